Context: an optimization exercise on an open-source flow, tuned for small area. The choices shown serve that exercise and are no tape-out recipe. RTL that was checked went through simulation tests only; none was proved equivalent to the original. The runs stand in the order in which they began. Some may have run side by side, so a run need not build on the results above it, and the first need not be the original design. Not every run is shown, and edits may drop behaviour that the tests do not exercise. The RTL of run 19 was laid out without a check of its function. No activity file was given, so power comes from the tool's default toggle rates. The clock port is modelled as an ideal driver; clocking choices that lean on that would not hold on a real chip.

## flow/run.sh

```bash
#!/bin/bash
# synth_recipe.tcl (not shown) runs the flow's synth.tcl, then flattens the netlist and writes it again
# the make line also repeats each setting of config.mk as NAME=value (left out here)
make -C /OpenROAD-flow-scripts/flow DESIGN_CONFIG=/design/flow/config.mk WORK_HOME=/design/flow/orfs CLKGATE_MAP_FILE= SYNTH_SCRIPT=/design/flow/synth_recipe.tcl finish
```

## flow/config.mk

```make
export PLATFORM = sky130hd
export DESIGN_NAME = ddr_memory_rtl
export DESIGN_NICKNAME = ddr_memory_rtl
export VERILOG_FILES = /design/flow/design.v
export SDC_FILE = /design/flow/constraint.sdc
export NUM_CORES = 4
export LEC_CHECK = 0
export CAP_MARGIN = 20
export CORE_MARGIN = 2
export CORE_UTILIZATION = 40
export SLEW_MARGIN = 20
```

## flow/constraint.sdc

```tcl
create_clock -name core_clock -period 4.0 [get_ports {clk}]
set_input_delay 0.8000 -clock core_clock [delete_from_list [all_inputs] [get_ports {clk}]]
set_output_delay 0.8000 -clock core_clock [all_outputs]
set_load 0.01 [all_outputs]
```

## flow/design.v

```verilog
module ddr_memory_rtl #(
    parameter ADDR_WIDTH = 4,
    parameter DATA_WIDTH = 32,
    parameter MEM_SIZE   = 16
) (
    input  logic                  clk,
    input  logic                  reset,
    input  logic                  wr,        
    input  logic                  rd,        
    input  logic [ADDR_WIDTH-1:0] addr,      
    input  logic [DATA_WIDTH-1:0] wdata,     
    output logic [DATA_WIDTH-1:0] rdata,     
    output logic                  response
);
  logic [DATA_WIDTH-1:0] mem[0:MEM_SIZE-1];
  logic [DATA_WIDTH-1:0] data_out;
  logic out_enable;
  assign rdata = out_enable ? data_out : '0;
  always_ff @(posedge clk or posedge reset) begin
    if (reset) begin
      for (int i = 0; i < MEM_SIZE; i++) mem[i] <= '0;
      response <= 0;
    end else if (wr) begin
      mem[addr] <= wdata;
      response  <= 1;
    end else begin
      response <= 0;
    end
  end
  always_ff @(posedge clk) begin
    if (rd) begin
      data_out   <= mem[addr];
      out_enable <= 1;
    end else begin
      out_enable <= 0;
    end
  end
endmodule
```

==> insert_results.sql, run 1 <==
INSERT INTO impl_metrics (metric_group, metric, value, unit) VALUES
('outcome', 'run_status', 'timing/DRC/antenna clean', ''),
('synthesis', 'post_synth_num_cell_types', '43', ''),
('synthesis', 'synth_ff_type', 'dfrtp_1', ''),
('layout', 'final_common_cell', 'dfrtp_1', ''),
('detailed_routing', 'maxUsedRoutingLayer', 'met5', ''),
('place', 'place.gp.congestion', '0.804', ''),
('cts', 'numClockSinks', '546', ''),
('synthesis', 'synthesized_area_fraction_occupied_by_ao_oa_aoi_and_oai_cells', '9.88', '%'),
('global_routing', 'grt_pass1_wl', '105000', 'um'),
('sta', 'max_clock_freq', '0.298', 'GHz'),
('power', 'internal_power', '11.3', 'mW'),
('min_path', 'hold_path.class', 'reg -> reg', ''),
('layout', 'final_design_instance_area_without_fill', '28000', 'um^2'),
('synthesis', 'post_synthesis_cell_area', '24300', 'um^2'),
('cts', 'tritoncts', 'done', ''),
('worst_setup_path', 'cp_slowest_stage_delay', '0.96', 'ns'),
('cts', 'clock_tree_root_buffer_cell', 'clkbuf_16', ''),
('global_routing', 'grt_antenna_before_repair', '4', ''),
('detailed_routing', 'routed-wl-met3', '4170', 'um'),
('global_routing', 'grtUsageTotal', '22.1', '%'),
('die', 'die_area', '62700', 'um^2'),
('synthesis', 'yosysSeqAreaShare', '56.9', '%'),
('power', 'power.net_switching', '3.82', 'mW'),
('synthesis', 'async_flop_share', '94.0', '%'),
('layout', 'filler_cell_count', '5295', ''),
('sta', 'final.setup_skew', '0.0127', 'ns'),
('worst_setup_path', 'critPathSlowestCell', 'dfxtp_2', ''),
('layout', 'final_cell_count_without_fillers', '2716', ''),
('worst_setup_path', 'crit_path_dat', '2.56', 'ns'),
('cts', 'hold_bufs_at_cts', '0', ''),
('worst_setup_path', 'critical_path_class', 'reg -> out', ''),
('detailed_routing', 'antenna_violating_nets_post_route', '0', ''),
('synthesis', 'ys_warn_count', '2', ''),
('synthesis', 'count_of_flip_flops_with_a_built_in_enable_after_synthesis', '32', ''),
('power', 'p_sw_share', '25.2', '%'),
('job', 'max_cap_viols', '0', ''),
('die', 'die_w', '250', 'um'),
('sta', 'grt_setup_unrepaired', 'no', ''),
('cts', 'postCtsResizedCells', '0', ''),
('synthesis', 'synth.avg_cell_area', '13.3', 'um^2'),
('synthesis', 'synth-xor-area-share', '0', '%'),
('worst_setup_path', 'worstPathCellList', 'and2_1, clkdlybuf4s50_1', ''),
('place', 'dpl.hpwl', '42100', 'um'),
('detailed_routing', 'drt_first_pass_iters', '5', ''),
('detailed_routing', 'detail_route.iter0.violations', '1078', ''),
('die', 'placementRows', '90', ''),
('cts', 'cts_made_buffers', '57', ''),
('layout', 'layout.cells.most_common_list', 'dfrtp_1 (513), mux2_2 (487), a21oi_1 (115)', ''),
('synthesis', 'yosys.area_share.adder', '0', '%'),
('cts', 'cts_buffer_depth', '3', ''),
('synthesis', 'synth_top_family_by_area', 'multiplexers', ''),
('sta', 'layout_worst_path_cycle_share', '84.0', '%'),
('layout', 'post_route_cells_drive_above_1_share', '36.0', '%'),
('detailed_routing', 'route.detailed.vias_per_inst', '5.80', ''),
('cts', 'htree_levels', '2', ''),
('sta', 'timing.setup.tns', '0', 'ns'),
('die', 'start_util', '40.3', '%'),
('synthesis', 'synth-seq-cells', '546', ''),
('power', 'p_comb_share', '15.3', '%'),
('detailed_routing', 'routed-wl-met2', '31700', 'um'),
('power', 'power_frac_clock', '35.4', '%'),
('power', 'pwr_density_cell', '541', 'nW/um^2'),
('power', 'p_leak', '11.8', 'nW'),
('worst_setup_path', 'timing.critical_path.required', '3.20', 'ns'),
('place', 'place.detailed.instances', '2606', ''),
('power', 'p_seq_share', '49.3', '%'),
('layout', 'num-nets-final', '1923', ''),
('global_routing', 'via_count_of_the_first_global_routing_pass', '16500', ''),
('global_routing', 'overflow', '0', ''),
('sta', 'timing.final.hold_violations', '0', ''),
('die', 'design.core.area', '60200', 'um^2');
worst max-delay path, delay by kind of cell (launching register included):
family	cells	cell delay (ns)
flops	1	0.96
buf+inv	1	0.60
simple gates	1	0.38
cell usage after synthesis (all sizes together) (32+ instances only):
| master | instances | area, um^2 |
|---|---|---|
| a21oi | 115 | 576 |
| a22oi | 98 | 736 |
| and2 | 39 | 244 |
| buf | 106 | 586 |
| clkbuf | 52 | 195 |
| dfrtp | 513 | 12800 |
| edfxtp | 32 | 961 |
| mux2 | 514 | 5790 |
| mux2i | 57 | 571 |
| nand2 | 43 | 166 |
| nor2 | 49 | 206 |
| o22ai | 57 | 357 |
routing by layer:
layer | GRT usage [%] | vias up
li1 | - | 6816
met1 | 30.5 | 8333
met2 | 35.0 | 485
met3 | 3.96 | 112
met4 | 8.09 | 2
met5 | 0 | -
through the flow:
stage	hold WS [ns]	setup slack, ns
after floorplan	0.450	-3.77
after global placement	0.461	0.292
after detailed placement	0.469	0.302
after CTS	0.483	0.601
after global routing	0.504	0.537
final	0.480	0.641
cell families (layout without fill, tap and decap cells):
| kind of cell | Yosys count | in the layout |
|---|---|---|
| buf+inv | 186 | 291 |
| mux | 571 | 571 |
| simple gates | 165 | 165 |
| flops | 546 | 546 |
| other cells | 0 | 4 |
| compound gates | 357 | 357 |
cell type report:
type | count | area, um^2 | area share, %
Tap cell | 782 | 978 | 3.49
Clock inverter | 14 | 156 | 0.558
Inverter | 28 | 109 | 0.388
Clock buffer | 92 | 1760 | 6.28
Multi-Input combinational cell | 1093 | 9710 | 34.6
Sequential cell | 546 | 13800 | 49.3
Antenna cell | 4 | 10.0 | 0.0357
Timing Repair Buffer | 157 | 1490 | 5.31
worst paths after layout:
path | startpoint | end | slack [ns] | depth (start not counted)
setup / recovery | out_enable | rdata[4] | 0.64 | 2
hold / removal | mem[2][31] | mem[2][31] | 0.48 | 1
setup reg to reg | mem[10][10] | data_out[10] | 2.15 | 5
hold reg to reg | mem[2][31] | mem[2][31] | 0.48 | 1
max in group asynchronous | reset | mem[7][25] | 2.36 | 3
min in group asynchronous | reset | mem[9][9] | 0.66 | 2
sequential cells by signal, indices dropped and copies added (netlist names):
register / count
mem: 512
data_out: 32
out_enable: 1
response: 1
power groups by stage:
stage / sequential, mW / clock, mW / combinational [mW]
6_report: 7.48 / 5.37 / 2.31
3_3_place_gp: 7.50 / 0 / 2.24
5_1_grt: 7.63 / 5.73 / 2.53
4_1_cts: 7.48 / 5.49 / 2.34
2_1_floorplan: 7.38 / 0 / 1.75
3_5_place_dp: 7.57 / 0 / 2.33
==> run 2: changes to the inputs <==
==> flow/design.v (replaced) <==
module ddr_memory_rtl #(
    parameter ADDR_WIDTH = 4,
    parameter DATA_WIDTH = 32,
    parameter MEM_SIZE   = 16
) (
    input  logic                  clk,
    input  logic                  reset,
    input  logic                  wr,        
    input  logic                  rd,        
    input  logic [ADDR_WIDTH-1:0] addr,      
    input  logic [DATA_WIDTH-1:0] wdata,     
    output logic [DATA_WIDTH-1:0] rdata,     
    output logic                  response
);
  logic [DATA_WIDTH-1:0] mem[0:MEM_SIZE-1];
  logic [MEM_SIZE-1:0]   valid;
  logic [DATA_WIDTH-1:0] rd_next;
  always_ff @(posedge clk or posedge reset) begin
    if (reset) begin
      valid    <= '0;
      response <= 1'b0;
    end else begin
      if (wr) valid[addr] <= 1'b1;
      response <= wr;
    end
  end
  always_ff @(posedge clk) begin
    if (wr) mem[addr] <= wdata;
  end
  always_comb begin
    rd_next = '0;
    for (int i = 0; i < MEM_SIZE; i++)
      if (rd && valid[i] && addr == i) rd_next = rd_next | mem[i];
  end
  always_ff @(posedge clk) begin
    rdata <= rd_next;
  end
endmodule
==> run 2 against run 1 <==
Still clean on timing, DRC and antenna. Design area down 15%. Maximum frequency rose by 20%. Register-to-register slack got worse by 0.03 ns. Sequential share of layout area rose by 19 points. Final cell count decreased by 32%. Worst setup slack better by 0.57 ns. Combinational power is 78% lower. Critical path depth increased by 5. Global-route usage fell by 3.2 points.
==> insert_results.sql, run 2 <==
INSERT INTO impl_metrics (metric_group, metric, value, unit) VALUES
('cts', 'clock_tree_root_buffer_cell', 'clkbuf_16', ''),
('worst_setup_path', 'reg2reg_to', 'rdata[29]', ''),
('die', 'die_area', '52700', 'um^2'),
('die', 'placementRows', '82', ''),
('power', 'p_sw_share', '20.7', '%'),
('worst_setup_path', 'timing.critical_path.required', '4.53', 'ns'),
('sta', 'max_clock_freq', '0.358', 'GHz'),
('worst_setup_path', 'origin_of_the_critical_flop_to_flop_path', 'valid[13]', ''),
('sta', 'setup_viol_count_final', '0', ''),
('synthesis', 'synthesized_area_fraction_occupied_by_and_or_nand_nor_cells', '3.15', '%'),
('worst_setup_path', 'crit_path_max_fanout', '20', ''),
('outcome', 'run_status', 'timing/DRC/antenna clean', ''),
('place', 'dpl.hpwl', '25800', 'um'),
('synthesis', 'post_synthesis_cell_area', '20300', 'um^2'),
('synthesis', 'synth_commonest_cells', 'edfxtp_1 (512), a22o_1 (121), a221oi_1 (66), a221oi_2 (56), nand4_1 (33)', ''),
('layout', 'final_cell_count_without_fillers', '1851', ''),
('min_path', 'endpoint_with_the_worst_hold_slack', 'rdata[0]', ''),
('detailed_routing', 'antenna_violating_nets_post_route', '0', ''),
('power', 'power_frac_clock', '41.5', '%'),
('sta', 'final_period_minus_worst_setup_slack', '2.79', 'ns'),
('synthesis', 'post-synth-top-count-cell', 'edfxtp_1', ''),
('sta', 'timing.final.hold_violations', '0', ''),
('worst_setup_path', 'worst_setup_path_end_kind', 'flop', ''),
('synthesis', 'post_synth_num_cell_types', '46', ''),
('synthesis', 'synth_ff_type', 'edfxtp_1', ''),
('layout', 'final_design_instance_area_without_fill', '23900', 'um^2'),
('sta', 'grt_setup_unrepaired', 'no', ''),
('global_routing', 'via_count_of_the_first_global_routing_pass', '10800', ''),
('synthesis', 'synth.largest_area_cell', 'edfxtp_1', ''),
('cts', 'cts_made_buffers', '56', ''),
('global_routing', 'overflow', '0', ''),
('synthesis', 'synthesis.instances', '1024', ''),
('place', 'place.detailed.instances', '1746', ''),
('power', 'ir_drop', '0.343', 'mV'),
('die', 'die_w', '230', 'um'),
('synthesis', 'synth-xor-area-share', '0', '%'),
('cts', 'hold_bufs_at_cts', '0', ''),
('min_path', 'hold_path.class', 'reg -> reg', ''),
('detailed_routing', 'post-route-drc-count', '0', ''),
('worst_setup_path', 'worstSetupStartpoint', 'addr[1]', ''),
('layout', 'filler_cell_count', '4087', ''),
('power', 'power.net_switching', '2.54', 'mW'),
('cts', 'htree_levels', '2', ''),
('synthesis', 'muxShareOfSynthArea', '0', '%'),
('power', 'p_seq_share', '54.3', '%'),
('layout', 'registers.top_by_ff_count', 'mem', ''),
('die', 'die_h', '230', 'um'),
('power', 'p_comb_share', '4.2', '%'),
('sta', 'timing.setup.tns', '0', 'ns'),
('synthesis', 'ys_top_cells_by_area', 'edfxtp_1 (76%), a22o_1 (5.2%), a221oi_2 (4.1%), dfxtp_1 (3.1%), a221oi_1 (2.8%)', ''),
('detailed_routing', 'route.detailed.vias_per_inst', '5.68', ''),
('worst_setup_path', 'critical_path_class', 'in -> reg', ''),
('cts', 'numClockSinks', '561', ''),
('cts', 'postCtsResizedCells', '0', ''),
('die', 'start_util', '40.6', '%'),
('sta', 'report.final.slew_viol_count', '0', ''),
('power', 'internal_power', '9.73', 'mW'),
('cts', 'tritoncts', 'done', ''),
('detailed_routing', 'wl_per_cell', '26.4', 'um'),
('min_path', 'hold_path_depth', '2', ''),
('detailed_routing', 'drt_first_pass_iters', '5', ''),
('layout', 'post_route_cells_drive_above_1_share', '18.4', '%'),
('synthesis', 'synthesized_area_fraction_occupied_by_ao_oa_aoi_and_oai_cells', '13.4', '%'),
('power', 'total_power', '12.3', 'mW'),
('die', 'io_pins', '73', ''),
('synthesis', 'mappedNetlistNets', '1069', ''),
('global_routing', 'grt_max_degree', '33', ''),
('die', 'design.core.area', '50200', 'um^2'),
('synthesis', 'synth.avg_cell_area', '19.9', 'um^2'),
('layout', 'num-nets-final', '1177', ''),
('sta', 'layout_worst_path_cycle_share', '69.7', '%'),
('cts', 'cts_buffer_depth', '3', ''),
('worst_setup_path', 'r2r_setup_slack', '2.12', 'ns'),
('detailed_routing', 'detail_route.iter0.violations', '1027', ''),
('global_routing', 'grt_antenna_before_repair', '1', ''),
('layout', 'largest_register_ffs', '512', ''),
('synthesis', 'synth-seq-cells', '561', ''),
('power', 'p_leak', '7.56', 'nW'),
('layout', 'layout_top_registers', 'mem (512), rdata (32), valid (16)', ''),
('synthesis', 'yosysSeqAreaShare', '80.8', '%'),
('power', 'pwr_density_cell', '513', 'nW/um^2'),
('synthesis', 'synth_top_family_by_area', 'compound AO/OA/AOI/OAI gates', ''),
('worst_setup_path', 'worst_r2r_path_depth', '6', ''),
('place', 'port-buffer-count', '72', ''),
('synthesis', 'yosys.area_share.adder', '0.308', '%'),
('place', 'place.gp.congestion', '0.823', ''),
('worst_setup_path', 'startpoint_type', 'input port', ''),
('layout', 'synthesis_to_finish_area_growth', '17.6', '%'),
('layout', 'layout.cells.most_common_list', 'edfxtp_1 (512), a22o_1 (121), clkdlybuf4s50_1 (72)', ''),
('job', 'max_cap_viols', '0', ''),
('global_routing', 'grt_pass1_wl', '72900', 'um'),
('cts', 'clk-insertion-delay-late', '0.60', 'ns'),
('sta', 'maxSlewHeadroom', '42.0', '%'),
('place', 'post_dp_cell_area', '22100', 'um^2'),
('synthesis', 'ys_warn_count', '1', ''),
('global_routing', 'grtUsageTotal', '18.9', '%'),
('detailed_routing', 'postRouteWirelength', '49000', 'um'),
('cts', 'post_cts_buffers', '0', ''),
('min_path', 'timing.hold.worst.start', 'mem[15][0]', ''),
('sta', 'final.setup_skew', '0.0224', 'ns'),
('detailed_routing', 'via_total_after_detailed_routing', '10500', ''),
('layout', 'final_common_cell', 'edfxtp_1', ''),
('cts', 'clkTransAtPathRegs', '0.06', 'ns'),
('synthesis', 'count_of_flip_flops_with_a_built_in_enable_after_synthesis', '512', ''),
('synthesis', 'async_flop_share', '3.03', '%'),
('worst_setup_path', 'crit_path_dat', '3.32', 'ns'),
('synthesis', 'yosysTopAreaCellShare', '75.6', '%'),
('sta', 'worstMarginPinSlew', '0.868', 'ns');
==> run 2: cell types whose count changed after synthesis, sizes merged, moves of 90 or more <==
cell,previous run,this run
a21oi,115,3
a221oi,6,122
a22o,31,121
dfrtp,513,17
edfxtp,32,512
mux2,514,0
==> run 2: logic make-up after synthesis <==
logic type                 Yosys count
AOI/OAI and AO/OA                  278
buffers and inverters               68
DFF                                561
adders and majority gates            5
and+or+nand+nor                    112
==> run 2: final cells by class <==
cell class                 count  area, um^2  area share, %
sequential                   561       16400           68.7
multi-input combinational    395        3610           15.1
clock buffer                  77        1560           6.53
timing repair buffer         113        1200           5.03
tap                          672         841           3.51
clock inverter                27         238          0.994
inverter                       5        18.8         0.0785
antenna                        1        2.50         0.0105
==> run 2: layer usage <==
metal / GRT usage (%) / part of all wire (%) / routed length, um
met2: 29.9 / 47 / 23200
met4: 6.41 / 2.6 / 1290
met5: 0 / 0 / 0
met3: 2.93 / 5.6 / 2760
met1: 26.6 / 44 / 21700
==> run 2: critical path, cell delays in order <==
cell	delay [ns]
clkdlybuf4s50_1	0.64
ha_1	0.33
and2_1	0.17
and4_2	0.71
buf_4	0.38
a221oi_1	0.14
nand4_1	0.12
==> run 2: power groups by stage <==
stage          Sequential (mW)  Combinational, mW  Clock, mW
4_1_cts                   6.67              0.516       5.19
5_1_grt                   6.68              0.555       5.41
3_5_place_dp              6.79              0.514          0
2_1_floorplan             6.77              0.204          0
3_3_place_gp              6.79              0.502          0
6_report                  6.66              0.511       5.09
==> run 2: per-stage QoR <==
| stage | setup slack (ns) | util [%] | hold WS [ns] |
|---|---|---|---|
| after CTS | 1.26 | 47.7 | 0.471 |
| after global placement | 0.501 | 44.1 | 0.452 |
| after global routing | 1.08 | 47.7 | 0.484 |
| after detailed placement | 0.627 | 44.1 | 0.458 |
| final | 1.21 | 47.7 | 0.466 |
| after floorplan | 0.687 | - | 0.432 |
==> run 2: worst max path at each step <==
stage	endpoint	slack, ns
3_5_place_dp	rdata[2]	0.63
4_1_cts	rdata[2]	1.26
3_3_place_gp	rdata[1]	0.50
2_1_floorplan	mem[12][0]	0.69
5_1_grt	rdata[2]	1.08
6_report	rdata[9]	1.21
==> run 3: changes to the inputs <==
--- a/flow/config.mk
+++ b/flow/config.mk
@@ -6,6 +6,8 @@
 export NUM_CORES = 4
 export LEC_CHECK = 0
+export ABC_AREA = 1
 export CAP_MARGIN = 20
 export CORE_MARGIN = 2
 export CORE_UTILIZATION = 40
+export CTS_BUF_LIST = sky130_fd_sc_hd__clkbuf_4
 export SLEW_MARGIN = 20
==> run 3 against run 2 <==
Still clean. Non-clock buffer count is 28 higher. Worst hold slack worse by 0.21 ns. Final cell count is 66% higher. Via count is 53% higher. Design area is 13% higher. Power is 6.8% higher. Sequential power hardly changed. Critical path depth is 6 lower. Sequential cell count stayed put. Largest power group unchanged. Highest routed layer unchanged.
==> insert_results.sql, run 3 <==
INSERT INTO impl_metrics (metric_group, metric, value, unit) VALUES
('detailed_routing', 'route.detailed.vias_per_inst', '5.24', ''),
('sta', 'maxSlewHeadroom', '34.6', '%'),
('worst_setup_path', 'worstPathCellList', 'clkdlybuf4s50_1', ''),
('die', 'die_h', '245', 'um'),
('sta', 'final_period_minus_worst_setup_slack', '2.74', 'ns'),
('cts', 'postCtsResizedCells', '0', ''),
('synthesis', 'post_synth_num_cell_types', '24', ''),
('layout', 'registers.top_by_ff_count', 'mem', ''),
('die', 'placementRows', '88', ''),
('place', 'dpl.hpwl', '37500', 'um'),
('job', 'max_cap_viols', '0', ''),
('synthesis', 'async_flop_share', '3.03', '%'),
('global_routing', 'via_count_of_the_first_global_routing_pass', '16200', ''),
('outcome', 'run_status', 'timing/DRC/antenna clean', ''),
('worst_setup_path', 'worst_setup_path_end_kind', 'output port', ''),
('min_path', 'hold_path.class', 'in -> async', ''),
('layout', 'filler_cell_count', '5256', ''),
('synthesis', 'count_of_flip_flops_with_a_built_in_enable_after_synthesis', '512', ''),
('cts', 'clk-insertion-delay-late', '0.97', 'ns'),
('place', 'port-buffer-count', '72', ''),
('cts', 'cts_made_buffers', '149', ''),
('worst_setup_path', 'worstSetupStartpoint', 'rdata[12]', ''),
('sta', 'report.final.slew_viol_count', '0', ''),
('sta', 'grt_setup_unrepaired', 'no', ''),
('power', 'p_leak', '10.6', 'nW'),
('power', 'internal_power', '9.94', 'mW'),
('sta', 'final.setup_skew', '0.0601', 'ns'),
('sta', 'layout_worst_path_cycle_share', '68.6', '%'),
('power', 'p_comb_share', '7.5', '%'),
('layout', 'post_route_cells_drive_above_1_share', '16.1', '%'),
('synthesis', 'mappedNetlistNets', '2051', ''),
('die', 'io_pins', '73', ''),
('cts', 'tritoncts', 'done', ''),
('die', 'die_w', '245', 'um'),
('detailed_routing', 'drt_first_pass_iters', '7', ''),
('worst_setup_path', 'timing.critical_path.required', '3.20', 'ns'),
('layout', 'final_core_utilization', '47.2', '%'),
('sta', 'timing.final.hold_violations', '0', ''),
('synthesis', 'yosysTopAreaCellShare', '66.4', '%'),
('sta', 'max_clock_freq', '0.365', 'GHz'),
('cts', 'post_cts_buffers', '0', ''),
('die', 'start_util', '40.3', '%'),
('synthesis', 'yosysSeqAreaShare', '71.0', '%'),
('power', 'p_seq_share', '50.9', '%'),
('synthesis', 'synth.largest_area_cell', 'edfxtp_1', ''),
('detailed_routing', 'antenna_violating_nets_post_route', '0', ''),
('worst_setup_path', 'critPathSlowestCell', 'clkdlybuf4s50_1', ''),
('worst_setup_path', 'crit_path_max_fanout', '1', ''),
('layout', 'layout_top_registers', 'mem (512), rdata (32), valid (16)', ''),
('worst_setup_path', 'origin_of_the_critical_flop_to_flop_path', 'valid[9]', ''),
('power', 'power_frac_clock', '41.6', '%'),
('cts', 'htree_levels', '4', ''),
('place', 'place.gp.congestion', '0.805', ''),
('worst_setup_path', 'cp_slowest_stage_delay', '0.57', 'ns'),
('power', 'ir_drop', '0.269', 'mV'),
('synthesis', 'synth.avg_cell_area', '11.5', 'um^2'),
('detailed_routing', 'via_total_after_detailed_routing', '16000', ''),
('synthesis', 'post-synth-top-count-cell', 'edfxtp_1', ''),
('sta', 'setup_viol_count_final', '0', ''),
('global_routing', 'grt_pass1_wl', '97300', 'um'),
('cts', 'clkTransAtPathRegs', '0.07', 'ns'),
('synthesis', 'synth-seq-cells', '561', ''),
('power', 'p_sw_share', '24.1', '%'),
('power', 'power.net_switching', '3.15', 'mW'),
('synthesis', 'synth_commonest_cells', 'edfxtp_1 (512), inv_1 (298), nand2_1 (243), nor2_1 (203), nand4_1 (192)', ''),
('worst_setup_path', 'crit_path_dat', '1.94', 'ns'),
('worst_setup_path', 'worst-path-buf-inv', '1', ''),
('global_routing', 'grt_antenna_before_repair', '1', ''),
('layout', 'largest_register_ffs', '512', ''),
('cts', 'numClockSinks', '561', ''),
('global_routing', 'overflow', '0', ''),
('worst_setup_path', 'cp_top_family', 'buffers and inverters', ''),
('synthesis', 'post_synthesis_cell_area', '23200', 'um^2'),
('layout', 'layout.cells.most_common_list', 'edfxtp_1 (512), inv_1 (298), nand2_1 (243)', ''),
('cts', 'cts_buffer_depth', '3', ''),
('sta', 'timing.setup.tns', '0', 'ns'),
('power', 'pwr_density_cell', '483', 'nW/um^2'),
('detailed_routing', 'detail_route.iter0.violations', '1346', ''),
('layout', 'synthesis_to_finish_area_growth', '17.0', '%'),
('cts', 'hold_bufs_at_cts', '0', ''),
('worst_setup_path', 'startpoint_type', 'flop', ''),
('synthesis', 'synthesis.instances', '2006', ''),
('worst_setup_path', 'critical_path_class', 'reg -> out', ''),
('cts', 'clock_tree_root_buffer_cell', 'clkbuf_4', ''),
('detailed_routing', 'post-route-drc-count', '0', ''),
('die', 'die_area', '59900', 'um^2'),
('global_routing', 'grt_max_degree', '67', ''),
('detailed_routing', 'wl_per_cell', '21.2', 'um'),
('power', 'total_power', '13.1', 'mW'),
('synthesis', 'ys_top_cells_by_area', 'edfxtp_1 (66%), nand4_1 (5.2%), inv_1 (4.8%), nand2_1 (3.9%), nand3_1 (3.6%)', ''),
('global_routing', 'grtUsageTotal', '22.0', '%'),
('sta', 'worstMarginPinSlew', '0.982', 'ns'),
('layout', 'final_common_cell', 'edfxtp_1', ''),
('synthesis', 'synth_ff_type', 'edfxtp_1', ''),
('detailed_routing', 'postRouteWirelength', '64900', 'um'),
('synthesis', 'ys_warn_count', '1', ''),
('layout', 'num-nets-final', '2224', ''),
('die', 'design.core.area', '57500', 'um^2');
==> run 3: per-stage QoR <==
| stage | worst slack (ns) | instances | hold slack, ns | instance area, um^2 |
|---|---|---|---|---|
| after floorplan | -0.0911 | 2006 | 0.443 | 23200 |
| after global placement | 0.711 | 2793 | 0.458 | 25000 |
| after detailed placement | 0.685 | 2793 | 0.462 | 25000 |
| after CTS | 1.11 | 3063 | 0.176 | 27100 |
| after global routing | 1.17 | 3064 | 0.255 | 27100 |
| final | 1.26 | 3064 | 0.252 | 27100 |
==> run 3: power groups by stage <==
stage                     logic [mW]  registers [mW]  clock network (mW)
after floorplan                0.458            6.77                   0
after global routing            1.05            6.67                5.91
after global placement         0.974            6.79                   0
after CTS                      0.987            6.67                5.57
after detailed placement       0.985            6.79                   0
final                          0.987            6.66                5.44
==> run 3: worst paths after layout <==
path | endpoint | slack [ns] | cells after the start
max in group asynchronous | valid[15] | 3.29 | 2
worst min-delay path | response | 0.25 | 2
worst max-delay path | rdata[12] | 1.26 | 1
worst max register to register | rdata[31] | 2.15 | 9
min in group core_clock | valid[5] | 0.48 | 1
worst min register to register | valid[5] | 0.48 | 1
==> run 3: per-layer routing <==
metal	wire length (um)	vias to the layer above	share of wire, %	global-route usage [%]
met1	26000	7905	40	27.0
met2	32000	616	49	36.9
met3	4640	126	7.1	5.17
li1	-	7394	-	-
met5	0	-	0	0
met4	2200	0	3.4	10.2
==> run 3: final cells by class <==
cell class                 instances  area [um^2]  area share, %
antenna                            1         2.50        0.00923
sequential                       561        16400           60.7
clock inverter                    37          338           1.25
tap                              765          957           3.53
clock buffer                     233         1750           6.45
inverter                         313         1170           4.34
timing repair buffer             141         1430           5.26
multi-input combinational       1013         5010           18.5
==> run 3: kinds of logic after synthesis <==
group / count (synthesis) / share of synthesized area (%)
adder cells (fa/ha/maj): 5 / 0.270
AO/OA/AOI/OAI: 16 / 0.508
flip-flops: 561 / 71.0
XOR/XNOR: 1 / 0.0702
AND/OR/NAND/NOR: 991 / 20.3
buffers and inverters: 432 / 7.86
==> run 4: changes to the inputs <==
--- a/flow/config.mk
+++ b/flow/config.mk
@@ -6,8 +6,6 @@
 export NUM_CORES = 4
 export LEC_CHECK = 0
-export ABC_AREA = 1
 export CAP_MARGIN = 20
 export CORE_MARGIN = 2
-export CORE_UTILIZATION = 40
-export CTS_BUF_LIST = sky130_fd_sc_hd__clkbuf_4
+export CORE_UTILIZATION = 60
 export SLEW_MARGIN = 20
==> run 4 against run 3 <==
Synthesized cell count down 49%. Worst hold slack better by 0.22 ns. Count of clock-buffer cells in the layout down 153. Utilization up 23 points. Still clean. Non-clock buffer count down 29. Register-to-register slack better by 0.02 ns. Highest routed layer is now met5. Critical path type is now in -> reg. Sequential cell count unchanged.
==> insert_results.sql, run 4 <==
INSERT INTO impl_metrics (metric_group, metric, value, unit) VALUES
('synthesis', 'synth.avg_cell_area', '19.9', 'um^2'),
('die', 'placementRows', '67', ''),
('worst_setup_path', 'startpoint_type', 'input port', ''),
('synthesis', 'async_flop_share', '3.03', '%'),
('power', 'pwr_density_cell', '516', 'nW/um^2'),
('die', 'design.core.area', '33400', 'um^2'),
('die', 'io_pins', '73', ''),
('sta', 'worstMarginPinSlew', '1.11', 'ns'),
('outcome', 'run_status', 'timing/DRC/antenna clean', ''),
('layout', 'synthesis_to_finish_area_growth', '15.8', '%'),
('sta', 'max_clock_freq', '0.354', 'GHz'),
('synthesis', 'synth_commonest_cells', 'edfxtp_1 (512), a22o_1 (121), a221oi_1 (66), a221oi_2 (56), nand4_1 (33)', ''),
('power', 'power.net_switching', '2.45', 'mW'),
('detailed_routing', 'postRouteWirelength', '47900', 'um'),
('sta', 'grt_setup_unrepaired', 'no', ''),
('detailed_routing', 'route.detailed.vias_per_inst', '6.49', ''),
('worst_setup_path', 'r2r_setup_slack', '2.17', 'ns'),
('die', 'start_util', '60.8', '%'),
('synthesis', 'synthesis.instances', '1024', ''),
('synthesis', 'synth-seq-cells', '561', ''),
('detailed_routing', 'wl_per_cell', '29.5', 'um'),
('worst_setup_path', 'worstPathCellList', 'clkdlybuf4s50_1, ha_1, and2_1, and3_2, a22o_1, a221oi_1, nand4_1', ''),
('synthesis', 'synth.largest_area_cell', 'edfxtp_1', ''),
('sta', 'report.final.slew_viol_count', '0', ''),
('worst_setup_path', 'origin_of_the_critical_flop_to_flop_path', 'valid[3]', ''),
('min_path', 'hold_path_depth', '1', ''),
('layout', 'layout_top_registers', 'mem (512), rdata (32), valid (16)', ''),
('job', 'max_cap_viols', '0', ''),
('power', 'p_seq_share', '54.7', '%'),
('cts', 'post_cts_buffers', '0', ''),
('sta', 'timing.setup.tns', '0', 'ns'),
('worst_setup_path', 'critical_path_class', 'in -> reg', ''),
('detailed_routing', 'via_total_after_detailed_routing', '10500', ''),
('sta', 'final_period_minus_worst_setup_slack', '2.82', 'ns'),
('place', 'place.gp.congestion', '0.829', ''),
('layout', 'layout.cells.most_common_list', 'edfxtp_1 (512), a22o_1 (121), clkdlybuf4s50_1 (72)', ''),
('synthesis', 'count_of_flip_flops_with_a_built_in_enable_after_synthesis', '512', ''),
('sta', 'layout_worst_path_cycle_share', '70.5', '%'),
('power', 'p_comb_share', '4.2', '%'),
('layout', 'largest_register_ffs', '512', ''),
('die', 'die_w', '188', 'um'),
('die', 'die_h', '188', 'um'),
('layout', 'post_route_cells_drive_above_1_share', '17.2', '%'),
('detailed_routing', 'drt_first_pass_iters', '5', ''),
('layout', 'registers.top_by_ff_count', 'mem', ''),
('worst_setup_path', 'crit_path_max_fanout', '32', ''),
('synthesis', 'mappedNetlistNets', '1069', ''),
('synthesis', 'ys_warn_count', '1', ''),
('place', 'dpl.hpwl', '24000', 'um'),
('cts', 'cts_made_buffers', '54', ''),
('global_routing', 'grt_pass1_wl', '69900', 'um'),
('worst_setup_path', 'worst_r2r_path_depth', '4', ''),
('sta', 'maxSlewHeadroom', '26.2', '%'),
('sta', 'timing.final.hold_violations', '0', ''),
('global_routing', 'grt_max_degree', '33', ''),
('sta', 'worst_hold_slack_after_final_layout', '0.475', 'ns'),
('synthesis', 'synth_ff_type', 'edfxtp_1', ''),
('layout', 'final_design_instance_area_without_fill', '23600', 'um^2'),
('cts', 'tritoncts', 'done', ''),
('layout', 'final-seq-area', '16400', 'um^2'),
('global_routing', 'overflow', '0', ''),
('sta', 'final.setup_skew', '0.0188', 'ns'),
('cts', 'numClockSinks', '561', ''),
('layout', 'multiInputGateArea', '3610', 'um^2'),
('place', 'port-buffer-count', '72', ''),
('sta', 'setup_viol_count_final', '0', ''),
('layout', 'num-nets-final', '1174', ''),
('synthesis', 'ys_top_cells_by_area', 'edfxtp_1 (76%), a22o_1 (5.2%), a221oi_2 (4.1%), dfxtp_1 (3.1%), a221oi_1 (2.8%)', ''),
('worst_setup_path', 'worst-path-buf-inv', '1', ''),
('power', 'internal_power', '9.71', 'mW'),
('place', 'place.detailed.instances', '1521', ''),
('power', 'ir_drop', '0.378', 'mV'),
('worst_setup_path', 'reg2reg_to', 'rdata[2]', ''),
('cts', 'clk-insertion-delay-late', '0.58', 'ns'),
('cts', 'cts_buffer_depth', '3', ''),
('layout', 'diodes', '0', ''),
('power', 'total_power', '12.2', 'mW'),
('cts', 'clock_tree_root_buffer_cell', 'clkbuf_16', ''),
('worst_setup_path', 'worst_setup_path_end_kind', 'flop', ''),
('synthesis', 'yosysSeqAreaShare', '80.8', '%'),
('synthesis', 'yosysTopAreaCellShare', '75.6', '%'),
('worst_setup_path', 'crit_path_dat', '3.32', 'ns'),
('min_path', 'timing.hold.worst.start', 'valid[3]', ''),
('layout', 'filler_cell_count', '2117', ''),
('worst_setup_path', 'cp_slowest_stage_delay', '0.93', 'ns'),
('cts', 'postCtsResizedCells', '0', ''),
('synthesis', 'post_synth_num_cell_types', '46', ''),
('layout', 'final_common_cell', 'edfxtp_1', ''),
('worst_setup_path', 'timing.critical_path.required', '4.50', 'ns'),
('power', 'p_sw_share', '20.1', '%'),
('layout', 'final_cell_count_without_fillers', '1623', ''),
('die', 'die_area', '35400', 'um^2'),
('place', 'post_dp_cell_area', '21800', 'um^2'),
('detailed_routing', 'post-route-drc-count', '0', ''),
('power', 'power_frac_clock', '41.1', '%'),
('synthesis', 'post_synthesis_cell_area', '20300', 'um^2'),
('cts', 'htree_levels', '2', ''),
('cts', 'hold_bufs_at_cts', '0', ''),
('min_path', 'endpoint_with_the_worst_hold_slack', 'valid[3]', ''),
('synthesis', 'post-synth-top-count-cell', 'edfxtp_1', ''),
('detailed_routing', 'antenna_violating_nets_post_route', '0', ''),
('global_routing', 'grt_antenna_before_repair', '1', ''),
('detailed_routing', 'detail_route.iter0.violations', '891', ''),
('worst_setup_path', 'critPathSlowestCell', 'and3_2', ''),
('worst_setup_path', 'cp_top_family', 'simple AND/OR/NAND/NOR gates', ''),
('global_routing', 'via_count_of_the_first_global_routing_pass', '10600', ''),
('min_path', 'hold_path.class', 'reg -> reg', ''),
('global_routing', 'grtUsageTotal', '27.6', '%'),
('power', 'p_leak', '7.51', 'nW'),
('cts', 'clkTransAtPathRegs', '0.06', 'ns');
==> run 4: cell types whose count changed after synthesis, moves of 56 or more <==
cell,previous run,this run
a221oi_1,0,66
a221oi_2,0,56
a22o_1,0,121
inv_1,298,5
nand2_1,243,16
nand3_1,168,7
nand4_1,192,33
nor2_1,203,25
nor3_1,168,0
==> run 4: cell type report <==
| cell class | instances | share of cell area [%] |
|---|---|---|
| sequential | 561 | 69.8 |
| inverter | 5 | 0.0797 |
| clock buffer | 80 | 6.55 |
| clock inverter | 22 | 0.871 |
| timing repair buffer | 112 | 5.02 |
| tap | 448 | 2.38 |
| multi-input combinational | 395 | 15.3 |
==> run 4: logic make-up (layout without fill, tap and decap cells) <==
family	after synthesis	after routing	synth area share [%]
compound gates	278	278	13.4
fa+ha+maj	5	5	0.308
buf+inv	68	219	2.29
flops	561	561	80.8
simple gates	112	112	3.15
==> run 4: metal layers <==
layer	vias up	GRT usage (%)	share of wire, %
li1	4575	-	-
met1	5459	39.8	42
met2	426	44.9	49
met3	71	4.77	7.2
met4	2	6.48	1.8
met5	-	0	0.027
==> run 4: power groups by stage <==
stage,Sequential (mW),Combinational (mW),Clock [mW]
after floorplan,6.77,0.204,0
final,6.65,0.510,4.99
after detailed placement,6.77,0.512,0
after global placement,6.77,0.502,0
after CTS,6.65,0.513,5.04
after global routing,6.67,0.548,5.26
==> run 4: how the worst max path moves through the flow <==
stage               startpoint         end  slack, ns  depth (start not counted)
global route           addr[0]   rdata[18]       0.97                          8
floorplan              addr[0]  mem[12][0]       0.69                          5
CTS                    addr[3]   rdata[25]       1.19                          6
finish                 addr[1]   rdata[25]       1.18                          7
detailed placement     addr[3]   rdata[22]       0.60                          6
global placement       addr[3]  mem[6][26]       0.61                          5
==> run 4: per-stage QoR <==
stage	worst slack, ns	utilization, %
after floorplan	0.687	-
after global placement	0.612	65.2
after detailed placement	0.600	65.2
after CTS	1.19	70.4
after global routing	0.967	70.4
final	1.18	70.4
==> run 5: changes to the inputs <==
--- a/flow/config.mk
+++ b/flow/config.mk
@@ -8,4 +8,6 @@
 export CAP_MARGIN = 20
 export CORE_MARGIN = 2
-export CORE_UTILIZATION = 60
+export CORE_UTILIZATION = 40
+export CTS_BUF_LIST = sky130_fd_sc_hd__clkbuf_8
+export CTS_CLUSTER_SIZE = 20
 export SLEW_MARGIN = 20
==> run 5 against run 4 <==
Worst setup slack better by 0.096 ns. Clock skew grew 0.013 ns. Non-clock buffer count grew 1. Sequential power is essentially flat. Clock power fell by 11%. Final cell count increased by 18%. Synthesized area stayed put. Register-to-register slack lost 0.07 ns. Count of clock-buffer cells in the layout up 14. Die area up 49%. Utilization down 23 points. Maximum frequency increased by 3.5%.
==> insert_results.sql, run 5 <==
INSERT INTO impl_metrics (metric_group, metric, value, unit) VALUES
('power', 'total_power', '11.6', 'mW'),
('job', 'max_cap_viols', '0', ''),
('detailed_routing', 'drt_first_pass_iters', '5', ''),
('layout', 'layout_top_registers', 'mem (512), rdata (32), valid (16)', ''),
('layout', 'final_common_cell', 'edfxtp_1', ''),
('synthesis', 'ys_warn_count', '1', ''),
('detailed_routing', 'route.detailed.vias_per_inst', '5.60', ''),
('die', 'start_util', '40.6', '%'),
('layout', 'final_design_instance_area_without_fill', '23800', 'um^2'),
('cts', 'tritoncts', 'done', ''),
('sta', 'setup_viol_count_final', '0', ''),
('worst_setup_path', 'cp_slowest_stage_delay', '0.70', 'ns'),
('cts', 'numClockSinks', '561', ''),
('sta', 'maxSlewHeadroom', '42.1', '%'),
('sta', 'max_clock_freq', '0.367', 'GHz'),
('synthesis', 'synthesis.instances', '1024', ''),
('cts', 'postCtsResizedCells', '0', ''),
('sta', 'timing.final.hold_violations', '0', ''),
('sta', 'layout_worst_path_cycle_share', '68.1', '%'),
('worst_setup_path', 'crit_path_dat', '3.31', 'ns'),
('power', 'ir_drop', '0.294', 'mV'),
('global_routing', 'grt_max_degree', '33', ''),
('detailed_routing', 'antenna_violating_nets_post_route', '0', ''),
('cts', 'clkTransAtPathRegs', '0.06', 'ns'),
('die', 'die_area', '52700', 'um^2'),
('synthesis', 'synth_ff_type', 'edfxtp_1', ''),
('die', 'placementRows', '82', ''),
('layout', 'num-nets-final', '1211', ''),
('cts', 'cts_buffer_depth', '3', ''),
('synthesis', 'mappedNetlistNets', '1069', ''),
('min_path', 'hold_path.class', 'reg -> reg', ''),
('synthesis', 'synth.largest_area_cell', 'edfxtp_1', ''),
('worst_setup_path', 'startpoint_type', 'input port', ''),
('power', 'pwr_density_cell', '489', 'nW/um^2'),
('cts', 'hold_bufs_at_cts', '0', ''),
('global_routing', 'via_count_of_the_first_global_routing_pass', '11000', ''),
('synthesis', 'ys_top_cells_by_area', 'edfxtp_1 (76%), a22o_1 (5.2%), a221oi_2 (4.1%), dfxtp_1 (3.1%), a221oi_1 (2.8%)', ''),
('synthesis', 'yosysTopAreaCellShare', '75.6', '%'),
('cts', 'clk-insertion-delay-late', '0.66', 'ns'),
('synthesis', 'post_synthesis_cell_area', '20300', 'um^2'),
('global_routing', 'grt_antenna_before_repair', '1', ''),
('global_routing', 'grt_pass1_wl', '73200', 'um'),
('synthesis', 'synth-seq-cells', '561', ''),
('place', 'dpl.hpwl', '25800', 'um'),
('cts', 'post_cts_buffers', '0', ''),
('layout', 'synthesis_to_finish_area_growth', '16.8', '%'),
('die', 'die_h', '230', 'um'),
('place', 'place.gp.congestion', '0.823', ''),
('sta', 'final.setup_skew', '0.0321', 'ns'),
('place', 'port-buffer-count', '72', ''),
('sta', 'worst_hold_slack_after_final_layout', '0.468', 'ns'),
('place', 'post-place-ws', '0.627', 'ns'),
('place', 'post_dp_cell_area', '22100', 'um^2'),
('layout', 'multiInputGateArea', '3610', 'um^2'),
('synthesis', 'synth.avg_cell_area', '19.9', 'um^2'),
('sta', 'final_period_minus_worst_setup_slack', '2.72', 'ns'),
('sta', 'report.final.slew_viol_count', '0', ''),
('worst_setup_path', 'worstPathCellList', 'clkdlybuf4s50_1, ha_1, and2_1, and4_2, buf_4, a221oi_1, nand4_1', ''),
('layout', 'final-seq-area', '16400', 'um^2'),
('power', 'p_leak', '7.64', 'nW'),
('worst_setup_path', 'crit_path_max_fanout', '20', ''),
('synthesis', 'async_flop_share', '3.03', '%'),
('cts', 'cts_made_buffers', '90', ''),
('cts', 'clock_tree_root_buffer_cell', 'clkbuf_8', ''),
('die', 'io_pins', '73', ''),
('detailed_routing', 'post-route-drc-count', '0', ''),
('layout', 'registers.top_by_ff_count', 'mem', ''),
('layout', 'post_route_cells_drive_above_1_share', '20.1', '%'),
('die', 'die_w', '230', 'um'),
('worst_setup_path', 'critPathSlowestCell', 'and4_2', ''),
('global_routing', 'grtUsageTotal', '19.1', '%'),
('detailed_routing', 'postRouteWirelength', '49400', 'um'),
('synthesis', 'post-synth-top-count-cell', 'edfxtp_1', ''),
('detailed_routing', 'detail_route.iter0.violations', '972', ''),
('cts', 'htree_levels', '3', ''),
('outcome', 'run_status', 'timing/DRC/antenna clean', ''),
('layout', 'layout.cells.most_common_list', 'edfxtp_1 (512), a22o_1 (121), clkbuf_8 (94)', ''),
('synthesis', 'synth_commonest_cells', 'edfxtp_1 (512), a22o_1 (121), a221oi_1 (66), a221oi_2 (56), nand4_1 (33)', ''),
('detailed_routing', 'via_total_after_detailed_routing', '10700', ''),
('detailed_routing', 'wl_per_cell', '25.9', 'um'),
('sta', 'grt_setup_unrepaired', 'no', ''),
('layout', 'filler_cell_count', '4150', ''),
('sta', 'worst_slack', '1.28', 'ns'),
('worst_setup_path', 'worst_setup_path_end_kind', 'flop', ''),
('die', 'design.core.area', '50200', 'um^2'),
('layout', 'largest_register_ffs', '512', ''),
('synthesis', 'post_synth_num_cell_types', '46', ''),
('sta', 'timing.setup.tns', '0', 'ns'),
('global_routing', 'overflow', '0', ''),
('worst_setup_path', 'timing.critical_path.required', '4.59', 'ns'),
('sta', 'worstMarginPinSlew', '0.867', 'ns'),
('synthesis', 'yosysSeqAreaShare', '80.8', '%'),
('synthesis', 'count_of_flip_flops_with_a_built_in_enable_after_synthesis', '512', ''),
('worst_setup_path', 'critical_path_class', 'in -> reg', '');
[run 5: area by class of cell]
cell class | instances | share of cell area (%)
flip-flops and latches | 561 | 69.2
multi-input cells | 395 | 15.2
clock buffers | 94 | 5.45
repair buffers | 113 | 5.07
well taps | 672 | 3.54
clock inverters | 69 | 1.42
inverters | 5 | 0.0790
diodes | 1 | 0.0105
[run 5: power by group]
group	total, mW	leakage [nW]	switching [mW]	internal [mW]
registers	6.67	5.07	0.0808	6.59
clock network	4.44	0.956	2.18	2.25
logic	0.511	1.62	0.301	0.211
total	11.6	7.64	2.56	9.05
[run 5: final timing paths]
kind                             endpoint        from  slack [ns]  cells past startpoint
worst max-delay path             rdata[9]     addr[1]        1.28                      7
worst min-delay path             rdata[5]  mem[15][5]        0.47                      2
worst max register to register  rdata[29]   valid[13]        2.10                      6
worst min register to register   rdata[5]  mem[15][5]        0.47                      2
max in group asynchronous       valid[15]       reset        3.04                      2
min in group asynchronous        valid[4]       reset        0.53                      2
[run 5: kinds of logic after synthesis]
logic type	synth area share [%]
fa+ha+maj	0.308
compound gates	13.4
buf+inv	2.29
simple gates	3.15
flops	80.8
[run 5: critical path, delay by kind of cell]
family / cells / cell delay (ns)
buffers and inverters: 2 / 1.02
AND/OR/NAND/NOR: 3 / 0.99
adder cells (fa/ha/maj): 1 / 0.33
AO/OA/AOI/OAI: 1 / 0.14
[run 5: routing by layer]
layer / GRT usage, % / vias up / wire length, um
li1: - / 4665 / -
met1: 26.3 / 5599 / 21900
met2: 30.1 / 351 / 23500
met3: 4.05 / 88 / 2840
met4: 6.35 / 0 / 1190
met5: 0 / - / 0
[run 5: stage by stage]
step                util (%)  std cells
finish                  47.3       1910
global route            47.3       1910
CTS                     47.3       1909
detailed placement      44.1       1746
global placement        44.1       1746
floorplan                  -       1024
==> run 6: changes to the inputs <==
--- a/flow/config.mk
+++ b/flow/config.mk
@@ -8,6 +8,7 @@
 export CAP_MARGIN = 20
 export CORE_MARGIN = 2
-export CORE_UTILIZATION = 40
-export CTS_BUF_LIST = sky130_fd_sc_hd__clkbuf_8
-export CTS_CLUSTER_SIZE = 20
+export CORE_UTILIZATION = 60
+export CTS_BUF_LIST = sky130_fd_sc_hd__clkbuf_16
+export CTS_CLUSTER_DIAMETER = 60
+export CTS_CLUSTER_SIZE = 34
 export SLEW_MARGIN = 20
==> run 6 against run 5 <==
First-iteration DRC count increased by 12%. Design area fell by 2.7%. Via count decreased by 2.2%. Routed wire length fell by 3.7%. Synthesized area stayed put. Die area down 33%. Sequential cell count did not move. Synthesized cell count did not move. Clock power shrank 7.4%. Utilization is 22 points higher. Non-clock buffer count down 1. Critical path type unchanged. Highest routed layer is now met5.
==> insert_results.sql, run 6 <==
INSERT INTO impl_metrics (metric_group, metric, value, unit) VALUES
('global_routing', 'global_route.usage.met3', '3.35', '%'),
('global_routing', 'grt_pass1_wl', '69400', 'um'),
('global_routing', 'grt_max_degree', '33', ''),
('detailed_routing', 'postRouteWirelength', '47600', 'um'),
('power', 'p_seq_share', '59.0', '%'),
('sta', 'worst_hold_slack_after_final_layout', '0.478', 'ns'),
('layout', 'final_cell_count_without_fillers', '1586', ''),
('worst_setup_path', 'critical_path_class', 'in -> reg', ''),
('min_path', 'hold_path.class', 'reg -> reg', ''),
('place', 'port-buffer-count', '72', ''),
('synthesis', 'synth-xor-area-share', '0', '%'),
('worst_setup_path', 'worst_setup_path_end_kind', 'flop', ''),
('cts', 'clock_tree_root_buffer_cell', 'clkbuf_16', ''),
('synthesis', 'ys_warn_count', '1', ''),
('global_routing', 'grtUsageTotal', '27.4', '%'),
('die', 'io_pins', '73', ''),
('place', 'dpl.hpwl', '24000', 'um'),
('cts', 'clk-insertion-delay-late', '0.55', 'ns'),
('synthesis', 'synth.largest_area_cell', 'edfxtp_1', ''),
('detailed_routing', 'detail_route.iter0.violations', '1084', ''),
('global_routing', 'globalRouteMet1Util', '40.4', '%'),
('sta', 'max_clock_freq', '0.350', 'GHz'),
('synthesis', 'synth_ff_type', 'edfxtp_1', ''),
('global_routing', 'use_met2', '44.9', '%'),
('synthesis', 'yosys.area_share.adder', '0.308', '%'),
('synthesis', 'synthesis.instances', '1024', ''),
('power', 'p_leak', '7.31', 'nW'),
('sta', 'maxSlewHeadroom', '25.1', '%'),
('worst_setup_path', 'startpoint_type', 'input port', ''),
('worst_setup_path', 'crit_path_dat', '3.33', 'ns'),
('cts', 'htree_levels', '2', ''),
('detailed_routing', 'wl_per_cell', '30.0', 'um'),
('layout', 'post_route_cells_drive_above_1_share', '16.9', '%'),
('die', 'design.core.area', '33400', 'um^2'),
('power', 'power.net_switching', '2.43', 'mW'),
('sta', 'worstMarginPinSlew', '1.12', 'ns'),
('power', 'p_sw_share', '21.5', '%'),
('global_routing', 'gr-max-usage-layer', 'met2', ''),
('worst_setup_path', 'crit_path_max_fanout', '32', ''),
('place', 'place.detailed.instances', '1521', ''),
('place', 'place.gp.congestion', '0.829', ''),
('layout', 'final_design_instance_area_without_fill', '23100', 'um^2'),
('synthesis', 'synth_commonest_cells', 'edfxtp_1 (512), a22o_1 (121), a221oi_1 (66), a221oi_2 (56), nand4_1 (33)', ''),
('cts', 'numClockSinks', '561', ''),
('synthesis', 'async_flop_share', '3.03', '%'),
('detailed_routing', 'drt_first_pass_iters', '5', ''),
('outcome', 'run_status', 'timing/DRC/antenna clean', ''),
('detailed_routing', 'via_total_after_detailed_routing', '10500', ''),
('synthesis', 'ys_top_cells_by_area', 'edfxtp_1 (76%), a22o_1 (5.2%), a221oi_2 (4.1%), dfxtp_1 (3.1%), a221oi_1 (2.8%)', ''),
('global_routing', 'grt_antenna_before_repair', '1', ''),
('detailed_routing', 'route.detailed.vias_per_inst', '6.60', ''),
('die', 'placementRows', '67', ''),
('global_routing', 'overflow', '0', ''),
('detailed_routing', 'antenna_violating_nets_post_route', '0', ''),
('job', 'max_cap_viols', '0', ''),
('die', 'die_h', '188', 'um'),
('synthesis', 'synth_top_family_by_area', 'compound AO/OA/AOI/OAI gates', ''),
('synthesis', 'yosysTopAreaCellShare', '75.6', '%'),
('cts', 'hold_bufs_at_cts', '0', ''),
('synthesis', 'post-synth-top-count-cell', 'edfxtp_1', ''),
('synthesis', 'synthesized_area_fraction_occupied_by_ao_oa_aoi_and_oai_cells', '13.4', '%'),
('die', 'die_w', '188', 'um'),
('synthesis', 'synthesized_area_fraction_occupied_by_and_or_nand_nor_cells', '3.15', '%'),
('synthesis', 'count_of_flip_flops_with_a_built_in_enable_after_synthesis', '512', ''),
('sta', 'timing.final.hold_violations', '0', ''),
('layout', 'diodes', '0', ''),
('place', 'post_dp_cell_area', '21800', 'um^2'),
('cts', 'clkTransAtPathRegs', '0.08', 'ns'),
('layout', 'synthesis_to_finish_area_growth', '13.6', '%'),
('sta', 'final_period_minus_worst_setup_slack', '2.86', 'ns'),
('layout', 'largest_register_ffs', '512', ''),
('sta', 'report.final.slew_viol_count', '0', ''),
('die', 'start_util', '60.8', '%'),
('layout', 'layout_top_registers', 'mem (512), rdata (32), valid (16)', ''),
('global_routing', 'via_count_of_the_first_global_routing_pass', '10400', ''),
('synthesis', 'synth.avg_cell_area', '19.9', 'um^2'),
('sta', 'layout_worst_path_cycle_share', '71.5', '%'),
('detailed_routing', 'post-route-drc-count', '0', ''),
('power', 'p_comb_share', '4.5', '%'),
('power', 'power_frac_clock', '36.5', '%'),
('sta', 'grt_setup_unrepaired', 'no', ''),
('cts', 'post_cts_buffers', '0', ''),
('cts', 'tritoncts', 'done', ''),
('cts', 'postCtsResizedCells', '0', ''),
('synthesis', 'mappedNetlistNets', '1069', ''),
('layout', 'final_common_cell', 'edfxtp_1', ''),
('cts', 'cts_made_buffers', '37', ''),
('power', 'ir_drop', '0.501', 'mV'),
('layout', 'layout.cells.most_common_list', 'edfxtp_1 (512), a22o_1 (121), clkdlybuf4s50_1 (72)', ''),
('cts', 'cts_buffer_depth', '3', ''),
('sta', 'timing.setup.tns', '0', 'ns'),
('layout', 'registers.top_by_ff_count', 'mem', ''),
('sta', 'setup_viol_count_final', '0', ''),
('layout', 'num-nets-final', '1157', ''),
('synthesis', 'yosysSeqAreaShare', '80.8', '%'),
('synthesis', 'post_synthesis_cell_area', '20300', 'um^2'),
('worst_setup_path', 'timing.critical_path.required', '4.47', 'ns'),
('power', 'internal_power', '8.84', 'mW'),
('synthesis', 'muxShareOfSynthArea', '0', '%'),
('die', 'die_area', '35400', 'um^2'),
('synthesis', 'synth-seq-cells', '561', ''),
('power', 'pwr_density_cell', '487', 'nW/um^2'),
('sta', 'final.setup_skew', '0.0237', 'ns'),
('synthesis', 'post_synth_num_cell_types', '46', '');
-- run 6: changes by cell type in the layout (fill, tap and decap cells not counted), moves of 3 or more --
| cell | delta |
|---|---|
| clkbuf_8 | -94 |
| clkbuf_16 | +37 |
| inv_1 | -27 |
| clkinv_1 | -15 |
| clkinv_2 | -14 |
| inv_6 | +4 |
| bufinv_16 | +3 |
| inv_8 | +3 |
-- run 6: worst paths after layout --
check | slack [ns] | endpoint | from | cells after the start
max in group asynchronous | 2.90 | valid[0] | reset | 2
min in group asynchronous | 0.65 | valid[15] | reset | 2
hold / removal | 0.48 | valid[3] | valid[3] | 1
setup reg to reg | 2.16 | rdata[10] | valid[2] | 4
setup / recovery | 1.14 | rdata[26] | addr[1] | 7
hold reg to reg | 0.48 | valid[3] | valid[3] | 1
-- run 6: power by group through the flow --
stage	Combinational, mW	Clock, mW	Sequential (mW)
finish	0.510	4.11	6.64
global route	0.548	4.36	6.66
CTS	0.513	4.16	6.64
detailed placement	0.512	0	6.77
global placement	0.502	0	6.77
floorplan	0.204	0	6.77
-- run 6: cell type report --
cell class	instances	area, um^2
Fill cell	2162	10300
Multi-Input combinational cell	395	3610
Tap cell	448	561
Timing Repair Buffer	112	1180
Clock buffer	37	926
Sequential cell	561	16400
Clock inverter	28	373
Inverter	5	18.8
-- run 6: metrics by stage --
stage          util [%]  setup slack (ns)  total power, mW
2_1_floorplan         -             0.687             6.98
3_3_place_gp       65.2             0.612             7.27
3_5_place_dp       65.2             0.600             7.29
4_1_cts            69.1              1.15             11.3
5_1_grt            69.1             0.985             11.6
6_report           69.1              1.14             11.3
-- run 6: cells by family (layout without fill, tap and decap cells) --
kind of cell	after synthesis	after routing
adder cells (fa/ha/maj)	5	5
AND/OR/NAND/NOR	112	112
AO/OA/AOI/OAI	278	278
buffers and inverters	68	182
flip-flops	561	561
-- run 6: critical path, stage by stage --
cell	delay, ns
clkdlybuf4s50_1	0.64
ha_1	0.32
and2_1	0.17
and3_2	0.95
a22o_1	0.24
a221oi_1	0.06
nand4_1	0.12
-- run 6: per-layer routing --
layer  up-vias  wire [um]
met1      5471      20300
met4         2        908
met5         -         13
met2       404      23300
met3        70       3000
li1       4519          -
==> run 7: changes to the inputs <==
--- a/flow/config.mk
+++ b/flow/config.mk
@@ -10,5 +10,4 @@
 export CORE_UTILIZATION = 60
 export CTS_BUF_LIST = sky130_fd_sc_hd__clkbuf_16
-export CTS_CLUSTER_DIAMETER = 60
-export CTS_CLUSTER_SIZE = 34
+export CTS_CLUSTER_SIZE = 25
 export SLEW_MARGIN = 20
==> run 7 against run 6 <==
Sequential share of layout area fell by 1.3 points. Highest routed layer unchanged. Power rose by 6.9%. Critical endpoint is now rdata[2]. Via count barely moved. Still clean on timing, DRC and antenna. Utilization rose by 1.3 points. Count of clock-buffer cells in the layout rose by 20. Largest power group unchanged. Synthesized cell count did not move.
==> insert_results.sql, run 7 <==
INSERT INTO impl_metrics (metric_group, metric, value, unit) VALUES
('layout', 'final_design_instance_area_without_fill', '23500', 'um^2'),
('layout', 'layout.cells.most_common_list', 'edfxtp_1 (512), a22o_1 (121), clkdlybuf4s50_1 (72)', ''),
('sta', 'layout_worst_path_cycle_share', '70.7', '%'),
('detailed_routing', 'wl_per_cell', '29.4', 'um'),
('sta', 'maxSlewHeadroom', '25.9', '%'),
('sta', 'worstMarginPinSlew', '1.11', 'ns'),
('synthesis', 'yosysTopAreaCellShare', '75.6', '%'),
('die', 'die_w', '188', 'um'),
('die', 'die_area', '35400', 'um^2'),
('cts', 'hold_bufs_at_cts', '0', ''),
('sta', 'setup_viol_count_final', '0', ''),
('worst_setup_path', 'startpoint_type', 'input port', ''),
('layout', 'layout_top_registers', 'mem (512), rdata (32), valid (16)', ''),
('detailed_routing', 'antenna_violating_nets_post_route', '0', ''),
('power', 'p_sw_share', '20.3', '%'),
('layout', 'filler_cell_count', '2126', ''),
('synthesis', 'synthesis.instances', '1024', ''),
('synthesis', 'count_of_flip_flops_with_a_built_in_enable_after_synthesis', '512', ''),
('detailed_routing', 'via_total_after_detailed_routing', '10500', ''),
('place', 'dpl.hpwl', '24000', 'um'),
('sta', 'grt_setup_unrepaired', 'no', ''),
('synthesis', 'ys_warn_count', '1', ''),
('place', 'post-place-ws', '0.600', 'ns'),
('layout', 'registers.top_by_ff_count', 'mem', ''),
('cts', 'numClockSinks', '561', ''),
('layout', 'largest_register_ffs', '512', ''),
('synthesis', 'post_synth_num_cell_types', '46', ''),
('power', 'p_seq_share', '55.2', '%'),
('detailed_routing', 'drt_first_pass_iters', '5', ''),
('sta', 'final.setup_skew', '0.0194', 'ns'),
('global_routing', 'grt_max_degree', '33', ''),
('synthesis', 'async_flop_share', '3.03', '%'),
('cts', 'cts_made_buffers', '54', ''),
('cts', 'clock_tree_root_buffer_cell', 'clkbuf_16', ''),
('cts', 'postCtsResizedCells', '0', ''),
('detailed_routing', 'post-route-drc-count', '0', ''),
('synthesis', 'synth_ff_type', 'edfxtp_1', ''),
('synthesis', 'post-synth-top-count-cell', 'edfxtp_1', ''),
('synthesis', 'mappedNetlistNets', '1069', ''),
('cts', 'clkTransAtPathRegs', '0.06', 'ns'),
('die', 'start_util', '60.8', '%'),
('die', 'io_pins', '73', ''),
('cts', 'clk-insertion-delay-late', '0.58', 'ns'),
('synthesis', 'synth.avg_cell_area', '19.9', 'um^2'),
('layout', 'synthesis_to_finish_area_growth', '15.7', '%'),
('global_routing', 'grtUsageTotal', '27.6', '%'),
('power', 'pwr_density_cell', '512', 'nW/um^2'),
('sta', 'final_period_minus_worst_setup_slack', '2.83', 'ns'),
('place', 'port-buffer-count', '72', ''),
('layout', 'post_route_cells_drive_above_1_share', '16.9', '%'),
('die', 'placementRows', '67', ''),
('global_routing', 'grt_pass1_wl', '69900', 'um'),
('synthesis', 'ys_top_cells_by_area', 'edfxtp_1 (76%), a22o_1 (5.2%), a221oi_2 (4.1%), dfxtp_1 (3.1%), a221oi_1 (2.8%)', ''),
('global_routing', 'grt_antenna_before_repair', '1', ''),
('layout', 'final_core_utilization', '70.4', '%'),
('power', 'internal_power', '9.60', 'mW'),
('layout', 'diodes', '0', ''),
('cts', 'htree_levels', '2', ''),
('synthesis', 'yosysSeqAreaShare', '80.8', '%'),
('detailed_routing', 'route.detailed.vias_per_inst', '6.45', ''),
('cts', 'cts_buffer_depth', '3', ''),
('synthesis', 'synth-seq-cells', '561', ''),
('job', 'max_cap_viols', '0', ''),
('sta', 'timing.setup.tns', '0', 'ns'),
('place', 'place.gp.congestion', '0.829', ''),
('global_routing', 'overflow', '0', ''),
('power', 'power_frac_clock', '40.5', '%'),
('cts', 'tritoncts', 'done', ''),
('layout', 'num-nets-final', '1174', ''),
('global_routing', 'via_count_of_the_first_global_routing_pass', '10600', ''),
('sta', 'max_clock_freq', '0.354', 'GHz'),
('sta', 'worst_slack', '1.17', 'ns'),
('power', 'power.net_switching', '2.44', 'mW'),
('min_path', 'hold_path.class', 'reg -> reg', ''),
('power', 'ir_drop', '0.379', 'mV'),
('sta', 'report.final.slew_viol_count', '0', ''),
('detailed_routing', 'detail_route.iter0.violations', '974', ''),
('cts', 'post_cts_buffers', '0', ''),
('synthesis', 'synth.largest_area_cell', 'edfxtp_1', ''),
('place', 'post_dp_cell_area', '21800', 'um^2'),
('layout', 'final_common_cell', 'edfxtp_1', ''),
('synthesis', 'post_synthesis_cell_area', '20300', 'um^2'),
('power', 'p_leak', '7.58', 'nW'),
('worst_setup_path', 'crit_path_dat', '3.26', 'ns'),
('sta', 'timing.final.hold_violations', '0', ''),
('die', 'die_h', '188', 'um'),
('worst_setup_path', 'timing.critical_path.required', '4.43', 'ns'),
('detailed_routing', 'postRouteWirelength', '47800', 'um'),
('outcome', 'run_status', 'timing/DRC/antenna clean', ''),
('worst_setup_path', 'crit_path_max_fanout', '32', ''),
('synthesis', 'synth_commonest_cells', 'edfxtp_1 (512), a22o_1 (121), a221oi_1 (66), a221oi_2 (56), nand4_1 (33)', ''),
('worst_setup_path', 'worst_setup_path_end_kind', 'flop', ''),
('die', 'design.core.area', '33400', 'um^2'),
('worst_setup_path', 'critical_path_class', 'in -> reg', ''),
('sta', 'worst_hold_slack_after_final_layout', '0.475', 'ns'),
('power', 'p_comb_share', '4.2', '%');
-- run 7: cell counts after synthesis --
No cell type changed its count.
-- run 7: final timing paths --
kind	endpoint	slack, ns	depth (start not counted)	from
setup / recovery	rdata[2]	1.17	6	addr[3]
hold / removal	valid[3]	0.47	1	valid[3]
setup reg to reg	rdata[2]	2.16	4	valid[3]
hold reg to reg	valid[3]	0.47	1	valid[3]
max in group asynchronous	valid[9]	2.97	2	reset
min in group asynchronous	valid[11]	0.61	2	reset
-- run 7: layer usage --
layer	up-vias	routed length, um	GRT usage (%)
met4	2	927	6.48
met3	75	3320	4.77
li1	4575	-	-
met2	385	23400	44.9
met1	5424	20100	39.7
met5	-	13	0
-- run 7: cell families after synthesis --
group,after synthesis,synth area share [%]
buffers and inverters,68,2.29
adders and majority gates,5,0.308
DFF,561,80.8
and+or+nand+nor,112,3.15
AOI/OAI and AO/OA,278,13.4
-- run 7: area by class of cell --
cell class                 instances  area (um^2)  area share [%]
inverter                           5         18.8          0.0798
multi-input combinational        395         3610            15.3
clock buffer                      57         1430            6.06
timing repair buffer             112         1180            5.03
sequential                       561        16400            69.9
clock inverter                    45          292            1.24
tap                              448          561            2.38
-- run 7: critical path, cell delays in order --
cell and delay [ns]:
clkdlybuf4s50_1 0.95, nor2_1 0.12, and3_2 0.61, a22o_1 0.39, a221oi_1 0.23, nand4_1 0.14
-- run 7: per-stage QoR --
stage / instances / total power [mW]
2_1_floorplan: 1024 / 6.98
3_3_place_gp: 1521 / 7.27
3_5_place_dp: 1521 / 7.29
4_1_cts: 1623 / 12.1
5_1_grt: 1623 / 12.4
6_report: 1623 / 12.0
-- run 7: power by group through the flow --
stage / logic (mW) / registers, mW / clock network (mW)
2_1_floorplan: 0.204 / 6.77 / 0
3_3_place_gp: 0.502 / 6.77 / 0
3_5_place_dp: 0.512 / 6.77 / 0
4_1_cts: 0.513 / 6.65 / 4.94
5_1_grt: 0.548 / 6.67 / 5.15
6_report: 0.510 / 6.65 / 4.88
==> run 8: changes to the inputs <==
--- a/flow/config.mk
+++ b/flow/config.mk
@@ -10,4 +10,5 @@
 export CORE_UTILIZATION = 60
 export CTS_BUF_LIST = sky130_fd_sc_hd__clkbuf_16
-export CTS_CLUSTER_SIZE = 25
+export CTS_CLUSTER_DIAMETER = 100
+export CTS_CLUSTER_SIZE = 30
 export SLEW_MARGIN = 20
==> run 8 against run 7 <==
Still clean on timing, DRC and antenna. Synthesized area unchanged. Die area unchanged. Maximum frequency decreased by 0.61%. Sequential power hardly changed. Clock power shrank 44%. Global-route usage decreased by 0.69 points. Design area is 4.6% lower. Sequential cell count is the same. Register-to-register slack barely moved. Critical path type unchanged. Largest cell class unchanged.
==> insert_results.sql, run 8 <==
INSERT INTO impl_metrics (metric_group, metric, value, unit) VALUES
('detailed_routing', 'detail_route.iter0.violations', '974', ''),
('worst_setup_path', 'cp_slowest_stage_delay', '0.81', 'ns'),
('power', 'p_leak', '7.05', 'nW'),
('detailed_routing', 'post-route-drc-count', '0', ''),
('layout', 'post_route_cells_drive_above_1_share', '14.0', '%'),
('die', 'die_w', '188', 'um'),
('synthesis', 'async_flop_share', '3.03', '%'),
('cts', 'clkTransAtPathRegs', '0.11', 'ns'),
('synthesis', 'post_synthesis_cell_area', '20300', 'um^2'),
('layout', 'layout.cells.most_common_list', 'edfxtp_1 (512), a22o_1 (121), clkdlybuf4s50_1 (72)', ''),
('worst_setup_path', 'critPathSlowestCell', 'clkdlybuf4s50_1', ''),
('cts', 'htree_levels', '1', ''),
('synthesis', 'ys_top_cells_by_area', 'edfxtp_1 (76%), a22o_1 (5.2%), a221oi_2 (4.1%), dfxtp_1 (3.1%), a221oi_1 (2.8%)', ''),
('cts', 'numClockSinks', '561', ''),
('synthesis', 'synth.largest_area_cell', 'edfxtp_1', ''),
('global_routing', 'grt_max_degree', '33', ''),
('sta', 'timing.setup.tns', '0', 'ns'),
('worst_setup_path', 'crit_path_dat', '3.04', 'ns'),
('sta', 'maxSlewHeadroom', '24.8', '%'),
('power', 'ir_drop', '0.400', 'mV'),
('worst_setup_path', 'critical_path_class', 'in -> reg', ''),
('sta', 'final.setup_skew', '0.0293', 'ns'),
('layout', 'final_cell_count_without_fillers', '1561', ''),
('place', 'dpl.hpwl', '24000', 'um'),
('sta', 'worstMarginPinSlew', '1.13', 'ns'),
('worst_setup_path', 'timing.critical_path.required', '4.20', 'ns'),
('detailed_routing', 'antenna_violating_nets_post_route', '0', ''),
('die', 'start_util', '60.8', '%'),
('sta', 'grt_setup_unrepaired', 'no', ''),
('sta', 'max_clock_freq', '0.351', 'GHz'),
('global_routing', 'grt_antenna_before_repair', '1', ''),
('worst_setup_path', 'crit_path_max_fanout', '24', ''),
('die', 'io_pins', '73', ''),
('cts', 'tritoncts', 'done', ''),
('worst_setup_path', 'cp_top_family', 'buffers and inverters', ''),
('min_path', 'hold_path.class', 'reg -> reg', ''),
('detailed_routing', 'postRouteWirelength', '46900', 'um'),
('layout', 'registers.top_by_ff_count', 'mem', ''),
('layout', 'final_core_utilization', '67.1', '%'),
('layout', 'num-nets-final', '1142', ''),
('worst_setup_path', 'worstPathCellList', 'clkdlybuf4s50_1, inv_1, nand2_1, nor2_4, buf_4', ''),
('synthesis', 'post-synth-top-count-cell', 'edfxtp_1', ''),
('cts', 'post_cts_buffers', '0', ''),
('synthesis', 'count_of_flip_flops_with_a_built_in_enable_after_synthesis', '512', ''),
('worst_setup_path', 'startpoint_type', 'input port', ''),
('sta', 'layout_worst_path_cycle_share', '71.1', '%'),
('layout', 'final_design_instance_area_without_fill', '22500', 'um^2'),
('synthesis', 'synth_commonest_cells', 'edfxtp_1 (512), a22o_1 (121), a221oi_1 (66), a221oi_2 (56), nand4_1 (33)', ''),
('place', 'post_dp_cell_area', '21800', 'um^2'),
('layout', 'diodes', '0', ''),
('cts', 'postCtsResizedCells', '0', ''),
('cts', 'hold_bufs_at_cts', '0', ''),
('global_routing', 'overflow', '0', ''),
('detailed_routing', 'wl_per_cell', '30.1', 'um'),
('detailed_routing', 'via_total_after_detailed_routing', '10300', ''),
('place', 'place.detailed.instances', '1521', ''),
('global_routing', 'grtUsageTotal', '26.9', '%'),
('cts', 'cts_buffer_depth', '3', ''),
('global_routing', 'via_count_of_the_first_global_routing_pass', '10200', ''),
('synthesis', 'yosysSeqAreaShare', '80.8', '%'),
('synthesis', 'synth_ff_type', 'edfxtp_1', ''),
('synthesis', 'synth.avg_cell_area', '19.9', 'um^2'),
('layout', 'filler_cell_count', '2230', ''),
('synthesis', 'yosysTopAreaCellShare', '75.6', '%'),
('synthesis', 'post_synth_num_cell_types', '46', ''),
('die', 'die_h', '188', 'um'),
('die', 'die_area', '35400', 'um^2'),
('worst_setup_path', 'worst-path-buf-inv', '3', ''),
('cts', 'clock_tree_root_buffer_cell', 'clkbuf_16', ''),
('power', 'total_power', '9.87', 'mW'),
('detailed_routing', 'drt_first_pass_iters', '5', ''),
('layout', 'final_common_cell', 'edfxtp_1', ''),
('layout', 'layout_top_registers', 'mem (512), rdata (32), valid (16)', ''),
('cts', 'cts_made_buffers', '22', ''),
('detailed_routing', 'route.detailed.vias_per_inst', '6.58', ''),
('place', 'place.gp.congestion', '0.829', ''),
('worst_setup_path', 'worst_setup_path_end_kind', 'flop', ''),
('sta', 'report.final.slew_viol_count', '0', ''),
('place', 'port-buffer-count', '72', ''),
('layout', 'largest_register_ffs', '512', ''),
('synthesis', 'mappedNetlistNets', '1069', ''),
('job', 'max_cap_viols', '0', ''),
('global_routing', 'grt_pass1_wl', '68400', 'um'),
('sta', 'final_period_minus_worst_setup_slack', '2.85', 'ns'),
('cts', 'clk-insertion-delay-late', '0.57', 'ns'),
('die', 'design.core.area', '33400', 'um^2'),
('synthesis', 'synthesis.instances', '1024', ''),
('synthesis', 'synth-seq-cells', '561', ''),
('power', 'pwr_density_cell', '440', 'nW/um^2'),
('synthesis', 'ys_warn_count', '1', ''),
('layout', 'synthesis_to_finish_area_growth', '10.4', '%'),
('outcome', 'run_status', 'timing/DRC/antenna clean', ''),
('sta', 'setup_viol_count_final', '0', ''),
('die', 'placementRows', '67', ''),
('sta', 'timing.final.hold_violations', '0', '');
run 8: cell counts after synthesis:
No cell type changed its count.
run 8: power breakdown:
part	switching (mW)	internal [mW]	leakage, nW
Combinational	0.301	0.209	1.61
Sequential	0.0682	6.57	5.07
Clock	1.66	1.06	0.369
run 8: cells by family (layout without fill, tap and decap cells):
family / after synthesis / count (layout) / synth area share, %
AOI/OAI and AO/OA: 278 / 278 / 13.4
and+or+nand+nor: 112 / 112 / 3.15
adders and majority gates: 5 / 5 / 0.308
buffers and inverters: 68 / 157 / 2.29
DFF: 561 / 561 / 80.8
run 8: path summary, 6_finish.rpt:
check | start | endpoint | slack (ns) | cells after the start
max in group asynchronous | reset | valid[4] | 2.95 | 2
setup / recovery | addr[3] | mem[4][29] | 1.15 | 5
hold reg to reg | mem[15][4] | rdata[4] | 0.49 | 2
min in group asynchronous | reset | valid[15] | 0.61 | 2
hold / removal | mem[15][4] | rdata[4] | 0.49 | 2
setup reg to reg | valid[2] | rdata[10] | 2.16 | 4
run 8: layout make-up:
type	instances	area [um^2]	area share, %
Multi-Input combinational cell	395	3610	16.1
Sequential cell	561	16400	73.2
Clock buffer	23	576	2.56
Inverter	5	18.8	0.0836
Clock inverter	17	68.8	0.306
Tap cell	448	561	2.50
Timing Repair Buffer	112	1180	5.27
run 8: metal layers:
layer	part of all wire, %	wire length [um]	global-route usage, %	up-vias
met5	0.023	11	0	-
met1	43	20200	39.9	5389
met4	1.8	837	4.88	2
met2	49	23200	44.6	356
met3	5.9	2790	2.83	53
li1	-	-	-	4469
run 8: worst min-delay path: stages, from the launching register on:
cell      delay [ns]
edfxtp_1        0.33
a221oi_1        0.07
nand4_1         0.06
run 8: per-stage QoR:
stage | hold WS, ns | setup WS [ns]
2_1_floorplan | 0.432 | 0.687
3_3_place_gp | 0.452 | 0.612
3_5_place_dp | 0.458 | 0.600
4_1_cts | 0.487 | 1.18
5_1_grt | 0.503 | 0.998
6_report | 0.488 | 1.15
==> run 9: changes to the inputs <==
--- a/flow/design.v
+++ b/flow/design.v
@@ -15,5 +15,13 @@
   logic [DATA_WIDTH-1:0] mem[0:MEM_SIZE-1];
   logic [MEM_SIZE-1:0]   valid;
+  logic [MEM_SIZE-1:0]   we;
+  logic [MEM_SIZE-1:0]   sel;
   logic [DATA_WIDTH-1:0] rd_next;
+  always_comb begin
+    for (int i = 0; i < MEM_SIZE; i++) begin
+      we[i]  = wr && addr == ADDR_WIDTH'(i);
+      sel[i] = rd && valid[i] && addr == ADDR_WIDTH'(i);
+    end
+  end
   always_ff @(posedge clk or posedge reset) begin
     if (reset) begin
@@ -21,15 +29,16 @@
       response <= 1'b0;
     end else begin
-      if (wr) valid[addr] <= 1'b1;
+      valid    <= valid | we;
       response <= wr;
     end
   end
   always_ff @(posedge clk) begin
-    if (wr) mem[addr] <= wdata;
+    for (int i = 0; i < MEM_SIZE; i++)
+      if (we[i]) mem[i] <= wdata;
   end
   always_comb begin
     rd_next = '0;
     for (int i = 0; i < MEM_SIZE; i++)
-      if (rd && valid[i] && addr == i) rd_next = rd_next | mem[i];
+      rd_next = rd_next | (mem[i] & {DATA_WIDTH{sel[i]}});
   end
   always_ff @(posedge clk) begin
==> run 9 against run 8 <==
Non-clock buffer count is 1 higher. Final cell count is 1.3% lower. First-iteration DRC count is 26% higher. Global-route usage is 0.55 points higher. Critical path depth is 2 higher. Via count hardly changed. Register-to-register slack worse by 0.17 ns. Routed wire length is 2.2% lower. Die area is 3.0% lower. Synthesized cell count is 1.4% lower. Clock skew is 0.015 ns lower. Critical path type unchanged.
==> insert_results.sql, run 9 <==
INSERT INTO impl_metrics (metric_group, metric, value, unit) VALUES
('outcome', 'run_status', 'timing/DRC/antenna clean', ''),
('place', 'place.gp.congestion', '0.818', ''),
('cts', 'clock_tree_root_buffer_cell', 'clkbuf_16', ''),
('die', 'die_h', '185', 'um'),
('layout', 'post_route_cells_drive_above_1_share', '10.5', '%'),
('detailed_routing', 'post-route-drc-count', '0', ''),
('worst_setup_path', 'timing.critical_path.required', '4.50', 'ns'),
('synthesis', 'synth_ff_type', 'edfxtp_1', ''),
('layout', 'diodes', '0', ''),
('detailed_routing', 'route.detailed.vias_per_inst', '6.67', ''),
('worst_setup_path', 'crit_path_max_fanout', '30', ''),
('layout', 'final_common_cell', 'edfxtp_1', ''),
('worst_setup_path', 'worst_setup_path_end_kind', 'flop', ''),
('synthesis', 'yosysSeqAreaShare', '83.3', '%'),
('die', 'die_area', '34300', 'um^2'),
('cts', 'tritoncts', 'done', ''),
('place', 'dpl.hpwl', '24400', 'um'),
('power', 'ir_drop', '0.395', 'mV'),
('sta', 'final_period_minus_worst_setup_slack', '2.84', 'ns'),
('cts', 'clkTransAtPathRegs', '0.11', 'ns'),
('power', 'pwr_density_cell', '449', 'nW/um^2'),
('sta', 'final.setup_skew', '0.0140', 'ns'),
('layout', 'layout_top_registers', 'mem (512), rdata (32), valid (16)', ''),
('global_routing', 'grt_antenna_before_repair', '1', ''),
('synthesis', 'synth.largest_area_cell', 'edfxtp_1', ''),
('worst_setup_path', 'startpoint_type', 'input port', ''),
('sta', 'report.final.slew_viol_count', '0', ''),
('layout', 'num-nets-final', '1123', ''),
('cts', 'numClockSinks', '561', ''),
('cts', 'clk-insertion-delay-late', '0.56', 'ns'),
('worst_setup_path', 'critPathSlowestCell', 'and3_2', ''),
('synthesis', 'ys_top_cells_by_area', 'edfxtp_1 (78%), a22o_1 (5.0%), a221oi_1 (4.8%), dfxtp_1 (3.2%), dfrtp_1 (2.2%)', ''),
('worst_setup_path', 'critical_path_class', 'in -> reg', ''),
('cts', 'htree_levels', '1', ''),
('place', 'place.detailed.instances', '1501', ''),
('power', 'p_leak', '6.88', 'nW'),
('layout', 'final_cell_count_without_fillers', '1541', ''),
('cts', 'hold_bufs_at_cts', '0', ''),
('global_routing', 'grt_max_degree', '34', ''),
('sta', 'setup_viol_count_final', '0', ''),
('job', 'max_cap_viols', '0', ''),
('detailed_routing', 'via_total_after_detailed_routing', '10300', ''),
('place', 'post-place-ws', '0.626', 'ns'),
('cts', 'cts_buffer_depth', '3', ''),
('synthesis', 'async_flop_share', '3.03', '%'),
('global_routing', 'overflow', '0', ''),
('sta', 'maxSlewHeadroom', '36.4', '%'),
('die', 'placementRows', '66', ''),
('synthesis', 'post-synth-top-count-cell', 'edfxtp_1', ''),
('cts', 'postCtsResizedCells', '0', ''),
('sta', 'max_clock_freq', '0.353', 'GHz'),
('detailed_routing', 'detail_route.iter0.violations', '1228', ''),
('worst_setup_path', 'crit_path_dat', '3.33', 'ns'),
('worst_setup_path', 'worst-path-buf-inv', '2', ''),
('sta', 'worst_slack', '1.16', 'ns'),
('global_routing', 'via_count_of_the_first_global_routing_pass', '10200', ''),
('layout', 'layout.cells.most_common_list', 'edfxtp_1 (512), a22o_1 (113), a221oi_1 (107)', ''),
('global_routing', 'grtUsageTotal', '27.5', '%'),
('layout', 'final_design_instance_area_without_fill', '21800', 'um^2'),
('cts', 'post_cts_buffers', '0', ''),
('sta', 'timing.final.hold_violations', '0', ''),
('synthesis', 'yosysTopAreaCellShare', '77.9', '%'),
('detailed_routing', 'drt_first_pass_iters', '5', ''),
('synthesis', 'synthesis.instances', '1010', ''),
('die', 'start_util', '60.8', '%'),
('layout', 'final_core_utilization', '67.3', '%'),
('synthesis', 'post_synthesis_cell_area', '19700', 'um^2'),
('synthesis', 'synth.avg_cell_area', '19.5', 'um^2'),
('synthesis', 'count_of_flip_flops_with_a_built_in_enable_after_synthesis', '512', ''),
('layout', 'largest_register_ffs', '512', ''),
('layout', 'registers.top_by_ff_count', 'mem', ''),
('min_path', 'hold_path.class', 'reg -> reg', ''),
('worst_setup_path', 'worstPathCellList', 'clkdlybuf4s50_1, nor2_1, and3_2, buf_4, a22o_1, a221oi_1, nand4_1', ''),
('die', 'io_pins', '73', ''),
('place', 'post_dp_cell_area', '21200', 'um^2'),
('detailed_routing', 'wl_per_cell', '29.8', 'um'),
('detailed_routing', 'antenna_violating_nets_post_route', '0', ''),
('sta', 'layout_worst_path_cycle_share', '70.9', '%'),
('global_routing', 'grt_pass1_wl', '67200', 'um'),
('detailed_routing', 'postRouteWirelength', '45900', 'um'),
('layout', 'synthesis_to_finish_area_growth', '10.7', '%'),
('die', 'design.core.area', '32500', 'um^2'),
('synthesis', 'ys_warn_count', '2', ''),
('die', 'die_w', '185', 'um'),
('place', 'port-buffer-count', '72', ''),
('cts', 'cts_made_buffers', '22', ''),
('synthesis', 'synth-seq-cells', '561', ''),
('sta', 'worstMarginPinSlew', '0.953', 'ns'),
('synthesis', 'synth_commonest_cells', 'edfxtp_1 (512), a22o_1 (113), a221oi_1 (107), nand4_1 (41), buf_2 (34)', ''),
('synthesis', 'mappedNetlistNets', '1050', ''),
('worst_setup_path', 'cp_slowest_stage_delay', '0.89', 'ns'),
('synthesis', 'post_synth_num_cell_types', '34', ''),
('sta', 'grt_setup_unrepaired', 'no', ''),
('worst_setup_path', 'cp_top_family', 'simple AND/OR/NAND/NOR gates', '');
==> run 9: cell families (layout without fill, tap and decap cells) <==
family	Yosys count	in the layout	synth area share, %
AO/OA/AOI/OAI	251	251	11.0
buffers and inverters	65	154	1.70
flip-flops	561	561	83.3
AND/OR/NAND/NOR	133	133	3.98
==> run 9: final timing paths <==
check                          from         to  slack (ns)  depth (start not counted)
setup reg to reg           valid[3]   rdata[5]        1.99                          4
min in group asynchronous     reset   response        0.63                          2
hold reg to reg            valid[1]   valid[1]        0.47                          1
hold / removal             valid[1]   valid[1]        0.47                          1
max in group asynchronous     reset  valid[14]        2.92                          2
setup / recovery            addr[1]   rdata[3]        1.16                          7
==> run 9: stage by stage <==
stage	hold slack (ns)	total power [mW]	TNS, ns
global placement	0.444	7.21	0
finish	0.469	9.81	0
global route	0.483	10.1	0
CTS	0.471	9.84	0
detailed placement	0.443	7.22	0
floorplan	0.430	6.93	-51.84
==> run 9: power by group <==
group	internal (mW)	switching [mW]
clock network	1.07	1.66
registers	6.57	0.0609
logic	0.189	0.272
==> run 9: final cells by class <==
class	count	area (um^2)
Tap cell	442	553
Clock buffer	23	576
Fill cell	2194	10600
Clock inverter	17	71.3
Multi-Input combinational cell	384	3080
Inverter	1	3.75
Sequential cell	561	16400
Timing Repair Buffer	113	1120
==> run 9: routing by layer <==
metal / vias to the layer above / track usage, % / routed length (um)
li1: 4404 / - / -
met1: 5339 / 40.7 / 19600
met2: 461 / 44.4 / 22000
met3: 70 / 3.48 / 3270
met4: 0 / 6.44 / 1050
met5: - / 0 / 0
==> run 10: changes to the inputs <==
==> flow/flow/run.sh (new file) <==
#!/bin/bash
# Standard layout, with the port buffers built from the smallest buffer cell and
# the clock tree built without dummy balancing loads.
set -euo pipefail
export BUFFER_PORTS_ARGS="-buffer_cell sky130_fd_sc_hd__buf_1"
export CTS_ARGS="-sink_clustering_enable -repair_clock_nets -buf_list sky130_fd_sc_hd__clkbuf_16 -sink_clustering_size 30 -sink_clustering_max_diameter 100 -dont_use_dummy_load"
bash standard.sh > standard_flow.log 2>&1
==> flow/standard.sh (new file) <==
#!/bin/bash
# synth_recipe.tcl (not shown) runs the flow's synth.tcl, then flattens the netlist and writes it again
# the make line also repeats each setting of config.mk as NAME=value (left out here)
make -C /OpenROAD-flow-scripts/flow DESIGN_CONFIG=/design/flow/config.mk WORK_HOME=/design/flow/orfs CLKGATE_MAP_FILE= SYNTH_SCRIPT=/design/flow/synth_recipe.tcl "${@:-finish}"
removed: flow/run.sh
==> run 10 against run 9 <==
Maximum frequency up 8.8%. Design area down 2.9%. Synthesized area unchanged. Worst setup slack better by 0.23 ns. Count of clock-buffer cells in the layout down 1. Clock power down 4%. Largest cell class unchanged.
==> insert_results.sql, run 10 <==
INSERT INTO impl_metrics (metric_group, metric, value, unit) VALUES
('cts', 'clk-insertion-delay-late', '0.56', 'ns'),
('layout', 'layout.cells.most_common_list', 'edfxtp_1 (512), a22o_1 (113), a221oi_1 (107)', ''),
('layout', 'synthesis_to_finish_area_growth', '7.52', '%'),
('sta', 'maxSlewHeadroom', '26.8', '%'),
('global_routing', 'via_count_of_the_first_global_routing_pass', '9912', ''),
('power', 'power_frac_clock', '27.1', '%'),
('min_path', 'hold_path.class', 'in -> async', ''),
('cts', 'hold_bufs_at_cts', '0', ''),
('layout', 'num-nets-final', '1119', ''),
('synthesis', 'synth_ff_type', 'edfxtp_1', ''),
('detailed_routing', 'antenna_violating_nets_post_route', '0', ''),
('synthesis', 'post_synthesis_cell_area', '19700', 'um^2'),
('synthesis', 'ys_top_cells_by_area', 'edfxtp_1 (78%), a22o_1 (5.0%), a221oi_1 (4.8%), dfxtp_1 (3.2%), dfrtp_1 (2.2%)', ''),
('cts', 'cts_buffer_depth', '3', ''),
('die', 'design.core.area', '32500', 'um^2'),
('power', 'internal_power', '7.67', 'mW'),
('synthesis', 'synth.largest_area_cell', 'edfxtp_1', ''),
('sta', 'final_period_minus_worst_setup_slack', '2.61', 'ns'),
('synthesis', 'async_flop_share', '3.03', '%'),
('layout', 'registers.top_by_ff_count', 'mem', ''),
('sta', 'timing.final.hold_violations', '0', ''),
('place', 'post-place-ws', '0.879', 'ns'),
('die', 'die_area', '34300', 'um^2'),
('cts', 'numClockSinks', '561', ''),
('worst_setup_path', 'crit_path_max_fanout', '18', ''),
('sta', 'final.setup_skew', '0.0229', 'ns'),
('detailed_routing', 'postRouteWirelength', '46900', 'um'),
('die', 'die_h', '185', 'um'),
('power', 'pwr_density_cell', '454', 'nW/um^2'),
('detailed_routing', 'post-route-drc-count', '0', ''),
('place', 'dpl.hpwl', '24400', 'um'),
('worst_setup_path', 'worst_path_most_repeated_cell', 'buf_4', ''),
('worst_setup_path', 'cp_slowest_stage_delay', '0.42', 'ns'),
('power', 'p_seq_share', '68.8', '%'),
('sta', 'max_clock_freq', '0.384', 'GHz'),
('power', 'p_leak', '6.56', 'nW'),
('sta', 'setup_viol_count_final', '0', ''),
('power', 'p_sw_share', '20.3', '%'),
('global_routing', 'grt_antenna_before_repair', '1', ''),
('worst_setup_path', 'critical_path_class', 'in -> reg', ''),
('layout', 'layout_top_registers', 'mem (512), rdata (32), valid (16)', ''),
('worst_setup_path', 'worstPathCellList', 'buf_1, nand2b_1, nor3_2, buf_4, buf_4, a22oi_1, and4_1, nand4_1', ''),
('cts', 'post_cts_buffers', '0', ''),
('die', 'placementRows', '66', ''),
('die', 'io_pins', '73', ''),
('global_routing', 'grtUsageTotal', '27.8', '%'),
('die', 'die_w', '185', 'um'),
('sta', 'worstMarginPinSlew', '1.10', 'ns'),
('worst_setup_path', 'worstSetupStartpoint', 'addr[2]', ''),
('layout', 'final_common_cell', 'edfxtp_1', ''),
('outcome', 'run_status', 'timing/DRC/antenna clean', ''),
('global_routing', 'overflow', '0', ''),
('synthesis', 'synthesis.instances', '1010', ''),
('synthesis', 'count_of_flip_flops_with_a_built_in_enable_after_synthesis', '512', ''),
('synthesis', 'post-synth-top-count-cell', 'edfxtp_1', ''),
('synthesis', 'yosysTopAreaCellShare', '77.9', '%'),
('detailed_routing', 'via_total_after_detailed_routing', '10300', ''),
('power', 'ir_drop', '0.359', 'mV'),
('die', 'start_util', '60.8', '%'),
('synthesis', 'synth_commonest_cells', 'edfxtp_1 (512), a22o_1 (113), a221oi_1 (107), nand4_1 (41), buf_2 (34)', ''),
('synthesis', 'synth-seq-cells', '561', ''),
('detailed_routing', 'route.detailed.vias_per_inst', '6.77', ''),
('cts', 'clock_tree_root_buffer_cell', 'clkbuf_16', ''),
('global_routing', 'grt_pass1_wl', '67500', 'um'),
('synthesis', 'ys_warn_count', '2', ''),
('layout', 'largest_register_ffs', '512', ''),
('worst_setup_path', 'origin_of_the_critical_flop_to_flop_path', 'valid[2]', ''),
('global_routing', 'grt_max_degree', '34', ''),
('synthesis', 'post_synth_num_cell_types', '34', ''),
('place', 'place.gp.congestion', '0.776', ''),
('sta', 'grt_setup_unrepaired', 'no', ''),
('sta', 'worst_slack', '1.39', 'ns'),
('sta', 'report.final.slew_viol_count', '0', ''),
('worst_setup_path', 'critPathSlowestCell', 'buf_1', ''),
('cts', 'htree_levels', '1', ''),
('synthesis', 'yosysSeqAreaShare', '83.3', '%'),
('worst_setup_path', 'timing.critical_path.required', '4.49', 'ns'),
('worst_setup_path', 'startpoint_type', 'input port', ''),
('cts', 'clkTransAtPathRegs', '0.11', 'ns'),
('sta', 'layout_worst_path_cycle_share', '65.2', '%'),
('place', 'place.detailed.instances', '1497', ''),
('sta', 'worst_hold_slack_after_final_layout', '0.317', 'ns'),
('synthesis', 'synth.avg_cell_area', '19.5', 'um^2'),
('cts', 'postCtsResizedCells', '0', ''),
('power', 'total_power', '9.62', 'mW'),
('worst_setup_path', 'crit_path_dat', '3.10', 'ns'),
('detailed_routing', 'detail_route.iter0.violations', '1356', ''),
('synthesis', 'mappedNetlistNets', '1050', ''),
('layout', 'final_cell_count_without_fillers', '1520', ''),
('power', 'p_comb_share', '4.0', '%'),
('cts', 'tritoncts', 'done', ''),
('layout', 'post_route_cells_drive_above_1_share', '10.1', '%'),
('place', 'port-buffer-count', '72', ''),
('cts', 'cts_made_buffers', '22', ''),
('power', 'power.net_switching', '1.95', 'mW'),
('detailed_routing', 'wl_per_cell', '30.8', 'um'),
('worst_setup_path', 'worst_setup_path_end_kind', 'flop', ''),
('detailed_routing', 'drt_first_pass_iters', '5', ''),
('job', 'max_cap_viols', '0', '');
## run 10: cell counts after synthesis
Identical to the previous run, type by type.
## run 10: final timing paths
| kind | cells after the start | end | slack (ns) |
|---|---|---|---|
| worst max-delay path | 8 | rdata[22] | 1.39 |
| worst min-delay path | 2 | valid[2] | 0.32 |
| worst max register to register | 5 | rdata[0] | 2.03 |
| worst min register to register | 1 | valid[13] | 0.47 |
| max in group asynchronous | 2 | valid[13] | 3.20 |
| min in group core_clock | 1 | response | 0.44 |
## run 10: final cells by class
type	instances	area (um^2)
antenna	1	2.50
clock buffer	22	551
fill	2221	11200
inverter	1	3.75
multi-input combinational	384	3080
sequential	561	16400
tap	442	553
timing repair buffer	109	586
## run 10: power groups by stage
stage / clock, mW / combinational [mW] / sequential (mW)
final: 2.61 / 0.388 / 6.63
after global routing: 2.82 / 0.422 / 6.64
after CTS: 2.63 / 0.389 / 6.63
after detailed placement: 0 / 0.389 / 6.76
after global placement: 0 / 0.381 / 6.75
after floorplan: 0 / 0.168 / 6.76
## run 10: worst max-delay path, delay by kind of cell
kind                   cells  cell delay (ns)
AND/OR/NAND/NOR            4             1.02
buffers and inverters      3             1.11
AO/OA/AOI/OAI              1             0.15
## run 10: cells by family after synthesis
| family | Yosys count | share of synthesized area, % |
|---|---|---|
| flip-flops | 561 | 83.3 |
| buffers and inverters | 65 | 1.70 |
| AO/OA/AOI/OAI | 251 | 11.0 |
| AND/OR/NAND/NOR | 133 | 3.98 |
## run 10: metrics by stage
stage | instance area (um^2) | util (%) | TNS [ns]
after global placement | 20700 | 63.7 | 0
after floorplan | 19700 | - | -51.84
after CTS | 21200 | 65.4 | 0
final | 21200 | 65.4 | 0
after detailed placement | 20700 | 63.7 | 0
after global routing | 21200 | 65.4 | 0
## run 10: layer usage
metal | vias to the layer above | share of wire [%] | track usage [%]
met4 | 0 | 2.1 | 5.68
li1 | 4373 | - | -
met1 | 5391 | 43 | 43.2
met2 | 473 | 47 | 43.1
met3 | 56 | 8.1 | 3.40
met5 | - | 0 | 0
==> run 11: changes to the inputs <==
--- a/flow/design.v
+++ b/flow/design.v
@@ -39,6 +39,7 @@
   always_comb begin
     rd_next = '0;
-    for (int i = 0; i < MEM_SIZE; i++)
-      rd_next = rd_next | (mem[i] & {DATA_WIDTH{sel[i]}});
+    for (int k = 0; k < 5; k++)
+      rd_next = rd_next | ((mem[3*k] & {DATA_WIDTH{sel[3*k]}}) | (mem[3*k+1] & {DATA_WIDTH{sel[3*k+1]}}) | (mem[3*k+2] & {DATA_WIDTH{sel[3*k+2]}}));
+    rd_next = rd_next | (mem[15] & {DATA_WIDTH{sel[15]}});
   end
   always_ff @(posedge clk) begin
--- a/flow/config.mk
+++ b/flow/config.mk
@@ -6,5 +6,5 @@
 export NUM_CORES = 4
 export LEC_CHECK = 0
-export CAP_MARGIN = 20
+export CAP_MARGIN = 0
 export CORE_MARGIN = 2
 export CORE_UTILIZATION = 60
@@ -12,3 +12,3 @@
 export CTS_CLUSTER_DIAMETER = 100
 export CTS_CLUSTER_SIZE = 30
-export SLEW_MARGIN = 20
+export SLEW_MARGIN = 0
==> run 11 against run 10 <==
Count of clock-buffer cells in the layout unchanged. Register-to-register slack got worse by 0.02 ns. Die area fell by 0.43%. Still clean. Power down 0.20%.
==> insert_results.sql, run 11 <==
INSERT INTO impl_metrics (metric_group, metric, value, unit) VALUES
('outcome', 'run_status', 'timing/DRC/antenna clean', ''),
('synthesis', 'synthesis.instances', '994', ''),
('worst_setup_path', 'crit_path_max_fanout', '32', ''),
('global_routing', 'via_count_of_the_first_global_routing_pass', '9828', ''),
('sta', 'max_clock_freq', '0.423', 'GHz'),
('worst_setup_path', 'r2r_setup_slack', '2.01', 'ns'),
('cts', 'clk-insertion-delay-late', '0.56', 'ns'),
('sta', 'final.setup_skew', '0.0187', 'ns'),
('sta', 'layout_worst_path_cycle_share', '59.1', '%'),
('die', 'die_area', '34200', 'um^2'),
('place', 'dpl.hpwl', '23600', 'um'),
('worst_setup_path', 'critPathCapture', 'rdata[18]', ''),
('die', 'die_w', '185', 'um'),
('die', 'design.core.area', '32400', 'um^2'),
('detailed_routing', 'post-route-drc-count', '0', ''),
('worst_setup_path', 'reg2reg_to', 'rdata[16]', ''),
('worst_setup_path', 'critical_path_class', 'in -> reg', ''),
('synthesis', 'yosysSeqAreaShare', '83.7', '%'),
('synthesis', 'async_flop_share', '3.03', '%'),
('layout', 'final_common_cell', 'edfxtp_1', ''),
('die', 'placementRows', '66', ''),
('power', 'ir_drop', '0.390', 'mV'),
('cts', 'hold_bufs_at_cts', '0', ''),
('sta', 'worstMarginPinSlew', '1.04', 'ns'),
('layout', 'layout_top_registers', 'mem (512), rdata (32), valid (16)', ''),
('synthesis', 'count_of_flip_flops_with_a_built_in_enable_after_synthesis', '512', ''),
('global_routing', 'overflow', '0', ''),
('worst_setup_path', 'worst_r2r_path_depth', '4', ''),
('power', 'total_power', '9.60', 'mW'),
('synthesis', 'post_synth_num_cell_types', '29', ''),
('synthesis', 'synth_ff_type', 'edfxtp_1', ''),
('synthesis', 'mappedNetlistNets', '1034', ''),
('synthesis', 'post_synthesis_cell_area', '19600', 'um^2'),
('cts', 'clock_tree_root_buffer_cell', 'clkbuf_16', ''),
('synthesis', 'yosysTopAreaCellShare', '78.3', '%'),
('synthesis', 'synth_commonest_cells', 'edfxtp_1 (512), a22o_1 (130), a221oi_1 (113), nand4_1 (36)', ''),
('layout', 'largest_register_ffs', '512', ''),
('worst_setup_path', 'origin_of_the_critical_flop_to_flop_path', 'valid[13]', ''),
('global_routing', 'grt_max_degree', '34', ''),
('global_routing', 'grtUsageTotal', '26.6', '%'),
('die', 'io_pins', '73', ''),
('sta', 'timing.final.hold_violations', '0', ''),
('job', 'max_cap_viols', '0', ''),
('detailed_routing', 'wl_per_cell', '30.2', 'um'),
('cts', 'clkTransAtPathRegs', '0.11', 'ns'),
('global_routing', 'use_met2', '44.7', '%'),
('synthesis', 'synth.largest_area_cell', 'edfxtp_1', ''),
('global_routing', 'globalRouteMet1Util', '37.0', '%'),
('sta', 'report.final.slew_viol_count', '0', ''),
('worst_setup_path', 'worstSetupStartpoint', 'addr[1]', ''),
('layout', 'filler_cell_count', '2249', ''),
('worst_setup_path', 'worst_setup_path_end_kind', 'flop', ''),
('min_path', 'hold_path.class', 'in -> async', ''),
('cts', 'htree_levels', '1', ''),
('cts', 'postCtsResizedCells', '0', ''),
('power', 'pwr_density_cell', '454', 'nW/um^2'),
('detailed_routing', 'postRouteWirelength', '45100', 'um'),
('sta', 'worst_hold_slack_after_final_layout', '0.306', 'ns'),
('cts', 'tritoncts', 'done', ''),
('sta', 'setup_viol_count_final', '0', ''),
('detailed_routing', 'drt_first_pass_iters', '5', ''),
('global_routing', 'gr-max-usage-layer', 'met2', ''),
('place', 'place.gp.congestion', '0.790', ''),
('layout', 'registers.top_by_ff_count', 'mem', ''),
('power', 'p_leak', '6.54', 'nW'),
('synthesis', 'synth-seq-cells', '561', ''),
('global_routing', 'grt_pass1_wl', '64900', 'um'),
('synthesis', 'ys_warn_count', '2', ''),
('synthesis', 'ys_top_cells_by_area', 'edfxtp_1 (78%), a22o_1 (5.8%), a221oi_1 (5.0%), dfxtp_1 (3.3%), dfrtp_1 (2.2%)', ''),
('layout', 'post_route_cells_drive_above_1_share', '9.60', '%'),
('synthesis', 'synth.avg_cell_area', '19.8', 'um^2'),
('layout', 'layout.cells.most_common_list', 'edfxtp_1 (512), a22o_1 (130), a221oi_1 (113)', ''),
('global_routing', 'global_route.usage.met3', '2.95', '%'),
('detailed_routing', 'route.detailed.vias_per_inst', '6.69', ''),
('layout', 'num-nets-final', '1094', ''),
('detailed_routing', 'detail_route.iter0.violations', '871', ''),
('worst_setup_path', 'timing.critical_path.required', '4.49', 'ns'),
('detailed_routing', 'via_total_after_detailed_routing', '10000', ''),
('global_routing', 'grt_antenna_before_repair', '3', ''),
('detailed_routing', 'antenna_violating_nets_post_route', '0', ''),
('sta', 'grt_setup_unrepaired', 'no', ''),
('die', 'die_h', '185', 'um'),
('sta', 'final_period_minus_worst_setup_slack', '2.36', 'ns'),
('worst_setup_path', 'crit_path_dat', '2.86', 'ns'),
('die', 'start_util', '60.7', '%'),
('cts', 'cts_buffer_depth', '3', ''),
('synthesis', 'post-synth-top-count-cell', 'edfxtp_1', ''),
('sta', 'timing.setup.tns', '0', 'ns'),
('layout', 'synthesis_to_finish_area_growth', '7.74', '%'),
('sta', 'maxSlewHeadroom', '30.5', '%'),
('place', 'port-buffer-count', '72', ''),
('cts', 'cts_made_buffers', '22', ''),
('cts', 'post_cts_buffers', '0', ''),
('worst_setup_path', 'startpoint_type', 'input port', ''),
('cts', 'numClockSinks', '561', '');
run 11: worst min-delay path by stage:
| stage | cells after the start | start | to |
|---|---|---|---|
| 2_1_floorplan | 1 | valid[0] | valid[0] |
| 3_3_place_gp | 1 | valid[3] | valid[3] |
| 3_5_place_dp | 1 | valid[3] | valid[3] |
| 4_1_cts | 2 | reset | valid[10] |
| 5_1_grt | 2 | reset | valid[10] |
| 6_report | 2 | reset | valid[10] |
run 11: per-layer routing:
layer	part of all wire [%]	vias up
li1	-	4292
met1	42	5264
met2	50	364
met3	5.0	80
met4	2.9	2
met5	0.029	-
run 11: power by group:
group | switching, mW | internal [mW]
clock | 1.60 | 0.997
sequential | 0.0584 | 6.57
combinational | 0.267 | 0.114
run 11: kinds of logic after synthesis:
family / share of synthesized area, %
compound gates: 11.3
flops: 83.7
simple gates: 3.34
buf+inv: 1.63
run 11: layout make-up:
type	instances	area (um^2)	share of cell area, %
Antenna cell	1	2.50	0.0118
Clock buffer	22	551	2.60
Inverter	1	3.75	0.0177
Multi-Input combinational cell	369	3020	14.3
Sequential cell	561	16400	77.7
Tap cell	442	553	2.61
Timing Repair Buffer	99	586	2.77
run 11: critical path, cell delays in order:
cell and delay [ns]:
buf_1 0.23, nor2b_1 0.40, and3_2 0.93, a22o_1 0.24, a221oi_1 0.06, nand4_1 0.18
run 11: per-stage QoR:
stage	utilization, %	area (um^2)	worst slack (ns)	cells
global route	65.4	21200	1.54	1495
CTS	65.4	21200	1.69	1494
detailed placement	63.7	20600	1.12	1472
global placement	63.7	20600	1.14	1472
floorplan	-	19600	0.886	994
finish	65.4	21200	1.64	1495
==> run 12: changes to the inputs <==
--- a/flow/config.mk
+++ b/flow/config.mk
@@ -8,5 +8,5 @@
 export CAP_MARGIN = 0
 export CORE_MARGIN = 2
-export CORE_UTILIZATION = 60
+export CORE_UTILIZATION = 75
 export CTS_BUF_LIST = sky130_fd_sc_hd__clkbuf_16
 export CTS_CLUSTER_DIAMETER = 100
==> run 12 against run 11 <==
Sequential share of layout area up 0.84 points. Maximum frequency down 4.4%. Worst hold slack worse by 0.0040 ns. Register-to-register slack worse by 0.11 ns. Synthesized area unchanged. Critical path type unchanged. Sequential power about the same.
==> insert_results.sql, run 12 <==
INSERT INTO impl_metrics (metric_group, metric, value, unit) VALUES
('outcome', 'run_status', 'timing/DRC/antenna clean', ''),
('global_routing', 'grt_antenna_before_repair', '1', ''),
('synthesis', 'count_of_flip_flops_with_a_built_in_enable_after_synthesis', '512', ''),
('die', 'placementRows', '59', ''),
('sta', 'final_period_minus_worst_setup_slack', '2.47', 'ns'),
('layout', 'multiInputGateArea', '3020', 'um^2'),
('detailed_routing', 'via_total_after_detailed_routing', '10300', ''),
('synthesis', 'synth_commonest_cells', 'edfxtp_1 (512), a22o_1 (130), a221oi_1 (113), nand4_1 (36)', ''),
('place', 'port-buffer-count', '72', ''),
('worst_setup_path', 'critical_path_class', 'in -> reg', ''),
('global_routing', 'overflow', '0', ''),
('layout', 'post_route_cells_drive_above_1_share', '9.43', '%'),
('cts', 'cts_buffer_depth', '3', ''),
('sta', 'final.setup_skew', '0.0325', 'ns'),
('layout', 'largest_register_ffs', '512', ''),
('detailed_routing', 'drt_first_pass_iters', '6', ''),
('worst_setup_path', 'critPathSlowestCell', 'and3_2', ''),
('synthesis', 'synth_ff_type', 'edfxtp_1', ''),
('synthesis', 'yosysTopAreaCellShare', '78.3', '%'),
('worst_setup_path', 'worstPathCellList', 'buf_1, nor2b_1, and3_2, a221oi_1, nand4_1', ''),
('power', 'pwr_density_cell', '457', 'nW/um^2'),
('sta', 'timing.final.hold_violations', '0', ''),
('place', 'place.gp.congestion', '0.801', ''),
('cts', 'numClockSinks', '561', ''),
('worst_setup_path', 'crit_path_max_fanout', '31', ''),
('power', 'p_sw_share', '19.8', '%'),
('layout', 'synthesis_to_finish_area_growth', '6.59', '%'),
('die', 'die_w', '166', 'um'),
('detailed_routing', 'routed-wl-met3', '4610', 'um'),
('layout', 'diodes', '0', ''),
('die', 'design.core.area', '25900', 'um^2'),
('sta', 'worst_slack', '1.53', 'ns'),
('place', 'dpl.hpwl', '23000', 'um'),
('synthesis', 'synth.largest_area_cell', 'edfxtp_1', ''),
('worst_setup_path', 'worst_setup_path_end_kind', 'flop', ''),
('cts', 'hold_bufs_at_cts', '0', ''),
('synthesis', 'yosysSeqAreaShare', '83.7', '%'),
('layout', 'registers.top_by_ff_count', 'mem', ''),
('detailed_routing', 'maxUsedRoutingLayer', 'met5', ''),
('sta', 'grt_setup_unrepaired', 'no', ''),
('global_routing', 'grt_pass1_wl', '64400', 'um'),
('worst_setup_path', 'cp_slowest_stage_delay', '1.00', 'ns'),
('die', 'start_util', '75.8', '%'),
('sta', 'worst_hold_slack_after_final_layout', '0.302', 'ns'),
('global_routing', 'grtUsageTotal', '32.2', '%'),
('sta', 'worstMarginPinSlew', '1.07', 'ns'),
('min_path', 'hold_path.class', 'in -> async', ''),
('synthesis', 'ys_top_cells_by_area', 'edfxtp_1 (78%), a22o_1 (5.8%), a221oi_1 (5.0%), dfxtp_1 (3.3%), dfrtp_1 (2.2%)', ''),
('synthesis', 'synthesis.instances', '994', ''),
('power', 'ir_drop', '0.550', 'mV'),
('detailed_routing', 'wl_per_cell', '31.6', 'um'),
('layout', 'final-seq-area', '16400', 'um^2'),
('worst_setup_path', 'crit_path_dat', '2.95', 'ns'),
('cts', 'clkTransAtPathRegs', '0.11', 'ns'),
('detailed_routing', 'route.layer.met1.wl', '16000', 'um'),
('cts', 'clk-insertion-delay-late', '0.56', 'ns'),
('synthesis', 'post_synth_num_cell_types', '29', ''),
('power', 'power_frac_clock', '26.8', '%'),
('cts', 'cts_made_buffers', '22', ''),
('synthesis', 'synth-seq-cells', '561', ''),
('sta', 'timing.setup.tns', '0', 'ns'),
('power', 'internal_power', '7.67', 'mW'),
('die', 'die_area', '27500', 'um^2'),
('global_routing', 'grt_max_degree', '34', ''),
('cts', 'post_cts_buffers', '0', ''),
('sta', 'layout_worst_path_cycle_share', '61.8', '%'),
('detailed_routing', 'routed-wl-met2', '21800', 'um'),
('synthesis', 'post_synthesis_cell_area', '19600', 'um^2'),
('cts', 'clock_tree_root_buffer_cell', 'clkbuf_16', ''),
('layout', 'layout.cells.most_common_list', 'edfxtp_1 (512), a22o_1 (130), a221oi_1 (113)', ''),
('die', 'io_pins', '73', ''),
('place', 'post-place-ws', '1.01', 'ns'),
('worst_setup_path', 'worst-path-buf-inv', '1', ''),
('die', 'die_h', '166', 'um'),
('cts', 'htree_levels', '1', ''),
('worst_setup_path', 'startpoint_type', 'input port', ''),
('layout', 'filler_cell_count', '1263', ''),
('worst_setup_path', 'timing.critical_path.required', '4.47', 'ns'),
('sta', 'setup_viol_count_final', '0', ''),
('layout', 'num-nets-final', '1092', ''),
('detailed_routing', 'post-route-drc-count', '0', ''),
('detailed_routing', 'route.detailed.vias_per_inst', '7.42', ''),
('synthesis', 'post-synth-top-count-cell', 'edfxtp_1', ''),
('detailed_routing', 'postRouteWirelength', '43800', 'um'),
('synthesis', 'synth.avg_cell_area', '19.8', 'um^2'),
('sta', 'report.final.slew_viol_count', '0', ''),
('sta', 'max_clock_freq', '0.405', 'GHz'),
('detailed_routing', 'detail_route.iter0.violations', '1515', ''),
('worst_setup_path', 'cp_top_family', 'simple AND/OR/NAND/NOR gates', ''),
('cts', 'tritoncts', 'done', ''),
('job', 'max_cap_viols', '0', ''),
('power', 'p_seq_share', '69.3', '%'),
('layout', 'final_common_cell', 'edfxtp_1', ''),
('synthesis', 'mappedNetlistNets', '1034', ''),
('synthesis', 'async_flop_share', '3.03', '%'),
('power', 'p_comb_share', '4.0', '%'),
('sta', 'maxSlewHeadroom', '28.4', '%'),
('power', 'power.net_switching', '1.89', 'mW'),
('synthesis', 'ys_warn_count', '2', ''),
('detailed_routing', 'antenna_violating_nets_post_route', '0', ''),
('cts', 'postCtsResizedCells', '0', ''),
('power', 'p_leak', '6.51', 'nW'),
('layout', 'layout_top_registers', 'mem (512), rdata (32), valid (16)', ''),
('global_routing', 'via_count_of_the_first_global_routing_pass', '10100', '');
-- run 12: cell types whose count changed in the layout (fill, tap and decap cells not counted), sizes merged --
cell   previous run  this run
buf              99        97
diode             1         0
-- run 12: power groups by stage --
stage                     logic [mW]  registers (mW)  clock network, mW
after floorplan                0.159            6.76                  0
after global placement         0.361            6.75                  0
after detailed placement       0.375            6.76                  0
after CTS                      0.375            6.62               2.55
after global routing           0.406            6.64               2.74
final                          0.378            6.63               2.56
-- run 12: final timing paths --
check / start / to / slack (ns) / depth (start not counted)
max: addr[1] / rdata[0] / 1.53 / 5
min: reset / response / 0.30 / 2
max reg2reg: valid[15] / rdata[13] / 1.90 / 6
min reg2reg: mem[15][16] / rdata[16] / 0.46 / 2
max in group asynchronous: reset / valid[4] / 3.25 / 2
min in group core_clock: wr / response / 0.42 / 1
-- run 12: cell families (layout without fill, tap and decap cells) --
family / count (synthesis) / count (layout) / share of synthesized area, %
compound gates: 254 / 254 / 11.3
buf+inv: 64 / 120 / 1.63
flops: 561 / 561 / 83.7
simple gates: 115 / 115 / 3.34
-- run 12: final cells by class --
type | count | share of cell area, %
clock buffers | 22 | 2.63
inverters | 1 | 0.0179
multi-input cells | 369 | 14.4
flip-flops and latches | 561 | 78.5
well taps | 335 | 2.00
repair buffers | 97 | 2.37
-- run 12: through the flow --
step | total power [mW] | std cells | utilization (%) | area, um^2
4_1_cts | 9.55 | 1385 | 80.8 | 20900
2_1_floorplan | 6.92 | 994 | - | 19600
6_report | 9.57 | 1385 | 80.8 | 20900
5_1_grt | 9.79 | 1385 | 80.8 | 20900
3_5_place_dp | 7.13 | 1363 | 78.7 | 20400
3_3_place_gp | 7.11 | 1363 | 78.7 | 20400
-- run 12: routing by layer --
layer	track usage [%]	vias to the layer above
li1	-	4290
met1	44.7	5190
met2	53.5	697
met3	5.39	104
met4	11.0	2
met5	0	-
==> run 13: changes to the inputs <==
==> flow/flow/run.sh (replaced) <==
#!/bin/bash
# Standard layout, with the port buffers built from the smallest buffer cell and
# the clock tree built without dummy balancing loads.
set -euo pipefail
export BUFFER_PORTS_ARGS="-buffer_cell sky130_fd_sc_hd__buf_1"
export CTS_ARGS="-sink_clustering_enable -repair_clock_nets -buf_list sky130_fd_sc_hd__clkbuf_8 -sink_clustering_size 16 -sink_clustering_max_diameter 100 -dont_use_dummy_load"
bash standard.sh > standard_flow.log 2>&1
--- a/flow/config.mk
+++ b/flow/config.mk
@@ -8,5 +8,5 @@
 export CAP_MARGIN = 0
 export CORE_MARGIN = 2
-export CORE_UTILIZATION = 75
+export CORE_UTILIZATION = 60
 export CTS_BUF_LIST = sky130_fd_sc_hd__clkbuf_16
 export CTS_CLUSTER_DIAMETER = 100
==> run 13 against run 12 <==
Still clean. Utilization down 15 points. Clock skew rose by 0.014 ns. Routed wire length is 2.8% higher. Combinational power is essentially flat. Via count down 3.0%. First-iteration DRC count fell by 39%. Final cell count increased by 9.3%. Sequential cell count is the same. Synthesized cell count is the same. Worst setup slack better by 0.11 ns. Critical path type unchanged.
==> insert_results.sql, run 13 <==
INSERT INTO impl_metrics (metric_group, metric, value, unit) VALUES
('outcome', 'run_status', 'timing/DRC/antenna clean', ''),
('sta', 'final.setup_skew', '0.0461', 'ns'),
('layout', 'final_core_utilization', '65.4', '%'),
('min_path', 'hold_path.class', 'in -> async', ''),
('synthesis', 'synth.avg_cell_area', '19.8', 'um^2'),
('global_routing', 'grt_max_degree', '34', ''),
('layout', 'filler_cell_count', '2264', ''),
('worst_setup_path', 'timing.critical_path.required', '4.50', 'ns'),
('cts', 'tritoncts', 'done', ''),
('synthesis', 'synth-xor-area-share', '0', '%'),
('worst_setup_path', 'crit_path_max_fanout', '32', ''),
('synthesis', 'yosysSeqAreaShare', '83.7', '%'),
('synthesis', 'async_flop_share', '3.03', '%'),
('cts', 'clk-insertion-delay-late', '0.54', 'ns'),
('worst_setup_path', 'startpoint_type', 'input port', ''),
('die', 'design.core.area', '32400', 'um^2'),
('cts', 'post_cts_buffers', '0', ''),
('die', 'die_h', '185', 'um'),
('layout', 'post_route_cells_drive_above_1_share', '11.2', '%'),
('die', 'io_pins', '73', ''),
('worst_setup_path', 'crit_path_dat', '2.87', 'ns'),
('worst_setup_path', 'critical_path_class', 'in -> reg', ''),
('synthesis', 'post_synthesis_cell_area', '19600', 'um^2'),
('detailed_routing', 'antenna_violating_nets_post_route', '0', ''),
('worst_setup_path', 'worst_setup_path_end_kind', 'flop', ''),
('job', 'max_cap_viols', '0', ''),
('synthesis', 'synth_commonest_cells', 'edfxtp_1 (512), a22o_1 (130), a221oi_1 (113), nand4_1 (36)', ''),
('die', 'die_area', '34200', 'um^2'),
('sta', 'report.final.slew_viol_count', '0', ''),
('global_routing', 'grt_antenna_before_repair', '2', ''),
('sta', 'grt_setup_unrepaired', 'no', ''),
('sta', 'layout_worst_path_cycle_share', '59.1', '%'),
('place', 'port-buffer-count', '72', ''),
('global_routing', 'grt_pass1_wl', '65200', 'um'),
('die', 'die_w', '185', 'um'),
('synthesis', 'muxShareOfSynthArea', '0', '%'),
('sta', 'worst_slack', '1.63', 'ns'),
('cts', 'cts_made_buffers', '41', ''),
('cts', 'htree_levels', '2', ''),
('synthesis', 'synthesized_area_fraction_occupied_by_ao_oa_aoi_and_oai_cells', '11.3', '%'),
('synthesis', 'synth_top_family_by_area', 'compound AO/OA/AOI/OAI gates', ''),
('sta', 'setup_viol_count_final', '0', ''),
('cts', 'clock_tree_root_buffer_cell', 'clkbuf_8', ''),
('layout', 'num-nets-final', '1113', ''),
('sta', 'final_period_minus_worst_setup_slack', '2.37', 'ns'),
('detailed_routing', 'drt_first_pass_iters', '5', ''),
('detailed_routing', 'wl_per_cell', '29.8', 'um'),
('synthesis', 'synth-seq-cells', '561', ''),
('detailed_routing', 'route.detailed.vias_per_inst', '6.59', ''),
('worst_setup_path', 'reg2reg_to', 'rdata[16]', ''),
('cts', 'clkTransAtPathRegs', '0.10', 'ns'),
('die', 'placementRows', '66', ''),
('place', 'post-place-ws', '1.12', 'ns'),
('worst_setup_path', 'worst_r2r_path_depth', '4', ''),
('synthesis', 'synth.largest_area_cell', 'edfxtp_1', ''),
('layout', 'synthesis_to_finish_area_growth', '7.81', '%'),
('place', 'place.gp.congestion', '0.790', ''),
('synthesis', 'synthesized_area_fraction_occupied_by_and_or_nand_nor_cells', '3.34', '%'),
('die', 'start_util', '60.7', '%'),
('power', 'pwr_density_cell', '452', 'nW/um^2'),
('layout', 'layout.cells.most_common_list', 'edfxtp_1 (512), a22o_1 (130), a221oi_1 (113)', ''),
('detailed_routing', 'post-route-drc-count', '0', ''),
('synthesis', 'yosysTopAreaCellShare', '78.3', '%'),
('synthesis', 'synthesis.instances', '994', ''),
('synthesis', 'post_synth_num_cell_types', '29', ''),
('cts', 'numClockSinks', '561', ''),
('sta', 'maxSlewHeadroom', '31.6', '%'),
('synthesis', 'synth_ff_type', 'edfxtp_1', ''),
('sta', 'timing.setup.tns', '0', 'ns'),
('detailed_routing', 'detail_route.iter0.violations', '917', ''),
('synthesis', 'post-synth-top-count-cell', 'edfxtp_1', ''),
('synthesis', 'yosys.area_share.adder', '0', '%'),
('cts', 'postCtsResizedCells', '0', ''),
('worst_setup_path', 'origin_of_the_critical_flop_to_flop_path', 'valid[13]', ''),
('layout', 'largest_register_ffs', '512', ''),
('layout', 'registers.top_by_ff_count', 'mem', ''),
('global_routing', 'overflow', '0', ''),
('synthesis', 'ys_warn_count', '2', ''),
('sta', 'max_clock_freq', '0.423', 'GHz'),
('layout', 'final_common_cell', 'edfxtp_1', ''),
('global_routing', 'grtUsageTotal', '26.8', '%'),
('place', 'dpl.hpwl', '23600', 'um'),
('worst_setup_path', 'r2r_setup_slack', '2.00', 'ns'),
('cts', 'cts_buffer_depth', '3', ''),
('power', 'p_leak', '6.56', 'nW'),
('sta', 'timing.final.hold_violations', '0', ''),
('power', 'ir_drop', '0.348', 'mV'),
('cts', 'hold_bufs_at_cts', '0', ''),
('global_routing', 'via_count_of_the_first_global_routing_pass', '9944', ''),
('detailed_routing', 'via_total_after_detailed_routing', '9976', ''),
('sta', 'worstMarginPinSlew', '1.03', 'ns'),
('synthesis', 'mappedNetlistNets', '1034', ''),
('synthesis', 'count_of_flip_flops_with_a_built_in_enable_after_synthesis', '512', ''),
('layout', 'layout_top_registers', 'mem (512), rdata (32), valid (16)', ''),
('detailed_routing', 'postRouteWirelength', '45100', 'um'),
('synthesis', 'ys_top_cells_by_area', 'edfxtp_1 (78%), a22o_1 (5.8%), a221oi_1 (5.0%), dfxtp_1 (3.3%), dfrtp_1 (2.2%)', '');
## run 13: per-layer routing
| metal | global-route usage (%) | vias to the layer above | wire length (um) |
|---|---|---|---|
| met2 | 44.3 | 368 | 22200 |
| met1 | 37.1 | 5177 | 18900 |
| met4 | 9.87 | 2 | 1540 |
| met5 | 0 | - | 12 |
| met3 | 3.68 | 105 | 2360 |
| li1 | - | 4324 | - |
## run 13: worst max path at each step
| stage | from | end | slack [ns] | cells after the start |
|---|---|---|---|---|
| after floorplan | addr[2] | mem[0][0] | 0.89 | 2 |
| after global placement | addr[3] | rdata[5] | 1.14 | 6 |
| after detailed placement | addr[1] | rdata[10] | 1.12 | 6 |
| after CTS | addr[3] | mem[11][15] | 1.70 | 4 |
| after global routing | addr[3] | mem[11][15] | 1.54 | 4 |
| final | addr[1] | rdata[6] | 1.63 | 6 |
## run 13: area by class of cell
class	count	area, um^2	share of cell area, %
Timing Repair Buffer	99	586	2.77
Tap cell	442	553	2.61
Sequential cell	561	16400	77.6
Inverter	1	3.75	0.0177
Clock buffer	41	564	2.67
Antenna cell	1	2.50	0.0118
Multi-Input combinational cell	369	3020	14.3
## run 13: power by group
group | switching [mW] | internal, mW | total [mW]
combinational | 0.264 | 0.114 | 0.378
sequential | 0.0586 | 6.57 | 6.62
clock | 1.64 | 0.924 | 2.57
total | 1.97 | 7.60 | 9.57
## run 13: critical path: stages
cell and delay [ns]:
buf_1 0.22, nor2b_1 0.41, and3_2 0.94, a22o_1 0.24, a221oi_1 0.06, nand4_1 0.17
## run 13: logic make-up (layout without fill, tap and decap cells)
| kind of cell | count (synthesis) | in the layout |
|---|---|---|
| flops | 561 | 561 |
| other cells | 0 | 1 |
| simple gates | 115 | 115 |
| buf+inv | 64 | 141 |
| compound gates | 254 | 254 |
## run 13: through the flow
step	area [um^2]	hold slack, ns	total power [mW]	instances
6_report	21200	0.282	9.57	1514
5_1_grt	21200	0.323	9.84	1514
4_1_cts	21200	0.277	9.62	1513
3_5_place_dp	20600	0.442	7.14	1472
3_3_place_gp	20600	0.449	7.13	1472
2_1_floorplan	19600	0.430	6.92	994
==> run 14: changes to the inputs <==
==> flow/flow/run.sh (replaced) <==
#!/bin/bash
# Standard layout, with the port buffers built from the smallest buffer cell and
# the clock tree built without dummy balancing loads.
set -euo pipefail
export BUFFER_PORTS_ARGS="-buffer_cell sky130_fd_sc_hd__buf_1"
export CTS_ARGS="-sink_clustering_enable -repair_clock_nets -buf_list sky130_fd_sc_hd__clkbuf_16 -sink_clustering_size 30 -sink_clustering_max_diameter 100 -dont_use_dummy_load"
bash standard.sh > standard_flow.log 2>&1
--- a/flow/config.mk
+++ b/flow/config.mk
@@ -8,7 +8,8 @@
 export CAP_MARGIN = 0
 export CORE_MARGIN = 2
-export CORE_UTILIZATION = 60
+export CORE_UTILIZATION = 75
 export CTS_BUF_LIST = sky130_fd_sc_hd__clkbuf_16
 export CTS_CLUSTER_DIAMETER = 100
 export CTS_CLUSTER_SIZE = 30
+export GPL_TIMING_DRIVEN = 0
 export SLEW_MARGIN = 0
==> run 14 against run 13 <==
Largest power group unchanged. Synthesized cell count unchanged. Non-clock buffer count grew 52. Via count rose by 7.5%.
==> insert_results.sql, run 14 <==
INSERT INTO impl_metrics (metric_group, metric, value, unit) VALUES
('sta', 'worst_hold_slack_after_final_layout', '0.310', 'ns'),
('layout', 'filler_cell_count', '1255', ''),
('synthesis', 'yosysSeqAreaShare', '83.7', '%'),
('worst_setup_path', 'critical_path_class', 'in -> reg', ''),
('layout', 'largest_register_ffs', '512', ''),
('synthesis', 'yosysTopAreaCellShare', '78.3', '%'),
('sta', 'setup_viol_count_final', '0', ''),
('synthesis', 'ys_top_cells_by_area', 'edfxtp_1 (78%), a22o_1 (5.8%), a221oi_1 (5.0%), dfxtp_1 (3.3%), dfrtp_1 (2.2%)', ''),
('power', 'p_leak', '6.72', 'nW'),
('detailed_routing', 'antenna_violating_nets_post_route', '0', ''),
('detailed_routing', 'via_total_after_detailed_routing', '10700', ''),
('worst_setup_path', 'crit_path_max_fanout', '10', ''),
('cts', 'postCtsResizedCells', '0', ''),
('worst_setup_path', 'cp_slowest_stage_delay', '0.81', 'ns'),
('sta', 'timing.setup.tns', '0', 'ns'),
('global_routing', 'grt_antenna_before_repair', '0', ''),
('job', 'max_cap_viols', '0', ''),
('sta', 'report.final.slew_viol_count', '0', ''),
('synthesis', 'mappedNetlistNets', '1034', ''),
('layout', 'post_route_cells_drive_above_1_share', '9.42', '%'),
('cts', 'clock_tree_root_buffer_cell', 'clkbuf_16', ''),
('detailed_routing', 'detail_route.iter0.violations', '1407', ''),
('power', 'ir_drop', '0.412', 'mV'),
('synthesis', 'synth.avg_cell_area', '19.8', 'um^2'),
('worst_setup_path', 'worstPathCellList', 'buf_1, nor3b_1, and3_1, clkbuf_1, clkbuf_1, a221oi_1, nand4_1', ''),
('detailed_routing', 'post-route-drc-count', '0', ''),
('worst_setup_path', 'worst-path-buf-inv', '3', ''),
('cts', 'clkTransAtPathRegs', '0.12', 'ns'),
('sta', 'grt_setup_unrepaired', 'no', ''),
('cts', 'numClockSinks', '561', ''),
('detailed_routing', 'wl_per_cell', '33.1', 'um'),
('power', 'pwr_density_cell', '449', 'nW/um^2'),
('global_routing', 'grt_pass1_wl', '68400', 'um'),
('worst_setup_path', 'origin_of_the_critical_flop_to_flop_path', 'valid[15]', ''),
('layout', 'multiInputGateArea', '3000', 'um^2'),
('sta', 'layout_worst_path_cycle_share', '71.0', '%'),
('layout', 'layout_top_registers', 'mem (512), rdata (32), valid (16)', ''),
('worst_setup_path', 'cp_top_family', 'buffers and inverters', ''),
('synthesis', 'count_of_flip_flops_with_a_built_in_enable_after_synthesis', '512', ''),
('synthesis', 'ys_warn_count', '2', ''),
('layout', 'layout.cells.most_common_list', 'edfxtp_1 (512), a22o_1 (130), a221oi_1 (113)', ''),
('die', 'die_h', '166', 'um'),
('sta', 'final.setup_skew', '0.0353', 'ns'),
('cts', 'hold_bufs_at_cts', '0', ''),
('synthesis', 'synth_ff_type', 'edfxtp_1', ''),
('layout', 'final_cell_count_without_fillers', '1439', ''),
('detailed_routing', 'route.detailed.vias_per_inst', '7.45', ''),
('die', 'placementRows', '59', ''),
('cts', 'tritoncts', 'done', ''),
('synthesis', 'synth-seq-cells', '561', ''),
('global_routing', 'via_count_of_the_first_global_routing_pass', '10700', ''),
('layout', 'final_core_utilization', '82.4', '%'),
('sta', 'final_period_minus_worst_setup_slack', '2.84', 'ns'),
('detailed_routing', 'postRouteWirelength', '47600', 'um'),
('synthesis', 'post-synth-top-count-cell', 'edfxtp_1', ''),
('die', 'die_w', '166', 'um'),
('cts', 'clk-insertion-delay-late', '0.55', 'ns'),
('global_routing', 'grt_max_degree', '31', ''),
('cts', 'htree_levels', '1', ''),
('layout', 'diodes', '0', ''),
('worst_setup_path', 'worst_setup_path_end_kind', 'flop', ''),
('worst_setup_path', 'critPathSlowestCell', 'clkbuf_1', ''),
('worst_setup_path', 'startpoint_type', 'input port', ''),
('detailed_routing', 'drt_first_pass_iters', '5', ''),
('synthesis', 'synth_commonest_cells', 'edfxtp_1 (512), a22o_1 (130), a221oi_1 (113), nand4_1 (36)', ''),
('sta', 'max_clock_freq', '0.352', 'GHz'),
('die', 'io_pins', '73', ''),
('sta', 'worstMarginPinSlew', '1.05', 'ns'),
('die', 'start_util', '75.8', '%'),
('layout', 'synthesis_to_finish_area_growth', '8.67', '%'),
('min_path', 'hold_path.class', 'in -> async', ''),
('synthesis', 'synth.largest_area_cell', 'edfxtp_1', ''),
('cts', 'cts_made_buffers', '22', ''),
('global_routing', 'overflow', '0', ''),
('cts', 'cts_buffer_depth', '3', ''),
('global_routing', 'grtUsageTotal', '34.9', '%'),
('worst_setup_path', 'worst_path_most_repeated_cell', 'clkbuf_1', ''),
('synthesis', 'synthesis.instances', '994', ''),
('synthesis', 'async_flop_share', '3.03', '%'),
('worst_setup_path', 'crit_path_dat', '3.34', 'ns'),
('place', 'dpl.hpwl', '28600', 'um'),
('layout', 'final-seq-area', '16400', 'um^2'),
('synthesis', 'post_synthesis_cell_area', '19600', 'um^2'),
('place', 'port-buffer-count', '72', ''),
('die', 'die_area', '27500', 'um^2'),
('synthesis', 'post_synth_num_cell_types', '29', ''),
('worst_setup_path', 'timing.critical_path.required', '4.50', 'ns'),
('layout', 'final_common_cell', 'edfxtp_1', ''),
('outcome', 'run_status', 'timing/DRC/antenna clean', ''),
('layout', 'num-nets-final', '1146', ''),
('place', 'place.gp.congestion', '0.882', ''),
('worst_setup_path', 'worstSetupStartpoint', 'addr[2]', ''),
('sta', 'timing.final.hold_violations', '0', ''),
('place', 'place.detailed.instances', '1417', ''),
('layout', 'registers.top_by_ff_count', 'mem', ''),
('sta', 'maxSlewHeadroom', '30.1', '%'),
('die', 'design.core.area', '25900', 'um^2'),
('cts', 'post_cts_buffers', '0', '');
==> run 14: layer usage <==
layer	vias to the layer above	part of all wire [%]	routed length (um)	GRT usage [%]
met5	-	0	0	0
met4	0	4.9	2320	15.2
met3	173	11	5250	6.27
met2	793	49	23500	58.1
met1	5362	35	16500	46.3
li1	4398	-	-	-
==> run 14: path summary, 6_finish.rpt <==
check	to	slack [ns]	cells after the start
worst max register to register	rdata[2]	1.70	6
max in group asynchronous	valid[4]	3.22	2
min in group core_clock	response	0.46	1
worst max-delay path	rdata[7]	1.16	7
worst min register to register	valid[4]	0.47	1
worst min-delay path	valid[9]	0.31	2
==> run 14: area by class of cell <==
class / count / area share, %
clock buffer: 22 / 2.58
buffer: 63 / 1.48
multi-input combinational: 369 / 14.1
tap: 335 / 1.96
sequential: 561 / 77.0
inverter: 1 / 0.0176
timing repair buffer: 88 / 2.87
==> run 14: cells by family after synthesis <==
family                 synth area share, %
DFF                                   83.7
AOI/OAI and AO/OA                     11.3
buffers and inverters                 1.63
and+or+nand+nor                       3.34
==> run 14: power by group <==
group / switching, mW / internal [mW]
clock: 1.57 / 0.994
combinational: 0.282 / 0.122
sequential: 0.0565 / 6.57
==> run 14: per-stage QoR <==
step | setup WS (ns) | instance area, um^2 | total power, mW
after CTS | 1.25 | 21300 | 9.56
after detailed placement | 0.687 | 20800 | 7.15
after global routing | 1.11 | 21300 | 9.78
after global placement | -0.975 | 20300 | 7.10
after floorplan | 0.886 | 19600 | 6.92
final | 1.16 | 21300 | 9.59
==> run 15: changes to the inputs <==
--- a/flow/config.mk
+++ b/flow/config.mk
@@ -8,8 +8,7 @@
 export CAP_MARGIN = 0
 export CORE_MARGIN = 2
-export CORE_UTILIZATION = 75
+export CORE_UTILIZATION = 85
 export CTS_BUF_LIST = sky130_fd_sc_hd__clkbuf_16
 export CTS_CLUSTER_DIAMETER = 100
 export CTS_CLUSTER_SIZE = 30
-export GPL_TIMING_DRIVEN = 0
 export SLEW_MARGIN = 0
==> run 15 against run 14 <==
Critical path type unchanged. Worst setup slack worse by 0.031 ns. Sequential share of layout area rose by 1.7 points. Synthesized cell count is the same. Largest cell class unchanged. Non-clock buffer count down 55. Global-route usage increased by 9.2 points. Design area fell by 2.1%. Routed wire length grew 10%.
==> insert_results.sql, run 15 <==
INSERT INTO impl_metrics (metric_group, metric, value, unit) VALUES
('layout', 'final_common_cell', 'edfxtp_1', ''),
('synthesis', 'muxShareOfSynthArea', '0', '%'),
('worst_setup_path', 'worst_setup_path_end_kind', 'flop', ''),
('synthesis', 'synth_ff_type', 'edfxtp_1', ''),
('cts', 'clk-insertion-delay-late', '0.58', 'ns'),
('detailed_routing', 'antenna_violating_nets_post_route', '0', ''),
('die', 'design.core.area', '22600', 'um^2'),
('cts', 'htree_levels', '1', ''),
('global_routing', 'use_met2', '71.7', '%'),
('synthesis', 'synth-seq-cells', '561', ''),
('cts', 'numClockSinks', '561', ''),
('global_routing', 'gr-max-usage-layer', 'met2', ''),
('die', 'io_pins', '73', ''),
('die', 'die_w', '156', 'um'),
('sta', 'grt_setup_unrepaired', 'no', ''),
('power', 'p_leak', '6.51', 'nW'),
('cts', 'postCtsResizedCells', '0', ''),
('worst_setup_path', 'critical_path_class', 'in -> reg', ''),
('cts', 'cts_buffer_depth', '3', ''),
('global_routing', 'overflow', '0', ''),
('layout', 'final_core_utilization', '92.3', '%'),
('synthesis', 'mappedNetlistNets', '1034', ''),
('global_routing', 'grt_max_degree', '34', ''),
('synthesis', 'synth.largest_area_cell', 'edfxtp_1', ''),
('cts', 'tritoncts', 'done', ''),
('layout', 'multiInputGateArea', '3020', 'um^2'),
('layout', 'layout_top_registers', 'mem (512), rdata (32), valid (16)', ''),
('synthesis', 'synthesized_area_fraction_occupied_by_and_or_nand_nor_cells', '3.34', '%'),
('worst_setup_path', 'r2r_setup_slack', '1.66', 'ns'),
('synthesis', 'post-synth-top-count-cell', 'edfxtp_1', ''),
('worst_setup_path', 'reg2reg_to', 'rdata[31]', ''),
('place', 'port-buffer-count', '72', ''),
('layout', 'layout.cells.most_common_list', 'edfxtp_1 (512), a22o_1 (130), a221oi_1 (113)', ''),
('detailed_routing', 'postRouteWirelength', '52400', 'um'),
('sta', 'final.setup_skew', '0.0419', 'ns'),
('synthesis', 'post_synthesis_cell_area', '19600', 'um^2'),
('synthesis', 'synth.avg_cell_area', '19.8', 'um^2'),
('worst_setup_path', 'crit_path_max_fanout', '31', ''),
('place', 'dpl.hpwl', '25800', 'um'),
('die', 'die_h', '156', 'um'),
('worst_setup_path', 'worst_r2r_path_depth', '4', ''),
('global_routing', 'globalRouteMet1Util', '57.4', '%'),
('detailed_routing', 'route.detailed.vias_per_inst', '8.53', ''),
('power', 'pwr_density_cell', '462', 'nW/um^2'),
('sta', 'worstMarginPinSlew', '1.24', 'ns'),
('detailed_routing', 'wl_per_cell', '39.2', 'um'),
('cts', 'clock_tree_root_buffer_cell', 'clkbuf_16', ''),
('power', 'total_power', '9.66', 'mW'),
('global_routing', 'global_route.usage.met3', '8.53', '%'),
('cts', 'hold_bufs_at_cts', '0', ''),
('sta', 'setup_viol_count_final', '0', ''),
('job', 'max_cap_viols', '0', ''),
('outcome', 'run_status', 'timing/DRC/antenna clean', ''),
('cts', 'clkTransAtPathRegs', '0.11', 'ns'),
('sta', 'maxSlewHeadroom', '17.4', '%'),
('cts', 'post_cts_buffers', '0', ''),
('layout', 'post_route_cells_drive_above_1_share', '9.34', '%'),
('die', 'placementRows', '55', ''),
('die', 'start_util', '86.7', '%'),
('synthesis', 'async_flop_share', '3.03', '%'),
('synthesis', 'synth-xor-area-share', '0', '%'),
('global_routing', 'grtUsageTotal', '44.1', '%'),
('place', 'place.gp.congestion', '0.829', ''),
('sta', 'report.final.slew_viol_count', '0', ''),
('sta', 'timing.final.hold_violations', '0', ''),
('layout', 'largest_register_ffs', '512', ''),
('synthesis', 'ys_top_cells_by_area', 'edfxtp_1 (78%), a22o_1 (5.8%), a221oi_1 (5.0%), dfxtp_1 (3.3%), dfrtp_1 (2.2%)', ''),
('layout', 'num-nets-final', '1091', ''),
('sta', 'timing.setup.tns', '0', 'ns'),
('detailed_routing', 'via_total_after_detailed_routing', '11400', ''),
('detailed_routing', 'drt_first_pass_iters', '5', ''),
('cts', 'cts_made_buffers', '22', ''),
('detailed_routing', 'detail_route.iter0.violations', '2244', ''),
('global_routing', 'grt_antenna_before_repair', '1', ''),
('layout', 'registers.top_by_ff_count', 'mem', ''),
('layout', 'final-seq-area', '16400', 'um^2'),
('worst_setup_path', 'origin_of_the_critical_flop_to_flop_path', 'valid[12]', ''),
('worst_setup_path', 'startpoint_type', 'input port', ''),
('sta', 'max_clock_freq', '0.348', 'GHz'),
('die', 'die_area', '24300', 'um^2'),
('worst_setup_path', 'crit_path_dat', '3.37', 'ns'),
('sta', 'final_period_minus_worst_setup_slack', '2.87', 'ns'),
('min_path', 'hold_path.class', 'in -> async', ''),
('detailed_routing', 'post-route-drc-count', '0', ''),
('layout', 'filler_cell_count', '594', ''),
('sta', 'layout_worst_path_cycle_share', '71.8', '%'),
('synthesis', 'synthesized_area_fraction_occupied_by_ao_oa_aoi_and_oai_cells', '11.3', '%'),
('worst_setup_path', 'timing.critical_path.required', '4.50', 'ns'),
('synthesis', 'post_synth_num_cell_types', '29', ''),
('synthesis', 'synth_commonest_cells', 'edfxtp_1 (512), a22o_1 (130), a221oi_1 (113), nand4_1 (36)', ''),
('global_routing', 'grt_pass1_wl', '74700', 'um'),
('synthesis', 'synthesis.instances', '994', ''),
('power', 'ir_drop', '0.480', 'mV'),
('synthesis', 'yosysSeqAreaShare', '83.7', '%'),
('synthesis', 'count_of_flip_flops_with_a_built_in_enable_after_synthesis', '512', ''),
('synthesis', 'synth_top_family_by_area', 'compound AO/OA/AOI/OAI gates', ''),
('layout', 'synthesis_to_finish_area_growth', '6.38', '%'),
('synthesis', 'yosysTopAreaCellShare', '78.3', '%'),
('synthesis', 'ys_warn_count', '2', ''),
('synthesis', 'yosys.area_share.adder', '0', '%'),
('global_routing', 'via_count_of_the_first_global_routing_pass', '11400', '');
run 15: cell counts after synthesis:
Identical to the previous run, type by type.
run 15: worst max-delay path by stage:
stage,start,to,slack (ns),depth (start not counted)
final,addr[3],rdata[19],1.13,6
after global routing,addr[2],rdata[19],1.18,6
after CTS,addr[2],rdata[19],1.39,6
after detailed placement,addr[2],rdata[24],0.96,6
after global placement,addr[2],mem[0][27],1.15,3
after floorplan,addr[2],mem[0][0],0.89,2
run 15: per-layer routing:
| layer | vias to the layer above | share of wire [%] |
|---|---|---|
| met2 | 1364 | 50 |
| met3 | 252 | 14 |
| met5 | - | 0 |
| li1 | 4289 | - |
| met1 | 5490 | 30 |
| met4 | 0 | 5.9 |
run 15: through the flow:
stage	cells	setup slack [ns]	cell area, um^2	hold WS, ns
2_1_floorplan	994	0.886	19600	0.430
3_3_place_gp	1312	1.15	20300	0.449
3_5_place_dp	1312	0.959	20300	0.454
4_1_cts	1334	1.39	20900	0.317
5_1_grt	1335	1.18	20900	0.382
6_report	1336	1.13	20900	0.308
run 15: power by group:
group          internal (mW)  total [mW]  switching, mW
registers               6.57        6.65         0.0806
logic                  0.112       0.410          0.299
clock network          0.996        2.60           1.60
run 15: layout make-up:
| class | count | share of cell area [%] |
|---|---|---|
| diodes | 2 | 0.0240 |
| multi-input cells | 369 | 14.5 |
| clock buffers | 22 | 2.63 |
| inverters | 1 | 0.0180 |
| repair buffers | 96 | 2.46 |
| well taps | 285 | 1.71 |
| flip-flops and latches | 561 | 78.7 |
run 15: cell families (layout without fill, tap and decap cells):
| family | count (synthesis) | after routing |
|---|---|---|
| buf+inv | 64 | 119 |
| other cells | 0 | 2 |
| compound gates | 254 | 254 |
| flops | 561 | 561 |
| simple gates | 115 | 115 |
run 15: critical path: stages:
cell and delay [ns]:
buf_1 0.23, nor3b_1 0.73, and3_2 0.90, a22o_1 0.34, a221oi_1 0.12, nand4_1 0.23
==> run 16: changes to the inputs <==
==> flow/flow/run.sh (replaced) <==
#!/bin/bash
# The standard layout (standard.sh), with three changes to how it is built:
#  - synthesis is synth_recipe.tcl unchanged, except that its technology mapping
#    call (abc) runs flow/abc_area.script, an area-oriented mapping, in place of
#    ORFS's speed script;
#  - the port buffers use the smallest buffer cell;
#  - the clock tree is built from large clusters of clkbuf_16, without dummy loads.
# Each tool's output goes to the logs under orfs/logs and to flow_standard.log.
set -euo pipefail
W=$PWD
cat > "$W/flow_synth.tcl" <<EOF
proc abc {args} {
  set i [lsearch -exact \$args -script]
  if {\$i >= 0} { lset args [expr {\$i + 1}] {$W/flow/abc_area.script} }
  yosys abc {*}\$args
}
source {$W/synth_recipe.tcl}
EOF
sed "s#SYNTH_SCRIPT=[^ ]*#SYNTH_SCRIPT=$W/flow_synth.tcl#" standard.sh > flow_standard.sh
grep -q "SYNTH_SCRIPT=$W/flow_synth.tcl" flow_standard.sh
export BUFFER_PORTS_ARGS="-buffer_cell sky130_fd_sc_hd__buf_1"
export CTS_ARGS="-sink_clustering_enable -repair_clock_nets -buf_list sky130_fd_sc_hd__clkbuf_16 -sink_clustering_size 30 -sink_clustering_max_diameter 100 -dont_use_dummy_load"
bash flow_standard.sh > flow_standard.log 2>&1
==> flow/flow/abc_area.script (new file) <==
strash
&get -n
&st
&dch
&nf -R 1000 -C 32
&put
--- a/flow/config.mk
+++ b/flow/config.mk
@@ -8,5 +8,5 @@
 export CAP_MARGIN = 0
 export CORE_MARGIN = 2
-export CORE_UTILIZATION = 85
+export CORE_UTILIZATION = 75
 export CTS_BUF_LIST = sky130_fd_sc_hd__clkbuf_16
 export CTS_CLUSTER_DIAMETER = 100
==> run 16 against run 15 <==
Power fell by 1.6%. Worst setup slack improved by 0.27 ns. Sequential cell count did not move. Via count fell by 10%. Sequential power barely moved. Worst hold slack got worse by 0.10 ns. Critical endpoint is now rdata[9]. Largest cell class unchanged. Largest power group unchanged. Highest routed layer unchanged.
==> insert_results.sql, run 16 <==
INSERT INTO impl_metrics (metric_group, metric, value, unit) VALUES
('place', 'place.detailed.instances', '1293', ''),
('power', 'pwr_density_cell', '466', 'nW/um^2'),
('synthesis', 'synth_top_family_by_area', 'compound AO/OA/AOI/OAI gates', ''),
('sta', 'final_period_minus_worst_setup_slack', '2.60', 'ns'),
('global_routing', 'overflow', '0', ''),
('synthesis', 'yosysSeqAreaShare', '86.7', '%'),
('worst_setup_path', 'origin_of_the_critical_flop_to_flop_path', 'valid[14]', ''),
('synthesis', 'synth-xor-area-share', '0', '%'),
('die', 'start_util', '75.9', '%'),
('power', 'p_seq_share', '69.7', '%'),
('synthesis', 'synth.avg_cell_area', '21.7', 'um^2'),
('synthesis', 'synth_commonest_cells', 'edfxtp_1 (512), a222oi_1 (160), and3_1 (48)', ''),
('synthesis', 'synthesized_area_fraction_occupied_by_ao_oa_aoi_and_oai_cells', '8.45', '%'),
('cts', 'numClockSinks', '561', ''),
('layout', 'num-nets-final', '1027', ''),
('cts', 'hold_bufs_at_cts', '0', ''),
('sta', 'grt_setup_unrepaired', 'no', ''),
('detailed_routing', 'route.detailed.vias_per_inst', '7.79', ''),
('die', 'die_w', '163', 'um'),
('die', 'io_pins', '73', ''),
('global_routing', 'grt_antenna_before_repair', '0', ''),
('synthesis', 'ys_warn_count', '2', ''),
('layout', 'diodes', '0', ''),
('layout', 'final_core_utilization', '81.7', '%'),
('sta', 'final.setup_skew', '0.0234', 'ns'),
('die', 'die_area', '26600', 'um^2'),
('synthesis', 'synth-seq-cells', '561', ''),
('worst_setup_path', 'crit_path_dat', '3.08', 'ns'),
('layout', 'final_cell_count_without_fillers', '1315', ''),
('global_routing', 'via_count_of_the_first_global_routing_pass', '10300', ''),
('cts', 'tritoncts', 'done', ''),
('layout', 'final_common_cell', 'edfxtp_1', ''),
('global_routing', 'grt_pass1_wl', '63000', 'um'),
('layout', 'layout_top_registers', 'mem (512), rdata (32), valid (16)', ''),
('layout', 'registers.top_by_ff_count', 'mem', ''),
('worst_setup_path', 'startpoint_type', 'input port', ''),
('cts', 'cts_buffer_depth', '3', ''),
('synthesis', 'mappedNetlistNets', '914', ''),
('detailed_routing', 'drt_first_pass_iters', '9', ''),
('sta', 'worst_slack', '1.40', 'ns'),
('cts', 'clkTransAtPathRegs', '0.11', 'ns'),
('synthesis', 'synthesized_area_fraction_occupied_by_and_or_nand_nor_cells', '4.78', '%'),
('cts', 'clk-insertion-delay-late', '0.55', 'ns'),
('layout', 'post_route_cells_drive_above_1_share', '5.58', '%'),
('place', 'place.gp.congestion', '0.799', ''),
('synthesis', 'async_flop_share', '3.03', '%'),
('place', 'port-buffer-count', '72', ''),
('sta', 'timing.setup.tns', '0', 'ns'),
('sta', 'max_clock_freq', '0.384', 'GHz'),
('synthesis', 'synth_ff_type', 'edfxtp_1', ''),
('layout', 'largest_register_ffs', '512', ''),
('synthesis', 'yosysTopAreaCellShare', '81.1', '%'),
('sta', 'maxSlewHeadroom', '13.8', '%'),
('worst_setup_path', 'critical_path_class', 'in -> reg', ''),
('global_routing', 'grtUsageTotal', '33.1', '%'),
('min_path', 'hold_path.class', 'in -> async', ''),
('sta', 'report.final.slew_viol_count', '0', ''),
('synthesis', 'post_synth_num_cell_types', '13', ''),
('detailed_routing', 'via_total_after_detailed_routing', '10200', ''),
('sta', 'timing.final.hold_violations', '0', ''),
('worst_setup_path', 'worst_setup_path_end_kind', 'flop', ''),
('detailed_routing', 'postRouteWirelength', '43000', 'um'),
('synthesis', 'muxShareOfSynthArea', '0', '%'),
('cts', 'postCtsResizedCells', '0', ''),
('power', 'power.net_switching', '1.84', 'mW'),
('worst_setup_path', 'timing.critical_path.required', '4.48', 'ns'),
('synthesis', 'count_of_flip_flops_with_a_built_in_enable_after_synthesis', '512', ''),
('cts', 'clock_tree_root_buffer_cell', 'clkbuf_16', ''),
('power', 'power_frac_clock', '26.5', '%'),
('layout', 'synthesis_to_finish_area_growth', '7.55', '%'),
('power', 'p_comb_share', '3.7', '%'),
('outcome', 'run_status', 'timing/DRC/antenna clean', ''),
('die', 'design.core.area', '25000', 'um^2'),
('worst_setup_path', 'worstSetupStartpoint', 'addr[1]', ''),
('detailed_routing', 'post-route-drc-count', '0', ''),
('power', 'total_power', '9.50', 'mW'),
('detailed_routing', 'antenna_violating_nets_post_route', '0', ''),
('sta', 'setup_viol_count_final', '0', ''),
('detailed_routing', 'detail_route.iter0.violations', '2090', ''),
('cts', 'htree_levels', '1', ''),
('synthesis', 'post_synthesis_cell_area', '19000', 'um^2'),
('synthesis', 'post-synth-top-count-cell', 'edfxtp_1', ''),
('cts', 'post_cts_buffers', '0', ''),
('power', 'p_leak', '6.16', 'nW'),
('detailed_routing', 'wl_per_cell', '32.7', 'um'),
('layout', 'layout.cells.most_common_list', 'edfxtp_1 (512), a222oi_1 (160), buf_1 (72)', ''),
('job', 'max_cap_viols', '0', ''),
('power', 'ir_drop', '0.461', 'mV'),
('die', 'placementRows', '58', ''),
('layout', 'filler_cell_count', '1231', ''),
('power', 'p_sw_share', '19.4', '%'),
('synthesis', 'synth.largest_area_cell', 'edfxtp_1', ''),
('synthesis', 'synthesis.instances', '874', ''),
('sta', 'worstMarginPinSlew', '1.29', 'ns'),
('place', 'dpl.hpwl', '22100', 'um'),
('synthesis', 'yosys.area_share.adder', '0', '%'),
('power', 'internal_power', '7.66', 'mW'),
('synthesis', 'ys_top_cells_by_area', 'edfxtp_1 (81%), a222oi_1 (8.5%), dfxtp_1 (3.4%), dfrtp_1 (2.2%), and3_1 (1.6%)', ''),
('worst_setup_path', 'crit_path_max_fanout', '17', ''),
('global_routing', 'grt_max_degree', '34', ''),
('cts', 'cts_made_buffers', '22', ''),
('place', 'post-place-ws', '0.957', 'ns'),
('sta', 'layout_worst_path_cycle_share', '65.1', '%'),
('die', 'die_h', '163', 'um');
run 16: changes by cell type after synthesis, sizes merged, moves of 4 or more:
| cell | delta |
|---|---|
| nor2 | -23 |
| and3 | +32 |
| a222oi | +160 |
| nand4 | -4 |
| a22oi | -10 |
| buf | -31 |
| nand2 | +25 |
| clkbuf | -32 |
| a221oi | -114 |
| and4 | +16 |
| a22o | -130 |
run 16: power groups by stage:
stage	sequential (mW)	clock [mW]	combinational [mW]
after floorplan	6.76	0	0.137
after global placement	6.74	0	0.332
after detailed placement	6.75	0	0.351
after CTS	6.62	2.52	0.352
after global routing	6.64	2.69	0.384
final	6.63	2.52	0.356
run 16: critical path, stage by stage:
cell,delay [ns]
buf_1,0.16
nor2b_1,0.39
and4_1,0.95
buf_4,0.45
a222oi_1,0.17
nand4_1,0.15
run 16: kinds of logic (layout without fill, tap and decap cells):
group | Yosys count | after routing
AOI/OAI and AO/OA | 160 | 160
buffers and inverters | 1 | 112
DFF | 561 | 561
and+or+nand+nor | 152 | 152
run 16: layer usage:
layer  share of wire (%)  vias to the layer above  track usage, %
met5                   0                        -               0
met1                  35                     5122            49.1
li1                    -                     4156               -
met2                  48                      858            51.7
met3                  13                      113            5.17
met4                 3.4                        0            12.5
run 16: worst paths after layout:
check / to / depth (start not counted) / slack [ns]
worst min register to register: rdata[10] / 2 / 0.44
worst min-delay path: valid[15] / 2 / 0.20
max in group asynchronous: valid[7] / 2 / 3.49
worst max-delay path: rdata[9] / 6 / 1.40
min in group core_clock: rdata[10] / 2 / 0.44
worst max register to register: rdata[9] / 4 / 1.93
run 16: metrics by stage:
stage / instance area, um^2 / hold WS [ns]
after detailed placement: 19800 / 0.439
after floorplan: 19000 / 0.421
after CTS: 20400 / 0.206
after global routing: 20400 / 0.231
after global placement: 19800 / 0.430
final: 20400 / 0.204
run 16: layout make-up:
| cell class | count | area [um^2] | area share [%] |
|---|---|---|---|
| clock buffer | 22 | 551 | 2.70 |
| inverter | 1 | 3.75 | 0.0184 |
| multi-input combinational | 312 | 2530 | 12.4 |
| sequential | 561 | 16400 | 80.7 |
| tap | 330 | 413 | 2.03 |
| timing repair buffer | 89 | 448 | 2.20 |
==> run 17: changes to the inputs <==
--- a/flow/flow/run.sh
+++ b/flow/flow/run.sh
@@ -20,4 +20,4 @@
 grep -q "SYNTH_SCRIPT=$W/flow_synth.tcl" flow_standard.sh
 export BUFFER_PORTS_ARGS="-buffer_cell sky130_fd_sc_hd__buf_1"
-export CTS_ARGS="-sink_clustering_enable -repair_clock_nets -buf_list sky130_fd_sc_hd__clkbuf_16 -sink_clustering_size 30 -sink_clustering_max_diameter 100 -dont_use_dummy_load"
+export CTS_ARGS="-sink_clustering_enable -repair_clock_nets -buf_list sky130_fd_sc_hd__clkbuf_16 -sink_clustering_size 40 -sink_clustering_max_diameter 60 -dont_use_dummy_load"
 bash flow_standard.sh > flow_standard.log 2>&1
==> run 17 against run 16 <==
Still clean on timing, DRC and antenna. Critical path depth is the same. Global-route usage grew 0.85 points. Power grew 4.7%. Count of clock-buffer cells in the layout grew 9. Register-to-register slack lost 0.05 ns. Sequential power is essentially flat. Final cell count grew 0.68%. Die area is the same. Synthesized area is the same. Highest routed layer unchanged.
==> insert_results.sql, run 17 <==
INSERT INTO impl_metrics (metric_group, metric, value, unit) VALUES
('outcome', 'run_status', 'timing/DRC/antenna clean', ''),
('job', 'max_cap_viols', '0', ''),
('place', 'post_dp_cell_area', '19800', 'um^2'),
('power', 'ir_drop', '0.441', 'mV'),
('layout', 'post_route_cells_drive_above_1_share', '6.44', '%'),
('detailed_routing', 'post-route-drc-count', '0', ''),
('cts', 'htree_levels', '1', ''),
('synthesis', 'synth.avg_cell_area', '21.7', 'um^2'),
('synthesis', 'synth-seq-cells', '561', ''),
('power', 'pwr_density_cell', '483', 'nW/um^2'),
('detailed_routing', 'wl_per_cell', '33.0', 'um'),
('worst_setup_path', 'crit_path_dat', '3.04', 'ns'),
('die', 'placementRows', '58', ''),
('sta', 'timing.setup.tns', '0', 'ns'),
('cts', 'tritoncts', 'done', ''),
('sta', 'final.setup_skew', '0.0437', 'ns'),
('global_routing', 'grt_pass1_wl', '64800', 'um'),
('cts', 'postCtsResizedCells', '0', ''),
('synthesis', 'post_synthesis_cell_area', '19000', 'um^2'),
('layout', 'synthesis_to_finish_area_growth', '8.74', '%'),
('detailed_routing', 'routed-wl-met2', '21700', 'um'),
('cts', 'numClockSinks', '561', ''),
('place', 'dpl.hpwl', '22100', 'um'),
('synthesis', 'synth.largest_area_cell', 'edfxtp_1', ''),
('layout', 'final-seq-area', '16400', 'um^2'),
('synthesis', 'ys_top_cells_by_area', 'edfxtp_1 (81%), a222oi_1 (8.5%), dfxtp_1 (3.4%), dfrtp_1 (2.2%), and3_1 (1.6%)', ''),
('synthesis', 'yosysSeqAreaShare', '86.7', '%'),
('worst_setup_path', 'critical_path_class', 'in -> reg', ''),
('global_routing', 'overflow', '0', ''),
('layout', 'num-nets-final', '1036', ''),
('detailed_routing', 'drt_first_pass_iters', '10', ''),
('synthesis', 'synthesis.instances', '874', ''),
('die', 'io_pins', '73', ''),
('die', 'start_util', '75.9', '%'),
('layout', 'final_design_instance_area_without_fill', '20600', 'um^2'),
('sta', 'grt_setup_unrepaired', 'no', ''),
('global_routing', 'grtUsageTotal', '34.0', '%'),
('detailed_routing', 'routed-wl-met3', '6180', 'um'),
('detailed_routing', 'via_total_after_detailed_routing', '10300', ''),
('cts', 'cts_made_buffers', '31', ''),
('cts', 'clock_tree_root_buffer_cell', 'clkbuf_16', ''),
('synthesis', 'mappedNetlistNets', '914', ''),
('sta', 'final_period_minus_worst_setup_slack', '2.56', 'ns'),
('die', 'die_area', '26600', 'um^2'),
('place', 'place.gp.congestion', '0.799', ''),
('cts', 'cts_buffer_depth', '3', ''),
('min_path', 'hold_path.class', 'in -> async', ''),
('sta', 'setup_viol_count_final', '0', ''),
('synthesis', 'synth_ff_type', 'edfxtp_1', ''),
('layout', 'largest_register_ffs', '512', ''),
('sta', 'maxSlewHeadroom', '18.1', '%'),
('layout', 'layout_top_registers', 'mem (512), rdata (32), valid (16)', ''),
('die', 'die_h', '163', 'um'),
('synthesis', 'yosysTopAreaCellShare', '81.1', '%'),
('detailed_routing', 'detail_route.iter0.violations', '2075', ''),
('place', 'port-buffer-count', '72', ''),
('layout', 'filler_cell_count', '1193', ''),
('synthesis', 'post_synth_num_cell_types', '13', ''),
('layout', 'registers.top_by_ff_count', 'mem', ''),
('cts', 'hold_bufs_at_cts', '0', ''),
('worst_setup_path', 'timing.critical_path.required', '4.48', 'ns'),
('layout', 'layout.cells.most_common_list', 'edfxtp_1 (512), a222oi_1 (160), buf_1 (72)', ''),
('detailed_routing', 'route.layer.met1.wl', '14600', 'um'),
('worst_setup_path', 'worst_setup_path_end_kind', 'flop', ''),
('worst_setup_path', 'crit_path_max_fanout', '17', ''),
('global_routing', 'grt_max_degree', '37', ''),
('die', 'die_w', '163', 'um'),
('power', 'p_leak', '6.28', 'nW'),
('detailed_routing', 'antenna_violating_nets_post_route', '0', ''),
('synthesis', 'async_flop_share', '3.03', '%'),
('sta', 'layout_worst_path_cycle_share', '64.0', '%'),
('detailed_routing', 'route.detailed.vias_per_inst', '7.79', ''),
('synthesis', 'count_of_flip_flops_with_a_built_in_enable_after_synthesis', '512', ''),
('detailed_routing', 'maxUsedRoutingLayer', 'met4', ''),
('synthesis', 'post-synth-top-count-cell', 'edfxtp_1', ''),
('cts', 'post_cts_buffers', '0', ''),
('sta', 'report.final.slew_viol_count', '0', ''),
('cts', 'clk-insertion-delay-late', '0.59', 'ns'),
('sta', 'max_clock_freq', '0.391', 'GHz'),
('synthesis', 'ys_warn_count', '2', ''),
('layout', 'final_core_utilization', '82.6', '%'),
('cts', 'clkTransAtPathRegs', '0.09', 'ns'),
('layout', 'multiInputGateArea', '2530', 'um^2'),
('global_routing', 'via_count_of_the_first_global_routing_pass', '10600', ''),
('die', 'design.core.area', '25000', 'um^2'),
('sta', 'worstMarginPinSlew', '1.23', 'ns'),
('detailed_routing', 'postRouteWirelength', '43700', 'um'),
('layout', 'final_common_cell', 'edfxtp_1', ''),
('global_routing', 'grt_antenna_before_repair', '0', ''),
('worst_setup_path', 'startpoint_type', 'input port', ''),
('layout', 'diodes', '0', ''),
('synthesis', 'synth_commonest_cells', 'edfxtp_1 (512), a222oi_1 (160), and3_1 (48)', ''),
('sta', 'timing.final.hold_violations', '0', '');
-- run 17: cell count changes in the layout (fill, tap and decap cells not counted) --
cell       change
clkbuf_16      +9
-- run 17: cell families after synthesis --
group                  share of synthesized area [%]
flip-flops                                      86.7
AO/OA/AOI/OAI                                   8.45
AND/OR/NAND/NOR                                 4.78
buffers and inverters                         0.0198
-- run 17: stage by stage --
stage	setup slack [ns]	cells	power [mW]	hold slack, ns
5_1_grt	1.31	1324	10.2	0.182
2_1_floorplan	1.65	874	6.89	0.421
4_1_cts	1.50	1324	9.95	0.171
3_5_place_dp	0.957	1293	7.11	0.439
3_3_place_gp	1.04	1293	7.08	0.430
6_report	1.44	1324	9.95	0.176
-- run 17: power by group --
part	total (mW)	internal, mW	switching, mW
Sequential	6.63	6.57	0.0590
Clock	2.96	1.37	1.59
Combinational	0.357	0.0993	0.258
-- run 17: layer usage --
| layer | vias to the layer above | track usage, % |
|---|---|---|
| li1 | 4181 | - |
| met1 | 5140 | 48.7 |
| met2 | 892 | 54.2 |
| met3 | 98 | 6.65 |
| met4 | 0 | 11.5 |
| met5 | - | 0 |
-- run 17: final cells by class --
class	count	area share, %
multi-input cells	312	12.3
flip-flops and latches	561	79.8
clock buffers	31	3.76
inverters	1	0.0182
repair buffers	89	2.17
well taps	330	2.00
-- run 17: worst paths after layout --
kind,startpoint,to,slack (ns),cells past startpoint
worst max-delay path,addr[1],rdata[9],1.44,6
worst min-delay path,reset,valid[11],0.18,2
worst max register to register,valid[2],rdata[9],1.88,5
worst min register to register,mem[15][7],rdata[7],0.43,2
max in group asynchronous,reset,valid[0],3.47,2
min in group core_clock,mem[15][7],rdata[7],0.43,2
-- run 17: critical path: stages --
cell	delay, ns
buf_1	0.15
nor2b_1	0.38
and4_1	0.92
buf_4	0.45
a222oi_1	0.17
nand4_1	0.16
==> run 18: changes to the inputs <==
--- a/flow/flow/run.sh
+++ b/flow/flow/run.sh
@@ -20,4 +20,4 @@
 grep -q "SYNTH_SCRIPT=$W/flow_synth.tcl" flow_standard.sh
 export BUFFER_PORTS_ARGS="-buffer_cell sky130_fd_sc_hd__buf_1"
-export CTS_ARGS="-sink_clustering_enable -repair_clock_nets -buf_list sky130_fd_sc_hd__clkbuf_16 -sink_clustering_size 40 -sink_clustering_max_diameter 60 -dont_use_dummy_load"
+export CTS_ARGS="-sink_clustering_enable -repair_clock_nets -buf_list sky130_fd_sc_hd__clkbuf_16 -sink_clustering_size 34 -sink_clustering_max_diameter 150 -dont_use_dummy_load"
 bash flow_standard.sh > flow_standard.log 2>&1
==> run 18 against run 17 <==
Global-route usage down 0.96 points. Synthesized area unchanged. Power down 5.4%. Worst hold slack better by 0.020 ns. First-iteration DRC count down 8.9%. Sequential power about the same. Critical path depth unchanged. Clock power down 18%. Utilization down 1.1 points. Sequential cell count unchanged. Critical path type unchanged. Largest cell class unchanged.
==> insert_results.sql, run 18 <==
INSERT INTO impl_metrics (metric_group, metric, value, unit) VALUES
('synthesis', 'ys_top_cells_by_area', 'edfxtp_1 (81%), a222oi_1 (8.5%), dfxtp_1 (3.4%), dfrtp_1 (2.2%), and3_1 (1.6%)', ''),
('power', 'total_power', '9.41', 'mW'),
('synthesis', 'synth-seq-cells', '561', ''),
('layout', 'largest_register_ffs', '512', ''),
('synthesis', 'mappedNetlistNets', '914', ''),
('sta', 'final_period_minus_worst_setup_slack', '2.58', 'ns'),
('detailed_routing', 'detail_route.iter0.violations', '1891', ''),
('sta', 'final.setup_skew', '0.0564', 'ns'),
('global_routing', 'grtUsageTotal', '33.0', '%'),
('global_routing', 'via_count_of_the_first_global_routing_pass', '10300', ''),
('synthesis', 'synth-xor-area-share', '0', '%'),
('synthesis', 'synthesis.instances', '874', ''),
('cts', 'cts_made_buffers', '20', ''),
('detailed_routing', 'route.detailed.vias_per_inst', '7.78', ''),
('layout', 'diodes', '0', ''),
('synthesis', 'post-synth-top-count-cell', 'edfxtp_1', ''),
('detailed_routing', 'post-route-drc-count', '0', ''),
('sta', 'timing.final.hold_violations', '0', ''),
('sta', 'worst_slack', '1.42', 'ns'),
('synthesis', 'yosysSeqAreaShare', '86.7', '%'),
('sta', 'setup_viol_count_final', '0', ''),
('synthesis', 'ys_warn_count', '2', ''),
('detailed_routing', 'antenna_violating_nets_post_route', '0', ''),
('layout', 'layout_top_registers', 'mem (512), rdata (32), valid (16)', ''),
('sta', 'maxSlewHeadroom', '14.2', '%'),
('place', 'post-place-ws', '0.957', 'ns'),
('cts', 'hold_bufs_at_cts', '0', ''),
('worst_setup_path', 'cp_top_family', 'simple AND/OR/NAND/NOR gates', ''),
('sta', 'layout_worst_path_cycle_share', '64.5', '%'),
('synthesis', 'synth.largest_area_cell', 'edfxtp_1', ''),
('global_routing', 'grt_pass1_wl', '62800', 'um'),
('place', 'dpl.hpwl', '22100', 'um'),
('synthesis', 'yosysTopAreaCellShare', '81.1', '%'),
('worst_setup_path', 'critPathSlowestCell', 'and4_1', ''),
('global_routing', 'grt_antenna_before_repair', '0', ''),
('worst_setup_path', 'worst_setup_path_end_kind', 'flop', ''),
('worst_setup_path', 'critical_path_class', 'in -> reg', ''),
('sta', 'max_clock_freq', '0.388', 'GHz'),
('synthesis', 'synthesized_area_fraction_occupied_by_and_or_nand_nor_cells', '4.78', '%'),
('die', 'io_pins', '73', ''),
('synthesis', 'synth.avg_cell_area', '21.7', 'um^2'),
('power', 'p_leak', '6.14', 'nW'),
('cts', 'numClockSinks', '561', ''),
('die', 'die_w', '163', 'um'),
('layout', 'num-nets-final', '1025', ''),
('cts', 'postCtsResizedCells', '0', ''),
('power', 'pwr_density_cell', '463', 'nW/um^2'),
('worst_setup_path', 'crit_path_dat', '3.02', 'ns'),
('cts', 'htree_levels', '1', ''),
('worst_setup_path', 'worstPathCellList', 'buf_1, nor2b_1, and4_1, buf_4, a222oi_1, nand4_1', ''),
('worst_setup_path', 'crit_path_max_fanout', '17', ''),
('job', 'max_cap_viols', '0', ''),
('cts', 'clkTransAtPathRegs', '0.11', 'ns'),
('cts', 'clock_tree_root_buffer_cell', 'clkbuf_16', ''),
('sta', 'worstMarginPinSlew', '1.29', 'ns'),
('sta', 'report.final.slew_viol_count', '0', ''),
('layout', 'post_route_cells_drive_above_1_share', '5.39', '%'),
('detailed_routing', 'drt_first_pass_iters', '12', ''),
('detailed_routing', 'via_total_after_detailed_routing', '10200', ''),
('place', 'place.detailed.instances', '1293', ''),
('worst_setup_path', 'cp_slowest_stage_delay', '0.92', 'ns'),
('die', 'die_h', '163', 'um'),
('cts', 'cts_buffer_depth', '3', ''),
('synthesis', 'synthesized_area_fraction_occupied_by_ao_oa_aoi_and_oai_cells', '8.45', '%'),
('die', 'die_area', '26600', 'um^2'),
('synthesis', 'synth_top_family_by_area', 'compound AO/OA/AOI/OAI gates', ''),
('global_routing', 'grt_max_degree', '35', ''),
('detailed_routing', 'wl_per_cell', '32.7', 'um'),
('die', 'placementRows', '58', ''),
('place', 'place.gp.congestion', '0.799', ''),
('synthesis', 'async_flop_share', '3.03', '%'),
('worst_setup_path', 'timing.critical_path.required', '4.44', 'ns'),
('synthesis', 'count_of_flip_flops_with_a_built_in_enable_after_synthesis', '512', ''),
('die', 'design.core.area', '25000', 'um^2'),
('sta', 'grt_setup_unrepaired', 'no', ''),
('worst_setup_path', 'worst-path-buf-inv', '2', ''),
('global_routing', 'overflow', '0', ''),
('layout', 'synthesis_to_finish_area_growth', '7.29', '%'),
('synthesis', 'synth_ff_type', 'edfxtp_1', ''),
('layout', 'final_cell_count_without_fillers', '1313', ''),
('outcome', 'run_status', 'timing/DRC/antenna clean', ''),
('synthesis', 'yosys.area_share.adder', '0', '%'),
('cts', 'tritoncts', 'done', ''),
('worst_setup_path', 'r2r_setup_slack', '1.94', 'ns'),
('layout', 'final_common_cell', 'edfxtp_1', ''),
('place', 'port-buffer-count', '72', ''),
('min_path', 'hold_path.class', 'in -> async', ''),
('die', 'start_util', '75.9', '%'),
('power', 'ir_drop', '0.522', 'mV'),
('cts', 'clk-insertion-delay-late', '0.55', 'ns'),
('synthesis', 'muxShareOfSynthArea', '0', '%'),
('synthesis', 'synth_commonest_cells', 'edfxtp_1 (512), a222oi_1 (160), and3_1 (48)', ''),
('layout', 'layout.cells.most_common_list', 'edfxtp_1 (512), a222oi_1 (160), buf_1 (72)', ''),
('sta', 'timing.setup.tns', '0', 'ns'),
('cts', 'post_cts_buffers', '0', ''),
('detailed_routing', 'postRouteWirelength', '42900', 'um'),
('synthesis', 'post_synth_num_cell_types', '13', ''),
('worst_setup_path', 'startpoint_type', 'input port', ''),
('synthesis', 'post_synthesis_cell_area', '19000', 'um^2'),
('layout', 'registers.top_by_ff_count', 'mem', '');
[run 18: kinds of logic (layout without fill, tap and decap cells)]
group,after synthesis,after routing
flip-flops,561,561
AO/OA/AOI/OAI,160,160
AND/OR/NAND/NOR,152,152
buffers and inverters,1,110
[run 18: through the flow]
| step | utilization [%] | hold WS (ns) | cell area [um^2] |
|---|---|---|---|
| after floorplan | - | 0.421 | 19000 |
| after global placement | 79.4 | 0.430 | 19800 |
| after detailed placement | 79.4 | 0.439 | 19800 |
| after CTS | 81.5 | 0.199 | 20300 |
| after global routing | 81.5 | 0.229 | 20300 |
| final | 81.5 | 0.195 | 20300 |
[run 18: power breakdown]
group          switching [mW]  total [mW]  internal (mW)  leakage, nW
combinational           0.256       0.356         0.0993        0.829
clock                    1.52        2.43          0.911        0.246
sequential             0.0577        6.63           6.57         5.06
total                    1.83        9.41           7.58         6.14
[run 18: cell type report]
cell class,instances,area (um^2)
inverters,1,3.75
clock buffers,20,500
fillers,1257,4630
well taps,330,413
multi-input cells,312,2530
repair buffers,89,448
flip-flops and latches,561,16400
[run 18: worst paths after layout]
| check | start | to | cells after the start |
|---|---|---|---|
| max in group asynchronous | reset | valid[1] | 2 |
| min reg2reg | mem[15][5] | rdata[5] | 2 |
| max | addr[1] | rdata[10] | 6 |
| max reg2reg | valid[2] | rdata[10] | 5 |
| min in group core_clock | mem[15][5] | rdata[5] | 2 |
| min | reset | valid[13] | 2 |
[run 18: layer usage]
| layer | GRT usage [%] | part of all wire [%] | vias to the layer above | routed length [um] |
|---|---|---|---|---|
| met4 | 11.4 | 2.7 | 0 | 1140 |
| met1 | 47.7 | 34 | 5082 | 14600 |
| met5 | 0 | 0 | - | 0 |
| met2 | 52.4 | 49 | 880 | 21000 |
| li1 | - | - | 4152 | - |
| met3 | 6.19 | 14 | 99 | 6130 |
[run 18: worst reg2reg max path: cells and delay by family (launching register included)]
family | cells | cell delay (ns)
AND/OR/NAND/NOR | 3 | 1.07
AO/OA/AOI/OAI | 1 | 0.14
buffers and inverters | 1 | 0.37
flip-flops | 1 | 0.38
==> run 19: changes to the inputs <==
--- a/flow/design.v
+++ b/flow/design.v
@@ -18,8 +18,14 @@
   logic [MEM_SIZE-1:0]   sel;
   logic [DATA_WIDTH-1:0] rd_next;
+  logic [3:0] lo, whi, rhi;
   always_comb begin
+    for (int j = 0; j < 4; j++) begin
+      lo[j]  = addr[1:0] == 2'(j);
+      whi[j] = wr && addr[3:2] == 2'(j);
+      rhi[j] = rd && addr[3:2] == 2'(j);
+    end
     for (int i = 0; i < MEM_SIZE; i++) begin
-      we[i]  = wr && addr == ADDR_WIDTH'(i);
-      sel[i] = rd && valid[i] && addr == ADDR_WIDTH'(i);
+      we[i]  = whi[i/4] && lo[i%4];
+      sel[i] = rhi[i/4] && lo[i%4] && valid[i];
     end
   end
--- a/flow/flow/run.sh
+++ b/flow/flow/run.sh
@@ -20,4 +20,4 @@
 grep -q "SYNTH_SCRIPT=$W/flow_synth.tcl" flow_standard.sh
 export BUFFER_PORTS_ARGS="-buffer_cell sky130_fd_sc_hd__buf_1"
-export CTS_ARGS="-sink_clustering_enable -repair_clock_nets -buf_list sky130_fd_sc_hd__clkbuf_16 -sink_clustering_size 34 -sink_clustering_max_diameter 150 -dont_use_dummy_load"
+export CTS_ARGS="-sink_clustering_enable -repair_clock_nets -buf_list sky130_fd_sc_hd__clkbuf_16 -sink_clustering_size 33 -sink_clustering_max_diameter 100 -dont_use_dummy_load"
 bash flow_standard.sh > flow_standard.log 2>&1
==> run 19 against run 18 <==
Largest cell class unchanged. Sequential cell count stayed put. Clock power about the same. Sequential share of layout area down 1.0 points. Count of clock-buffer cells in the layout is the same. Design area up 1.3%. Sequential power hardly changed. Global-route usage up 0.69 points. Maximum frequency down 9.4%. Routed wire length up 2.1%. Non-clock buffer count up 22.
==> insert_results.sql, run 19 <==
INSERT INTO impl_metrics (metric_group, metric, value, unit) VALUES
('outcome', 'run_status', 'timing/DRC/antenna clean', ''),
('global_routing', 'grt_max_degree', '34', ''),
('sta', 'timing.final.hold_violations', '0', ''),
('synthesis', 'synth.avg_cell_area', '21.5', 'um^2'),
('layout', 'layout_top_registers', 'mem (512), rdata (32), valid (16)', ''),
('global_routing', 'overflow', '0', ''),
('layout', 'largest_register_ffs', '512', ''),
('sta', 'worst_slack', '1.15', 'ns'),
('sta', 'final.setup_skew', '0.0209', 'ns'),
('die', 'design.core.area', '25000', 'um^2'),
('global_routing', 'grtUsageTotal', '33.7', '%'),
('die', 'placementRows', '58', ''),
('cts', 'clock_tree_root_buffer_cell', 'clkbuf_16', ''),
('place', 'post-place-ws', '0.684', 'ns'),
('layout', 'final_cell_count_without_fillers', '1343', ''),
('synthesis', 'yosysTopAreaCellShare', '81.2', '%'),
('global_routing', 'grt_antenna_before_repair', '0', ''),
('worst_setup_path', 'timing.critical_path.required', '4.48', 'ns'),
('layout', 'layout.cells.most_common_list', 'edfxtp_1 (512), a222oi_1 (160), buf_1 (72)', ''),
('synthesis', 'synthesis.instances', '882', ''),
('min_path', 'hold_path.class', 'in -> async', ''),
('worst_setup_path', 'crit_path_max_fanout', '18', ''),
('cts', 'tritoncts', 'done', ''),
('sta', 'grt_setup_unrepaired', 'no', ''),
('sta', 'maxSlewHeadroom', '12.3', '%'),
('layout', 'post_route_cells_drive_above_1_share', '7.40', '%'),
('die', 'die_w', '163', 'um'),
('synthesis', 'synth.largest_area_cell', 'edfxtp_1', ''),
('layout', 'diodes', '0', ''),
('sta', 'layout_worst_path_cycle_share', '71.2', '%'),
('die', 'die_area', '26500', 'um^2'),
('synthesis', 'synth_commonest_cells', 'edfxtp_1 (512), a222oi_1 (160), and3_1 (49), nand2_1 (34)', ''),
('power', 'ir_drop', '0.473', 'mV'),
('place', 'dpl.hpwl', '24400', 'um'),
('synthesis', 'synth_ff_type', 'edfxtp_1', ''),
('job', 'max_cap_viols', '0', ''),
('place', 'place.gp.congestion', '0.838', ''),
('detailed_routing', 'postRouteWirelength', '43800', 'um'),
('worst_setup_path', 'critical_path_class', 'in -> reg', ''),
('sta', 'worstMarginPinSlew', '1.31', 'ns'),
('layout', 'num-nets-final', '1055', ''),
('die', 'start_util', '75.8', '%'),
('sta', 'max_clock_freq', '0.351', 'GHz'),
('cts', 'cts_made_buffers', '20', ''),
('global_routing', 'globalRouteMet1Util', '47.9', '%'),
('synthesis', 'yosysSeqAreaShare', '86.9', '%'),
('worst_setup_path', 'crit_path_dat', '3.33', 'ns'),
('cts', 'htree_levels', '1', ''),
('cts', 'numClockSinks', '561', ''),
('detailed_routing', 'drt_first_pass_iters', '9', ''),
('detailed_routing', 'wl_per_cell', '32.6', 'um'),
('synthesis', 'count_of_flip_flops_with_a_built_in_enable_after_synthesis', '512', ''),
('global_routing', 'grt_pass1_wl', '63700', 'um'),
('synthesis', 'post-synth-top-count-cell', 'edfxtp_1', ''),
('detailed_routing', 'antenna_violating_nets_post_route', '0', ''),
('power', 'total_power', '9.42', 'mW'),
('layout', 'final_core_utilization', '82.5', '%'),
('place', 'port-buffer-count', '72', ''),
('detailed_routing', 'via_total_after_detailed_routing', '10400', ''),
('power', 'pwr_density_cell', '457', 'nW/um^2'),
('power', 'p_leak', '6.27', 'nW'),
('synthesis', 'ys_warn_count', '2', ''),
('global_routing', 'gr-max-usage-layer', 'met2', ''),
('detailed_routing', 'post-route-drc-count', '0', ''),
('die', 'io_pins', '73', ''),
('sta', 'final_period_minus_worst_setup_slack', '2.85', 'ns'),
('die', 'die_h', '163', 'um'),
('global_routing', 'global_route.usage.met3', '5.88', '%'),
('synthesis', 'ys_top_cells_by_area', 'edfxtp_1 (81%), a222oi_1 (8.5%), dfxtp_1 (3.4%), dfrtp_1 (2.2%), and3_1 (1.6%)', ''),
('detailed_routing', 'route.detailed.vias_per_inst', '7.72', ''),
('cts', 'clk-insertion-delay-late', '0.55', 'ns'),
('worst_setup_path', 'worst_setup_path_end_kind', 'flop', ''),
('detailed_routing', 'detail_route.iter0.violations', '2240', ''),
('global_routing', 'use_met2', '55.2', '%'),
('worst_setup_path', 'startpoint_type', 'input port', ''),
('place', 'place.detailed.instances', '1323', ''),
('synthesis', 'mappedNetlistNets', '922', ''),
('synthesis', 'post_synth_num_cell_types', '17', ''),
('layout', 'synthesis_to_finish_area_growth', '8.78', '%'),
('synthesis', 'async_flop_share', '3.03', '%'),
('synthesis', 'post_synthesis_cell_area', '18900', 'um^2'),
('sta', 'setup_viol_count_final', '0', ''),
('global_routing', 'via_count_of_the_first_global_routing_pass', '10400', ''),
('cts', 'cts_buffer_depth', '3', ''),
('cts', 'hold_bufs_at_cts', '0', ''),
('sta', 'timing.setup.tns', '0', 'ns'),
('cts', 'post_cts_buffers', '0', ''),
('sta', 'report.final.slew_viol_count', '0', ''),
('layout', 'registers.top_by_ff_count', 'mem', ''),
('cts', 'postCtsResizedCells', '0', ''),
('cts', 'clkTransAtPathRegs', '0.12', 'ns'),
('synthesis', 'synth-seq-cells', '561', ''),
('layout', 'final_common_cell', 'edfxtp_1', '');
## run 19: cell types whose count changed after synthesis
cell and delta:
and3_1 +1, nand2b_1 +2, nand3_1 +1, nor2b_1 -2, nand2_1 +2, nor2_1 +12
nand3b_1 +2, and3b_1 +2, and4_1 -16, nor3_1 +4
## run 19: report_power, final
group          total [mW]  switching (mW)  leakage, nW  internal, mW
logic               0.375           0.269        0.961         0.106
clock network        2.42            1.51        0.246         0.910
registers            6.63          0.0602         5.06          6.57
total                9.42            1.83         6.27          7.58
## run 19: worst paths after layout
check	end	startpoint	slack, ns	cells past startpoint
min in group core_clock	rdata[21]	mem[15][21]	0.44	2
max in group asynchronous	valid[13]	reset	3.46	2
min reg2reg	rdata[21]	mem[15][21]	0.44	2
min	valid[12]	reset	0.22	2
max	rdata[25]	addr[1]	1.15	7
max reg2reg	rdata[25]	valid[2]	1.84	5
## run 19: cell type report
cell class / instances / area, um^2
sequential: 561 / 16400
fill: 1213 / 4370
multi-input combinational: 320 / 2590
timing repair buffer: 111 / 638
clock buffer: 20 / 500
tap: 330 / 413
inverter: 1 / 3.75
## run 19: cells by family (layout without fill, tap and decap cells)
kind of cell / after synthesis / after routing / share of synthesized area [%]
simple gates: 160 / 160 / 4.66
compound gates: 160 / 160 / 8.46
flops: 561 / 561 / 86.9
buf+inv: 1 / 132 / 0.0198
## run 19: critical path, stage by stage
cell	delay (ns)
buf_1	0.41
nor2b_1	0.35
and3_1	0.80
buf_4	0.45
a222oi_1	0.16
and3_1	0.23
nand4_1	0.11
## run 19: stage by stage
step / instance area (um^2) / hold slack, ns
3_5_place_dp: 20100 / 0.433
3_3_place_gp: 20100 / 0.428
5_1_grt: 20600 / 0.243
2_1_floorplan: 18900 / 0.421
6_report: 20600 / 0.218
4_1_cts: 20600 / 0.218
## run 19: per-layer routing
| metal | up-vias | wire (um) |
|---|---|---|
| met4 | 0 | 1310 |
| met3 | 87 | 6130 |
| met1 | 5194 | 14600 |
| met2 | 882 | 21700 |
| met5 | - | 0 |
| li1 | 4203 | - |
==> run 20: changes to the inputs <==
--- a/flow/design.v
+++ b/flow/design.v
@@ -18,14 +18,8 @@
   logic [MEM_SIZE-1:0]   sel;
   logic [DATA_WIDTH-1:0] rd_next;
-  logic [3:0] lo, whi, rhi;
   always_comb begin
-    for (int j = 0; j < 4; j++) begin
-      lo[j]  = addr[1:0] == 2'(j);
-      whi[j] = wr && addr[3:2] == 2'(j);
-      rhi[j] = rd && addr[3:2] == 2'(j);
-    end
     for (int i = 0; i < MEM_SIZE; i++) begin
-      we[i]  = whi[i/4] && lo[i%4];
-      sel[i] = rhi[i/4] && lo[i%4] && valid[i];
+      we[i]  = wr && addr == ADDR_WIDTH'(i);
+      sel[i] = rd && valid[i] && addr == ADDR_WIDTH'(i);
     end
   end
--- a/flow/config.mk
+++ b/flow/config.mk
@@ -12,3 +12,4 @@
 export CTS_CLUSTER_DIAMETER = 100
 export CTS_CLUSTER_SIZE = 30
+export PLACE_DENSITY = 0.85
 export SLEW_MARGIN = 0
==> run 20 against run 19 <==
The layout now fails its checks (max-capacitance violations, max-slew violations). Non-clock buffer count down 7. Synthesized cell count is 0.91% lower. Synthesized area is 0.13% higher. Critical path depth shrank 1. Critical endpoint is now rdata[30]. Largest cell class unchanged. Largest power group unchanged.
==> insert_results.sql, run 20 <==
INSERT INTO impl_metrics (metric_group, metric, value, unit) VALUES
('outcome', 'run_status', 'complete, but fails checks', ''),
('outcome', 'checkFailReasons', 'max-capacitance violations, max-slew violations', ''),
('place', 'place.gp.congestion', '0.780', ''),
('layout', 'final_common_cell', 'edfxtp_1', ''),
('die', 'io_pins', '73', ''),
('cts', 'clkTransAtPathRegs', '0.11', 'ns'),
('synthesis', 'synth_top_family_by_area', 'compound AO/OA/AOI/OAI gates', ''),
('worst_setup_path', 'cp_top_family', 'simple AND/OR/NAND/NOR gates', ''),
('global_routing', 'grt_antenna_before_repair', '0', ''),
('detailed_routing', 'antenna_violating_nets_post_route', '0', ''),
('synthesis', 'synthesis.instances', '874', ''),
('sta', 'setup_viol_count_final', '0', ''),
('layout', 'registers.top_by_ff_count', 'mem', ''),
('cts', 'numClockSinks', '561', ''),
('worst_setup_path', 'crit_path_max_fanout', '23', ''),
('synthesis', 'synthesized_area_fraction_occupied_by_and_or_nand_nor_cells', '4.78', '%'),
('sta', 'timing.setup.tns', '0', 'ns'),
('sta', 'maxSlewHeadroom', '-0.427', '%'),
('sta', 'worst_hold_slack_after_final_layout', '0.202', 'ns'),
('die', 'placementRows', '58', ''),
('detailed_routing', 'drt_first_pass_iters', '12', ''),
('detailed_routing', 'postRouteWirelength', '45800', 'um'),
('detailed_routing', 'via_total_after_detailed_routing', '10600', ''),
('synthesis', 'synth-xor-area-share', '0', '%'),
('detailed_routing', 'wl_per_cell', '34.5', 'um'),
('die', 'start_util', '75.9', '%'),
('sta', 'worstMarginPinSlew', '1.51', 'ns'),
('power', 'total_power', '9.41', 'mW'),
('cts', 'htree_levels', '1', ''),
('sta', 'layout_worst_path_cycle_share', '70.9', '%'),
('worst_setup_path', 'reg2reg_to', 'rdata[30]', ''),
('synthesis', 'yosysTopAreaCellShare', '81.1', '%'),
('worst_setup_path', 'critical_path_class', 'in -> reg', ''),
('layout', 'layout.cells.most_common_list', 'edfxtp_1 (512), a222oi_1 (160), buf_1 (72)', ''),
('die', 'design.core.area', '25000', 'um^2'),
('worst_setup_path', 'worst_setup_path_end_kind', 'flop', ''),
('synthesis', 'synth.avg_cell_area', '21.7', 'um^2'),
('layout', 'filler_cell_count', '1160', ''),
('cts', 'tritoncts', 'done', ''),
('synthesis', 'synthesized_area_fraction_occupied_by_ao_oa_aoi_and_oai_cells', '8.45', '%'),
('layout', 'synthesis_to_finish_area_growth', '7.62', '%'),
('detailed_routing', 'route.detailed.vias_per_inst', '7.97', ''),
('layout', 'num-nets-final', '1040', ''),
('global_routing', 'global_route.usage.met3', '6.57', '%'),
('sta', 'grt_setup_unrepaired', 'no', ''),
('global_routing', 'grt_pass1_wl', '66000', 'um'),
('die', 'die_h', '163', 'um'),
('synthesis', 'post-synth-top-count-cell', 'edfxtp_1', ''),
('synthesis', 'count_of_flip_flops_with_a_built_in_enable_after_synthesis', '512', ''),
('worst_setup_path', 'worst_r2r_path_depth', '4', ''),
('layout', 'final_core_utilization', '81.7', '%'),
('synthesis', 'muxShareOfSynthArea', '0', '%'),
('global_routing', 'gr-max-usage-layer', 'met2', ''),
('sta', 'max_clock_freq', '0.352', 'GHz'),
('global_routing', 'grtUsageTotal', '35.3', '%'),
('worst_setup_path', 'worstPathCellList', 'buf_1, nor2b_1, and4_1, buf_4, a222oi_1, nand4_1', ''),
('worst_setup_path', 'critPathSlowestCell', 'and4_1', ''),
('min_path', 'hold_path.class', 'in -> async', ''),
('synthesis', 'ys_warn_count', '2', ''),
('worst_setup_path', 'crit_path_dat', '3.31', 'ns'),
('global_routing', 'use_met2', '55.3', '%'),
('synthesis', 'synth-seq-cells', '561', ''),
('synthesis', 'synth_commonest_cells', 'edfxtp_1 (512), a222oi_1 (160), and3_1 (48)', ''),
('cts', 'clk-insertion-delay-late', '0.56', 'ns'),
('global_routing', 'via_count_of_the_first_global_routing_pass', '10600', ''),
('sta', 'report.final.slew_viol_count', '24', ''),
('cts', 'post_cts_buffers', '0', ''),
('cts', 'cts_made_buffers', '20', ''),
('synthesis', 'async_flop_share', '3.03', '%'),
('layout', 'post_route_cells_drive_above_1_share', '6.81', '%'),
('worst_setup_path', 'worst-path-buf-inv', '2', ''),
('worst_setup_path', 'cp_slowest_stage_delay', '1.29', 'ns'),
('cts', 'hold_bufs_at_cts', '0', ''),
('power', 'p_leak', '6.21', 'nW'),
('synthesis', 'mappedNetlistNets', '914', ''),
('die', 'die_w', '163', 'um'),
('synthesis', 'synth_ff_type', 'edfxtp_1', ''),
('worst_setup_path', 'timing.critical_path.required', '4.47', 'ns'),
('global_routing', 'globalRouteMet1Util', '50.4', '%'),
('layout', 'layout_top_registers', 'mem (512), rdata (32), valid (16)', ''),
('sta', 'final.setup_skew', '0.0385', 'ns'),
('power', 'ir_drop', '0.590', 'mV'),
('job', 'max_cap_viols', '1', ''),
('worst_setup_path', 'r2r_setup_slack', '1.66', 'ns'),
('cts', 'postCtsResizedCells', '0', ''),
('die', 'die_area', '26600', 'um^2'),
('worst_setup_path', 'startpoint_type', 'input port', ''),
('detailed_routing', 'post-route-drc-count', '0', ''),
('worst_setup_path', 'origin_of_the_critical_flop_to_flop_path', 'valid[14]', ''),
('sta', 'final_period_minus_worst_setup_slack', '2.84', 'ns'),
('layout', 'largest_register_ffs', '512', ''),
('synthesis', 'post_synthesis_cell_area', '19000', 'um^2'),
('place', 'port-buffer-count', '72', ''),
('layout', 'diodes', '0', ''),
('global_routing', 'overflow', '0', ''),
('synthesis', 'post_synth_num_cell_types', '13', ''),
('synthesis', 'yosys.area_share.adder', '0', '%'),
('place', 'dpl.hpwl', '23700', 'um'),
('cts', 'clock_tree_root_buffer_cell', 'clkbuf_16', ''),
('synthesis', 'ys_top_cells_by_area', 'edfxtp_1 (81%), a222oi_1 (8.5%), dfxtp_1 (3.4%), dfrtp_1 (2.2%), and3_1 (1.6%)', ''),
('layout', 'final_cell_count_without_fillers', '1328', ''),
('synthesis', 'yosysSeqAreaShare', '86.7', '%'),
('sta', 'timing.final.hold_violations', '0', ''),
('synthesis', 'synth.largest_area_cell', 'edfxtp_1', ''),
('detailed_routing', 'detail_route.iter0.violations', '2616', ''),
('place', 'place.detailed.instances', '1308', ''),
('global_routing', 'grt_max_degree', '34', ''),
('power', 'pwr_density_cell', '462', 'nW/um^2'),
('cts', 'cts_buffer_depth', '3', '');
## run 20: power by group
part	switching, mW	leakage [nW]	internal (mW)	total, mW
Sequential	0.0651	5.06	6.57	6.63
Combinational	0.262	0.899	0.100	0.363
Clock	1.51	0.246	0.911	2.42
## run 20: kinds of logic after synthesis
group	count (synthesis)
simple gates	152
compound gates	160
flops	561
buf+inv	1
## run 20: worst max path at each step
| stage | to | cells past startpoint | startpoint | slack, ns |
|---|---|---|---|---|
| final | rdata[30] | 6 | addr[1] | 1.16 |
| after global routing | rdata[30] | 6 | addr[1] | 1.16 |
| after CTS | rdata[30] | 6 | addr[1] | 1.31 |
| after detailed placement | rdata[30] | 6 | addr[1] | 0.73 |
| after global placement | rdata[30] | 6 | addr[1] | 0.95 |
| after floorplan | mem[11][0] | 2 | addr[3] | 1.65 |
## run 20: layer usage
layer / routed length [um] / up-vias
met5: 0 / -
met4: 1980 / 0
met3: 7540 / 165
met2: 21900 / 1126
met1: 14400 / 5103
li1: - / 4186
## run 20: final cells by class
class	count	area, um^2	share of cell area [%]
multi-input cells	312	2530	12.4
inverters	1	3.75	0.0184
clock buffers	20	500	2.45
flip-flops and latches	561	16400	80.6
repair buffers	104	510	2.50
well taps	330	413	2.02
## run 20: worst register-to-register path: stages (launching register included)
cell and delay (ns):
dfrtp_1 0.37, and4_1 1.20, buf_4 0.42, a222oi_1 0.16, nand4_1 0.12
## run 20: metrics by stage
step | cell area, um^2 | setup slack [ns]
4_1_cts | 20400 | 1.31
3_5_place_dp | 19900 | 0.729
3_3_place_gp | 19900 | 0.950
5_1_grt | 20400 | 1.16
6_report | 20400 | 1.16
2_1_floorplan | 19000 | 1.65
==> run 21: changes to the inputs <==
--- a/flow/config.mk
+++ b/flow/config.mk
@@ -12,4 +12,3 @@
 export CTS_CLUSTER_DIAMETER = 100
 export CTS_CLUSTER_SIZE = 30
-export PLACE_DENSITY = 0.85
 export SLEW_MARGIN = 0
==> run 21 against run 20 <==
The run now finishes clean. Die area stayed put. Synthesized area stayed put. Design area is 0.31% lower. Critical path type unchanged. Sequential share of layout area is 0.25 points higher. First-iteration DRC count is 28% lower.
==> insert_results.sql, run 21 <==
INSERT INTO impl_metrics (metric_group, metric, value, unit) VALUES
('cts', 'clk-insertion-delay-late', '0.55', 'ns'),
('worst_setup_path', 'r2r_setup_slack', '1.91', 'ns'),
('worst_setup_path', 'origin_of_the_critical_flop_to_flop_path', 'valid[2]', ''),
('global_routing', 'grt_pass1_wl', '63100', 'um'),
('synthesis', 'synth.avg_cell_area', '21.7', 'um^2'),
('cts', 'postCtsResizedCells', '0', ''),
('cts', 'clock_tree_root_buffer_cell', 'clkbuf_16', ''),
('layout', 'final_common_cell', 'edfxtp_1', ''),
('synthesis', 'post_synth_num_cell_types', '13', ''),
('cts', 'tritoncts', 'done', ''),
('die', 'die_area', '26600', 'um^2'),
('synthesis', 'post_synthesis_cell_area', '19000', 'um^2'),
('cts', 'htree_levels', '1', ''),
('synthesis', 'yosysTopAreaCellShare', '81.1', '%'),
('layout', 'final_design_instance_area_without_fill', '20300', 'um^2'),
('global_routing', 'globalRouteMet1Util', '47.9', '%'),
('synthesis', 'muxShareOfSynthArea', '0', '%'),
('outcome', 'run_status', 'timing/DRC/antenna clean', ''),
('place', 'place.gp.congestion', '0.799', ''),
('sta', 'maxSlewHeadroom', '14.1', '%'),
('global_routing', 'use_met2', '52.0', '%'),
('power', 'ir_drop', '0.394', 'mV'),
('detailed_routing', 'detail_route.iter0.violations', '1871', ''),
('global_routing', 'grt_antenna_before_repair', '0', ''),
('synthesis', 'synth_top_family_by_area', 'compound AO/OA/AOI/OAI gates', ''),
('layout', 'synthesis_to_finish_area_growth', '7.29', '%'),
('place', 'post_dp_cell_area', '19800', 'um^2'),
('layout', 'registers.top_by_ff_count', 'mem', ''),
('power', 'power.net_switching', '1.82', 'mW'),
('layout', 'filler_cell_count', '1250', ''),
('global_routing', 'global_route.usage.met3', '6.34', '%'),
('synthesis', 'synth-seq-cells', '561', ''),
('job', 'max_cap_viols', '0', ''),
('power', 'p_comb_share', '3.8', '%'),
('global_routing', 'via_count_of_the_first_global_routing_pass', '10400', ''),
('die', 'die_h', '163', 'um'),
('detailed_routing', 'via_total_after_detailed_routing', '10200', ''),
('cts', 'cts_buffer_depth', '3', ''),
('sta', 'worst_hold_slack_after_final_layout', '0.207', 'ns'),
('worst_setup_path', 'worst_r2r_path_depth', '5', ''),
('synthesis', 'ys_warn_count', '2', ''),
('worst_setup_path', 'worst_setup_path_end_kind', 'flop', ''),
('layout', 'num-nets-final', '1025', ''),
('sta', 'timing.setup.tns', '0', 'ns'),
('synthesis', 'async_flop_share', '3.03', '%'),
('die', 'die_w', '163', 'um'),
('layout', 'largest_register_ffs', '512', ''),
('detailed_routing', 'antenna_violating_nets_post_route', '0', ''),
('power', 'p_seq_share', '70.5', '%'),
('synthesis', 'count_of_flip_flops_with_a_built_in_enable_after_synthesis', '512', ''),
('sta', 'report.final.slew_viol_count', '0', ''),
('detailed_routing', 'drt_first_pass_iters', '9', ''),
('cts', 'clkTransAtPathRegs', '0.11', 'ns'),
('layout', 'diodes', '0', ''),
('sta', 'layout_worst_path_cycle_share', '64.8', '%'),
('power', 'power_frac_clock', '25.7', '%'),
('cts', 'numClockSinks', '561', ''),
('sta', 'final.setup_skew', '0.0271', 'ns'),
('global_routing', 'grt_max_degree', '34', ''),
('die', 'io_pins', '73', ''),
('worst_setup_path', 'timing.critical_path.required', '4.48', 'ns'),
('min_path', 'hold_path.class', 'in -> async', ''),
('worst_setup_path', 'crit_path_dat', '3.08', 'ns'),
('power', 'internal_power', '7.58', 'mW'),
('sta', 'timing.final.hold_violations', '0', ''),
('die', 'start_util', '75.9', '%'),
('synthesis', 'synthesized_area_fraction_occupied_by_ao_oa_aoi_and_oai_cells', '8.45', '%'),
('cts', 'post_cts_buffers', '0', ''),
('sta', 'max_clock_freq', '0.386', 'GHz'),
('power', 'p_sw_share', '19.4', '%'),
('die', 'placementRows', '58', ''),
('place', 'dpl.hpwl', '22100', 'um'),
('synthesis', 'synthesized_area_fraction_occupied_by_and_or_nand_nor_cells', '4.78', '%'),
('layout', 'post_route_cells_drive_above_1_share', '5.39', '%'),
('detailed_routing', 'postRouteWirelength', '42700', 'um'),
('synthesis', 'post-synth-top-count-cell', 'edfxtp_1', ''),
('worst_setup_path', 'crit_path_max_fanout', '17', ''),
('layout', 'layout_top_registers', 'mem (512), rdata (32), valid (16)', ''),
('global_routing', 'grtUsageTotal', '33.2', '%'),
('synthesis', 'synth-xor-area-share', '0', '%'),
('sta', 'grt_setup_unrepaired', 'no', ''),
('detailed_routing', 'route.detailed.vias_per_inst', '7.78', ''),
('layout', 'final_cell_count_without_fillers', '1313', ''),
('global_routing', 'gr-max-usage-layer', 'met2', ''),
('layout', 'multiInputGateArea', '2530', 'um^2'),
('detailed_routing', 'post-route-drc-count', '0', ''),
('synthesis', 'synth.largest_area_cell', 'edfxtp_1', ''),
('synthesis', 'synth_ff_type', 'edfxtp_1', ''),
('synthesis', 'synth_commonest_cells', 'edfxtp_1 (512), a222oi_1 (160), and3_1 (48)', ''),
('power', 'p_leak', '6.14', 'nW'),
('synthesis', 'ys_top_cells_by_area', 'edfxtp_1 (81%), a222oi_1 (8.5%), dfxtp_1 (3.4%), dfrtp_1 (2.2%), and3_1 (1.6%)', ''),
('layout', 'layout.cells.most_common_list', 'edfxtp_1 (512), a222oi_1 (160), buf_1 (72)', ''),
('power', 'pwr_density_cell', '462', 'nW/um^2'),
('synthesis', 'synthesis.instances', '874', ''),
('detailed_routing', 'wl_per_cell', '32.6', 'um'),
('layout', 'final-seq-area', '16400', 'um^2'),
('worst_setup_path', 'startpoint_type', 'input port', ''),
('synthesis', 'yosysSeqAreaShare', '86.7', '%'),
('die', 'design.core.area', '25000', 'um^2'),
('worst_setup_path', 'reg2reg_to', 'rdata[9]', ''),
('sta', 'final_period_minus_worst_setup_slack', '2.59', 'ns'),
('sta', 'setup_viol_count_final', '0', ''),
('layout', 'final_core_utilization', '81.5', '%'),
('global_routing', 'overflow', '0', ''),
('worst_setup_path', 'critical_path_class', 'in -> reg', ''),
('place', 'port-buffer-count', '72', ''),
('synthesis', 'yosys.area_share.adder', '0', '%'),
('synthesis', 'mappedNetlistNets', '914', ''),
('cts', 'cts_made_buffers', '20', ''),
('sta', 'worstMarginPinSlew', '1.29', 'ns'),
('cts', 'hold_bufs_at_cts', '0', ''),
('place', 'place.detailed.instances', '1293', '');
[run 21: cell counts after synthesis]
No cell type changed its count.
[run 21: critical path, stage by stage]
cell,delay [ns]
buf_1,0.15
nor2b_1,0.38
and4_1,0.95
buf_4,0.45
a222oi_1,0.17
nand4_1,0.17
[run 21: cell families (layout without fill, tap and decap cells)]
| family | after synthesis | after routing |
|---|---|---|
| simple gates | 152 | 152 |
| buf+inv | 1 | 110 |
| compound gates | 160 | 160 |
| flops | 561 | 561 |
[run 21: worst max path at each step]
stage	from	end	cells past startpoint
floorplan	addr[3]	mem[11][0]	2
detailed placement	addr[1]	rdata[9]	6
CTS	addr[1]	rdata[9]	6
global placement	addr[1]	rdata[12]	7
finish	addr[1]	rdata[9]	6
global route	addr[1]	rdata[1]	7
[run 21: cell type report]
| class | instances | share of cell area, % |
|---|---|---|
| flip-flops and latches | 561 | 80.9 |
| multi-input cells | 312 | 12.4 |
| clock buffers | 20 | 2.46 |
| repair buffers | 89 | 2.20 |
| well taps | 330 | 2.03 |
| inverters | 1 | 0.0185 |
[run 21: stage by stage]
stage | power, mW | setup slack (ns)
CTS | 9.40 | 1.53
floorplan | 6.89 | 1.65
global placement | 7.08 | 1.04
detailed placement | 7.11 | 0.957
finish | 9.40 | 1.41
global route | 9.63 | 1.34
[run 21: metal layers]
layer	vias up	share of wire [%]
met1	5063	35
met2	885	48
met5	-	0
met4	0	3.3
met3	113	14
li1	4153	-
[run 21: power groups by stage]
stage / Clock, mW / Combinational [mW] / Sequential [mW]
final: 2.42 / 0.355 / 6.63
after global routing: 2.61 / 0.384 / 6.64
after CTS: 2.42 / 0.353 / 6.62
after detailed placement: 0 / 0.351 / 6.75
after global placement: 0 / 0.332 / 6.74
after floorplan: 0 / 0.137 / 6.76
==> run 22: changes to the inputs <==
--- a/flow/flow/run.sh
+++ b/flow/flow/run.sh
@@ -17,5 +17,5 @@
 source {$W/synth_recipe.tcl}
 EOF
-sed "s#SYNTH_SCRIPT=[^ ]*#SYNTH_SCRIPT=$W/flow_synth.tcl#" standard.sh > flow_standard.sh
+sed -e "s#SYNTH_SCRIPT=[^ ]*#SYNTH_SCRIPT=$W/flow_synth.tcl MATCH_CELL_FOOTPRINT=0#" standard.sh > flow_standard.sh
 grep -q "SYNTH_SCRIPT=$W/flow_synth.tcl" flow_standard.sh
 export BUFFER_PORTS_ARGS="-buffer_cell sky130_fd_sc_hd__buf_1"
==> run 22 against run 21 <==
Count of clock-buffer cells in the layout unchanged. Via count did not move. Sequential power barely moved. Combinational power about the same. Clock skew did not move. Final cell count is the same. Worst setup slack did not move. Clock power hardly changed. Global-route usage stayed put. Utilization is the same.
==> insert_results.sql, run 22 <==
INSERT INTO impl_metrics (metric_group, metric, value, unit) VALUES
('global_routing', 'overflow', '0', ''),
('worst_setup_path', 'worst_r2r_path_depth', '5', ''),
('global_routing', 'via_count_of_the_first_global_routing_pass', '10400', ''),
('die', 'die_area', '26600', 'um^2'),
('worst_setup_path', 'startpoint_type', 'input port', ''),
('synthesis', 'synth_commonest_cells', 'edfxtp_1 (512), a222oi_1 (160), and3_1 (48)', ''),
('cts', 'postCtsResizedCells', '0', ''),
('synthesis', 'post-synth-top-count-cell', 'edfxtp_1', ''),
('sta', 'timing.final.hold_violations', '0', ''),
('power', 'internal_power', '7.58', 'mW'),
('synthesis', 'synth_ff_type', 'edfxtp_1', ''),
('synthesis', 'post_synth_num_cell_types', '13', ''),
('die', 'io_pins', '73', ''),
('synthesis', 'synthesized_area_fraction_occupied_by_and_or_nand_nor_cells', '4.78', '%'),
('sta', 'report.final.slew_viol_count', '0', ''),
('place', 'place.gp.congestion', '0.799', ''),
('place', 'dpl.hpwl', '22100', 'um'),
('power', 'power.net_switching', '1.82', 'mW'),
('cts', 'cts_buffer_depth', '3', ''),
('detailed_routing', 'route.detailed.vias_per_inst', '7.78', ''),
('power', 'p_sw_share', '19.4', '%'),
('synthesis', 'async_flop_share', '3.03', '%'),
('power', 'power_frac_clock', '25.7', '%'),
('sta', 'max_clock_freq', '0.386', 'GHz'),
('synthesis', 'count_of_flip_flops_with_a_built_in_enable_after_synthesis', '512', ''),
('cts', 'clk-insertion-delay-late', '0.55', 'ns'),
('global_routing', 'grt_max_degree', '34', ''),
('cts', 'numClockSinks', '561', ''),
('power', 'ir_drop', '0.394', 'mV'),
('synthesis', 'post_synthesis_cell_area', '19000', 'um^2'),
('sta', 'timing.setup.tns', '0', 'ns'),
('cts', 'clock_tree_root_buffer_cell', 'clkbuf_16', ''),
('sta', 'grt_setup_unrepaired', 'no', ''),
('min_path', 'hold_path.class', 'in -> async', ''),
('worst_setup_path', 'crit_path_max_fanout', '17', ''),
('power', 'p_comb_share', '3.8', '%'),
('power', 'p_leak', '6.14', 'nW'),
('die', 'start_util', '75.9', '%'),
('synthesis', 'muxShareOfSynthArea', '0', '%'),
('layout', 'post_route_cells_drive_above_1_share', '5.39', '%'),
('global_routing', 'grt_antenna_before_repair', '0', ''),
('cts', 'tritoncts', 'done', ''),
('sta', 'maxSlewHeadroom', '14.1', '%'),
('synthesis', 'synth.avg_cell_area', '21.7', 'um^2'),
('die', 'die_w', '163', 'um'),
('layout', 'layout_top_registers', 'mem (512), rdata (32), valid (16)', ''),
('sta', 'final_period_minus_worst_setup_slack', '2.59', 'ns'),
('detailed_routing', 'detail_route.iter0.violations', '1871', ''),
('place', 'post-place-ws', '0.957', 'ns'),
('cts', 'cts_made_buffers', '20', ''),
('worst_setup_path', 'critical_path_class', 'in -> reg', ''),
('synthesis', 'synthesis.instances', '874', ''),
('detailed_routing', 'wl_per_cell', '32.6', 'um'),
('synthesis', 'synth-seq-cells', '561', ''),
('synthesis', 'ys_warn_count', '2', ''),
('detailed_routing', 'post-route-drc-count', '0', ''),
('sta', 'final.setup_skew', '0.0271', 'ns'),
('layout', 'synthesis_to_finish_area_growth', '7.29', '%'),
('cts', 'clkTransAtPathRegs', '0.11', 'ns'),
('synthesis', 'mappedNetlistNets', '914', ''),
('worst_setup_path', 'r2r_setup_slack', '1.91', 'ns'),
('sta', 'worst_slack', '1.41', 'ns'),
('synthesis', 'synthesized_area_fraction_occupied_by_ao_oa_aoi_and_oai_cells', '8.45', '%'),
('layout', 'diodes', '0', ''),
('worst_setup_path', 'crit_path_dat', '3.08', 'ns'),
('worst_setup_path', 'worst_setup_path_end_kind', 'flop', ''),
('layout', 'registers.top_by_ff_count', 'mem', ''),
('die', 'placementRows', '58', ''),
('synthesis', 'ys_top_cells_by_area', 'edfxtp_1 (81%), a222oi_1 (8.5%), dfxtp_1 (3.4%), dfrtp_1 (2.2%), and3_1 (1.6%)', ''),
('synthesis', 'synth.largest_area_cell', 'edfxtp_1', ''),
('detailed_routing', 'drt_first_pass_iters', '9', ''),
('layout', 'largest_register_ffs', '512', ''),
('place', 'port-buffer-count', '72', ''),
('synthesis', 'synth_top_family_by_area', 'compound AO/OA/AOI/OAI gates', ''),
('cts', 'post_cts_buffers', '0', ''),
('layout', 'layout.cells.most_common_list', 'edfxtp_1 (512), a222oi_1 (160), buf_1 (72)', ''),
('worst_setup_path', 'timing.critical_path.required', '4.48', 'ns'),
('cts', 'hold_bufs_at_cts', '0', ''),
('detailed_routing', 'antenna_violating_nets_post_route', '0', ''),
('layout', 'num-nets-final', '1025', ''),
('power', 'pwr_density_cell', '462', 'nW/um^2'),
('synthesis', 'yosysTopAreaCellShare', '81.1', '%'),
('job', 'max_cap_viols', '0', ''),
('layout', 'final_common_cell', 'edfxtp_1', ''),
('synthesis', 'yosys.area_share.adder', '0', '%'),
('outcome', 'run_status', 'timing/DRC/antenna clean', ''),
('global_routing', 'grtUsageTotal', '33.2', '%'),
('sta', 'worstMarginPinSlew', '1.29', 'ns'),
('sta', 'layout_worst_path_cycle_share', '64.8', '%'),
('detailed_routing', 'postRouteWirelength', '42700', 'um'),
('global_routing', 'grt_pass1_wl', '63100', 'um'),
('cts', 'htree_levels', '1', ''),
('sta', 'setup_viol_count_final', '0', ''),
('detailed_routing', 'via_total_after_detailed_routing', '10200', ''),
('die', 'die_h', '163', 'um'),
('layout', 'filler_cell_count', '1250', ''),
('power', 'p_seq_share', '70.5', '%'),
('synthesis', 'synth-xor-area-share', '0', '%'),
('synthesis', 'yosysSeqAreaShare', '86.7', '%'),
('die', 'design.core.area', '25000', 'um^2');
-- run 22: routing by layer --
layer  GRT usage, %  routed length, um
met1           47.9              14800
met2           52.0              20600
met3           6.34               5890
met4           12.8               1410
met5              0                  0
-- run 22: cells by family after synthesis --
family | count (synthesis)
DFF | 561
AOI/OAI and AO/OA | 160
and+or+nand+nor | 152
buffers and inverters | 1
-- run 22: per-stage QoR --
step	instances	util, %	hold WS, ns	cell area (um^2)	power (mW)
after detailed placement	1293	79.4	0.439	19800	7.11
after global placement	1293	79.4	0.430	19800	7.08
after CTS	1313	81.5	0.208	20300	9.40
after global routing	1313	81.5	0.231	20300	9.63
final	1313	81.5	0.207	20300	9.40
after floorplan	874	-	0.421	19000	6.89
-- run 22: worst paths after layout --
kind / startpoint / end
hold reg to reg: mem[15][23] / rdata[23]
setup / recovery: addr[1] / rdata[9]
hold / removal: reset / valid[13]
setup reg to reg: valid[2] / rdata[9]
min in group core_clock: mem[15][23] / rdata[23]
max in group asynchronous: reset / valid[1]
-- run 22: cell type report --
type                    count  area [um^2]  area share [%]
clock buffers              20          500            2.46
multi-input cells         312         2530            12.4
well taps                 330          413            2.03
repair buffers             89          448            2.20
flip-flops and latches    561        16400            80.9
inverters                   1         3.75          0.0185
-- run 22: critical path, cell delays in order --
cell and delay (ns):
buf_1 0.15, nor2b_1 0.38, and4_1 0.95, buf_4 0.45, a222oi_1 0.17, nand4_1 0.17
-- run 22: power by group through the flow --
stage	Sequential, mW	Combinational, mW	Clock (mW)
finish	6.63	0.355	2.42
global route	6.64	0.384	2.61
detailed placement	6.75	0.351	0
floorplan	6.76	0.137	0
CTS	6.62	0.353	2.42
global placement	6.74	0.332	0
==> run 23: changes to the inputs <==
--- a/flow/flow/run.sh
+++ b/flow/flow/run.sh
@@ -17,5 +17,5 @@
 source {$W/synth_recipe.tcl}
 EOF
-sed -e "s#SYNTH_SCRIPT=[^ ]*#SYNTH_SCRIPT=$W/flow_synth.tcl MATCH_CELL_FOOTPRINT=0#" standard.sh > flow_standard.sh
+sed "s#SYNTH_SCRIPT=[^ ]*#SYNTH_SCRIPT=$W/flow_synth.tcl#" standard.sh > flow_standard.sh
 grep -q "SYNTH_SCRIPT=$W/flow_synth.tcl" flow_standard.sh
 export BUFFER_PORTS_ARGS="-buffer_cell sky130_fd_sc_hd__buf_1"
--- a/flow/config.mk
+++ b/flow/config.mk
@@ -8,5 +8,5 @@
 export CAP_MARGIN = 0
 export CORE_MARGIN = 2
-export CORE_UTILIZATION = 75
+export CORE_UTILIZATION = 70
 export CTS_BUF_LIST = sky130_fd_sc_hd__clkbuf_16
 export CTS_CLUSTER_DIAMETER = 100
==> run 23 against run 22 <==
Register-to-register slack better by 0.13 ns. Worst setup slack better by 0.11 ns. Sequential power is essentially flat. Utilization shrank 5.7 points. Count of clock-buffer cells in the layout is the same. Critical path type unchanged. Die area up 7.0%. Global-route usage fell by 4.3 points. Final cell count up 0.99%. Non-clock buffer count rose by 2. Sequential share of layout area rose by 0.085 points. First-iteration DRC count fell by 3.1%. Sequential cell count did not move.
==> insert_results.sql, run 23 <==
INSERT INTO impl_metrics (metric_group, metric, value, unit) VALUES
('sta', 'worstMarginPinSlew', '1.13', 'ns'),
('place', 'dpl.hpwl', '21500', 'um'),
('worst_setup_path', 'worst_r2r_path_depth', '5', ''),
('synthesis', 'synth_commonest_cells', 'edfxtp_1 (512), a222oi_1 (160), and3_1 (48)', ''),
('job', 'max_cap_viols', '0', ''),
('sta', 'report.final.slew_viol_count', '0', ''),
('cts', 'htree_levels', '1', ''),
('cts', 'clock_tree_root_buffer_cell', 'clkbuf_16', ''),
('detailed_routing', 'postRouteWirelength', '40800', 'um'),
('layout', 'registers.top_by_ff_count', 'mem', ''),
('cts', 'cts_buffer_depth', '3', ''),
('synthesis', 'synth.largest_area_cell', 'edfxtp_1', ''),
('synthesis', 'synth_top_family_by_area', 'compound AO/OA/AOI/OAI gates', ''),
('place', 'place.gp.congestion', '0.801', ''),
('cts', 'tritoncts', 'done', ''),
('cts', 'cts_made_buffers', '20', ''),
('cts', 'clkTransAtPathRegs', '0.12', 'ns'),
('die', 'design.core.area', '26800', 'um^2'),
('sta', 'worst_hold_slack_after_final_layout', '0.181', 'ns'),
('worst_setup_path', 'timing.critical_path.required', '4.49', 'ns'),
('synthesis', 'yosys.area_share.adder', '0', '%'),
('min_path', 'hold_path.class', 'in -> async', ''),
('synthesis', 'post_synthesis_cell_area', '19000', 'um^2'),
('layout', 'post_route_cells_drive_above_1_share', '5.58', '%'),
('global_routing', 'grt_antenna_before_repair', '0', ''),
('worst_setup_path', 'cp_slowest_stage_delay', '0.89', 'ns'),
('detailed_routing', 'drt_first_pass_iters', '7', ''),
('worst_setup_path', 'worst_setup_path_end_kind', 'flop', ''),
('global_routing', 'global_route.usage.met3', '4.33', '%'),
('power', 'pwr_density_cell', '462', 'nW/um^2'),
('synthesis', 'count_of_flip_flops_with_a_built_in_enable_after_synthesis', '512', ''),
('global_routing', 'grt_max_degree', '34', ''),
('detailed_routing', 'route.detailed.vias_per_inst', '7.42', ''),
('outcome', 'run_status', 'timing/DRC/antenna clean', ''),
('sta', 'final_period_minus_worst_setup_slack', '2.48', 'ns'),
('die', 'die_w', '169', 'um'),
('layout', 'diodes', '0', ''),
('synthesis', 'synth-xor-area-share', '0', '%'),
('sta', 'timing.setup.tns', '0', 'ns'),
('synthesis', 'synthesis.instances', '874', ''),
('layout', 'layout.cells.most_common_list', 'edfxtp_1 (512), a222oi_1 (160), buf_1 (72)', ''),
('layout', 'final_common_cell', 'edfxtp_1', ''),
('synthesis', 'ys_top_cells_by_area', 'edfxtp_1 (81%), a222oi_1 (8.5%), dfxtp_1 (3.4%), dfrtp_1 (2.2%), and3_1 (1.6%)', ''),
('die', 'start_util', '70.7', '%'),
('die', 'die_area', '28400', 'um^2'),
('detailed_routing', 'antenna_violating_nets_post_route', '0', ''),
('sta', 'setup_viol_count_final', '0', ''),
('detailed_routing', 'post-route-drc-count', '0', ''),
('global_routing', 'overflow', '0', ''),
('place', 'post_dp_cell_area', '19800', 'um^2'),
('worst_setup_path', 'reg2reg_to', 'rdata[23]', ''),
('global_routing', 'gr-max-usage-layer', 'met2', ''),
('worst_setup_path', 'origin_of_the_critical_flop_to_flop_path', 'valid[6]', ''),
('layout', 'final_design_instance_area_without_fill', '20300', 'um^2'),
('layout', 'final_cell_count_without_fillers', '1326', ''),
('synthesis', 'post_synth_num_cell_types', '13', ''),
('synthesis', 'synthesized_area_fraction_occupied_by_and_or_nand_nor_cells', '4.78', '%'),
('die', 'die_h', '169', 'um'),
('detailed_routing', 'wl_per_cell', '30.7', 'um'),
('global_routing', 'globalRouteMet1Util', '40.9', '%'),
('worst_setup_path', 'r2r_setup_slack', '2.04', 'ns'),
('cts', 'postCtsResizedCells', '0', ''),
('cts', 'numClockSinks', '561', ''),
('layout', 'final_core_utilization', '75.8', '%'),
('sta', 'grt_setup_unrepaired', 'no', ''),
('place', 'place.detailed.instances', '1306', ''),
('worst_setup_path', 'startpoint_type', 'input port', ''),
('sta', 'final.setup_skew', '0.0347', 'ns'),
('worst_setup_path', 'crit_path_max_fanout', '14', ''),
('synthesis', 'yosysTopAreaCellShare', '81.1', '%'),
('power', 'ir_drop', '0.396', 'mV'),
('layout', 'synthesis_to_finish_area_growth', '7.18', '%'),
('sta', 'maxSlewHeadroom', '24.3', '%'),
('layout', 'layout_top_registers', 'mem (512), rdata (32), valid (16)', ''),
('synthesis', 'async_flop_share', '3.03', '%'),
('global_routing', 'via_count_of_the_first_global_routing_pass', '9819', ''),
('sta', 'timing.final.hold_violations', '0', ''),
('sta', 'max_clock_freq', '0.403', 'GHz'),
('die', 'io_pins', '73', ''),
('synthesis', 'synth-seq-cells', '561', ''),
('synthesis', 'ys_warn_count', '2', ''),
('place', 'port-buffer-count', '72', ''),
('synthesis', 'post-synth-top-count-cell', 'edfxtp_1', ''),
('synthesis', 'synthesized_area_fraction_occupied_by_ao_oa_aoi_and_oai_cells', '8.45', '%'),
('die', 'placementRows', '60', ''),
('layout', 'num-nets-final', '1027', ''),
('worst_setup_path', 'crit_path_dat', '2.97', 'ns'),
('worst_setup_path', 'critPathSlowestCell', 'and4_1', ''),
('detailed_routing', 'via_total_after_detailed_routing', '9842', ''),
('global_routing', 'grtUsageTotal', '28.9', '%'),
('synthesis', 'mappedNetlistNets', '914', ''),
('detailed_routing', 'detail_route.iter0.violations', '1813', ''),
('global_routing', 'use_met2', '48.4', '%'),
('power', 'total_power', '9.39', 'mW'),
('cts', 'hold_bufs_at_cts', '0', ''),
('layout', 'filler_cell_count', '1477', ''),
('sta', 'layout_worst_path_cycle_share', '62.0', '%'),
('cts', 'post_cts_buffers', '0', ''),
('worst_setup_path', 'critical_path_class', 'in -> reg', ''),
('synthesis', 'synth_ff_type', 'edfxtp_1', ''),
('cts', 'clk-insertion-delay-late', '0.56', 'ns'),
('layout', 'largest_register_ffs', '512', ''),
('worst_setup_path', 'worstPathCellList', 'buf_1, nor2b_1, and4_1, buf_4, a222oi_1, and3_1, nand4_1', ''),
('synthesis', 'yosysSeqAreaShare', '86.7', '%'),
('sta', 'worst_slack', '1.52', 'ns'),
('synthesis', 'synth.avg_cell_area', '21.7', 'um^2'),
('power', 'p_leak', '6.14', 'nW'),
('synthesis', 'muxShareOfSynthArea', '0', '%'),
('global_routing', 'grt_pass1_wl', '60100', 'um'),
('place', 'post-place-ws', '1.04', 'ns');
==> run 23: cell counts after synthesis <==
No cell type changed its count.
==> run 23: logic make-up after synthesis <==
kind of cell    after synthesis
compound gates              160
buf+inv                       1
flops                       561
simple gates                152
==> run 23: worst max path at each step <==
stage	from	end	slack (ns)	depth (start not counted)
final	addr[2]	rdata[23]	1.52	7
after global routing	addr[2]	rdata[18]	1.45	7
after CTS	addr[2]	rdata[18]	1.60	7
after detailed placement	addr[2]	rdata[18]	1.04	7
after global placement	addr[1]	rdata[19]	1.14	7
after floorplan	addr[3]	mem[11][0]	1.65	2
==> run 23: area by class of cell <==
class | instances | area [um^2] | share of cell area (%)
timing repair buffer | 91 | 413 | 2.03
tap | 341 | 427 | 2.10
multi-input combinational | 312 | 2530 | 12.4
sequential | 561 | 16400 | 80.9
inverter | 1 | 3.75 | 0.0185
clock buffer | 20 | 500 | 2.46
==> run 23: where the power goes <==
group | switching, mW | internal [mW] | total [mW]
Sequential | 0.0565 | 6.57 | 6.62
Clock | 1.50 | 0.911 | 2.42
Combinational | 0.252 | 0.0978 | 0.350
==> run 23: critical path: cells and delay by family <==
kind / cells / cell delay [ns]
AOI/OAI and AO/OA: 1 / 0.11
buffers and inverters: 2 / 0.49
and+or+nand+nor: 4 / 1.57
==> run 23: metal layers <==
metal  vias up  part of all wire, %
li1       4155                    -
met1      5033                   38
met2       594                   50
met3        60                  9.5
met4         0                  2.1
met5         -                    0
==> run 24: changes to the inputs <==
--- a/flow/config.mk
+++ b/flow/config.mk
@@ -8,5 +8,5 @@
 export CAP_MARGIN = 0
 export CORE_MARGIN = 2
-export CORE_UTILIZATION = 70
+export CORE_UTILIZATION = 80
 export CTS_BUF_LIST = sky130_fd_sc_hd__clkbuf_16
 export CTS_CLUSTER_DIAMETER = 100
==> run 24 against run 23 <==
Via count rose by 5.4%. Largest power group unchanged. Sequential power barely moved. Utilization rose by 11 points. Still clean. Clock power barely moved. Critical endpoint is now rdata[18]. Combinational power rose by 3%. Synthesized area did not move. Count of clock-buffer cells in the layout did not move. Routed wire length rose by 7.2%. Highest routed layer unchanged. Non-clock buffer count fell by 3. Clock skew fell by 0.0032 ns.
==> insert_results.sql, run 24 <==
INSERT INTO impl_metrics (metric_group, metric, value, unit) VALUES
('outcome', 'run_status', 'timing/DRC/antenna clean', ''),
('worst_setup_path', 'critical_path_class', 'in -> reg', ''),
('worst_setup_path', 'crit_path_max_fanout', '19', ''),
('synthesis', 'synth.largest_area_cell', 'edfxtp_1', ''),
('power', 'p_comb_share', '3.8', '%'),
('place', 'dpl.hpwl', '22200', 'um'),
('power', 'power.net_switching', '1.84', 'mW'),
('cts', 'postCtsResizedCells', '0', ''),
('global_routing', 'grtUsageTotal', '35.8', '%'),
('layout', 'registers.top_by_ff_count', 'mem', ''),
('place', 'post-place-ws', '0.959', 'ns'),
('worst_setup_path', 'crit_path_dat', '3.13', 'ns'),
('detailed_routing', 'antenna_violating_nets_post_route', '0', ''),
('synthesis', 'synth-xor-area-share', '0', '%'),
('synthesis', 'synth.avg_cell_area', '21.7', 'um^2'),
('synthesis', 'synth_top_family_by_area', 'compound AO/OA/AOI/OAI gates', ''),
('power', 'power_frac_clock', '25.7', '%'),
('synthesis', 'ys_warn_count', '2', ''),
('power', 'pwr_density_cell', '463', 'nW/um^2'),
('synthesis', 'synthesized_area_fraction_occupied_by_and_or_nand_nor_cells', '4.78', '%'),
('power', 'p_leak', '6.13', 'nW'),
('detailed_routing', 'route.detailed.vias_per_inst', '7.97', ''),
('sta', 'maxSlewHeadroom', '20.2', '%'),
('detailed_routing', 'drt_first_pass_iters', '10', ''),
('global_routing', 'via_count_of_the_first_global_routing_pass', '10700', ''),
('worst_setup_path', 'startpoint_type', 'input port', ''),
('min_path', 'hold_path.class', 'in -> async', ''),
('synthesis', 'yosysTopAreaCellShare', '81.1', '%'),
('worst_setup_path', 'critPathSlowestCell', 'and4_1', ''),
('synthesis', 'count_of_flip_flops_with_a_built_in_enable_after_synthesis', '512', ''),
('global_routing', 'overflow', '0', ''),
('sta', 'worstMarginPinSlew', '1.20', 'ns'),
('layout', 'diodes', '0', ''),
('power', 'ir_drop', '0.440', 'mV'),
('detailed_routing', 'post-route-drc-count', '0', ''),
('sta', 'final_period_minus_worst_setup_slack', '2.65', 'ns'),
('synthesis', 'synthesized_area_fraction_occupied_by_ao_oa_aoi_and_oai_cells', '8.45', '%'),
('cts', 'htree_levels', '1', ''),
('synthesis', 'ys_top_cells_by_area', 'edfxtp_1 (81%), a222oi_1 (8.5%), dfxtp_1 (3.4%), dfrtp_1 (2.2%), and3_1 (1.6%)', ''),
('worst_setup_path', 'r2r_setup_slack', '1.81', 'ns'),
('synthesis', 'yosysSeqAreaShare', '86.7', '%'),
('sta', 'max_clock_freq', '0.377', 'GHz'),
('synthesis', 'mappedNetlistNets', '914', ''),
('synthesis', 'post-synth-top-count-cell', 'edfxtp_1', ''),
('cts', 'numClockSinks', '561', ''),
('sta', 'setup_viol_count_final', '0', ''),
('power', 'total_power', '9.41', 'mW'),
('layout', 'num-nets-final', '1024', ''),
('cts', 'cts_buffer_depth', '3', ''),
('cts', 'hold_bufs_at_cts', '0', ''),
('detailed_routing', 'postRouteWirelength', '43700', 'um'),
('cts', 'clkTransAtPathRegs', '0.11', 'ns'),
('global_routing', 'grt_antenna_before_repair', '0', ''),
('power', 'internal_power', '7.58', 'mW'),
('layout', 'post_route_cells_drive_above_1_share', '5.30', '%'),
('layout', 'layout.cells.most_common_list', 'edfxtp_1 (512), a222oi_1 (160), buf_1 (72)', ''),
('die', 'io_pins', '73', ''),
('cts', 'cts_made_buffers', '20', ''),
('cts', 'tritoncts', 'done', ''),
('synthesis', 'synth_commonest_cells', 'edfxtp_1 (512), a222oi_1 (160), and3_1 (48)', ''),
('die', 'die_w', '158', 'um'),
('sta', 'grt_setup_unrepaired', 'no', ''),
('layout', 'largest_register_ffs', '512', ''),
('power', 'p_seq_share', '70.5', '%'),
('sta', 'report.final.slew_viol_count', '0', ''),
('sta', 'final.setup_skew', '0.0315', 'ns'),
('worst_setup_path', 'cp_slowest_stage_delay', '0.94', 'ns'),
('die', 'design.core.area', '23300', 'um^2'),
('die', 'die_h', '158', 'um'),
('detailed_routing', 'detail_route.iter0.violations', '2416', ''),
('synthesis', 'post_synthesis_cell_area', '19000', 'um^2'),
('power', 'p_sw_share', '19.5', '%'),
('synthesis', 'synth_ff_type', 'edfxtp_1', ''),
('place', 'post_dp_cell_area', '19800', 'um^2'),
('synthesis', 'synthesis.instances', '874', ''),
('detailed_routing', 'via_total_after_detailed_routing', '10400', ''),
('job', 'max_cap_viols', '0', ''),
('die', 'start_util', '81.2', '%'),
('worst_setup_path', 'worst_setup_path_end_kind', 'flop', ''),
('synthesis', 'muxShareOfSynthArea', '0', '%'),
('worst_setup_path', 'worstPathCellList', 'buf_1, nor2b_1, and4_1, buf_12, a222oi_1, and3_1, nand4_1', ''),
('layout', 'layout_top_registers', 'mem (512), rdata (32), valid (16)', ''),
('place', 'port-buffer-count', '72', ''),
('detailed_routing', 'wl_per_cell', '33.6', 'um'),
('global_routing', 'grt_pass1_wl', '63400', 'um'),
('layout', 'final_design_instance_area_without_fill', '20300', 'um^2'),
('global_routing', 'grt_max_degree', '34', ''),
('sta', 'worst_slack', '1.35', 'ns'),
('cts', 'clk-insertion-delay-late', '0.56', 'ns'),
('cts', 'clock_tree_root_buffer_cell', 'clkbuf_16', ''),
('cts', 'post_cts_buffers', '0', ''),
('synthesis', 'async_flop_share', '3.03', '%'),
('synthesis', 'yosys.area_share.adder', '0', '%'),
('worst_setup_path', 'timing.critical_path.required', '4.48', 'ns'),
('die', 'placementRows', '56', ''),
('layout', 'synthesis_to_finish_area_growth', '7.18', '%'),
('synthesis', 'synth-seq-cells', '561', ''),
('sta', 'timing.setup.tns', '0', 'ns'),
('layout', 'final_common_cell', 'edfxtp_1', ''),
('synthesis', 'post_synth_num_cell_types', '13', ''),
('die', 'die_area', '24900', 'um^2'),
('sta', 'layout_worst_path_cycle_share', '66.3', '%'),
('sta', 'timing.final.hold_violations', '0', ''),
('place', 'place.gp.congestion', '0.793', '');
==> run 24: cell types whose count changed in the layout (fill, tap and decap cells not counted), sizes merged <==
| cell | change |
|---|---|
| buf | -3 |
==> run 24: worst paths after layout <==
path                                   from        end  cells past startpoint
worst max-delay path                addr[2]  rdata[18]                      7
worst min-delay path                  reset   response                      2
worst max register to register     valid[5]  rdata[18]                      5
worst min register to register  mem[15][13]  rdata[13]                      2
max in group asynchronous             reset   valid[8]                      2
min in group core_clock         mem[15][13]  rdata[13]                      2
==> run 24: critical path, delay by kind of cell <==
| family | cells | cell delay, ns |
|---|---|---|
| buffers and inverters | 2 | 0.43 |
| AO/OA/AOI/OAI | 1 | 0.13 |
| AND/OR/NAND/NOR | 4 | 1.74 |
==> run 24: logic make-up (layout without fill, tap and decap cells) <==
kind of cell,count (synthesis),after routing
flip-flops,561,561
buffers and inverters,1,109
AND/OR/NAND/NOR,152,152
AO/OA/AOI/OAI,160,160
==> run 24: routing by layer <==
| metal | part of all wire, % | track usage (%) | up-vias |
|---|---|---|---|
| li1 | - | - | 4153 |
| met1 | 32 | 50.4 | 5029 |
| met2 | 48 | 56.5 | 1039 |
| met3 | 15 | 6.43 | 152 |
| met4 | 4.3 | 16.9 | 0 |
| met5 | 0 | 0 | - |
==> run 24: per-stage QoR <==
step                std cells  util (%)  hold slack [ns]
detailed placement       1281      84.9            0.439
floorplan                 874         -            0.421
finish                   1301      87.1            0.210
global route             1301      87.1            0.228
CTS                      1301      87.1            0.214
global placement         1281      84.9            0.429
==> run 24: area by class of cell <==
type / instances / area, um^2
fillers: 933 / 3020
well taps: 319 / 399
multi-input cells: 312 / 2530
inverters: 1 / 3.75
repair buffers: 88 / 440
flip-flops and latches: 561 / 16400
clock buffers: 20 / 500
==> run 24: power groups by stage <==
stage / sequential [mW] / combinational, mW / clock (mW)
after global routing: 6.65 / 0.386 / 2.57
after global placement: 6.75 / 0.326 / 0
final: 6.63 / 0.360 / 2.42
after floorplan: 6.76 / 0.137 / 0
after CTS: 6.63 / 0.355 / 2.40
after detailed placement: 6.76 / 0.352 / 0
==> run 25: changes to the inputs <==
--- a/flow/config.mk
+++ b/flow/config.mk
@@ -8,7 +8,8 @@
 export CAP_MARGIN = 0
 export CORE_MARGIN = 2
-export CORE_UTILIZATION = 80
+export CORE_UTILIZATION = 75
 export CTS_BUF_LIST = sky130_fd_sc_hd__clkbuf_16
 export CTS_CLUSTER_DIAMETER = 100
 export CTS_CLUSTER_SIZE = 30
+export GPL_TIMING_DRIVEN = 0
 export SLEW_MARGIN = 0
==> run 25 against run 24 <==
Still clean on timing, DRC and antenna. Clock skew down 0.0086 ns. Sequential share of layout area down 1.5 points. Design area up 1.9%. Routed wire length up 2.0%. Via count down 0.25%.
==> insert_results.sql, run 25 <==
INSERT INTO impl_metrics (metric_group, metric, value, unit) VALUES
('outcome', 'run_status', 'timing/DRC/antenna clean', ''),
('worst_setup_path', 'cp_top_family', 'simple AND/OR/NAND/NOR gates', ''),
('cts', 'clk-insertion-delay-late', '0.55', 'ns'),
('sta', 'final_period_minus_worst_setup_slack', '2.65', 'ns'),
('worst_setup_path', 'critPathSlowestCell', 'and4_2', ''),
('layout', 'final_common_cell', 'edfxtp_1', ''),
('worst_setup_path', 'cp_slowest_stage_delay', '1.00', 'ns'),
('layout', 'post_route_cells_drive_above_1_share', '7.68', '%'),
('synthesis', 'post_synth_num_cell_types', '13', ''),
('worst_setup_path', 'r2r_setup_slack', '1.95', 'ns'),
('detailed_routing', 'postRouteWirelength', '44500', 'um'),
('cts', 'clock_tree_root_buffer_cell', 'clkbuf_16', ''),
('synthesis', 'post-synth-top-count-cell', 'edfxtp_1', ''),
('detailed_routing', 'via_total_after_detailed_routing', '10300', ''),
('die', 'start_util', '75.9', '%'),
('power', 'ir_drop', '0.463', 'mV'),
('worst_setup_path', 'origin_of_the_critical_flop_to_flop_path', 'valid[2]', ''),
('detailed_routing', 'drt_first_pass_iters', '9', ''),
('worst_setup_path', 'worst_r2r_path_depth', '4', ''),
('detailed_routing', 'wl_per_cell', '33.7', 'um'),
('sta', 'worstMarginPinSlew', '1.01', 'ns'),
('place', 'post_dp_cell_area', '20200', 'um^2'),
('sta', 'timing.setup.tns', '0', 'ns'),
('synthesis', 'synth_ff_type', 'edfxtp_1', ''),
('synthesis', 'synth.avg_cell_area', '21.7', 'um^2'),
('synthesis', 'ys_warn_count', '2', ''),
('synthesis', 'ys_top_cells_by_area', 'edfxtp_1 (81%), a222oi_1 (8.5%), dfxtp_1 (3.4%), dfrtp_1 (2.2%), and3_1 (1.6%)', ''),
('sta', 'worst_hold_slack_after_final_layout', '0.200', 'ns'),
('synthesis', 'yosysTopAreaCellShare', '81.1', '%'),
('die', 'die_h', '163', 'um'),
('cts', 'postCtsResizedCells', '0', ''),
('min_path', 'hold_path.class', 'in -> async', ''),
('place', 'port-buffer-count', '72', ''),
('worst_setup_path', 'worst_setup_path_end_kind', 'flop', ''),
('synthesis', 'count_of_flip_flops_with_a_built_in_enable_after_synthesis', '512', ''),
('cts', 'tritoncts', 'done', ''),
('synthesis', 'synthesis.instances', '874', ''),
('layout', 'layout.cells.most_common_list', 'edfxtp_1 (512), a222oi_1 (160), buf_1 (72)', ''),
('synthesis', 'synth-seq-cells', '561', ''),
('die', 'die_w', '163', 'um'),
('die', 'placementRows', '58', ''),
('synthesis', 'synth_commonest_cells', 'edfxtp_1 (512), a222oi_1 (160), and3_1 (48)', ''),
('worst_setup_path', 'startpoint_type', 'input port', ''),
('worst_setup_path', 'crit_path_max_fanout', '32', ''),
('layout', 'num-nets-final', '1032', ''),
('place', 'post-place-ws', '0.979', 'ns'),
('global_routing', 'grt_max_degree', '34', ''),
('worst_setup_path', 'worst-path-buf-inv', '1', ''),
('sta', 'setup_viol_count_final', '0', ''),
('die', 'die_area', '26600', 'um^2'),
('cts', 'cts_buffer_depth', '3', ''),
('detailed_routing', 'route.detailed.vias_per_inst', '7.84', ''),
('die', 'design.core.area', '25000', 'um^2'),
('layout', 'registers.top_by_ff_count', 'mem', ''),
('detailed_routing', 'antenna_violating_nets_post_route', '0', ''),
('global_routing', 'overflow', '0', ''),
('detailed_routing', 'post-route-drc-count', '0', ''),
('synthesis', 'mappedNetlistNets', '914', ''),
('sta', 'grt_setup_unrepaired', 'no', ''),
('synthesis', 'synth.largest_area_cell', 'edfxtp_1', ''),
('worst_setup_path', 'path_depth', '6', ''),
('global_routing', 'grt_pass1_wl', '64400', 'um'),
('synthesis', 'async_flop_share', '3.03', '%'),
('synthesis', 'post_synthesis_cell_area', '19000', 'um^2'),
('cts', 'clkTransAtPathRegs', '0.12', 'ns'),
('global_routing', 'grtUsageTotal', '34.3', '%'),
('sta', 'maxSlewHeadroom', '32.7', '%'),
('layout', 'synthesis_to_finish_area_growth', '9.23', '%'),
('power', 'p_leak', '6.25', 'nW'),
('sta', 'report.final.slew_viol_count', '0', ''),
('place', 'place.gp.congestion', '0.746', ''),
('cts', 'hold_bufs_at_cts', '0', ''),
('detailed_routing', 'detail_route.iter0.violations', '2420', ''),
('worst_setup_path', 'worstSetupStartpoint', 'addr[1]', ''),
('worst_setup_path', 'critical_path_class', 'in -> reg', ''),
('worst_setup_path', 'crit_path_dat', '3.12', 'ns'),
('cts', 'post_cts_buffers', '0', ''),
('sta', 'timing.final.hold_violations', '0', ''),
('worst_setup_path', 'reg2reg_to', 'rdata[24]', ''),
('sta', 'final.setup_skew', '0.0229', 'ns'),
('power', 'pwr_density_cell', '456', 'nW/um^2'),
('layout', 'final_core_utilization', '82.9', '%'),
('layout', 'largest_register_ffs', '512', ''),
('layout', 'final-seq-area', '16400', 'um^2'),
('cts', 'numClockSinks', '561', ''),
('sta', 'max_clock_freq', '0.378', 'GHz'),
('layout', 'diodes', '0', ''),
('layout', 'multiInputGateArea', '2550', 'um^2'),
('layout', 'filler_cell_count', '1107', ''),
('job', 'max_cap_viols', '0', ''),
('die', 'io_pins', '73', ''),
('cts', 'cts_made_buffers', '20', ''),
('sta', 'worst_slack', '1.35', 'ns'),
('cts', 'htree_levels', '1', ''),
('layout', 'final_design_instance_area_without_fill', '20700', 'um^2'),
('layout', 'layout_top_registers', 'mem (512), rdata (32), valid (16)', ''),
('global_routing', 'grt_antenna_before_repair', '0', ''),
('worst_setup_path', 'worstPathCellList', 'buf_1, nor2b_1, and4_2, a222oi_1, and3_1, nand4_1', ''),
('synthesis', 'yosysSeqAreaShare', '86.7', '%'),
('worst_setup_path', 'critPathCapture', 'rdata[24]', ''),
('global_routing', 'via_count_of_the_first_global_routing_pass', '10400', ''),
('sta', 'layout_worst_path_cycle_share', '66.2', '%'),
('worst_setup_path', 'timing.critical_path.required', '4.47', 'ns'),
('place', 'dpl.hpwl', '24100', 'um');
==> run 25: worst register-to-register path, cell delays in order (launching register included) <==
cell and delay [ns]:
dfrtp_1 0.38, and4_2 0.90, a222oi_1 0.28, and3_1 0.29, nand4_1 0.13
==> run 25: logic make-up (layout without fill, tap and decap cells) <==
| group | count (synthesis) | in the layout | share of synthesized area, % |
|---|---|---|---|
| AOI/OAI and AO/OA | 160 | 160 | 8.45 |
| buffers and inverters | 1 | 117 | 0.0198 |
| DFF | 561 | 561 | 86.7 |
| and+or+nand+nor | 152 | 152 | 4.78 |
==> run 25: layout make-up <==
class | count | area share (%)
timing repair buffer | 96 | 3.84
tap | 330 | 1.99
inverter | 1 | 0.0181
multi-input combinational | 312 | 12.3
clock buffer | 20 | 2.42
sequential | 561 | 79.4
==> run 25: where the power goes <==
part           switching, mW  internal [mW]  leakage (nW)  total [mW]
clock network           1.53          0.910         0.246        2.44
registers             0.0586           6.57          5.06        6.62
logic                  0.258          0.112         0.943       0.370
total                   1.85           7.59          6.25        9.43
==> run 25: how the worst min path moves through the flow <==
stage                 from         to  slack [ns]
2_1_floorplan   mem[15][0]   rdata[0]        0.42
3_3_place_gp   mem[15][27]  rdata[27]        0.43
3_5_place_dp   mem[15][31]  rdata[31]        0.43
4_1_cts              reset  valid[14]        0.21
5_1_grt              reset  valid[14]        0.23
6_report             reset  valid[14]        0.20
==> run 25: metrics by stage <==
step	power, mW	cells
4_1_cts	9.42	1320
3_3_place_gp	7.06	1276
5_1_grt	9.65	1320
3_5_place_dp	7.12	1300
2_1_floorplan	6.89	874
6_report	9.43	1320
==> run 25: metal layers <==
layer | part of all wire, % | up-vias | wire [um] | track usage, %
met5 | 0 | - | 0 | 0
met4 | 3.3 | 0 | 1460 | 12.1
met3 | 15 | 126 | 6670 | 6.85
met2 | 47 | 925 | 20900 | 52.4
met1 | 35 | 5118 | 15500 | 51.1
li1 | - | 4178 | - | -
==> run 26: changes to the inputs <==
--- a/flow/config.mk
+++ b/flow/config.mk
@@ -12,4 +12,4 @@
 export CTS_CLUSTER_DIAMETER = 100
 export CTS_CLUSTER_SIZE = 30
-export GPL_TIMING_DRIVEN = 0
+export GPL_ROUTABILITY_DRIVEN = 0
 export SLEW_MARGIN = 0
==> run 26 against run 25 <==
Still clean on timing, DRC and antenna. Via count down 1.3%. Routed wire length fell by 4.0%. Register-to-register slack got worse by 0.04 ns. Sequential share of layout area up 1.4 points. Die area unchanged. Design area down 1.8%. Power shrank 0.33%. Count of clock-buffer cells in the layout stayed put. Final cell count fell by 0.53%. Non-clock buffer count decreased by 7. Sequential cell count stayed put. Largest cell class unchanged. Highest routed layer unchanged.
==> insert_results.sql, run 26 <==
INSERT INTO impl_metrics (metric_group, metric, value, unit) VALUES
('outcome', 'run_status', 'timing/DRC/antenna clean', ''),
('global_routing', 'grt_pass1_wl', '63100', 'um'),
('detailed_routing', 'detail_route.iter0.violations', '1871', ''),
('synthesis', 'async_flop_share', '3.03', '%'),
('die', 'die_w', '163', 'um'),
('sta', 'report.final.slew_viol_count', '0', ''),
('synthesis', 'count_of_flip_flops_with_a_built_in_enable_after_synthesis', '512', ''),
('worst_setup_path', 'startpoint_type', 'input port', ''),
('worst_setup_path', 'worst-path-buf-inv', '2', ''),
('worst_setup_path', 'timing.critical_path.required', '4.48', 'ns'),
('layout', 'final_common_cell', 'edfxtp_1', ''),
('sta', 'timing.final.hold_violations', '0', ''),
('power', 'pwr_density_cell', '462', 'nW/um^2'),
('synthesis', 'synthesis.instances', '874', ''),
('global_routing', 'overflow', '0', ''),
('detailed_routing', 'drt_first_pass_iters', '9', ''),
('die', 'die_area', '26600', 'um^2'),
('detailed_routing', 'via_total_after_detailed_routing', '10200', ''),
('detailed_routing', 'route.detailed.vias_per_inst', '7.78', ''),
('synthesis', 'mappedNetlistNets', '914', ''),
('worst_setup_path', 'crit_path_dat', '3.08', 'ns'),
('power', 'p_leak', '6.14', 'nW'),
('synthesis', 'yosysSeqAreaShare', '86.7', '%'),
('sta', 'worstMarginPinSlew', '1.29', 'ns'),
('sta', 'final.setup_skew', '0.0271', 'ns'),
('layout', 'synthesis_to_finish_area_growth', '7.29', '%'),
('cts', 'hold_bufs_at_cts', '0', ''),
('synthesis', 'ys_warn_count', '2', ''),
('synthesis', 'synth_commonest_cells', 'edfxtp_1 (512), a222oi_1 (160), and3_1 (48)', ''),
('sta', 'worst_slack', '1.41', 'ns'),
('layout', 'post_route_cells_drive_above_1_share', '5.39', '%'),
('layout', 'layout_top_registers', 'mem (512), rdata (32), valid (16)', ''),
('worst_setup_path', 'critical_path_class', 'in -> reg', ''),
('cts', 'htree_levels', '1', ''),
('global_routing', 'via_count_of_the_first_global_routing_pass', '10400', ''),
('synthesis', 'synth.largest_area_cell', 'edfxtp_1', ''),
('sta', 'setup_viol_count_final', '0', ''),
('global_routing', 'grt_antenna_before_repair', '0', ''),
('power', 'ir_drop', '0.394', 'mV'),
('synthesis', 'post_synth_num_cell_types', '13', ''),
('layout', 'registers.top_by_ff_count', 'mem', ''),
('synthesis', 'synth_ff_type', 'edfxtp_1', ''),
('layout', 'diodes', '0', ''),
('synthesis', 'ys_top_cells_by_area', 'edfxtp_1 (81%), a222oi_1 (8.5%), dfxtp_1 (3.4%), dfrtp_1 (2.2%), and3_1 (1.6%)', ''),
('layout', 'layout.cells.most_common_list', 'edfxtp_1 (512), a222oi_1 (160), buf_1 (72)', ''),
('worst_setup_path', 'crit_path_max_fanout', '17', ''),
('synthesis', 'post-synth-top-count-cell', 'edfxtp_1', ''),
('place', 'port-buffer-count', '72', ''),
('cts', 'cts_buffer_depth', '3', ''),
('sta', 'grt_setup_unrepaired', 'no', ''),
('sta', 'worst_hold_slack_after_final_layout', '0.207', 'ns'),
('synthesis', 'post_synthesis_cell_area', '19000', 'um^2'),
('layout', 'num-nets-final', '1025', ''),
('detailed_routing', 'antenna_violating_nets_post_route', '0', ''),
('sta', 'final_period_minus_worst_setup_slack', '2.59', 'ns'),
('worst_setup_path', 'worstPathCellList', 'buf_1, nor2b_1, and4_1, buf_4, a222oi_1, nand4_1', ''),
('die', 'io_pins', '73', ''),
('place', 'post-place-ws', '0.957', 'ns'),
('global_routing', 'grtUsageTotal', '33.2', '%'),
('detailed_routing', 'postRouteWirelength', '42700', 'um'),
('cts', 'tritoncts', 'done', ''),
('job', 'max_cap_viols', '0', ''),
('layout', 'largest_register_ffs', '512', ''),
('cts', 'numClockSinks', '561', ''),
('power', 'total_power', '9.40', 'mW'),
('worst_setup_path', 'cp_slowest_stage_delay', '0.95', 'ns'),
('cts', 'clkTransAtPathRegs', '0.11', 'ns'),
('die', 'placementRows', '58', ''),
('die', 'design.core.area', '25000', 'um^2'),
('worst_setup_path', 'cp_top_family', 'simple AND/OR/NAND/NOR gates', ''),
('sta', 'maxSlewHeadroom', '14.1', '%'),
('layout', 'filler_cell_count', '1250', ''),
('cts', 'cts_made_buffers', '20', ''),
('place', 'dpl.hpwl', '22100', 'um'),
('detailed_routing', 'post-route-drc-count', '0', ''),
('global_routing', 'grt_max_degree', '34', ''),
('cts', 'post_cts_buffers', '0', ''),
('synthesis', 'synth.avg_cell_area', '21.7', 'um^2'),
('sta', 'timing.setup.tns', '0', 'ns'),
('die', 'die_h', '163', 'um'),
('cts', 'postCtsResizedCells', '0', ''),
('cts', 'clock_tree_root_buffer_cell', 'clkbuf_16', ''),
('sta', 'layout_worst_path_cycle_share', '64.8', '%'),
('die', 'start_util', '75.9', '%'),
('cts', 'clk-insertion-delay-late', '0.55', 'ns'),
('worst_setup_path', 'worst_setup_path_end_kind', 'flop', ''),
('min_path', 'hold_path.class', 'in -> async', ''),
('synthesis', 'synth-seq-cells', '561', ''),
('synthesis', 'yosysTopAreaCellShare', '81.1', '%'),
('sta', 'max_clock_freq', '0.386', 'GHz'),
('detailed_routing', 'wl_per_cell', '32.6', 'um'),
('worst_setup_path', 'critPathSlowestCell', 'and4_1', '');
## run 26: changes by cell type in the layout (fill, tap and decap cells not counted)
cell    change
buf_12     -14
and4_1     +16
buf_16      -6
buf_4      +13
and4_2     -16
## run 26: routing by layer
metal	part of all wire (%)	global-route usage, %	vias up
met4	3.3	12.8	0
met2	48	52.0	885
li1	-	-	4153
met1	35	47.9	5063
met5	0	0	-
met3	14	6.34	113
## run 26: cells by family after synthesis
family	share of synthesized area (%)
AO/OA/AOI/OAI	8.45
flip-flops	86.7
buffers and inverters	0.0198
AND/OR/NAND/NOR	4.78
## run 26: per-stage QoR
step                      cell area [um^2]  cells  util, %
final                                20300   1313     81.5
after global routing                 20300   1313     81.5
after CTS                            20300   1313     81.5
after detailed placement             19800   1293     79.4
after global placement               19800   1293     79.4
after floorplan                      19000    874        -
## run 26: worst paths after layout
| kind | slack, ns | from | end | cells past startpoint |
|---|---|---|---|---|
| max | 1.41 | addr[1] | rdata[9] | 6 |
| min | 0.21 | reset | valid[13] | 2 |
| max reg2reg | 1.91 | valid[2] | rdata[9] | 5 |
| min reg2reg | 0.46 | mem[15][23] | rdata[23] | 2 |
| max in group asynchronous | 3.47 | reset | valid[1] | 2 |
| min in group core_clock | 0.46 | mem[15][23] | rdata[23] | 2 |
## run 26: layout make-up
type	count	area, um^2	area share [%]
Timing Repair Buffer	89	448	2.20
Clock buffer	20	500	2.46
Multi-Input combinational cell	312	2530	12.4
Inverter	1	3.75	0.0185
Sequential cell	561	16400	80.9
Tap cell	330	413	2.03
## run 26: report_power, final
part | internal, mW | leakage [nW] | switching [mW]
Sequential | 6.57 | 5.06 | 0.0574
Combinational | 0.0993 | 0.829 | 0.256
Clock | 0.911 | 0.246 | 1.51
Total | 7.58 | 6.14 | 1.82
==> run 27: changes to the inputs <==
--- a/flow/flow/run.sh
+++ b/flow/flow/run.sh
@@ -5,5 +5,8 @@
 #    ORFS's speed script;
 #  - the port buffers use the smallest buffer cell;
-#  - the clock tree is built from large clusters of clkbuf_16, without dummy loads.
+#  - the clock tree is built from large clusters of clkbuf_16, without dummy loads;
+#  - before the resizer's repair after global placement, flow/upsize.tcl swaps the
+#    buffers timing-driven placement put on internal high-fanout nets for
+#    stronger drivers of those nets.
 # Each tool's output goes to the logs under orfs/logs and to flow_standard.log.
 set -euo pipefail
@@ -20,4 +23,5 @@
 grep -q "SYNTH_SCRIPT=$W/flow_synth.tcl" flow_standard.sh
 export BUFFER_PORTS_ARGS="-buffer_cell sky130_fd_sc_hd__buf_1"
+export PRE_RESIZE_TCL="$W/flow/upsize.tcl"
 export CTS_ARGS="-sink_clustering_enable -repair_clock_nets -buf_list sky130_fd_sc_hd__clkbuf_16 -sink_clustering_size 33 -sink_clustering_max_diameter 100 -dont_use_dummy_load"
 bash flow_standard.sh > flow_standard.log 2>&1
==> flow/flow/upsize.tcl (new file) <==
# Before the resizer's repair: take out the buffers that timing-driven global
# placement put on internal nets (never a port's buffer), and give the drivers
# of the high-fanout nets left the strongest drive of their own cell family.
set bufs {}
foreach cell [get_cells *] {
  set ref [get_property $cell ref_name]
  if {![regexp {^sky130_fd_sc_hd__buf_[0-9]+$} $ref]} { continue }
  set port 0
  foreach pin [get_pins -of_objects $cell] {
    set net [get_nets -quiet -of_objects $pin]
    if {$net ne "" && [llength [get_ports -quiet -of_objects $net]] > 0} { set port 1 }
  }
  if {!$port} { lappend bufs [get_full_name $cell] }
}
puts "upsize.tcl: removing [llength $bufs] internal buffers"
if {[llength $bufs] > 0} { remove_buffers {*}$bufs }
set n_up 0
foreach cell [get_cells *] {
  set ref [get_property $cell ref_name]
  if {![regexp {^(sky130_fd_sc_hd__(and|nand|nor|or)[0-9][a-z]*)_([12])$} $ref -> fam]} { continue }
  foreach pin [get_pins -of_objects $cell -filter "direction == output"] {
    set net [get_nets -quiet -of_objects $pin]
    if {$net eq ""} { continue }
    set nload [llength [get_pins -quiet -of_objects $net -filter "direction == input"]]
    if {$nload > 12 && [llength [get_ports -quiet -of_objects $net]] == 0 &&
        [llength [get_lib_cells -quiet */${fam}_4]] > 0} {
      replace_cell $cell ${fam}_4
      incr n_up
    }
  }
}
puts "upsize.tcl: upsized $n_up drivers"
--- a/flow/config.mk
+++ b/flow/config.mk
@@ -8,8 +8,7 @@
 export CAP_MARGIN = 0
 export CORE_MARGIN = 2
-export CORE_UTILIZATION = 75
+export CORE_UTILIZATION = 70
 export CTS_BUF_LIST = sky130_fd_sc_hd__clkbuf_16
 export CTS_CLUSTER_DIAMETER = 100
 export CTS_CLUSTER_SIZE = 30
-export GPL_ROUTABILITY_DRIVEN = 0
 export SLEW_MARGIN = 0
==> run 27 against run 26 <==
Clock power barely moved. Combinational power fell by 1%. Via count fell by 4.5%. Final cell count fell by 0.46%. Die area rose by 7.0%. Critical endpoint is now rdata[20]. Largest power group unchanged.
==> insert_results.sql, run 27 <==
INSERT INTO impl_metrics (metric_group, metric, value, unit) VALUES
('die', 'design.core.area', '26800', 'um^2'),
('worst_setup_path', 'worstSetupStartpoint', 'addr[0]', ''),
('detailed_routing', 'post-route-drc-count', '0', ''),
('power', 'p_seq_share', '70.5', '%'),
('synthesis', 'mappedNetlistNets', '914', ''),
('die', 'die_area', '28400', 'um^2'),
('layout', 'registers.top_by_ff_count', 'mem', ''),
('worst_setup_path', 'timing.critical_path.required', '4.47', 'ns'),
('worst_setup_path', 'worstPathCellList', 'buf_1, nor2b_1, and4_4, a222oi_1, and3_1, nand4_1', ''),
('die', 'die_w', '169', 'um'),
('synthesis', 'yosysTopAreaCellShare', '81.1', '%'),
('sta', 'timing.setup.tns', '0', 'ns'),
('global_routing', 'grtUsageTotal', '28.8', '%'),
('layout', 'num-nets-final', '1008', ''),
('cts', 'hold_bufs_at_cts', '0', ''),
('synthesis', 'synth.largest_area_cell', 'edfxtp_1', ''),
('cts', 'cts_made_buffers', '20', ''),
('synthesis', 'synth.avg_cell_area', '21.7', 'um^2'),
('layout', 'final_common_cell', 'edfxtp_1', ''),
('job', 'max_cap_viols', '0', ''),
('power', 'p_comb_share', '3.7', '%'),
('place', 'place.detailed.instances', '1287', ''),
('detailed_routing', 'postRouteWirelength', '40700', 'um'),
('sta', 'worstMarginPinSlew', '0.721', 'ns'),
('detailed_routing', 'wl_per_cell', '31.1', 'um'),
('detailed_routing', 'route.detailed.vias_per_inst', '7.46', ''),
('detailed_routing', 'detail_route.iter0.violations', '1871', ''),
('sta', 'timing.final.hold_violations', '0', ''),
('place', 'dpl.hpwl', '20800', 'um'),
('power', 'p_leak', '6.03', 'nW'),
('layout', 'final_cell_count_without_fillers', '1307', ''),
('worst_setup_path', 'worst_r2r_path_depth', '4', ''),
('global_routing', 'grt_pass1_wl', '60200', 'um'),
('global_routing', 'grt_antenna_before_repair', '0', ''),
('layout', 'layout.cells.most_common_list', 'edfxtp_1 (512), a222oi_1 (160), buf_1 (72)', ''),
('detailed_routing', 'drt_first_pass_iters', '10', ''),
('layout', 'layout_top_registers', 'mem (512), rdata (32), valid (16)', ''),
('global_routing', 'grt_max_degree', '34', ''),
('cts', 'tritoncts', 'done', ''),
('worst_setup_path', 'origin_of_the_critical_flop_to_flop_path', 'valid[2]', ''),
('sta', 'worst_slack', '1.65', 'ns'),
('synthesis', 'yosysSeqAreaShare', '86.7', '%'),
('power', 'ir_drop', '0.394', 'mV'),
('die', 'placementRows', '60', ''),
('worst_setup_path', 'r2r_setup_slack', '2.23', 'ns'),
('place', 'place.gp.congestion', '0.801', ''),
('synthesis', 'count_of_flip_flops_with_a_built_in_enable_after_synthesis', '512', ''),
('global_routing', 'overflow', '0', ''),
('synthesis', 'ys_warn_count', '2', ''),
('synthesis', 'post_synth_num_cell_types', '13', ''),
('power', 'power.net_switching', '1.83', 'mW'),
('sta', 'maxSlewHeadroom', '51.9', '%'),
('cts', 'clk-insertion-delay-late', '0.55', 'ns'),
('worst_setup_path', 'critPathCapture', 'rdata[20]', ''),
('sta', 'final_period_minus_worst_setup_slack', '2.35', 'ns'),
('min_path', 'hold_path.class', 'in -> async', ''),
('power', 'power_frac_clock', '25.8', '%'),
('worst_setup_path', 'critical_path_class', 'in -> reg', ''),
('sta', 'report.final.slew_viol_count', '0', ''),
('cts', 'clock_tree_root_buffer_cell', 'clkbuf_16', ''),
('detailed_routing', 'antenna_violating_nets_post_route', '0', ''),
('sta', 'final.setup_skew', '0.0319', 'ns'),
('layout', 'final-seq-area', '16400', 'um^2'),
('power', 'p_sw_share', '19.4', '%'),
('die', 'io_pins', '73', ''),
('worst_setup_path', 'critPathSlowestCell', 'and4_4', ''),
('cts', 'htree_levels', '1', ''),
('cts', 'cts_buffer_depth', '3', ''),
('layout', 'multiInputGateArea', '2630', 'um^2'),
('worst_setup_path', 'startpoint_type', 'input port', ''),
('die', 'die_h', '169', 'um'),
('sta', 'layout_worst_path_cycle_share', '58.7', '%'),
('worst_setup_path', 'crit_path_max_fanout', '32', ''),
('synthesis', 'synth_commonest_cells', 'edfxtp_1 (512), a222oi_1 (160), and3_1 (48)', ''),
('layout', 'synthesis_to_finish_area_growth', '6.95', '%'),
('outcome', 'run_status', 'timing/DRC/antenna clean', ''),
('layout', 'diodes', '0', ''),
('cts', 'clkTransAtPathRegs', '0.12', 'ns'),
('synthesis', 'async_flop_share', '3.03', '%'),
('sta', 'max_clock_freq', '0.426', 'GHz'),
('layout', 'filler_cell_count', '1473', ''),
('global_routing', 'via_count_of_the_first_global_routing_pass', '9991', ''),
('detailed_routing', 'via_total_after_detailed_routing', '9751', ''),
('layout', 'largest_register_ffs', '512', ''),
('synthesis', 'synth-seq-cells', '561', ''),
('cts', 'numClockSinks', '561', ''),
('worst_setup_path', 'cp_slowest_stage_delay', '0.73', 'ns'),
('sta', 'grt_setup_unrepaired', 'no', ''),
('cts', 'post_cts_buffers', '0', ''),
('synthesis', 'synth_ff_type', 'edfxtp_1', ''),
('synthesis', 'ys_top_cells_by_area', 'edfxtp_1 (81%), a222oi_1 (8.5%), dfxtp_1 (3.4%), dfrtp_1 (2.2%), and3_1 (1.6%)', ''),
('synthesis', 'synthesis.instances', '874', ''),
('place', 'port-buffer-count', '72', ''),
('synthesis', 'post-synth-top-count-cell', 'edfxtp_1', ''),
('worst_setup_path', 'reg2reg_to', 'rdata[20]', ''),
('power', 'internal_power', '7.58', 'mW'),
('layout', 'post_route_cells_drive_above_1_share', '5.38', '%'),
('sta', 'setup_viol_count_final', '0', ''),
('synthesis', 'post_synthesis_cell_area', '19000', 'um^2'),
('worst_setup_path', 'crit_path_dat', '2.82', 'ns'),
('power', 'pwr_density_cell', '464', 'nW/um^2'),
('die', 'start_util', '70.7', '%'),
('worst_setup_path', 'worst_setup_path_end_kind', 'flop', ''),
('cts', 'postCtsResizedCells', '0', ''),
('place', 'post-place-ws', '1.18', 'ns');
## run 27: cell count changes in the layout (fill, tap and decap cells not counted), sizes merged
cell | previous run | this run
buf | 89 | 72
## run 27: worst max-delay path, delay by kind of cell
| family | cells | cell delay (ns) |
|---|---|---|
| AOI/OAI and AO/OA | 1 | 0.25 |
| and+or+nand+nor | 4 | 1.63 |
| buffers and inverters | 1 | 0.13 |
## run 27: logic make-up after synthesis
group	after synthesis	share of synthesized area, %
buffers and inverters	1	0.0198
AND/OR/NAND/NOR	152	4.78
AO/OA/AOI/OAI	160	8.45
flip-flops	561	86.7
## run 27: final cells by class
type,instances,area share (%)
well taps,341,2.10
inverters,1,0.0185
repair buffers,72,1.33
flip-flops and latches,561,81.1
multi-input cells,312,13.0
clock buffers,20,2.47
## run 27: stage by stage
stage          utilization, %  hold slack, ns  total power, mW  cell area (um^2)
6_report                 75.6           0.191             9.40             20300
5_1_grt                  75.6           0.237             9.61             20300
4_1_cts                  75.6           0.212             9.41             20300
3_5_place_dp             73.8           0.433             7.11             19800
3_3_place_gp             73.9           0.426             7.08             19800
2_1_floorplan               -           0.421             6.89             19000
## run 27: per-layer routing
layer	global-route usage [%]	wire length (um)
met1	40.8	15600
met2	48.6	20700
met3	4.21	3630
met4	7.72	745
met5	0	0
## run 27: worst min-delay path by stage
stage	startpoint	end	slack (ns)	cells after the start
floorplan	mem[15][0]	rdata[0]	0.42	2
global placement	mem[15][17]	rdata[17]	0.43	2
detailed placement	mem[15][26]	rdata[26]	0.43	2
CTS	reset	valid[1]	0.21	2
global route	reset	valid[2]	0.24	2
finish	reset	response	0.19	2
## run 27: power by group through the flow
stage	logic, mW	clock network, mW	registers [mW]
after floorplan	0.137	0	6.76
after global placement	0.331	0	6.75
after detailed placement	0.351	0	6.76
after CTS	0.353	2.43	6.62
after global routing	0.383	2.59	6.64
final	0.351	2.42	6.63
==> run 28: changes to the inputs <==
--- a/flow/flow/upsize.tcl
+++ b/flow/flow/upsize.tcl
@@ -1,5 +1,5 @@
 # Before the resizer's repair: take out the buffers that timing-driven global
 # placement put on internal nets (never a port's buffer), and give the drivers
-# of the high-fanout nets left the strongest drive of their own cell family.
+# of the high-fanout nets left the next drive strength of their own cell family.
 set bufs {}
 foreach cell [get_cells *] {
@@ -18,5 +18,5 @@
 foreach cell [get_cells *] {
   set ref [get_property $cell ref_name]
-  if {![regexp {^(sky130_fd_sc_hd__(and|nand|nor|or)[0-9][a-z]*)_([12])$} $ref -> fam]} { continue }
+  if {![regexp {^(sky130_fd_sc_hd__(and|nand|nor|or)[0-9][a-z]*)_1$} $ref -> fam]} { continue }
   foreach pin [get_pins -of_objects $cell -filter "direction == output"] {
     set net [get_nets -quiet -of_objects $pin]
@@ -24,6 +24,6 @@
     set nload [llength [get_pins -quiet -of_objects $net -filter "direction == input"]]
     if {$nload > 12 && [llength [get_ports -quiet -of_objects $net]] == 0 &&
-        [llength [get_lib_cells -quiet */${fam}_4]] > 0} {
-      replace_cell $cell ${fam}_4
+        [llength [get_lib_cells -quiet */${fam}_2]] > 0} {
+      replace_cell $cell ${fam}_2
       incr n_up
     }
==> run 28 against run 27 <==
Still clean. Critical path type unchanged. Maximum frequency shrank 9.5%. Register-to-register slack worse by 0.23 ns. Critical endpoint is now rdata[16]. Sequential power about the same.
==> insert_results.sql, run 28 <==
INSERT INTO impl_metrics (metric_group, metric, value, unit) VALUES
('die', 'die_h', '169', 'um'),
('synthesis', 'count_of_flip_flops_with_a_built_in_enable_after_synthesis', '512', ''),
('place', 'place.detailed.instances', '1287', ''),
('synthesis', 'yosysSeqAreaShare', '86.7', '%'),
('worst_setup_path', 'critical_path_class', 'in -> reg', ''),
('die', 'die_w', '169', 'um'),
('sta', 'timing.final.hold_violations', '0', ''),
('outcome', 'run_status', 'timing/DRC/antenna clean', ''),
('layout', 'final_common_cell', 'edfxtp_1', ''),
('cts', 'hold_bufs_at_cts', '0', ''),
('synthesis', 'synth.largest_area_cell', 'edfxtp_1', ''),
('worst_setup_path', 'cp_top_family', 'simple AND/OR/NAND/NOR gates', ''),
('job', 'max_cap_viols', '0', ''),
('die', 'placementRows', '60', ''),
('sta', 'layout_worst_path_cycle_share', '64.9', '%'),
('die', 'die_area', '28400', 'um^2'),
('synthesis', 'ys_top_cells_by_area', 'edfxtp_1 (81%), a222oi_1 (8.5%), dfxtp_1 (3.4%), dfrtp_1 (2.2%), and3_1 (1.6%)', ''),
('synthesis', 'async_flop_share', '3.03', '%'),
('detailed_routing', 'detail_route.iter0.violations', '1775', ''),
('global_routing', 'grt_antenna_before_repair', '0', ''),
('layout', 'post_route_cells_drive_above_1_share', '5.38', '%'),
('sta', 'worstMarginPinSlew', '1.14', 'ns'),
('sta', 'setup_viol_count_final', '0', ''),
('cts', 'htree_levels', '1', ''),
('sta', 'final.setup_skew', '0.0308', 'ns'),
('detailed_routing', 'drt_first_pass_iters', '10', ''),
('worst_setup_path', 'cp_slowest_stage_delay', '1.01', 'ns'),
('detailed_routing', 'post-route-drc-count', '0', ''),
('layout', 'layout_top_registers', 'mem (512), rdata (32), valid (16)', ''),
('synthesis', 'mappedNetlistNets', '914', ''),
('detailed_routing', 'postRouteWirelength', '40700', 'um'),
('place', 'dpl.hpwl', '20700', 'um'),
('synthesis', 'ys_warn_count', '2', ''),
('detailed_routing', 'via_total_after_detailed_routing', '9872', ''),
('detailed_routing', 'antenna_violating_nets_post_route', '0', ''),
('synthesis', 'synth_commonest_cells', 'edfxtp_1 (512), a222oi_1 (160), and3_1 (48)', ''),
('global_routing', 'grt_pass1_wl', '59900', 'um'),
('power', 'ir_drop', '0.402', 'mV'),
('die', 'design.core.area', '26800', 'um^2'),
('layout', 'num-nets-final', '1008', ''),
('worst_setup_path', 'timing.critical_path.required', '4.47', 'ns'),
('sta', 'final_period_minus_worst_setup_slack', '2.60', 'ns'),
('worst_setup_path', 'startpoint_type', 'input port', ''),
('layout', 'registers.top_by_ff_count', 'mem', ''),
('sta', 'max_clock_freq', '0.385', 'GHz'),
('worst_setup_path', 'worstPathCellList', 'buf_1, nor2b_1, and4_2, a222oi_1, and3_1, nand4_1', ''),
('cts', 'tritoncts', 'done', ''),
('cts', 'cts_buffer_depth', '3', ''),
('layout', 'synthesis_to_finish_area_growth', '6.53', '%'),
('global_routing', 'overflow', '0', ''),
('layout', 'final_core_utilization', '75.3', '%'),
('cts', 'clk-insertion-delay-late', '0.55', 'ns'),
('synthesis', 'yosysTopAreaCellShare', '81.1', '%'),
('synthesis', 'post_synth_num_cell_types', '13', ''),
('worst_setup_path', 'crit_path_max_fanout', '32', ''),
('synthesis', 'synthesis.instances', '874', ''),
('sta', 'report.final.slew_viol_count', '0', ''),
('detailed_routing', 'route.detailed.vias_per_inst', '7.55', ''),
('power', 'total_power', '9.39', 'mW'),
('cts', 'cts_made_buffers', '20', ''),
('synthesis', 'post-synth-top-count-cell', 'edfxtp_1', ''),
('global_routing', 'via_count_of_the_first_global_routing_pass', '9974', ''),
('cts', 'post_cts_buffers', '0', ''),
('layout', 'largest_register_ffs', '512', ''),
('die', 'io_pins', '73', ''),
('worst_setup_path', 'worst-path-buf-inv', '1', ''),
('global_routing', 'grtUsageTotal', '28.7', '%'),
('detailed_routing', 'wl_per_cell', '31.1', 'um'),
('sta', 'worst_slack', '1.40', 'ns'),
('worst_setup_path', 'critPathSlowestCell', 'and4_2', ''),
('synthesis', 'post_synthesis_cell_area', '19000', 'um^2'),
('sta', 'timing.setup.tns', '0', 'ns'),
('cts', 'numClockSinks', '561', ''),
('synthesis', 'synth.avg_cell_area', '21.7', 'um^2'),
('sta', 'grt_setup_unrepaired', 'no', ''),
('cts', 'clkTransAtPathRegs', '0.12', 'ns'),
('sta', 'maxSlewHeadroom', '24.3', '%'),
('layout', 'diodes', '0', ''),
('worst_setup_path', 'crit_path_dat', '3.06', 'ns'),
('place', 'post-place-ws', '0.969', 'ns'),
('layout', 'layout.cells.most_common_list', 'edfxtp_1 (512), a222oi_1 (160), buf_1 (72)', ''),
('cts', 'clock_tree_root_buffer_cell', 'clkbuf_16', ''),
('layout', 'final_cell_count_without_fillers', '1307', ''),
('power', 'p_leak', '6.04', 'nW'),
('power', 'pwr_density_cell', '465', 'nW/um^2'),
('cts', 'postCtsResizedCells', '0', ''),
('worst_setup_path', 'worst_setup_path_end_kind', 'flop', ''),
('place', 'place.gp.congestion', '0.801', ''),
('synthesis', 'synth-seq-cells', '561', ''),
('die', 'start_util', '70.7', '%'),
('place', 'port-buffer-count', '72', ''),
('synthesis', 'synth_ff_type', 'edfxtp_1', ''),
('global_routing', 'grt_max_degree', '34', ''),
('min_path', 'hold_path.class', 'in -> async', '');
run 28: cell counts after synthesis:
No cell type changed its count.
run 28: final cells by class:
type	instances	area [um^2]
Fill cell	1469	6610
Timing Repair Buffer	72	270
Tap cell	341	427
Multi-Input combinational cell	312	2550
Clock buffer	20	500
Sequential cell	561	16400
Inverter	1	3.75
run 28: power by group:
part / internal [mW] / total [mW] / switching (mW)
combinational: 0.0944 / 0.344 / 0.250
clock: 0.911 / 2.42 / 1.51
sequential: 6.57 / 6.62 / 0.0565
total: 7.57 / 9.39 / 1.82
run 28: path summary, 6_finish.rpt:
| check | from | endpoint | slack, ns | cells after the start |
|---|---|---|---|---|
| max | addr[0] | rdata[16] | 1.40 | 6 |
| min | reset | response | 0.20 | 2 |
| max reg2reg | valid[2] | rdata[16] | 2.00 | 4 |
| min reg2reg | mem[15][8] | rdata[8] | 0.44 | 2 |
| max in group asynchronous | reset | valid[9] | 3.50 | 2 |
| min in group core_clock | mem[15][8] | rdata[8] | 0.44 | 2 |
run 28: per-layer routing:
layer / vias to the layer above / routed length [um] / global-route usage [%] / share of wire (%)
met1: 5059 / 15100 / 40.0 / 37
li1: 4120 / - / - / -
met2: 620 / 20500 / 48.4 / 51
met5: - / 0 / 0 / 0
met4: 0 / 890 / 8.28 / 2.2
met3: 73 / 4080 / 4.72 / 10
run 28: cells by family after synthesis:
group / Yosys count / share of synthesized area (%)
buffers and inverters: 1 / 0.0198
AOI/OAI and AO/OA: 160 / 8.45
and+or+nand+nor: 152 / 4.78
DFF: 561 / 86.7
run 28: metrics by stage:
stage                     area [um^2]  hold slack (ns)
after floorplan                 19000            0.421
after global placement          19800            0.426
after detailed placement        19700            0.433
after CTS                       20200            0.203
after global routing            20200            0.224
final                           20200            0.197
==> run 29: changes to the inputs <==
--- a/flow/flow/run.sh
+++ b/flow/flow/run.sh
@@ -1,4 +1,4 @@
 #!/bin/bash
-# The standard layout (standard.sh), with three changes to how it is built:
+# The standard layout (standard.sh), with four changes to how it is built:
 #  - synthesis is synth_recipe.tcl unchanged, except that its technology mapping
 #    call (abc) runs flow/abc_area.script, an area-oriented mapping, in place of
==> run 29 against run 28 <==
First-iteration DRC count unchanged. Power did not move. Worst hold slack did not move. Critical path depth stayed put. Register-to-register slack is essentially flat. Sequential share of layout area unchanged. Combinational power hardly changed. Sequential cell count unchanged. Critical endpoint unchanged. Via count unchanged. Clock power hardly changed.
==> insert_results.sql, run 29 <==
INSERT INTO impl_metrics (metric_group, metric, value, unit) VALUES
('die', 'io_pins', '73', ''),
('cts', 'clk-insertion-delay-late', '0.55', 'ns'),
('power', 'internal_power', '7.57', 'mW'),
('synthesis', 'synth.largest_area_cell', 'edfxtp_1', ''),
('worst_setup_path', 'critical_path_class', 'in -> reg', ''),
('global_routing', 'grt_pass1_wl', '59900', 'um'),
('cts', 'clock_tree_root_buffer_cell', 'clkbuf_16', ''),
('detailed_routing', 'post-route-drc-count', '0', ''),
('layout', 'layout.cells.most_common_list', 'edfxtp_1 (512), a222oi_1 (160), buf_1 (72)', ''),
('cts', 'htree_levels', '1', ''),
('cts', 'cts_buffer_depth', '3', ''),
('die', 'design.core.area', '26800', 'um^2'),
('worst_setup_path', 'crit_path_dat', '3.06', 'ns'),
('min_path', 'hold_path.class', 'in -> async', ''),
('synthesis', 'synth_ff_type', 'edfxtp_1', ''),
('synthesis', 'synthesis.instances', '874', ''),
('global_routing', 'via_count_of_the_first_global_routing_pass', '9974', ''),
('worst_setup_path', 'timing.critical_path.required', '4.47', 'ns'),
('synthesis', 'synth_commonest_cells', 'edfxtp_1 (512), a222oi_1 (160), and3_1 (48)', ''),
('cts', 'clkTransAtPathRegs', '0.12', 'ns'),
('power', 'p_leak', '6.04', 'nW'),
('power', 'p_seq_share', '70.5', '%'),
('power', 'ir_drop', '0.402', 'mV'),
('layout', 'synthesis_to_finish_area_growth', '6.53', '%'),
('place', 'post-place-ws', '0.969', 'ns'),
('worst_setup_path', 'worst_setup_path_end_kind', 'flop', ''),
('layout', 'filler_cell_count', '1469', ''),
('die', 'start_util', '70.7', '%'),
('synthesis', 'post_synthesis_cell_area', '19000', 'um^2'),
('sta', 'worst_hold_slack_after_final_layout', '0.197', 'ns'),
('power', 'pwr_density_cell', '465', 'nW/um^2'),
('synthesis', 'ys_top_cells_by_area', 'edfxtp_1 (81%), a222oi_1 (8.5%), dfxtp_1 (3.4%), dfrtp_1 (2.2%), and3_1 (1.6%)', ''),
('synthesis', 'synth-seq-cells', '561', ''),
('die', 'die_w', '169', 'um'),
('detailed_routing', 'postRouteWirelength', '40700', 'um'),
('detailed_routing', 'antenna_violating_nets_post_route', '0', ''),
('place', 'place.gp.congestion', '0.801', ''),
('power', 'p_sw_share', '19.4', '%'),
('cts', 'hold_bufs_at_cts', '0', ''),
('detailed_routing', 'detail_route.iter0.violations', '1775', ''),
('sta', 'worst_slack', '1.40', 'ns'),
('detailed_routing', 'wl_per_cell', '31.1', 'um'),
('die', 'placementRows', '60', ''),
('sta', 'timing.setup.tns', '0', 'ns'),
('sta', 'final_period_minus_worst_setup_slack', '2.60', 'ns'),
('synthesis', 'async_flop_share', '3.03', '%'),
('layout', 'num-nets-final', '1008', ''),
('place', 'dpl.hpwl', '20700', 'um'),
('power', 'p_comb_share', '3.7', '%'),
('synthesis', 'synth.avg_cell_area', '21.7', 'um^2'),
('cts', 'numClockSinks', '561', ''),
('cts', 'cts_made_buffers', '20', ''),
('global_routing', 'grtUsageTotal', '28.7', '%'),
('sta', 'report.final.slew_viol_count', '0', ''),
('layout', 'multiInputGateArea', '2550', 'um^2'),
('sta', 'maxSlewHeadroom', '24.3', '%'),
('sta', 'final.setup_skew', '0.0308', 'ns'),
('sta', 'layout_worst_path_cycle_share', '64.9', '%'),
('detailed_routing', 'drt_first_pass_iters', '10', ''),
('die', 'die_area', '28400', 'um^2'),
('sta', 'timing.final.hold_violations', '0', ''),
('sta', 'worstMarginPinSlew', '1.14', 'ns'),
('cts', 'postCtsResizedCells', '0', ''),
('layout', 'largest_register_ffs', '512', ''),
('outcome', 'run_status', 'timing/DRC/antenna clean', ''),
('job', 'max_cap_viols', '0', ''),
('die', 'die_h', '169', 'um'),
('synthesis', 'ys_warn_count', '2', ''),
('synthesis', 'post-synth-top-count-cell', 'edfxtp_1', ''),
('layout', 'final-seq-area', '16400', 'um^2'),
('place', 'port-buffer-count', '72', ''),
('power', 'power_frac_clock', '25.8', '%'),
('detailed_routing', 'route.detailed.vias_per_inst', '7.55', ''),
('cts', 'post_cts_buffers', '0', ''),
('sta', 'setup_viol_count_final', '0', ''),
('synthesis', 'yosysSeqAreaShare', '86.7', '%'),
('worst_setup_path', 'startpoint_type', 'input port', ''),
('global_routing', 'overflow', '0', ''),
('power', 'power.net_switching', '1.82', 'mW'),
('worst_setup_path', 'crit_path_max_fanout', '32', ''),
('sta', 'max_clock_freq', '0.385', 'GHz'),
('global_routing', 'grt_max_degree', '34', ''),
('layout', 'post_route_cells_drive_above_1_share', '5.38', '%'),
('synthesis', 'yosysTopAreaCellShare', '81.1', '%'),
('synthesis', 'count_of_flip_flops_with_a_built_in_enable_after_synthesis', '512', ''),
('layout', 'registers.top_by_ff_count', 'mem', ''),
('detailed_routing', 'via_total_after_detailed_routing', '9872', ''),
('synthesis', 'mappedNetlistNets', '914', ''),
('layout', 'final_common_cell', 'edfxtp_1', ''),
('layout', 'diodes', '0', ''),
('sta', 'grt_setup_unrepaired', 'no', ''),
('cts', 'tritoncts', 'done', ''),
('layout', 'layout_top_registers', 'mem (512), rdata (32), valid (16)', ''),
('global_routing', 'grt_antenna_before_repair', '0', ''),
('power', 'total_power', '9.39', 'mW'),
('synthesis', 'post_synth_num_cell_types', '13', ''),
('layout', 'final_core_utilization', '75.3', '%');
[run 29: final cells by class]
cell class	count	area share, %
Inverter	1	0.0186
Timing Repair Buffer	72	1.34
Multi-Input combinational cell	312	12.6
Clock buffer	20	2.48
Tap cell	341	2.11
Sequential cell	561	81.4
[run 29: cell families (layout without fill, tap and decap cells)]
family	after synthesis	after routing	synth area share [%]
and+or+nand+nor	152	152	4.78
buffers and inverters	1	93	0.0198
AOI/OAI and AO/OA	160	160	8.45
DFF	561	561	86.7
[run 29: worst paths after layout]
path,cells after the start,slack (ns),end,from
hold / removal,2,0.20,response,reset
max in group asynchronous,2,3.50,valid[9],reset
setup reg to reg,4,2.00,rdata[16],valid[2]
hold reg to reg,2,0.44,rdata[8],mem[15][8]
setup / recovery,6,1.40,rdata[16],addr[0]
min in group core_clock,2,0.44,rdata[8],mem[15][8]
[run 29: critical path, cell delays in order]
cell and delay [ns]:
buf_1 0.12, nor2b_1 0.47, and4_2 1.01, a222oi_1 0.30, and3_1 0.28, nand4_1 0.08
[run 29: stage by stage]
stage	cell area [um^2]	cells
CTS	20200	1307
detailed placement	19700	1287
floorplan	19000	874
global placement	19800	1306
global route	20200	1307
finish	20200	1307
[run 29: power by group through the flow]
stage	logic, mW	registers (mW)	clock network (mW)
after CTS	0.344	6.62	2.44
after global placement	0.331	6.75	0
after detailed placement	0.343	6.75	0
final	0.344	6.62	2.42
after floorplan	0.137	6.76	0
after global routing	0.375	6.64	2.61
[run 29: metal layers]
layer	vias up	part of all wire, %	GRT usage [%]
li1	4120	-	-
met1	5059	37	40.0
met2	620	51	48.4
met3	73	10	4.72
met4	0	2.2	8.28
met5	-	0	0
==> run 30: changes to the inputs <==
--- a/flow/flow/run.sh
+++ b/flow/flow/run.sh
@@ -24,4 +24,4 @@
 export BUFFER_PORTS_ARGS="-buffer_cell sky130_fd_sc_hd__buf_1"
 export PRE_RESIZE_TCL="$W/flow/upsize.tcl"
-export CTS_ARGS="-sink_clustering_enable -repair_clock_nets -buf_list sky130_fd_sc_hd__clkbuf_16 -sink_clustering_size 33 -sink_clustering_max_diameter 100 -dont_use_dummy_load"
+export CTS_ARGS="-sink_clustering_enable -repair_clock_nets -buf_list sky130_fd_sc_hd__clkbuf_16 -sink_clustering_size 35 -sink_clustering_max_diameter 100 -dont_use_dummy_load"
 bash flow_standard.sh > flow_standard.log 2>&1
==> run 30 against run 29 <==
Sequential cell count is the same. Sequential share of layout area is the same. Final cell count is the same. Power is essentially flat. Worst hold slack lost 0.0069 ns. Largest cell class unchanged. Largest power group unchanged. Highest routed layer unchanged.
==> insert_results.sql, run 30 <==
INSERT INTO impl_metrics (metric_group, metric, value, unit) VALUES
('worst_setup_path', 'worstSetupStartpoint', 'addr[0]', ''),
('worst_setup_path', 'crit_path_dat', '3.07', 'ns'),
('cts', 'htree_levels', '1', ''),
('detailed_routing', 'via_total_after_detailed_routing', '9812', ''),
('detailed_routing', 'detail_route.iter0.violations', '1807', ''),
('layout', 'layout.cells.most_common_list', 'edfxtp_1 (512), a222oi_1 (160), buf_1 (72)', ''),
('synthesis', 'yosysSeqAreaShare', '86.7', '%'),
('die', 'die_area', '28400', 'um^2'),
('global_routing', 'via_count_of_the_first_global_routing_pass', '9922', ''),
('synthesis', 'synthesized_area_fraction_occupied_by_and_or_nand_nor_cells', '4.78', '%'),
('sta', 'report.final.slew_viol_count', '0', ''),
('layout', 'final-seq-area', '16400', 'um^2'),
('sta', 'max_clock_freq', '0.387', 'GHz'),
('layout', 'multiInputGateArea', '2550', 'um^2'),
('worst_setup_path', 'crit_path_max_fanout', '32', ''),
('detailed_routing', 'route.detailed.vias_per_inst', '7.51', ''),
('sta', 'maxSlewHeadroom', '25.1', '%'),
('worst_setup_path', 'startpoint_type', 'input port', ''),
('power', 'power.net_switching', '1.82', 'mW'),
('sta', 'worstMarginPinSlew', '1.12', 'ns'),
('power', 'internal_power', '7.57', 'mW'),
('synthesis', 'synth_top_family_by_area', 'compound AO/OA/AOI/OAI gates', ''),
('place', 'dpl.hpwl', '20700', 'um'),
('power', 'pwr_density_cell', '465', 'nW/um^2'),
('sta', 'timing.setup.tns', '0', 'ns'),
('place', 'port-buffer-count', '72', ''),
('cts', 'cts_buffer_depth', '3', ''),
('synthesis', 'yosysTopAreaCellShare', '81.1', '%'),
('global_routing', 'grtUsageTotal', '28.7', '%'),
('synthesis', 'synth-xor-area-share', '0', '%'),
('worst_setup_path', 'critPathSlowestCell', 'and4_2', ''),
('synthesis', 'mappedNetlistNets', '914', ''),
('sta', 'final.setup_skew', '0.0711', 'ns'),
('power', 'p_leak', '6.04', 'nW'),
('sta', 'layout_worst_path_cycle_share', '64.5', '%'),
('synthesis', 'post-synth-top-count-cell', 'edfxtp_1', ''),
('die', 'design.core.area', '26800', 'um^2'),
('synthesis', 'ys_warn_count', '2', ''),
('synthesis', 'synth_ff_type', 'edfxtp_1', ''),
('layout', 'filler_cell_count', '1460', ''),
('layout', 'registers.top_by_ff_count', 'mem', ''),
('worst_setup_path', 'critPathCapture', 'rdata[16]', ''),
('sta', 'grt_setup_unrepaired', 'no', ''),
('layout', 'layout_top_registers', 'mem (512), rdata (32), valid (16)', ''),
('synthesis', 'synth.largest_area_cell', 'edfxtp_1', ''),
('synthesis', 'ys_top_cells_by_area', 'edfxtp_1 (81%), a222oi_1 (8.5%), dfxtp_1 (3.4%), dfrtp_1 (2.2%), and3_1 (1.6%)', ''),
('die', 'die_h', '169', 'um'),
('cts', 'post_cts_buffers', '0', ''),
('place', 'place.gp.congestion', '0.801', ''),
('min_path', 'hold_path.class', 'in -> async', ''),
('layout', 'diodes', '0', ''),
('detailed_routing', 'drt_first_pass_iters', '9', ''),
('cts', 'cts_made_buffers', '20', ''),
('job', 'max_cap_viols', '0', ''),
('worst_setup_path', 'r2r_setup_slack', '1.99', 'ns'),
('cts', 'clk-insertion-delay-late', '0.54', 'ns'),
('synthesis', 'yosys.area_share.adder', '0', '%'),
('outcome', 'run_status', 'timing/DRC/antenna clean', ''),
('synthesis', 'post_synth_num_cell_types', '13', ''),
('synthesis', 'synthesis.instances', '874', ''),
('worst_setup_path', 'reg2reg_to', 'rdata[17]', ''),
('global_routing', 'grt_max_degree', '36', ''),
('cts', 'hold_bufs_at_cts', '0', ''),
('layout', 'post_route_cells_drive_above_1_share', '5.38', '%'),
('detailed_routing', 'postRouteWirelength', '40500', 'um'),
('worst_setup_path', 'worst_r2r_path_depth', '4', ''),
('die', 'start_util', '70.7', '%'),
('worst_setup_path', 'cp_top_family', 'simple AND/OR/NAND/NOR gates', ''),
('synthesis', 'async_flop_share', '3.03', '%'),
('global_routing', 'grt_antenna_before_repair', '0', ''),
('worst_setup_path', 'worstPathCellList', 'buf_1, nor2b_1, and4_2, a222oi_1, and3_1, nand4_1', ''),
('synthesis', 'synthesized_area_fraction_occupied_by_ao_oa_aoi_and_oai_cells', '8.45', '%'),
('power', 'ir_drop', '0.398', 'mV'),
('synthesis', 'muxShareOfSynthArea', '0', '%'),
('worst_setup_path', 'worst-path-buf-inv', '1', ''),
('synthesis', 'post_synthesis_cell_area', '19000', 'um^2'),
('worst_setup_path', 'critical_path_class', 'in -> reg', ''),
('synthesis', 'synth_commonest_cells', 'edfxtp_1 (512), a222oi_1 (160), and3_1 (48)', ''),
('detailed_routing', 'antenna_violating_nets_post_route', '0', ''),
('cts', 'clock_tree_root_buffer_cell', 'clkbuf_16', ''),
('worst_setup_path', 'timing.critical_path.required', '4.49', 'ns'),
('die', 'placementRows', '60', ''),
('global_routing', 'overflow', '0', ''),
('synthesis', 'synth.avg_cell_area', '21.7', 'um^2'),
('layout', 'final_core_utilization', '75.3', '%'),
('cts', 'postCtsResizedCells', '0', ''),
('cts', 'tritoncts', 'done', ''),
('synthesis', 'synth-seq-cells', '561', ''),
('detailed_routing', 'post-route-drc-count', '0', ''),
('power', 'power_frac_clock', '25.8', '%'),
('worst_setup_path', 'cp_slowest_stage_delay', '1.00', 'ns'),
('layout', 'num-nets-final', '1008', ''),
('die', 'die_w', '169', 'um'),
('sta', 'timing.final.hold_violations', '0', ''),
('layout', 'synthesis_to_finish_area_growth', '6.53', '%'),
('sta', 'setup_viol_count_final', '0', ''),
('power', 'p_seq_share', '70.5', '%'),
('power', 'p_sw_share', '19.4', '%'),
('worst_setup_path', 'path_depth', '6', ''),
('worst_setup_path', 'worst_setup_path_end_kind', 'flop', ''),
('layout', 'largest_register_ffs', '512', ''),
('synthesis', 'count_of_flip_flops_with_a_built_in_enable_after_synthesis', '512', ''),
('cts', 'clkTransAtPathRegs', '0.12', 'ns'),
('power', 'p_comb_share', '3.7', '%'),
('sta', 'final_period_minus_worst_setup_slack', '2.58', 'ns'),
('die', 'io_pins', '73', ''),
('global_routing', 'grt_pass1_wl', '59800', 'um'),
('detailed_routing', 'wl_per_cell', '31.0', 'um'),
('layout', 'final_common_cell', 'edfxtp_1', ''),
('cts', 'numClockSinks', '561', ''),
('worst_setup_path', 'origin_of_the_critical_flop_to_flop_path', 'valid[2]', '');
run 30: cell counts in the layout (fill, tap and decap cells not counted):
No cell type changed its count.
run 30: logic make-up after synthesis:
logic type | count (synthesis)
AOI/OAI and AO/OA | 160
DFF | 561
and+or+nand+nor | 152
buffers and inverters | 1
run 30: cell type report:
type,instances,area share [%]
multi-input cells,312,12.6
well taps,341,2.11
clock buffers,20,2.48
inverters,1,0.0186
flip-flops and latches,561,81.4
repair buffers,72,1.34
run 30: per-stage QoR:
stage / std cells / hold slack [ns] / setup WS (ns) / instance area (um^2) / total power, mW
2_1_floorplan: 874 / 0.421 / 1.65 / 19000 / 6.89
3_3_place_gp: 1306 / 0.426 / 1.14 / 19800 / 7.08
3_5_place_dp: 1287 / 0.433 / 0.969 / 19700 / 7.10
4_1_cts: 1307 / 0.209 / 1.54 / 20200 / 9.40
5_1_grt: 1307 / 0.230 / 1.34 / 20200 / 9.62
6_report: 1307 / 0.190 / 1.42 / 20200 / 9.39
run 30: worst min path at each step:
stage / from / endpoint / slack, ns / depth (start not counted)
4_1_cts: reset / response / 0.21 / 2
3_5_place_dp: mem[15][2] / rdata[2] / 0.43 / 2
5_1_grt: reset / valid[0] / 0.23 / 2
3_3_place_gp: mem[15][17] / rdata[17] / 0.43 / 2
2_1_floorplan: mem[15][0] / rdata[0] / 0.42 / 2
6_report: reset / response / 0.19 / 2
run 30: power groups by stage:
stage	Clock, mW	Sequential (mW)	Combinational, mW
after floorplan	0	6.76	0.137
after global placement	0	6.75	0.331
after detailed placement	0	6.75	0.343
after CTS	2.44	6.62	0.345
after global routing	2.60	6.64	0.375
final	2.42	6.62	0.343
run 30: routing by layer:
metal / vias to the layer above / global-route usage [%] / share of wire [%]
met5: - / 0 / 0
met4: 0 / 7.91 / 2.0
met3: 67 / 5.31 / 10
met2: 636 / 48.2 / 51
met1: 4990 / 39.8 / 37
li1: 4119 / - / -
==> run 31: changes to the inputs <==
--- a/flow/flow/run.sh
+++ b/flow/flow/run.sh
@@ -24,4 +24,4 @@
 export BUFFER_PORTS_ARGS="-buffer_cell sky130_fd_sc_hd__buf_1"
 export PRE_RESIZE_TCL="$W/flow/upsize.tcl"
-export CTS_ARGS="-sink_clustering_enable -repair_clock_nets -buf_list sky130_fd_sc_hd__clkbuf_16 -sink_clustering_size 35 -sink_clustering_max_diameter 100 -dont_use_dummy_load"
+export CTS_ARGS="-sink_clustering_enable -repair_clock_nets -buf_list sky130_fd_sc_hd__clkbuf_16 -sink_clustering_size 34 -sink_clustering_max_diameter 90 -dont_use_dummy_load"
 bash flow_standard.sh > flow_standard.log 2>&1
==> run 31 against run 30 <==
Still clean. Worst hold slack improved by 0.0028 ns. Non-clock buffer count did not move. Combinational power barely moved. Sequential power barely moved. Highest routed layer unchanged.
==> insert_results.sql, run 31 <==
INSERT INTO impl_metrics (metric_group, metric, value, unit) VALUES
('outcome', 'run_status', 'timing/DRC/antenna clean', ''),
('sta', 'final_period_minus_worst_setup_slack', '2.62', 'ns'),
('global_routing', 'via_count_of_the_first_global_routing_pass', '10000', ''),
('power', 'ir_drop', '0.373', 'mV'),
('power', 'total_power', '9.40', 'mW'),
('worst_setup_path', 'cp_top_family', 'simple AND/OR/NAND/NOR gates', ''),
('layout', 'diodes', '0', ''),
('layout', 'layout.cells.most_common_list', 'edfxtp_1 (512), a222oi_1 (160), buf_1 (72)', ''),
('die', 'placementRows', '60', ''),
('cts', 'clock_tree_root_buffer_cell', 'clkbuf_16', ''),
('worst_setup_path', 'worst_r2r_path_depth', '4', ''),
('worst_setup_path', 'critical_path_class', 'in -> reg', ''),
('cts', 'clk-insertion-delay-late', '0.56', 'ns'),
('synthesis', 'synth.avg_cell_area', '21.7', 'um^2'),
('synthesis', 'synth_ff_type', 'edfxtp_1', ''),
('global_routing', 'grt_max_degree', '35', ''),
('detailed_routing', 'post-route-drc-count', '0', ''),
('die', 'die_area', '28400', 'um^2'),
('worst_setup_path', 'r2r_setup_slack', '1.97', 'ns'),
('worst_setup_path', 'critPathSlowestCell', 'and4_2', ''),
('sta', 'timing.setup.tns', '0', 'ns'),
('power', 'p_sw_share', '19.4', '%'),
('synthesis', 'post-synth-top-count-cell', 'edfxtp_1', ''),
('power', 'power_frac_clock', '25.8', '%'),
('layout', 'synthesis_to_finish_area_growth', '6.53', '%'),
('layout', 'final_design_instance_area_without_fill', '20200', 'um^2'),
('sta', 'report.final.slew_viol_count', '0', ''),
('cts', 'cts_buffer_depth', '3', ''),
('cts', 'hold_bufs_at_cts', '0', ''),
('cts', 'numClockSinks', '561', ''),
('power', 'p_comb_share', '3.7', '%'),
('cts', 'tritoncts', 'done', ''),
('global_routing', 'overflow', '0', ''),
('worst_setup_path', 'origin_of_the_critical_flop_to_flop_path', 'valid[2]', ''),
('worst_setup_path', 'cp_slowest_stage_delay', '1.01', 'ns'),
('synthesis', 'mappedNetlistNets', '914', ''),
('power', 'p_leak', '6.04', 'nW'),
('die', 'die_h', '169', 'um'),
('detailed_routing', 'wl_per_cell', '31.1', 'um'),
('detailed_routing', 'antenna_violating_nets_post_route', '0', ''),
('global_routing', 'grtUsageTotal', '28.8', '%'),
('job', 'max_cap_viols', '0', ''),
('layout', 'final_common_cell', 'edfxtp_1', ''),
('worst_setup_path', 'crit_path_dat', '3.10', 'ns'),
('power', 'p_seq_share', '70.5', '%'),
('worst_setup_path', 'startpoint_type', 'input port', ''),
('sta', 'worstMarginPinSlew', '1.10', 'ns'),
('layout', 'largest_register_ffs', '512', ''),
('synthesis', 'synth_commonest_cells', 'edfxtp_1 (512), a222oi_1 (160), and3_1 (48)', ''),
('synthesis', 'synthesis.instances', '874', ''),
('global_routing', 'grt_pass1_wl', '60000', 'um'),
('place', 'dpl.hpwl', '20700', 'um'),
('synthesis', 'count_of_flip_flops_with_a_built_in_enable_after_synthesis', '512', ''),
('cts', 'clkTransAtPathRegs', '0.12', 'ns'),
('sta', 'final.setup_skew', '0.0602', 'ns'),
('die', 'design.core.area', '26800', 'um^2'),
('layout', 'post_route_cells_drive_above_1_share', '5.38', '%'),
('synthesis', 'ys_top_cells_by_area', 'edfxtp_1 (81%), a222oi_1 (8.5%), dfxtp_1 (3.4%), dfrtp_1 (2.2%), and3_1 (1.6%)', ''),
('synthesis', 'synth.largest_area_cell', 'edfxtp_1', ''),
('layout', 'final_core_utilization', '75.3', '%'),
('global_routing', 'grt_antenna_before_repair', '0', ''),
('synthesis', 'post_synth_num_cell_types', '13', ''),
('layout', 'num-nets-final', '1008', ''),
('detailed_routing', 'route.detailed.vias_per_inst', '7.48', ''),
('place', 'port-buffer-count', '72', ''),
('cts', 'htree_levels', '1', ''),
('sta', 'max_clock_freq', '0.382', 'GHz'),
('worst_setup_path', 'worstSetupStartpoint', 'addr[0]', ''),
('power', 'internal_power', '7.57', 'mW'),
('worst_setup_path', 'worstPathCellList', 'buf_1, nor2b_1, and4_2, a222oi_1, and3_1, nand4_1', ''),
('cts', 'cts_made_buffers', '20', ''),
('die', 'start_util', '70.7', '%'),
('sta', 'setup_viol_count_final', '0', ''),
('sta', 'timing.final.hold_violations', '0', ''),
('layout', 'registers.top_by_ff_count', 'mem', ''),
('detailed_routing', 'detail_route.iter0.violations', '1871', ''),
('detailed_routing', 'postRouteWirelength', '40600', 'um'),
('cts', 'postCtsResizedCells', '0', ''),
('power', 'pwr_density_cell', '465', 'nW/um^2'),
('min_path', 'hold_path.class', 'in -> async', ''),
('worst_setup_path', 'reg2reg_to', 'rdata[16]', ''),
('die', 'die_w', '169', 'um'),
('synthesis', 'yosysTopAreaCellShare', '81.1', '%'),
('synthesis', 'async_flop_share', '3.03', '%'),
('detailed_routing', 'drt_first_pass_iters', '10', ''),
('die', 'io_pins', '73', ''),
('power', 'power.net_switching', '1.82', 'mW'),
('worst_setup_path', 'crit_path_max_fanout', '32', ''),
('layout', 'layout_top_registers', 'mem (512), rdata (32), valid (16)', ''),
('sta', 'maxSlewHeadroom', '26.3', '%'),
('sta', 'grt_setup_unrepaired', 'no', ''),
('synthesis', 'ys_warn_count', '2', ''),
('synthesis', 'post_synthesis_cell_area', '19000', 'um^2'),
('worst_setup_path', 'worst_setup_path_end_kind', 'flop', ''),
('cts', 'post_cts_buffers', '0', ''),
('synthesis', 'yosysSeqAreaShare', '86.7', '%'),
('synthesis', 'synth-seq-cells', '561', ''),
('place', 'post_dp_cell_area', '19700', 'um^2'),
('worst_setup_path', 'worst-path-buf-inv', '1', ''),
('sta', 'layout_worst_path_cycle_share', '65.5', '%'),
('place', 'place.gp.congestion', '0.801', ''),
('detailed_routing', 'via_total_after_detailed_routing', '9779', ''),
('worst_setup_path', 'timing.critical_path.required', '4.48', 'ns');
run 31: cell counts after synthesis:
Identical to the previous run, type by type.
run 31: power by group through the flow:
stage | sequential, mW | clock [mW] | combinational (mW)
2_1_floorplan | 6.76 | 0 | 0.137
3_3_place_gp | 6.75 | 0 | 0.331
3_5_place_dp | 6.75 | 0 | 0.343
4_1_cts | 6.62 | 2.43 | 0.345
5_1_grt | 6.64 | 2.60 | 0.376
6_report | 6.62 | 2.43 | 0.344
run 31: worst max-delay path by stage:
stage / end / slack (ns) / depth (start not counted)
finish: rdata[16] / 1.38 / 6
CTS: rdata[20] / 1.52 / 6
floorplan: mem[11][0] / 1.65 / 2
global placement: rdata[19] / 1.14 / 7
detailed placement: rdata[20] / 0.97 / 6
global route: rdata[20] / 1.33 / 6
run 31: metrics by stage:
step	instances	hold WS, ns	worst slack [ns]
after global routing	1307	0.220	1.33
after CTS	1307	0.205	1.52
after floorplan	874	0.421	1.65
after detailed placement	1287	0.433	0.969
final	1307	0.193	1.38
after global placement	1306	0.426	1.14
run 31: layer usage:
layer,vias to the layer above,GRT usage (%),wire (um)
met5,-,0,0
met4,0,7.91,791
met3,64,4.58,4240
met2,630,48.4,20400
met1,4965,40.5,15200
li1,4120,-,-
run 31: cell type report:
cell class / count / area, um^2
Inverter: 1 / 3.75
Multi-Input combinational cell: 312 / 2550
Tap cell: 341 / 427
Fill cell: 1464 / 6610
Timing Repair Buffer: 72 / 270
Clock buffer: 20 / 500
Sequential cell: 561 / 16400
run 31: worst register-to-register path, cell delays in order, from the launching register on:
cell	delay, ns
dfrtp_1	0.36
and4_2	0.88
a222oi_1	0.36
and3_1	0.28
nand4_1	0.08
run 31: logic make-up after synthesis:
logic type             Yosys count  share of synthesized area, %
AND/OR/NAND/NOR                152                          4.78
buffers and inverters            1                        0.0198
flip-flops                     561                          86.7
AO/OA/AOI/OAI                  160                          8.45
==> run 32: changes to the inputs <==
--- a/flow/flow/run.sh
+++ b/flow/flow/run.sh
@@ -24,4 +24,4 @@
 export BUFFER_PORTS_ARGS="-buffer_cell sky130_fd_sc_hd__buf_1"
 export PRE_RESIZE_TCL="$W/flow/upsize.tcl"
-export CTS_ARGS="-sink_clustering_enable -repair_clock_nets -buf_list sky130_fd_sc_hd__clkbuf_16 -sink_clustering_size 34 -sink_clustering_max_diameter 90 -dont_use_dummy_load"
+export CTS_ARGS="-sink_clustering_enable -repair_clock_nets -buf_list sky130_fd_sc_hd__clkbuf_8 -sink_clustering_size 18 -sink_clustering_max_diameter 60 -dont_use_dummy_load"
 bash flow_standard.sh > flow_standard.log 2>&1
==> run 32 against run 31 <==
Synthesized area unchanged. Power down 0.44%. Non-clock buffer count stayed put. Maximum frequency increased by 1.1%. Critical endpoint is now rdata[7]. Largest power group unchanged. Highest routed layer unchanged. Still clean on timing, DRC and antenna. Via count up 0.77%. Sequential power about the same. Routed wire length grew 0.72%. Synthesized cell count stayed put. Sequential share of layout area hardly changed. Clock power is 2% lower.
==> insert_results.sql, run 32 <==
INSERT INTO impl_metrics (metric_group, metric, value, unit) VALUES
('detailed_routing', 'drt_first_pass_iters', '7', ''),
('cts', 'post_cts_buffers', '0', ''),
('worst_setup_path', 'timing.critical_path.required', '4.49', 'ns'),
('sta', 'setup_viol_count_final', '0', ''),
('cts', 'clkTransAtPathRegs', '0.11', 'ns'),
('die', 'die_h', '169', 'um'),
('global_routing', 'overflow', '0', ''),
('die', 'placementRows', '60', ''),
('cts', 'hold_bufs_at_cts', '0', ''),
('layout', 'layout.cells.most_common_list', 'edfxtp_1 (512), a222oi_1 (160), buf_1 (72)', ''),
('synthesis', 'post_synth_num_cell_types', '13', ''),
('sta', 'layout_worst_path_cycle_share', '64.7', '%'),
('synthesis', 'synth_commonest_cells', 'edfxtp_1 (512), a222oi_1 (160), and3_1 (48)', ''),
('place', 'port-buffer-count', '72', ''),
('layout', 'diodes', '0', ''),
('cts', 'tritoncts', 'done', ''),
('place', 'post-place-ws', '0.969', 'ns'),
('place', 'dpl.hpwl', '20700', 'um'),
('worst_setup_path', 'r2r_setup_slack', '2.07', 'ns'),
('job', 'max_cap_viols', '0', ''),
('cts', 'clk-insertion-delay-late', '0.57', 'ns'),
('place', 'place.gp.congestion', '0.801', ''),
('synthesis', 'synthesis.instances', '874', ''),
('sta', 'max_clock_freq', '0.386', 'GHz'),
('power', 'p_sw_share', '19.8', '%'),
('global_routing', 'grt_antenna_before_repair', '0', ''),
('power', 'power_frac_clock', '25.5', '%'),
('detailed_routing', 'postRouteWirelength', '40900', 'um'),
('die', 'design.core.area', '26800', 'um^2'),
('global_routing', 'via_count_of_the_first_global_routing_pass', '10200', ''),
('synthesis', 'yosysTopAreaCellShare', '81.1', '%'),
('worst_setup_path', 'worstSetupStartpoint', 'addr[0]', ''),
('layout', 'final_core_utilization', '75.4', '%'),
('sta', 'worst_hold_slack_after_final_layout', '0.195', 'ns'),
('worst_setup_path', 'critical_path_class', 'in -> reg', ''),
('synthesis', 'yosysSeqAreaShare', '86.7', '%'),
('sta', 'final.setup_skew', '0.0588', 'ns'),
('sta', 'report.final.slew_viol_count', '0', ''),
('cts', 'numClockSinks', '561', ''),
('worst_setup_path', 'crit_path_dat', '3.08', 'ns'),
('die', 'die_area', '28400', 'um^2'),
('min_path', 'hold_path.class', 'in -> async', ''),
('layout', 'layout_top_registers', 'mem (512), rdata (32), valid (16)', ''),
('synthesis', 'post-synth-top-count-cell', 'edfxtp_1', ''),
('detailed_routing', 'antenna_violating_nets_post_route', '0', ''),
('detailed_routing', 'via_total_after_detailed_routing', '9854', ''),
('detailed_routing', 'post-route-drc-count', '0', ''),
('synthesis', 'ys_top_cells_by_area', 'edfxtp_1 (81%), a222oi_1 (8.5%), dfxtp_1 (3.4%), dfrtp_1 (2.2%), and3_1 (1.6%)', ''),
('sta', 'worstMarginPinSlew', '1.12', 'ns'),
('power', 'p_seq_share', '70.8', '%'),
('power', 'total_power', '9.35', 'mW'),
('synthesis', 'synth-seq-cells', '561', ''),
('power', 'power.net_switching', '1.86', 'mW'),
('power', 'pwr_density_cell', '463', 'nW/um^2'),
('synthesis', 'synth.largest_area_cell', 'edfxtp_1', ''),
('global_routing', 'grtUsageTotal', '29.1', '%'),
('synthesis', 'post_synthesis_cell_area', '19000', 'um^2'),
('power', 'internal_power', '7.50', 'mW'),
('sta', 'maxSlewHeadroom', '25.0', '%'),
('synthesis', 'ys_warn_count', '2', ''),
('cts', 'postCtsResizedCells', '0', ''),
('die', 'start_util', '70.7', '%'),
('detailed_routing', 'detail_route.iter0.violations', '1799', ''),
('layout', 'num-nets-final', '1025', ''),
('worst_setup_path', 'crit_path_max_fanout', '32', ''),
('cts', 'clock_tree_root_buffer_cell', 'clkbuf_8', ''),
('power', 'ir_drop', '0.425', 'mV'),
('sta', 'timing.final.hold_violations', '0', ''),
('cts', 'cts_made_buffers', '37', ''),
('sta', 'grt_setup_unrepaired', 'no', ''),
('worst_setup_path', 'reg2reg_to', 'rdata[7]', ''),
('synthesis', 'count_of_flip_flops_with_a_built_in_enable_after_synthesis', '512', ''),
('layout', 'filler_cell_count', '1464', ''),
('layout', 'final_common_cell', 'edfxtp_1', ''),
('sta', 'timing.setup.tns', '0', 'ns'),
('sta', 'worst_slack', '1.41', 'ns'),
('global_routing', 'grt_pass1_wl', '60400', 'um'),
('synthesis', 'mappedNetlistNets', '914', ''),
('worst_setup_path', 'origin_of_the_critical_flop_to_flop_path', 'valid[1]', ''),
('power', 'p_comb_share', '3.7', '%'),
('power', 'p_leak', '6.06', 'nW'),
('die', 'die_w', '169', 'um'),
('synthesis', 'async_flop_share', '3.03', '%'),
('detailed_routing', 'wl_per_cell', '30.9', 'um'),
('detailed_routing', 'route.detailed.vias_per_inst', '7.44', ''),
('layout', 'post_route_cells_drive_above_1_share', '7.02', '%'),
('layout', 'registers.top_by_ff_count', 'mem', ''),
('cts', 'cts_buffer_depth', '3', ''),
('cts', 'htree_levels', '2', ''),
('synthesis', 'synth.avg_cell_area', '21.7', 'um^2'),
('worst_setup_path', 'startpoint_type', 'input port', ''),
('die', 'io_pins', '73', ''),
('worst_setup_path', 'worst_r2r_path_depth', '4', ''),
('global_routing', 'grt_max_degree', '34', ''),
('outcome', 'run_status', 'timing/DRC/antenna clean', ''),
('layout', 'synthesis_to_finish_area_growth', '6.58', '%'),
('layout', 'largest_register_ffs', '512', ''),
('synthesis', 'synth_ff_type', 'edfxtp_1', ''),
('sta', 'final_period_minus_worst_setup_slack', '2.59', 'ns'),
('worst_setup_path', 'worst_setup_path_end_kind', 'flop', '');
==> run 32: cell counts after synthesis <==
No cell type changed its count.
==> run 32: final cells by class <==
| type | instances | area (um^2) | area share [%] |
|---|---|---|---|
| Sequential cell | 561 | 16400 | 81.4 |
| Inverter | 1 | 3.75 | 0.0186 |
| Timing Repair Buffer | 72 | 270 | 1.34 |
| Clock buffer | 37 | 509 | 2.52 |
| Tap cell | 341 | 427 | 2.11 |
| Multi-Input combinational cell | 312 | 2550 | 12.6 |
==> run 32: critical path, cell delays in order <==
cell and delay [ns]:
buf_1 0.12, nor2b_1 0.48, and4_2 1.01, a222oi_1 0.27, and3_1 0.29, nand4_1 0.09
==> run 32: worst max-delay path by stage <==
stage,slack [ns],to,cells after the start
2_1_floorplan,1.65,mem[11][0],2
3_3_place_gp,1.14,rdata[19],7
3_5_place_dp,0.97,rdata[20],6
4_1_cts,1.57,rdata[20],6
5_1_grt,1.36,rdata[17],6
6_report,1.41,rdata[7],6
==> run 32: metrics by stage <==
| step | instances | cell area [um^2] |
|---|---|---|
| CTS | 1324 | 20200 |
| global placement | 1306 | 19800 |
| finish | 1324 | 20200 |
| floorplan | 874 | 19000 |
| global route | 1324 | 20200 |
| detailed placement | 1287 | 19700 |
==> run 32: cells by family (layout without fill, tap and decap cells) <==
| group | after synthesis | count (layout) | synth area share, % |
|---|---|---|---|
| AOI/OAI and AO/OA | 160 | 160 | 8.45 |
| buffers and inverters | 1 | 110 | 0.0198 |
| DFF | 561 | 561 | 86.7 |
| and+or+nand+nor | 152 | 152 | 4.78 |
==> run 32: power by group through the flow <==
stage	Sequential [mW]	Clock, mW	Combinational, mW
finish	6.62	2.39	0.344
global route	6.64	2.59	0.375
floorplan	6.76	0	0.137
CTS	6.62	2.42	0.345
global placement	6.75	0	0.331
detailed placement	6.75	0	0.343
==> run 32: layer usage <==
metal  track usage [%]  routed length, um  up-vias
met5                 0                  0        -
met4              10.2               1070        0
met2              48.2              20300      633
met3              5.87               4070       88
met1              39.8              15400     4987
li1                  -                  -     4146
==> run 33: changes to the inputs <==
--- a/flow/flow/run.sh
+++ b/flow/flow/run.sh
@@ -24,4 +24,4 @@
 export BUFFER_PORTS_ARGS="-buffer_cell sky130_fd_sc_hd__buf_1"
 export PRE_RESIZE_TCL="$W/flow/upsize.tcl"
-export CTS_ARGS="-sink_clustering_enable -repair_clock_nets -buf_list sky130_fd_sc_hd__clkbuf_8 -sink_clustering_size 18 -sink_clustering_max_diameter 60 -dont_use_dummy_load"
+export CTS_ARGS="-sink_clustering_enable -repair_clock_nets -buf_list sky130_fd_sc_hd__clkbuf_8 -sink_clustering_size 20 -sink_clustering_max_diameter 80 -dont_use_dummy_load"
 bash flow_standard.sh > flow_standard.log 2>&1
==> run 33 against run 32 <==
Still clean. Clock skew rose by 0.0094 ns. Sequential cell count did not move. Sequential share of layout area rose by 0.17 points. Via count fell by 0.18%. Maximum frequency rose by 2.2%. Power fell by 0.66%. Non-clock buffer count did not move. Worst setup slack improved by 0.055 ns. First-iteration DRC count fell by 2.9%. Clock power fell by 3%. Utilization fell by 0.15 points. Critical endpoint is now rdata[16]. Largest cell class unchanged. Highest routed layer unchanged.
==> insert_results.sql, run 33 <==
INSERT INTO impl_metrics (metric_group, metric, value, unit) VALUES
('global_routing', 'grtUsageTotal', '29.1', '%'),
('synthesis', 'synth.avg_cell_area', '21.7', 'um^2'),
('power', 'p_seq_share', '71.3', '%'),
('layout', 'diodes', '0', ''),
('global_routing', 'via_count_of_the_first_global_routing_pass', '10100', ''),
('layout', 'final-seq-area', '16400', 'um^2'),
('worst_setup_path', 'worst_setup_path_end_kind', 'flop', ''),
('min_path', 'hold_path.class', 'in -> async', ''),
('detailed_routing', 'postRouteWirelength', '40700', 'um'),
('worst_setup_path', 'worst_r2r_path_depth', '4', ''),
('detailed_routing', 'post-route-drc-count', '0', ''),
('power', 'total_power', '9.29', 'mW'),
('detailed_routing', 'detail_route.iter0.violations', '1747', ''),
('cts', 'hold_bufs_at_cts', '0', ''),
('power', 'internal_power', '7.43', 'mW'),
('synthesis', 'async_flop_share', '3.03', '%'),
('synthesis', 'mappedNetlistNets', '914', ''),
('sta', 'layout_worst_path_cycle_share', '63.4', '%'),
('sta', 'maxSlewHeadroom', '25.0', '%'),
('layout', 'registers.top_by_ff_count', 'mem', ''),
('sta', 'worstMarginPinSlew', '1.13', 'ns'),
('cts', 'numClockSinks', '561', ''),
('layout', 'post_route_cells_drive_above_1_share', '6.73', '%'),
('layout', 'final_common_cell', 'edfxtp_1', ''),
('place', 'place.gp.congestion', '0.801', ''),
('global_routing', 'overflow', '0', ''),
('power', 'pwr_density_cell', '461', 'nW/um^2'),
('global_routing', 'grt_antenna_before_repair', '0', ''),
('synthesis', 'count_of_flip_flops_with_a_built_in_enable_after_synthesis', '512', ''),
('worst_setup_path', 'cp_slowest_stage_delay', '0.99', 'ns'),
('sta', 'max_clock_freq', '0.395', 'GHz'),
('global_routing', 'grt_pass1_wl', '60400', 'um'),
('synthesis', 'synth-seq-cells', '561', ''),
('power', 'power.net_switching', '1.86', 'mW'),
('synthesis', 'ys_top_cells_by_area', 'edfxtp_1 (81%), a222oi_1 (8.5%), dfxtp_1 (3.4%), dfrtp_1 (2.2%), and3_1 (1.6%)', ''),
('sta', 'worst_hold_slack_after_final_layout', '0.184', 'ns'),
('power', 'p_sw_share', '20.0', '%'),
('layout', 'largest_register_ffs', '512', ''),
('power', 'ir_drop', '0.388', 'mV'),
('worst_setup_path', 'worstPathCellList', 'buf_1, nor2b_1, and4_2, a222oi_1, and3_1, nand4_1', ''),
('detailed_routing', 'via_total_after_detailed_routing', '9836', ''),
('cts', 'post_cts_buffers', '0', ''),
('layout', 'multiInputGateArea', '2550', 'um^2'),
('die', 'die_area', '28400', 'um^2'),
('power', 'p_comb_share', '3.7', '%'),
('worst_setup_path', 'crit_path_max_fanout', '32', ''),
('sta', 'final_period_minus_worst_setup_slack', '2.53', 'ns'),
('die', 'die_w', '169', 'um'),
('die', 'die_h', '169', 'um'),
('sta', 'timing.final.hold_violations', '0', ''),
('power', 'p_leak', '6.04', 'nW'),
('detailed_routing', 'wl_per_cell', '30.8', 'um'),
('cts', 'cts_buffer_depth', '3', ''),
('outcome', 'run_status', 'timing/DRC/antenna clean', ''),
('detailed_routing', 'drt_first_pass_iters', '9', ''),
('layout', 'layout_top_registers', 'mem (512), rdata (32), valid (16)', ''),
('worst_setup_path', 'critical_path_class', 'in -> reg', ''),
('cts', 'postCtsResizedCells', '0', ''),
('worst_setup_path', 'startpoint_type', 'input port', ''),
('sta', 'final.setup_skew', '0.0682', 'ns'),
('synthesis', 'yosysTopAreaCellShare', '81.1', '%'),
('die', 'start_util', '70.7', '%'),
('synthesis', 'ys_warn_count', '2', ''),
('job', 'max_cap_viols', '0', ''),
('synthesis', 'post-synth-top-count-cell', 'edfxtp_1', ''),
('layout', 'synthesis_to_finish_area_growth', '6.36', '%'),
('power', 'power_frac_clock', '25.0', '%'),
('synthesis', 'post_synthesis_cell_area', '19000', 'um^2'),
('place', 'dpl.hpwl', '20700', 'um'),
('cts', 'clk-insertion-delay-late', '0.57', 'ns'),
('sta', 'timing.setup.tns', '0', 'ns'),
('detailed_routing', 'antenna_violating_nets_post_route', '0', ''),
('layout', 'filler_cell_count', '1475', ''),
('worst_setup_path', 'critPathSlowestCell', 'and4_2', ''),
('worst_setup_path', 'timing.critical_path.required', '4.52', 'ns'),
('synthesis', 'synth_commonest_cells', 'edfxtp_1 (512), a222oi_1 (160), and3_1 (48)', ''),
('synthesis', 'post_synth_num_cell_types', '13', ''),
('layout', 'final_core_utilization', '75.2', '%'),
('synthesis', 'synth_ff_type', 'edfxtp_1', ''),
('layout', 'final_cell_count_without_fillers', '1321', ''),
('synthesis', 'synthesis.instances', '874', ''),
('synthesis', 'yosysSeqAreaShare', '86.7', '%'),
('place', 'port-buffer-count', '72', ''),
('cts', 'htree_levels', '2', ''),
('sta', 'grt_setup_unrepaired', 'no', ''),
('worst_setup_path', 'crit_path_dat', '3.06', 'ns'),
('layout', 'layout.cells.most_common_list', 'edfxtp_1 (512), a222oi_1 (160), buf_1 (72)', ''),
('cts', 'tritoncts', 'done', ''),
('detailed_routing', 'route.detailed.vias_per_inst', '7.45', ''),
('global_routing', 'grt_max_degree', '34', ''),
('die', 'design.core.area', '26800', 'um^2'),
('layout', 'num-nets-final', '1022', ''),
('die', 'io_pins', '73', ''),
('cts', 'clkTransAtPathRegs', '0.12', 'ns'),
('synthesis', 'synth.largest_area_cell', 'edfxtp_1', ''),
('sta', 'report.final.slew_viol_count', '0', ''),
('cts', 'cts_made_buffers', '34', ''),
('cts', 'clock_tree_root_buffer_cell', 'clkbuf_8', ''),
('die', 'placementRows', '60', ''),
('place', 'place.detailed.instances', '1287', ''),
('sta', 'setup_viol_count_final', '0', '');
run 33: stage by stage:
| stage | cell area, um^2 | setup slack, ns |
|---|---|---|
| 6_report | 20200 | 1.47 |
| 5_1_grt | 20200 | 1.36 |
| 4_1_cts | 20200 | 1.57 |
| 3_5_place_dp | 19700 | 0.969 |
| 3_3_place_gp | 19800 | 1.14 |
| 2_1_floorplan | 19000 | 1.65 |
run 33: power by group through the flow:
stage	Clock [mW]	Sequential [mW]	Combinational, mW
final	2.33	6.62	0.344
after global routing	2.53	6.64	0.375
after CTS	2.34	6.62	0.344
after detailed placement	0	6.75	0.343
after global placement	0	6.75	0.331
after floorplan	0	6.76	0.137
run 33: path summary, 6_finish.rpt:
check	from	end	slack [ns]
worst max-delay path	addr[0]	rdata[16]	1.47
worst min-delay path	reset	response	0.18
worst max register to register	valid[2]	rdata[7]	2.03
worst min register to register	mem[15][18]	rdata[18]	0.45
max in group asynchronous	reset	valid[6]	3.51
min in group core_clock	mem[15][18]	rdata[18]	0.45
run 33: area by class of cell:
cell class | instances | area share (%)
well taps | 341 | 2.12
multi-input cells | 312 | 12.6
inverters | 1 | 0.0186
clock buffers | 34 | 2.32
repair buffers | 72 | 1.34
flip-flops and latches | 561 | 81.6
run 33: routing by layer:
| layer | routed length (um) | global-route usage [%] | vias to the layer above |
|---|---|---|---|
| li1 | - | - | 4139 |
| met1 | 15000 | 40.3 | 4972 |
| met2 | 20400 | 48.0 | 642 |
| met3 | 4350 | 5.68 | 83 |
| met4 | 1040 | 9.41 | 0 |
| met5 | 0 | 0 | - |
run 33: logic make-up after synthesis:
family	count (synthesis)	share of synthesized area [%]
AND/OR/NAND/NOR	152	4.78
buffers and inverters	1	0.0198
AO/OA/AOI/OAI	160	8.45
flip-flops	561	86.7
run 33: worst max-delay path, delay by kind of cell:
kind	cells	cell delay, ns
AO/OA/AOI/OAI	1	0.30
AND/OR/NAND/NOR	4	1.82
buffers and inverters	1	0.12
==> run 34: changes to the inputs <==
--- a/flow/flow/run.sh
+++ b/flow/flow/run.sh
@@ -24,4 +24,4 @@
 export BUFFER_PORTS_ARGS="-buffer_cell sky130_fd_sc_hd__buf_1"
 export PRE_RESIZE_TCL="$W/flow/upsize.tcl"
-export CTS_ARGS="-sink_clustering_enable -repair_clock_nets -buf_list sky130_fd_sc_hd__clkbuf_8 -sink_clustering_size 20 -sink_clustering_max_diameter 80 -dont_use_dummy_load"
+export CTS_ARGS="-sink_clustering_enable -repair_clock_nets -buf_list sky130_fd_sc_hd__clkbuf_8 -sink_clustering_size 21 -sink_clustering_max_diameter 120 -dont_use_dummy_load"
 bash flow_standard.sh > flow_standard.log 2>&1
==> run 34 against run 33 <==
Still clean on timing, DRC and antenna. Combinational power is essentially flat. Maximum frequency is 1.2% higher. First-iteration DRC count increased by 0.40%. Power decreased by 1.4%. Sequential cell count is the same. Routed wire length is 0.11% lower. Critical path type unchanged.
==> insert_results.sql, run 34 <==
INSERT INTO impl_metrics (metric_group, metric, value, unit) VALUES
('cts', 'hold_bufs_at_cts', '0', ''),
('detailed_routing', 'detail_route.iter0.violations', '1754', ''),
('cts', 'tritoncts', 'done', ''),
('worst_setup_path', 'crit_path_max_fanout', '32', ''),
('sta', 'maxSlewHeadroom', '25.0', '%'),
('layout', 'final_common_cell', 'edfxtp_1', ''),
('global_routing', 'grtUsageTotal', '28.9', '%'),
('cts', 'htree_levels', '1', ''),
('die', 'die_w', '169', 'um'),
('cts', 'clkTransAtPathRegs', '0.12', 'ns'),
('layout', 'diodes', '0', ''),
('outcome', 'run_status', 'timing/DRC/antenna clean', ''),
('global_routing', 'via_count_of_the_first_global_routing_pass', '10000', ''),
('global_routing', 'globalRouteMet1Util', '41.3', '%'),
('worst_setup_path', 'worstSetupStartpoint', 'addr[0]', ''),
('layout', 'layout.cells.most_common_list', 'edfxtp_1 (512), a222oi_1 (160), buf_1 (72)', ''),
('worst_setup_path', 'timing.critical_path.required', '4.57', 'ns'),
('power', 'p_sw_share', '19.9', '%'),
('worst_setup_path', 'critical_path_class', 'in -> reg', ''),
('synthesis', 'ys_top_cells_by_area', 'edfxtp_1 (81%), a222oi_1 (8.5%), dfxtp_1 (3.4%), dfrtp_1 (2.2%), and3_1 (1.6%)', ''),
('power', 'p_leak', '6.01', 'nW'),
('synthesis', 'synth.avg_cell_area', '21.7', 'um^2'),
('synthesis', 'mappedNetlistNets', '914', ''),
('synthesis', 'synth_commonest_cells', 'edfxtp_1 (512), a222oi_1 (160), and3_1 (48)', ''),
('global_routing', 'overflow', '0', ''),
('detailed_routing', 'postRouteWirelength', '40700', 'um'),
('global_routing', 'use_met2', '48.0', '%'),
('detailed_routing', 'antenna_violating_nets_post_route', '0', ''),
('detailed_routing', 'route.detailed.vias_per_inst', '7.46', ''),
('cts', 'clk-insertion-delay-late', '0.63', 'ns'),
('cts', 'cts_buffer_depth', '3', ''),
('detailed_routing', 'wl_per_cell', '30.9', 'um'),
('power', 'pwr_density_cell', '456', 'nW/um^2'),
('die', 'die_h', '169', 'um'),
('place', 'post_dp_cell_area', '19700', 'um^2'),
('power', 'internal_power', '7.34', 'mW'),
('place', 'dpl.hpwl', '20700', 'um'),
('layout', 'num-nets-final', '1018', ''),
('sta', 'timing.setup.tns', '0', 'ns'),
('global_routing', 'grt_pass1_wl', '60300', 'um'),
('sta', 'worstMarginPinSlew', '1.13', 'ns'),
('cts', 'cts_made_buffers', '30', ''),
('cts', 'postCtsResizedCells', '0', ''),
('detailed_routing', 'drt_first_pass_iters', '7', ''),
('worst_setup_path', 'worst_r2r_path_depth', '4', ''),
('detailed_routing', 'via_total_after_detailed_routing', '9825', ''),
('die', 'io_pins', '73', ''),
('sta', 'max_clock_freq', '0.399', 'GHz'),
('synthesis', 'synth_ff_type', 'edfxtp_1', '');
==> run 34: worst max path at each step <==
| stage | to | slack [ns] | cells after the start |
|---|---|---|---|
| 3_5_place_dp | rdata[20] | 0.97 | 6 |
| 3_3_place_gp | rdata[19] | 1.14 | 7 |
| 6_report | rdata[7] | 1.50 | 6 |
| 2_1_floorplan | mem[11][0] | 1.65 | 2 |
| 4_1_cts | rdata[20] | 1.65 | 6 |
| 5_1_grt | rdata[17] | 1.43 | 6 |
==> run 34: power groups by stage <==
stage	Sequential, mW	Combinational, mW	Clock (mW)
3_5_place_dp	6.75	0.343	0
6_report	6.62	0.344	2.20
4_1_cts	6.62	0.344	2.22
5_1_grt	6.64	0.375	2.40
3_3_place_gp	6.75	0.331	0
2_1_floorplan	6.76	0.137	0
==> run 34: kinds of logic (layout without fill, tap and decap cells) <==
family | Yosys count | after routing | share of synthesized area [%]
flip-flops | 561 | 561 | 86.7
buffers and inverters | 1 | 103 | 0.0198
AND/OR/NAND/NOR | 152 | 152 | 4.78
AO/OA/AOI/OAI | 160 | 160 | 8.45
==> run 34: stage by stage <==
step / setup WS (ns) / utilization [%] / hold slack [ns] / instances / power (mW)
floorplan: 1.65 / - / 0.421 / 874 / 6.89
global placement: 1.14 / 73.9 / 0.426 / 1306 / 7.08
detailed placement: 0.969 / 73.5 / 0.433 / 1287 / 7.10
CTS: 1.65 / 75.0 / 0.112 / 1317 / 9.19
global route: 1.43 / 75.0 / 0.133 / 1317 / 9.41
finish: 1.50 / 75.0 / 0.115 / 1317 / 9.16
==> run 34: area by class of cell <==
class,count,area share [%]
Clock buffer,30,2.05
Timing Repair Buffer,72,1.34
Sequential cell,561,81.8
Multi-Input combinational cell,312,12.7
Tap cell,341,2.12
Inverter,1,0.0187
==> run 34: worst max-delay path: cells and delay by family <==
family	cells	cell delay (ns)
AO/OA/AOI/OAI	1	0.26
AND/OR/NAND/NOR	4	1.86
buffers and inverters	1	0.12
==> run 34: layer usage <==
| layer | vias to the layer above | wire length [um] |
|---|---|---|
| li1 | 4129 | - |
| met1 | 5049 | 15800 |
| met2 | 576 | 20500 |
| met3 | 71 | 3640 |
| met4 | 0 | 800 |
| met5 | - | 0 |

==> static timing again, ports no longer ideal <==
Ports are ideal in the flow. The routed layouts listed here were re-timed in OpenROAD. Step 1 assumes that a clkbuf_16 drives the clock port and a buf_2 every other input. Step 2 adds t to the input delays and takes it off the output delays; t is the mean of the earliest and latest rising clock arrival at the registers after step 1. Input paths then give back, and output paths get back, about the clock's delay inside the block. a / b / c = no drivers / after step 1 / after step 2; a / b = the first two.
run | shift t [ns] | setup slack, ns | worst register clock-pin slew, ns
run 1 | 0.667 | 0.641 / 0.583 / 0.246 | 0.06 / 0.06
run 2 | 0.641 | 1.210 / 1.242 / 0.601 | 0.06 / 0.06
run 3 | 0.992 | 1.258 / 1.205 / 0.636 | 0.08 / 0.08
run 4 | 0.621 | 1.179 / 1.203 / 0.582 | 0.06 / 0.06
run 5 | 0.695 | 1.275 / 1.302 / 0.608 | 0.06 / 0.06
run 6 | 0.587 | 1.139 / 1.165 / 0.578 | 0.10 / 0.10
run 7 | 0.620 | 1.172 / 1.198 / 0.578 | 0.06 / 0.06
run 8 | 0.609 | 1.155 / 1.182 / 0.574 | 0.12 / 0.12
run 9 | 0.611 | 1.163 / 1.195 / 0.584 | 0.11 / 0.11
run 10 | 0.604 | 1.393 / 1.420 / 0.816 | 0.11 / 0.11
run 11 | 0.603 | 1.637 / 1.657 / 1.054 | 0.11 / 0.11
run 12 | 0.595 | 1.528 / 1.552 / 0.958 | 0.11 / 0.11
run 13 | 0.588 | 1.635 / 1.652 / 1.064 | 0.11 / 0.11
run 14 | 0.592 | 1.159 / 1.191 / 0.599 | 0.12 / 0.12
run 15 | 0.609 | 1.128 / 1.155 / 0.546 | 0.12 / 0.12
run 16 | 0.589 | 1.396 / 1.420 / 0.831 | 0.11 / 0.11
run 17 | 0.615 | 1.441 / 1.467 / 0.852 | 0.12 / 0.12
run 18 | 0.579 | 1.420 / 1.443 / 0.864 | 0.12 / 0.12
run 19 | 0.587 | 1.151 / 1.176 / 0.589 | 0.12 / 0.12
run 20 | 0.590 | 1.163 / 1.189 / 0.599 | 0.12 / 0.12
run 21 | 0.581 | 1.407 / 1.427 / 0.846 | 0.12 / 0.12
run 22 | 0.581 | 1.407 / 1.427 / 0.846 | 0.12 / 0.12
run 23 | 0.595 | 1.521 / 1.556 / 0.961 | 0.12 / 0.12
run 24 | 0.589 | 1.350 / 1.367 / 0.777 | 0.12 / 0.12
run 25 | 0.591 | 1.352 / 1.380 / 0.788 | 0.12 / 0.12
run 26 | 0.581 | 1.407 / 1.427 / 0.846 | 0.12 / 0.12
run 27 | 0.589 | 1.651 / 1.681 / 1.092 | 0.12 / 0.12
run 28 | 0.589 | 1.404 / 1.431 / 0.841 | 0.12 / 0.12
run 29 | 0.589 | 1.404 / 1.431 / 0.841 | 0.12 / 0.12
run 30 | 0.561 | 1.419 / 1.445 / 0.883 | 0.12 / 0.12
run 31 | 0.582 | 1.382 / 1.410 / 0.828 | 0.12 / 0.12
run 32 | 0.595 | 1.411 / 1.436 / 0.841 | 0.11 / 0.11
run 33 | 0.588 | 1.466 / 1.486 / 0.899 | 0.12 / 0.12
run 34 | 0.669 | 1.495 / 1.517 / 0.849 | 0.12 / 0.12
The setup slack of run 5, which loses most, moves by +0.027 ns with the drivers and by -0.667 ns with both steps.
